Source: an optimization exercise on an open RTL-to-GDS flow (aim: small area and a short achievable clock period). Production flows keep margins and buffers that such runs may drop.
Where RTL was checked, it was by simulation tests only, not by an equivalence proof against the original.
The runs stand in the order in which they began. Some may have run side by side, so a run need not build on the results above it, and the first need not be the original design.
The series may have gaps, and a smaller design here may also do less where the tests do not look.
No functional check of the RTL was part of runs 2 to 11, 13, 16 to 18, 21, 25, 26, 28 and 29.
No activity file was given, so power comes from the tool's default toggle rates.

===== config.mk =====
export PLATFORM = sky130hd
export DESIGN_NAME = CannyEdge
export DESIGN_NICKNAME = CannyEdge
export VERILOG_FILES = /design/flow/design.v
export SDC_FILE = /design/flow/constraint.sdc
export NUM_CORES = 4
export LEC_CHECK = 0
export CAP_MARGIN = 20
export CORE_MARGIN = 2
export CORE_UTILIZATION = 40
export SLEW_MARGIN = 20

===== constraint.sdc =====
create_clock -name core_clock -period 10.0 [get_ports {clk}]
set_input_delay 2.0000 -clock core_clock [delete_from_list [all_inputs] [get_ports {clk}]]
set_output_delay 2.0000 -clock core_clock [all_outputs]
set_load 0.01 [all_outputs]

===== design.v =====
`timescale 1ns/10ps
module CannyEdge(dAddrRegRow, dAddrRegCol, bWE, bCE, InData, OutData,
	OPMode, bOPEnable, dReadReg, dWriteReg,	clk, rst_b);
input 	[2:0]			dAddrRegRow, dAddrRegCol;
input				bWE, bCE;
input 	[8-1:0] 	InData;
output 	[8-1:0] 	OutData;
reg     [8-1:0] 	OutData;
input 	[2:0]			OPMode;
input 				bOPEnable;
input 	[3:0]			dReadReg, dWriteReg;
input				clk, rst_b;
reg [8-1:0] 	regX[0:24];	 
reg [8-1:0]	regY[0:24];	 
reg [8-1:0]	regZ[0:24];	 
function integer gf;
	input integer k;
	case (k)
		0, 4, 20, 24:		gf = 1;
		1, 3, 5, 9, 15, 19, 21, 23:	gf = 3;
		2, 10, 14, 22:		gf = 4;
		6, 8, 16, 18:		gf = 7;
		7, 11, 13, 17:		gf = 10;
		default:		gf = 16;
	endcase
endfunction
function integer Sobeldx;
	input integer k;
	case (k)
		0, 6:	Sobeldx = -1;
		3:	Sobeldx = -2;
		2, 8:	Sobeldx = 1;
		5:	Sobeldx = 2;
		default: Sobeldx = 0;
	endcase
endfunction
function integer Sobeldy;
	input integer k;
	case (k)
		0, 2:	Sobeldy = 1;
		1:	Sobeldy = 2;
		6, 8:	Sobeldy = -1;
		7:	Sobeldy = -2;
		default: Sobeldy = 0;
	endcase
endfunction
function [8-1:0] rdX;
	input integer k;
	rdX = (k >= 0 && k <= 24) ? regX[k] : 0;
endfunction
function [8-1:0] rdZ;
	input integer k;
	rdZ = (k >= 0 && k <= 24) ? regZ[k] : 0;
endfunction
reg signed 	[8-1:0]	Out_gf, Out_gradient, Out_direction, Out_bThres;
parameter 			dThresHigh = 10;
parameter			dThresLow = 3;
reg 	   [31:0]		tpSum;
reg		   [1:0]		IntSignal;
reg signed [31:0] 		Gx, Gy, fGx, fGy;
reg signed [1:0]		dx, dy;
reg [3:0] index1, index2;	 
integer  i, j, addr;
always @(*)
	addr = dAddrRegRow*5+dAddrRegCol;
always @(posedge clk or negedge rst_b)
begin
	if(!rst_b)
        begin
            IntSignal <= 2'b00;
            dx <= 0;
            dy <= 0;
            Out_gf <= 0;
            Out_gradient <= 0;
            Out_direction <= 0;
            Out_bThres <= 0;
            index1 <= 0;
            index2 <= 0;
	end
	else if(bCE==1'b0)
	begin
	end
	else
	begin
	if(bOPEnable==1'b0)
	begin
		if(OPMode == 0)
		begin
			if(IntSignal == 2'b00)
                            IntSignal <= 2'b01;
			else if(IntSignal == 2'b01)
                            Out_gf <= (tpSum >> 7);  
		end
		else if(OPMode == 1)
		begin
                    if(IntSignal == 2'b00)
                        IntSignal <= 2'b01;
                    else if(IntSignal == 2'b01)
                    begin
                        Out_gradient <= (((Gx < 0) ? -Gx : Gx) + ((Gy < 0) ? -Gy : Gy)) >> 3;
                        IntSignal <= 2'b10;
                    end
                    else if(IntSignal == 2'b10)
                        IntSignal <= 2'b11;
                    else if(IntSignal == 2'b11)
                    begin
                        if(fGx >=0)
                        begin
                            if(fGy <= (fGx >> 1))
                                Out_direction <= 0;
                            else if(fGy <= ((5 * fGx) >> 1))
                                Out_direction <= 45;
                            else
                                Out_direction <= 90;
                        end
                        else  
                        begin
                            if(fGy <= ((-fGx) >> 1))
                                Out_direction <= 0;
                            else if(fGy <= ((-5 * fGx) >> 1))
                                Out_direction <= 135;
                            else
                                Out_direction <= 90;
                        end
                    end
		end
		else if(OPMode == 2 || OPMode == 3)
		begin
                    if(IntSignal == 2'b00)
                    begin
                        if(regY[6] == 0)
                        begin
                            index1 <= 5;
                            index2 <= 7;
                        end
                        else if(regY[6] == 45)
                        begin
                            index1 <= 2;
                            index2 <= 10;
                        end
                        else if(regY[6] == 90)
                        begin
                            index1 <= 11;
                            index2 <= 1;
                        end
                        else
                        begin
                            index1 <= 12;
                            index2 <= 0;
                        end
                        if(OPMode == 3)
                        begin
                            dx <= index1;
                            dy <= index2;
                        end
                        IntSignal <= 2'b01;
                    end
                    else if(IntSignal == 2'b01 && OPMode == 3)
                    begin
                            if(regX[6] >= dThresHigh)		 
                                Out_bThres <= 1;
                            else if(regX[6] <= dThresLow)		 
                                Out_bThres <= 0;
                            else					 
                            begin
                                if(rdX(6-5*dy-dx) >= dThresHigh || rdX(6+5*dy+dx) >= dThresHigh)
                                    Out_bThres <= 1;
                                else if(rdZ(6-5*dy-dx) == 1 || rdZ(6+5*dy+dx) == 1)
                                    Out_bThres <= 1;
                                else
                                    Out_bThres <= 0;
                            end
                    end
		end
	end
	else
            IntSignal <= 2'b00;
	end
end
always @(posedge clk)
begin
	if(rst_b)
	begin
	if(bCE==1'b0 && bWE==1'b0)
	begin
		if(addr <= 24)
		begin
		if(dWriteReg == 0)
			regX[addr] <= InData;
		else if(dWriteReg == 1)
			regY[addr] <= InData;
		else
			regZ[addr] <= InData;
		end
	end
	else if(bCE==1'b0 && bWE==1'b1)
	begin
		if(dReadReg == 0)
			OutData <= Out_gf;
		else if(dReadReg == 1)
			OutData <= Out_gradient;
		else if(dReadReg == 2)
			OutData <= Out_direction;
		else if(dReadReg == 3)
			OutData <= rdX(addr);
		else if(dReadReg == 4)
			OutData <= Out_bThres;
	end
	else if(bOPEnable==1'b0)
	begin
		if(OPMode == 0 && IntSignal == 2'b00)
		begin
                    tpSum = 0;
                    for(i = 0; i <= 4; i = i + 1)
                        for(j = 0; j <= 4; j = j + 1)
                            tpSum = tpSum + (regX[i*5+j] * gf(i*5+j));
		end
		else if(OPMode == 1)
		begin
                    if(IntSignal == 2'b00)
                    begin
                        Gx = 0;
                        Gy = 0;
                        for(i = 0; i <= 2; i = i + 1)
                            for(j = 0; j <= 2; j = j + 1)
                            begin
                                Gx = Gx + (regX[i*5+j] * Sobeldx(i*3+j));
                                Gy = Gy + (regX[i*5+j] * Sobeldy(i*3+j));
                            end
                    end
                    else if(IntSignal == 2'b01)
                    begin
                        fGx = (Gx < 0) ? -Gx : Gx;
                        fGy = (Gy < 0) ? -Gy : Gy;
                    end
                    else if(IntSignal == 2'b10)
                    begin
                        if(Gy < 0)
                        begin
                            fGx = -Gx;
                            fGy = -Gy;
                        end
                        else
                        begin
                            fGx = Gx;
                            fGy = Gy;
                        end
                    end
		end
		else if(OPMode == 2 && IntSignal == 2'b01)
		begin
                    if((regX[6] >= regX[index1]) && (regX[6] >= regX[index2]))
                    begin
                        regX[index1] <= 0;
                        regX[index2] <= 0;
                    end
                    else
                        regX[6] <= 0;
		end
	end
	end
end
endmodule

===== run.sh =====
#!/bin/bash
# synth_recipe.tcl (not shown) runs the flow's synth.tcl, then flattens the netlist and writes it again
# the make line also repeats each setting of config.mk as NAME=value (left out here)
make -C /OpenROAD-flow-scripts/flow DESIGN_CONFIG=/design/flow/config.mk WORK_HOME=/design/flow/orfs CLKGATE_MAP_FILE= SYNTH_SCRIPT=/design/flow/synth_recipe.tcl finish

==> results of run 1 <==
-- power breakdown --
group          leakage, uW  internal (uW)  switching [uW]  total [uW]
Combinational       0.0246           1530            2650        4180
Sequential         0.00503           2590             101        2690
Clock              0.00102           1380            1000        2390
-- kinds of logic (layout without fill, tap and decap cells) --
group | after synthesis | after routing
muxes | 297 | 297
xor gates and xnor gates | 281 | 281
buffers and inverters | 1318 | 1481
AOI/OAI and AO/OA | 757 | 757
and+or+nand+nor | 920 | 920
other | 1 | 63
DFF | 547 | 547
adders and majority gates | 1408 | 1408
-- final timing paths --
path,slack [ns],end,cells after the start,start
max in group asynchronous,8.17,index1[0],2,rst_b
worst max register to register,0.37,Gy[30],35,regX[10][1]
min in group asynchronous,1.39,Out_gradient[1],2,rst_b
worst max-delay path,0.37,Gy[30],35,regX[10][1]
worst min register to register,0.48,Out_gf[3],1,tpSum[10]
worst min-delay path,0.48,Out_gf[3],1,tpSum[10]
-- per-layer routing --
layer,track usage,share of wire,vias to the layer above
met4,0.114,0.055,8
li1,-,-,18800
met1,0.305,0.41,20800
met2,0.400,0.47,1491
met5,0,0.00026,-
met3,0.0471,0.070,423
-- cell usage in the layout, fill, tap and decap left out, types with 145 or more instances in the layout --
cell | synthesis | layout
sky130_fd_sc_hd__nor2_1 | 290 | 286
sky130_fd_sc_hd__fa_1 | 762 | 758
sky130_fd_sc_hd__nand2_1 | 193 | 193
sky130_fd_sc_hd__edfxtp_1 | 384 | 384
sky130_fd_sc_hd__a21oi_1 | 199 | 195
sky130_fd_sc_hd__mux4_2 | 145 | 145
sky130_fd_sc_hd__ha_1 | 646 | 644
sky130_fd_sc_hd__inv_1 | 1219 | 1207
sky130_fd_sc_hd__xnor2_1 | 204 | 203
sky130_fd_sc_hd__o21ai_0 | 168 | 165
-- per-stage QoR --
| step | setup WS, ns | area [um^2] | hold WS [ns] | std cells |
|---|---|---|---|---|
| detailed placement | 0.178 | 63700 | 0.467 | 7645 |
| floorplan | 0.404 | 60300 | 0.450 | 5584 |
| finish | 0.374 | 65900 | 0.478 | 7770 |
| CTS | 0.116 | 65800 | 0.481 | 7760 |
| global placement | 0.286 | 63700 | 0.467 | 7645 |
| global route | -0.000195 | 65900 | 0.496 | 7765 |
-- flip-flops by register name (all words and copies together) (netlist names) --
signal and flops:
regX 256, dx 1, Gx 32, regZ 104, tpSum 8, Out_gf 8, index2 3, index1 4
Out_direction 6, Out_bThres 1, Gy 32, dy 2, IntSignal 2, fGx 32, fGy 32, regY 8
OutData 8, Out_gradient 8
-- worst max-delay path: cells and delay by family (launching register included) --
family | cells | cell delay [ns]
AOI/OAI and AO/OA | 14 | 3.25
xor gates and xnor gates | 1 | 0.08
adders and majority gates | 10 | 4.40
buffers and inverters | 9 | 0.86
DFF | 1 | 0.62
and+or+nand+nor | 1 | 0.09
-- repair_timing --
item | 4_1_cts | 5_1_grt
setup buffers | 0 | 1
setup endpoints to repair | 0 | 11
gates resized for setup | 0 | 16
-- area by class of cell --
| cell class | count | area [um^2] | area share |
|---|---|---|---|
| timing repair buffer | 146 | 1190 | 0.0180 |
| clock inverter | 39 | 485 | 0.00737 |
| antenna | 7 | 17.5 | 0.000266 |
| tap | 2016 | 2520 | 0.0383 |
| multi-input combinational | 3719 | 40500 | 0.614 |
| sequential | 547 | 15000 | 0.227 |
| clock buffer | 76 | 1640 | 0.0249 |
| inverter | 1220 | 4580 | 0.0695 |
==> out/qor.yml, run 1 <==
timing:
  finalHoldViolations: 0
  min_period_over_period: 0.963
  setup_viol: 0
  worst-slew-pin-transition_ns: 1.17
  grt_setup_unrepaired: "yes"
  setup_tns_ns: 0
  final_report_max_slew_violation_count: 0
  fmaxAchievable_mhz: 104
  timing.max_slew.rel_slack: 0.217
  final.min_clock_period_ns: 9.63
  skew_ns: 0.0889
critical_path:
  crit_arrival_ns: 10.03
  worst_ep_required_time_ns: 10.41
  cpPeakStageDelay_ns: 0.62
  end_kind: "register"
  critPathMaxFanout: 8
  crit_top_cell: "sky130_fd_sc_hd__inv_1"
  timing_worst_setup_path_type: "register to register"
  worst_path_max_delay_cell: "sky130_fd_sc_hd__dfxtp_1"
  start_kind: "register"
placement:
  place_hpwl_mm: 149
  buffer_ports.inserted: 37
  gp_congestion: 0.989
routing:
  wl_per_cell_um: 23.6
  antenna_violating_nets_post_route: 0
  route.detailed.vias_per_inst: 5.35
  drt_iter0_markers: 3385
  detail_route.wirelength_mm: 183
  route.vias.total: 41500
  first_pass_iters: 6
  drc_errors: 0
logic_synthesis:
  synth_fa_ha_area_frac: 0.389
  most_instantiated_library_cell_after_synthesis: "sky130_fd_sc_hd__inv_1"
  synthTopCellsByArea: "sky130_fd_sc_hd__fa_1 25%, sky130_fd_sc_hd__edfxtp_1 19%, sky130_fd_sc_hd__ha_1 13%"
  synth.ff_latch_count: 547
  netlist.area_leader.share: 0.254
  yosysSeqAreaShare: 0.249
  ys_async_sr_fraction: 0.0640
  synth-xor-area-share: 0.0411
  post_synthesis_simple_gate_area_fraction: 0.0766
  synthCells: 5529
  synth-edff-count: 384
  synth_compound_gate_area_share: 0.0820
  warnings_from_yosys: 1
  synth_top_family_by_area: "adder cells"
  ys.flop_type: "sky130_fd_sc_hd__edfxtp_1"
  synth_common_cells: "1219 x sky130_fd_sc_hd__inv_1, 762 x sky130_fd_sc_hd__fa_1, 646 x sky130_fd_sc_hd__ha_1"
  synth.mux.area_fraction: 0.0799
  synth_area_leader_cell: "sky130_fd_sc_hd__fa_1"
  ys_types: 101
  synth_area_mm2: 0.0601
  syn_avg_cell_area_um2: 10.9
layout:
  design.final.nets: 7133
  final_layout_size_suffix_gt1_frac: 0.0767
  area_growth_syn_to_fin_pct: 9.73
  finish.utilization: 0.441
  layout.filler_cells: 14000
clock_tree:
  numCtsBuffers: 61
  ctsHtreeMaxLevel: 2
  tritoncts: "yes"
  cts_max_path_buffers: 3
  cts.clk_slew.worst_paths_ns: 0.06
  clk_root_buffer_cell: "sky130_fd_sc_hd__clkbuf_16"
  clock_insertion_delay_worst_skew_ns: 0.74
  cts.sinks: 547
  cts.hold.buffers_added: 0
global_route:
  globalRouteOverflowTotal: 0
  grt_first_pass_wirelength_mm: 275
  grt_usage: 0.242
  antenna_found_initial: 13
  grt_pass1_vias: 43800
  grt_max_degree: 65
die:
  die_height_um: 392
  die_width_um: 392
  num_rows: 142
  die_area_mm2: 0.153
  ios: 38
  start_util: 0.402
  design.core.area_mm2: 0.149
power:
  totalPowerFinal_uw: 9260
  leak_uw: 0.0306
  peakVddDrop_uv: 281
  power-per-cell-area_mw_per_mm2: 140
run:
  max_cap_violations: 0
outcome:
  status: "finished clean"
hold_path:
  timing.hold.worst.class: "register to register"
==> run 2: changes to the inputs <==
==> design.v (replaced) <==
`timescale 1ns/10ps
module CannyEdge(dAddrRegRow, dAddrRegCol, bWE, bCE, InData, OutData,
	OPMode, bOPEnable, dReadReg, dWriteReg,	clk, rst_b);
input 	[2:0]	dAddrRegRow, dAddrRegCol;
input		bWE, bCE;
input 	[7:0] 	InData;
output 	[7:0] 	OutData;
reg     [7:0] 	OutData;
input 	[2:0]	OPMode;
input 		bOPEnable;
input 	[3:0]	dReadReg, dWriteReg;
input		clk, rst_b;
reg [7:0] regX [0:24];
reg [1:0] y6c;			 
reg z2, z6, z10, z18;		 
reg [1:0] st;			 
reg [1:0] pc;			 
reg [1:0] dc;			 
reg [7:0] Out_gf, Out_gradient;
reg [1:0] Out_dir;		 
reg       Out_bThres;
reg [14:0] gs, gc;		 
reg signed [10:0] Gx, Gy;
wire [5:0] addr = dAddrRegRow*5 + dAddrRegCol;
wire step   = bCE & ~bOPEnable;
wire m_gau  = OPMode == 3'd0;
wire m_sob  = OPMode == 3'd1;
wire m_nms  = OPMode == 3'd2;
wire m_hys  = OPMode == 3'd3;
wire [7:0] x0 = regX[0], x1 = regX[1], x2 = regX[2], x3 = regX[3], x4 = regX[4];
wire [7:0] x5 = regX[5], x6 = regX[6], x7 = regX[7], x8 = regX[8], x9 = regX[9];
wire [7:0] x10 = regX[10], x11 = regX[11], x12 = regX[12], x13 = regX[13], x14 = regX[14];
wire [7:0] x15 = regX[15], x16 = regX[16], x17 = regX[17], x18 = regX[18], x19 = regX[19];
wire [7:0] x20 = regX[20], x21 = regX[21], x22 = regX[22], x23 = regX[23], x24 = regX[24];
wire [14:0] gsum0, gsum1;
wire g_1 = x0[2] ^ x1[1] ^ x1[2];
wire g_2 = (x0[2] & x1[1]) | (x0[2] & x1[2]) | (x1[1] & x1[2]);
wire g_3 = x2[0] ^ x3[1] ^ x3[2];
wire g_4 = (x2[0] & x3[1]) | (x2[0] & x3[2]) | (x3[1] & x3[2]);
wire g_5 = x4[2] ^ x5[1];
wire g_6 = x4[2] & x5[1];
wire g_7 = x0[3] ^ x1[2] ^ x1[3];
wire g_8 = (x0[3] & x1[2]) | (x0[3] & x1[3]) | (x1[2] & x1[3]);
wire g_9 = x2[1] ^ x3[2] ^ x3[3];
wire g_10 = (x2[1] & x3[2]) | (x2[1] & x3[3]) | (x3[2] & x3[3]);
wire g_11 = x4[3] ^ x5[2] ^ x5[3];
wire g_12 = (x4[3] & x5[2]) | (x4[3] & x5[3]) | (x5[2] & x5[3]);
wire g_13 = x6[0] ^ ~x6[3] ^ x7[0];
wire g_14 = (x6[0] & ~x6[3]) | (x6[0] & x7[0]) | (~x6[3] & x7[0]);
wire g_15 = x7[2] ^ x8[0] ^ ~x8[3];
wire g_16 = (x7[2] & x8[0]) | (x7[2] & ~x8[3]) | (x8[0] & ~x8[3]);
wire g_17 = x9[2] ^ x9[3] ^ x10[1];
wire g_18 = (x9[2] & x9[3]) | (x9[2] & x10[1]) | (x9[3] & x10[1]);
wire g_19 = x11[0] ^ x11[2] ^ x13[0];
wire g_20 = (x11[0] & x11[2]) | (x11[0] & x13[0]) | (x11[2] & x13[0]);
wire g_21 = x13[2] ^ x14[1];
wire g_22 = x13[2] & x14[1];
wire g_23 = x0[4] ^ x1[3] ^ x1[4];
wire g_24 = (x0[4] & x1[3]) | (x0[4] & x1[4]) | (x1[3] & x1[4]);
wire g_25 = x2[2] ^ x3[3] ^ x3[4];
wire g_26 = (x2[2] & x3[3]) | (x2[2] & x3[4]) | (x3[3] & x3[4]);
wire g_27 = x4[4] ^ x5[3] ^ x5[4];
wire g_28 = (x4[4] & x5[3]) | (x4[4] & x5[4]) | (x5[3] & x5[4]);
wire g_29 = x6[1] ^ ~x6[4] ^ x7[1];
wire g_30 = (x6[1] & ~x6[4]) | (x6[1] & x7[1]) | (~x6[4] & x7[1]);
wire g_31 = x7[3] ^ x8[1] ^ ~x8[4];
wire g_32 = (x7[3] & x8[1]) | (x7[3] & ~x8[4]) | (x8[1] & ~x8[4]);
wire g_33 = x9[3] ^ x9[4] ^ x10[2];
wire g_34 = (x9[3] & x9[4]) | (x9[3] & x10[2]) | (x9[4] & x10[2]);
wire g_35 = x11[1] ^ x11[3] ^ x12[0];
wire g_36 = (x11[1] & x11[3]) | (x11[1] & x12[0]) | (x11[3] & x12[0]);
wire g_37 = x13[1] ^ x13[3] ^ x14[2];
wire g_38 = (x13[1] & x13[3]) | (x13[1] & x14[2]) | (x13[3] & x14[2]);
wire g_39 = x15[3] ^ x15[4] ^ x16[1];
wire g_40 = (x15[3] & x15[4]) | (x15[3] & x16[1]) | (x15[4] & x16[1]);
wire g_41 = ~x16[4] ^ x17[1] ^ x17[3];
wire g_42 = (~x16[4] & x17[1]) | (~x16[4] & x17[3]) | (x17[1] & x17[3]);
wire g_43 = x18[1] ^ ~x18[4];
wire g_44 = x18[1] & ~x18[4];
wire g_45 = x0[5] ^ x1[4] ^ x1[5];
wire g_46 = (x0[5] & x1[4]) | (x0[5] & x1[5]) | (x1[4] & x1[5]);
wire g_47 = x2[3] ^ x3[4] ^ x3[5];
wire g_48 = (x2[3] & x3[4]) | (x2[3] & x3[5]) | (x3[4] & x3[5]);
wire g_49 = x4[5] ^ x5[4] ^ x5[5];
wire g_50 = (x4[5] & x5[4]) | (x4[5] & x5[5]) | (x5[4] & x5[5]);
wire g_51 = x6[2] ^ ~x6[5] ^ x7[2];
wire g_52 = (x6[2] & ~x6[5]) | (x6[2] & x7[2]) | (~x6[5] & x7[2]);
wire g_53 = x7[4] ^ x8[2] ^ ~x8[5];
wire g_54 = (x7[4] & x8[2]) | (x7[4] & ~x8[5]) | (x8[2] & ~x8[5]);
wire g_55 = x9[4] ^ x9[5] ^ x10[3];
wire g_56 = (x9[4] & x9[5]) | (x9[4] & x10[3]) | (x9[5] & x10[3]);
wire g_57 = x11[2] ^ x11[4] ^ x12[1];
wire g_58 = (x11[2] & x11[4]) | (x11[2] & x12[1]) | (x11[4] & x12[1]);
wire g_59 = x13[2] ^ x13[4] ^ x14[3];
wire g_60 = (x13[2] & x13[4]) | (x13[2] & x14[3]) | (x13[4] & x14[3]);
wire g_61 = x15[4] ^ x15[5] ^ x16[2];
wire g_62 = (x15[4] & x15[5]) | (x15[4] & x16[2]) | (x15[5] & x16[2]);
wire g_63 = ~x16[5] ^ x17[2] ^ x17[4];
wire g_64 = (~x16[5] & x17[2]) | (~x16[5] & x17[4]) | (x17[2] & x17[4]);
wire g_65 = x18[2] ^ ~x18[5] ^ x19[4];
wire g_66 = (x18[2] & ~x18[5]) | (x18[2] & x19[4]) | (~x18[5] & x19[4]);
wire g_67 = x19[5] ^ x20[5] ^ x21[4];
wire g_68 = (x19[5] & x20[5]) | (x19[5] & x21[4]) | (x20[5] & x21[4]);
wire g_69 = x0[6] ^ x1[5] ^ x1[6];
wire g_70 = (x0[6] & x1[5]) | (x0[6] & x1[6]) | (x1[5] & x1[6]);
wire g_71 = x2[4] ^ x3[5] ^ x3[6];
wire g_72 = (x2[4] & x3[5]) | (x2[4] & x3[6]) | (x3[5] & x3[6]);
wire g_73 = x4[6] ^ x5[5] ^ x5[6];
wire g_74 = (x4[6] & x5[5]) | (x4[6] & x5[6]) | (x5[5] & x5[6]);
wire g_75 = x6[3] ^ ~x6[6] ^ x7[3];
wire g_76 = (x6[3] & ~x6[6]) | (x6[3] & x7[3]) | (~x6[6] & x7[3]);
wire g_77 = x7[5] ^ x8[3] ^ ~x8[6];
wire g_78 = (x7[5] & x8[3]) | (x7[5] & ~x8[6]) | (x8[3] & ~x8[6]);
wire g_79 = x9[5] ^ x9[6] ^ x10[4];
wire g_80 = (x9[5] & x9[6]) | (x9[5] & x10[4]) | (x9[6] & x10[4]);
wire g_81 = x11[3] ^ x11[5] ^ x12[2];
wire g_82 = (x11[3] & x11[5]) | (x11[3] & x12[2]) | (x11[5] & x12[2]);
wire g_83 = x13[3] ^ x13[5] ^ x14[4];
wire g_84 = (x13[3] & x13[5]) | (x13[3] & x14[4]) | (x13[5] & x14[4]);
wire g_85 = x15[5] ^ x15[6] ^ x16[3];
wire g_86 = (x15[5] & x15[6]) | (x15[5] & x16[3]) | (x15[6] & x16[3]);
wire g_87 = ~x16[6] ^ x17[3] ^ x17[5];
wire g_88 = (~x16[6] & x17[3]) | (~x16[6] & x17[5]) | (x17[3] & x17[5]);
wire g_89 = x18[3] ^ ~x18[6] ^ x19[5];
wire g_90 = (x18[3] & ~x18[6]) | (x18[3] & x19[5]) | (~x18[6] & x19[5]);
wire g_91 = x19[6] ^ x20[6] ^ x21[5];
wire g_92 = (x19[6] & x20[6]) | (x19[6] & x21[5]) | (x20[6] & x21[5]);
wire g_93 = x21[6] ^ x22[4];
wire g_94 = x21[6] & x22[4];
wire g_95 = x0[7] ^ x1[6] ^ x1[7];
wire g_96 = (x0[7] & x1[6]) | (x0[7] & x1[7]) | (x1[6] & x1[7]);
wire g_97 = x2[5] ^ x3[6] ^ x3[7];
wire g_98 = (x2[5] & x3[6]) | (x2[5] & x3[7]) | (x3[6] & x3[7]);
wire g_99 = x4[7] ^ x5[6] ^ x5[7];
wire g_100 = (x4[7] & x5[6]) | (x4[7] & x5[7]) | (x5[6] & x5[7]);
wire g_101 = x6[4] ^ ~x6[7] ^ x7[4];
wire g_102 = (x6[4] & ~x6[7]) | (x6[4] & x7[4]) | (~x6[7] & x7[4]);
wire g_103 = x7[6] ^ x8[4] ^ ~x8[7];
wire g_104 = (x7[6] & x8[4]) | (x7[6] & ~x8[7]) | (x8[4] & ~x8[7]);
wire g_105 = x9[6] ^ x9[7] ^ x10[5];
wire g_106 = (x9[6] & x9[7]) | (x9[6] & x10[5]) | (x9[7] & x10[5]);
wire g_107 = x11[4] ^ x11[6] ^ x12[3];
wire g_108 = (x11[4] & x11[6]) | (x11[4] & x12[3]) | (x11[6] & x12[3]);
wire g_109 = x13[4] ^ x13[6] ^ x14[5];
wire g_110 = (x13[4] & x13[6]) | (x13[4] & x14[5]) | (x13[6] & x14[5]);
wire g_111 = x15[6] ^ x15[7] ^ x16[4];
wire g_112 = (x15[6] & x15[7]) | (x15[6] & x16[4]) | (x15[7] & x16[4]);
wire g_113 = ~x16[7] ^ x17[4] ^ x17[6];
wire g_114 = (~x16[7] & x17[4]) | (~x16[7] & x17[6]) | (x17[4] & x17[6]);
wire g_115 = x18[4] ^ ~x18[7] ^ x19[6];
wire g_116 = (x18[4] & ~x18[7]) | (x18[4] & x19[6]) | (~x18[7] & x19[6]);
wire g_117 = x19[7] ^ x20[7] ^ x21[6];
wire g_118 = (x19[7] & x20[7]) | (x19[7] & x21[6]) | (x20[7] & x21[6]);
wire g_119 = x21[7] ^ x22[5] ^ x23[6];
wire g_120 = (x21[7] & x22[5]) | (x21[7] & x23[6]) | (x22[5] & x23[6]);
wire g_121 = x1[7] ^ x2[6] ^ x3[7];
wire g_122 = (x1[7] & x2[6]) | (x1[7] & x3[7]) | (x2[6] & x3[7]);
wire g_123 = x5[7] ^ x6[5] ^ x7[5];
wire g_124 = (x5[7] & x6[5]) | (x5[7] & x7[5]) | (x6[5] & x7[5]);
wire g_125 = x7[7] ^ x8[5] ^ x9[7];
wire g_126 = (x7[7] & x8[5]) | (x7[7] & x9[7]) | (x8[5] & x9[7]);
wire g_127 = x10[6] ^ x11[5] ^ x11[7];
wire g_128 = (x10[6] & x11[5]) | (x10[6] & x11[7]) | (x11[5] & x11[7]);
wire g_129 = x12[4] ^ x13[5] ^ x13[7];
wire g_130 = (x12[4] & x13[5]) | (x12[4] & x13[7]) | (x13[5] & x13[7]);
wire g_131 = x0[1] ^ x1[0] ^ x1[1];
wire g_132 = (x0[1] & x1[0]) | (x0[1] & x1[1]) | (x1[0] & x1[1]);
wire g_133 = x3[0] ^ x3[1] ^ x4[1];
wire g_134 = (x3[0] & x3[1]) | (x3[0] & x4[1]) | (x3[1] & x4[1]);
wire g_135 = x5[0] ^ x5[1] ^ ~x6[1];
wire g_136 = (x5[0] & x5[1]) | (x5[0] & ~x6[1]) | (x5[1] & ~x6[1]);
wire g_137 = x7[0] ^ ~x8[1] ^ x9[0];
wire g_138 = (x7[0] & ~x8[1]) | (x7[0] & x9[0]) | (~x8[1] & x9[0]);
wire g_139 = x9[1] ^ x11[0];
wire g_140 = x9[1] & x11[0];
wire g_141 = x5[2] ^ ~x6[2] ^ x7[1];
wire g_142 = (x5[2] & ~x6[2]) | (x5[2] & x7[1]) | (~x6[2] & x7[1]);
wire g_143 = ~x8[2] ^ x9[1] ^ x9[2];
wire g_144 = (~x8[2] & x9[1]) | (~x8[2] & x9[2]) | (x9[1] & x9[2]);
wire g_145 = x10[0] ^ x11[1] ^ x13[1];
wire g_146 = (x10[0] & x11[1]) | (x10[0] & x13[1]) | (x11[1] & x13[1]);
wire g_147 = x14[0] ^ x15[1] ^ x15[2];
wire g_148 = (x14[0] & x15[1]) | (x14[0] & x15[2]) | (x15[1] & x15[2]);
wire g_149 = ~x16[2] ^ x17[1] ^ ~x18[2];
wire g_150 = (~x16[2] & x17[1]) | (~x16[2] & ~x18[2]) | (x17[1] & ~x18[2]);
wire g_151 = x19[1] ^ x19[2] ^ x20[2];
wire g_152 = (x19[1] & x19[2]) | (x19[1] & x20[2]) | (x19[2] & x20[2]);
wire g_153 = x21[1] ^ x21[2] ^ x22[0];
wire g_154 = (x21[1] & x21[2]) | (x21[1] & x22[0]) | (x21[2] & x22[0]);
wire g_155 = x15[2] ^ x15[3] ^ x16[0];
wire g_156 = (x15[2] & x15[3]) | (x15[2] & x16[0]) | (x15[3] & x16[0]);
wire g_157 = ~x16[3] ^ x17[0] ^ x17[2];
wire g_158 = (~x16[3] & x17[0]) | (~x16[3] & x17[2]) | (x17[0] & x17[2]);
wire g_159 = x18[0] ^ ~x18[3] ^ x19[2];
wire g_160 = (x18[0] & ~x18[3]) | (x18[0] & x19[2]) | (~x18[3] & x19[2]);
wire g_161 = x19[3] ^ x20[3] ^ x21[2];
wire g_162 = (x19[3] & x20[3]) | (x19[3] & x21[2]) | (x20[3] & x21[2]);
wire g_163 = x21[3] ^ x22[1] ^ x23[2];
wire g_164 = (x21[3] & x22[1]) | (x21[3] & x23[2]) | (x22[1] & x23[2]);
wire g_165 = x23[3] ^ x24[3] ^ g_7;
wire g_166 = (x23[3] & x24[3]) | (x23[3] & g_7) | (x24[3] & g_7);
wire g_167 = g_9 ^ g_11 ^ g_13;
wire g_168 = (g_9 & g_11) | (g_9 & g_13) | (g_11 & g_13);
wire g_169 = g_15 ^ g_17 ^ g_19;
wire g_170 = (g_15 & g_17) | (g_15 & g_19) | (g_17 & g_19);
wire g_171 = x19[3] ^ x19[4] ^ x20[4];
wire g_172 = (x19[3] & x19[4]) | (x19[3] & x20[4]) | (x19[4] & x20[4]);
wire g_173 = x21[3] ^ x21[4] ^ x22[2];
wire g_174 = (x21[3] & x21[4]) | (x21[3] & x22[2]) | (x21[4] & x22[2]);
wire g_175 = x23[3] ^ x23[4] ^ x24[4];
wire g_176 = (x23[3] & x23[4]) | (x23[3] & x24[4]) | (x23[4] & x24[4]);
wire g_177 = g_23 ^ g_25 ^ g_27;
wire g_178 = (g_23 & g_25) | (g_23 & g_27) | (g_25 & g_27);
wire g_179 = g_29 ^ g_31 ^ g_33;
wire g_180 = (g_29 & g_31) | (g_29 & g_33) | (g_31 & g_33);
wire g_181 = g_35 ^ g_37 ^ g_39;
wire g_182 = (g_35 & g_37) | (g_35 & g_39) | (g_37 & g_39);
wire g_183 = g_41 ^ g_43 ^ g_8;
wire g_184 = (g_41 & g_43) | (g_41 & g_8) | (g_43 & g_8);
wire g_185 = g_10 ^ g_12 ^ g_14;
wire g_186 = (g_10 & g_12) | (g_10 & g_14) | (g_12 & g_14);
wire g_187 = g_16 ^ g_18;
wire g_188 = g_16 & g_18;
wire g_189 = x21[5] ^ x22[3] ^ x23[4];
wire g_190 = (x21[5] & x22[3]) | (x21[5] & x23[4]) | (x22[3] & x23[4]);
wire g_191 = x23[5] ^ x24[5] ^ g_45;
wire g_192 = (x23[5] & x24[5]) | (x23[5] & g_45) | (x24[5] & g_45);
wire g_193 = g_47 ^ g_49 ^ g_51;
wire g_194 = (g_47 & g_49) | (g_47 & g_51) | (g_49 & g_51);
wire g_195 = g_53 ^ g_55 ^ g_57;
wire g_196 = (g_53 & g_55) | (g_53 & g_57) | (g_55 & g_57);
wire g_197 = g_59 ^ g_61 ^ g_63;
wire g_198 = (g_59 & g_61) | (g_59 & g_63) | (g_61 & g_63);
wire g_199 = g_65 ^ g_67 ^ g_24;
wire g_200 = (g_65 & g_67) | (g_65 & g_24) | (g_67 & g_24);
wire g_201 = g_26 ^ g_28 ^ g_30;
wire g_202 = (g_26 & g_28) | (g_26 & g_30) | (g_28 & g_30);
wire g_203 = g_32 ^ g_34 ^ g_36;
wire g_204 = (g_32 & g_34) | (g_32 & g_36) | (g_34 & g_36);
wire g_205 = g_38 ^ g_40 ^ g_42;
wire g_206 = (g_38 & g_40) | (g_38 & g_42) | (g_40 & g_42);
wire g_207 = x23[5] ^ x23[6] ^ x24[6];
wire g_208 = (x23[5] & x23[6]) | (x23[5] & x24[6]) | (x23[6] & x24[6]);
wire g_209 = g_69 ^ g_71 ^ g_73;
wire g_210 = (g_69 & g_71) | (g_69 & g_73) | (g_71 & g_73);
wire g_211 = g_75 ^ g_77 ^ g_79;
wire g_212 = (g_75 & g_77) | (g_75 & g_79) | (g_77 & g_79);
wire g_213 = g_81 ^ g_83 ^ g_85;
wire g_214 = (g_81 & g_83) | (g_81 & g_85) | (g_83 & g_85);
wire g_215 = g_87 ^ g_89 ^ g_91;
wire g_216 = (g_87 & g_89) | (g_87 & g_91) | (g_89 & g_91);
wire g_217 = g_93 ^ g_46 ^ g_48;
wire g_218 = (g_93 & g_46) | (g_93 & g_48) | (g_46 & g_48);
wire g_219 = g_50 ^ g_52 ^ g_54;
wire g_220 = (g_50 & g_52) | (g_50 & g_54) | (g_52 & g_54);
wire g_221 = g_56 ^ g_58 ^ g_60;
wire g_222 = (g_56 & g_58) | (g_56 & g_60) | (g_58 & g_60);
wire g_223 = g_62 ^ g_64 ^ g_66;
wire g_224 = (g_62 & g_64) | (g_62 & g_66) | (g_64 & g_66);
wire g_225 = x23[7] ^ x24[7] ^ g_95;
wire g_226 = (x23[7] & x24[7]) | (x23[7] & g_95) | (x24[7] & g_95);
wire g_227 = g_97 ^ g_99 ^ g_101;
wire g_228 = (g_97 & g_99) | (g_97 & g_101) | (g_99 & g_101);
wire g_229 = g_103 ^ g_105 ^ g_107;
wire g_230 = (g_103 & g_105) | (g_103 & g_107) | (g_105 & g_107);
wire g_231 = g_109 ^ g_111 ^ g_113;
wire g_232 = (g_109 & g_111) | (g_109 & g_113) | (g_111 & g_113);
wire g_233 = g_115 ^ g_117 ^ g_119;
wire g_234 = (g_115 & g_117) | (g_115 & g_119) | (g_117 & g_119);
wire g_235 = g_70 ^ g_72 ^ g_74;
wire g_236 = (g_70 & g_72) | (g_70 & g_74) | (g_72 & g_74);
wire g_237 = g_76 ^ g_78 ^ g_80;
wire g_238 = (g_76 & g_78) | (g_76 & g_80) | (g_78 & g_80);
wire g_239 = g_82 ^ g_84 ^ g_86;
wire g_240 = (g_82 & g_84) | (g_82 & g_86) | (g_84 & g_86);
wire g_241 = g_88 ^ g_90 ^ g_92;
wire g_242 = (g_88 & g_90) | (g_88 & g_92) | (g_90 & g_92);
wire g_243 = x14[6] ^ x15[7] ^ x16[5];
wire g_244 = (x14[6] & x15[7]) | (x14[6] & x16[5]) | (x15[7] & x16[5]);
wire g_245 = x17[5] ^ x17[7] ^ x18[5];
wire g_246 = (x17[5] & x17[7]) | (x17[5] & x18[5]) | (x17[7] & x18[5]);
wire g_247 = x19[7] ^ x21[7] ^ x22[6];
wire g_248 = (x19[7] & x21[7]) | (x19[7] & x22[6]) | (x21[7] & x22[6]);
wire g_249 = x23[7] ^ g_121 ^ g_123;
wire g_250 = (x23[7] & g_121) | (x23[7] & g_123) | (g_121 & g_123);
wire g_251 = g_125 ^ g_127 ^ g_129;
wire g_252 = (g_125 & g_127) | (g_125 & g_129) | (g_127 & g_129);
wire g_253 = g_96 ^ g_98 ^ g_100;
wire g_254 = (g_96 & g_98) | (g_96 & g_100) | (g_98 & g_100);
wire g_255 = g_102 ^ g_104 ^ g_106;
wire g_256 = (g_102 & g_104) | (g_102 & g_106) | (g_104 & g_106);
wire g_257 = g_108 ^ g_110 ^ g_112;
wire g_258 = (g_108 & g_110) | (g_108 & g_112) | (g_110 & g_112);
wire g_259 = g_114 ^ g_116 ^ g_118;
wire g_260 = (g_114 & g_116) | (g_114 & g_118) | (g_116 & g_118);
wire g_261 = x2[7] ^ x6[6] ^ x7[6];
wire g_262 = (x2[7] & x6[6]) | (x2[7] & x7[6]) | (x6[6] & x7[6]);
wire g_263 = x8[6] ^ x10[7] ^ x11[6];
wire g_264 = (x8[6] & x10[7]) | (x8[6] & x11[6]) | (x10[7] & x11[6]);
wire g_265 = x12[5] ^ x13[6] ^ x14[7];
wire g_266 = (x12[5] & x13[6]) | (x12[5] & x14[7]) | (x13[6] & x14[7]);
wire g_267 = x16[6] ^ x17[6] ^ x18[6];
wire g_268 = (x16[6] & x17[6]) | (x16[6] & x18[6]) | (x17[6] & x18[6]);
wire g_269 = x0[0] ^ x1[0] ^ x3[0];
wire g_270 = (x0[0] & x1[0]) | (x0[0] & x3[0]) | (x1[0] & x3[0]);
wire g_271 = x4[0] ^ x5[0];
wire g_272 = x4[0] & x5[0];
wire g_273 = x13[0] ^ x15[0] ^ x15[1];
wire g_274 = (x13[0] & x15[0]) | (x13[0] & x15[1]) | (x15[0] & x15[1]);
wire g_275 = ~x16[1] ^ x17[0] ^ ~x18[1];
wire g_276 = (~x16[1] & x17[0]) | (~x16[1] & ~x18[1]) | (x17[0] & ~x18[1]);
wire g_277 = x19[0] ^ x19[1] ^ x20[1];
wire g_278 = (x19[0] & x19[1]) | (x19[0] & x20[1]) | (x19[1] & x20[1]);
wire g_279 = x21[0] ^ x21[1] ^ x23[0];
wire g_280 = (x21[0] & x21[1]) | (x21[0] & x23[0]) | (x21[1] & x23[0]);
wire g_281 = x23[1] ^ x23[2] ^ x24[2];
wire g_282 = (x23[1] & x23[2]) | (x23[1] & x24[2]) | (x23[2] & x24[2]);
wire g_283 = 1'b1 ^ g_1 ^ g_3;
wire g_284 = (1'b1 & g_1) | (1'b1 & g_3) | (g_1 & g_3);
wire g_285 = g_5 ^ g_141 ^ g_143;
wire g_286 = (g_5 & g_141) | (g_5 & g_143) | (g_141 & g_143);
wire g_287 = g_145 ^ g_147 ^ g_149;
wire g_288 = (g_145 & g_147) | (g_145 & g_149) | (g_147 & g_149);
wire g_289 = g_151 ^ g_153 ^ g_132;
wire g_290 = (g_151 & g_153) | (g_151 & g_132) | (g_153 & g_132);
wire g_291 = g_21 ^ g_2 ^ g_4;
wire g_292 = (g_21 & g_2) | (g_21 & g_4) | (g_2 & g_4);
wire g_293 = g_6 ^ g_155 ^ g_157;
wire g_294 = (g_6 & g_155) | (g_6 & g_157) | (g_155 & g_157);
wire g_295 = g_159 ^ g_161 ^ g_163;
wire g_296 = (g_159 & g_161) | (g_159 & g_163) | (g_161 & g_163);
wire g_297 = g_165 ^ g_167 ^ g_169;
wire g_298 = (g_165 & g_167) | (g_165 & g_169) | (g_167 & g_169);
wire g_299 = g_142 ^ g_144 ^ g_146;
wire g_300 = (g_142 & g_144) | (g_142 & g_146) | (g_144 & g_146);
wire g_301 = g_148 ^ g_150;
wire g_302 = g_148 & g_150;
wire g_303 = g_20 ^ g_22 ^ g_171;
wire g_304 = (g_20 & g_22) | (g_20 & g_171) | (g_22 & g_171);
wire g_305 = g_173 ^ g_175 ^ g_177;
wire g_306 = (g_173 & g_175) | (g_173 & g_177) | (g_175 & g_177);
wire g_307 = g_179 ^ g_181 ^ g_183;
wire g_308 = (g_179 & g_181) | (g_179 & g_183) | (g_181 & g_183);
wire g_309 = g_185 ^ g_187 ^ g_156;
wire g_310 = (g_185 & g_187) | (g_185 & g_156) | (g_187 & g_156);
wire g_311 = g_158 ^ g_160 ^ g_162;
wire g_312 = (g_158 & g_160) | (g_158 & g_162) | (g_160 & g_162);
wire g_313 = g_164 ^ g_166 ^ g_168;
wire g_314 = (g_164 & g_166) | (g_164 & g_168) | (g_166 & g_168);
wire g_315 = g_44 ^ g_189 ^ g_191;
wire g_316 = (g_44 & g_189) | (g_44 & g_191) | (g_189 & g_191);
wire g_317 = g_193 ^ g_195 ^ g_197;
wire g_318 = (g_193 & g_195) | (g_193 & g_197) | (g_195 & g_197);
wire g_319 = g_199 ^ g_201 ^ g_203;
wire g_320 = (g_199 & g_201) | (g_199 & g_203) | (g_201 & g_203);
wire g_321 = g_205 ^ g_172 ^ g_174;
wire g_322 = (g_205 & g_172) | (g_205 & g_174) | (g_172 & g_174);
wire g_323 = g_176 ^ g_178 ^ g_180;
wire g_324 = (g_176 & g_178) | (g_176 & g_180) | (g_178 & g_180);
wire g_325 = g_182 ^ g_184 ^ g_186;
wire g_326 = (g_182 & g_184) | (g_182 & g_186) | (g_184 & g_186);
wire g_327 = g_68 ^ g_207 ^ g_209;
wire g_328 = (g_68 & g_207) | (g_68 & g_209) | (g_207 & g_209);
wire g_329 = g_211 ^ g_213 ^ g_215;
wire g_330 = (g_211 & g_213) | (g_211 & g_215) | (g_213 & g_215);
wire g_331 = g_217 ^ g_219 ^ g_221;
wire g_332 = (g_217 & g_219) | (g_217 & g_221) | (g_219 & g_221);
wire g_333 = g_223 ^ g_190 ^ g_192;
wire g_334 = (g_223 & g_190) | (g_223 & g_192) | (g_190 & g_192);
wire g_335 = g_194 ^ g_196 ^ g_198;
wire g_336 = (g_194 & g_196) | (g_194 & g_198) | (g_196 & g_198);
wire g_337 = g_200 ^ g_202 ^ g_204;
wire g_338 = (g_200 & g_202) | (g_200 & g_204) | (g_202 & g_204);
wire g_339 = g_94 ^ g_225 ^ g_227;
wire g_340 = (g_94 & g_225) | (g_94 & g_227) | (g_225 & g_227);
wire g_341 = g_229 ^ g_231 ^ g_233;
wire g_342 = (g_229 & g_231) | (g_229 & g_233) | (g_231 & g_233);
wire g_343 = g_235 ^ g_237 ^ g_239;
wire g_344 = (g_235 & g_237) | (g_235 & g_239) | (g_237 & g_239);
wire g_345 = g_241 ^ g_208 ^ g_210;
wire g_346 = (g_241 & g_208) | (g_241 & g_210) | (g_208 & g_210);
wire g_347 = g_212 ^ g_214 ^ g_216;
wire g_348 = (g_212 & g_214) | (g_212 & g_216) | (g_214 & g_216);
wire g_349 = g_218 ^ g_220 ^ g_222;
wire g_350 = (g_218 & g_220) | (g_218 & g_222) | (g_220 & g_222);
wire g_351 = g_120 ^ g_243 ^ g_245;
wire g_352 = (g_120 & g_243) | (g_120 & g_245) | (g_243 & g_245);
wire g_353 = g_247 ^ g_249 ^ g_251;
wire g_354 = (g_247 & g_249) | (g_247 & g_251) | (g_249 & g_251);
wire g_355 = g_253 ^ g_255 ^ g_257;
wire g_356 = (g_253 & g_255) | (g_253 & g_257) | (g_255 & g_257);
wire g_357 = g_259 ^ g_226 ^ g_228;
wire g_358 = (g_259 & g_226) | (g_259 & g_228) | (g_226 & g_228);
wire g_359 = g_230 ^ g_232 ^ g_234;
wire g_360 = (g_230 & g_232) | (g_230 & g_234) | (g_232 & g_234);
wire g_361 = g_236 ^ g_238 ^ g_240;
wire g_362 = (g_236 & g_238) | (g_236 & g_240) | (g_238 & g_240);
wire g_363 = x22[7] ^ g_122 ^ g_124;
wire g_364 = (x22[7] & g_122) | (x22[7] & g_124) | (g_122 & g_124);
wire g_365 = g_126 ^ g_128 ^ g_130;
wire g_366 = (g_126 & g_128) | (g_126 & g_130) | (g_128 & g_130);
wire g_367 = g_261 ^ g_263 ^ g_265;
wire g_368 = (g_261 & g_263) | (g_261 & g_265) | (g_263 & g_265);
wire g_369 = g_267 ^ g_244 ^ g_246;
wire g_370 = (g_267 & g_244) | (g_267 & g_246) | (g_244 & g_246);
wire g_371 = g_248 ^ g_250 ^ g_252;
wire g_372 = (g_248 & g_250) | (g_248 & g_252) | (g_250 & g_252);
wire g_373 = g_254 ^ g_256 ^ g_258;
wire g_374 = (g_254 & g_256) | (g_254 & g_258) | (g_256 & g_258);
wire g_375 = x6[7] ^ x7[7] ^ x8[7];
wire g_376 = (x6[7] & x7[7]) | (x6[7] & x8[7]) | (x7[7] & x8[7]);
wire g_377 = x11[7] ^ x12[6] ^ x13[7];
wire g_378 = (x11[7] & x12[6]) | (x11[7] & x13[7]) | (x12[6] & x13[7]);
wire g_379 = x16[7] ^ x17[7] ^ x18[7];
wire g_380 = (x16[7] & x17[7]) | (x16[7] & x18[7]) | (x17[7] & x18[7]);
wire g_381 = 1'b1 ^ g_262;
wire g_382 = 1'b1 & g_262;
wire g_383 = ~x6[0] ^ ~x8[0] ^ x9[0];
wire g_384 = (~x6[0] & ~x8[0]) | (~x6[0] & x9[0]) | (~x8[0] & x9[0]);
wire g_385 = x15[0] ^ ~x16[0] ^ ~x18[0];
wire g_386 = (x15[0] & ~x16[0]) | (x15[0] & ~x18[0]) | (~x16[0] & ~x18[0]);
wire g_387 = x23[1] ^ x24[1] ^ g_131;
wire g_388 = (x23[1] & x24[1]) | (x23[1] & g_131) | (x24[1] & g_131);
wire g_389 = g_133 ^ g_135 ^ g_137;
wire g_390 = (g_133 & g_135) | (g_133 & g_137) | (g_135 & g_137);
wire g_391 = g_139 ^ g_273 ^ g_275;
wire g_392 = (g_139 & g_273) | (g_139 & g_275) | (g_273 & g_275);
wire g_393 = g_134 ^ g_136 ^ g_138;
wire g_394 = (g_134 & g_136) | (g_134 & g_138) | (g_136 & g_138);
wire g_395 = g_140 ^ g_281 ^ g_283;
wire g_396 = (g_140 & g_281) | (g_140 & g_283) | (g_281 & g_283);
wire g_397 = g_285 ^ g_287 ^ g_289;
wire g_398 = (g_285 & g_287) | (g_285 & g_289) | (g_287 & g_289);
wire g_399 = g_274 ^ g_276;
wire g_400 = g_274 & g_276;
wire g_401 = g_152 ^ g_154 ^ g_291;
wire g_402 = (g_152 & g_154) | (g_152 & g_291) | (g_154 & g_291);
wire g_403 = g_293 ^ g_295 ^ g_297;
wire g_404 = (g_293 & g_295) | (g_293 & g_297) | (g_295 & g_297);
wire g_405 = g_299 ^ g_301 ^ g_282;
wire g_406 = (g_299 & g_301) | (g_299 & g_282) | (g_301 & g_282);
wire g_407 = g_284 ^ g_286 ^ g_288;
wire g_408 = (g_284 & g_286) | (g_284 & g_288) | (g_286 & g_288);
wire g_409 = g_170 ^ g_303 ^ g_305;
wire g_410 = (g_170 & g_303) | (g_170 & g_305) | (g_303 & g_305);
wire g_411 = g_307 ^ g_309 ^ g_311;
wire g_412 = (g_307 & g_309) | (g_307 & g_311) | (g_309 & g_311);
wire g_413 = g_313 ^ g_292 ^ g_294;
wire g_414 = (g_313 & g_292) | (g_313 & g_294) | (g_292 & g_294);
wire g_415 = g_296 ^ g_298 ^ g_300;
wire g_416 = (g_296 & g_298) | (g_296 & g_300) | (g_298 & g_300);
wire g_417 = g_188 ^ g_315 ^ g_317;
wire g_418 = (g_188 & g_315) | (g_188 & g_317) | (g_315 & g_317);
wire g_419 = g_319 ^ g_321 ^ g_323;
wire g_420 = (g_319 & g_321) | (g_319 & g_323) | (g_321 & g_323);
wire g_421 = g_325 ^ g_304 ^ g_306;
wire g_422 = (g_325 & g_304) | (g_325 & g_306) | (g_304 & g_306);
wire g_423 = g_308 ^ g_310 ^ g_312;
wire g_424 = (g_308 & g_310) | (g_308 & g_312) | (g_310 & g_312);
wire g_425 = g_206 ^ g_327 ^ g_329;
wire g_426 = (g_206 & g_327) | (g_206 & g_329) | (g_327 & g_329);
wire g_427 = g_331 ^ g_333 ^ g_335;
wire g_428 = (g_331 & g_333) | (g_331 & g_335) | (g_333 & g_335);
wire g_429 = g_337 ^ g_316 ^ g_318;
wire g_430 = (g_337 & g_316) | (g_337 & g_318) | (g_316 & g_318);
wire g_431 = g_320 ^ g_322 ^ g_324;
wire g_432 = (g_320 & g_322) | (g_320 & g_324) | (g_322 & g_324);
wire g_433 = g_224 ^ g_339 ^ g_341;
wire g_434 = (g_224 & g_339) | (g_224 & g_341) | (g_339 & g_341);
wire g_435 = g_343 ^ g_345 ^ g_347;
wire g_436 = (g_343 & g_345) | (g_343 & g_347) | (g_345 & g_347);
wire g_437 = g_349 ^ g_328 ^ g_330;
wire g_438 = (g_349 & g_328) | (g_349 & g_330) | (g_328 & g_330);
wire g_439 = g_332 ^ g_334 ^ g_336;
wire g_440 = (g_332 & g_334) | (g_332 & g_336) | (g_334 & g_336);
wire g_441 = g_242 ^ g_351 ^ g_353;
wire g_442 = (g_242 & g_351) | (g_242 & g_353) | (g_351 & g_353);
wire g_443 = g_355 ^ g_357 ^ g_359;
wire g_444 = (g_355 & g_357) | (g_355 & g_359) | (g_357 & g_359);
wire g_445 = g_361 ^ g_340 ^ g_342;
wire g_446 = (g_361 & g_340) | (g_361 & g_342) | (g_340 & g_342);
wire g_447 = g_344 ^ g_346 ^ g_348;
wire g_448 = (g_344 & g_346) | (g_344 & g_348) | (g_346 & g_348);
wire g_449 = g_260 ^ g_363 ^ g_365;
wire g_450 = (g_260 & g_363) | (g_260 & g_365) | (g_363 & g_365);
wire g_451 = g_367 ^ g_369 ^ g_371;
wire g_452 = (g_367 & g_369) | (g_367 & g_371) | (g_369 & g_371);
wire g_453 = g_373 ^ g_352 ^ g_354;
wire g_454 = (g_373 & g_352) | (g_373 & g_354) | (g_352 & g_354);
wire g_455 = g_356 ^ g_358 ^ g_360;
wire g_456 = (g_356 & g_358) | (g_356 & g_360) | (g_358 & g_360);
wire g_457 = g_264 ^ g_266 ^ g_268;
wire g_458 = (g_264 & g_266) | (g_264 & g_268) | (g_266 & g_268);
wire g_459 = g_375 ^ g_377 ^ g_379;
wire g_460 = (g_375 & g_377) | (g_375 & g_379) | (g_377 & g_379);
wire g_461 = g_381 ^ g_364 ^ g_366;
wire g_462 = (g_381 & g_364) | (g_381 & g_366) | (g_364 & g_366);
wire g_463 = g_368 ^ g_370 ^ g_372;
wire g_464 = (g_368 & g_370) | (g_368 & g_372) | (g_370 & g_372);
wire g_465 = x12[7] ^ 1'b1;
wire g_466 = x12[7] & 1'b1;
wire g_467 = x19[0] ^ x20[0] ^ x21[0];
wire g_468 = (x19[0] & x20[0]) | (x19[0] & x21[0]) | (x20[0] & x21[0]);
wire g_469 = x23[0] ^ x24[0];
wire g_470 = x23[0] & x24[0];
wire g_471 = g_277 ^ g_279 ^ g_270;
wire g_472 = (g_277 & g_279) | (g_277 & g_270) | (g_279 & g_270);
wire g_473 = g_272 ^ g_387 ^ g_389;
wire g_474 = (g_272 & g_387) | (g_272 & g_389) | (g_387 & g_389);
wire g_475 = g_391 ^ g_384;
wire g_476 = g_391 & g_384;
wire g_477 = g_278 ^ g_280 ^ g_393;
wire g_478 = (g_278 & g_280) | (g_278 & g_393) | (g_280 & g_393);
wire g_479 = g_395 ^ g_397 ^ g_399;
wire g_480 = (g_395 & g_397) | (g_395 & g_399) | (g_397 & g_399);
wire g_481 = g_388 ^ g_390 ^ g_392;
wire g_482 = (g_388 & g_390) | (g_388 & g_392) | (g_390 & g_392);
wire g_483 = g_290 ^ g_401 ^ g_403;
wire g_484 = (g_290 & g_401) | (g_290 & g_403) | (g_401 & g_403);
wire g_485 = g_405 ^ g_407 ^ g_394;
wire g_486 = (g_405 & g_407) | (g_405 & g_394) | (g_407 & g_394);
wire g_487 = g_396 ^ g_398 ^ g_400;
wire g_488 = (g_396 & g_398) | (g_396 & g_400) | (g_398 & g_400);
wire g_489 = g_302 ^ g_409 ^ g_411;
wire g_490 = (g_302 & g_409) | (g_302 & g_411) | (g_409 & g_411);
wire g_491 = g_413 ^ g_415 ^ g_402;
wire g_492 = (g_413 & g_415) | (g_413 & g_402) | (g_415 & g_402);
wire g_493 = g_404 ^ g_406 ^ g_408;
wire g_494 = (g_404 & g_406) | (g_404 & g_408) | (g_406 & g_408);
wire g_495 = g_314 ^ g_417 ^ g_419;
wire g_496 = (g_314 & g_417) | (g_314 & g_419) | (g_417 & g_419);
wire g_497 = g_421 ^ g_423 ^ g_410;
wire g_498 = (g_421 & g_423) | (g_421 & g_410) | (g_423 & g_410);
wire g_499 = g_412 ^ g_414 ^ g_416;
wire g_500 = (g_412 & g_414) | (g_412 & g_416) | (g_414 & g_416);
wire g_501 = g_326 ^ g_425 ^ g_427;
wire g_502 = (g_326 & g_425) | (g_326 & g_427) | (g_425 & g_427);
wire g_503 = g_429 ^ g_431 ^ g_418;
wire g_504 = (g_429 & g_431) | (g_429 & g_418) | (g_431 & g_418);
wire g_505 = g_420 ^ g_422 ^ g_424;
wire g_506 = (g_420 & g_422) | (g_420 & g_424) | (g_422 & g_424);
wire g_507 = g_338 ^ g_433 ^ g_435;
wire g_508 = (g_338 & g_433) | (g_338 & g_435) | (g_433 & g_435);
wire g_509 = g_437 ^ g_439 ^ g_426;
wire g_510 = (g_437 & g_439) | (g_437 & g_426) | (g_439 & g_426);
wire g_511 = g_428 ^ g_430 ^ g_432;
wire g_512 = (g_428 & g_430) | (g_428 & g_432) | (g_430 & g_432);
wire g_513 = g_350 ^ g_441 ^ g_443;
wire g_514 = (g_350 & g_441) | (g_350 & g_443) | (g_441 & g_443);
wire g_515 = g_445 ^ g_447 ^ g_434;
wire g_516 = (g_445 & g_447) | (g_445 & g_434) | (g_447 & g_434);
wire g_517 = g_436 ^ g_438 ^ g_440;
wire g_518 = (g_436 & g_438) | (g_436 & g_440) | (g_438 & g_440);
wire g_519 = g_362 ^ g_449 ^ g_451;
wire g_520 = (g_362 & g_449) | (g_362 & g_451) | (g_449 & g_451);
wire g_521 = g_453 ^ g_455 ^ g_442;
wire g_522 = (g_453 & g_455) | (g_453 & g_442) | (g_455 & g_442);
wire g_523 = g_444 ^ g_446 ^ g_448;
wire g_524 = (g_444 & g_446) | (g_444 & g_448) | (g_446 & g_448);
wire g_525 = g_374 ^ g_457 ^ g_459;
wire g_526 = (g_374 & g_457) | (g_374 & g_459) | (g_457 & g_459);
wire g_527 = g_461 ^ g_463 ^ g_450;
wire g_528 = (g_461 & g_463) | (g_461 & g_450) | (g_463 & g_450);
wire g_529 = g_452 ^ g_454 ^ g_456;
wire g_530 = (g_452 & g_454) | (g_452 & g_456) | (g_454 & g_456);
wire g_531 = g_376 ^ g_378 ^ g_380;
wire g_532 = (g_376 & g_378) | (g_376 & g_380) | (g_378 & g_380);
wire g_533 = g_382 ^ g_465 ^ g_458;
wire g_534 = (g_382 & g_465) | (g_382 & g_458) | (g_465 & g_458);
wire g_535 = g_460 ^ g_462 ^ g_464;
wire g_536 = (g_460 & g_462) | (g_460 & g_464) | (g_462 & g_464);
wire g_537 = g_269 ^ g_271 ^ g_383;
wire g_538 = (g_269 & g_271) | (g_269 & g_383) | (g_271 & g_383);
wire g_539 = g_386 ^ g_471 ^ g_473;
wire g_540 = (g_386 & g_471) | (g_386 & g_473) | (g_471 & g_473);
wire g_541 = g_475 ^ g_468;
wire g_542 = g_475 & g_468;
wire g_543 = g_477 ^ g_479 ^ g_481;
wire g_544 = (g_477 & g_479) | (g_477 & g_481) | (g_479 & g_481);
wire g_545 = g_472 ^ g_474 ^ g_476;
wire g_546 = (g_472 & g_474) | (g_472 & g_476) | (g_474 & g_476);
wire g_547 = g_483 ^ g_485 ^ g_487;
wire g_548 = (g_483 & g_485) | (g_483 & g_487) | (g_485 & g_487);
wire g_549 = g_478 ^ g_480 ^ g_482;
wire g_550 = (g_478 & g_480) | (g_478 & g_482) | (g_480 & g_482);
wire g_551 = g_489 ^ g_491 ^ g_493;
wire g_552 = (g_489 & g_491) | (g_489 & g_493) | (g_491 & g_493);
wire g_553 = g_484 ^ g_486 ^ g_488;
wire g_554 = (g_484 & g_486) | (g_484 & g_488) | (g_486 & g_488);
wire g_555 = g_495 ^ g_497 ^ g_499;
wire g_556 = (g_495 & g_497) | (g_495 & g_499) | (g_497 & g_499);
wire g_557 = g_490 ^ g_492 ^ g_494;
wire g_558 = (g_490 & g_492) | (g_490 & g_494) | (g_492 & g_494);
wire g_559 = g_501 ^ g_503 ^ g_505;
wire g_560 = (g_501 & g_503) | (g_501 & g_505) | (g_503 & g_505);
wire g_561 = g_496 ^ g_498 ^ g_500;
wire g_562 = (g_496 & g_498) | (g_496 & g_500) | (g_498 & g_500);
wire g_563 = g_507 ^ g_509 ^ g_511;
wire g_564 = (g_507 & g_509) | (g_507 & g_511) | (g_509 & g_511);
wire g_565 = g_502 ^ g_504 ^ g_506;
wire g_566 = (g_502 & g_504) | (g_502 & g_506) | (g_504 & g_506);
wire g_567 = g_513 ^ g_515 ^ g_517;
wire g_568 = (g_513 & g_515) | (g_513 & g_517) | (g_515 & g_517);
wire g_569 = g_508 ^ g_510 ^ g_512;
wire g_570 = (g_508 & g_510) | (g_508 & g_512) | (g_510 & g_512);
wire g_571 = g_519 ^ g_521 ^ g_523;
wire g_572 = (g_519 & g_521) | (g_519 & g_523) | (g_521 & g_523);
wire g_573 = g_514 ^ g_516 ^ g_518;
wire g_574 = (g_514 & g_516) | (g_514 & g_518) | (g_516 & g_518);
wire g_575 = g_525 ^ g_527 ^ g_529;
wire g_576 = (g_525 & g_527) | (g_525 & g_529) | (g_527 & g_529);
wire g_577 = g_520 ^ g_522 ^ g_524;
wire g_578 = (g_520 & g_522) | (g_520 & g_524) | (g_522 & g_524);
wire g_579 = g_531 ^ g_533 ^ g_535;
wire g_580 = (g_531 & g_533) | (g_531 & g_535) | (g_533 & g_535);
wire g_581 = g_526 ^ g_528 ^ g_530;
wire g_582 = (g_526 & g_528) | (g_526 & g_530) | (g_528 & g_530);
wire g_583 = 1'b1 ^ g_466 ^ g_532;
wire g_584 = (1'b1 & g_466) | (1'b1 & g_532) | (g_466 & g_532);
wire g_585 = g_534 ^ g_536;
wire g_586 = g_534 & g_536;
wire g_587 = g_385 ^ g_467;
wire g_588 = g_385 & g_467;
wire g_589 = g_470 ^ g_539 ^ g_541;
wire g_590 = (g_470 & g_539) | (g_470 & g_541) | (g_539 & g_541);
wire g_591 = g_543 ^ g_545 ^ g_540;
wire g_592 = (g_543 & g_545) | (g_543 & g_540) | (g_545 & g_540);
wire g_593 = g_547 ^ g_549 ^ g_544;
wire g_594 = (g_547 & g_549) | (g_547 & g_544) | (g_549 & g_544);
wire g_595 = g_551 ^ g_553 ^ g_548;
wire g_596 = (g_551 & g_553) | (g_551 & g_548) | (g_553 & g_548);
wire g_597 = g_555 ^ g_557 ^ g_552;
wire g_598 = (g_555 & g_557) | (g_555 & g_552) | (g_557 & g_552);
wire g_599 = g_559 ^ g_561 ^ g_556;
wire g_600 = (g_559 & g_561) | (g_559 & g_556) | (g_561 & g_556);
wire g_601 = g_563 ^ g_565 ^ g_560;
wire g_602 = (g_563 & g_565) | (g_563 & g_560) | (g_565 & g_560);
wire g_603 = g_567 ^ g_569 ^ g_564;
wire g_604 = (g_567 & g_569) | (g_567 & g_564) | (g_569 & g_564);
wire g_605 = g_571 ^ g_573 ^ g_568;
wire g_606 = (g_571 & g_573) | (g_571 & g_568) | (g_573 & g_568);
wire g_607 = g_575 ^ g_577 ^ g_572;
wire g_608 = (g_575 & g_577) | (g_575 & g_572) | (g_577 & g_572);
wire g_609 = g_579 ^ g_581 ^ g_576;
wire g_610 = (g_579 & g_581) | (g_579 & g_576) | (g_581 & g_576);
wire g_611 = g_583 ^ g_585 ^ g_580;
wire g_612 = (g_583 & g_585) | (g_583 & g_580) | (g_585 & g_580);
wire g_613 = 1'b1 ^ g_584;
wire g_614 = 1'b1 & g_584;
wire g_615 = g_469 ^ g_537;
wire g_616 = g_469 & g_537;
wire g_617 = g_538 ^ g_589 ^ g_588;
wire g_618 = (g_538 & g_589) | (g_538 & g_588) | (g_589 & g_588);
wire g_619 = g_542 ^ g_591 ^ g_590;
wire g_620 = (g_542 & g_591) | (g_542 & g_590) | (g_591 & g_590);
wire g_621 = g_546 ^ g_593 ^ g_592;
wire g_622 = (g_546 & g_593) | (g_546 & g_592) | (g_593 & g_592);
wire g_623 = g_550 ^ g_595 ^ g_594;
wire g_624 = (g_550 & g_595) | (g_550 & g_594) | (g_595 & g_594);
wire g_625 = g_554 ^ g_597 ^ g_596;
wire g_626 = (g_554 & g_597) | (g_554 & g_596) | (g_597 & g_596);
wire g_627 = g_558 ^ g_599 ^ g_598;
wire g_628 = (g_558 & g_599) | (g_558 & g_598) | (g_599 & g_598);
wire g_629 = g_562 ^ g_601 ^ g_600;
wire g_630 = (g_562 & g_601) | (g_562 & g_600) | (g_601 & g_600);
wire g_631 = g_566 ^ g_603 ^ g_602;
wire g_632 = (g_566 & g_603) | (g_566 & g_602) | (g_603 & g_602);
wire g_633 = g_570 ^ g_605 ^ g_604;
wire g_634 = (g_570 & g_605) | (g_570 & g_604) | (g_605 & g_604);
wire g_635 = g_574 ^ g_607 ^ g_606;
wire g_636 = (g_574 & g_607) | (g_574 & g_606) | (g_607 & g_606);
wire g_637 = g_578 ^ g_609 ^ g_608;
wire g_638 = (g_578 & g_609) | (g_578 & g_608) | (g_609 & g_608);
wire g_639 = g_582 ^ g_611 ^ g_610;
wire g_640 = (g_582 & g_611) | (g_582 & g_610) | (g_611 & g_610);
wire g_641 = g_586 ^ g_613 ^ g_612;
wire g_642 = (g_586 & g_613) | (g_586 & g_612) | (g_613 & g_612);
wire g_643 = 1'b1 ^ g_614;
wire g_644 = 1'b1 & g_614;
assign gsum0 = {g_643, g_641, g_639, g_637, g_635, g_633, g_631, g_629, g_627, g_625, g_623, g_621, g_619, g_617, g_587};
assign gsum1 = {g_642, g_640, g_638, g_636, g_634, g_632, g_630, g_628, g_626, g_624, g_622, g_620, g_618, g_616, g_615};
wire signed [10:0] gx_n = $signed({3'b0, x2}) + $signed({3'b0, x12}) + $signed({2'b0, x7, 1'b0})
                        - $signed({3'b0, x0}) - $signed({3'b0, x10}) - $signed({2'b0, x5, 1'b0});
wire signed [10:0] gy_n = $signed({3'b0, x0}) + $signed({3'b0, x2}) + $signed({2'b0, x1, 1'b0})
                        - $signed({3'b0, x10}) - $signed({3'b0, x12}) - $signed({2'b0, x11, 1'b0});
wire sx = Gx[10], sy = Gy[10];
wire [10:0] ax = sx ? -Gx : Gx;
wire [10:0] ay = sy ? -Gy : Gy;
wire [11:0] asum = ax + ay;
wire d0  = {ay, 1'b0} <= {1'b0, ax};
wire d45 = {2'b0, ay, 1'b0} <= ({1'b0, ax, 2'b0} + {3'b0, ax});
wire [1:0] dir_n = d0 ? 2'd0 : d45 ? ((sx ^ sy) ? 2'd3 : 2'd1) : 2'd2;
reg [7:0] xa, xb;
always @(*)
	case (pc)
	2'd0: begin xa = x5;  xb = x7;  end
	2'd1: begin xa = x2;  xb = x10; end
	2'd2: begin xa = x11; xb = x1;  end
	default: begin xa = x12; xb = x0; end
	endcase
wire nms_ge = (x6 >= xa) && (x6 >= xb);
wire nms_do = step & m_nms & (st == 2'd1);
wire h6 = x6 >= 8'd10;
wire l6 = x6 <= 8'd3;
reg trace;
always @(*)
	case (dc)
	2'd0, 2'd2: trace = (x10 >= 8'd10) | (x2 >= 8'd10) | z10 | z2;
	2'd1:       trace = (x18 >= 8'd10) | z18;
	default:    trace = z6;
	endcase
wire bthres_n = h6 | (~l6 & trace);
always @(posedge clk or negedge rst_b)
	if (!rst_b) begin
		st <= 2'd0;
		pc <= 2'd3;
		dc <= 2'd3;
		Out_gf <= 8'd0;
		Out_gradient <= 8'd0;
		Out_dir <= 2'd0;
		Out_bThres <= 1'b0;
	end else if (bCE) begin
		if (bOPEnable)
			st <= 2'd0;
		else if (m_gau) begin
			if (st == 2'd0) st <= 2'd1;
			else if (st == 2'd1) Out_gf <= (gs + gc) >> 7;
		end else if (m_sob) begin
			st <= (st == 2'd3) ? 2'd3 : st + 2'd1;
			if (st == 2'd1) Out_gradient <= asum[10:3];
			if (st == 2'd3) Out_dir <= dir_n;
		end else if (m_nms | m_hys) begin
			if (st == 2'd0) begin
				pc <= y6c;
				if (m_hys) dc <= pc;
				st <= 2'd1;
			end else if (st == 2'd1 && m_hys)
				Out_bThres <= bthres_n;
		end
	end
wire wr = rst_b & ~bCE & ~bWE;
wire rd = rst_b & ~bCE & bWE;
wire [7:0] wdata = bCE ? 8'd0 : InData;	 
integer k;
always @(posedge clk) begin
	for (k = 0; k < 25; k = k + 1)
		if ((wr && dWriteReg == 4'd0 && addr == k) ||
		    (rst_b && nms_do && (nms_ge ? (
			(pc == 2'd0 && (k == 5 || k == 7)) ||
			(pc == 2'd1 && (k == 2 || k == 10)) ||
			(pc == 2'd2 && (k == 11 || k == 1)) ||
			(pc == 2'd3 && (k == 12 || k == 0))) : k == 6)))
			regX[k] <= wdata;
	if (wr && dWriteReg == 4'd1 && addr == 6'd6)
		y6c <= (InData == 8'd0) ? 2'd0 : (InData == 8'd45) ? 2'd1 : (InData == 8'd90) ? 2'd2 : 2'd3;
	if (wr && dWriteReg[3:1] != 3'd0) begin
		if (addr == 6'd2)  z2  <= InData == 8'd1;
		if (addr == 6'd6)  z6  <= InData == 8'd1;
		if (addr == 6'd10) z10 <= InData == 8'd1;
		if (addr == 6'd18) z18 <= InData == 8'd1;
	end
	if (rd)
		case (dReadReg)
		4'd0: OutData <= Out_gf;
		4'd1: OutData <= Out_gradient;
		4'd2: case (Out_dir)
		      2'd0: OutData <= 8'd0;
		      2'd1: OutData <= 8'd45;
		      2'd2: OutData <= 8'd90;
		      default: OutData <= 8'h87;
		      endcase
		4'd3: OutData <= (addr <= 6'd24) ? regX[addr[4:0]] : 8'd0;
		4'd4: OutData <= {7'd0, Out_bThres};
		default: ;
		endcase
	if (rst_b && step && m_gau && st == 2'd0) begin
		gs <= gsum0;
		gc <= gsum1;
	end
	if (rst_b && step && m_sob && st == 2'd0) begin
		Gx <= gx_n;
		Gy <= gy_n;
	end
end
endmodule
==> run 2 against run 1 <==
- largest cell class unchanged
- flip-flop and latch count decreased by 256
- final cell count decreased by 63%
- non-clock buffer count decreased by 86
- die area decreased by 59%
- critical path depth decreased by 23
- fmax increased by 52%
- routed wire length decreased by 51%
==> out/qor.yml, run 2 <==
clock_tree:
  cts.clk_slew.worst_paths_ns: 0.06
  ctsHtreeMaxLevel: 2
  cts.sinks: 291
  cts_max_path_buffers: 3
  post_cts_buffers: 0
  cts.hold.buffers_added: 0
  post_cts_resized: 0
  numCtsBuffers: 35
  tritoncts: "yes"
  clock_insertion_delay_worst_skew_ns: 0.58
  clk_root_buffer_cell: "sky130_fd_sc_hd__clkbuf_16"
layout:
  area_growth_syn_to_fin_pct: 10.9
  mostFrequentLayoutCells: "480 x sky130_fd_sc_hd__inv_1, 364 x sky130_fd_sc_hd__fa_1, 266 x sky130_fd_sc_hd__edfxtp_1"
  final_layout_size_suffix_gt1_frac: 0.0700
  largest_register_ff_count: 200
  non_filler_cells_in_the_finished_layout: 2883
  multi_input_comb_area_mm2: 0.0138
  layout_top_registers: "regX (200), gc (15), gs (15)"
  layout.filler_cells: 5449
  insertedDiodeCount: 0
  sequential_cell_area_mm2: 0.00862
  design.final.nets: 2575
  final_common_cell: "sky130_fd_sc_hd__inv_1"
  top_reg_by_flops: "regX"
critical_path:
  cpPeakStageDelay_ns: 1.07
  timing.critical_path.to: "OutData[4]"
  timing.critical_path.depth: 12
  end_kind: "register"
  timing_worst_setup_path_type: "primary input to register"
  number_of_cells_traversed_by_the_worst_register_to_register_path: 12
  critical_path.cell_chain: "clkdlybuf4s50_1, ha_1, ha_1, fa_1, nand2b_1, nor2_1, buf_4, a222oi_1, a31oi_1, a2111oi_0, a31oi_1, o32a_1"
  worst_path_max_delay_cell: "sky130_fd_sc_hd__fa_1"
  crit_arrival_ns: 6.63
  worst_ep_required_time_ns: 10.31
  r2r-end: "gs[5]"
  critical_path.startpoint: "dAddrRegRow[0]"
  critPathMaxFanout: 18
  cp_num_buf_inv: 2
  start_kind: "primary input"
  reg2reg_from: "regX[6][2]"
  critical-path-top-delay-family: "adder cells"
  r2r_setup_slack_ns: 4.32
power:
  power.switching_uw: 854
  intPower_uw: 2340
  totalPowerFinal_uw: 3190
  power.switching_fraction: 0.268
  share_of_power_burned_in_the_clock_network: 0.440
  power-per-cell-area_mw_per_mm2: 118
  p_comb_frac: 0.131
  sequentialPowerShare: 0.429
  leak_uw: 0.0113
  peakVddDrop_uv: 126
timing:
  worst-slew-pin-transition_ns: 1.15
  final.min_clock_period_ns: 6.32
  min_period_over_period: 0.632
  finalHoldViolations: 0
  final_report_max_slew_violation_count: 0
  setup_viol: 0
  fmaxAchievable_mhz: 158
  timing.max_slew.rel_slack: 0.230
  setup_tns_ns: 0
  skew_ns: 0.0305
  grt_setup_unrepaired: "no"
die:
  start_util: 0.403
  num_rows: 90
  die_height_um: 250
  die_area_mm2: 0.0627
  design.core.area_mm2: 0.0602
  die_width_um: 250
  ios: 38
logic_synthesis:
  ys_async_sr_fraction: 0.0859
  synthTopCellsByArea: "sky130_fd_sc_hd__edfxtp_1 33%, sky130_fd_sc_hd__fa_1 30%, sky130_fd_sc_hd__inv_1 7.4%"
  synth_area_mm2: 0.0243
  netlist.area_leader.share: 0.329
  ys_types: 87
  synth.ff_latch_count: 291
  yosysSeqAreaShare: 0.355
  synthCells: 2022
  synth_area_leader_cell: "sky130_fd_sc_hd__edfxtp_1"
  ys.flop_type: "sky130_fd_sc_hd__edfxtp_1"
  syn_avg_cell_area_um2: 12.0
  most_instantiated_library_cell_after_synthesis: "sky130_fd_sc_hd__inv_1"
  synth_common_cells: "480 x sky130_fd_sc_hd__inv_1, 364 x sky130_fd_sc_hd__fa_1, 266 x sky130_fd_sc_hd__edfxtp_1"
  warnings_from_yosys: 2
  synth-edff-count: 266
routing:
  first_pass_iters: 6
  route.vias.total: 16700
  route.detailed.vias_per_inst: 5.80
  wl_per_cell_um: 31.0
  detail_route.wirelength_mm: 89.2
  drc_errors: 0
  antenna_violating_nets_post_route: 0
  drt_iter0_markers: 1926
global_route:
  antenna_found_initial: 0
  globalRouteOverflowTotal: 0
  grt_first_pass_wirelength_mm: 128
  grt_max_degree: 41
  grt_pass1_vias: 17200
  grt_usage: 0.292
hold_path:
  timing.hold.worst.class: "register to register"
placement:
  place_hpwl_mm: 71.9
  buffer_ports.inserted: 37
  dpl.cell_count: 2819
  gp_congestion: 1.01
outcome:
  status: "finished clean"
run:
  max_cap_violations: 0
-- run 2: changes by cell type in the layout (fill, tap and decap cells not counted), sizes merged, moves of 135 or more --
cell   change
inv      -739
ha       -540
fa       -398
nor2     -225
xnor2    -155
a21oi    -137
mux2i    -135
-- run 2: how the worst min path moves through the flow --
stage	start	to	slack, ns	depth (start not counted)
final	Out_gf[1]	Out_gf[1]	0.49	2
after global routing	Out_bThres	Out_bThres	0.50	1
after CTS	Out_gf[1]	Out_gf[1]	0.48	2
after detailed placement	Out_gf[1]	Out_gf[1]	0.47	2
after global placement	Out_gf[1]	Out_gf[1]	0.47	2
after floorplan	Out_bThres	Out_bThres	0.44	1
-- run 2: final cells by class --
type,instances,area share
clock inverters,23,0.0121
well taps,782,0.0363
flip-flops and latches,291,0.320
clock buffers,40,0.0336
inverters,480,0.0668
multi-input cells,1207,0.512
repair buffers,60,0.0200
-- run 2: logic make-up after synthesis --
kind of cell / share of synthesized area
buffers and inverters: 0.0814
flip-flops: 0.355
AND/OR/NAND/NOR: 0.0642
AO/OA/AOI/OAI: 0.0973
multiplexers: 0.0204
XOR/XNOR: 0.0253
adder cells (fa/ha/maj): 0.357
-- run 2: layer usage --
layer | track usage | up-vias | wire [um]
li1 | - | 6868 | -
met1 | 0.403 | 8701 | 35700
met2 | 0.434 | 979 | 39500
met3 | 0.0766 | 173 | 9400
met4 | 0.130 | 0 | 4630
met5 | 0 | - | 0
-- run 2: tightest hold or removal path, stage by stage (launching register included) --
cell	delay, ns
sky130_fd_sc_hd__dfrtp_1	0.34
sky130_fd_sc_hd__nand2_1	0.05
sky130_fd_sc_hd__o21ai_0	0.06
-- run 2: power groups by stage --
stage	Combinational, uW	Clock [uW]	Sequential [uW]
after floorplan	256	0	1380
after global placement	408	0	1390
after detailed placement	412	0	1390
after CTS	413	1410	1370
after global routing	453	1460	1370
final	419	1400	1370
-- run 2: through the flow --
| step | worst slack, ns | hold slack [ns] | util | instance area (um^2) |
|---|---|---|---|---|
| 4_1_cts | 3.40 | 0.484 | 0.447 | 26900 |
| 3_5_place_dp | 2.79 | 0.472 | 0.427 | 25700 |
| 6_report | 3.68 | 0.487 | 0.447 | 27000 |
| 5_1_grt | 3.59 | 0.500 | 0.447 | 27000 |
| 3_3_place_gp | 3.09 | 0.466 | 0.426 | 25700 |
| 2_1_floorplan | 4.42 | 0.442 | - | 24300 |
## Run 3: large edit since run 2, in outline
design.v: 785 -> 649 lines; modules unchanged: 0
  CannyEdge: edited, 784 -> 648 lines, shown in part
==> module CannyEdge, changes in run 3, first 44 of 1210 lines <==
@@ -20,7 +20,17 @@
 reg       Out_bThres;
 reg [14:0] gs, gc;		 
 reg signed [10:0] Gx, Gy;
-wire [5:0] addr = dAddrRegRow*5 + dAddrRegCol;
+wire [7:0] rdec = 8'd1 << dAddrRegRow;
+wire [7:0] cdec = 8'd1 << dAddrRegCol;
+reg  [24:0] hit;
+integer hr, hc;
+always @(*) begin
+	hit = 25'd0;
+	for (hr = 0; hr < 8; hr = hr + 1)
+		for (hc = 0; hc < 8; hc = hc + 1)
+			if (hr*5 + hc <= 24)
+				hit[hr*5 + hc] = hit[hr*5 + hc] | (rdec[hr] & cdec[hc]);
+end
 wire step   = bCE & ~bOPEnable;
 wire m_gau  = OPMode == 3'd0;
 wire m_sob  = OPMode == 3'd1;
@@ -32,652 +42,500 @@
 wire [7:0] x15 = regX[15], x16 = regX[16], x17 = regX[17], x18 = regX[18], x19 = regX[19];
 wire [7:0] x20 = regX[20], x21 = regX[21], x22 = regX[22], x23 = regX[23], x24 = regX[24];
 wire [14:0] gsum0, gsum1;
-wire g_1 = x0[2] ^ x1[1] ^ x1[2];
-wire g_2 = (x0[2] & x1[1]) | (x0[2] & x1[2]) | (x1[1] & x1[2]);
-wire g_3 = x2[0] ^ x3[1] ^ x3[2];
-wire g_4 = (x2[0] & x3[1]) | (x2[0] & x3[2]) | (x3[1] & x3[2]);
-wire g_5 = x4[2] ^ x5[1];
-wire g_6 = x4[2] & x5[1];
-wire g_7 = x0[3] ^ x1[2] ^ x1[3];
-wire g_8 = (x0[3] & x1[2]) | (x0[3] & x1[3]) | (x1[2] & x1[3]);
-wire g_9 = x2[1] ^ x3[2] ^ x3[3];
-wire g_10 = (x2[1] & x3[2]) | (x2[1] & x3[3]) | (x3[2] & x3[3]);
-wire g_11 = x4[3] ^ x5[2] ^ x5[3];
-wire g_12 = (x4[3] & x5[2]) | (x4[3] & x5[3]) | (x5[2] & x5[3]);
-wire g_13 = x6[0] ^ ~x6[3] ^ x7[0];
-wire g_14 = (x6[0] & ~x6[3]) | (x6[0] & x7[0]) | (~x6[3] & x7[0]);
-wire g_15 = x7[2] ^ x8[0] ^ ~x8[3];
-wire g_16 = (x7[2] & x8[0]) | (x7[2] & ~x8[3]) | (x8[0] & ~x8[3]);
-wire g_17 = x9[2] ^ x9[3] ^ x10[1];
-wire g_18 = (x9[2] & x9[3]) | (x9[2] & x10[1]) | (x9[3] & x10[1]);
-wire g_19 = x11[0] ^ x11[2] ^ x13[0];
-wire g_20 = (x11[0] & x11[2]) | (x11[0] & x13[0]) | (x11[2] & x13[0]);
-wire g_21 = x13[2] ^ x14[1];
==> run 3 against run 2 <==
- global-route usage down 2.9 points
- non-clock buffer count up 7
- utilization up 0.40 points
- routed wire length down 15%
- sequential share of layout area up 2.0 points
- sequential power about the same
- final cell count down 4.4%
- synthesized cell count down 5.1%
- clock power up 6%
- flip-flop and latch count unchanged
- via count down 7.7%
- fmax up 20%
- critical endpoint is now gc[7]
- largest cell class unchanged
==> out/qor.yml, run 3 <==
outcome:
  status: "finished clean"
die:
  ios: 38
  num_rows: 87
  die_height_um: 242
  start_util: 0.403
  design.core.area_mm2: 0.0562
  die_width_um: 242
  die_area_mm2: 0.0585
critical_path:
  critPathMaxFanout: 4
  crit_arrival_ns: 5.57
  start_kind: "register"
  worst_ep_required_time_ns: 10.29
  timing_worst_setup_path_type: "register to register"
  r2r_setup_slack_ns: 4.72
  end_kind: "register"
timing:
  worst-slew-pin-transition_ns: 1.14
  holdWs_ns: 0.473
  final_report_max_slew_violation_count: 0
  setup_viol: 0
  setup_tns_ns: 0
  timing.max_slew.rel_slack: 0.237
  finalHoldViolations: 0
  final.min_clock_period_ns: 5.28
  grt_setup_unrepaired: "no"
  skew_ns: 0.0240
  fmaxAchievable_mhz: 189
  min_period_over_period: 0.528
layout:
  final_common_cell: "sky130_fd_sc_hd__inv_1"
  area_growth_syn_to_fin_pct: 12.0
  largest_register_ff_count: 200
  design.final.nets: 2406
  layout.filler_cells: 5181
  final_layout_size_suffix_gt1_frac: 0.0720
  non_filler_cells_in_the_finished_layout: 2757
  top_reg_by_flops: "regX"
  multi_input_comb_area_mm2: 0.0122
  finish.utilization: 0.451
  layout_top_registers: "regX (200), gc (15), gs (15)"
  mostFrequentLayoutCells: "439 x sky130_fd_sc_hd__inv_1, 289 x sky130_fd_sc_hd__fa_1, 266 x sky130_fd_sc_hd__edfxtp_1"
  sequential_cell_area_mm2: 0.00862
power:
  leak_uw: 0.0104
  power-per-cell-area_mw_per_mm2: 120
  peakVddDrop_uv: 88.3
logic_synthesis:
  synth_area_leader_cell: "sky130_fd_sc_hd__edfxtp_1"
  synth_common_cells: "439 x sky130_fd_sc_hd__inv_1, 289 x sky130_fd_sc_hd__fa_1, 266 x sky130_fd_sc_hd__edfxtp_1"
  syn_avg_cell_area_um2: 11.8
  ys_types: 79
  warnings_from_yosys: 2
  yosysSeqAreaShare: 0.381
  netlist.area_leader.share: 0.353
  synthCells: 1918
  most_instantiated_library_cell_after_synthesis: "sky130_fd_sc_hd__inv_1"
  synth.ff_latch_count: 291
  synthTopCellsByArea: "sky130_fd_sc_hd__edfxtp_1 35%, sky130_fd_sc_hd__fa_1 26%, sky130_fd_sc_hd__inv_1 7.3%"
  ys.flop_type: "sky130_fd_sc_hd__edfxtp_1"
  synth-edff-count: 266
  synth_area_mm2: 0.0226
  ys_async_sr_fraction: 0.0859
hold_path:
  timing.hold.worst.class: "register to register"
routing:
  route.vias.total: 15400
  detail_route.wirelength_mm: 75.6
  antenna_violating_nets_post_route: 0
  first_pass_iters: 6
  wl_per_cell_um: 27.4
  drc_errors: 0
  route.detailed.vias_per_inst: 5.60
  drt_iter0_markers: 1614
clock_tree:
  clock_insertion_delay_worst_skew_ns: 0.57
  cts.hold.buffers_added: 0
  ctsHtreeMaxLevel: 2
  numCtsBuffers: 36
  post_cts_resized: 0
  tritoncts: "yes"
  clk_root_buffer_cell: "sky130_fd_sc_hd__clkbuf_16"
  cts_max_path_buffers: 3
  cts.clk_slew.worst_paths_ns: 0.06
  cts.sinks: 291
  post_cts_buffers: 0
global_route:
  met1_usage: 0.349
  grt.met3_usage: 0.0418
  grt_usage: 0.263
  globalRoute.busiestLayer: "met2"
  grt_util_met2: 0.411
  globalRouteOverflowTotal: 0
  grt_pass1_vias: 16300
  antenna_found_initial: 0
  grt_first_pass_wirelength_mm: 111
  grt_max_degree: 46
placement:
  dpl.cell_count: 2691
  place_hpwl_mm: 61.1
  buffer_ports.inserted: 37
  gp_congestion: 1.04
run:
  max_cap_violations: 0
run 3: layout make-up:
class / instances / share of cell area
Clock inverter: 24 / 0.0146
Antenna cell: 1 / 0.0000987
Clock buffer: 41 / 0.0379
Timing Repair Buffer: 67 / 0.0233
Sequential cell: 291 / 0.340
Tap cell: 756 / 0.0373
Inverter: 439 / 0.0650
Multi-Input combinational cell: 1138 / 0.482
run 3: path summary, 6_finish.rpt:
kind	startpoint	end	depth (start not counted)
hold / removal	Out_gradient[1]	Out_gradient[1]	2
min in group asynchronous	rst_b	Out_gradient[4]	2
max in group asynchronous	rst_b	pc[1]	2
hold reg to reg	Out_gradient[1]	Out_gradient[1]	2
setup / recovery	regX[5][4]	gc[7]	13
setup reg to reg	regX[5][4]	gc[7]	13
run 3: logic make-up after synthesis:
family | share of synthesized area
adder cells (fa/ha/maj) | 0.319
AND/OR/NAND/NOR | 0.0822
XOR/XNOR | 0.0174
flip-flops | 0.381
multiplexers | 0.0206
buffers and inverters | 0.0825
AO/OA/AOI/OAI | 0.0979
run 3: routing by layer:
metal  routed length, um  part of all wire
met4                5100             0.067
met2               34100              0.45
met3                5430             0.072
met5                   0                 0
met1               31000              0.41
run 3: through the flow:
step           cell area (um^2)  worst slack [ns]  total power (uW)
2_1_floorplan             22600              4.22              1490
3_3_place_gp              24000              4.38              1570
3_5_place_dp              24000              4.37              1580
4_1_cts                   25300              4.69              3060
5_1_grt                   25400              4.59              3130
6_report                  25400              4.72              3040
run 3: critical path: stages (launching register included):
cell and delay (ns):
sky130_fd_sc_hd__edfxtp_1 0.55, sky130_fd_sc_hd__fa_1 0.62, sky130_fd_sc_hd__inv_1 0.08, sky130_fd_sc_hd__fa_1 0.41, sky130_fd_sc_hd__fa_1 0.52, sky130_fd_sc_hd__inv_1 0.05, sky130_fd_sc_hd__fa_1 0.49, sky130_fd_sc_hd__fa_1 0.50
sky130_fd_sc_hd__inv_1 0.05, sky130_fd_sc_hd__fa_1 0.38, sky130_fd_sc_hd__fa_1 0.39, sky130_fd_sc_hd__fa_1 0.49, sky130_fd_sc_hd__inv_1 0.05, sky130_fd_sc_hd__fa_1 0.42
run 3: power breakdown:
part	total, uW	internal, uW	leakage (uW)	switching (uW)
combinational	184	67.2	0.00726	117
sequential	1370	1350	0.00251	23.8
clock	1490	929	0.000655	562
==> run 4: changes to the inputs <==
--- a/config.mk
+++ b/config.mk
@@ -8,4 +8,5 @@
 export CAP_MARGIN = 20
 export CORE_MARGIN = 2
 export CORE_UTILIZATION = 40
+export SETUP_SLACK_MARGIN = 5
 export SLEW_MARGIN = 20
==> run 4 against run 3 <==
- largest power group is now sequential cells
- clock-buffer cell count down 1
- critical endpoint unchanged
- critical path type unchanged
- area after synthesis unchanged
- critical path depth unchanged
==> out/qor.yml, run 4 <==
timing:
  min_period_over_period: 0.504
  timing.max_slew.rel_slack: 0.281
  final.min_clock_period_ns: 5.04
  skew_ns: 0.0503
  worst-slew-pin-transition_ns: 1.07
  finalHoldViolations: 0
  setup_tns_ns: 0
  setup_viol: 0
  final_report_max_slew_violation_count: 0
  fmaxAchievable_mhz: 198
  grt_setup_unrepaired: "yes"
clock_tree:
  clock_insertion_delay_worst_skew_ns: 0.60
  cts_max_path_buffers: 3
  tritoncts: "yes"
  clk_root_buffer_cell: "sky130_fd_sc_hd__clkbuf_16"
  cts.sinks: 291
  numCtsBuffers: 36
  cts.hold.buffers_added: 0
  ctsHtreeMaxLevel: 2
  cts.clk_slew.worst_paths_ns: 0.06
logic_synthesis:
  ys.flop_type: "sky130_fd_sc_hd__edfxtp_1"
  synth_area_leader_cell: "sky130_fd_sc_hd__edfxtp_1"
  ys_types: 79
  warnings_from_yosys: 2
  synthTopCellsByArea: "sky130_fd_sc_hd__edfxtp_1 35%, sky130_fd_sc_hd__fa_1 26%, sky130_fd_sc_hd__inv_1 7.3%"
  synth-edff-count: 266
  synth.ff_latch_count: 291
  ys_async_sr_fraction: 0.0859
  synth_area_mm2: 0.0226
  yosysSeqAreaShare: 0.381
  netlist.area_leader.share: 0.353
  syn_avg_cell_area_um2: 11.8
  synthCells: 1918
  synth_common_cells: "439 x sky130_fd_sc_hd__inv_1, 289 x sky130_fd_sc_hd__fa_1, 266 x sky130_fd_sc_hd__edfxtp_1"
  most_instantiated_library_cell_after_synthesis: "sky130_fd_sc_hd__inv_1"
global_route:
  grt_first_pass_wirelength_mm: 113
  antenna_found_initial: 0
  grt_pass1_vias: 16200
  grt_max_degree: 46
  globalRouteOverflowTotal: 0
  grt_usage: 0.271
critical_path:
  r2r_setup_slack_ns: 4.96
  worst_ep_required_time_ns: 10.29
  timing_worst_setup_path_type: "register to register"
  critPathMaxFanout: 2
  crit_arrival_ns: 5.33
  end_kind: "register"
  start_kind: "register"
outcome:
  status: "finished clean"
routing:
  antenna_violating_nets_post_route: 0
  first_pass_iters: 6
  route.detailed.vias_per_inst: 5.62
  route.vias.total: 15800
  detail_route.wirelength_mm: 78.4
  drt_iter0_markers: 1884
  wl_per_cell_um: 27.9
  drc_errors: 0
layout:
  mostFrequentLayoutCells: "429 x sky130_fd_sc_hd__inv_1, 266 x sky130_fd_sc_hd__edfxtp_1, 245 x sky130_fd_sc_hd__fa_1"
  area_growth_syn_to_fin_pct: 13.9
  final_common_cell: "sky130_fd_sc_hd__inv_1"
  layout_top_registers: "regX (200), gc (15), gs (15)"
  insertedDiodeCount: 0
  design.final.nets: 2455
  largest_register_ff_count: 200
  final_layout_size_suffix_gt1_frac: 0.118
  top_reg_by_flops: "regX"
  non_filler_cells_in_the_finished_layout: 2804
die:
  design.core.area_mm2: 0.0562
  num_rows: 87
  ios: 38
  die_height_um: 242
  die_width_um: 242
  start_util: 0.403
  die_area_mm2: 0.0585
placement:
  place_hpwl_mm: 61.3
  buffer_ports.inserted: 37
  gp_congestion: 0.992
  dpl.cell_count: 2681
power:
  p_comb_frac: 0.067
  peakVddDrop_uv: 96.2
  sequentialPowerShare: 0.478
  share_of_power_burned_in_the_clock_network: 0.455
  intPower_uw: 2150
  power.switching_uw: 706
  leak_uw: 0.0105
  power-per-cell-area_mw_per_mm2: 111
  power.switching_fraction: 0.247
hold_path:
  timing.hold.worst.class: "register to register"
run:
  max_cap_violations: 0
run 4: kinds of logic after synthesis:
logic type,Yosys count,synth area share
AOI/OAI and AO/OA,316,0.0979
xor gates and xnor gates,45,0.0174
adders and majority gates,403,0.319
buffers and inverters,489,0.0825
DFF,291,0.381
muxes,26,0.0206
and+or+nand+nor,348,0.0822
run 4: layout make-up:
cell class              instances  area (um^2)
fillers                      5144        30400
repair buffers                116          978
well taps                     756          946
clock buffers                  40          926
flip-flops and latches        291         8620
clock inverters                24          248
inverters                     439         1650
multi-input cells            1138        12400
run 4: critical path, stage by stage (launching register included):
cell and delay [ns]:
sky130_fd_sc_hd__edfxtp_1 0.53, sky130_fd_sc_hd__fa_2 0.42, sky130_fd_sc_hd__fa_1 0.51, sky130_fd_sc_hd__inv_2 0.05, sky130_fd_sc_hd__fa_1 0.53, sky130_fd_sc_hd__inv_1 0.06
sky130_fd_sc_hd__fa_1 0.49, sky130_fd_sc_hd__fa_1 0.50, sky130_fd_sc_hd__inv_1 0.05, sky130_fd_sc_hd__fa_2 0.33, sky130_fd_sc_hd__fa_2 0.34, sky130_fd_sc_hd__fa_1 0.43
sky130_fd_sc_hd__inv_1 0.08, sky130_fd_sc_hd__fa_2 0.42
run 4: through the flow:
step	instance area [um^2]	setup slack [ns]	util	hold WS [ns]	total power [uW]
floorplan	22600	5.02	-	0.440	1490
global placement	23900	4.14	0.425	0.471	1570
detailed placement	23900	4.17	0.426	0.466	1580
CTS	25500	4.71	0.453	0.478	2870
global route	25800	4.85	0.459	0.504	2940
finish	25800	4.96	0.459	0.476	2860
run 4: routing by layer:
metal	vias up	wire length [um]	global-route usage
li1	6715	-	-
met1	7999	31000	0.355
met2	845	35400	0.426
met3	207	5890	0.0358
met4	0	6090	0.177
met5	-	0	0
run 4: timing repair:
item | CTS | global route
setup endpoints to repair | 61 | 113
pin swaps | 18 | 25
gates cloned | 0 | 0
buffers inserted | 40 | 19
resized for setup | 37 | 26
hold endpoints to repair | 0 | 0
run 4: power by group through the flow:
stage / clock network [uW] / logic [uW] / registers (uW)
global placement: 0 / 181 / 1390
finish: 1300 / 190 / 1370
CTS: 1320 / 185 / 1370
global route: 1360 / 207 / 1370
floorplan: 0 / 108 / 1380
detailed placement: 0 / 184 / 1390
run 4: worst paths after layout:
check	cells past startpoint	start	end
hold / removal	2	Out_gradient[1]	Out_gradient[1]
hold reg to reg	2	Out_gradient[1]	Out_gradient[1]
setup reg to reg	13	regX[1][4]	gc[7]
setup / recovery	13	regX[1][4]	gc[7]
max in group asynchronous	2	rst_b	dc[1]
min in group asynchronous	2	rst_b	Out_dir[0]
==> run 5: changes to the inputs <==
==> flow/run.sh (new file) <==
#!/bin/bash
cp standard.sh standard_sh.log
cp config.mk config_mk.log
export SETUP_SLACK_MARGIN=7
bash standard.sh > standard.log 2>&1
==> standard.sh (new file) <==
#!/bin/bash
# synth_recipe.tcl (not shown) runs the flow's synth.tcl, then flattens the netlist and writes it again
# the make line also repeats each setting of config.mk as NAME=value (left out here)
make -C /OpenROAD-flow-scripts/flow DESIGN_CONFIG=/design/flow/config.mk WORK_HOME=/design/flow/orfs CLKGATE_MAP_FILE= SYNTH_SCRIPT=/design/flow/synth_recipe.tcl "${@:-finish}"
--- a/config.mk
+++ b/config.mk
@@ -8,5 +8,4 @@
 export CAP_MARGIN = 20
 export CORE_MARGIN = 2
 export CORE_UTILIZATION = 40
-export SETUP_SLACK_MARGIN = 5
 export SLEW_MARGIN = 20
removed: run.sh
==> run 5 against run 4 <==
- final cell count is 7.1% higher
- largest power group unchanged
- still clean on timing, DRC and antenna
- synthesized cell count stayed put
- global-route usage is 1.8 points higher
- clock power is 5% higher
- area after synthesis stayed put
- sequential share of layout area is 4.6 points lower
- critical path depth is 2 higher
- sequential power hardly changed
- fmax is 0.91% higher
- non-clock buffer count is 198 higher
- clock-buffer cell count is 3 higher
==> out/qor.yml, run 5 <==
outcome:
  status: "finished clean"
routing:
  drc_errors: 0
  wl_per_cell_um: 28.0
  drt_iter0_markers: 1514
  antenna_violating_nets_post_route: 0
  detail_route.wirelength_mm: 84.1
  first_pass_iters: 8
  route.detailed.vias_per_inst: 5.52
  route.vias.total: 16600
critical_path:
  crit_arrival_ns: 5.28
  crit_top_cell: "sky130_fd_sc_hd__fa_2"
  end_kind: "register"
  worst_path_max_delay_cell: "sky130_fd_sc_hd__fa_2"
  timing_worst_setup_path_type: "register to register"
  critPathMaxFanout: 2
  cpPeakStageDelay_ns: 0.58
  worst_ep_required_time_ns: 10.29
  critical_path.cell_chain: "fa_1, inv_2, fa_2, fa_1, inv_1, fa_2, inv_2, fa_2, inv_2, fa_2, inv_2, fa_2, fa_1, inv_1, fa_2"
  r2r_setup_slack_ns: 5.00
  start_kind: "register"
logic_synthesis:
  synthCells: 1918
  ys.flop_type: "sky130_fd_sc_hd__edfxtp_1"
  netlist.area_leader.share: 0.353
  synth_area_leader_cell: "sky130_fd_sc_hd__edfxtp_1"
  synth-edff-count: 266
  ys_async_sr_fraction: 0.0859
  synth_area_mm2: 0.0226
  synthTopCellsByArea: "sky130_fd_sc_hd__edfxtp_1 35%, sky130_fd_sc_hd__fa_1 26%, sky130_fd_sc_hd__inv_1 7.3%"
  yosysSeqAreaShare: 0.381
  warnings_from_yosys: 2
  ys_types: 79
  syn_avg_cell_area_um2: 11.8
  most_instantiated_library_cell_after_synthesis: "sky130_fd_sc_hd__inv_1"
  synth_common_cells: "439 x sky130_fd_sc_hd__inv_1, 289 x sky130_fd_sc_hd__fa_1, 266 x sky130_fd_sc_hd__edfxtp_1"
  synth.ff_latch_count: 291
clock_tree:
  ctsHtreeMaxLevel: 2
  cts.hold.buffers_added: 0
  tritoncts: "yes"
  clock_insertion_delay_worst_skew_ns: 0.56
  cts_max_path_buffers: 3
  clk_root_buffer_cell: "sky130_fd_sc_hd__clkbuf_16"
  cts.sinks: 291
  numCtsBuffers: 36
  cts.clk_slew.worst_paths_ns: 0.07
power:
  leak_uw: 0.0122
  power.switching_uw: 723
  share_of_power_burned_in_the_clock_network: 0.457
  sequentialPowerShare: 0.458
  intPower_uw: 2260
  peakVddDrop_uv: 95.9
  power.switching_fraction: 0.242
  p_comb_frac: 0.085
  power-per-cell-area_mw_per_mm2: 99.7
layout:
  area_growth_syn_to_fin_pct: 32.3
  final_common_cell: "sky130_fd_sc_hd__inv_1"
  layout_top_registers: "regX (200), gc (15), gs (15)"
  mostFrequentLayoutCells: "380 x sky130_fd_sc_hd__inv_1, 266 x sky130_fd_sc_hd__edfxtp_1, 192 x sky130_fd_sc_hd__fa_1"
  insertedDiodeCount: 0
  design.final.nets: 2654
  largest_register_ff_count: 200
  final_layout_size_suffix_gt1_frac: 0.344
  top_reg_by_flops: "regX"
die:
  start_util: 0.403
  die_area_mm2: 0.0585
  design.core.area_mm2: 0.0562
  die_width_um: 242
  die_height_um: 242
  ios: 38
  num_rows: 87
placement:
  place_hpwl_mm: 61.3
  gp_congestion: 1.01
  buffer_ports.inserted: 37
global_route:
  antenna_found_initial: 1
  grt_pass1_vias: 17300
  grt_first_pass_wirelength_mm: 120
  globalRouteOverflowTotal: 0
  grt_max_degree: 31
  grt_usage: 0.289
timing:
  timing.max_slew.rel_slack: 0.360
  final.min_clock_period_ns: 5.00
  setup_viol: 0
  setup_tns_ns: 0
  skew_ns: 0.0193
  grt_setup_unrepaired: "yes"
  worst-slew-pin-transition_ns: 0.951
  holdWs_ns: 0.478
  fmaxAchievable_mhz: 200
  finalHoldViolations: 0
  final_report_max_slew_violation_count: 0
  min_period_over_period: 0.500
run:
  max_cap_violations: 0
hold_path:
  timing.hold.worst.class: "register to register"
## run 5: cell count changes in the layout (fill, tap and decap cells not counted), moves of 21 or more
cell and delta:
sky130_fd_sc_hd__buf_6 +56, sky130_fd_sc_hd__ha_4 +22, sky130_fd_sc_hd__inv_2 +46, sky130_fd_sc_hd__buf_12 +39, sky130_fd_sc_hd__nor2_4 +21, sky130_fd_sc_hd__inv_1 -49
sky130_fd_sc_hd__ha_1 -23, sky130_fd_sc_hd__fa_1 -53, sky130_fd_sc_hd__fa_2 +53, sky130_fd_sc_hd__nor2_1 -27, sky130_fd_sc_hd__clkdlybuf4s50_1 -26, sky130_fd_sc_hd__buf_4 +105
sky130_fd_sc_hd__o21ai_0 -21
## run 5: layout make-up
type / count / area [um^2]
sequential: 291 / 8630
multi-input combinational: 1139 / 14200
fill: 4784 / 26200
inverter: 439 / 1660
timing repair buffer: 314 / 3300
tap: 756 / 946
clock buffer: 43 / 948
clock inverter: 22 / 246
## run 5: worst paths after layout
| check | startpoint | endpoint | cells past startpoint |
|---|---|---|---|
| max | regX[1][4] | gc[8] | 15 |
| min | Out_gradient[1] | Out_gradient[1] | 2 |
| max reg2reg | regX[1][4] | gc[8] | 15 |
| min reg2reg | Out_gradient[1] | Out_gradient[1] | 2 |
| max in group asynchronous | rst_b | pc[0] | 3 |
| min in group asynchronous | rst_b | Out_gradient[2] | 3 |
## run 5: layer usage
layer | track usage | up-vias | part of all wire
li1 | - | 7117 | -
met1 | 0.374 | 8457 | 0.40
met2 | 0.449 | 784 | 0.46
met3 | 0.0576 | 211 | 0.073
met4 | 0.178 | 0 | 0.069
met5 | 0 | - | 0
## run 5: cell families after synthesis
family,after synthesis,share of synthesized area
buffers and inverters,489,0.0825
adder cells (fa/ha/maj),403,0.319
AND/OR/NAND/NOR,348,0.0822
AO/OA/AOI/OAI,316,0.0979
flip-flops,291,0.381
XOR/XNOR,45,0.0174
multiplexers,26,0.0206
## run 5: per-stage QoR
step | utilization | setup slack [ns] | instance area [um^2] | power (uW) | cells
floorplan | - | 5.22 | 23600 | 1510 | 1918
global placement | 0.439 | 4.70 | 24600 | 1580 | 2676
detailed placement | 0.439 | 4.75 | 24600 | 1590 | 2676
CTS | 0.518 | 5.00 | 29100 | 2990 | 2945
global route | 0.533 | 4.87 | 29900 | 3070 | 3004
finish | 0.533 | 5.00 | 29900 | 2990 | 3004
## run 5: critical path: cells and delay by family, from the launching register on
| kind | cells | cell delay [ns] |
|---|---|---|
| fa+ha+maj | 9 | 3.88 |
| flops | 1 | 0.50 |
| buf+inv | 6 | 0.32 |
## run 5: what timing repair did
action / in CTS / in global routing
resized for setup: 413 / 105
setup endpoints to repair: 400 / 338
hold endpoints to repair: 0 / 0
setup buffers: 198 / 57
pin swaps: 172 / 119
cloned: 6 / 2
## run 5: power by group through the flow
stage | sequential, uW | clock [uW] | combinational [uW]
detailed placement | 1390 | 0 | 194
finish | 1370 | 1360 | 254
global placement | 1390 | 0 | 192
CTS | 1370 | 1380 | 241
global route | 1370 | 1420 | 273
floorplan | 1380 | 0 | 124
==> run 6: too many edits to list; what changed since run 5 <==
design.v: 649 -> 625 lines; modules unchanged: 0
  CannyEdge: edited, 648 -> 624 lines, shown in part
==> module CannyEdge, changes in run 6, first 40 of 655 lines <==
@@ -18,7 +18,7 @@
 reg [7:0] Out_gf, Out_gradient;
 reg [1:0] Out_dir;		 
 reg       Out_bThres;
-reg [14:0] gs, gc;		 
+reg [14:0] gs0, gs1, gs2;	 
 reg signed [10:0] Gx, Gy;
 wire [7:0] rdec = 8'd1 << dAddrRegRow;
 wire [7:0] cdec = 8'd1 << dAddrRegCol;
@@ -41,7 +41,7 @@
 wire [7:0] x10 = regX[10], x11 = regX[11], x12 = regX[12], x13 = regX[13], x14 = regX[14];
 wire [7:0] x15 = regX[15], x16 = regX[16], x17 = regX[17], x18 = regX[18], x19 = regX[19];
 wire [7:0] x20 = regX[20], x21 = regX[21], x22 = regX[22], x23 = regX[23], x24 = regX[24];
-wire [14:0] gsum0, gsum1;
+wire [14:0] gsum0, gsum1, gsum2;
 wire g_1 = x1[0] ^ x3[0] ^ x5[0];
 wire g_2 = (x1[0] & x3[0]) | (x1[0] & x5[0]) | (x3[0] & x5[0]);
 wire g_3 = x9[0] ^ x15[0] ^ x19[0];
@@ -198,8 +198,8 @@
 wire g_154 = (x0[0] & x4[0]) | (x0[0] & x20[0]) | (x4[0] & x20[0]);
 wire g_155 = x24[0] ^ ~x18[0] ^ g_3;
 wire g_156 = (x24[0] & ~x18[0]) | (x24[0] & g_3) | (~x18[0] & g_3);
-wire g_157 = ~g_93 ^ g_153 ^ g_5;
-wire g_158 = (~g_93 & g_153) | (~g_93 & g_5) | (g_153 & g_5);
+wire g_157 = ~g_93 ^ g_153;
+wire g_158 = ~g_93 & g_153;
 wire g_159 = x0[1] ^ x4[1] ^ x20[1];
 wire g_160 = (x0[1] & x4[1]) | (x0[1] & x20[1]) | (x4[1] & x20[1]);
 wire g_161 = x24[1] ^ x17[0] ^ 1'b1;
@@ -208,12 +208,12 @@
 wire g_164 = (g_3 & ~g_95) | (g_3 & g_123) | (~g_95 & g_123);
 wire g_165 = g_154 ^ g_159 ^ g_161;
 wire g_166 = (g_154 & g_159) | (g_154 & g_161) | (g_159 & g_161);
-wire g_167 = ~g_97 ^ g_13 ^ g_5;
-wire g_168 = (~g_97 & g_13) | (~g_97 & g_5) | (g_13 & g_5);
-wire g_169 = g_156 ^ g_163 ^ g_165;
-wire g_170 = (g_156 & g_163) | (g_156 & g_165) | (g_163 & g_165);
-wire g_171 = g_15 ^ g_158 ^ g_167;
-wire g_172 = (g_15 & g_158) | (g_15 & g_167) | (g_158 & g_167);
+wire g_167 = ~g_97 ^ g_158 ^ g_13;
removed: flow/run.sh
removed: standard.sh
==> run.sh (new file) <==
#!/bin/bash
# synth_recipe.tcl (not shown) runs the flow's synth.tcl, then flattens the netlist and writes it again
# the make line also repeats each setting of config.mk as NAME=value (left out here)
make -C /OpenROAD-flow-scripts/flow DESIGN_CONFIG=/design/flow/config.mk WORK_HOME=/design/flow/orfs CLKGATE_MAP_FILE= SYNTH_SCRIPT=/design/flow/synth_recipe.tcl finish
--- a/config.mk
+++ b/config.mk
@@ -8,4 +8,5 @@
 export CAP_MARGIN = 20
 export CORE_MARGIN = 2
 export CORE_UTILIZATION = 40
+export SETUP_SLACK_MARGIN = 5
 export SLEW_MARGIN = 20
==> run 6 against run 5 <==
- global-route usage decreased by 1.2 points
- utilization fell by 7.8 points
- sequential share of layout area up 6.9 points
- sequential power increased by 4%
- first-iteration DRC count decreased by 3.8%
- combinational power is 29% lower
- critical path depth decreased by 10
- non-clock buffer count shrank 248
==> out/qor.yml, run 6 <==
critical_path:
  worst_ep_required_time_ns: 10.17
  critical_path.cell_chain: "clkdlybuf4s50_1, and3_1, and4b_1, nand4_1, o31ai_2"
  worst_path_max_delay_cell: "sky130_fd_sc_hd__clkdlybuf4s50_1"
  reg2reg_from: "regX[6][3]"
  r2r_setup_slack_ns: 5.32
  timing_worst_setup_path_type: "primary input to register"
  r2r-end: "gs2[11]"
  start_kind: "primary input"
  end_kind: "register"
  critical_path.startpoint: "bCE"
  crit_arrival_ns: 5.09
  number_of_cells_traversed_by_the_worst_register_to_register_path: 10
  cpPeakStageDelay_ns: 0.97
  critPathMaxFanout: 16
die:
  design.core.area_mm2: 0.0554
  start_util: 0.407
  die_area_mm2: 0.0583
  ios: 38
  die_height_um: 241
  num_rows: 86
  die_width_um: 241
layout:
  final_common_cell: "sky130_fd_sc_hd__inv_1"
  design.final.nets: 2297
  top_reg_by_flops: "regX"
  layout_top_registers: "regX (200), gs1 (15)"
  finish.utilization: 0.455
  area_growth_syn_to_fin_pct: 11.9
  mostFrequentLayoutCells: "379 x sky130_fd_sc_hd__inv_1, 290 x sky130_fd_sc_hd__fa_1, 279 x sky130_fd_sc_hd__edfxtp_1"
  insertedDiodeCount: 0
  layout.filler_cells: 5021
  largest_register_ff_count: 200
  final_layout_size_suffix_gt1_frac: 0.0793
power:
  power-per-cell-area_mw_per_mm2: 118
  leak_uw: 0.0100
  peakVddDrop_uv: 89.3
routing:
  drc_errors: 0
  detail_route.wirelength_mm: 77.4
  route.detailed.vias_per_inst: 5.58
  antenna_violating_nets_post_route: 0
  route.vias.total: 14700
  first_pass_iters: 7
  wl_per_cell_um: 29.3
  drt_iter0_markers: 1456
logic_synthesis:
  synthCells: 1795
  ys_types: 85
  synth-edff-count: 279
  netlist.area_leader.share: 0.372
  yosysSeqAreaShare: 0.400
  synth.ff_latch_count: 304
  ys_async_sr_fraction: 0.0822
  synthTopCellsByArea: "sky130_fd_sc_hd__edfxtp_1 37%, sky130_fd_sc_hd__fa_1 26%, sky130_fd_sc_hd__inv_1 6.3%"
  syn_avg_cell_area_um2: 12.6
  warnings_from_yosys: 2
  most_instantiated_library_cell_after_synthesis: "sky130_fd_sc_hd__inv_1"
  synth_area_mm2: 0.0225
  ys.flop_type: "sky130_fd_sc_hd__edfxtp_1"
  synth_common_cells: "379 x sky130_fd_sc_hd__inv_1, 290 x sky130_fd_sc_hd__fa_1, 279 x sky130_fd_sc_hd__edfxtp_1"
  synth_area_leader_cell: "sky130_fd_sc_hd__edfxtp_1"
timing:
  setup_tns_ns: 0
  worst-slew-pin-transition_ns: 1.14
  worst_slack_setup_final_ns: 5.08
  final.min_clock_period_ns: 4.92
  finalHoldViolations: 0
  setup_viol: 0
  timing.max_slew.rel_slack: 0.234
  grt_setup_unrepaired: "yes"
  min_period_over_period: 0.492
  fmaxAchievable_mhz: 203
  skew_ns: 0.0303
  final_report_max_slew_violation_count: 0
clock_tree:
  cts.sinks: 304
  cts_max_path_buffers: 3
  clock_insertion_delay_worst_skew_ns: 0.57
  cts.clk_slew.worst_paths_ns: 0.06
  ctsHtreeMaxLevel: 2
  clk_root_buffer_cell: "sky130_fd_sc_hd__clkbuf_16"
  tritoncts: "yes"
  numCtsBuffers: 37
run:
  max_cap_violations: 0
placement:
  gp_congestion: 0.981
  place_hpwl_mm: 62.8
  buffer_ports.inserted: 37
  pre_cts_slack_ns: 4.36
global_route:
  grt_first_pass_wirelength_mm: 111
  grt_pass1_vias: 15400
  grt_max_degree: 44
  grt_usage: 0.277
  antenna_found_initial: 0
  globalRouteOverflowTotal: 0
hold_path:
  min_path_cells: 1
  hold_end: "pc[0]"
  holdCritStartpoint: "y6c[0]"
  timing.hold.worst.class: "register to register"
outcome:
  status: "finished clean"
## run 6: timing repair
item	in CTS	in global routing
buffers inserted	0	0
setup endpoints to repair	36	8
hold buffers	0	0
gates resized for setup	1	1
## run 6: critical path, delay by kind of cell
| kind | cells | cell delay (ns) |
|---|---|---|
| buffers and inverters | 1 | 0.97 |
| AND/OR/NAND/NOR | 3 | 1.22 |
| AO/OA/AOI/OAI | 1 | 0.88 |
## run 6: layout make-up
type                       count  area [um^2]  share of cell area
multi-input combinational   1076        12100               0.478
sequential                   304         9010               0.357
inverter                     379         1420              0.0564
clock buffer                  51         1070              0.0425
tap                          748          936              0.0371
timing repair buffer          66          583              0.0231
clock inverter                15          140             0.00555
## run 6: report_power, final
| group | switching (uW) | internal (uW) | leakage [uW] | total [uW] |
|---|---|---|---|---|
| Combinational | 117 | 63.9 | 0.00684 | 181 |
| Sequential | 22.3 | 1400 | 0.00262 | 1430 |
| Clock | 556 | 805 | 0.000588 | 1360 |
## run 6: per-stage QoR
stage	instances	hold WS, ns	area [um^2]	total power (uW)
2_1_floorplan	1795	0.445	22600	1540
3_3_place_gp	2573	0.462	24000	1630
3_5_place_dp	2573	0.465	24000	1630
4_1_cts	2639	0.479	25200	2990
5_1_grt	2639	0.516	25200	3050
6_report	2639	0.479	25200	2970
## run 6: cells by family (layout without fill, tap and decap cells)
family,Yosys count,after routing,share of synthesized area
buf+inv,415,511,0.0704
flops,304,304,0.400
mux,22,22,0.0189
xor+xnor,53,53,0.0209
fa+ha+maj,408,408,0.323
compound gates,303,303,0.0959
simple gates,290,290,0.0715
## run 6: layer usage
| metal | global-route usage | vias to the layer above | share of wire |
|---|---|---|---|
| met1 | 0.390 | 7645 | 0.43 |
| met4 | 0.107 | 0 | 0.045 |
| met3 | 0.0605 | 144 | 0.079 |
| li1 | - | 6309 | - |
| met2 | 0.419 | 619 | 0.44 |
| met5 | 0 | - | 0 |
## run 6: how the worst max path moves through the flow
stage                              to  slack (ns)  depth (start not counted)
after floorplan                 Gx[0]        5.41                          3
after global placement    regX[20][6]        4.44                          5
after detailed placement  regX[20][6]        4.36                          5
after CTS                 regX[11][2]        5.05                          5
after global routing      regX[11][2]        4.98                          5
final                     regX[11][2]        5.08                          5
==> run 7: changes to the inputs <==
==> flow/run.sh (new file) <==
#!/bin/bash
# The standard layout (standard.sh), with:
#  - port buffers of a plain buffer cell (buf_2) instead of the default pick,
#  - the resizer's setup margin raised so repair_timing keeps shortening
#    the critical paths past the 10 ns constraint.
export BUFFER_PORTS_ARGS="-buffer_cell sky130_fd_sc_hd__buf_2"
export SETUP_SLACK_MARGIN=5.5
bash standard.sh > standard.log 2>&1
==> standard.sh (new file) <==
#!/bin/bash
# synth_recipe.tcl (not shown) runs the flow's synth.tcl, then flattens the netlist and writes it again
# the make line also repeats each setting of config.mk as NAME=value (left out here)
make -C /OpenROAD-flow-scripts/flow DESIGN_CONFIG=/design/flow/config.mk WORK_HOME=/design/flow/orfs CLKGATE_MAP_FILE= SYNTH_SCRIPT=/design/flow/synth_recipe.tcl "${@:-finish}"
--- a/config.mk
+++ b/config.mk
@@ -8,5 +8,4 @@
 export CAP_MARGIN = 20
 export CORE_MARGIN = 2
 export CORE_UTILIZATION = 40
-export SETUP_SLACK_MARGIN = 5
 export SLEW_MARGIN = 20
removed: run.sh
==> run 7 against run 6 <==
- still clean on timing, DRC and antenna
- fmax up 11%
- clock power down 7%
- flip-flop and latch count unchanged
- final cell count up 1.0%
- die area unchanged
- non-clock buffer count up 29
- clock skew down 0.0071 ns
- total power down 3.5%
- clock-buffer cell count down 8
- largest power group unchanged
- highest routed layer is now met5
==> out/qor.yml, run 7 <==
outcome:
  status: "finished clean"
logic_synthesis:
  ys_types: 85
  synthCells: 1795
  syn_avg_cell_area_um2: 12.6
  ys_async_sr_fraction: 0.0822
  yosysSeqAreaShare: 0.400
  synth.ff_latch_count: 304
  ys.flop_type: "sky130_fd_sc_hd__edfxtp_1"
  synthTopCellsByArea: "sky130_fd_sc_hd__edfxtp_1 37%, sky130_fd_sc_hd__fa_1 26%, sky130_fd_sc_hd__inv_1 6.3%"
  warnings_from_yosys: 2
  most_instantiated_library_cell_after_synthesis: "sky130_fd_sc_hd__inv_1"
  netlist.area_leader.share: 0.372
  synth_area_leader_cell: "sky130_fd_sc_hd__edfxtp_1"
  synth_common_cells: "379 x sky130_fd_sc_hd__inv_1, 290 x sky130_fd_sc_hd__fa_1, 279 x sky130_fd_sc_hd__edfxtp_1"
  synth-edff-count: 279
  synth_area_mm2: 0.0225
die:
  design.core.area_mm2: 0.0554
  die_height_um: 241
  die_width_um: 241
  die_area_mm2: 0.0583
  ios: 38
  num_rows: 86
  start_util: 0.407
placement:
  gp_congestion: 1.06
  place_hpwl_mm: 60.8
  buffer_ports.inserted: 37
power:
  sequentialPowerShare: 0.498
  p_comb_frac: 0.059
  power.switching_fraction: 0.238
  leak_uw: 0.0101
  intPower_uw: 2180
  peakVddDrop_uv: 84.3
  power.switching_uw: 682
  power-per-cell-area_mw_per_mm2: 114
  share_of_power_burned_in_the_clock_network: 0.443
timing:
  final.min_clock_period_ns: 4.44
  grt_setup_unrepaired: "yes"
  worst-slew-pin-transition_ns: 0.982
  final_report_max_slew_violation_count: 0
  timing.max_slew.rel_slack: 0.340
  setup_viol: 0
  min_period_over_period: 0.444
  finalHoldViolations: 0
  holdWs_ns: 0.480
  skew_ns: 0.0232
  setup_tns_ns: 0
  fmaxAchievable_mhz: 225
global_route:
  met1_usage: 0.365
  grt_pass1_vias: 15400
  grt_first_pass_wirelength_mm: 108
  antenna_found_initial: 5
  globalRouteOverflowTotal: 0
  grt.met3_usage: 0.0580
  grt_usage: 0.267
  globalRoute.busiestLayer: "met2"
  grt_util_met2: 0.409
  grt_max_degree: 44
clock_tree:
  cts.sinks: 304
  clock_insertion_delay_worst_skew_ns: 0.56
  tritoncts: "yes"
  ctsHtreeMaxLevel: 2
  numCtsBuffers: 35
  clk_root_buffer_cell: "sky130_fd_sc_hd__clkbuf_16"
  cts.hold.buffers_added: 0
  cts.clk_slew.worst_paths_ns: 0.07
  cts_max_path_buffers: 3
critical_path:
  worst_ep_required_time_ns: 10.30
  critPathMaxFanout: 4
  crit_arrival_ns: 4.74
  start_kind: "register"
  timing_worst_setup_path_type: "register to register"
  end_kind: "register"
layout:
  layout.filler_cells: 4988
  finish.utilization: 0.455
  sequential_cell_area_mm2: 0.00901
  multi_input_comb_area_mm2: 0.0121
  final_common_cell: "sky130_fd_sc_hd__inv_1"
  layout_top_registers: "regX (200), gs1 (15)"
  top_reg_by_flops: "regX"
  area_growth_syn_to_fin_pct: 11.9
  final_layout_size_suffix_gt1_frac: 0.119
  mostFrequentLayoutCells: "378 x sky130_fd_sc_hd__inv_1, 281 x sky130_fd_sc_hd__fa_1, 279 x sky130_fd_sc_hd__edfxtp_1"
  design.final.nets: 2324
  largest_register_ff_count: 200
hold_path:
  timing.hold.worst.class: "register to register"
routing:
  first_pass_iters: 6
  wl_per_cell_um: 28.1
  route.vias.total: 15000
  route.detailed.vias_per_inst: 5.62
  antenna_violating_nets_post_route: 0
  drt_iter0_markers: 1507
  drc_errors: 0
  detail_route.wirelength_mm: 75.0
run:
  max_cap_violations: 0
## run 7: cell counts after synthesis
Identical to the previous run, type by type.
## run 7: cell families after synthesis
| kind of cell | share of synthesized area |
|---|---|
| adder cells (fa/ha/maj) | 0.323 |
| AND/OR/NAND/NOR | 0.0715 |
| AO/OA/AOI/OAI | 0.0959 |
| XOR/XNOR | 0.0209 |
| multiplexers | 0.0189 |
| buffers and inverters | 0.0704 |
| flip-flops | 0.400 |
## run 7: metrics by stage
| step | instance area [um^2] | instances | power, uW | worst slack, ns |
|---|---|---|---|---|
| floorplan | 22600 | 1795 | 1540 | 5.62 |
| CTS | 24900 | 2640 | 2880 | 5.50 |
| detailed placement | 23700 | 2567 | 1620 | 5.02 |
| finish | 25200 | 2666 | 2860 | 5.56 |
| global route | 25200 | 2665 | 2940 | 5.47 |
| global placement | 23700 | 2567 | 1620 | 5.19 |
## run 7: layer usage
| metal | vias up | routed length, um |
|---|---|---|
| met5 | - | 13 |
| met4 | 2 | 4120 |
| met3 | 174 | 6040 |
| met2 | 715 | 33700 |
| met1 | 7727 | 31200 |
| li1 | 6354 | - |
## run 7: area by class of cell
type                            instances  share of cell area
Multi-Input combinational cell       1076               0.479
Sequential cell                       304               0.357
Inverter                              379              0.0564
Clock buffer                           43              0.0384
Tap cell                              748              0.0371
Timing Repair Buffer                   95              0.0256
Clock inverter                         20             0.00561
Antenna cell                            1           0.0000993
## run 7: worst max-delay path, cell delays in order (launching register included)
cell and delay (ns):
sky130_fd_sc_hd__edfxtp_1 0.61, sky130_fd_sc_hd__fa_1 0.58, sky130_fd_sc_hd__fa_1 0.49, sky130_fd_sc_hd__inv_1 0.09
sky130_fd_sc_hd__fa_1 0.41, sky130_fd_sc_hd__fa_1 0.50, sky130_fd_sc_hd__inv_1 0.05, sky130_fd_sc_hd__fa_1 0.38
sky130_fd_sc_hd__fa_1 0.42, sky130_fd_sc_hd__fa_1 0.37, sky130_fd_sc_hd__ha_1 0.27
## run 7: power groups by stage
| stage | Combinational [uW] | Clock, uW | Sequential (uW) |
|---|---|---|---|
| floorplan | 101 | 0 | 1440 |
| global placement | 162 | 0 | 1450 |
| detailed placement | 164 | 0 | 1450 |
| CTS | 165 | 1290 | 1430 |
| global route | 184 | 1330 | 1430 |
| finish | 168 | 1270 | 1430 |
## run 7: worst paths after layout
path / end / slack [ns] / depth (start not counted) / from
max in group asynchronous: Out_dir[1] / 8.03 / 1 / rst_b
hold reg to reg: pc[0] / 0.48 / 1 / y6c[0]
setup reg to reg: gs2[11] / 5.56 / 10 / regX[7][4]
hold / removal: pc[0] / 0.48 / 1 / y6c[0]
setup / recovery: gs2[11] / 5.56 / 10 / regX[7][4]
min in group asynchronous: Out_gf[6] / 1.49 / 1 / rst_b
## run 7: repair_timing
item / CTS / global route
pin swaps: 0 / 10
gates cloned: 0 / 0
buffers inserted: 10 / 24
endpoints found under the setup margin: 5 / 21
gates resized for setup: 2 / 11
==> run 8: changes to the inputs <==
==> flow/run.sh (replaced) <==
#!/bin/bash
# The standard layout (standard.sh), with:
#  - port buffers of a plain buffer cell (buf_2) instead of the default pick,
#  - the resizer's setup margin raised so repair_timing keeps shortening
#    the critical paths past the 10 ns constraint,
#  - a clock tree of smaller buffers and no dummy loads.
export BUFFER_PORTS_ARGS="-buffer_cell sky130_fd_sc_hd__buf_2"
export SETUP_SLACK_MARGIN=6
export CTS_ARGS="-sink_clustering_enable -repair_clock_nets -dont_use_dummy_load -buf_list sky130_fd_sc_hd__clkbuf_8 -sink_clustering_size 16 -sink_clustering_max_diameter 60"
bash standard.sh > standard.log 2>&1
==> run 8 against run 7 <==
- clock-buffer cell count decreased by 9
- combinational power increased by 6%
- synthesized cell count unchanged
- flip-flop and latch count unchanged
- total power decreased by 18%
- still clean
- largest cell class unchanged
- sequential share of layout area is 0.83 points lower
- die area is the same
==> out/qor.yml, run 8 <==
timing:
  final.min_clock_period_ns: 4.38
  grt_setup_unrepaired: "yes"
  min_period_over_period: 0.438
  timing.max_slew.rel_slack: 0.404
  final_report_max_slew_violation_count: 0
  finalHoldViolations: 0
  skew_ns: 0.0628
  setup_viol: 0
  setup_tns_ns: 0
  fmaxAchievable_mhz: 228
  holdWs_ns: 0.491
  worst-slew-pin-transition_ns: 0.890
global_route:
  antenna_found_initial: 2
  grt_usage: 0.271
  globalRouteOverflowTotal: 0
  grt_max_degree: 44
  grt_pass1_vias: 15800
  grt_first_pass_wirelength_mm: 110
die:
  die_width_um: 241
  die_area_mm2: 0.0583
  ios: 38
  design.core.area_mm2: 0.0554
  start_util: 0.407
  die_height_um: 241
  num_rows: 86
layout:
  non_filler_cells_in_the_finished_layout: 2724
  final_layout_size_suffix_gt1_frac: 0.228
  largest_register_ff_count: 200
  design.final.nets: 2410
  mostFrequentLayoutCells: "344 x sky130_fd_sc_hd__inv_1, 279 x sky130_fd_sc_hd__edfxtp_1, 222 x sky130_fd_sc_hd__fa_1"
  layout.filler_cells: 4926
  final_common_cell: "sky130_fd_sc_hd__inv_1"
  area_growth_syn_to_fin_pct: 14.6
  top_reg_by_flops: "regX"
  layout_top_registers: "regX (200), gs1 (15)"
routing:
  drt_iter0_markers: 1603
  wl_per_cell_um: 28.2
  route.detailed.vias_per_inst: 5.69
  drc_errors: 0
  route.vias.total: 15500
  first_pass_iters: 6
  detail_route.wirelength_mm: 76.9
  antenna_violating_nets_post_route: 0
power:
  sequentialPowerShare: 0.607
  peakVddDrop_uv: 60.6
  intPower_uw: 1770
  power.switching_fraction: 0.247
  share_of_power_burned_in_the_clock_network: 0.317
  power-per-cell-area_mw_per_mm2: 90.9
  p_comb_frac: 0.076
  leak_uw: 0.0103
  power.switching_uw: 579
clock_tree:
  ctsHtreeMaxLevel: 2
  clk_root_buffer_cell: "sky130_fd_sc_hd__clkbuf_8"
  cts.clk_slew.worst_paths_ns: 0.10
  tritoncts: "yes"
  clock_insertion_delay_worst_skew_ns: 0.63
  cts_max_path_buffers: 3
  numCtsBuffers: 34
  cts.sinks: 304
logic_synthesis:
  synth-edff-count: 279
  syn_avg_cell_area_um2: 12.6
  synth_common_cells: "379 x sky130_fd_sc_hd__inv_1, 290 x sky130_fd_sc_hd__fa_1, 279 x sky130_fd_sc_hd__edfxtp_1"
  most_instantiated_library_cell_after_synthesis: "sky130_fd_sc_hd__inv_1"
  ys.flop_type: "sky130_fd_sc_hd__edfxtp_1"
  warnings_from_yosys: 2
  yosysSeqAreaShare: 0.400
  synthCells: 1795
  synth_area_mm2: 0.0225
  netlist.area_leader.share: 0.372
  synth_area_leader_cell: "sky130_fd_sc_hd__edfxtp_1"
  synthTopCellsByArea: "sky130_fd_sc_hd__edfxtp_1 37%, sky130_fd_sc_hd__fa_1 26%, sky130_fd_sc_hd__inv_1 6.3%"
  synth.ff_latch_count: 304
  ys_async_sr_fraction: 0.0822
  ys_types: 85
outcome:
  status: "finished clean"
run:
  max_cap_violations: 0
critical_path:
  r2r_setup_slack_ns: 5.62
  critPathMaxFanout: 2
  start_kind: "register"
  crit_arrival_ns: 4.71
  worst_ep_required_time_ns: 10.34
  end_kind: "register"
  timing_worst_setup_path_type: "register to register"
placement:
  buffer_ports.inserted: 37
  place_hpwl_mm: 60.2
  gp_congestion: 1.03
  dpl.cell_count: 2567
hold_path:
  timing.hold.worst.class: "register to register"
-- run 8: changes by cell type in the layout (fill, tap and decap cells not counted), sizes merged --
cell,before,now
clkinvlp,2,0
bufinv,1,0
clkbuf,43,34
buf,95,182
inv,382,379
clkinv,14,0
-- run 8: worst max-delay path: stages, from the launching register on --
cell and delay, ns:
sky130_fd_sc_hd__edfxtp_1 0.54, sky130_fd_sc_hd__fa_2 0.41, sky130_fd_sc_hd__inv_2 0.06, sky130_fd_sc_hd__fa_1 0.42
sky130_fd_sc_hd__inv_2 0.07, sky130_fd_sc_hd__fa_1 0.43, sky130_fd_sc_hd__fa_1 0.49, sky130_fd_sc_hd__buf_4 0.16
sky130_fd_sc_hd__fa_2 0.52, sky130_fd_sc_hd__inv_2 0.04, sky130_fd_sc_hd__fa_2 0.52, sky130_fd_sc_hd__inv_2 0.04
sky130_fd_sc_hd__fa_2 0.40
-- run 8: what timing repair did --
action / CTS / global route
gates cloned: 0 / 0
buffers inserted: 75 / 46
setup endpoints to repair: 145 / 120
gates resized for setup: 79 / 107
hold buffers: 0 / 0
pin swaps: 37 / 50
-- run 8: final timing paths --
| check | cells after the start | from | to |
|---|---|---|---|
| min reg2reg | 1 | y6c[1] | pc[1] |
| min | 1 | y6c[1] | pc[1] |
| max | 12 | regX[1][6] | gs2[8] |
| max reg2reg | 12 | regX[1][6] | gs2[8] |
| max in group asynchronous | 1 | rst_b | st[0] |
| min in group asynchronous | 1 | rst_b | Out_gf[3] |
-- run 8: per-layer routing --
layer	routed length, um	GRT usage
met5	9	0
met4	5010	0.148
met3	6840	0.0573
met2	34100	0.412
met1	31000	0.364
-- run 8: final cells by class --
class / instances / area [um^2] / area share
inverters: 379 / 1420 / 0.0551
multi-input cells: 1076 / 12700 / 0.490
repair buffers: 182 / 1330 / 0.0515
well taps: 748 / 936 / 0.0362
flip-flops and latches: 304 / 9020 / 0.349
diodes: 1 / 2.50 / 0.0000969
clock buffers: 34 / 468 / 0.0181
-- run 8: power by group through the flow --
stage	Combinational, uW	Sequential, uW	Clock, uW
floorplan	102	1440	0
finish	178	1430	744
global route	194	1430	802
detailed placement	166	1450	0
CTS	169	1430	759
global placement	162	1450	0
-- run 8: per-stage QoR --
| stage | area, um^2 | setup slack, ns | power [uW] | util |
|---|---|---|---|---|
| 2_1_floorplan | 22600 | 5.69 | 1540 | - |
| 3_3_place_gp | 23800 | 5.11 | 1620 | 0.430 |
| 3_5_place_dp | 23800 | 5.07 | 1620 | 0.430 |
| 4_1_cts | 25100 | 5.64 | 2350 | 0.453 |
| 5_1_grt | 25800 | 5.53 | 2420 | 0.466 |
| 6_report | 25800 | 5.62 | 2350 | 0.466 |
-- run 8: cells by family after synthesis --
group | Yosys count | share of synthesized area
AO/OA/AOI/OAI | 303 | 0.0959
multiplexers | 22 | 0.0189
adder cells (fa/ha/maj) | 408 | 0.323
AND/OR/NAND/NOR | 290 | 0.0715
XOR/XNOR | 53 | 0.0209
buffers and inverters | 415 | 0.0704
flip-flops | 304 | 0.400
==> run 9: changes to the inputs <==
==> design.v (replaced) <==
`timescale 1ns/10ps
module CannyEdge(dAddrRegRow, dAddrRegCol, bWE, bCE, InData, OutData,
	OPMode, bOPEnable, dReadReg, dWriteReg,	clk, rst_b);
input 	[2:0]	dAddrRegRow, dAddrRegCol;
input		bWE, bCE;
input 	[7:0] 	InData;
output 	[7:0] 	OutData;
reg     [7:0] 	OutData;
input 	[2:0]	OPMode;
input 		bOPEnable;
input 	[3:0]	dReadReg, dWriteReg;
input		clk, rst_b;
reg [7:0] regX [0:24];
reg [1:0] y6c;			 
reg z2, z6, z10, z18;		 
reg [1:0] st;			 
reg [1:0] pc;			 
reg [1:0] dc;			 
reg [7:0] Out_gf, Out_gradient;
reg [1:0] Out_dir;		 
reg       Out_bThres;
reg [14:0] gs0, gs1, gs2, gs3;	 
reg signed [10:0] Gx, Gy;
wire [7:0] rdec = 8'd1 << dAddrRegRow;
wire [7:0] cdec = 8'd1 << dAddrRegCol;
reg  [24:0] hit;
integer hr, hc;
always @(*) begin
	hit = 25'd0;
	for (hr = 0; hr < 8; hr = hr + 1)
		for (hc = 0; hc < 8; hc = hc + 1)
			if (hr*5 + hc <= 24)
				hit[hr*5 + hc] = hit[hr*5 + hc] | (rdec[hr] & cdec[hc]);
end
wire step   = bCE & ~bOPEnable;
wire m_gau  = OPMode == 3'd0;
wire m_sob  = OPMode == 3'd1;
wire m_nms  = OPMode == 3'd2;
wire m_hys  = OPMode == 3'd3;
wire [7:0] x0 = regX[0], x1 = regX[1], x2 = regX[2], x3 = regX[3], x4 = regX[4];
wire [7:0] x5 = regX[5], x6 = regX[6], x7 = regX[7], x8 = regX[8], x9 = regX[9];
wire [7:0] x10 = regX[10], x11 = regX[11], x12 = regX[12], x13 = regX[13], x14 = regX[14];
wire [7:0] x15 = regX[15], x16 = regX[16], x17 = regX[17], x18 = regX[18], x19 = regX[19];
wire [7:0] x20 = regX[20], x21 = regX[21], x22 = regX[22], x23 = regX[23], x24 = regX[24];
wire [14:0] gsum0, gsum1, gsum2, gsum3;
wire g_1 = x1[0] ^ x3[0] ^ x5[0];
wire g_2 = (x1[0] & x3[0]) | (x1[0] & x5[0]) | (x3[0] & x5[0]);
wire g_3 = x9[0] ^ x15[0] ^ x19[0];
wire g_4 = (x9[0] & x15[0]) | (x9[0] & x19[0]) | (x15[0] & x19[0]);
wire g_5 = x21[0] ^ x23[0] ^ g_1;
wire g_6 = (x21[0] & x23[0]) | (x21[0] & g_1) | (x23[0] & g_1);
wire g_7 = x1[1] ^ x3[1] ^ x5[1];
wire g_8 = (x1[1] & x3[1]) | (x1[1] & x5[1]) | (x3[1] & x5[1]);
wire g_9 = x9[1] ^ x15[1] ^ x19[1];
wire g_10 = (x9[1] & x15[1]) | (x9[1] & x19[1]) | (x15[1] & x19[1]);
wire g_11 = x21[1] ^ x23[1] ^ g_2;
wire g_12 = (x21[1] & x23[1]) | (x21[1] & g_2) | (x23[1] & g_2);
wire g_13 = g_4 ^ g_7 ^ g_9;
wire g_14 = (g_4 & g_7) | (g_4 & g_9) | (g_7 & g_9);
wire g_15 = g_6 ^ g_11;
wire g_16 = g_6 & g_11;
wire g_17 = x1[2] ^ x3[2] ^ x5[2];
wire g_18 = (x1[2] & x3[2]) | (x1[2] & x5[2]) | (x3[2] & x5[2]);
wire g_19 = x9[2] ^ x15[2] ^ x19[2];
wire g_20 = (x9[2] & x15[2]) | (x9[2] & x19[2]) | (x15[2] & x19[2]);
wire g_21 = x21[2] ^ x23[2] ^ g_8;
wire g_22 = (x21[2] & x23[2]) | (x21[2] & g_8) | (x23[2] & g_8);
wire g_23 = g_10 ^ g_17 ^ g_19;
wire g_24 = (g_10 & g_17) | (g_10 & g_19) | (g_17 & g_19);
wire g_25 = g_12 ^ g_14 ^ g_21;
wire g_26 = (g_12 & g_14) | (g_12 & g_21) | (g_14 & g_21);
wire g_27 = g_23 ^ g_16;
wire g_28 = g_23 & g_16;
wire g_29 = x1[3] ^ x3[3] ^ x5[3];
wire g_30 = (x1[3] & x3[3]) | (x1[3] & x5[3]) | (x3[3] & x5[3]);
wire g_31 = x9[3] ^ x15[3] ^ x19[3];
wire g_32 = (x9[3] & x15[3]) | (x9[3] & x19[3]) | (x15[3] & x19[3]);
wire g_33 = x21[3] ^ x23[3] ^ g_18;
wire g_34 = (x21[3] & x23[3]) | (x21[3] & g_18) | (x23[3] & g_18);
wire g_35 = g_20 ^ g_29 ^ g_31;
wire g_36 = (g_20 & g_29) | (g_20 & g_31) | (g_29 & g_31);
wire g_37 = g_22 ^ g_24 ^ g_33;
wire g_38 = (g_22 & g_24) | (g_22 & g_33) | (g_24 & g_33);
wire g_39 = g_35 ^ g_26 ^ g_37;
wire g_40 = (g_35 & g_26) | (g_35 & g_37) | (g_26 & g_37);
wire g_41 = x1[4] ^ x3[4] ^ x5[4];
wire g_42 = (x1[4] & x3[4]) | (x1[4] & x5[4]) | (x3[4] & x5[4]);
wire g_43 = x9[4] ^ x15[4] ^ x19[4];
wire g_44 = (x9[4] & x15[4]) | (x9[4] & x19[4]) | (x15[4] & x19[4]);
wire g_45 = x21[4] ^ x23[4] ^ g_30;
wire g_46 = (x21[4] & x23[4]) | (x21[4] & g_30) | (x23[4] & g_30);
wire g_47 = g_32 ^ g_41 ^ g_43;
wire g_48 = (g_32 & g_41) | (g_32 & g_43) | (g_41 & g_43);
wire g_49 = g_34 ^ g_36 ^ g_45;
wire g_50 = (g_34 & g_36) | (g_34 & g_45) | (g_36 & g_45);
wire g_51 = g_47 ^ g_38 ^ g_49;
wire g_52 = (g_47 & g_38) | (g_47 & g_49) | (g_38 & g_49);
wire g_53 = x1[5] ^ x3[5] ^ x5[5];
wire g_54 = (x1[5] & x3[5]) | (x1[5] & x5[5]) | (x3[5] & x5[5]);
wire g_55 = x9[5] ^ x15[5] ^ x19[5];
wire g_56 = (x9[5] & x15[5]) | (x9[5] & x19[5]) | (x15[5] & x19[5]);
wire g_57 = x21[5] ^ x23[5] ^ g_42;
wire g_58 = (x21[5] & x23[5]) | (x21[5] & g_42) | (x23[5] & g_42);
wire g_59 = g_44 ^ g_53 ^ g_55;
wire g_60 = (g_44 & g_53) | (g_44 & g_55) | (g_53 & g_55);
wire g_61 = g_46 ^ g_48 ^ g_57;
wire g_62 = (g_46 & g_48) | (g_46 & g_57) | (g_48 & g_57);
wire g_63 = g_59 ^ g_50 ^ g_61;
wire g_64 = (g_59 & g_50) | (g_59 & g_61) | (g_50 & g_61);
wire g_65 = x1[6] ^ x3[6] ^ x5[6];
wire g_66 = (x1[6] & x3[6]) | (x1[6] & x5[6]) | (x3[6] & x5[6]);
wire g_67 = x9[6] ^ x15[6] ^ x19[6];
wire g_68 = (x9[6] & x15[6]) | (x9[6] & x19[6]) | (x15[6] & x19[6]);
wire g_69 = x21[6] ^ x23[6] ^ g_54;
wire g_70 = (x21[6] & x23[6]) | (x21[6] & g_54) | (x23[6] & g_54);
wire g_71 = g_56 ^ g_65 ^ g_67;
wire g_72 = (g_56 & g_65) | (g_56 & g_67) | (g_65 & g_67);
wire g_73 = g_58 ^ g_60 ^ g_69;
wire g_74 = (g_58 & g_60) | (g_58 & g_69) | (g_60 & g_69);
wire g_75 = g_71 ^ g_62 ^ g_73;
wire g_76 = (g_71 & g_62) | (g_71 & g_73) | (g_62 & g_73);
wire g_77 = x1[7] ^ x3[7] ^ x5[7];
wire g_78 = (x1[7] & x3[7]) | (x1[7] & x5[7]) | (x3[7] & x5[7]);
wire g_79 = x9[7] ^ x15[7] ^ x19[7];
wire g_80 = (x9[7] & x15[7]) | (x9[7] & x19[7]) | (x15[7] & x19[7]);
wire g_81 = x21[7] ^ x23[7] ^ g_66;
wire g_82 = (x21[7] & x23[7]) | (x21[7] & g_66) | (x23[7] & g_66);
wire g_83 = g_68 ^ g_77 ^ g_79;
wire g_84 = (g_68 & g_77) | (g_68 & g_79) | (g_77 & g_79);
wire g_85 = g_70 ^ g_72 ^ g_81;
wire g_86 = (g_70 & g_72) | (g_70 & g_81) | (g_72 & g_81);
wire g_87 = g_83 ^ g_74 ^ g_85;
wire g_88 = (g_83 & g_74) | (g_83 & g_85) | (g_74 & g_85);
wire g_89 = g_78 ^ g_80 ^ g_82;
wire g_90 = (g_78 & g_80) | (g_78 & g_82) | (g_80 & g_82);
wire g_91 = g_84 ^ g_86 ^ g_89;
wire g_92 = (g_84 & g_86) | (g_84 & g_89) | (g_86 & g_89);
wire g_93 = x6[0] ^ x8[0] ^ x16[0];
wire g_94 = (x6[0] & x8[0]) | (x6[0] & x16[0]) | (x8[0] & x16[0]);
wire g_95 = x6[1] ^ x8[1] ^ x16[1];
wire g_96 = (x6[1] & x8[1]) | (x6[1] & x16[1]) | (x8[1] & x16[1]);
wire g_97 = x18[1] ^ g_94;
wire g_98 = x18[1] & g_94;
wire g_99 = x6[2] ^ x8[2] ^ x16[2];
wire g_100 = (x6[2] & x8[2]) | (x6[2] & x16[2]) | (x8[2] & x16[2]);
wire g_101 = x18[2] ^ g_96 ^ g_99;
wire g_102 = (x18[2] & g_96) | (x18[2] & g_99) | (g_96 & g_99);
wire g_103 = x6[3] ^ x8[3] ^ x16[3];
wire g_104 = (x6[3] & x8[3]) | (x6[3] & x16[3]) | (x8[3] & x16[3]);
wire g_105 = x18[3] ^ g_100 ^ g_103;
wire g_106 = (x18[3] & g_100) | (x18[3] & g_103) | (g_100 & g_103);
wire g_107 = x6[4] ^ x8[4] ^ x16[4];
wire g_108 = (x6[4] & x8[4]) | (x6[4] & x16[4]) | (x8[4] & x16[4]);
wire g_109 = x18[4] ^ g_104 ^ g_107;
wire g_110 = (x18[4] & g_104) | (x18[4] & g_107) | (g_104 & g_107);
wire g_111 = x6[5] ^ x8[5] ^ x16[5];
wire g_112 = (x6[5] & x8[5]) | (x6[5] & x16[5]) | (x8[5] & x16[5]);
wire g_113 = x18[5] ^ g_108 ^ g_111;
wire g_114 = (x18[5] & g_108) | (x18[5] & g_111) | (g_108 & g_111);
wire g_115 = x6[6] ^ x8[6] ^ x16[6];
wire g_116 = (x6[6] & x8[6]) | (x6[6] & x16[6]) | (x8[6] & x16[6]);
wire g_117 = x18[6] ^ g_112 ^ g_115;
wire g_118 = (x18[6] & g_112) | (x18[6] & g_115) | (g_112 & g_115);
wire g_119 = x6[7] ^ x8[7] ^ x16[7];
wire g_120 = (x6[7] & x8[7]) | (x6[7] & x16[7]) | (x8[7] & x16[7]);
wire g_121 = x18[7] ^ g_116 ^ g_119;
wire g_122 = (x18[7] & g_116) | (x18[7] & g_119) | (g_116 & g_119);
wire g_123 = x7[0] ^ x11[0] ^ x13[0];
wire g_124 = (x7[0] & x11[0]) | (x7[0] & x13[0]) | (x11[0] & x13[0]);
wire g_125 = x7[1] ^ x11[1] ^ x13[1];
wire g_126 = (x7[1] & x11[1]) | (x7[1] & x13[1]) | (x11[1] & x13[1]);
wire g_127 = x17[1] ^ g_124;
wire g_128 = x17[1] & g_124;
wire g_129 = x7[2] ^ x11[2] ^ x13[2];
wire g_130 = (x7[2] & x11[2]) | (x7[2] & x13[2]) | (x11[2] & x13[2]);
wire g_131 = x17[2] ^ g_126 ^ g_129;
wire g_132 = (x17[2] & g_126) | (x17[2] & g_129) | (g_126 & g_129);
wire g_133 = x7[3] ^ x11[3] ^ x13[3];
wire g_134 = (x7[3] & x11[3]) | (x7[3] & x13[3]) | (x11[3] & x13[3]);
wire g_135 = x17[3] ^ g_130 ^ g_133;
wire g_136 = (x17[3] & g_130) | (x17[3] & g_133) | (g_130 & g_133);
wire g_137 = x7[4] ^ x11[4] ^ x13[4];
wire g_138 = (x7[4] & x11[4]) | (x7[4] & x13[4]) | (x11[4] & x13[4]);
wire g_139 = x17[4] ^ g_134 ^ g_137;
wire g_140 = (x17[4] & g_134) | (x17[4] & g_137) | (g_134 & g_137);
wire g_141 = x7[5] ^ x11[5] ^ x13[5];
wire g_142 = (x7[5] & x11[5]) | (x7[5] & x13[5]) | (x11[5] & x13[5]);
wire g_143 = x17[5] ^ g_138 ^ g_141;
wire g_144 = (x17[5] & g_138) | (x17[5] & g_141) | (g_138 & g_141);
wire g_145 = x7[6] ^ x11[6] ^ x13[6];
wire g_146 = (x7[6] & x11[6]) | (x7[6] & x13[6]) | (x11[6] & x13[6]);
wire g_147 = x17[6] ^ g_142 ^ g_145;
wire g_148 = (x17[6] & g_142) | (x17[6] & g_145) | (g_142 & g_145);
wire g_149 = x7[7] ^ x11[7] ^ x13[7];
wire g_150 = (x7[7] & x11[7]) | (x7[7] & x13[7]) | (x11[7] & x13[7]);
wire g_151 = x17[7] ^ g_146 ^ g_149;
wire g_152 = (x17[7] & g_146) | (x17[7] & g_149) | (g_146 & g_149);
wire g_153 = x0[0] ^ x4[0] ^ x20[0];
wire g_154 = (x0[0] & x4[0]) | (x0[0] & x20[0]) | (x4[0] & x20[0]);
wire g_155 = x24[0] ^ ~x18[0] ^ g_3;
wire g_156 = (x24[0] & ~x18[0]) | (x24[0] & g_3) | (~x18[0] & g_3);
wire g_157 = x0[1] ^ x4[1] ^ x20[1];
wire g_158 = (x0[1] & x4[1]) | (x0[1] & x20[1]) | (x4[1] & x20[1]);
wire g_159 = x24[1] ^ x17[0] ^ 1'b1;
wire g_160 = (x24[1] & x17[0]) | (x24[1] & 1'b1) | (x17[0] & 1'b1);
wire g_161 = g_3 ^ ~g_95 ^ g_123;
wire g_162 = (g_3 & ~g_95) | (g_3 & g_123) | (~g_95 & g_123);
wire g_163 = g_154 ^ g_157 ^ g_159;
wire g_164 = (g_154 & g_157) | (g_154 & g_159) | (g_157 & g_159);
wire g_165 = ~g_97 ^ g_13 ^ g_5;
wire g_166 = (~g_97 & g_13) | (~g_97 & g_5) | (g_13 & g_5);
wire g_167 = g_156 ^ g_161;
wire g_168 = g_156 & g_161;
wire g_169 = x0[2] ^ x4[2] ^ x20[2];
wire g_170 = (x0[2] & x4[2]) | (x0[2] & x20[2]) | (x4[2] & x20[2]);
wire g_171 = x24[2] ^ x2[0] ^ x10[0];
wire g_172 = (x24[2] & x2[0]) | (x24[2] & x10[0]) | (x2[0] & x10[0]);
wire g_173 = x14[0] ^ x22[0] ^ g_125;
wire g_174 = (x14[0] & x22[0]) | (x14[0] & g_125) | (x22[0] & g_125);
wire g_175 = g_158 ^ g_160 ^ g_169;
wire g_176 = (g_158 & g_160) | (g_158 & g_169) | (g_160 & g_169);
wire g_177 = g_171 ^ ~g_98 ^ g_127;
wire g_178 = (g_171 & ~g_98) | (g_171 & g_127) | (~g_98 & g_127);
wire g_179 = g_13 ^ ~g_101 ^ g_162;
wire g_180 = (g_13 & ~g_101) | (g_13 & g_162) | (~g_101 & g_162);
wire g_181 = g_164 ^ g_173 ^ g_175;
wire g_182 = (g_164 & g_173) | (g_164 & g_175) | (g_173 & g_175);
wire g_183 = g_15 ^ g_168 ^ g_177;
wire g_184 = (g_15 & g_168) | (g_15 & g_177) | (g_168 & g_177);
wire g_185 = g_25 ^ g_166 ^ g_179;
wire g_186 = (g_25 & g_166) | (g_25 & g_179) | (g_166 & g_179);
wire g_187 = x0[3] ^ x4[3] ^ x20[3];
wire g_188 = (x0[3] & x4[3]) | (x0[3] & x20[3]) | (x4[3] & x20[3]);
wire g_189 = x24[3] ^ x2[1] ^ x10[1];
wire g_190 = (x24[3] & x2[1]) | (x24[3] & x10[1]) | (x2[1] & x10[1]);
wire g_191 = x14[1] ^ x22[1] ^ x18[0];
wire g_192 = (x14[1] & x22[1]) | (x14[1] & x18[0]) | (x22[1] & x18[0]);
wire g_193 = x17[0] ^ g_93 ^ g_123;
wire g_194 = (x17[0] & g_93) | (x17[0] & g_123) | (g_93 & g_123);
wire g_195 = g_170 ^ g_172 ^ g_187;
wire g_196 = (g_170 & g_172) | (g_170 & g_187) | (g_172 & g_187);
wire g_197 = g_189 ^ g_191 ^ g_128;
wire g_198 = (g_189 & g_191) | (g_189 & g_128) | (g_191 & g_128);
wire g_199 = ~g_102 ^ ~g_105 ^ g_131;
wire g_200 = (~g_102 & ~g_105) | (~g_102 & g_131) | (~g_105 & g_131);
wire g_201 = g_174 ^ g_176 ^ g_193;
wire g_202 = (g_174 & g_176) | (g_174 & g_193) | (g_176 & g_193);
wire g_203 = g_195 ^ g_178 ^ g_197;
wire g_204 = (g_195 & g_178) | (g_195 & g_197) | (g_178 & g_197);
wire g_205 = g_25 ^ g_180 ^ g_182;
wire g_206 = (g_25 & g_180) | (g_25 & g_182) | (g_180 & g_182);
wire g_207 = g_199 ^ g_201 ^ g_28;
wire g_208 = (g_199 & g_201) | (g_199 & g_28) | (g_201 & g_28);
wire g_209 = g_27 ^ g_184 ^ g_203;
wire g_210 = (g_27 & g_184) | (g_27 & g_203) | (g_184 & g_203);
wire g_211 = g_39 ^ g_186;
wire g_212 = g_39 & g_186;
wire g_213 = x0[4] ^ x4[4] ^ x20[4];
wire g_214 = (x0[4] & x4[4]) | (x0[4] & x20[4]) | (x4[4] & x20[4]);
wire g_215 = x24[4] ^ x2[2] ^ x10[2];
wire g_216 = (x24[4] & x2[2]) | (x24[4] & x10[2]) | (x2[2] & x10[2]);
wire g_217 = x14[2] ^ x22[2] ^ x12[0];
wire g_218 = (x14[2] & x22[2]) | (x14[2] & x12[0]) | (x22[2] & x12[0]);
wire g_219 = g_95 ^ g_125 ^ g_188;
wire g_220 = (g_95 & g_125) | (g_95 & g_188) | (g_125 & g_188);
wire g_221 = g_190 ^ g_192 ^ g_213;
wire g_222 = (g_190 & g_192) | (g_190 & g_213) | (g_192 & g_213);
wire g_223 = g_215 ^ g_217 ^ g_97;
wire g_224 = (g_215 & g_217) | (g_215 & g_97) | (g_217 & g_97);
wire g_225 = g_127 ^ ~g_106 ^ ~g_109;
wire g_226 = (g_127 & ~g_106) | (g_127 & ~g_109) | (~g_106 & ~g_109);
wire g_227 = g_132 ^ g_135 ^ g_194;
wire g_228 = (g_132 & g_135) | (g_132 & g_194) | (g_135 & g_194);
wire g_229 = g_196 ^ g_219 ^ g_221;
wire g_230 = (g_196 & g_219) | (g_196 & g_221) | (g_219 & g_221);
wire g_231 = g_198 ^ g_223 ^ g_200;
wire g_232 = (g_198 & g_223) | (g_198 & g_200) | (g_223 & g_200);
wire g_233 = g_202 ^ g_225 ^ g_227;
wire g_234 = (g_202 & g_225) | (g_202 & g_227) | (g_225 & g_227);
wire g_235 = g_229 ^ g_28 ^ g_204;
wire g_236 = (g_229 & g_28) | (g_229 & g_204) | (g_28 & g_204);
wire g_237 = g_40 ^ g_51 ^ g_39;
wire g_238 = (g_40 & g_51) | (g_40 & g_39) | (g_51 & g_39);
wire g_239 = g_206 ^ g_231 ^ g_233;
wire g_240 = (g_206 & g_231) | (g_206 & g_233) | (g_231 & g_233);
wire g_241 = g_208 ^ g_210 ^ g_212;
wire g_242 = (g_208 & g_210) | (g_208 & g_212) | (g_210 & g_212);
wire g_243 = x0[5] ^ x4[5] ^ x20[5];
wire g_244 = (x0[5] & x4[5]) | (x0[5] & x20[5]) | (x4[5] & x20[5]);
wire g_245 = x24[5] ^ x2[3] ^ x10[3];
wire g_246 = (x24[5] & x2[3]) | (x24[5] & x10[3]) | (x2[3] & x10[3]);
wire g_247 = x14[3] ^ x22[3] ^ x12[1];
wire g_248 = (x14[3] & x22[3]) | (x14[3] & x12[1]) | (x22[3] & x12[1]);
wire g_249 = g_214 ^ g_216 ^ g_218;
wire g_250 = (g_214 & g_216) | (g_214 & g_218) | (g_216 & g_218);
wire g_251 = g_243 ^ g_245 ^ g_247;
wire g_252 = (g_243 & g_245) | (g_243 & g_247) | (g_245 & g_247);
wire g_253 = g_98 ^ g_128 ^ g_101;
wire g_254 = (g_98 & g_128) | (g_98 & g_101) | (g_128 & g_101);
wire g_255 = ~g_110 ^ ~g_113 ^ g_136;
wire g_256 = (~g_110 & ~g_113) | (~g_110 & g_136) | (~g_113 & g_136);
wire g_257 = g_139 ^ g_131 ^ g_220;
wire g_258 = (g_139 & g_131) | (g_139 & g_220) | (g_131 & g_220);
wire g_259 = g_222 ^ g_249 ^ g_251;
wire g_260 = (g_222 & g_249) | (g_222 & g_251) | (g_249 & g_251);
wire g_261 = g_224 ^ g_226 ^ g_228;
wire g_262 = (g_224 & g_226) | (g_224 & g_228) | (g_226 & g_228);
wire g_263 = g_230 ^ g_253 ^ g_255;
wire g_264 = (g_230 & g_253) | (g_230 & g_255) | (g_253 & g_255);
wire g_265 = g_257 ^ g_259 ^ g_52;
wire g_266 = (g_257 & g_259) | (g_257 & g_52) | (g_259 & g_52);
wire g_267 = g_63 ^ g_40 ^ g_51;
wire g_268 = (g_63 & g_40) | (g_63 & g_51) | (g_40 & g_51);
wire g_269 = g_232 ^ g_234 ^ g_261;
wire g_270 = (g_232 & g_234) | (g_232 & g_261) | (g_234 & g_261);
wire g_271 = g_263 ^ g_236 ^ g_238;
wire g_272 = (g_263 & g_236) | (g_263 & g_238) | (g_236 & g_238);
wire g_273 = g_240 ^ g_265 ^ g_267;
wire g_274 = (g_240 & g_265) | (g_240 & g_267) | (g_265 & g_267);
wire g_275 = x0[6] ^ x4[6] ^ x20[6];
wire g_276 = (x0[6] & x4[6]) | (x0[6] & x20[6]) | (x4[6] & x20[6]);
wire g_277 = x24[6] ^ x2[4] ^ x10[4];
wire g_278 = (x24[6] & x2[4]) | (x24[6] & x10[4]) | (x2[4] & x10[4]);
wire g_279 = x14[4] ^ x22[4] ^ x12[2];
wire g_280 = (x14[4] & x22[4]) | (x14[4] & x12[2]) | (x22[4] & x12[2]);
wire g_281 = g_244 ^ g_246 ^ g_248;
wire g_282 = (g_244 & g_246) | (g_244 & g_248) | (g_246 & g_248);
wire g_283 = g_275 ^ g_277 ^ g_279;
wire g_284 = (g_275 & g_277) | (g_275 & g_279) | (g_277 & g_279);
wire g_285 = g_102 ^ g_105 ^ ~g_114;
wire g_286 = (g_102 & g_105) | (g_102 & ~g_114) | (g_105 & ~g_114);
wire g_287 = ~g_117 ^ g_140 ^ g_143;
wire g_288 = (~g_117 & g_140) | (~g_117 & g_143) | (g_140 & g_143);
wire g_289 = g_132 ^ g_135 ^ g_250;
wire g_290 = (g_132 & g_135) | (g_132 & g_250) | (g_135 & g_250);
wire g_291 = g_252 ^ g_281 ^ g_283;
wire g_292 = (g_252 & g_281) | (g_252 & g_283) | (g_281 & g_283);
wire g_293 = g_254 ^ g_256 ^ g_258;
wire g_294 = (g_254 & g_256) | (g_254 & g_258) | (g_256 & g_258);
wire g_295 = g_260 ^ g_285 ^ g_287;
wire g_296 = (g_260 & g_285) | (g_260 & g_287) | (g_285 & g_287);
wire g_297 = g_289 ^ g_291 ^ g_64;
wire g_298 = (g_289 & g_291) | (g_289 & g_64) | (g_291 & g_64);
wire g_299 = g_75 ^ g_52 ^ g_63;
wire g_300 = (g_75 & g_52) | (g_75 & g_63) | (g_52 & g_63);
wire g_301 = g_262 ^ g_264 ^ g_293;
wire g_302 = (g_262 & g_264) | (g_262 & g_293) | (g_264 & g_293);
wire g_303 = g_295 ^ g_266 ^ g_268;
wire g_304 = (g_295 & g_266) | (g_295 & g_268) | (g_266 & g_268);
wire g_305 = g_270 ^ g_297 ^ g_299;
wire g_306 = (g_270 & g_297) | (g_270 & g_299) | (g_297 & g_299);
wire g_307 = g_301 ^ g_272;
wire g_308 = g_301 & g_272;
wire g_309 = x0[7] ^ x4[7] ^ x20[7];
wire g_310 = (x0[7] & x4[7]) | (x0[7] & x20[7]) | (x4[7] & x20[7]);
wire g_311 = x24[7] ^ x2[5] ^ x10[5];
wire g_312 = (x24[7] & x2[5]) | (x24[7] & x10[5]) | (x2[5] & x10[5]);
wire g_313 = x14[5] ^ x22[5] ^ x12[3];
wire g_314 = (x14[5] & x22[5]) | (x14[5] & x12[3]) | (x22[5] & x12[3]);
wire g_315 = g_276 ^ g_278 ^ g_280;
wire g_316 = (g_276 & g_278) | (g_276 & g_280) | (g_278 & g_280);
wire g_317 = g_309 ^ g_311 ^ g_313;
wire g_318 = (g_309 & g_311) | (g_309 & g_313) | (g_311 & g_313);
wire g_319 = g_106 ^ g_109 ^ ~g_118;
wire g_320 = (g_106 & g_109) | (g_106 & ~g_118) | (g_109 & ~g_118);
wire g_321 = ~g_121 ^ g_144 ^ g_147;
wire g_322 = (~g_121 & g_144) | (~g_121 & g_147) | (g_144 & g_147);
wire g_323 = g_136 ^ g_139 ^ g_282;
wire g_324 = (g_136 & g_139) | (g_136 & g_282) | (g_139 & g_282);
wire g_325 = g_284 ^ g_315 ^ g_317;
wire g_326 = (g_284 & g_315) | (g_284 & g_317) | (g_315 & g_317);
wire g_327 = g_286 ^ g_288 ^ g_290;
wire g_328 = (g_286 & g_288) | (g_286 & g_290) | (g_288 & g_290);
wire g_329 = g_292 ^ g_319 ^ g_321;
wire g_330 = (g_292 & g_319) | (g_292 & g_321) | (g_319 & g_321);
wire g_331 = g_323 ^ g_325 ^ g_76;
wire g_332 = (g_323 & g_325) | (g_323 & g_76) | (g_325 & g_76);
wire g_333 = g_87 ^ g_64 ^ g_75;
wire g_334 = (g_87 & g_64) | (g_87 & g_75) | (g_64 & g_75);
wire g_335 = g_294 ^ g_296 ^ g_327;
wire g_336 = (g_294 & g_296) | (g_294 & g_327) | (g_296 & g_327);
wire g_337 = g_329 ^ g_298 ^ g_300;
wire g_338 = (g_329 & g_298) | (g_329 & g_300) | (g_298 & g_300);
wire g_339 = g_302 ^ g_331 ^ g_333;
wire g_340 = (g_302 & g_331) | (g_302 & g_333) | (g_331 & g_333);
wire g_341 = g_335 ^ g_304 ^ g_306;
wire g_342 = (g_335 & g_304) | (g_335 & g_306) | (g_304 & g_306);
wire g_343 = x2[6] ^ x10[6] ^ x14[6];
wire g_344 = (x2[6] & x10[6]) | (x2[6] & x14[6]) | (x10[6] & x14[6]);
wire g_345 = x22[6] ^ x12[4] ^ ~g_120;
wire g_346 = (x22[6] & x12[4]) | (x22[6] & ~g_120) | (x12[4] & ~g_120);
wire g_347 = g_310 ^ g_312 ^ g_314;
wire g_348 = (g_310 & g_312) | (g_310 & g_314) | (g_312 & g_314);
wire g_349 = g_343 ^ g_110 ^ g_113;
wire g_350 = (g_343 & g_110) | (g_343 & g_113) | (g_110 & g_113);
wire g_351 = ~g_122 ^ g_148 ^ g_151;
wire g_352 = (~g_122 & g_148) | (~g_122 & g_151) | (g_148 & g_151);
wire g_353 = g_140 ^ g_143 ^ g_316;
wire g_354 = (g_140 & g_143) | (g_140 & g_316) | (g_143 & g_316);
wire g_355 = g_318 ^ g_345 ^ g_347;
wire g_356 = (g_318 & g_345) | (g_318 & g_347) | (g_345 & g_347);
wire g_357 = g_320 ^ g_322 ^ g_324;
wire g_358 = (g_320 & g_322) | (g_320 & g_324) | (g_322 & g_324);
wire g_359 = g_326 ^ g_349 ^ g_351;
wire g_360 = (g_326 & g_349) | (g_326 & g_351) | (g_349 & g_351);
wire g_361 = g_353 ^ g_355 ^ g_88;
wire g_362 = (g_353 & g_355) | (g_353 & g_88) | (g_355 & g_88);
wire g_363 = g_91 ^ g_76 ^ g_87;
wire g_364 = (g_91 & g_76) | (g_91 & g_87) | (g_76 & g_87);
wire g_365 = g_328 ^ g_330 ^ g_357;
wire g_366 = (g_328 & g_330) | (g_328 & g_357) | (g_330 & g_357);
wire g_367 = g_359 ^ g_332 ^ g_334;
wire g_368 = (g_359 & g_332) | (g_359 & g_334) | (g_332 & g_334);
wire g_369 = g_336 ^ g_361 ^ g_363;
wire g_370 = (g_336 & g_361) | (g_336 & g_363) | (g_361 & g_363);
wire g_371 = g_365 ^ g_338 ^ g_340;
wire g_372 = (g_365 & g_338) | (g_365 & g_340) | (g_338 & g_340);
wire g_373 = x2[7] ^ x10[7] ^ x14[7];
wire g_374 = (x2[7] & x10[7]) | (x2[7] & x14[7]) | (x10[7] & x14[7]);
wire g_375 = x22[7] ^ ~1'b0 ^ ~1'b0;
wire g_376 = (x22[7] & ~1'b0) | (x22[7] & ~1'b0) | (~1'b0 & ~1'b0);
wire g_377 = x12[5] ^ g_150 ^ g_344;
wire g_378 = (x12[5] & g_150) | (x12[5] & g_344) | (g_150 & g_344);
wire g_379 = g_373 ^ g_375 ^ g_114;
wire g_380 = (g_373 & g_375) | (g_373 & g_114) | (g_375 & g_114);
wire g_381 = g_117 ^ g_152 ^ g_144;
wire g_382 = (g_117 & g_152) | (g_117 & g_144) | (g_152 & g_144);
wire g_383 = g_147 ^ g_346 ^ g_348;
wire g_384 = (g_147 & g_346) | (g_147 & g_348) | (g_346 & g_348);
wire g_385 = g_377 ^ g_90 ^ g_350;
wire g_386 = (g_377 & g_90) | (g_377 & g_350) | (g_90 & g_350);
wire g_387 = g_352 ^ g_354 ^ g_356;
wire g_388 = (g_352 & g_354) | (g_352 & g_356) | (g_354 & g_356);
wire g_389 = g_379 ^ g_381 ^ g_383;
wire g_390 = (g_379 & g_381) | (g_379 & g_383) | (g_381 & g_383);
wire g_391 = g_92 ^ g_88 ^ g_91;
wire g_392 = (g_92 & g_88) | (g_92 & g_91) | (g_88 & g_91);
wire g_393 = g_358 ^ g_360 ^ g_385;
wire g_394 = (g_358 & g_360) | (g_358 & g_385) | (g_360 & g_385);
wire g_395 = g_387 ^ g_389 ^ g_362;
wire g_396 = (g_387 & g_389) | (g_387 & g_362) | (g_389 & g_362);
wire g_397 = g_364 ^ g_366 ^ g_391;
wire g_398 = (g_364 & g_366) | (g_364 & g_391) | (g_366 & g_391);
wire g_399 = g_393 ^ g_368 ^ g_370;
wire g_400 = (g_393 & g_368) | (g_393 & g_370) | (g_368 & g_370);
wire g_401 = ~1'b0 ^ ~1'b0 ^ x12[6];
wire g_402 = (~1'b0 & ~1'b0) | (~1'b0 & x12[6]) | (~1'b0 & x12[6]);
wire g_403 = g_374 ^ g_376 ^ g_401;
wire g_404 = (g_374 & g_376) | (g_374 & g_401) | (g_376 & g_401);
wire g_405 = g_118 ^ g_121 ^ g_148;
wire g_406 = (g_118 & g_121) | (g_118 & g_148) | (g_121 & g_148);
wire g_407 = g_151 ^ g_378 ^ g_403;
wire g_408 = (g_151 & g_378) | (g_151 & g_403) | (g_378 & g_403);
wire g_409 = g_90 ^ g_380 ^ g_382;
wire g_410 = (g_90 & g_380) | (g_90 & g_382) | (g_380 & g_382);
wire g_411 = g_384 ^ g_405 ^ g_407;
wire g_412 = (g_384 & g_405) | (g_384 & g_407) | (g_405 & g_407);
wire g_413 = g_92 ^ g_386 ^ g_388;
wire g_414 = (g_92 & g_386) | (g_92 & g_388) | (g_386 & g_388);
wire g_415 = g_390 ^ g_409 ^ g_411;
wire g_416 = (g_390 & g_409) | (g_390 & g_411) | (g_409 & g_411);
wire g_417 = g_392 ^ g_394 ^ g_413;
wire g_418 = (g_392 & g_394) | (g_392 & g_413) | (g_394 & g_413);
wire g_419 = g_415 ^ g_396;
wire g_420 = g_415 & g_396;
wire g_421 = ~1'b0 ^ ~1'b0 ^ x12[7];
wire g_422 = (~1'b0 & ~1'b0) | (~1'b0 & x12[7]) | (~1'b0 & x12[7]);
wire g_423 = g_120 ^ g_150 ^ g_402;
wire g_424 = (g_120 & g_150) | (g_120 & g_402) | (g_150 & g_402);
wire g_425 = g_421 ^ g_122 ^ g_152;
wire g_426 = (g_421 & g_122) | (g_421 & g_152) | (g_122 & g_152);
wire g_427 = g_404 ^ g_423 ^ g_406;
wire g_428 = (g_404 & g_423) | (g_404 & g_406) | (g_423 & g_406);
wire g_429 = g_408 ^ g_425 ^ g_410;
wire g_430 = (g_408 & g_425) | (g_408 & g_410) | (g_425 & g_410);
wire g_431 = g_412 ^ g_427 ^ g_414;
wire g_432 = (g_412 & g_427) | (g_412 & g_414) | (g_427 & g_414);
wire g_433 = g_416 ^ g_429;
wire g_434 = g_416 & g_429;
wire g_435 = g_422 ^ g_424 ^ g_426;
wire g_436 = (g_422 & g_424) | (g_422 & g_426) | (g_424 & g_426);
wire g_437 = g_428 ^ g_435;
wire g_438 = g_428 & g_435;
assign gsum0 = {1'b1, 1'b1, g_430, g_418, g_398, g_395, g_367, g_337, g_274, g_269, g_235, g_205, g_181, g_163, ~g_93};
assign gsum1 = {1'b0, g_436, g_434, g_431, g_417, g_397, g_369, g_339, g_303, g_242, g_237, g_207, g_27, g_15, g_153};
assign gsum2 = {1'b0, g_438, g_432, g_420, g_400, g_372, g_342, g_308, g_305, g_271, g_239, g_209, g_183, g_165, g_5};
assign gsum3 = {1'b0, 1'b0, g_437, g_433, g_419, g_399, g_371, g_341, g_307, g_273, g_241, g_211, g_185, g_167, g_155};
wire signed [10:0] gx_n = $signed({3'b0, x2}) + $signed({3'b0, x12}) + $signed({2'b0, x7, 1'b0})
                        - $signed({3'b0, x0}) - $signed({3'b0, x10}) - $signed({2'b0, x5, 1'b0});
wire signed [10:0] gy_n = $signed({3'b0, x0}) + $signed({3'b0, x2}) + $signed({2'b0, x1, 1'b0})
                        - $signed({3'b0, x10}) - $signed({3'b0, x12}) - $signed({2'b0, x11, 1'b0});
wire sx = Gx[10], sy = Gy[10];
wire [10:0] ax = sx ? -Gx : Gx;
wire [10:0] ay = sy ? -Gy : Gy;
wire [11:0] asum = ax + ay;
wire d0  = {ay, 1'b0} <= {1'b0, ax};
wire d45 = {2'b0, ay, 1'b0} <= ({1'b0, ax, 2'b0} + {3'b0, ax});
wire [1:0] dir_n = d0 ? 2'd0 : d45 ? ((sx ^ sy) ? 2'd3 : 2'd1) : 2'd2;
reg [7:0] xa, xb;
always @(*)
	case (pc)
	2'd0: begin xa = x5;  xb = x7;  end
	2'd1: begin xa = x2;  xb = x10; end
	2'd2: begin xa = x11; xb = x1;  end
	default: begin xa = x12; xb = x0; end
	endcase
wire nms_ge = (x6 >= xa) && (x6 >= xb);
wire nms_do = step & m_nms & (st == 2'd1);
wire h6 = x6 >= 8'd10;
wire l6 = x6 <= 8'd3;
reg trace;
always @(*)
	case (dc)
	2'd0, 2'd2: trace = (x10 >= 8'd10) | (x2 >= 8'd10) | z10 | z2;
	2'd1:       trace = (x18 >= 8'd10) | z18;
	default:    trace = z6;
	endcase
wire bthres_n = h6 | (~l6 & trace);
always @(posedge clk or negedge rst_b)
	if (!rst_b) begin
		st <= 2'd0;
		pc <= 2'd3;
		dc <= 2'd3;
		Out_gf <= 8'd0;
		Out_gradient <= 8'd0;
		Out_dir <= 2'd0;
		Out_bThres <= 1'b0;
	end else if (bCE) begin
		if (bOPEnable)
			st <= 2'd0;
		else if (m_gau) begin
			if (st == 2'd0) st <= 2'd1;
			else if (st == 2'd1) Out_gf <= (gs0 + gs1 + gs2 + gs3) >> 7;
		end else if (m_sob) begin
			st <= (st == 2'd3) ? 2'd3 : st + 2'd1;
			if (st == 2'd1) Out_gradient <= asum[10:3];
			if (st == 2'd3) Out_dir <= dir_n;
		end else if (m_nms | m_hys) begin
			if (st == 2'd0) begin
				pc <= y6c;
				if (m_hys) dc <= pc;
				st <= 2'd1;
			end else if (st == 2'd1 && m_hys)
				Out_bThres <= bthres_n;
		end
	end
wire wr = rst_b & ~bCE & ~bWE;
wire rd = rst_b & ~bCE & bWE;
wire [7:0] wdata = bCE ? 8'd0 : InData;	 
integer k;
reg [7:0] xr;	 
always @(*) begin
	xr = 8'd0;
	for (k = 0; k < 25; k = k + 1)
		xr = xr | ({8{hit[k]}} & regX[k]);
end
always @(posedge clk) begin
	for (k = 0; k < 25; k = k + 1)
		if ((wr && dWriteReg == 4'd0 && hit[k]) ||
		    (rst_b && nms_do && (nms_ge ? (
			(pc == 2'd0 && (k == 5 || k == 7)) ||
			(pc == 2'd1 && (k == 2 || k == 10)) ||
			(pc == 2'd2 && (k == 11 || k == 1)) ||
			(pc == 2'd3 && (k == 12 || k == 0))) : k == 6)))
			regX[k] <= wdata;
	if (wr && dWriteReg == 4'd1 && hit[6])
		y6c <= (InData == 8'd0) ? 2'd0 : (InData == 8'd45) ? 2'd1 : (InData == 8'd90) ? 2'd2 : 2'd3;
	if (wr && dWriteReg[3:1] != 3'd0) begin
		if (hit[2])  z2  <= InData == 8'd1;
		if (hit[6])  z6  <= InData == 8'd1;
		if (hit[10]) z10 <= InData == 8'd1;
		if (hit[18]) z18 <= InData == 8'd1;
	end
	if (rd)
		case (dReadReg)
		4'd0: OutData <= Out_gf;
		4'd1: OutData <= Out_gradient;
		4'd2: case (Out_dir)
		      2'd0: OutData <= 8'd0;
		      2'd1: OutData <= 8'd45;
		      2'd2: OutData <= 8'd90;
		      default: OutData <= 8'h87;
		      endcase
		4'd3: OutData <= xr;
		4'd4: OutData <= {7'd0, Out_bThres};
		default: ;
		endcase
	if (rst_b && step && m_gau && st == 2'd0) begin
		gs0 <= gsum0;
		gs1 <= gsum1;
		gs2 <= gsum2;
		gs3 <= gsum3;
	end
	if (rst_b && step && m_sob && st == 2'd0) begin
		Gx <= gx_n;
		Gy <= gy_n;
	end
end
endmodule
==> run 9 against run 8 <==
- still clean
- hold slack worse by 0.0013 ns
- clock skew is 0.0056 ns higher
- synthesized cell count is 0.89% higher
- area after synthesis is 2.0% higher
- design area is 0.32% higher
- total power is 2.7% higher
- clock power is 2% higher
- register-to-register slack better by 0.15 ns
- sequential power is 3% higher
- sequential share of layout area is 1.1 points higher
- critical path type unchanged
- critical endpoint is now gs3[7]
- highest routed layer is now met4
==> out/qor.yml, run 9 <==
global_route:
  grt_max_degree: 55
  grt_first_pass_wirelength_mm: 109
  grt_usage: 0.260
  antenna_found_initial: 1
  grt_pass1_vias: 15800
  globalRouteOverflowTotal: 0
critical_path:
  worst_ep_required_time_ns: 10.37
  end_kind: "register"
  crit_arrival_ns: 4.60
  r2r-end: "gs3[7]"
  start_kind: "register"
  timing_worst_setup_path_type: "register to register"
  critPathMaxFanout: 2
  number_of_cells_traversed_by_the_worst_register_to_register_path: 11
  critical_path.startpoint: "regX[1][4]"
  r2r_setup_slack_ns: 5.77
  reg2reg_from: "regX[1][4]"
die:
  design.core.area_mm2: 0.0566
  die_area_mm2: 0.0594
  start_util: 0.406
  die_height_um: 244
  num_rows: 87
  ios: 38
  die_width_um: 244
logic_synthesis:
  ys_types: 81
  synth.ff_latch_count: 315
  most_instantiated_library_cell_after_synthesis: "sky130_fd_sc_hd__inv_1"
  synthTopCellsByArea: "sky130_fd_sc_hd__edfxtp_1 38%, sky130_fd_sc_hd__fa_1 25%, sky130_fd_sc_hd__inv_1 6.4%"
  synth_area_mm2: 0.0230
  yosysSeqAreaShare: 0.406
  ys.flop_type: "sky130_fd_sc_hd__edfxtp_1"
  synthCells: 1811
  netlist.area_leader.share: 0.379
  synth_common_cells: "394 x sky130_fd_sc_hd__inv_1, 290 x sky130_fd_sc_hd__edfxtp_1, 290 x sky130_fd_sc_hd__fa_1"
  synth_area_leader_cell: "sky130_fd_sc_hd__edfxtp_1"
  warnings_from_yosys: 2
  ys_async_sr_fraction: 0.0794
  syn_avg_cell_area_um2: 12.7
  synth-edff-count: 290
power:
  sequentialPowerShare: 0.611
  share_of_power_burned_in_the_clock_network: 0.314
  leak_uw: 0.0104
  p_comb_frac: 0.075
  peakVddDrop_uv: 67.9
  power.switching_uw: 587
  totalPowerFinal_uw: 2410
  power-per-cell-area_mw_per_mm2: 93.1
  intPower_uw: 1830
  power.switching_fraction: 0.243
timing:
  fmaxAchievable_mhz: 237
  setup_viol: 0
  worst-slew-pin-transition_ns: 1.11
  grt_setup_unrepaired: "yes"
  final.min_clock_period_ns: 4.23
  setup_tns_ns: 0
  final_report_max_slew_violation_count: 0
  finalHoldViolations: 0
  timing.max_slew.rel_slack: 0.251
  skew_ns: 0.0684
  min_period_over_period: 0.423
  worst_slack_setup_final_ns: 5.77
clock_tree:
  cts_max_path_buffers: 3
  tritoncts: "yes"
  cts.sinks: 315
  clk_root_buffer_cell: "sky130_fd_sc_hd__clkbuf_8"
  clock_insertion_delay_worst_skew_ns: 0.62
  numCtsBuffers: 35
  ctsHtreeMaxLevel: 2
  cts.clk_slew.worst_paths_ns: 0.10
layout:
  final_layout_size_suffix_gt1_frac: 0.176
  largest_register_ff_count: 200
  final_common_cell: "sky130_fd_sc_hd__inv_1"
  top_reg_by_flops: "regX"
  mostFrequentLayoutCells: "379 x sky130_fd_sc_hd__inv_1, 290 x sky130_fd_sc_hd__edfxtp_1, 256 x sky130_fd_sc_hd__fa_1"
  layout_top_registers: "regX (200), gs1 (14), gs2 (14)"
  area_growth_syn_to_fin_pct: 12.8
  design.final.nets: 2379
routing:
  wl_per_cell_um: 28.2
  detail_route.wirelength_mm: 76.1
  route.detailed.vias_per_inst: 5.62
  route.vias.total: 15200
  first_pass_iters: 7
  drt_iter0_markers: 1589
  drc_errors: 0
  antenna_violating_nets_post_route: 0
placement:
  place_hpwl_mm: 59.9
  buffer_ports.inserted: 37
  gp_congestion: 0.994
  pre_cts_slack_ns: 4.63
hold_path:
  min_path_cells: 2
  holdCritStartpoint: "Out_gradient[3]"
  hold_end: "Out_gradient[3]"
  timing.hold.worst.class: "register to register"
run:
  max_cap_violations: 0
outcome:
  status: "finished clean"
[run 9: cell types whose count changed in the layout (fill, tap and decap cells not counted), moves of 16 or more]
cell,before,now
sky130_fd_sc_hd__fa_2,68,34
sky130_fd_sc_hd__mux2i_1,2,18
sky130_fd_sc_hd__buf_4,137,82
sky130_fd_sc_hd__inv_1,344,379
sky130_fd_sc_hd__fa_1,222,256
sky130_fd_sc_hd__inv_2,35,14
sky130_fd_sc_hd__a22oi_1,49,25
[run 9: power groups by stage]
stage | clock network, uW | registers [uW] | logic (uW)
floorplan | 0 | 1490 | 104
finish | 757 | 1470 | 181
global placement | 0 | 1500 | 166
global route | 814 | 1470 | 199
CTS | 773 | 1470 | 175
detailed placement | 0 | 1500 | 169
[run 9: cell type report]
| type | instances | area [um^2] |
|---|---|---|
| fill | 5093 | 30700 |
| multi-input combinational | 1070 | 12600 |
| sequential | 315 | 9340 |
| tap | 756 | 946 |
| inverter | 395 | 1490 |
| clock buffer | 35 | 482 |
| timing repair buffer | 129 | 1000 |
| antenna | 2 | 5.00 |
[run 9: kinds of logic (layout without fill, tap and decap cells)]
group	after synthesis	after routing	synth area share
xor+xnor	56	56	0.0213
other cells	0	2	0
fa+ha+maj	406	406	0.316
buf+inv	427	559	0.0722
simple gates	282	283	0.0712
flops	315	315	0.406
compound gates	287	287	0.0878
mux	38	38	0.0255
[run 9: worst max-delay path, cell delays in order, from the launching register on]
cell and delay [ns]:
sky130_fd_sc_hd__edfxtp_1 0.52, sky130_fd_sc_hd__fa_2 0.59, sky130_fd_sc_hd__inv_2 0.06, sky130_fd_sc_hd__fa_2 0.36, sky130_fd_sc_hd__fa_1 0.50, sky130_fd_sc_hd__inv_1 0.05, sky130_fd_sc_hd__fa_1 0.50, sky130_fd_sc_hd__inv_2 0.05
sky130_fd_sc_hd__fa_1 0.49, sky130_fd_sc_hd__inv_1 0.05, sky130_fd_sc_hd__fa_2 0.33, sky130_fd_sc_hd__fa_1 0.44
[run 9: worst max path at each step]
stage | to | slack [ns] | depth (start not counted)
after detailed placement | regX[16][0] | 4.63 | 5
after global placement | regX[16][2] | 4.73 | 5
final | gs3[7] | 5.77 | 11
after CTS | gs3[7] | 5.73 | 11
after floorplan | gs0[0] | 5.36 | 4
after global routing | gs3[7] | 5.70 | 11
[run 9: timing repair]
item                       CTS  global route
resized for setup           71            69
cloned                       1             0
setup endpoints to repair  224            97
hold buffers                 0             0
pin swaps                   14            24
buffers inserted            33            43
[run 9: per-stage QoR]
step                      std cells   util  hold slack [ns]  instance area [um^2]
after detailed placement       2588  0.427            0.475                 24200
after floorplan                1811      -            0.445                 23000
after CTS                      2657  0.446            0.493                 25300
after global placement         2588  0.427            0.478                 24200
after global routing           2701  0.458            0.536                 25900
final                          2702  0.458            0.490                 25900
[run 9: layer usage]
layer | wire (um) | GRT usage | part of all wire | vias to the layer above
met3 | 5810 | 0.0433 | 0.076 | 197
met1 | 30600 | 0.344 | 0.40 | 7800
met4 | 4670 | 0.137 | 0.061 | 0
met5 | 0 | 0 | 0 | -
met2 | 35000 | 0.411 | 0.46 | 722
li1 | - | - | - | 6457
==> run 10: too many edits to list; what changed since run 9 <==
design.v: 599 -> 634 lines; modules unchanged: 0
  CannyEdge: edited, 598 -> 633 lines, shown in part
==> module CannyEdge as of run 10, first 49 of 633 lines <==
module CannyEdge(dAddrRegRow, dAddrRegCol, bWE, bCE, InData, OutData,
	OPMode, bOPEnable, dReadReg, dWriteReg,	clk, rst_b);
input 	[2:0]	dAddrRegRow, dAddrRegCol;
input		bWE, bCE;
input 	[7:0] 	InData;
output 	[7:0] 	OutData;
reg     [7:0] 	OutData;
input 	[2:0]	OPMode;
input 		bOPEnable;
input 	[3:0]	dReadReg, dWriteReg;
input		clk, rst_b;
reg [7:0] regX [0:24];
reg [1:0] y6c;			 
reg z2, z6, z10, z18;		 
reg [1:0] st;			 
reg [1:0] pc;			 
reg [1:0] dc;			 
reg [7:0] Out_gf, Out_gradient;
reg [1:0] Out_dir;		 
reg       Out_bThres;
reg [10:0] gs0, gs1, gs2;	 
reg signed [10:0] Gx, Gy;
wire [7:0] rdec = 8'd1 << dAddrRegRow;
wire [7:0] cdec = 8'd1 << dAddrRegCol;
reg  [24:0] hit;
integer hr, hc;
always @(*) begin
	hit = 25'd0;
	for (hr = 0; hr < 8; hr = hr + 1)
		for (hc = 0; hc < 8; hc = hc + 1)
			if (hr*5 + hc <= 24)
				hit[hr*5 + hc] = hit[hr*5 + hc] | (rdec[hr] & cdec[hc]);
end
wire step   = bCE & ~bOPEnable;
wire m_gau  = OPMode == 3'd0;
wire m_sob  = OPMode == 3'd1;
wire m_nms  = OPMode == 3'd2;
wire m_hys  = OPMode == 3'd3;
wire [7:0] x0 = regX[0], x1 = regX[1], x2 = regX[2], x3 = regX[3], x4 = regX[4];
wire [7:0] x5 = regX[5], x6 = regX[6], x7 = regX[7], x8 = regX[8], x9 = regX[9];
wire [7:0] x10 = regX[10], x11 = regX[11], x12 = regX[12], x13 = regX[13], x14 = regX[14];
wire [7:0] x15 = regX[15], x16 = regX[16], x17 = regX[17], x18 = regX[18], x19 = regX[19];
wire [7:0] x20 = regX[20], x21 = regX[21], x22 = regX[22], x23 = regX[23], x24 = regX[24];
wire [10:0] gsum0, gsum1, gsum2;
wire g_1 = x1[0] ^ x3[0] ^ x5[0];
wire g_2 = (x1[0] & x3[0]) | (x1[0] & x5[0]) | (x3[0] & x5[0]);
wire g_3 = x9[0] ^ x15[0] ^ x19[0];
wire g_4 = (x9[0] & x15[0]) | (x9[0] & x19[0]) | (x15[0] & x19[0]);
wire g_5 = x21[0] ^ x23[0] ^ g_1;
new, not shown: flow/fapol.py
==> flow/run.sh (replaced) <==
#!/bin/bash
# Layout flow: the standard flow (standard.sh), unchanged synthesis, plus
#  1. fapol.py on the synthesized netlist: full adders are self-dual, so
#     each fa cell may be fed complemented inputs and give complemented
#     outputs; fapol picks the polarities that need the fewest inverters
#     and rewrites the netlist (registers and ports untouched).
#  2. port buffers of a plain buffer cell (buf_2) instead of the default pick,
#  3. the resizer's setup margin raised so repair_timing keeps shortening
#     the critical paths past the 10 ns constraint,
#  4. a clock tree of smaller buffers and no dummy loads.
# Each tool's output goes to a log file in this folder.
set -u
R=orfs/results/${FLOW_PLATFORM:-sky130hd}/CannyEdge/base
export BUFFER_PORTS_ARGS="-buffer_cell sky130_fd_sc_hd__buf_2"
export SETUP_SLACK_MARGIN=${MARGIN:-5.6}
export CTS_ARGS="-sink_clustering_enable -repair_clock_nets -dont_use_dummy_load -buf_list sky130_fd_sc_hd__clkbuf_8 -sink_clustering_size 16 -sink_clustering_max_diameter 60"
bash standard.sh synth > synth.log 2>&1 || exit 1
if python3 flow/fapol.py $R/1_2_yosys.v $R/1_2_yosys_fapol.v > fapol.log 2>&1; then
  cp $R/1_2_yosys.v $R/1_2_yosys_std.v
  cp $R/1_2_yosys_fapol.v $R/1_2_yosys.v
  rm -f $R/1_synth.odb $R/1_synth.sdc
fi
bash standard.sh > standard.log 2>&1
==> run 10 against run 9 <==
- first-iteration DRC count up 8.7%
- total power decreased by 8.5%
- non-clock buffer count is 18 higher
- global-route usage fell by 0.60 points
- via count fell by 9.1%
- area after synthesis decreased by 7.9%
- synthesized cell count decreased by 15%
- routed wire length fell by 11%
- combinational power decreased by 8%
- largest cell class unchanged
- highest routed layer unchanged
==> out/qor.yml, run 10 <==
power:
  p_comb_frac: 0.075
  intPower_uw: 1670
  peakVddDrop_uv: 94.2
  share_of_power_burned_in_the_clock_network: 0.306
  power-per-cell-area_mw_per_mm2: 93.3
  power.switching_fraction: 0.244
  power.switching_uw: 538
  leak_uw: 0.00833
  sequentialPowerShare: 0.619
critical_path:
  cpPeakStageDelay_ns: 0.61
  number_of_cells_traversed_by_the_worst_register_to_register_path: 9
  crit_arrival_ns: 4.85
  worst_path_max_delay_cell: "sky130_fd_sc_hd__fa_2"
  critPathMaxFanout: 2
  crit_top_cell: "sky130_fd_sc_hd__fa_2"
  r2r-end: "gs2[2]"
  timing_worst_setup_path_type: "register to register"
  critical_path.cell_chain: "fa_1, fa_2, inv_2, fa_2, fa_2, fa_2, fa_2, ha_4, fa_1"
  worst_ep_required_time_ns: 10.36
  end_kind: "register"
  reg2reg_from: "regX[6][4]"
  r2r_setup_slack_ns: 5.51
  start_kind: "register"
timing:
  setup_tns_ns: 0
  holdWs_ns: 0.481
  worst-slew-pin-transition_ns: 1.17
  final.min_clock_period_ns: 4.49
  setup_viol: 0
  grt_setup_unrepaired: "yes"
  timing.max_slew.rel_slack: 0.220
  skew_ns: 0.0572
  min_period_over_period: 0.449
  worst_slack_setup_final_ns: 5.51
  fmaxAchievable_mhz: 223
  final_report_max_slew_violation_count: 0
  finalHoldViolations: 0
routing:
  wl_per_cell_um: 28.6
  route.vias.total: 13800
  first_pass_iters: 7
  detail_route.wirelength_mm: 67.9
  drt_iter0_markers: 1728
  antenna_violating_nets_post_route: 0
  route.detailed.vias_per_inst: 5.82
  drc_errors: 0
global_route:
  antenna_found_initial: 2
  grt_first_pass_wirelength_mm: 98.1
  grt_usage: 0.254
  globalRouteOverflowTotal: 0
  grt_max_degree: 32
  grt_pass1_vias: 14400
logic_synthesis:
  synthCells: 1540
  warnings_from_yosys: 2
  syn_avg_cell_area_um2: 13.7
  synth_area_mm2: 0.0212
clock_tree:
  clk_root_buffer_cell: "sky130_fd_sc_hd__clkbuf_8"
  tritoncts: "yes"
  cts.sinks: 292
  cts_max_path_buffers: 3
  numCtsBuffers: 30
  cts.hold.buffers_added: 0
  clock_insertion_delay_worst_skew_ns: 0.66
  ctsHtreeMaxLevel: 1
  cts.clk_slew.worst_paths_ns: 0.11
layout:
  top_reg_by_flops: "regX"
  mostFrequentLayoutCells: "267 x sky130_fd_sc_hd__edfxtp_1, 239 x sky130_fd_sc_hd__fa_1, 121 x sky130_fd_sc_hd__inv_1"
  final_layout_size_suffix_gt1_frac: 0.178
  design.final.nets: 2114
  largest_register_ff_count: 200
  area_growth_syn_to_fin_pct: 11.7
  final_common_cell: "sky130_fd_sc_hd__edfxtp_1"
placement:
  buffer_ports.inserted: 37
  gp_congestion: 0.999
  pre_cts_slack_ns: 5.22
  place_hpwl_mm: 54.1
die:
  die_height_um: 234
  design.core.area_mm2: 0.0524
  die_area_mm2: 0.0548
  num_rows: 84
  ios: 38
  die_width_um: 234
  start_util: 0.404
outcome:
  status: "finished clean"
hold_path:
  min_path_cells: 1
  holdCritStartpoint: "y6c[0]"
  hold_end: "pc[0]"
  timing.hold.worst.class: "register to register"
run:
  max_cap_violations: 0
-- run 10: repair_timing --
item | CTS | global route
setup endpoints to repair | 17 | 17
gates resized for setup | 45 | 31
endpoints found under the hold margin | 0 | 0
setup buffers | 46 | 27
pin swaps | 21 | 21
-- run 10: worst max path at each step --
stage / start / endpoint / slack, ns / cells past startpoint
final: regX[6][4] / gs2[2] / 5.51 / 9
after global routing: regX[6][4] / gs2[2] / 5.46 / 9
after CTS: regX[1][4] / gs2[2] / 5.51 / 8
after detailed placement: dAddrRegRow[0] / regX[12][7] / 5.22 / 6
after global placement: rst_b / regX[9][6] / 4.73 / 5
after floorplan: regX[6][4] / gs2[3] / 5.61 / 9
-- run 10: final cells by class --
cell class,instances,area [um^2]
Antenna cell,1,2.50
Clock buffer,30,413
Fill cell,4682,28800
Inverter,124,465
Multi-Input combinational cell,1087,12200
Sequential cell,292,8650
Tap cell,688,861
Timing Repair Buffer,147,1010
-- run 10: power by group through the flow --
stage          Sequential (uW)  Combinational, uW  Clock (uW)
2_1_floorplan             1380               97.3           0
3_3_place_gp              1390                157           0
3_5_place_dp              1390                159           0
4_1_cts                   1370                162         691
5_1_grt                   1370                183         732
6_report                  1370                166         674
-- run 10: critical path, delay by kind of cell, from the launching register on --
family / cells / cell delay [ns]
buf+inv: 1 / 0.07
flops: 1 / 0.47
fa+ha+maj: 8 / 3.63
-- run 10: per-layer routing --
metal  vias to the layer above  track usage  part of all wire
met1                      7096        0.332              0.40
met3                       181       0.0512             0.075
li1                       5874            -                 -
met5                         -            0                 0
met4                         0        0.132             0.060
met2                       638        0.400              0.46
-- run 10: per-stage QoR --
step,area [um^2],util,cells,total power (uW)
2_1_floorplan,21200,-,1540,1480
3_3_place_gp,22300,0.425,2255,1550
3_5_place_dp,22400,0.428,2264,1550
4_1_cts,23300,0.444,2340,2220
5_1_grt,23600,0.451,2369,2280
6_report,23600,0.451,2369,2210
==> run 11: changes to the inputs <==
--- a/design.v
+++ b/design.v
@@ -19,7 +19,7 @@
 reg [7:0] Out_gf, Out_gradient;
 reg [1:0] Out_dir;		 
 reg       Out_bThres;
-reg [10:0] gs0, gs1, gs2;	 
+reg [11:0] gs0, gs1, gs2, gs3;	 
 reg signed [10:0] Gx, Gy;
 wire [7:0] rdec = 8'd1 << dAddrRegRow;
 wire [7:0] cdec = 8'd1 << dAddrRegCol;
@@ -42,7 +42,7 @@
 wire [7:0] x10 = regX[10], x11 = regX[11], x12 = regX[12], x13 = regX[13], x14 = regX[14];
 wire [7:0] x15 = regX[15], x16 = regX[16], x17 = regX[17], x18 = regX[18], x19 = regX[19];
 wire [7:0] x20 = regX[20], x21 = regX[21], x22 = regX[22], x23 = regX[23], x24 = regX[24];
-wire [10:0] gsum0, gsum1, gsum2;
+wire [11:0] gsum0, gsum1, gsum2, gsum3;
 wire g_1 = x1[0] ^ x3[0] ^ x5[0];
 wire g_2 = (x1[0] & x3[0]) | (x1[0] & x5[0]) | (x3[0] & x5[0]);
 wire g_3 = x9[0] ^ x15[0] ^ x19[0];
@@ -237,6 +237,7 @@
 wire g_192 = (g_185 & g_27) | (g_185 & g_172) | (g_27 & g_172);
 wire g_193 = g_187 ^ g_189;
 wire g_194 = g_187 & g_189;
+wire [3:0] glow = {1'b0, g_191, g_169, g_155} + {1'b0, g_193, g_171, g_157};
 wire g_195 = x0[3] ^ x4[3] ^ x20[3];
 wire g_196 = (x0[3] & x4[3]) | (x0[3] & x20[3]) | (x4[3] & x20[3]);
 wire g_197 = x24[3] ^ x2[1] ^ x10[1];
@@ -265,262 +266,240 @@
 wire g_220 = (g_188 & g_190) | (g_188 & g_213) | (g_190 & g_213);
 wire g_221 = g_215 ^ g_194 ^ g_192;
 wire g_222 = (g_215 & g_194) | (g_215 & g_192) | (g_194 & g_192);
-wire g_223 = g_217 ^ g_219;
-wire g_224 = g_217 & g_219;
-wire [4:0] glow = {1'b0, g_221, g_191, g_169, g_155} + {1'b0, g_223, g_193, g_171, g_157};
-wire g_225 = x0[4] ^ x4[4] ^ x20[4];
-wire g_226 = (x0[4] & x4[4]) | (x0[4] & x20[4]) | (x4[4] & x20[4]);
-wire g_227 = x24[4] ^ x2[2] ^ x10[2];
-wire g_228 = (x24[4] & x2[2]) | (x24[4] & x10[2]) | (x2[2] & x10[2]);
-wire g_229 = x14[2] ^ x22[2] ^ x12[0];
-wire g_230 = (x14[2] & x22[2]) | (x14[2] & x12[0]) | (x22[2] & x12[0]);
-wire g_231 = g_95 ^ g_125 ^ g_196;
-wire g_232 = (g_95 & g_125) | (g_95 & g_196) | (g_125 & g_196);
-wire g_233 = g_198 ^ g_200 ^ g_225;
-wire g_234 = (g_198 & g_200) | (g_198 & g_225) | (g_200 & g_225);
-wire g_235 = g_227 ^ g_229 ^ g_97;
-wire g_236 = (g_227 & g_229) | (g_227 & g_97) | (g_229 & g_97);
-wire g_237 = g_127 ^ ~g_106 ^ ~g_109;
-wire g_238 = (g_127 & ~g_106) | (g_127 & ~g_109) | (~g_106 & ~g_109);
-wire g_239 = g_132 ^ g_135 ^ g_202;
-wire g_240 = (g_132 & g_135) | (g_132 & g_202) | (g_135 & g_202);
-wire g_241 = g_204 ^ g_231 ^ g_233;
-wire g_242 = (g_204 & g_231) | (g_204 & g_233) | (g_231 & g_233);
-wire g_243 = g_206 ^ g_235 ^ g_208;
-wire g_244 = (g_206 & g_235) | (g_206 & g_208) | (g_235 & g_208);
-wire g_245 = g_210 ^ g_237 ^ g_239;
-wire g_246 = (g_210 & g_237) | (g_210 & g_239) | (g_237 & g_239);
-wire g_247 = g_241 ^ g_28 ^ g_212;
-wire g_248 = (g_241 & g_28) | (g_241 & g_212) | (g_28 & g_212);
-wire g_249 = g_40 ^ g_51 ^ g_39;
-wire g_250 = (g_40 & g_51) | (g_40 & g_39) | (g_51 & g_39);
-wire g_251 = g_214 ^ g_243 ^ g_245;
-wire g_252 = (g_214 & g_243) | (g_214 & g_245) | (g_243 & g_245);
-wire g_253 = g_216 ^ g_247 ^ g_218;
-wire g_254 = (g_216 & g_247) | (g_216 & g_218) | (g_247 & g_218);
-wire g_255 = g_220 ^ g_249 ^ g_251;
-wire g_256 = (g_220 & g_249) | (g_220 & g_251) | (g_249 & g_251);
-wire g_257 = g_224 ^ g_222 ^ g_253;
-wire g_258 = (g_224 & g_222) | (g_224 & g_253) | (g_222 & g_253);
-wire g_259 = x0[5] ^ x4[5] ^ x20[5];
-wire g_260 = (x0[5] & x4[5]) | (x0[5] & x20[5]) | (x4[5] & x20[5]);
-wire g_261 = x24[5] ^ x2[3] ^ x10[3];
-wire g_262 = (x24[5] & x2[3]) | (x24[5] & x10[3]) | (x2[3] & x10[3]);
-wire g_263 = x14[3] ^ x22[3] ^ x12[1];
-wire g_264 = (x14[3] & x22[3]) | (x14[3] & x12[1]) | (x22[3] & x12[1]);
-wire g_265 = g_226 ^ g_228 ^ g_230;
-wire g_266 = (g_226 & g_228) | (g_226 & g_230) | (g_228 & g_230);
-wire g_267 = g_259 ^ g_261 ^ g_263;
-wire g_268 = (g_259 & g_261) | (g_259 & g_263) | (g_261 & g_263);
-wire g_269 = g_98 ^ g_128 ^ g_101;
-wire g_270 = (g_98 & g_128) | (g_98 & g_101) | (g_128 & g_101);
-wire g_271 = ~g_110 ^ ~g_113 ^ g_136;
-wire g_272 = (~g_110 & ~g_113) | (~g_110 & g_136) | (~g_113 & g_136);
-wire g_273 = g_139 ^ g_131 ^ g_232;
-wire g_274 = (g_139 & g_131) | (g_139 & g_232) | (g_131 & g_232);
-wire g_275 = g_234 ^ g_265 ^ g_267;
-wire g_276 = (g_234 & g_265) | (g_234 & g_267) | (g_265 & g_267);
-wire g_277 = g_236 ^ g_238 ^ g_240;
-wire g_278 = (g_236 & g_238) | (g_236 & g_240) | (g_238 & g_240);
-wire g_279 = g_242 ^ g_269 ^ g_271;
-wire g_280 = (g_242 & g_269) | (g_242 & g_271) | (g_269 & g_271);
-wire g_281 = g_273 ^ g_275 ^ g_52;
-wire g_282 = (g_273 & g_275) | (g_273 & g_52) | (g_275 & g_52);
-wire g_283 = g_63 ^ g_40 ^ g_51;
-wire g_284 = (g_63 & g_40) | (g_63 & g_51) | (g_40 & g_51);
-wire g_285 = g_244 ^ g_246 ^ g_277;
-wire g_286 = (g_244 & g_246) | (g_244 & g_277) | (g_246 & g_277);
-wire g_287 = g_279 ^ g_248 ^ g_250;
-wire g_288 = (g_279 & g_248) | (g_279 & g_250) | (g_248 & g_250);
-wire g_289 = g_252 ^ g_281 ^ g_283;
-wire g_290 = (g_252 & g_281) | (g_252 & g_283) | (g_281 & g_283);
-wire g_291 = g_285 ^ g_254 ^ g_256;
-wire g_292 = (g_285 & g_254) | (g_285 & g_256) | (g_254 & g_256);
-wire g_293 = g_287 ^ g_289;
-wire g_294 = g_287 & g_289;
-wire g_295 = x0[6] ^ x4[6] ^ x20[6];
-wire g_296 = (x0[6] & x4[6]) | (x0[6] & x20[6]) | (x4[6] & x20[6]);
-wire g_297 = x24[6] ^ x2[4] ^ x10[4];
-wire g_298 = (x24[6] & x2[4]) | (x24[6] & x10[4]) | (x2[4] & x10[4]);
-wire g_299 = x14[4] ^ x22[4] ^ x12[2];
-wire g_300 = (x14[4] & x22[4]) | (x14[4] & x12[2]) | (x22[4] & x12[2]);
-wire g_301 = g_260 ^ g_262 ^ g_264;
-wire g_302 = (g_260 & g_262) | (g_260 & g_264) | (g_262 & g_264);
-wire g_303 = g_295 ^ g_297 ^ g_299;
-wire g_304 = (g_295 & g_297) | (g_295 & g_299) | (g_297 & g_299);
-wire g_305 = g_102 ^ g_105 ^ ~g_114;
-wire g_306 = (g_102 & g_105) | (g_102 & ~g_114) | (g_105 & ~g_114);
-wire g_307 = ~g_117 ^ g_140 ^ g_143;
-wire g_308 = (~g_117 & g_140) | (~g_117 & g_143) | (g_140 & g_143);
-wire g_309 = g_132 ^ g_135 ^ g_266;
-wire g_310 = (g_132 & g_135) | (g_132 & g_266) | (g_135 & g_266);
-wire g_311 = g_268 ^ g_301 ^ g_303;
-wire g_312 = (g_268 & g_301) | (g_268 & g_303) | (g_301 & g_303);
-wire g_313 = g_270 ^ g_272 ^ g_274;
-wire g_314 = (g_270 & g_272) | (g_270 & g_274) | (g_272 & g_274);
-wire g_315 = g_276 ^ g_305 ^ g_307;
-wire g_316 = (g_276 & g_305) | (g_276 & g_307) | (g_305 & g_307);
-wire g_317 = g_309 ^ g_311 ^ g_64;
-wire g_318 = (g_309 & g_311) | (g_309 & g_64) | (g_311 & g_64);
-wire g_319 = g_75 ^ g_52 ^ g_63;
-wire g_320 = (g_75 & g_52) | (g_75 & g_63) | (g_52 & g_63);
-wire g_321 = g_278 ^ g_280 ^ g_313;
-wire g_322 = (g_278 & g_280) | (g_278 & g_313) | (g_280 & g_313);
-wire g_323 = g_315 ^ g_282 ^ g_284;
-wire g_324 = (g_315 & g_282) | (g_315 & g_284) | (g_282 & g_284);
-wire g_325 = g_286 ^ g_317 ^ g_319;
-wire g_326 = (g_286 & g_317) | (g_286 & g_319) | (g_317 & g_319);
-wire g_327 = g_321 ^ g_288 ^ g_290;
-wire g_328 = (g_321 & g_288) | (g_321 & g_290) | (g_288 & g_290);
-wire g_329 = g_323 ^ g_325 ^ g_294;
-wire g_330 = (g_323 & g_325) | (g_323 & g_294) | (g_325 & g_294);
-wire g_331 = x0[7] ^ x4[7] ^ x20[7];
-wire g_332 = (x0[7] & x4[7]) | (x0[7] & x20[7]) | (x4[7] & x20[7]);
-wire g_333 = x24[7] ^ x2[5] ^ x10[5];
-wire g_334 = (x24[7] & x2[5]) | (x24[7] & x10[5]) | (x2[5] & x10[5]);
-wire g_335 = x14[5] ^ x22[5] ^ x12[3];
-wire g_336 = (x14[5] & x22[5]) | (x14[5] & x12[3]) | (x22[5] & x12[3]);
-wire g_337 = g_296 ^ g_298 ^ g_300;
-wire g_338 = (g_296 & g_298) | (g_296 & g_300) | (g_298 & g_300);
-wire g_339 = g_331 ^ g_333 ^ g_335;
-wire g_340 = (g_331 & g_333) | (g_331 & g_335) | (g_333 & g_335);
-wire g_341 = g_106 ^ g_109 ^ ~g_118;
-wire g_342 = (g_106 & g_109) | (g_106 & ~g_118) | (g_109 & ~g_118);
-wire g_343 = ~g_121 ^ g_144 ^ g_147;
-wire g_344 = (~g_121 & g_144) | (~g_121 & g_147) | (g_144 & g_147);
-wire g_345 = g_136 ^ g_139 ^ g_302;
-wire g_346 = (g_136 & g_139) | (g_136 & g_302) | (g_139 & g_302);
-wire g_347 = g_304 ^ g_337 ^ g_339;
-wire g_348 = (g_304 & g_337) | (g_304 & g_339) | (g_337 & g_339);
-wire g_349 = g_306 ^ g_308 ^ g_310;
-wire g_350 = (g_306 & g_308) | (g_306 & g_310) | (g_308 & g_310);
-wire g_351 = g_312 ^ g_341 ^ g_343;
-wire g_352 = (g_312 & g_341) | (g_312 & g_343) | (g_341 & g_343);
-wire g_353 = g_345 ^ g_347 ^ g_76;
-wire g_354 = (g_345 & g_347) | (g_345 & g_76) | (g_347 & g_76);
-wire g_355 = g_87 ^ g_64 ^ g_75;
-wire g_356 = (g_87 & g_64) | (g_87 & g_75) | (g_64 & g_75);
-wire g_357 = g_314 ^ g_316 ^ g_349;
-wire g_358 = (g_314 & g_316) | (g_314 & g_349) | (g_316 & g_349);
-wire g_359 = g_351 ^ g_318 ^ g_320;
-wire g_360 = (g_351 & g_318) | (g_351 & g_320) | (g_318 & g_320);
-wire g_361 = g_322 ^ g_353 ^ g_355;
-wire g_362 = (g_322 & g_353) | (g_322 & g_355) | (g_353 & g_355);
-wire g_363 = g_357 ^ g_324 ^ g_326;
-wire g_364 = (g_357 & g_324) | (g_357 & g_326) | (g_324 & g_326);
-wire g_365 = g_359 ^ g_361 ^ g_328;
-wire g_366 = (g_359 & g_361) | (g_359 & g_328) | (g_361 & g_328);
-wire g_367 = x2[6] ^ x10[6] ^ x14[6];
-wire g_368 = (x2[6] & x10[6]) | (x2[6] & x14[6]) | (x10[6] & x14[6]);
-wire g_369 = x22[6] ^ x12[4] ^ ~g_120;
-wire g_370 = (x22[6] & x12[4]) | (x22[6] & ~g_120) | (x12[4] & ~g_120);
-wire g_371 = g_332 ^ g_334 ^ g_336;
-wire g_372 = (g_332 & g_334) | (g_332 & g_336) | (g_334 & g_336);
-wire g_373 = g_367 ^ g_110 ^ g_113;
-wire g_374 = (g_367 & g_110) | (g_367 & g_113) | (g_110 & g_113);
-wire g_375 = ~g_122 ^ g_148 ^ g_151;
-wire g_376 = (~g_122 & g_148) | (~g_122 & g_151) | (g_148 & g_151);
-wire g_377 = g_140 ^ g_143 ^ g_338;
-wire g_378 = (g_140 & g_143) | (g_140 & g_338) | (g_143 & g_338);
-wire g_379 = g_340 ^ g_369 ^ g_371;
-wire g_380 = (g_340 & g_369) | (g_340 & g_371) | (g_369 & g_371);
-wire g_381 = g_342 ^ g_344 ^ g_346;
-wire g_382 = (g_342 & g_344) | (g_342 & g_346) | (g_344 & g_346);
-wire g_383 = g_348 ^ g_373 ^ g_375;
-wire g_384 = (g_348 & g_373) | (g_348 & g_375) | (g_373 & g_375);
-wire g_385 = g_377 ^ g_379 ^ g_88;
-wire g_386 = (g_377 & g_379) | (g_377 & g_88) | (g_379 & g_88);
-wire g_387 = g_91 ^ g_76 ^ g_87;
-wire g_388 = (g_91 & g_76) | (g_91 & g_87) | (g_76 & g_87);
-wire g_389 = g_350 ^ g_352 ^ g_381;
-wire g_390 = (g_350 & g_352) | (g_350 & g_381) | (g_352 & g_381);
-wire g_391 = g_383 ^ g_354 ^ g_356;
-wire g_392 = (g_383 & g_354) | (g_383 & g_356) | (g_354 & g_356);
-wire g_393 = g_358 ^ g_385 ^ g_387;
-wire g_394 = (g_358 & g_385) | (g_358 & g_387) | (g_385 & g_387);
-wire g_395 = g_389 ^ g_360 ^ g_362;
-wire g_396 = (g_389 & g_360) | (g_389 & g_362) | (g_360 & g_362);
-wire g_397 = g_391 ^ g_393 ^ g_364;
-wire g_398 = (g_391 & g_393) | (g_391 & g_364) | (g_393 & g_364);
-wire g_399 = x2[7] ^ x10[7] ^ x14[7];
-wire g_400 = (x2[7] & x10[7]) | (x2[7] & x14[7]) | (x10[7] & x14[7]);
-wire g_401 = x22[7] ^ ~1'b0 ^ ~1'b0;
-wire g_402 = (x22[7] & ~1'b0) | (x22[7] & ~1'b0) | (~1'b0 & ~1'b0);
-wire g_403 = x12[5] ^ g_150 ^ g_368;
-wire g_404 = (x12[5] & g_150) | (x12[5] & g_368) | (g_150 & g_368);
-wire g_405 = g_399 ^ g_401 ^ g_114;
-wire g_406 = (g_399 & g_401) | (g_399 & g_114) | (g_401 & g_114);
-wire g_407 = g_117 ^ g_152 ^ g_144;
-wire g_408 = (g_117 & g_152) | (g_117 & g_144) | (g_152 & g_144);
-wire g_409 = g_147 ^ g_370 ^ g_372;
-wire g_410 = (g_147 & g_370) | (g_147 & g_372) | (g_370 & g_372);
-wire g_411 = g_403 ^ g_90 ^ g_374;
-wire g_412 = (g_403 & g_90) | (g_403 & g_374) | (g_90 & g_374);
-wire g_413 = g_376 ^ g_378 ^ g_380;
-wire g_414 = (g_376 & g_378) | (g_376 & g_380) | (g_378 & g_380);
-wire g_415 = g_405 ^ g_407 ^ g_409;
-wire g_416 = (g_405 & g_407) | (g_405 & g_409) | (g_407 & g_409);
-wire g_417 = g_92 ^ g_88 ^ g_91;
-wire g_418 = (g_92 & g_88) | (g_92 & g_91) | (g_88 & g_91);
-wire g_419 = g_382 ^ g_384 ^ g_411;
-wire g_420 = (g_382 & g_384) | (g_382 & g_411) | (g_384 & g_411);
-wire g_421 = g_413 ^ g_415 ^ g_386;
-wire g_422 = (g_413 & g_415) | (g_413 & g_386) | (g_415 & g_386);
-wire g_423 = g_388 ^ g_390 ^ g_417;
-wire g_424 = (g_388 & g_390) | (g_388 & g_417) | (g_390 & g_417);
-wire g_425 = g_419 ^ g_392 ^ g_394;
-wire g_426 = (g_419 & g_392) | (g_419 & g_394) | (g_392 & g_394);
-wire g_427 = g_421 ^ g_423 ^ g_396;
-wire g_428 = (g_421 & g_423) | (g_421 & g_396) | (g_423 & g_396);
-wire g_429 = ~1'b0 ^ ~1'b0 ^ x12[6];
-wire g_430 = (~1'b0 & ~1'b0) | (~1'b0 & x12[6]) | (~1'b0 & x12[6]);
-wire g_431 = g_400 ^ g_402 ^ g_429;
-wire g_432 = (g_400 & g_402) | (g_400 & g_429) | (g_402 & g_429);
-wire g_433 = g_118 ^ g_121 ^ g_148;
-wire g_434 = (g_118 & g_121) | (g_118 & g_148) | (g_121 & g_148);
-wire g_435 = g_151 ^ g_404 ^ g_431;
-wire g_436 = (g_151 & g_404) | (g_151 & g_431) | (g_404 & g_431);
-wire g_437 = g_90 ^ g_406 ^ g_408;
-wire g_438 = (g_90 & g_406) | (g_90 & g_408) | (g_406 & g_408);
-wire g_439 = g_410 ^ g_433 ^ g_435;
-wire g_440 = (g_410 & g_433) | (g_410 & g_435) | (g_433 & g_435);
-wire g_441 = g_92 ^ g_412 ^ g_414;
-wire g_442 = (g_92 & g_412) | (g_92 & g_414) | (g_412 & g_414);
-wire g_443 = g_416 ^ g_437 ^ g_439;
-wire g_444 = (g_416 & g_437) | (g_416 & g_439) | (g_437 & g_439);
-wire g_445 = g_418 ^ g_420 ^ g_441;
-wire g_446 = (g_418 & g_420) | (g_418 & g_441) | (g_420 & g_441);
-wire g_447 = g_443 ^ g_422 ^ g_424;
-wire g_448 = (g_443 & g_422) | (g_443 & g_424) | (g_422 & g_424);
-wire g_449 = g_445 ^ g_426;
-wire g_450 = g_445 & g_426;
-wire g_451 = ~1'b0 ^ ~1'b0 ^ x12[7];
-wire g_452 = (~1'b0 & ~1'b0) | (~1'b0 & x12[7]) | (~1'b0 & x12[7]);
-wire g_453 = g_120 ^ g_150 ^ g_430;
-wire g_454 = (g_120 & g_150) | (g_120 & g_430) | (g_150 & g_430);
-wire g_455 = g_451 ^ g_122 ^ g_152;
-wire g_456 = (g_451 & g_122) | (g_451 & g_152) | (g_122 & g_152);
-wire g_457 = g_432 ^ g_453 ^ g_434;
-wire g_458 = (g_432 & g_453) | (g_432 & g_434) | (g_453 & g_434);
-wire g_459 = g_436 ^ g_455 ^ g_438;
-wire g_460 = (g_436 & g_455) | (g_436 & g_438) | (g_455 & g_438);
-wire g_461 = g_440 ^ g_457 ^ g_442;
-wire g_462 = (g_440 & g_457) | (g_440 & g_442) | (g_457 & g_442);
-wire g_463 = g_444 ^ g_459 ^ g_446;
-wire g_464 = (g_444 & g_459) | (g_444 & g_446) | (g_459 & g_446);
-wire g_465 = g_461 ^ g_448;
-wire g_466 = g_461 & g_448;
-wire g_467 = g_452 ^ g_454 ^ g_456;
-wire g_468 = (g_452 & g_454) | (g_452 & g_456) | (g_454 & g_456);
-wire g_469 = g_458 ^ g_467 ^ g_460;
-wire g_470 = (g_458 & g_467) | (g_458 & g_460) | (g_467 & g_460);
-wire g_471 = g_462 ^ g_469;
-wire g_472 = g_462 & g_469;
-wire g_473 = 1'b1 ^ g_468;
-wire g_474 = 1'b1 & g_468;
-assign gsum0 = {1'b1, g_470, g_464, g_463, g_447, g_425, g_395, g_363, g_292, g_258, g_255};
-assign gsum1 = {g_474, g_472, g_466, g_450, g_428, g_398, g_366, g_330, g_327, g_291, glow[4]};
-assign gsum2 = {1'b0, g_473, g_471, g_465, g_449, g_427, g_397, g_365, g_329, g_293, g_257};
+wire g_223 = x0[4] ^ x4[4] ^ x20[4];
+wire g_224 = (x0[4] & x4[4]) | (x0[4] & x20[4]) | (x4[4] & x20[4]);
+wire g_225 = x24[4] ^ x2[2] ^ x10[2];
+wire g_226 = (x24[4] & x2[2]) | (x24[4] & x10[2]) | (x2[2] & x10[2]);
+wire g_227 = x14[2] ^ x22[2] ^ x12[0];
+wire g_228 = (x14[2] & x22[2]) | (x14[2] & x12[0]) | (x22[2] & x12[0]);
+wire g_229 = g_95 ^ g_125 ^ g_196;
+wire g_230 = (g_95 & g_125) | (g_95 & g_196) | (g_125 & g_196);
+wire g_231 = g_198 ^ g_200 ^ g_223;
+wire g_232 = (g_198 & g_200) | (g_198 & g_223) | (g_200 & g_223);
+wire g_233 = g_225 ^ g_227 ^ g_97;
+wire g_234 = (g_225 & g_227) | (g_225 & g_97) | (g_227 & g_97);
+wire g_235 = g_127 ^ ~g_106 ^ ~g_109;
+wire g_236 = (g_127 & ~g_106) | (g_127 & ~g_109) | (~g_106 & ~g_109);
+wire g_237 = g_132 ^ g_135 ^ g_202;
+wire g_238 = (g_132 & g_135) | (g_132 & g_202) | (g_135 & g_202);
+wire g_239 = g_204 ^ g_229 ^ g_231;
+wire g_240 = (g_204 & g_229) | (g_204 & g_231) | (g_229 & g_231);
+wire g_241 = g_206 ^ g_233 ^ g_208;
+wire g_242 = (g_206 & g_233) | (g_206 & g_208) | (g_233 & g_208);
+wire g_243 = g_210 ^ g_235 ^ g_237;
+wire g_244 = (g_210 & g_235) | (g_210 & g_237) | (g_235 & g_237);
+wire g_245 = g_239 ^ g_28 ^ g_212;
+wire g_246 = (g_239 & g_28) | (g_239 & g_212) | (g_28 & g_212);
+wire g_247 = g_40 ^ g_51 ^ g_39;
+wire g_248 = (g_40 & g_51) | (g_40 & g_39) | (g_51 & g_39);
+wire g_249 = g_214 ^ g_241 ^ g_243;
+wire g_250 = (g_214 & g_241) | (g_214 & g_243) | (g_241 & g_243);
+wire g_251 = g_216 ^ g_245 ^ g_218;
+wire g_252 = (g_216 & g_245) | (g_216 & g_218) | (g_245 & g_218);
+wire g_253 = g_220 ^ g_247;
+wire g_254 = g_220 & g_247;
+wire g_255 = x0[5] ^ x4[5] ^ x20[5];
+wire g_256 = (x0[5] & x4[5]) | (x0[5] & x20[5]) | (x4[5] & x20[5]);
+wire g_257 = x24[5] ^ x2[3] ^ x10[3];
+wire g_258 = (x24[5] & x2[3]) | (x24[5] & x10[3]) | (x2[3] & x10[3]);
+wire g_259 = x14[3] ^ x22[3] ^ x12[1];
+wire g_260 = (x14[3] & x22[3]) | (x14[3] & x12[1]) | (x22[3] & x12[1]);
+wire g_261 = g_224 ^ g_226 ^ g_228;
+wire g_262 = (g_224 & g_226) | (g_224 & g_228) | (g_226 & g_228);
+wire g_263 = g_255 ^ g_257 ^ g_259;
+wire g_264 = (g_255 & g_257) | (g_255 & g_259) | (g_257 & g_259);
+wire g_265 = g_98 ^ g_128 ^ g_101;
+wire g_266 = (g_98 & g_128) | (g_98 & g_101) | (g_128 & g_101);
+wire g_267 = ~g_110 ^ ~g_113 ^ g_136;
+wire g_268 = (~g_110 & ~g_113) | (~g_110 & g_136) | (~g_113 & g_136);
+wire g_269 = g_139 ^ g_131 ^ g_230;
+wire g_270 = (g_139 & g_131) | (g_139 & g_230) | (g_131 & g_230);
+wire g_271 = g_232 ^ g_261 ^ g_263;
+wire g_272 = (g_232 & g_261) | (g_232 & g_263) | (g_261 & g_263);
+wire g_273 = g_234 ^ g_236 ^ g_238;
+wire g_274 = (g_234 & g_236) | (g_234 & g_238) | (g_236 & g_238);
+wire g_275 = g_240 ^ g_265 ^ g_267;
+wire g_276 = (g_240 & g_265) | (g_240 & g_267) | (g_265 & g_267);
+wire g_277 = g_269 ^ g_271 ^ g_52;
+wire g_278 = (g_269 & g_271) | (g_269 & g_52) | (g_271 & g_52);
+wire g_279 = g_63 ^ g_40 ^ g_51;
+wire g_280 = (g_63 & g_40) | (g_63 & g_51) | (g_40 & g_51);
+wire g_281 = g_242 ^ g_244 ^ g_273;
+wire g_282 = (g_242 & g_244) | (g_242 & g_273) | (g_244 & g_273);
+wire g_283 = g_275 ^ g_246 ^ g_248;
+wire g_284 = (g_275 & g_246) | (g_275 & g_248) | (g_246 & g_248);
+wire g_285 = g_250 ^ g_277 ^ g_279;
+wire g_286 = (g_250 & g_277) | (g_250 & g_279) | (g_277 & g_279);
+wire g_287 = g_281 ^ g_254;
+wire g_288 = g_281 & g_254;
+wire g_289 = x0[6] ^ x4[6] ^ x20[6];
+wire g_290 = (x0[6] & x4[6]) | (x0[6] & x20[6]) | (x4[6] & x20[6]);
+wire g_291 = x24[6] ^ x2[4] ^ x10[4];
+wire g_292 = (x24[6] & x2[4]) | (x24[6] & x10[4]) | (x2[4] & x10[4]);
+wire g_293 = x14[4] ^ x22[4] ^ x12[2];
+wire g_294 = (x14[4] & x22[4]) | (x14[4] & x12[2]) | (x22[4] & x12[2]);
+wire g_295 = g_256 ^ g_258 ^ g_260;
+wire g_296 = (g_256 & g_258) | (g_256 & g_260) | (g_258 & g_260);
+wire g_297 = g_289 ^ g_291 ^ g_293;
+wire g_298 = (g_289 & g_291) | (g_289 & g_293) | (g_291 & g_293);
+wire g_299 = g_102 ^ g_105 ^ ~g_114;
+wire g_300 = (g_102 & g_105) | (g_102 & ~g_114) | (g_105 & ~g_114);
+wire g_301 = ~g_117 ^ g_140 ^ g_143;
+wire g_302 = (~g_117 & g_140) | (~g_117 & g_143) | (g_140 & g_143);
+wire g_303 = g_132 ^ g_135 ^ g_262;
+wire g_304 = (g_132 & g_135) | (g_132 & g_262) | (g_135 & g_262);
+wire g_305 = g_264 ^ g_295 ^ g_297;
+wire g_306 = (g_264 & g_295) | (g_264 & g_297) | (g_295 & g_297);
+wire g_307 = g_266 ^ g_268 ^ g_270;
+wire g_308 = (g_266 & g_268) | (g_266 & g_270) | (g_268 & g_270);
+wire g_309 = g_272 ^ g_299 ^ g_301;
+wire g_310 = (g_272 & g_299) | (g_272 & g_301) | (g_299 & g_301);
+wire g_311 = g_303 ^ g_305 ^ g_64;
+wire g_312 = (g_303 & g_305) | (g_303 & g_64) | (g_305 & g_64);
+wire g_313 = g_75 ^ g_52 ^ g_63;
+wire g_314 = (g_75 & g_52) | (g_75 & g_63) | (g_52 & g_63);
+wire g_315 = g_274 ^ g_276 ^ g_307;
+wire g_316 = (g_274 & g_276) | (g_274 & g_307) | (g_276 & g_307);
+wire g_317 = g_309 ^ g_278 ^ g_280;
+wire g_318 = (g_309 & g_278) | (g_309 & g_280) | (g_278 & g_280);
+wire g_319 = g_282 ^ g_311 ^ g_313;
+wire g_320 = (g_282 & g_311) | (g_282 & g_313) | (g_311 & g_313);
+wire g_321 = g_315 ^ g_284 ^ g_286;
+wire g_322 = (g_315 & g_284) | (g_315 & g_286) | (g_284 & g_286);
+wire g_323 = x0[7] ^ x4[7] ^ x20[7];
+wire g_324 = (x0[7] & x4[7]) | (x0[7] & x20[7]) | (x4[7] & x20[7]);
+wire g_325 = x24[7] ^ x2[5] ^ x10[5];
+wire g_326 = (x24[7] & x2[5]) | (x24[7] & x10[5]) | (x2[5] & x10[5]);
+wire g_327 = x14[5] ^ x22[5] ^ x12[3];
+wire g_328 = (x14[5] & x22[5]) | (x14[5] & x12[3]) | (x22[5] & x12[3]);
+wire g_329 = g_290 ^ g_292 ^ g_294;
+wire g_330 = (g_290 & g_292) | (g_290 & g_294) | (g_292 & g_294);
+wire g_331 = g_323 ^ g_325 ^ g_327;
+wire g_332 = (g_323 & g_325) | (g_323 & g_327) | (g_325 & g_327);
+wire g_333 = g_106 ^ g_109 ^ ~g_118;
+wire g_334 = (g_106 & g_109) | (g_106 & ~g_118) | (g_109 & ~g_118);
+wire g_335 = ~g_121 ^ g_144 ^ g_147;
+wire g_336 = (~g_121 & g_144) | (~g_121 & g_147) | (g_144 & g_147);
+wire g_337 = g_136 ^ g_139 ^ g_296;
+wire g_338 = (g_136 & g_139) | (g_136 & g_296) | (g_139 & g_296);
+wire g_339 = g_298 ^ g_329 ^ g_331;
+wire g_340 = (g_298 & g_329) | (g_298 & g_331) | (g_329 & g_331);
+wire g_341 = g_300 ^ g_302 ^ g_304;
+wire g_342 = (g_300 & g_302) | (g_300 & g_304) | (g_302 & g_304);
+wire g_343 = g_306 ^ g_333 ^ g_335;
+wire g_344 = (g_306 & g_333) | (g_306 & g_335) | (g_333 & g_335);
+wire g_345 = g_337 ^ g_339 ^ g_76;
+wire g_346 = (g_337 & g_339) | (g_337 & g_76) | (g_339 & g_76);
+wire g_347 = g_87 ^ g_64 ^ g_75;
+wire g_348 = (g_87 & g_64) | (g_87 & g_75) | (g_64 & g_75);
+wire g_349 = g_308 ^ g_310 ^ g_341;
+wire g_350 = (g_308 & g_310) | (g_308 & g_341) | (g_310 & g_341);
+wire g_351 = g_343 ^ g_312 ^ g_314;
+wire g_352 = (g_343 & g_312) | (g_343 & g_314) | (g_312 & g_314);
+wire g_353 = g_316 ^ g_345 ^ g_347;
+wire g_354 = (g_316 & g_345) | (g_316 & g_347) | (g_345 & g_347);
+wire g_355 = g_349 ^ g_318 ^ g_320;
+wire g_356 = (g_349 & g_318) | (g_349 & g_320) | (g_318 & g_320);
+wire g_357 = x2[6] ^ x10[6] ^ x14[6];
+wire g_358 = (x2[6] & x10[6]) | (x2[6] & x14[6]) | (x10[6] & x14[6]);
+wire g_359 = x22[6] ^ x12[4] ^ ~g_120;
+wire g_360 = (x22[6] & x12[4]) | (x22[6] & ~g_120) | (x12[4] & ~g_120);
+wire g_361 = g_324 ^ g_326 ^ g_328;
+wire g_362 = (g_324 & g_326) | (g_324 & g_328) | (g_326 & g_328);
+wire g_363 = g_357 ^ g_110 ^ g_113;
+wire g_364 = (g_357 & g_110) | (g_357 & g_113) | (g_110 & g_113);
+wire g_365 = ~g_122 ^ g_148 ^ g_151;
+wire g_366 = (~g_122 & g_148) | (~g_122 & g_151) | (g_148 & g_151);
+wire g_367 = g_140 ^ g_143 ^ g_330;
+wire g_368 = (g_140 & g_143) | (g_140 & g_330) | (g_143 & g_330);
+wire g_369 = g_332 ^ g_359 ^ g_361;
+wire g_370 = (g_332 & g_359) | (g_332 & g_361) | (g_359 & g_361);
+wire g_371 = g_334 ^ g_336 ^ g_338;
+wire g_372 = (g_334 & g_336) | (g_334 & g_338) | (g_336 & g_338);
+wire g_373 = g_340 ^ g_363 ^ g_365;
+wire g_374 = (g_340 & g_363) | (g_340 & g_365) | (g_363 & g_365);
+wire g_375 = g_367 ^ g_369 ^ g_88;
+wire g_376 = (g_367 & g_369) | (g_367 & g_88) | (g_369 & g_88);
+wire g_377 = g_91 ^ g_76 ^ g_87;
+wire g_378 = (g_91 & g_76) | (g_91 & g_87) | (g_76 & g_87);
+wire g_379 = g_342 ^ g_344 ^ g_371;
+wire g_380 = (g_342 & g_344) | (g_342 & g_371) | (g_344 & g_371);
+wire g_381 = g_373 ^ g_346 ^ g_348;
+wire g_382 = (g_373 & g_346) | (g_373 & g_348) | (g_346 & g_348);
+wire g_383 = g_350 ^ g_375 ^ g_377;
+wire g_384 = (g_350 & g_375) | (g_350 & g_377) | (g_375 & g_377);
+wire g_385 = g_379 ^ g_352 ^ g_354;
+wire g_386 = (g_379 & g_352) | (g_379 & g_354) | (g_352 & g_354);
+wire g_387 = x2[7] ^ x10[7] ^ x14[7];
+wire g_388 = (x2[7] & x10[7]) | (x2[7] & x14[7]) | (x10[7] & x14[7]);
+wire g_389 = x22[7] ^ ~1'b0 ^ ~1'b0;
+wire g_390 = (x22[7] & ~1'b0) | (x22[7] & ~1'b0) | (~1'b0 & ~1'b0);
+wire g_391 = x12[5] ^ g_150 ^ g_358;
+wire g_392 = (x12[5] & g_150) | (x12[5] & g_358) | (g_150 & g_358);
+wire g_393 = g_387 ^ g_389 ^ g_114;
+wire g_394 = (g_387 & g_389) | (g_387 & g_114) | (g_389 & g_114);
+wire g_395 = g_117 ^ g_152 ^ g_144;
+wire g_396 = (g_117 & g_152) | (g_117 & g_144) | (g_152 & g_144);
+wire g_397 = g_147 ^ g_360 ^ g_362;
+wire g_398 = (g_147 & g_360) | (g_147 & g_362) | (g_360 & g_362);
+wire g_399 = g_391 ^ g_90 ^ g_364;
+wire g_400 = (g_391 & g_90) | (g_391 & g_364) | (g_90 & g_364);
+wire g_401 = g_366 ^ g_368 ^ g_370;
+wire g_402 = (g_366 & g_368) | (g_366 & g_370) | (g_368 & g_370);
+wire g_403 = g_393 ^ g_395 ^ g_397;
+wire g_404 = (g_393 & g_395) | (g_393 & g_397) | (g_395 & g_397);
+wire g_405 = g_92 ^ g_88 ^ g_91;
+wire g_406 = (g_92 & g_88) | (g_92 & g_91) | (g_88 & g_91);
+wire g_407 = g_372 ^ g_374 ^ g_399;
+wire g_408 = (g_372 & g_374) | (g_372 & g_399) | (g_374 & g_399);
+wire g_409 = g_401 ^ g_403 ^ g_376;
+wire g_410 = (g_401 & g_403) | (g_401 & g_376) | (g_403 & g_376);
+wire g_411 = g_378 ^ g_380 ^ g_405;
+wire g_412 = (g_378 & g_380) | (g_378 & g_405) | (g_380 & g_405);
+wire g_413 = g_407 ^ g_382 ^ g_384;
+wire g_414 = (g_407 & g_382) | (g_407 & g_384) | (g_382 & g_384);
+wire g_415 = ~1'b0 ^ ~1'b0 ^ x12[6];
+wire g_416 = (~1'b0 & ~1'b0) | (~1'b0 & x12[6]) | (~1'b0 & x12[6]);
+wire g_417 = g_388 ^ g_390 ^ g_415;
+wire g_418 = (g_388 & g_390) | (g_388 & g_415) | (g_390 & g_415);
+wire g_419 = g_118 ^ g_121 ^ g_148;
+wire g_420 = (g_118 & g_121) | (g_118 & g_148) | (g_121 & g_148);
+wire g_421 = g_151 ^ g_392 ^ g_417;
+wire g_422 = (g_151 & g_392) | (g_151 & g_417) | (g_392 & g_417);
+wire g_423 = g_90 ^ g_394 ^ g_396;
+wire g_424 = (g_90 & g_394) | (g_90 & g_396) | (g_394 & g_396);
+wire g_425 = g_398 ^ g_419 ^ g_421;
+wire g_426 = (g_398 & g_419) | (g_398 & g_421) | (g_419 & g_421);
+wire g_427 = g_92 ^ g_400 ^ g_402;
+wire g_428 = (g_92 & g_400) | (g_92 & g_402) | (g_400 & g_402);
+wire g_429 = g_404 ^ g_423 ^ g_425;
+wire g_430 = (g_404 & g_423) | (g_404 & g_425) | (g_423 & g_425);
+wire g_431 = g_406 ^ g_408 ^ g_427;
+wire g_432 = (g_406 & g_408) | (g_406 & g_427) | (g_408 & g_427);
+wire g_433 = g_429 ^ g_410;
+wire g_434 = g_429 & g_410;
+wire g_435 = ~1'b0 ^ ~1'b0 ^ x12[7];
+wire g_436 = (~1'b0 & ~1'b0) | (~1'b0 & x12[7]) | (~1'b0 & x12[7]);
+wire g_437 = g_120 ^ g_150 ^ g_416;
+wire g_438 = (g_120 & g_150) | (g_120 & g_416) | (g_150 & g_416);
+wire g_439 = g_435 ^ g_122 ^ g_152;
+wire g_440 = (g_435 & g_122) | (g_435 & g_152) | (g_122 & g_152);
+wire g_441 = g_418 ^ g_437 ^ g_420;
+wire g_442 = (g_418 & g_437) | (g_418 & g_420) | (g_437 & g_420);
+wire g_443 = g_422 ^ g_439 ^ g_424;
+wire g_444 = (g_422 & g_439) | (g_422 & g_424) | (g_439 & g_424);
+wire g_445 = g_426 ^ g_441 ^ g_428;
+wire g_446 = (g_426 & g_441) | (g_426 & g_428) | (g_441 & g_428);
+wire g_447 = g_430 ^ g_443;
+wire g_448 = g_430 & g_443;
+wire g_449 = g_436 ^ g_438 ^ g_440;
+wire g_450 = (g_436 & g_438) | (g_436 & g_440) | (g_438 & g_440);
+wire g_451 = g_442 ^ g_449;
+wire g_452 = g_442 & g_449;
+assign gsum0 = {1'b1, 1'b1, g_444, g_432, g_412, g_409, g_381, g_351, g_317, g_252, g_249, g_217};
+assign gsum1 = {1'b0, g_450, g_448, g_445, g_431, g_411, g_383, g_353, g_319, g_283, g_222, g_219};
+assign gsum2 = {1'b0, g_452, g_446, g_434, g_414, g_386, g_356, g_322, g_288, g_285, g_251, glow[3]};
+assign gsum3 = {1'b0, 1'b0, g_451, g_447, g_433, g_413, g_385, g_355, g_321, g_287, g_253, g_221};
 wire signed [10:0] gx_n = $signed({3'b0, x2}) + $signed({3'b0, x12}) + $signed({2'b0, x7, 1'b0})
                         - $signed({3'b0, x0}) - $signed({3'b0, x10}) - $signed({2'b0, x5, 1'b0});
 wire signed [10:0] gy_n = $signed({3'b0, x0}) + $signed({3'b0, x2}) + $signed({2'b0, x1, 1'b0})
@@ -566,7 +545,7 @@
 			st <= 2'd0;
 		else if (m_gau) begin
 			if (st == 2'd0) st <= 2'd1;
-			else if (st == 2'd1) Out_gf <= (gs0 + gs1 + gs2) >> 3;
+			else if (st == 2'd1) Out_gf <= (gs0 + gs1 + gs2 + gs3) >> 4;
 		end else if (m_sob) begin
 			st <= (st == 2'd3) ? 2'd3 : st + 2'd1;
 			if (st == 2'd1) Out_gradient <= asum[10:3];
@@ -625,6 +604,7 @@
 		gs0 <= gsum0;
 		gs1 <= gsum1;
 		gs2 <= gsum2;
+		gs3 <= gsum3;
 	end
 	if (rst_b && step && m_sob && st == 2'd0) begin
 		Gx <= gx_n;
==> run 11 against run 10 <==
- global-route usage is 2.8 points higher
- non-clock buffer count is 76 lower
- clock power rose by 11%
- critical endpoint is now regX[5][7]
- die area increased by 3.0%
- register-to-register slack improved by 0.17 ns
- total power up 6.6%
- final cell count is 1.4% lower
==> out/qor.yml, run 11 <==
routing:
  route.detailed.vias_per_inst: 6.16
  drt_iter0_markers: 1919
  route.vias.total: 14400
  drc_errors: 0
  wl_per_cell_um: 33.2
  antenna_violating_nets_post_route: 0
  first_pass_iters: 6
  detail_route.wirelength_mm: 77.5
layout:
  layout.filler_cells: 4879
  final_layout_size_suffix_gt1_frac: 0.102
  largest_register_ff_count: 200
  mostFrequentLayoutCells: "286 x sky130_fd_sc_hd__fa_1, 278 x sky130_fd_sc_hd__edfxtp_1, 133 x sky130_fd_sc_hd__inv_1"
  top_reg_by_flops: "regX"
  area_growth_syn_to_fin_pct: 7.65
  multi_input_comb_area_mm2: 0.0122
  sequential_cell_area_mm2: 0.00898
  design.final.nets: 2075
  final_common_cell: "sky130_fd_sc_hd__fa_1"
clock_tree:
  clk_root_buffer_cell: "sky130_fd_sc_hd__clkbuf_8"
  ctsHtreeMaxLevel: 2
  cts.sinks: 303
  cts_max_path_buffers: 3
  clock_insertion_delay_worst_skew_ns: 0.65
  numCtsBuffers: 34
  tritoncts: "yes"
  cts.clk_slew.worst_paths_ns: 0.10
timing:
  min_period_over_period: 0.432
  setup_tns_ns: 0
  timing.max_slew.rel_slack: 0.338
  finalHoldViolations: 0
  skew_ns: 0.0764
  grt_setup_unrepaired: "yes"
  setup_viol: 0
  final_report_max_slew_violation_count: 0
  worst-slew-pin-transition_ns: 0.993
  final.min_clock_period_ns: 4.32
  fmaxAchievable_mhz: 231
critical_path:
  worst_ep_required_time_ns: 10.19
  crit_arrival_ns: 4.51
  end_kind: "register"
  reg2reg_from: "regX[7][2]"
  timing_worst_setup_path_type: "primary input to register"
  number_of_cells_traversed_by_the_worst_register_to_register_path: 7
  critPathMaxFanout: 30
  r2r-end: "gs3[3]"
  r2r_setup_slack_ns: 5.68
  start_kind: "primary input"
placement:
  place_hpwl_mm: 61.9
  buffer_ports.inserted: 37
  gp_congestion: 0.995
power:
  totalPowerFinal_uw: 2350
  leak_uw: 0.00822
  power-per-cell-area_mw_per_mm2: 100
  peakVddDrop_uv: 63.2
global_route:
  antenna_found_initial: 4
  grt_max_degree: 43
  grt_first_pass_wirelength_mm: 110
  grt_usage: 0.282
  grt_pass1_vias: 14600
  globalRouteOverflowTotal: 0
logic_synthesis:
  syn_avg_cell_area_um2: 13.8
  warnings_from_yosys: 2
  synthCells: 1579
  synth_area_mm2: 0.0218
die:
  die_area_mm2: 0.0564
  die_width_um: 238
  num_rows: 85
  start_util: 0.405
  ios: 38
  design.core.area_mm2: 0.0539
  die_height_um: 238
outcome:
  status: "finished clean"
run:
  max_cap_violations: 0
hold_path:
  holdCritStartpoint: "y6c[1]"
  hold_end: "pc[1]"
  min_path_cells: 1
  timing.hold.worst.class: "register to register"
run 11: changes by cell type in the layout (fill, tap and decap cells not counted), sizes merged, moves of 7 or more:
cell    previous run  this run
a21boi             1         8
a22oi             40        33
and2              10        30
buf              147        71
edfxtp           267       278
inv              124       133
nand2             75        63
nor2              57        47
nor3              27        19
nor3b              2         9
run 11: cell type report:
type,instances,area share
Multi-Input combinational cell,1097,0.520
Timing Repair Buffer,71,0.0188
Antenna cell,1,0.000107
Inverter,135,0.0217
Tap cell,696,0.0371
Sequential cell,303,0.382
Clock buffer,34,0.0199
run 11: power by group:
group	switching (uW)	internal, uW	total [uW]
clock network	446	304	749
logic	121	61.7	182
registers	22.1	1400	1420
total	589	1760	2350
run 11: timing repair:
action / CTS / global route
buffers inserted: 6 / 10
resized for setup: 5 / 11
hold buffers: 0 / 0
endpoints found under the setup margin: 39 / 83
run 11: worst max-delay path, stage by stage:
cell	delay, ns
sky130_fd_sc_hd__buf_2	0.07
sky130_fd_sc_hd__buf_4	0.45
sky130_fd_sc_hd__nor3b_1	0.38
sky130_fd_sc_hd__nand3b_1	0.46
sky130_fd_sc_hd__clkinvlp_4	0.56
sky130_fd_sc_hd__nand2_1	0.11
sky130_fd_sc_hd__o21ai_1	0.44
run 11: metal layers:
layer  GRT usage  routed length, um  vias to the layer above
met2       0.417              33600                      812
met1       0.400              32500                     7539
met3      0.0723               7770                      170
met4       0.106               3530                        2
li1            -                  -                     5867
met5           0                 13                        -
run 11: stage by stage:
| step | hold WS [ns] | instances | instance area [um^2] | setup slack [ns] | utilization |
|---|---|---|---|---|---|
| finish | 0.488 | 2337 | 23500 | 5.68 | 0.436 |
| global route | 0.502 | 2337 | 23500 | 5.58 | 0.436 |
| CTS | 0.490 | 2326 | 23400 | 5.60 | 0.433 |
| detailed placement | 0.467 | 2286 | 22800 | 4.82 | 0.424 |
| global placement | 0.469 | 2286 | 22800 | 5.03 | 0.424 |
| floorplan | 0.445 | 1579 | 21800 | 5.97 | - |
run 11: worst max-delay path by stage:
stage / startpoint / to / slack [ns]
floorplan: regX[6][2] / gs3[3] / 5.97
global placement: rst_b / regX[5][4] / 5.03
detailed placement: bCE / regX[1][6] / 4.82
CTS: regX[16][2] / gs3[5] / 5.60
global route: rst_b / regX[5][7] / 5.58
finish: rst_b / regX[5][7] / 5.68
==> run 12: changes to the inputs <==
--- a/design.v
+++ b/design.v
@@ -500,10 +500,10 @@
 assign gsum1 = {1'b0, g_450, g_448, g_445, g_431, g_411, g_383, g_353, g_319, g_283, g_222, g_219};
 assign gsum2 = {1'b0, g_452, g_446, g_434, g_414, g_386, g_356, g_322, g_288, g_285, g_251, glow[3]};
 assign gsum3 = {1'b0, 1'b0, g_451, g_447, g_433, g_413, g_385, g_355, g_321, g_287, g_253, g_221};
-wire signed [10:0] gx_n = $signed({3'b0, x2}) + $signed({3'b0, x12}) + $signed({2'b0, x7, 1'b0})
-                        - $signed({3'b0, x0}) - $signed({3'b0, x10}) - $signed({2'b0, x5, 1'b0});
-wire signed [10:0] gy_n = $signed({3'b0, x0}) + $signed({3'b0, x2}) + $signed({2'b0, x1, 1'b0})
-                        - $signed({3'b0, x10}) - $signed({3'b0, x12}) - $signed({2'b0, x11, 1'b0});
+wire signed [10:0] gx_n = {3'b0, x2} + {3'b0, x12} + {2'b0, x7, 1'b0}
+                        - {3'b0, x0} - {3'b0, x10} - {2'b0, x5, 1'b0};
+wire signed [10:0] gy_n = {3'b0, x0} + {3'b0, x2} + {2'b0, x1, 1'b0}
+                        - {3'b0, x10} - {3'b0, x12} - {2'b0, x11, 1'b0};
 wire sx = Gx[10], sy = Gy[10];
 wire [10:0] ax = sx ? -Gx : Gx;
 wire [10:0] ay = sy ? -Gy : Gy;
==> run 12 against run 11 <==
- still clean
- routed wire length did not move
- fmax did not move
- hold slack did not move
- clock power barely moved
- design area did not move
- utilization did not move
- combinational power barely moved
- area after synthesis did not move
- synthesized cell count did not move
- critical endpoint unchanged
==> out/qor.yml, run 12 <==
outcome:
  status: "finished clean"
timing:
  worst_slack_setup_final_ns: 5.68
  finalHoldViolations: 0
  final_report_max_slew_violation_count: 0
  worst-slew-pin-transition_ns: 0.993
  timing.max_slew.rel_slack: 0.338
  grt_setup_unrepaired: "yes"
  fmaxAchievable_mhz: 231
  setup_viol: 0
  min_period_over_period: 0.432
  skew_ns: 0.0764
  setup_tns_ns: 0
  final.min_clock_period_ns: 4.32
power:
  p_comb_frac: 0.078
  share_of_power_burned_in_the_clock_network: 0.319
  leak_uw: 0.00822
  sequentialPowerShare: 0.604
  power.switching_fraction: 0.250
  peakVddDrop_uv: 63.2
  intPower_uw: 1760
  power.switching_uw: 589
  power-per-cell-area_mw_per_mm2: 100
critical_path:
  critical_path.startpoint: "rst_b"
  number_of_cells_traversed_by_the_worst_register_to_register_path: 7
  reg2reg_from: "regX[7][2]"
  cp_num_buf_inv: 3
  r2r-end: "gs3[3]"
  cpPeakStageDelay_ns: 0.56
  critPathMaxFanout: 30
  start_kind: "primary input"
  worst_ep_required_time_ns: 10.19
  end_kind: "register"
  r2r_setup_slack_ns: 5.68
  timing.critical_path.to: "regX[5][7]"
  crit_arrival_ns: 4.51
  worst_path_max_delay_cell: "sky130_fd_sc_hd__clkinvlp_4"
  critical-path-top-delay-family: "buffers and inverters"
  critical_path.cell_chain: "buf_2, buf_4, nor3b_1, nand3b_1, clkinvlp_4, nand2_1, o21ai_1"
  timing.critical_path.depth: 7
  timing_worst_setup_path_type: "primary input to register"
routing:
  wl_per_cell_um: 33.2
  drc_errors: 0
  route.detailed.vias_per_inst: 6.16
  route.vias.total: 14400
  antenna_violating_nets_post_route: 0
  drt_iter0_markers: 1919
  first_pass_iters: 6
  detail_route.wirelength_mm: 77.5
logic_synthesis:
  synthCells: 1579
  syn_avg_cell_area_um2: 13.8
  synth_area_mm2: 0.0218
  warnings_from_yosys: 2
clock_tree:
  cts.hold.buffers_added: 0
  clock_insertion_delay_worst_skew_ns: 0.65
  ctsHtreeMaxLevel: 2
  cts.clk_slew.worst_paths_ns: 0.10
  clk_root_buffer_cell: "sky130_fd_sc_hd__clkbuf_8"
  cts_max_path_buffers: 3
  tritoncts: "yes"
  cts.sinks: 303
  numCtsBuffers: 34
layout:
  largest_register_ff_count: 200
  final_layout_size_suffix_gt1_frac: 0.102
  area_growth_syn_to_fin_pct: 7.65
  mostFrequentLayoutCells: "286 x sky130_fd_sc_hd__fa_1, 278 x sky130_fd_sc_hd__edfxtp_1, 133 x sky130_fd_sc_hd__inv_1"
  design.final.nets: 2075
  final_common_cell: "sky130_fd_sc_hd__fa_1"
  top_reg_by_flops: "regX"
global_route:
  grt_first_pass_wirelength_mm: 110
  antenna_found_initial: 4
  grt_usage: 0.282
  globalRouteOverflowTotal: 0
  grt_max_degree: 43
  grt_pass1_vias: 14600
die:
  start_util: 0.405
  design.core.area_mm2: 0.0539
  die_width_um: 238
  num_rows: 85
  ios: 38
  die_height_um: 238
  die_area_mm2: 0.0564
hold_path:
  timing.hold.worst.class: "register to register"
  holdCritStartpoint: "y6c[1]"
placement:
  pre_cts_slack_ns: 4.82
  gp_congestion: 0.995
  place_hpwl_mm: 61.9
  buffer_ports.inserted: 37
run:
  max_cap_violations: 0
## run 12: cell type report
| type | count | area, um^2 |
|---|---|---|
| Multi-Input combinational cell | 1097 | 12200 |
| Antenna cell | 1 | 2.50 |
| Tap cell | 696 | 871 |
| Inverter | 135 | 510 |
| Timing Repair Buffer | 71 | 440 |
| Fill cell | 4879 | 30400 |
| Clock buffer | 34 | 468 |
| Sequential cell | 303 | 8980 |
## run 12: how the worst min path moves through the flow
stage                     end  slack [ns]  cells after the start
floorplan           Out_gf[2]        0.44                      2
global placement        pc[0]        0.47                      1
detailed placement      pc[1]        0.47                      1
CTS                     pc[1]        0.49                      1
global route            pc[1]        0.50                      1
finish                  pc[1]        0.49                      1
## run 12: worst register-to-register path, delay by kind of cell, from the launching register on
kind	cells	cell delay, ns
fa+ha+maj	7	3.54
flops	1	0.57
## run 12: stage by stage
step                      power (uW)   util  hold WS (ns)  area [um^2]  cells
after global placement          1620  0.424         0.469        22800   2286
after detailed placement        1630  0.424         0.467        22800   2286
final                           2350  0.436         0.488        23500   2337
after global routing            2420  0.436         0.502        23500   2337
after CTS                       2360  0.433         0.490        23400   2326
after floorplan                 1540      -         0.445        21800   1579
## run 12: power by group through the flow
stage	clock network (uW)	logic [uW]	registers (uW)
after CTS	759	177	1420
after detailed placement	0	176	1450
final	749	182	1420
after global routing	801	197	1420
after global placement	0	175	1450
after floorplan	0	105	1430
## run 12: what timing repair did
item | CTS | global route
setup endpoints to repair | 39 | 83
gates resized for setup | 5 | 11
setup buffers | 6 | 10
pin swaps | 0 | 0
## run 12: per-layer routing
metal / part of all wire / global-route usage / vias up
met1: 0.42 / 0.400 / 7539
li1: - / - / 5867
met5: 0.00017 / 0 / -
met4: 0.046 / 0.106 / 2
met2: 0.43 / 0.417 / 812
met3: 0.10 / 0.0723 / 170
--- run 13: outline of the changes from run 12 ---
design.v: 614 -> 879 lines; modules unchanged: 0
  CannyEdge: edited, 613 -> 878 lines, shown in part
==> module CannyEdge as of run 13, first 49 of 878 lines <==
module CannyEdge(dAddrRegRow, dAddrRegCol, bWE, bCE, InData, OutData,
	OPMode, bOPEnable, dReadReg, dWriteReg,	clk, rst_b);
input 	[2:0]	dAddrRegRow, dAddrRegCol;
input		bWE, bCE;
input 	[7:0] 	InData;
output 	[7:0] 	OutData;
reg     [7:0] 	OutData;
input 	[2:0]	OPMode;
input 		bOPEnable;
input 	[3:0]	dReadReg, dWriteReg;
input		clk, rst_b;
reg [7:0] regX [0:24];
reg [1:0] y6c;			 
reg z2, z6, z10, z18;		 
reg [1:0] st;			 
reg [1:0] pc;			 
reg [1:0] dc;			 
reg [7:0] Out_gf, Out_gradient;
reg [1:0] Out_dir;		 
reg       Out_bThres;
reg [10:0] gs0, gs1, gs2;	 
reg signed [10:0] Gx, Gy;
wire [7:0] rdec = 8'd1 << dAddrRegRow;
wire [7:0] cdec = 8'd1 << dAddrRegCol;
reg  [24:0] hit;
integer hr, hc;
always @(*) begin
	hit = 25'd0;
	for (hr = 0; hr < 8; hr = hr + 1)
		for (hc = 0; hc < 8; hc = hc + 1)
			if (hr*5 + hc <= 24)
				hit[hr*5 + hc] = hit[hr*5 + hc] | (rdec[hr] & cdec[hc]);
end
wire step   = bCE & ~bOPEnable;
wire m_gau  = OPMode == 3'd0;
wire m_sob  = OPMode == 3'd1;
wire m_nms  = OPMode == 3'd2;
wire m_hys  = OPMode == 3'd3;
wire [7:0] x0 = regX[0], x1 = regX[1], x2 = regX[2], x3 = regX[3], x4 = regX[4];
wire [7:0] x5 = regX[5], x6 = regX[6], x7 = regX[7], x8 = regX[8], x9 = regX[9];
wire [7:0] x10 = regX[10], x11 = regX[11], x12 = regX[12], x13 = regX[13], x14 = regX[14];
wire [7:0] x15 = regX[15], x16 = regX[16], x17 = regX[17], x18 = regX[18], x19 = regX[19];
wire [7:0] x20 = regX[20], x21 = regX[21], x22 = regX[22], x23 = regX[23], x24 = regX[24];
wire [10:0] gsum0, gsum1, gsum2;
wire g_1 = x1[0] ^ x3[0] ^ x5[0];
wire g_2 = (x1[0] & x3[0]) | (x1[0] & x5[0]) | (x3[0] & x5[0]);
wire g_3 = x9[0] ^ x15[0] ^ x19[0];
wire g_4 = (x9[0] & x15[0]) | (x9[0] & x19[0]) | (x15[0] & x19[0]);
wire g_5 = x21[0] ^ x23[0] ^ g_1;
==> run 13 against run 12 <==
- hold slack improved by 0.0021 ns
- clock-buffer cell count fell by 6
- utilization rose by 1.5 points
- global-route usage fell by 0.14 points
==> out/qor.yml, run 13 <==
power:
  sequentialPowerShare: 0.619
  p_comb_frac: 0.086
  power.switching_fraction: 0.246
  power.switching_uw: 542
  power-per-cell-area_mw_per_mm2: 92.6
  totalPowerFinal_uw: 2200
  intPower_uw: 1660
  share_of_power_burned_in_the_clock_network: 0.294
  leak_uw: 0.00836
  peakVddDrop_uv: 83.1
timing:
  final_report_max_slew_violation_count: 0
  final.min_clock_period_ns: 4.53
  setup_viol: 0
  skew_ns: 0.0795
  timing.max_slew.rel_slack: 0.238
  holdWs_ns: 0.491
  min_period_over_period: 0.453
  fmaxAchievable_mhz: 221
  setup_tns_ns: 0
  grt_setup_unrepaired: "yes"
  worst-slew-pin-transition_ns: 1.14
  finalHoldViolations: 0
clock_tree:
  ctsHtreeMaxLevel: 1
  cts_max_path_buffers: 3
  tritoncts: "yes"
  numCtsBuffers: 28
  cts.clk_slew.worst_paths_ns: 0.09
  clk_root_buffer_cell: "sky130_fd_sc_hd__clkbuf_8"
  clock_insertion_delay_worst_skew_ns: 0.67
  cts.hold.buffers_added: 0
  cts.sinks: 292
logic_synthesis:
  synthCells: 1509
  warnings_from_yosys: 2
  syn_avg_cell_area_um2: 14.2
  synth_area_mm2: 0.0214
hold_path:
  timing.hold.worst.class: "register to register"
die:
  die_width_um: 235
  ios: 38
  design.core.area_mm2: 0.0528
  die_area_mm2: 0.0554
  die_height_um: 235
  start_util: 0.406
  num_rows: 84
placement:
  gp_congestion: 1.07
  buffer_ports.inserted: 37
  place_hpwl_mm: 60.8
  placed_cell_area_mm2: 0.0224
critical_path:
  worst_ep_required_time_ns: 10.34
  critPathMaxFanout: 2
  end_kind: "register"
  timing_worst_setup_path_type: "register to register"
  start_kind: "register"
  crit_arrival_ns: 4.86
layout:
  design.final.nets: 2090
  final_layout_size_suffix_gt1_frac: 0.195
  top_reg_by_flops: "regX"
  finish.utilization: 0.450
  final_common_cell: "sky130_fd_sc_hd__edfxtp_1"
  largest_register_ff_count: 200
  layout.filler_cells: 4742
  area_growth_syn_to_fin_pct: 10.9
  postLayoutCellArea_mm2: 0.0237
  mostFrequentLayoutCells: "267 x sky130_fd_sc_hd__edfxtp_1, 218 x sky130_fd_sc_hd__fa_1, 129 x sky130_fd_sc_hd__inv_1"
routing:
  route.detailed.vias_per_inst: 6.07
  drc_errors: 0
  first_pass_iters: 6
  drt_iter0_markers: 1822
  wl_per_cell_um: 33.2
  route.vias.total: 14100
  antenna_violating_nets_post_route: 0
  detail_route.wirelength_mm: 77.1
outcome:
  status: "finished clean"
global_route:
  grt_max_degree: 40
  antenna_found_initial: 5
  grt_pass1_vias: 14600
  grt_usage: 0.280
  globalRouteOverflowTotal: 0
  grt_first_pass_wirelength_mm: 109
run:
  max_cap_violations: 0
## run 13: per-layer routing
metal  track usage  share of wire
met1         0.377           0.40
met2         0.431           0.44
met3        0.0501          0.090
met4         0.159          0.068
met5             0        0.00017
## run 13: timing repair
item | CTS | global route
hold endpoints to repair | 0 | 0
buffers inserted | 58 | 16
pin swaps | 44 | 54
setup endpoints to repair | 65 | 53
resized for setup | 59 | 47
## run 13: layout make-up
type	count	area, um^2	share of cell area
Clock buffer	28	385	0.0162
Antenna cell	2	5.00	0.000211
Timing Repair Buffer	130	928	0.0391
Tap cell	688	861	0.0363
Multi-Input combinational cell	1049	12400	0.523
Inverter	130	488	0.0206
Sequential cell	292	8650	0.364
## run 13: critical path: stages, from the launching register on
cell	delay [ns]
sky130_fd_sc_hd__edfxtp_1	0.54
sky130_fd_sc_hd__fa_2	0.44
sky130_fd_sc_hd__fa_2	0.60
sky130_fd_sc_hd__fa_2	0.45
sky130_fd_sc_hd__fa_2	0.62
sky130_fd_sc_hd__fa_1	0.45
sky130_fd_sc_hd__fa_2	0.35
sky130_fd_sc_hd__fa_2	0.35
sky130_fd_sc_hd__fa_2	0.41
## run 13: worst paths after layout
check                           start  depth (start not counted)  slack [ns]              end
setup / recovery           regX[3][3]                          8        5.47           gs2[3]
hold / removal              Out_gf[0]                          2        0.49        Out_gf[0]
setup reg to reg           regX[3][3]                          8        5.47           gs2[3]
hold reg to reg             Out_gf[0]                          2        0.49        Out_gf[0]
max in group asynchronous       rst_b                          1        8.15        Out_gf[2]
min in group asynchronous       rst_b                          1        1.39  Out_gradient[4]
## run 13: power groups by stage
| stage | clock, uW | combinational, uW | sequential [uW] |
|---|---|---|---|
| final | 648 | 189 | 1360 |
| after CTS | 658 | 184 | 1360 |
| after global placement | 0 | 180 | 1390 |
| after floorplan | 0 | 110 | 1380 |
| after detailed placement | 0 | 182 | 1390 |
| after global routing | 699 | 205 | 1360 |
## run 13: metrics by stage
step                instances  setup slack [ns]
floorplan                1509              5.61
global route             2318              5.43
finish                   2319              5.47
global placement         2214              4.86
detailed placement       2215              4.83
CTS                      2301              5.47
==> run 14: changes to the inputs <==
==> design.v: back to that of run 12 <==
--- a/flow/run.sh
+++ b/flow/run.sh
@@ -12,7 +12,7 @@
 set -u
 R=orfs/results/${FLOW_PLATFORM:-sky130hd}/CannyEdge/base
 export BUFFER_PORTS_ARGS="-buffer_cell sky130_fd_sc_hd__buf_2"
-export SETUP_SLACK_MARGIN=${MARGIN:-5.6}
+export SETUP_SLACK_MARGIN=${MARGIN:-6.0}
 export CTS_ARGS="-sink_clustering_enable -repair_clock_nets -dont_use_dummy_load -buf_list sky130_fd_sc_hd__clkbuf_8 -sink_clustering_size 16 -sink_clustering_max_diameter 60"
 bash standard.sh synth > synth.log 2>&1 || exit 1
 if python3 flow/fapol.py $R/1_2_yosys.v $R/1_2_yosys_fapol.v > fapol.log 2>&1; then
==> run 14 against run 13 <==
- total power up 7.4%
- final cell count rose by 3.8%
- critical endpoint is now gs3[3]
- sequential share of layout area up 0.28 points
- design area rose by 3.1%
==> out/qor.yml, run 14 <==
routing:
  wl_met1_mm: 29.4
  drt_iter0_markers: 2037
  route.vias.total: 14700
  route.detailed.vias_per_inst: 6.09
  drc_errors: 0
  first_pass_iters: 8
  top_layer_in_use: "met5"
  wl_per_cell_um: 31.6
  dr_wl_met2_mm: 33.4
  antenna_violating_nets_post_route: 0
  detail_route.wirelength_mm: 76.0
  met3_wirelength_mm: 8.39
die:
  ios: 38
  die_area_mm2: 0.0564
  die_width_um: 238
  die_height_um: 238
  num_rows: 85
  design.core.area_mm2: 0.0539
  start_util: 0.405
clock_tree:
  clock_insertion_delay_worst_skew_ns: 0.64
  tritoncts: "yes"
  cts.sinks: 303
  cts.clk_slew.worst_paths_ns: 0.10
  numCtsBuffers: 35
  ctsHtreeMaxLevel: 2
  cts_max_path_buffers: 3
  clk_root_buffer_cell: "sky130_fd_sc_hd__clkbuf_8"
logic_synthesis:
  syn_avg_cell_area_um2: 13.8
  synth_area_mm2: 0.0218
  synthCells: 1579
  warnings_from_yosys: 2
power:
  power-per-cell-area_mw_per_mm2: 96.5
  leak_uw: 0.00861
  totalPowerFinal_uw: 2360
  peakVddDrop_uv: 70.4
global_route:
  grt_max_degree: 43
  grt_first_pass_wirelength_mm: 108
  grt_pass1_vias: 14900
  globalRouteOverflowTotal: 0
  grt_usage: 0.274
  antenna_found_initial: 4
critical_path:
  end_kind: "register"
  start_kind: "register"
  crit_arrival_ns: 4.48
  worst_ep_required_time_ns: 10.34
  critPathMaxFanout: 2
  timing_worst_setup_path_type: "register to register"
placement:
  buffer_ports.inserted: 37
  gp_congestion: 1.05
  place_hpwl_mm: 58.5
layout:
  final_layout_size_suffix_gt1_frac: 0.191
  finish.utilization: 0.454
  final_common_cell: "sky130_fd_sc_hd__edfxtp_1"
  top_reg_by_flops: "regX"
  design.final.nets: 2144
  area_growth_syn_to_fin_pct: 12.2
  mostFrequentLayoutCells: "278 x sky130_fd_sc_hd__edfxtp_1, 237 x sky130_fd_sc_hd__fa_1, 128 x sky130_fd_sc_hd__inv_1"
  largest_register_ff_count: 200
timing:
  setup_tns_ns: 0
  final_report_max_slew_violation_count: 0
  fmaxAchievable_mhz: 242
  min_period_over_period: 0.414
  grt_setup_unrepaired: "yes"
  worst-slew-pin-transition_ns: 1.26
  setup_viol: 0
  finalHoldViolations: 0
  skew_ns: 0.0692
  holdWs_ns: 0.499
  final.min_clock_period_ns: 4.14
  timing.max_slew.rel_slack: 0.157
hold_path:
  timing.hold.worst.class: "register to register"
run:
  max_cap_violations: 0
outcome:
  status: "finished clean"
## run 14: final timing paths
kind,startpoint,to,slack [ns],cells after the start
worst min register to register,Out_gradient[5],Out_gradient[5],0.50,2
worst min-delay path,Out_gradient[5],Out_gradient[5],0.50,2
min in group asynchronous,rst_b,Out_gf[3],1.40,1
worst max-delay path,regX[1][3],gs3[3],5.86,7
worst max register to register,regX[1][3],gs3[3],5.86,7
max in group asynchronous,rst_b,Out_gradient[1],8.18,1
## run 14: per-stage QoR
step                      instance area [um^2]  instances  setup slack, ns
after floorplan                          21800       1579             6.00
after global placement                   22800       2278             4.86
after detailed placement                 22800       2278             4.71
after CTS                                23900       2371             5.88
after global routing                     24500       2406             5.79
final                                    24500       2407             5.86
## run 14: repair_timing
| item | CTS | global route |
|---|---|---|
| pin swaps | 39 | 49 |
| buffers inserted | 57 | 34 |
| cloned | 1 | 0 |
| hold buffers | 0 | 0 |
| endpoints found under the setup margin | 225 | 139 |
| gates resized for setup | 71 | 65 |
## run 14: per-layer routing
metal	up-vias	global-route usage
met5	-	0
met4	2	0.139
met3	216	0.0736
met2	899	0.413
met1	7533	0.366
li1	6020	-
## run 14: cell type report
cell class                      count  area (um^2)
Sequential cell                   303         8990
Fill cell                        4787        29400
Timing Repair inverter              1         7.51
Inverter                          135          513
Clock buffer                       35          482
Multi-Input combinational cell   1097        12600
Tap cell                          696          871
Antenna cell                        2         5.00
Timing Repair Buffer              138          973
## run 14: power by group
group | total (uW) | switching (uW) | internal (uW)
Clock | 763 | 451 | 312
Combinational | 180 | 117 | 63.4
Sequential | 1420 | 20.6 | 1400
Total | 2360 | 588 | 1770
## run 14: critical path, cell delays in order, from the launching register on
cell and delay (ns):
sky130_fd_sc_hd__edfxtp_1 0.50, sky130_fd_sc_hd__fa_2 0.54, sky130_fd_sc_hd__fa_1 0.43, sky130_fd_sc_hd__fa_1 0.52
sky130_fd_sc_hd__fa_2 0.62, sky130_fd_sc_hd__fa_2 0.48, sky130_fd_sc_hd__fa_2 0.40, sky130_fd_sc_hd__fa_2 0.41
==> run 15: changes to the inputs <==
--- a/flow/run.sh
+++ b/flow/run.sh
@@ -12,7 +12,7 @@
 set -u
 R=orfs/results/${FLOW_PLATFORM:-sky130hd}/CannyEdge/base
 export BUFFER_PORTS_ARGS="-buffer_cell sky130_fd_sc_hd__buf_2"
-export SETUP_SLACK_MARGIN=${MARGIN:-6.0}
+export SETUP_SLACK_MARGIN=${MARGIN:-6.4}
 export CTS_ARGS="-sink_clustering_enable -repair_clock_nets -dont_use_dummy_load -buf_list sky130_fd_sc_hd__clkbuf_8 -sink_clustering_size 16 -sink_clustering_max_diameter 60"
 bash standard.sh synth > synth.log 2>&1 || exit 1
 if python3 flow/fapol.py $R/1_2_yosys.v $R/1_2_yosys_fapol.v > fapol.log 2>&1; then
==> run 15 against run 14 <==
- synthesized cell count did not move
- flip-flop and latch count unchanged
- combinational power increased by 9%
- final cell count increased by 3.2%
- non-clock buffer count is 80 higher
- routed wire length is 4.5% higher
- total power down 2.2%
- global-route usage is 0.71 points higher
- via count rose by 2.2%
- critical path type unchanged
- largest cell class unchanged
- highest routed layer is now met4
==> out/qor.yml, run 15 <==
logic_synthesis:
  synth_area_mm2: 0.0218
  syn_avg_cell_area_um2: 13.8
  synthCells: 1579
  warnings_from_yosys: 2
routing:
  route.vias.total: 15000
  antenna_violating_nets_post_route: 0
  met3_wirelength_mm: 7.23
  wl_met1_mm: 31.2
  first_pass_iters: 6
  drc_errors: 0
  top_layer_in_use: "met4"
  detail_route.wirelength_mm: 79.4
  wl_per_cell_um: 32.0
  drt_iter0_markers: 1699
  route.detailed.vias_per_inst: 6.03
  dr_wl_met2_mm: 35.7
critical_path:
  r2r-end: "gs3[3]"
  number_of_cells_traversed_by_the_worst_register_to_register_path: 7
  start_kind: "register"
  crit_arrival_ns: 4.51
  end_kind: "register"
  critPathMaxFanout: 2
  reg2reg_from: "regX[5][4]"
  r2r_setup_slack_ns: 5.86
  timing_worst_setup_path_type: "register to register"
  worst_ep_required_time_ns: 10.37
layout:
  sequential_cell_area_mm2: 0.00899
  non_filler_cells_in_the_finished_layout: 2484
  finish.utilization: 0.478
  multi_input_comb_area_mm2: 0.0132
  largest_register_ff_count: 200
  top_reg_by_flops: "regX"
  design.final.nets: 2221
  postLayoutCellArea_mm2: 0.0258
  final_common_cell: "sky130_fd_sc_hd__edfxtp_1"
  final_layout_size_suffix_gt1_frac: 0.300
  area_growth_syn_to_fin_pct: 18.1
  layout.filler_cells: 4683
  mostFrequentLayoutCells: "278 x sky130_fd_sc_hd__edfxtp_1, 184 x sky130_fd_sc_hd__fa_1, 159 x sky130_fd_sc_hd__buf_4"
hold_path:
  timing.hold.worst.class: "register to register"
  holdCritStartpoint: "Out_gradient[4]"
  hold_end: "Out_gradient[4]"
  min_path_cells: 2
clock_tree:
  numCtsBuffers: 31
  cts.sinks: 303
  clk_root_buffer_cell: "sky130_fd_sc_hd__clkbuf_8"
  cts.clk_slew.worst_paths_ns: 0.10
  cts_max_path_buffers: 3
  tritoncts: "yes"
  ctsHtreeMaxLevel: 1
  clock_insertion_delay_worst_skew_ns: 0.66
die:
  num_rows: 85
  die_area_mm2: 0.0564
  design.core.area_mm2: 0.0539
  ios: 38
  start_util: 0.405
  die_width_um: 238
  die_height_um: 238
placement:
  buffer_ports.inserted: 37
  placed_cell_area_mm2: 0.0230
  place_hpwl_mm: 59.6
  dpl.cell_count: 2280
  gp_congestion: 1.02
timing:
  final_report_max_slew_violation_count: 0
  setup_tns_ns: 0
  worst-slew-pin-transition_ns: 0.933
  finalHoldViolations: 0
  min_period_over_period: 0.414
  skew_ns: 0.0704
  fmaxAchievable_mhz: 242
  grt_setup_unrepaired: "yes"
  timing.max_slew.rel_slack: 0.371
  final.min_clock_period_ns: 4.14
  setup_viol: 0
global_route:
  grt_max_degree: 35
  antenna_found_initial: 2
  grt_usage: 0.281
  grt_first_pass_wirelength_mm: 111
  grt_pass1_vias: 15400
  globalRouteOverflowTotal: 0
power:
  power-per-cell-area_mw_per_mm2: 89.7
  totalPowerFinal_uw: 2310
  leak_uw: 0.00905
  peakVddDrop_uv: 104
run:
  max_cap_violations: 0
outcome:
  status: "finished clean"
-- run 15: cell types whose count changed in the layout (fill, tap and decap cells not counted), sizes merged --
cell / previous run / this run
and3b: 1 / 2
clkinvlp: 2 / 3
buf: 137 / 215
clkbuf: 36 / 34
clkinv: 1 / 0
-- run 15: how the worst max path moves through the flow --
stage / from / to / slack [ns] / depth (start not counted)
after global routing: regX[6][4] / gs3[3] / 5.81 / 8
after floorplan: regX[1][4] / gs3[3] / 6.09 / 7
after global placement: rst_b / regX[17][4] / 4.29 / 6
after CTS: regX[5][3] / gs3[3] / 5.91 / 7
final: regX[5][4] / gs3[3] / 5.86 / 7
after detailed placement: rst_b / regX[17][7] / 4.23 / 6
-- run 15: repair_timing --
| item | in CTS | in global routing |
|---|---|---|
| setup buffers | 128 | 41 |
| endpoints found under the hold margin | 0 | 0 |
| gates resized for setup | 146 | 99 |
| pin swaps | 93 | 83 |
| hold buffers | 0 | 0 |
| cloned | 2 | 0 |
| setup endpoints to repair | 306 | 238 |
-- run 15: layer usage --
layer,up-vias,GRT usage
met2,841,0.441
met3,228,0.0663
met1,7732,0.364
li1,6185,-
met4,0,0.149
met5,-,0
-- run 15: critical path, cell delays in order, from the launching register on --
cell and delay [ns]:
sky130_fd_sc_hd__edfxtp_1 0.54, sky130_fd_sc_hd__fa_2 0.40, sky130_fd_sc_hd__fa_2 0.59, sky130_fd_sc_hd__fa_1 0.45
sky130_fd_sc_hd__fa_2 0.59, sky130_fd_sc_hd__fa_1 0.46, sky130_fd_sc_hd__fa_2 0.41, sky130_fd_sc_hd__fa_2 0.40
-- run 15: area by class of cell --
cell class                 count  area share
multi-input combinational   1098       0.514
clock buffer                  31      0.0166
sequential                   303       0.349
timing repair buffer         218      0.0667
timing repair inverter         1    0.000291
tap                          696      0.0338
antenna                        2    0.000194
inverter                     135      0.0200
-- run 15: per-stage QoR --
step / setup slack (ns) / hold slack [ns]
after floorplan: 6.09 / 0.445
after global placement: 4.29 / 0.472
after detailed placement: 4.23 / 0.480
after CTS: 5.91 / 0.498
after global routing: 5.81 / 0.530
final: 5.86 / 0.497
-- run 15: power by group --
group	internal [uW]	switching (uW)	leakage (uW)	total [uW]
Clock	273	421	0.000223	694
Sequential	1400	21.2	0.00261	1420
Combinational	72.3	125	0.00622	197
Total	1740	567	0.00905	2310
==> run 16: too many edits to list; what changed since run 15 <==
design.v: 614 -> 594 lines; modules unchanged: 0
  CannyEdge: edited, 613 -> 593 lines, shown in part
==> module CannyEdge as of run 16, first 49 of 593 lines <==
module CannyEdge(dAddrRegRow, dAddrRegCol, bWE, bCE, InData, OutData,
	OPMode, bOPEnable, dReadReg, dWriteReg,	clk, rst_b);
input 	[2:0]	dAddrRegRow, dAddrRegCol;
input		bWE, bCE;
input 	[7:0] 	InData;
output 	[7:0] 	OutData;
reg     [7:0] 	OutData;
input 	[2:0]	OPMode;
input 		bOPEnable;
input 	[3:0]	dReadReg, dWriteReg;
input		clk, rst_b;
reg [7:0] regX [0:24];
reg [1:0] y6c;			 
reg z2, z6, z10, z18;		 
reg [1:0] st;			 
reg [1:0] pc;			 
reg [1:0] dc;			 
reg [7:0] Out_gf, Out_gradient;
reg [1:0] Out_dir;		 
reg       Out_bThres;
reg [12:0] gs0, gs1, gs2, gs3, gs4;	 
reg signed [10:0] Gx, Gy;
wire [7:0] rdec = 8'd1 << dAddrRegRow;
wire [7:0] cdec = 8'd1 << dAddrRegCol;
reg  [24:0] hit;
integer hr, hc;
always @(*) begin
	hit = 25'd0;
	for (hr = 0; hr < 8; hr = hr + 1)
		for (hc = 0; hc < 8; hc = hc + 1)
			if (hr*5 + hc <= 24)
				hit[hr*5 + hc] = hit[hr*5 + hc] | (rdec[hr] & cdec[hc]);
end
wire step   = bCE & ~bOPEnable;
wire m_gau  = OPMode == 3'd0;
wire m_sob  = OPMode == 3'd1;
wire m_nms  = OPMode == 3'd2;
wire m_hys  = OPMode == 3'd3;
wire [7:0] x0 = regX[0], x1 = regX[1], x2 = regX[2], x3 = regX[3], x4 = regX[4];
wire [7:0] x5 = regX[5], x6 = regX[6], x7 = regX[7], x8 = regX[8], x9 = regX[9];
wire [7:0] x10 = regX[10], x11 = regX[11], x12 = regX[12], x13 = regX[13], x14 = regX[14];
wire [7:0] x15 = regX[15], x16 = regX[16], x17 = regX[17], x18 = regX[18], x19 = regX[19];
wire [7:0] x20 = regX[20], x21 = regX[21], x22 = regX[22], x23 = regX[23], x24 = regX[24];
wire [12:0] gsum0, gsum1, gsum2, gsum3, gsum4;
wire g_1 = x1[0] ^ x3[0] ^ x5[0];
wire g_2 = (x1[0] & x3[0]) | (x1[0] & x5[0]) | (x3[0] & x5[0]);
wire g_3 = x9[0] ^ x15[0] ^ x19[0];
wire g_4 = (x9[0] & x15[0]) | (x9[0] & x19[0]) | (x15[0] & x19[0]);
wire g_5 = x21[0] ^ x23[0] ^ g_1;
--- a/flow/run.sh
+++ b/flow/run.sh
@@ -12,7 +12,7 @@
 set -u
 R=orfs/results/${FLOW_PLATFORM:-sky130hd}/CannyEdge/base
 export BUFFER_PORTS_ARGS="-buffer_cell sky130_fd_sc_hd__buf_2"
-export SETUP_SLACK_MARGIN=${MARGIN:-6.4}
+export SETUP_SLACK_MARGIN=${MARGIN:-6.0}
 export CTS_ARGS="-sink_clustering_enable -repair_clock_nets -dont_use_dummy_load -buf_list sky130_fd_sc_hd__clkbuf_8 -sink_clustering_size 16 -sink_clustering_max_diameter 60"
 bash standard.sh synth > synth.log 2>&1 || exit 1
 if python3 flow/fapol.py $R/1_2_yosys.v $R/1_2_yosys_fapol.v > fapol.log 2>&1; then
==> run 16 against run 15 <==
- first-iteration DRC count fell by 2.4%
- flip-flop and latch count grew 14
- register-to-register slack improved by 0.07 ns
- largest cell class unchanged
- still clean
- total power rose by 4.7%
- synthesized cell count down 0.44%
- area after synthesis is 1.8% higher
- fmax increased by 1.6%
- largest power group unchanged
- clock skew is 0.039 ns higher
- non-clock buffer count decreased by 99
- final cell count decreased by 1.7%
- clock-buffer cell count rose by 3
- routed wire length is 5.3% lower
==> out/qor.yml, run 16 <==
critical_path:
  worst_ep_required_time_ns: 10.45
  worst_path_max_delay_cell: "sky130_fd_sc_hd__edfxtp_1"
  cpPeakStageDelay_ns: 0.40
  reg2reg_from: "Gx[1]"
  critical_path.cell_chain: "inv_2, ha_4, nor3b_4, nand2_1, o31a_1, xor2_4, ha_4, or4_4, o211ai_1, nand2b_1, a21oi_2, xnor2_1, ha_1, o21ai_1, a21oi_1, o31ai_2, a31oi_1, buf_4, o22ai_4, nand2_1"
  r2r_setup_slack_ns: 5.93
  start_kind: "register"
  critPathMaxFanout: 6
  r2r-end: "Out_dir[1]"
  end_kind: "register"
  crit_arrival_ns: 4.52
  number_of_cells_traversed_by_the_worst_register_to_register_path: 20
  timing_worst_setup_path_type: "register to register"
global_route:
  grt_max_degree: 57
  antenna_found_initial: 6
  grt_pass1_vias: 14700
  grt_usage: 0.268
  grt_first_pass_wirelength_mm: 107
  globalRouteOverflowTotal: 0
hold_path:
  timing.hold.worst.class: "register to register"
  hold_end: "Out_gradient[0]"
  holdCritStartpoint: "Out_gradient[0]"
  min_path_cells: 2
die:
  num_rows: 86
  design.core.area_mm2: 0.0550
  die_area_mm2: 0.0574
  ios: 38
  die_width_um: 240
  die_height_um: 240
  start_util: 0.404
logic_synthesis:
  synthCells: 1572
  warnings_from_yosys: 2
  synth_area_mm2: 0.0222
  syn_avg_cell_area_um2: 14.1
outcome:
  status: "finished clean"
timing:
  holdWs_ns: 0.486
  setup_viol: 0
  worst-slew-pin-transition_ns: 1.12
  final.min_clock_period_ns: 4.07
  grt_setup_unrepaired: "yes"
  setup_tns_ns: 0
  finalHoldViolations: 0
  timing.max_slew.rel_slack: 0.247
  skew_ns: 0.109
  min_period_over_period: 0.407
  fmaxAchievable_mhz: 246
  final_report_max_slew_violation_count: 0
clock_tree:
  tritoncts: "yes"
  clock_insertion_delay_worst_skew_ns: 0.65
  numCtsBuffers: 34
  clk_root_buffer_cell: "sky130_fd_sc_hd__clkbuf_8"
  cts.sinks: 317
  cts.hold.buffers_added: 0
  cts_max_path_buffers: 3
  cts.clk_slew.worst_paths_ns: 0.07
  ctsHtreeMaxLevel: 2
power:
  power-per-cell-area_mw_per_mm2: 97.9
  leak_uw: 0.00863
  peakVddDrop_uv: 74.0
routing:
  route.vias.total: 14300
  detail_route.wirelength_mm: 75.2
  route.detailed.vias_per_inst: 5.85
  drc_errors: 0
  wl_per_cell_um: 30.8
  first_pass_iters: 5
  drt_iter0_markers: 1658
  antenna_violating_nets_post_route: 0
layout:
  mostFrequentLayoutCells: "292 x sky130_fd_sc_hd__edfxtp_1, 285 x sky130_fd_sc_hd__fa_1, 125 x sky130_fd_sc_hd__inv_1"
  final_layout_size_suffix_gt1_frac: 0.166
  largest_register_ff_count: 200
  top_reg_by_flops: "regX"
  layout.filler_cells: 4907
  design.final.nets: 2130
  layout_top_registers: "regX (200), gs1 (12)"
  final_common_cell: "sky130_fd_sc_hd__edfxtp_1"
  area_growth_syn_to_fin_pct: 11.4
placement:
  place_hpwl_mm: 59.5
  gp_congestion: 0.994
  buffer_ports.inserted: 37
run:
  max_cap_violations: 0
## run 16: through the flow
| step | utilization | setup WS [ns] | total power [uW] | cell area, um^2 | instances |
|---|---|---|---|---|---|
| 5_1_grt | 0.450 | 5.79 | 2490 | 24700 | 2442 |
| 3_3_place_gp | 0.424 | 4.79 | 1680 | 23300 | 2346 |
| 6_report | 0.450 | 5.93 | 2420 | 24700 | 2442 |
| 2_1_floorplan | - | 5.48 | 1610 | 22200 | 1572 |
| 4_1_cts | 0.441 | 5.99 | 2430 | 24300 | 2411 |
| 3_5_place_dp | 0.424 | 4.69 | 1680 | 23300 | 2346 |
## run 16: where the power goes
group	internal, uW	switching, uW	leakage (uW)
registers	1460	14.6	0.00274
logic	64.2	122	0.00565
clock network	304	454	0.000244
total	1830	591	0.00863
## run 16: final cells by class
type	count	area, um^2	share of cell area
multi-input combinational	1095	12600	0.510
sequential	317	9410	0.380
tap	748	936	0.0378
timing repair buffer	119	828	0.0335
inverter	128	480	0.0194
clock buffer	34	468	0.0189
antenna	1	2.50	0.000101
## run 16: how the worst max path moves through the flow
stage | startpoint | to | cells after the start
floorplan | bOPEnable | gs0[0] | 3
global placement | rst_b | regX[9][0] | 6
detailed placement | rst_b | regX[9][5] | 6
CTS | rst_b | regX[10][4] | 6
global route | Gx[7] | Out_dir[1] | 16
finish | Gx[1] | Out_dir[1] | 20
## run 16: what timing repair did
| item | 4_1_cts | 5_1_grt |
|---|---|---|
| buffers inserted | 31 | 30 |
| pin swaps | 3 | 22 |
| gates resized for setup | 45 | 48 |
| setup endpoints to repair | 198 | 149 |
## run 16: worst max-delay path: cells and delay by family, from the launching register on
family	cells	cell delay, ns
flops	1	0.40
buf+inv	2	0.28
xor+xnor	2	0.33
compound gates	8	1.49
fa+ha+maj	3	0.59
simple gates	5	0.89
## run 16: layer usage
| metal | track usage | wire length [um] |
|---|---|---|
| met5 | 0 | 15 |
| met1 | 0.364 | 31000 |
| met3 | 0.0475 | 5520 |
| met4 | 0.128 | 3910 |
| met2 | 0.420 | 34800 |
==> run 17: changes to the inputs <==
--- a/flow/run.sh
+++ b/flow/run.sh
@@ -12,7 +12,7 @@
 set -u
 R=orfs/results/${FLOW_PLATFORM:-sky130hd}/CannyEdge/base
 export BUFFER_PORTS_ARGS="-buffer_cell sky130_fd_sc_hd__buf_2"
-export SETUP_SLACK_MARGIN=${MARGIN:-6.0}
+export SETUP_SLACK_MARGIN=${MARGIN:-6.2}
 export CTS_ARGS="-sink_clustering_enable -repair_clock_nets -dont_use_dummy_load -buf_list sky130_fd_sc_hd__clkbuf_8 -sink_clustering_size 16 -sink_clustering_max_diameter 60"
 bash standard.sh synth > synth.log 2>&1 || exit 1
 if python3 flow/fapol.py $R/1_2_yosys.v $R/1_2_yosys_fapol.v > fapol.log 2>&1; then
==> run 17 against run 16 <==
- still clean on timing, DRC and antenna
- fmax grew 4.4%
- synthesized cell count unchanged
- design area is 3.2% higher
- critical path depth stayed put
- via count grew 1.9%
- clock-buffer cell count is the same
- utilization up 1.4 points
- critical endpoint unchanged
==> out/qor.yml, run 17 <==
power:
  power.switching_uw: 603
  power-per-cell-area_mw_per_mm2: 95.5
  totalPowerFinal_uw: 2440
  p_comb_frac: 0.081
  leak_uw: 0.00895
  sequentialPowerShare: 0.606
  peakVddDrop_uv: 74.2
  intPower_uw: 1830
  power.switching_fraction: 0.247
  share_of_power_burned_in_the_clock_network: 0.313
routing:
  wl_per_cell_um: 31.7
  first_pass_iters: 8
  antenna_violating_nets_post_route: 0
  route.detailed.vias_per_inst: 5.86
  detail_route.wirelength_mm: 78.7
  route.vias.total: 14600
  drt_iter0_markers: 1601
  drc_errors: 0
timing:
  finalHoldViolations: 0
  worst_slack_setup_final_ns: 6.10
  worst-slew-pin-transition_ns: 0.965
  final_report_max_slew_violation_count: 0
  final.min_clock_period_ns: 3.90
  setup_tns_ns: 0
  fmaxAchievable_mhz: 256
  grt_setup_unrepaired: "yes"
  timing.max_slew.rel_slack: 0.352
  min_period_over_period: 0.390
  skew_ns: 0.103
  holdWs_ns: 0.481
  setup_viol: 0
global_route:
  met1_usage: 0.366
  globalRoute.busiestLayer: "met2"
  globalRouteOverflowTotal: 0
  grt_pass1_vias: 15000
  grt_first_pass_wirelength_mm: 111
  grt_max_degree: 57
  grt_util_met2: 0.427
  grt.met3_usage: 0.0557
  antenna_found_initial: 3
  grt_usage: 0.280
die:
  design.core.area_mm2: 0.0550
  die_height_um: 240
  die_area_mm2: 0.0574
  die_width_um: 240
  ios: 38
  num_rows: 86
  start_util: 0.404
logic_synthesis:
  synthCells: 1572
  syn_avg_cell_area_um2: 14.1
  synth_area_mm2: 0.0222
  warnings_from_yosys: 2
critical_path:
  cpPeakStageDelay_ns: 0.41
  cp_num_buf_inv: 1
  worst_path_max_delay_cell: "sky130_fd_sc_hd__edfxtp_1"
  critical_path.cell_chain: "inv_2, ha_4, nor3b_4, nand2_1, o31a_1, xor2_4, ha_4, or4_1, o211ai_1, nand2b_1, a21oi_2, xnor2_1, ha_1, nand2_2, nor2_1, a41oi_2, o31ai_4, a31oi_4, o22ai_1, nand2_1"
  end_kind: "register"
  start_kind: "register"
  crit_arrival_ns: 4.42
  worst_ep_required_time_ns: 10.52
  critPathMaxFanout: 5
  critical-path-top-delay-family: "compound AO/OA/AOI/OAI gates"
  timing_worst_setup_path_type: "register to register"
placement:
  buffer_ports.inserted: 37
  place_hpwl_mm: 59.6
  gp_congestion: 1.01
  pre_cts_slack_ns: 4.64
layout:
  finish.utilization: 0.464
  layout_top_registers: "regX (200), gs1 (12)"
  largest_register_ff_count: 200
  final_layout_size_suffix_gt1_frac: 0.223
  final_common_cell: "sky130_fd_sc_hd__edfxtp_1"
  top_reg_by_flops: "regX"
  area_growth_syn_to_fin_pct: 14.9
  mostFrequentLayoutCells: "292 x sky130_fd_sc_hd__edfxtp_1, 248 x sky130_fd_sc_hd__fa_1, 124 x sky130_fd_sc_hd__inv_1"
  design.final.nets: 2171
clock_tree:
  clk_root_buffer_cell: "sky130_fd_sc_hd__clkbuf_8"
  cts.sinks: 317
  numCtsBuffers: 34
  clock_insertion_delay_worst_skew_ns: 0.65
  tritoncts: "yes"
  cts_max_path_buffers: 3
  ctsHtreeMaxLevel: 2
  cts.hold.buffers_added: 0
  cts.clk_slew.worst_paths_ns: 0.09
hold_path:
  timing.hold.worst.class: "register to register"
outcome:
  status: "finished clean"
run:
  max_cap_violations: 0
==> run 17: changes by cell type in the layout (fill, tap and decap cells not counted), sizes merged <==
cell / before / now
buf: 119 / 159
clkbuf: 34 / 35
==> run 17: per-layer routing <==
metal  up-vias  routed length [um]
met5         -                  18
met4         2                6090
met3       213                6810
met2       811               35200
met1      7485               30600
li1       6047                   -
==> run 17: final cells by class <==
type	count	area, um^2
sequential	317	9410
multi-input combinational	1095	13000
inverter	128	480
antenna	1	2.50
fill	4828	29500
tap	748	936
clock buffer	34	468
timing repair buffer	160	1260
==> run 17: worst reg2reg max path, cell delays in order, from the launching register on <==
cell                       delay [ns]
sky130_fd_sc_hd__edfxtp_1        0.41
sky130_fd_sc_hd__inv_2           0.10
sky130_fd_sc_hd__ha_4            0.13
sky130_fd_sc_hd__nor3b_4         0.22
sky130_fd_sc_hd__nand2_1         0.11
sky130_fd_sc_hd__o31a_1          0.31
sky130_fd_sc_hd__xor2_4          0.18
sky130_fd_sc_hd__ha_4            0.18
sky130_fd_sc_hd__or4_1           0.40
sky130_fd_sc_hd__o211ai_1        0.28
sky130_fd_sc_hd__nand2b_1        0.12
sky130_fd_sc_hd__a21oi_2         0.16
sky130_fd_sc_hd__xnor2_1         0.13
sky130_fd_sc_hd__ha_1            0.26
sky130_fd_sc_hd__nand2_2         0.09
sky130_fd_sc_hd__nor2_1          0.05
sky130_fd_sc_hd__a41oi_2         0.18
sky130_fd_sc_hd__o31ai_4         0.12
sky130_fd_sc_hd__a31oi_4         0.21
sky130_fd_sc_hd__o22ai_1         0.10
sky130_fd_sc_hd__nand2_1         0.07
==> run 17: power groups by stage <==
stage                     Sequential [uW]  Combinational, uW  Clock, uW
after floorplan                      1500                108          0
after global placement               1510                178          0
after detailed placement             1510                180          0
after CTS                            1480                189        772
after global routing                 1480                214        820
final                                1480                198        764
==> run 17: worst paths after layout <==
kind	end	startpoint	cells after the start	slack, ns
min in group asynchronous	Out_gf[1]	rst_b	1	1.33
max	Out_dir[1]	Gx[1]	20	6.10
max reg2reg	Out_dir[1]	Gx[1]	20	6.10
min	Out_gradient[3]	Out_gradient[3]	2	0.48
max in group asynchronous	pc[0]	rst_b	1	8.30
min reg2reg	Out_gradient[3]	Out_gradient[3]	2	0.48
==> run 17: repair_timing <==
| item | 4_1_cts | 5_1_grt |
|---|---|---|
| hold endpoints to repair | 0 | 0 |
| cloned | 0 | 0 |
| pin swaps | 46 | 40 |
| endpoints found under the setup margin | 234 | 151 |
| buffers inserted | 78 | 26 |
| gates resized for setup | 107 | 70 |
==> run 17: metrics by stage <==
step                cell area, um^2  instances
floorplan                     22300       1572
global placement              23300       2344
detailed placement            23400       2344
CTS                           24900       2456
global route                  25500       2483
finish                        25500       2483
==> run 18: changes to the inputs <==
--- a/config.mk
+++ b/config.mk
@@ -7,5 +7,5 @@
 export LEC_CHECK = 0
 export CAP_MARGIN = 20
 export CORE_MARGIN = 2
-export CORE_UTILIZATION = 40
+export CORE_UTILIZATION = 60
 export SLEW_MARGIN = 20
==> run 18 against run 17 <==
- combinational power shrank 2%
- area after synthesis is the same
- setup slack lost 0.20 ns
==> out/qor.yml, run 18 <==
routing:
  drc_errors: 0
  detail_route.wirelength_mm: 76.7
  antenna_violating_nets_post_route: 0
  drt_iter0_markers: 2095
  wl_per_cell_um: 34.3
  route.detailed.vias_per_inst: 6.76
  route.vias.total: 15100
  first_pass_iters: 6
global_route:
  grt_pass1_vias: 15500
  globalRouteOverflowTotal: 0
  grt_max_degree: 57
  antenna_found_initial: 3
  grt_first_pass_wirelength_mm: 108
  grt_usage: 0.406
timing:
  final_report_max_slew_violation_count: 0
  final.min_clock_period_ns: 4.10
  skew_ns: 0.108
  fmaxAchievable_mhz: 244
  setup_viol: 0
  setup_tns_ns: 0
  grt_setup_unrepaired: "yes"
  finalHoldViolations: 0
  timing.max_slew.rel_slack: 0.308
  worst-slew-pin-transition_ns: 1.03
  min_period_over_period: 0.410
logic_synthesis:
  warnings_from_yosys: 2
  synth_area_mm2: 0.0222
  syn_avg_cell_area_um2: 14.1
  synthCells: 1572
clock_tree:
  cts.sinks: 317
  clk_root_buffer_cell: "sky130_fd_sc_hd__clkbuf_8"
  numCtsBuffers: 29
  ctsHtreeMaxLevel: 1
  tritoncts: "yes"
  cts.clk_slew.worst_paths_ns: 0.09
  cts_max_path_buffers: 3
  clock_insertion_delay_worst_skew_ns: 0.68
layout:
  final_layout_size_suffix_gt1_frac: 0.243
  largest_register_ff_count: 200
  non_filler_cells_in_the_finished_layout: 2235
  design.final.nets: 2204
  insertedDiodeCount: 0
  multi_input_comb_area_mm2: 0.0129
  area_growth_syn_to_fin_pct: 13.8
  sequential_cell_area_mm2: 0.00941
  top_reg_by_flops: "regX"
  mostFrequentLayoutCells: "292 x sky130_fd_sc_hd__edfxtp_1, 237 x sky130_fd_sc_hd__fa_1, 151 x sky130_fd_sc_hd__buf_4"
  layout_top_registers: "regX (200), gs1 (12)"
  final_common_cell: "sky130_fd_sc_hd__edfxtp_1"
  layout.filler_cells: 2436
critical_path:
  crit_arrival_ns: 4.61
  start_kind: "register"
  worst_path_max_delay_cell: "sky130_fd_sc_hd__edfxtp_1"
  cp_num_buf_inv: 1
  end_kind: "register"
  cpPeakStageDelay_ns: 0.41
  critical_path.cell_chain: "inv_2, ha_4, nor3b_4, nand2_1, o31a_1, xor2_2, ha_4, or4_4, o211ai_1, nand2b_1, a21oi_2, xnor2_1, ha_1, nand2_2, nor2_1, a41oi_2, o31ai_2, a31oi_2, o22ai_2, nand2_1"
  timing_worst_setup_path_type: "register to register"
  worst_ep_required_time_ns: 10.51
  critPathMaxFanout: 5
  critical-path-top-delay-family: "compound AO/OA/AOI/OAI gates"
die:
  start_util: 0.608
  ios: 38
  die_area_mm2: 0.0386
  die_width_um: 196
  design.core.area_mm2: 0.0365
  num_rows: 70
  die_height_um: 196
power:
  intPower_uw: 1790
  power.switching_uw: 565
  power.switching_fraction: 0.240
  peakVddDrop_uv: 110
  share_of_power_burned_in_the_clock_network: 0.290
  p_comb_frac: 0.083
  sequentialPowerShare: 0.628
  leak_uw: 0.00904
  power-per-cell-area_mw_per_mm2: 93.1
placement:
  gp_congestion: 1.02
  buffer_ports.inserted: 37
  dpl.cell_count: 2070
  place_hpwl_mm: 58.2
hold_path:
  timing.hold.worst.class: "register to register"
outcome:
  status: "finished clean"
run:
  max_cap_violations: 0
run 18: per-layer routing:
metal  vias to the layer above  GRT usage  wire (um)
li1                       6128          -          -
met1                      7602      0.533      27500
met2                      1099      0.611      33900
met3                       288      0.114       9500
met4                         2      0.239       5860
met5                         -          0         11
run 18: worst paths after layout:
| check | to | slack, ns | cells past startpoint | start |
|---|---|---|---|---|
| worst max-delay path | Out_dir[1] | 5.90 | 20 | Gx[1] |
| worst min-delay path | Out_gradient[3] | 0.49 | 2 | Out_gradient[3] |
| worst max register to register | Out_dir[1] | 5.90 | 20 | Gx[1] |
| worst min register to register | Out_gradient[3] | 0.49 | 2 | Out_gradient[3] |
| max in group asynchronous | Out_dir[1] | 8.38 | 1 | rst_b |
| min in group asynchronous | Out_gf[7] | 1.29 | 1 | rst_b |
run 18: timing repair:
action / in CTS / in global routing
hold buffers: 0 / 0
pin swaps: 40 / 48
endpoints found under the setup margin: 239 / 104
resized for setup: 117 / 64
buffers inserted: 90 / 46
run 18: layout make-up:
cell class                      count  area share
Multi-Input combinational cell   1095       0.511
Sequential cell                   317       0.372
Timing Repair Buffer              198      0.0588
Tap cell                          468      0.0232
Inverter                          128      0.0190
Clock buffer                       29      0.0158
run 18: through the flow:
| stage | total power (uW) | hold WS [ns] | utilization | instance area, um^2 | worst slack, ns |
|---|---|---|---|---|---|
| final | 2350 | 0.489 | 0.692 | 25300 | 5.90 |
| after global routing | 2410 | 0.524 | 0.692 | 25300 | 5.78 |
| after CTS | 2340 | 0.490 | 0.674 | 24600 | 6.12 |
| after detailed placement | 1680 | 0.476 | 0.631 | 23000 | 5.02 |
| after global placement | 1680 | 0.467 | 0.631 | 23000 | 5.14 |
| after floorplan | 1610 | 0.444 | - | 22300 | 5.48 |
run 18: worst register-to-register path, stage by stage (launching register included):
cell and delay, ns:
sky130_fd_sc_hd__edfxtp_1 0.41, sky130_fd_sc_hd__inv_2 0.10, sky130_fd_sc_hd__ha_4 0.13, sky130_fd_sc_hd__nor3b_4 0.24
sky130_fd_sc_hd__nand2_1 0.13, sky130_fd_sc_hd__o31a_1 0.34, sky130_fd_sc_hd__xor2_2 0.18, sky130_fd_sc_hd__ha_4 0.19
sky130_fd_sc_hd__or4_4 0.40, sky130_fd_sc_hd__o211ai_1 0.27, sky130_fd_sc_hd__nand2b_1 0.12, sky130_fd_sc_hd__a21oi_2 0.17
sky130_fd_sc_hd__xnor2_1 0.14, sky130_fd_sc_hd__ha_1 0.28, sky130_fd_sc_hd__nand2_2 0.09, sky130_fd_sc_hd__nor2_1 0.06
sky130_fd_sc_hd__a41oi_2 0.15, sky130_fd_sc_hd__o31ai_2 0.11, sky130_fd_sc_hd__a31oi_2 0.27, sky130_fd_sc_hd__o22ai_2 0.13
sky130_fd_sc_hd__nand2_1 0.08
run 18: power groups by stage:
stage	Combinational (uW)	Clock [uW]	Sequential, uW
floorplan	108	0	1500
global placement	175	0	1510
detailed placement	178	0	1510
CTS	185	680	1480
global route	209	727	1480
finish	194	681	1480
==> run 19: changes to the inputs <==
--- a/design.v
+++ b/design.v
@@ -484,11 +484,256 @@
 wire signed [10:0] gy_n = {3'b0, x0} + {3'b0, x2} + {2'b0, x1, 1'b0}
                         - {3'b0, x10} - {3'b0, x12} - {2'b0, x11, 1'b0};
 wire sx = Gx[10], sy = Gy[10];
-wire [10:0] ax = sx ? -Gx : Gx;
-wire [10:0] ay = sy ? -Gy : Gy;
-wire [11:0] asum = ax + ay;
-wire d0  = {ay, 1'b0} <= {1'b0, ax};
-wire d45 = {2'b0, ay, 1'b0} <= ({1'b0, ax, 2'b0} + {3'b0, ax});
+wire [10:0] A = Gx ^ {11{sx}};
+wire [10:0] B = Gy ^ {11{sy}};
+wire sg_1 = A[0] ^ B[0] ^ sx;
+wire sg_2 = (A[0] & B[0]) | (A[0] & sx) | (B[0] & sx);
+wire sg_3 = A[1] ^ B[1];
+wire sg_4 = A[1] & B[1];
+wire sg_5 = A[2] ^ B[2];
+wire sg_6 = A[2] & B[2];
+wire sg_7 = A[3] ^ B[3];
+wire sg_8 = A[3] & B[3];
+wire sg_9 = A[4] ^ B[4];
+wire sg_10 = A[4] & B[4];
+wire sg_11 = A[5] ^ B[5];
+wire sg_12 = A[5] & B[5];
+wire sg_13 = A[6] ^ B[6];
+wire sg_14 = A[6] & B[6];
+wire sg_15 = A[7] ^ B[7];
+wire sg_16 = A[7] & B[7];
+wire sg_17 = A[8] ^ B[8];
+wire sg_18 = A[8] & B[8];
+wire sg_19 = A[9] ^ B[9];
+wire sg_20 = A[9] & B[9];
+wire sg_21 = A[10] ^ B[10];
+wire sg_22 = A[10] & B[10];
+wire [11:0] sg_r0 = {sg_22, sg_20, sg_18, sg_16, sg_14, sg_12, sg_10, sg_8, sg_6, sg_4, sg_2, sy};
+wire [11:0] sg_r1 = {1'b0, sg_21, sg_19, sg_17, sg_15, sg_13, sg_11, sg_9, sg_7, sg_5, sg_3, sg_1};
+wire s0_1 = A[1] ^ ~B[0];
+wire s0_2 = A[1] & ~B[0];
+wire s0_3 = A[2] ^ ~B[1];
+wire s0_4 = A[2] & ~B[1];
+wire s0_5 = A[3] ^ ~B[2];
+wire s0_6 = A[3] & ~B[2];
+wire s0_7 = A[4] ^ ~B[3];
+wire s0_8 = A[4] & ~B[3];
+wire s0_9 = A[5] ^ ~B[4];
+wire s0_10 = A[5] & ~B[4];
+wire s0_11 = A[6] ^ ~B[5];
+wire s0_12 = A[6] & ~B[5];
+wire s0_13 = A[7] ^ ~B[6];
+wire s0_14 = A[7] & ~B[6];
+wire s0_15 = A[8] ^ ~B[7];
+wire s0_16 = A[8] & ~B[7];
+wire s0_17 = A[9] ^ ~B[8];
+wire s0_18 = A[9] & ~B[8];
+wire s0_19 = A[10] ^ ~B[9];
+wire s0_20 = A[10] & ~B[9];
+wire [13:0] s0_r0 = {1'b1, 1'b1, ~B[10], s0_18, s0_16, s0_14, s0_12, s0_10, s0_8, s0_6, s0_4, s0_2, ~sy, A[0]};
+wire [13:0] s0_r1 = {1'b0, 1'b0, s0_20, s0_19, s0_17, s0_15, s0_13, s0_11, s0_9, s0_7, s0_5, s0_3, s0_1, sx};
+wire s5_1 = A[1] ^ ~B[0];
+wire s5_2 = A[1] & ~B[0];
+wire s5_3 = A[0] ^ A[2] ^ sx;
+wire s5_4 = (A[0] & A[2]) | (A[0] & sx) | (A[2] & sx);
+wire s5_5 = ~B[1] ^ s5_2;
+wire s5_6 = ~B[1] & s5_2;
+wire s5_7 = A[1] ^ A[3] ^ ~B[2];
+wire s5_8 = (A[1] & A[3]) | (A[1] & ~B[2]) | (A[3] & ~B[2]);
+wire s5_9 = s5_4 ^ s5_7;
+wire s5_10 = s5_4 & s5_7;
+wire s5_11 = A[2] ^ A[4] ^ ~B[3];
+wire s5_12 = (A[2] & A[4]) | (A[2] & ~B[3]) | (A[4] & ~B[3]);
+wire s5_13 = s5_8 ^ s5_11;
+wire s5_14 = s5_8 & s5_11;
+wire s5_15 = A[3] ^ A[5] ^ ~B[4];
+wire s5_16 = (A[3] & A[5]) | (A[3] & ~B[4]) | (A[5] & ~B[4]);
+wire s5_17 = s5_12 ^ s5_15;
+wire s5_18 = s5_12 & s5_15;
+wire s5_19 = A[4] ^ A[6] ^ ~B[5];
+wire s5_20 = (A[4] & A[6]) | (A[4] & ~B[5]) | (A[6] & ~B[5]);
+wire s5_21 = s5_16 ^ s5_19;
+wire s5_22 = s5_16 & s5_19;
+wire s5_23 = A[5] ^ A[7] ^ ~B[6];
+wire s5_24 = (A[5] & A[7]) | (A[5] & ~B[6]) | (A[7] & ~B[6]);
+wire s5_25 = s5_20 ^ s5_23;
+wire s5_26 = s5_20 & s5_23;
+wire s5_27 = A[6] ^ A[8] ^ ~B[7];
+wire s5_28 = (A[6] & A[8]) | (A[6] & ~B[7]) | (A[8] & ~B[7]);
+wire s5_29 = s5_24 ^ s5_27;
+wire s5_30 = s5_24 & s5_27;
+wire s5_31 = A[7] ^ A[9] ^ ~B[8];
+wire s5_32 = (A[7] & A[9]) | (A[7] & ~B[8]) | (A[9] & ~B[8]);
+wire s5_33 = s5_28 ^ s5_31;
+wire s5_34 = s5_28 & s5_31;
+wire s5_35 = A[8] ^ A[10] ^ ~B[9];
+wire s5_36 = (A[8] & A[10]) | (A[8] & ~B[9]) | (A[10] & ~B[9]);
+wire s5_37 = s5_32 ^ s5_35;
+wire s5_38 = s5_32 & s5_35;
+wire s5_39 = A[9] ^ ~B[10] ^ s5_36;
+wire s5_40 = (A[9] & ~B[10]) | (A[9] & s5_36) | (~B[10] & s5_36);
+wire s5_41 = A[10] ^ 1'b1;
+wire s5_42 = A[10] & 1'b1;
+wire [14:0] s5_r0 = {1'b1, 1'b1, s5_40, s5_38, s5_34, s5_30, s5_26, s5_22, s5_18, s5_14, s5_10, s5_6, s5_3, ~sy, A[0]};
+wire [14:0] s5_r1 = {1'b0, s5_42, s5_41, s5_39, s5_37, s5_33, s5_29, s5_25, s5_21, s5_17, s5_13, s5_9, s5_5, s5_1, sx};
+wire [11:0] sga_g0 = sg_r0 & sg_r1;
+wire [11:0] sga_p0 = sg_r0 ^ sg_r1;
+wire sga_G1_1 = sga_g0[1] | (sga_p0[1] & sga_g0[0]);
+wire sga_P1_1 = sga_p0[1] & sga_p0[0];
+wire sga_G1_3 = sga_g0[3] | (sga_p0[3] & sga_g0[2]);
+wire sga_P1_3 = sga_p0[3] & sga_p0[2];
+wire sga_G1_5 = sga_g0[5] | (sga_p0[5] & sga_g0[4]);
+wire sga_P1_5 = sga_p0[5] & sga_p0[4];
+wire sga_G1_7 = sga_g0[7] | (sga_p0[7] & sga_g0[6]);
+wire sga_P1_7 = sga_p0[7] & sga_p0[6];
+wire sga_G1_9 = sga_g0[9] | (sga_p0[9] & sga_g0[8]);
+wire sga_P1_9 = sga_p0[9] & sga_p0[8];
+wire sga_G1_11 = sga_g0[11] | (sga_p0[11] & sga_g0[10]);
+wire sga_P1_11 = sga_p0[11] & sga_p0[10];
+wire sga_G2_2 = sga_g0[2] | (sga_p0[2] & sga_G1_1);
+wire sga_P2_2 = sga_p0[2] & sga_P1_1;
+wire sga_G2_3 = sga_G1_3 | (sga_P1_3 & sga_G1_1);
+wire sga_P2_3 = sga_P1_3 & sga_P1_1;
+wire sga_G2_6 = sga_g0[6] | (sga_p0[6] & sga_G1_5);
+wire sga_P2_6 = sga_p0[6] & sga_P1_5;
+wire sga_G2_7 = sga_G1_7 | (sga_P1_7 & sga_G1_5);
+wire sga_P2_7 = sga_P1_7 & sga_P1_5;
+wire sga_G2_10 = sga_g0[10] | (sga_p0[10] & sga_G1_9);
+wire sga_P2_10 = sga_p0[10] & sga_P1_9;
+wire sga_G2_11 = sga_G1_11 | (sga_P1_11 & sga_G1_9);
+wire sga_P2_11 = sga_P1_11 & sga_P1_9;
+wire sga_G3_4 = sga_g0[4] | (sga_p0[4] & sga_G2_3);
+wire sga_P3_4 = sga_p0[4] & sga_P2_3;
+wire sga_G3_5 = sga_G1_5 | (sga_P1_5 & sga_G2_3);
+wire sga_P3_5 = sga_P1_5 & sga_P2_3;
+wire sga_G3_6 = sga_G2_6 | (sga_P2_6 & sga_G2_3);
+wire sga_P3_6 = sga_P2_6 & sga_P2_3;
+wire sga_G3_7 = sga_G2_7 | (sga_P2_7 & sga_G2_3);
+wire sga_P3_7 = sga_P2_7 & sga_P2_3;
+wire sga_G4_8 = sga_g0[8] | (sga_p0[8] & sga_G3_7);
+wire sga_P4_8 = sga_p0[8] & sga_P3_7;
+wire sga_G4_9 = sga_G1_9 | (sga_P1_9 & sga_G3_7);
+wire sga_P4_9 = sga_P1_9 & sga_P3_7;
+wire sga_G4_10 = sga_G2_10 | (sga_P2_10 & sga_G3_7);
+wire sga_P4_10 = sga_P2_10 & sga_P3_7;
+wire sga_G4_11 = sga_G2_11 | (sga_P2_11 & sga_G3_7);
+wire sga_P4_11 = sga_P2_11 & sga_P3_7;
+wire [11:0] sga_s = {(sga_p0[11] ^ sga_G4_10), (sga_p0[10] ^ sga_G4_9), (sga_p0[9] ^ sga_G4_8), (sga_p0[8] ^ sga_G3_7), (sga_p0[7] ^ sga_G3_6), (sga_p0[6] ^ sga_G3_5), (sga_p0[5] ^ sga_G3_4), (sga_p0[4] ^ sga_G2_3), (sga_p0[3] ^ sga_G2_2), (sga_p0[2] ^ sga_G1_1), (sga_p0[1] ^ sga_g0[0]), sga_p0[0]};
+wire [13:0] s0a_g0 = s0_r0 & s0_r1;
+wire [13:0] s0a_p0 = s0_r0 ^ s0_r1;
+wire s0a_G1_1 = s0a_g0[1] | (s0a_p0[1] & s0a_g0[0]);
+wire s0a_P1_1 = s0a_p0[1] & s0a_p0[0];
+wire s0a_G1_3 = s0a_g0[3] | (s0a_p0[3] & s0a_g0[2]);
+wire s0a_P1_3 = s0a_p0[3] & s0a_p0[2];
+wire s0a_G1_5 = s0a_g0[5] | (s0a_p0[5] & s0a_g0[4]);
+wire s0a_P1_5 = s0a_p0[5] & s0a_p0[4];
+wire s0a_G1_7 = s0a_g0[7] | (s0a_p0[7] & s0a_g0[6]);
+wire s0a_P1_7 = s0a_p0[7] & s0a_p0[6];
+wire s0a_G1_9 = s0a_g0[9] | (s0a_p0[9] & s0a_g0[8]);
+wire s0a_P1_9 = s0a_p0[9] & s0a_p0[8];
+wire s0a_G1_11 = s0a_g0[11] | (s0a_p0[11] & s0a_g0[10]);
+wire s0a_P1_11 = s0a_p0[11] & s0a_p0[10];
+wire s0a_G1_13 = s0a_g0[13] | (s0a_p0[13] & s0a_g0[12]);
+wire s0a_P1_13 = s0a_p0[13] & s0a_p0[12];
+wire s0a_G2_2 = s0a_g0[2] | (s0a_p0[2] & s0a_G1_1);
+wire s0a_P2_2 = s0a_p0[2] & s0a_P1_1;
+wire s0a_G2_3 = s0a_G1_3 | (s0a_P1_3 & s0a_G1_1);
+wire s0a_P2_3 = s0a_P1_3 & s0a_P1_1;
+wire s0a_G2_6 = s0a_g0[6] | (s0a_p0[6] & s0a_G1_5);
+wire s0a_P2_6 = s0a_p0[6] & s0a_P1_5;
+wire s0a_G2_7 = s0a_G1_7 | (s0a_P1_7 & s0a_G1_5);
+wire s0a_P2_7 = s0a_P1_7 & s0a_P1_5;
+wire s0a_G2_10 = s0a_g0[10] | (s0a_p0[10] & s0a_G1_9);
+wire s0a_P2_10 = s0a_p0[10] & s0a_P1_9;
+wire s0a_G2_11 = s0a_G1_11 | (s0a_P1_11 & s0a_G1_9);
+wire s0a_P2_11 = s0a_P1_11 & s0a_P1_9;
+wire s0a_G3_4 = s0a_g0[4] | (s0a_p0[4] & s0a_G2_3);
+wire s0a_P3_4 = s0a_p0[4] & s0a_P2_3;
+wire s0a_G3_5 = s0a_G1_5 | (s0a_P1_5 & s0a_G2_3);
+wire s0a_P3_5 = s0a_P1_5 & s0a_P2_3;
+wire s0a_G3_6 = s0a_G2_6 | (s0a_P2_6 & s0a_G2_3);
+wire s0a_P3_6 = s0a_P2_6 & s0a_P2_3;
+wire s0a_G3_7 = s0a_G2_7 | (s0a_P2_7 & s0a_G2_3);
+wire s0a_P3_7 = s0a_P2_7 & s0a_P2_3;
+wire s0a_G3_12 = s0a_g0[12] | (s0a_p0[12] & s0a_G2_11);
+wire s0a_P3_12 = s0a_p0[12] & s0a_P2_11;
+wire s0a_G3_13 = s0a_G1_13 | (s0a_P1_13 & s0a_G2_11);
+wire s0a_P3_13 = s0a_P1_13 & s0a_P2_11;
+wire s0a_G4_8 = s0a_g0[8] | (s0a_p0[8] & s0a_G3_7);
+wire s0a_P4_8 = s0a_p0[8] & s0a_P3_7;
+wire s0a_G4_9 = s0a_G1_9 | (s0a_P1_9 & s0a_G3_7);
+wire s0a_P4_9 = s0a_P1_9 & s0a_P3_7;
+wire s0a_G4_10 = s0a_G2_10 | (s0a_P2_10 & s0a_G3_7);
+wire s0a_P4_10 = s0a_P2_10 & s0a_P3_7;
+wire s0a_G4_11 = s0a_G2_11 | (s0a_P2_11 & s0a_G3_7);
+wire s0a_P4_11 = s0a_P2_11 & s0a_P3_7;
+wire s0a_G4_12 = s0a_G3_12 | (s0a_P3_12 & s0a_G3_7);
+wire s0a_P4_12 = s0a_P3_12 & s0a_P3_7;
+wire s0a_G4_13 = s0a_G3_13 | (s0a_P3_13 & s0a_G3_7);
+wire s0a_P4_13 = s0a_P3_13 & s0a_P3_7;
+wire s0a_msb = s0a_p0[13] ^ s0a_G4_12;
+wire [14:0] s5a_g0 = s5_r0 & s5_r1;
+wire [14:0] s5a_p0 = s5_r0 ^ s5_r1;
+wire s5a_G1_1 = s5a_g0[1] | (s5a_p0[1] & s5a_g0[0]);
+wire s5a_P1_1 = s5a_p0[1] & s5a_p0[0];
+wire s5a_G1_3 = s5a_g0[3] | (s5a_p0[3] & s5a_g0[2]);
+wire s5a_P1_3 = s5a_p0[3] & s5a_p0[2];
+wire s5a_G1_5 = s5a_g0[5] | (s5a_p0[5] & s5a_g0[4]);
+wire s5a_P1_5 = s5a_p0[5] & s5a_p0[4];
+wire s5a_G1_7 = s5a_g0[7] | (s5a_p0[7] & s5a_g0[6]);
+wire s5a_P1_7 = s5a_p0[7] & s5a_p0[6];
+wire s5a_G1_9 = s5a_g0[9] | (s5a_p0[9] & s5a_g0[8]);
+wire s5a_P1_9 = s5a_p0[9] & s5a_p0[8];
+wire s5a_G1_11 = s5a_g0[11] | (s5a_p0[11] & s5a_g0[10]);
+wire s5a_P1_11 = s5a_p0[11] & s5a_p0[10];
+wire s5a_G1_13 = s5a_g0[13] | (s5a_p0[13] & s5a_g0[12]);
+wire s5a_P1_13 = s5a_p0[13] & s5a_p0[12];
+wire s5a_G2_2 = s5a_g0[2] | (s5a_p0[2] & s5a_G1_1);
+wire s5a_P2_2 = s5a_p0[2] & s5a_P1_1;
+wire s5a_G2_3 = s5a_G1_3 | (s5a_P1_3 & s5a_G1_1);
+wire s5a_P2_3 = s5a_P1_3 & s5a_P1_1;
+wire s5a_G2_6 = s5a_g0[6] | (s5a_p0[6] & s5a_G1_5);
+wire s5a_P2_6 = s5a_p0[6] & s5a_P1_5;
+wire s5a_G2_7 = s5a_G1_7 | (s5a_P1_7 & s5a_G1_5);
+wire s5a_P2_7 = s5a_P1_7 & s5a_P1_5;
+wire s5a_G2_10 = s5a_g0[10] | (s5a_p0[10] & s5a_G1_9);
+wire s5a_P2_10 = s5a_p0[10] & s5a_P1_9;
+wire s5a_G2_11 = s5a_G1_11 | (s5a_P1_11 & s5a_G1_9);
+wire s5a_P2_11 = s5a_P1_11 & s5a_P1_9;
+wire s5a_G2_14 = s5a_g0[14] | (s5a_p0[14] & s5a_G1_13);
+wire s5a_P2_14 = s5a_p0[14] & s5a_P1_13;
+wire s5a_G3_4 = s5a_g0[4] | (s5a_p0[4] & s5a_G2_3);
+wire s5a_P3_4 = s5a_p0[4] & s5a_P2_3;
+wire s5a_G3_5 = s5a_G1_5 | (s5a_P1_5 & s5a_G2_3);
+wire s5a_P3_5 = s5a_P1_5 & s5a_P2_3;
+wire s5a_G3_6 = s5a_G2_6 | (s5a_P2_6 & s5a_G2_3);
+wire s5a_P3_6 = s5a_P2_6 & s5a_P2_3;
+wire s5a_G3_7 = s5a_G2_7 | (s5a_P2_7 & s5a_G2_3);
+wire s5a_P3_7 = s5a_P2_7 & s5a_P2_3;
+wire s5a_G3_12 = s5a_g0[12] | (s5a_p0[12] & s5a_G2_11);
+wire s5a_P3_12 = s5a_p0[12] & s5a_P2_11;
+wire s5a_G3_13 = s5a_G1_13 | (s5a_P1_13 & s5a_G2_11);
+wire s5a_P3_13 = s5a_P1_13 & s5a_P2_11;
+wire s5a_G3_14 = s5a_G2_14 | (s5a_P2_14 & s5a_G2_11);
+wire s5a_P3_14 = s5a_P2_14 & s5a_P2_11;
+wire s5a_G4_8 = s5a_g0[8] | (s5a_p0[8] & s5a_G3_7);
+wire s5a_P4_8 = s5a_p0[8] & s5a_P3_7;
+wire s5a_G4_9 = s5a_G1_9 | (s5a_P1_9 & s5a_G3_7);
+wire s5a_P4_9 = s5a_P1_9 & s5a_P3_7;
+wire s5a_G4_10 = s5a_G2_10 | (s5a_P2_10 & s5a_G3_7);
+wire s5a_P4_10 = s5a_P2_10 & s5a_P3_7;
+wire s5a_G4_11 = s5a_G2_11 | (s5a_P2_11 & s5a_G3_7);
+wire s5a_P4_11 = s5a_P2_11 & s5a_P3_7;
+wire s5a_G4_12 = s5a_G3_12 | (s5a_P3_12 & s5a_G3_7);
+wire s5a_P4_12 = s5a_P3_12 & s5a_P3_7;
+wire s5a_G4_13 = s5a_G3_13 | (s5a_P3_13 & s5a_G3_7);
+wire s5a_P4_13 = s5a_P3_13 & s5a_P3_7;
+wire s5a_G4_14 = s5a_G3_14 | (s5a_P3_14 & s5a_G3_7);
+wire s5a_P4_14 = s5a_P3_14 & s5a_P3_7;
+wire s5a_msb = s5a_p0[14] ^ s5a_G4_13;
+wire [11:0] asum = sga_s;		 
+wire d0  = ~s0a_msb;			 
+wire d45 = ~s5a_msb;			 
 wire [1:0] dir_n = d0 ? 2'd0 : d45 ? ((sx ^ sy) ? 2'd3 : 2'd1) : 2'd2;
 reg [7:0] xa, xb;
 always @(*)
--- a/config.mk
+++ b/config.mk
@@ -7,5 +7,5 @@
 export LEC_CHECK = 0
 export CAP_MARGIN = 20
 export CORE_MARGIN = 2
-export CORE_UTILIZATION = 60
+export CORE_UTILIZATION = 40
 export SLEW_MARGIN = 20
==> run 19 against run 18 <==
- still clean
- flip-flop and latch count did not move
- sequential power barely moved
- synthesized cell count fell by 4.8%
- fmax rose by 7.5%
- critical path type unchanged
==> out/qor.yml, run 19 <==
outcome:
  status: "finished clean"
clock_tree:
  clk_root_buffer_cell: "sky130_fd_sc_hd__clkbuf_8"
  clock_insertion_delay_worst_skew_ns: 0.68
  ctsHtreeMaxLevel: 1
  tritoncts: "yes"
  numCtsBuffers: 31
  cts.clk_slew.worst_paths_ns: 0.10
  cts.sinks: 317
  cts_max_path_buffers: 3
die:
  die_area_mm2: 0.0566
  die_height_um: 238
  design.core.area_mm2: 0.0539
  die_width_um: 238
  ios: 38
  start_util: 0.406
  num_rows: 85
timing:
  setup_tns_ns: 0
  min_period_over_period: 0.381
  holdWs_ns: 0.492
  setup_viol: 0
  fmaxAchievable_mhz: 262
  final_report_max_slew_violation_count: 0
  final.min_clock_period_ns: 3.81
  grt_setup_unrepaired: "yes"
  worst-slew-pin-transition_ns: 0.922
  worst_slack_setup_final_ns: 6.19
  finalHoldViolations: 0
  timing.max_slew.rel_slack: 0.383
  skew_ns: 0.0632
layout:
  largest_register_ff_count: 200
  mostFrequentLayoutCells: "292 x sky130_fd_sc_hd__edfxtp_1, 251 x sky130_fd_sc_hd__fa_1, 129 x sky130_fd_sc_hd__ha_1"
  multi_input_comb_area_mm2: 0.0125
  sequential_cell_area_mm2: 0.00941
  final_common_cell: "sky130_fd_sc_hd__edfxtp_1"
  design.final.nets: 2126
  top_reg_by_flops: "regX"
  area_growth_syn_to_fin_pct: 14.3
  layout_top_registers: "regX (200), gs1 (12)"
  postLayoutCellArea_mm2: 0.0250
  final_layout_size_suffix_gt1_frac: 0.218
  layout.filler_cells: 4730
power:
  peakVddDrop_uv: 75.5
  totalPowerFinal_uw: 2380
  power-per-cell-area_mw_per_mm2: 95.3
  leak_uw: 0.00890
placement:
  buffer_ports.inserted: 37
  gp_congestion: 1.11
  pre_cts_slack_ns: 5.27
  placed_cell_area_mm2: 0.0231
  place_hpwl_mm: 61.1
run:
  max_cap_violations: 0
routing:
  route.detailed.vias_per_inst: 5.98
  drc_errors: 0
  antenna_violating_nets_post_route: 0
  route.vias.total: 14100
  wl_per_cell_um: 33.3
  drt_iter0_markers: 1732
  detail_route.wirelength_mm: 78.6
  first_pass_iters: 6
logic_synthesis:
  warnings_from_yosys: 2
  synth_area_mm2: 0.0219
  syn_avg_cell_area_um2: 14.6
  synthCells: 1496
hold_path:
  timing.hold.worst.class: "register to register"
critical_path:
  critPathMaxFanout: 2
  timing_worst_setup_path_type: "register to register"
  start_kind: "register"
  crit_top_cell: "sky130_fd_sc_hd__fa_1"
  worst_ep_required_time_ns: 10.38
  crit_arrival_ns: 4.19
  critical_path.cell_chain: "fa_2, fa_1, fa_1, fa_2, fa_1, fa_1"
  end_kind: "register"
  critical-path-top-delay-family: "adder cells"
  worst_path_max_delay_cell: "sky130_fd_sc_hd__fa_2"
  cp_num_buf_inv: 0
  cpPeakStageDelay_ns: 0.61
global_route:
  grt.met3_usage: 0.0545
  grt_max_degree: 57
  globalRoute.busiestLayer: "met2"
  antenna_found_initial: 5
  grt_usage: 0.280
  grt_util_met2: 0.428
  globalRouteOverflowTotal: 0
  grt_pass1_vias: 14800
  grt_first_pass_wirelength_mm: 110
  met1_usage: 0.375
-- run 19: metrics by stage --
| stage | util | instances |
|---|---|---|
| after floorplan | - | 1496 |
| after global placement | 0.429 | 2213 |
| after detailed placement | 0.429 | 2213 |
| after CTS | 0.454 | 2327 |
| after global routing | 0.464 | 2359 |
| final | 0.464 | 2360 |
-- run 19: timing repair --
action,CTS,global route
pin swaps,44,46
hold buffers,0,0
hold endpoints to repair,0,0
endpoints found under the setup margin,205,204
gates resized for setup,62,68
buffers inserted,83,31
-- run 19: worst paths after layout --
| kind | from | endpoint | slack, ns | depth (start not counted) |
|---|---|---|---|---|
| setup / recovery | regX[1][6] | gs4[5] | 6.19 | 6 |
| hold / removal | Out_gradient[5] | Out_gradient[5] | 0.49 | 2 |
| setup reg to reg | regX[1][6] | gs4[5] | 6.19 | 6 |
| hold reg to reg | Out_gradient[5] | Out_gradient[5] | 0.49 | 2 |
| max in group asynchronous | rst_b | dc[1] | 8.39 | 2 |
| min in group asynchronous | rst_b | Out_gf[6] | 1.32 | 2 |
-- run 19: metal layers --
metal	routed length, um	share of wire
met3	7310	0.093
met2	35000	0.45
met1	30700	0.39
met5	23	0.00029
met4	5610	0.071
-- run 19: final cells by class --
cell class	count	area share
repair buffers	167	0.0524
well taps	696	0.0348
clock buffers	31	0.0171
multi-input cells	1017	0.500
flip-flops and latches	317	0.376
inverters	130	0.0195
diodes	2	0.000200
-- run 19: worst register-to-register path, cell delays in order, from the launching register on --
cell and delay, ns:
sky130_fd_sc_hd__edfxtp_1 0.54, sky130_fd_sc_hd__fa_2 0.44, sky130_fd_sc_hd__fa_1 0.47, sky130_fd_sc_hd__fa_1 0.51, sky130_fd_sc_hd__fa_2 0.61, sky130_fd_sc_hd__fa_1 0.46, sky130_fd_sc_hd__fa_1 0.46
-- run 19: report_power, final --
| part | switching (uW) | internal [uW] | total, uW |
|---|---|---|---|
| Combinational | 122 | 63.9 | 186 |
| Sequential | 14.5 | 1460 | 1480 |
| Clock | 448 | 274 | 722 |
==> run 20: changes to the inputs <==
--- a/flow/run.sh
+++ b/flow/run.sh
@@ -12,7 +12,7 @@
 set -u
 R=orfs/results/${FLOW_PLATFORM:-sky130hd}/CannyEdge/base
 export BUFFER_PORTS_ARGS="-buffer_cell sky130_fd_sc_hd__buf_2"
-export SETUP_SLACK_MARGIN=${MARGIN:-6.2}
+export SETUP_SLACK_MARGIN=${MARGIN:-6.4}
 export CTS_ARGS="-sink_clustering_enable -repair_clock_nets -dont_use_dummy_load -buf_list sky130_fd_sc_hd__clkbuf_8 -sink_clustering_size 16 -sink_clustering_max_diameter 60"
 bash standard.sh synth > synth.log 2>&1 || exit 1
 if python3 flow/fapol.py $R/1_2_yosys.v $R/1_2_yosys_fapol.v > fapol.log 2>&1; then
==> run 20 against run 19 <==
- fmax shrank 2.7%
- utilization grew 0.87 points
- setup slack lost 0.11 ns
- area after synthesis did not move
- critical path depth stayed put
- global-route usage down 0.14 points
- total power hardly changed
- hold slack better by 0.0056 ns
- clock-buffer cell count unchanged
- via count shrank 0.23%
==> out/qor.yml, run 20 <==
routing:
  route.vias.total: 14100
  antenna_violating_nets_post_route: 0
  drt_iter0_markers: 1694
  wl_per_cell_um: 32.7
  drc_errors: 0
  first_pass_iters: 6
  route.detailed.vias_per_inst: 5.91
  detail_route.wirelength_mm: 77.7
timing:
  final_report_max_slew_violation_count: 0
  min_period_over_period: 0.392
  worst-slew-pin-transition_ns: 0.972
  final.min_clock_period_ns: 3.92
  skew_ns: 0.0800
  setup_viol: 0
  grt_setup_unrepaired: "yes"
  setup_tns_ns: 0
  timing.max_slew.rel_slack: 0.350
  fmaxAchievable_mhz: 255
  finalHoldViolations: 0
clock_tree:
  clock_insertion_delay_worst_skew_ns: 0.68
  tritoncts: "yes"
  ctsHtreeMaxLevel: 1
  cts.clk_slew.worst_paths_ns: 0.10
  clk_root_buffer_cell: "sky130_fd_sc_hd__clkbuf_8"
  cts_max_path_buffers: 3
  cts.sinks: 317
  numCtsBuffers: 31
layout:
  final_common_cell: "sky130_fd_sc_hd__edfxtp_1"
  final_layout_size_suffix_gt1_frac: 0.253
  layout_top_registers: "regX (200), gs1 (12)"
  design.final.nets: 2145
  mostFrequentLayoutCells: "292 x sky130_fd_sc_hd__edfxtp_1, 220 x sky130_fd_sc_hd__fa_1, 127 x sky130_fd_sc_hd__ha_1"
  area_growth_syn_to_fin_pct: 16.5
  largest_register_ff_count: 200
  non_filler_cells_in_the_finished_layout: 2380
  top_reg_by_flops: "regX"
die:
  start_util: 0.406
  design.core.area_mm2: 0.0539
  die_width_um: 238
  ios: 38
  die_area_mm2: 0.0566
  die_height_um: 238
  num_rows: 85
global_route:
  grt.met3_usage: 0.0383
  grt_usage: 0.279
  globalRouteOverflowTotal: 0
  met1_usage: 0.381
  grt_first_pass_wirelength_mm: 109
  grt_max_degree: 57
  grt_util_met2: 0.437
  grt_pass1_vias: 14600
  globalRoute.busiestLayer: "met2"
  antenna_found_initial: 3
hold_path:
  min_path_cells: 2
  timing.hold.worst.class: "register to register"
power:
  peakVddDrop_uv: 98.3
  leak_uw: 0.00906
  power-per-cell-area_mw_per_mm2: 93.6
critical_path:
  r2r-end: "gs4[4]"
  crit_arrival_ns: 4.28
  start_kind: "register"
  reg2reg_from: "regX[15][5]"
  r2r_setup_slack_ns: 6.08
  critical_path.startpoint: "regX[15][5]"
  worst_ep_required_time_ns: 10.36
  timing_worst_setup_path_type: "register to register"
  timing.critical_path.to: "gs4[4]"
  end_kind: "register"
  critPathMaxFanout: 2
  number_of_cells_traversed_by_the_worst_register_to_register_path: 6
logic_synthesis:
  synth_area_mm2: 0.0219
  synthCells: 1496
  syn_avg_cell_area_um2: 14.6
  warnings_from_yosys: 2
placement:
  place_hpwl_mm: 60.1
  dpl.cell_count: 2217
  gp_congestion: 1.03
  buffer_ports.inserted: 37
run:
  max_cap_violations: 0
outcome:
  status: "finished clean"
run 20: cell type report:
| cell class | count | area, um^2 |
|---|---|---|
| clock buffers | 31 | 427 |
| flip-flops and latches | 317 | 9410 |
| repair buffers | 186 | 1550 |
| fillers | 4649 | 28500 |
| multi-input cells | 1017 | 12700 |
| inverters | 130 | 488 |
| diodes | 3 | 7.51 |
| well taps | 696 | 871 |
run 20: routing by layer:
| metal | up-vias | share of wire |
|---|---|---|
| li1 | 5832 | - |
| met5 | - | 0 |
| met4 | 0 | 0.066 |
| met1 | 7384 | 0.41 |
| met3 | 167 | 0.072 |
| met2 | 689 | 0.45 |
run 20: where the power goes:
part           leakage (uW)  total (uW)  switching (uW)  internal (uW)
clock              0.000223         712             438            273
sequential          0.00274        1480            14.3           1460
combinational       0.00609         196             125           71.4
total               0.00906        2380             577           1810
run 20: how the worst min path moves through the flow:
| stage | start | end | slack, ns |
|---|---|---|---|
| 2_1_floorplan | Out_gf[6] | Out_gf[6] | 0.45 |
| 5_1_grt | Out_gradient[4] | Out_gradient[4] | 0.53 |
| 6_report | Out_gradient[3] | Out_gradient[3] | 0.50 |
| 4_1_cts | Out_gradient[3] | Out_gradient[3] | 0.50 |
| 3_3_place_gp | Out_gradient[4] | Out_gradient[4] | 0.47 |
| 3_5_place_dp | Out_gradient[3] | Out_gradient[3] | 0.48 |
run 20: critical path, stage by stage (launching register included):
cell and delay [ns]:
sky130_fd_sc_hd__edfxtp_1 0.53, sky130_fd_sc_hd__fa_1 0.54, sky130_fd_sc_hd__fa_2 0.41, sky130_fd_sc_hd__fa_1 0.60
sky130_fd_sc_hd__fa_2 0.51, sky130_fd_sc_hd__fa_2 0.56, sky130_fd_sc_hd__fa_2 0.44
run 20: timing repair:
item | in CTS | in global routing
pin swaps | 91 | 54
buffers inserted | 101 | 28
hold endpoints to repair | 0 | 0
gates resized for setup | 132 | 37
setup endpoints to repair | 254 | 195
hold buffers | 0 | 0
run 20: stage by stage:
step | util | setup WS, ns | area [um^2] | hold slack (ns) | power, uW
after floorplan | - | 5.29 | 22300 | 0.450 | 1610
after global placement | 0.433 | 5.04 | 23300 | 0.470 | 1680
after detailed placement | 0.433 | 4.92 | 23300 | 0.476 | 1680
after CTS | 0.465 | 6.13 | 25100 | 0.500 | 2390
after global routing | 0.472 | 6.04 | 25500 | 0.527 | 2460
final | 0.472 | 6.08 | 25500 | 0.497 | 2380
## Run 21: large edit since run 20, in outline
design.v: 839 -> 859 lines; modules unchanged: 0
  CannyEdge: edited, 838 -> 858 lines, shown in part
==> module CannyEdge as of run 21, first 49 of 858 lines <==
module CannyEdge(dAddrRegRow, dAddrRegCol, bWE, bCE, InData, OutData,
	OPMode, bOPEnable, dReadReg, dWriteReg,	clk, rst_b);
input 	[2:0]	dAddrRegRow, dAddrRegCol;
input		bWE, bCE;
input 	[7:0] 	InData;
output 	[7:0] 	OutData;
reg     [7:0] 	OutData;
input 	[2:0]	OPMode;
input 		bOPEnable;
input 	[3:0]	dReadReg, dWriteReg;
input		clk, rst_b;
reg [7:0] regX [0:24];
reg [1:0] y6c;			 
reg z2, z6, z10, z18;		 
reg [1:0] st;			 
reg [1:0] pc;			 
reg [1:0] dc;			 
reg [7:0] Out_gf, Out_gradient;
reg [1:0] Out_dir;		 
reg       Out_bThres;
reg [11:0] gs0, gs1, gs2, gs3;	 
reg signed [10:0] Gx, Gy;
wire [7:0] rdec = 8'd1 << dAddrRegRow;
wire [7:0] cdec = 8'd1 << dAddrRegCol;
reg  [24:0] hit;
integer hr, hc;
always @(*) begin
	hit = 25'd0;
	for (hr = 0; hr < 8; hr = hr + 1)
		for (hc = 0; hc < 8; hc = hc + 1)
			if (hr*5 + hc <= 24)
				hit[hr*5 + hc] = hit[hr*5 + hc] | (rdec[hr] & cdec[hc]);
end
wire step   = bCE & ~bOPEnable;
wire m_gau  = OPMode == 3'd0;
wire m_sob  = OPMode == 3'd1;
wire m_nms  = OPMode == 3'd2;
wire m_hys  = OPMode == 3'd3;
wire [7:0] x0 = regX[0], x1 = regX[1], x2 = regX[2], x3 = regX[3], x4 = regX[4];
wire [7:0] x5 = regX[5], x6 = regX[6], x7 = regX[7], x8 = regX[8], x9 = regX[9];
wire [7:0] x10 = regX[10], x11 = regX[11], x12 = regX[12], x13 = regX[13], x14 = regX[14];
wire [7:0] x15 = regX[15], x16 = regX[16], x17 = regX[17], x18 = regX[18], x19 = regX[19];
wire [7:0] x20 = regX[20], x21 = regX[21], x22 = regX[22], x23 = regX[23], x24 = regX[24];
wire [11:0] gsum0, gsum1, gsum2, gsum3;
wire g_1 = x1[0] ^ x3[0] ^ x5[0];
wire g_2 = (x1[0] & x3[0]) | (x1[0] & x5[0]) | (x3[0] & x5[0]);
wire g_3 = x9[0] ^ x15[0] ^ x19[0];
wire g_4 = (x9[0] & x15[0]) | (x9[0] & x19[0]) | (x15[0] & x19[0]);
wire g_5 = x21[0] ^ x23[0] ^ g_1;
--- a/flow/run.sh
+++ b/flow/run.sh
@@ -12,7 +12,7 @@
 set -u
 R=orfs/results/${FLOW_PLATFORM:-sky130hd}/CannyEdge/base
 export BUFFER_PORTS_ARGS="-buffer_cell sky130_fd_sc_hd__buf_2"
-export SETUP_SLACK_MARGIN=${MARGIN:-6.4}
+export SETUP_SLACK_MARGIN=${MARGIN:-6.2}
 export CTS_ARGS="-sink_clustering_enable -repair_clock_nets -dont_use_dummy_load -buf_list sky130_fd_sc_hd__clkbuf_8 -sink_clustering_size 16 -sink_clustering_max_diameter 60"
 bash standard.sh synth > synth.log 2>&1 || exit 1
 if python3 flow/fapol.py $R/1_2_yosys.v $R/1_2_yosys_fapol.v > fapol.log 2>&1; then
==> run 21 against run 20 <==
- clock skew down 0.0087 ns
- combinational power is 8% lower
- setup slack got worse by 0.23 ns
- via count fell by 0.95%
- critical path depth up 1
- final cell count shrank 0.50%
- utilization grew 0.22 points
- non-clock buffer count up 7
- first-iteration DRC count up 4.3%
- critical endpoint is now gs3[3]
==> out/qor.yml, run 21 <==
routing:
  detail_route.wirelength_mm: 72.8
  drc_errors: 0
  route.detailed.vias_per_inst: 5.89
  route.vias.total: 13900
  antenna_violating_nets_post_route: 0
  wl_per_cell_um: 30.8
  drt_iter0_markers: 1767
  first_pass_iters: 7
clock_tree:
  cts_max_path_buffers: 3
  cts.sinks: 303
  clock_insertion_delay_worst_skew_ns: 0.63
  tritoncts: "yes"
  clk_root_buffer_cell: "sky130_fd_sc_hd__clkbuf_8"
  cts.hold.buffers_added: 0
  ctsHtreeMaxLevel: 2
  numCtsBuffers: 35
  cts.clk_slew.worst_paths_ns: 0.10
die:
  die_width_um: 235
  num_rows: 84
  die_height_um: 235
  die_area_mm2: 0.0555
  start_util: 0.406
  design.core.area_mm2: 0.0528
  ios: 38
critical_path:
  start_kind: "register"
  timing_worst_setup_path_type: "register to register"
  critical_path.cell_chain: "fa_2, fa_2, fa_1, fa_2, fa_1, fa_2, fa_2"
  number_of_cells_traversed_by_the_worst_register_to_register_path: 7
  r2r_setup_slack_ns: 5.86
  reg2reg_from: "regX[1][4]"
  crit_top_cell: "sky130_fd_sc_hd__fa_2"
  worst_ep_required_time_ns: 10.31
  r2r-end: "gs3[3]"
  cpPeakStageDelay_ns: 0.60
  critPathMaxFanout: 2
  worst_path_max_delay_cell: "sky130_fd_sc_hd__fa_2"
  cp_num_buf_inv: 0
  timing.critical_path.to: "gs3[3]"
  crit_arrival_ns: 4.45
  critical-path-top-delay-family: "adder cells"
  timing.critical_path.depth: 7
  critical_path.startpoint: "regX[1][4]"
  end_kind: "register"
layout:
  postLayoutCellArea_mm2: 0.0250
  mostFrequentLayoutCells: "278 x sky130_fd_sc_hd__edfxtp_1, 218 x sky130_fd_sc_hd__fa_1, 135 x sky130_fd_sc_hd__inv_1, 135 x sky130_fd_sc_hd__buf_4, 125 x sky130_fd_sc_hd__ha_1"
  final_layout_size_suffix_gt1_frac: 0.260
  finish.utilization: 0.475
  design.final.nets: 2141
  area_growth_syn_to_fin_pct: 16.8
  top_reg_by_flops: "regX"
  layout.filler_cells: 4616
  largest_register_ff_count: 200
  non_filler_cells_in_the_finished_layout: 2368
  final_common_cell: "sky130_fd_sc_hd__edfxtp_1"
run:
  max_cap_violations: 0
placement:
  place_hpwl_mm: 55.7
  gp_congestion: 0.973
  placed_cell_area_mm2: 0.0227
  dpl.cell_count: 2193
  buffer_ports.inserted: 37
power:
  peakVddDrop_uv: 66.3
  power-per-cell-area_mw_per_mm2: 93.8
  leak_uw: 0.00888
timing:
  min_period_over_period: 0.414
  finalHoldViolations: 0
  setup_viol: 0
  timing.max_slew.rel_slack: 0.464
  fmaxAchievable_mhz: 241
  skew_ns: 0.0714
  final.min_clock_period_ns: 4.14
  setup_tns_ns: 0
  final_report_max_slew_violation_count: 0
  worst-slew-pin-transition_ns: 0.799
  grt_setup_unrepaired: "yes"
global_route:
  grt_usage: 0.265
  antenna_found_initial: 2
  grt_first_pass_wirelength_mm: 104
  grt_max_degree: 43
  globalRouteOverflowTotal: 0
  grt_pass1_vias: 14500
hold_path:
  timing.hold.worst.class: "register to register"
  holdCritStartpoint: "Out_gf[4]"
logic_synthesis:
  synthCells: 1487
  warnings_from_yosys: 2
  synth_area_mm2: 0.0214
  syn_avg_cell_area_um2: 14.4
outcome:
  status: "finished clean"
==> run 21: cell count changes in the layout (fill, tap and decap cells not counted), sizes merged, moves of 5 or more <==
cell,before,now
a2111oi,7,2
a221oi,9,29
a222oi,21,15
a22o,6,11
a22oi,46,37
buf,183,190
edfxtp,292,278
inv,130,140
nand3,19,10
nand4,9,15
nor2,39,44
o21ai,56,49
o32ai,2,8
==> run 21: how the worst min path moves through the flow <==
| stage | endpoint | slack [ns] | cells after the start |
|---|---|---|---|
| floorplan | Out_gradient[3] | 0.44 | 2 |
| global placement | Out_gf[3] | 0.46 | 2 |
| detailed placement | pc[0] | 0.47 | 1 |
| CTS | Out_gf[4] | 0.49 | 2 |
| global route | Out_gf[1] | 0.50 | 2 |
| finish | Out_gf[4] | 0.48 | 2 |
==> run 21: where the power goes <==
group,switching [uW],internal (uW),total [uW]
clock network,445,312,757
registers,14.0,1400,1410
logic,118,62.8,181
==> run 21: worst register-to-register path, stage by stage, from the launching register on <==
cell	delay, ns
sky130_fd_sc_hd__edfxtp_1	0.50
sky130_fd_sc_hd__fa_2	0.56
sky130_fd_sc_hd__fa_2	0.38
sky130_fd_sc_hd__fa_1	0.52
sky130_fd_sc_hd__fa_2	0.60
sky130_fd_sc_hd__fa_1	0.47
sky130_fd_sc_hd__fa_2	0.40
sky130_fd_sc_hd__fa_2	0.41
==> run 21: through the flow <==
step                hold slack (ns)  setup slack, ns  total power [uW]
global route                  0.500             5.82              2430
detailed placement            0.466             5.11              1610
floorplan                     0.441             5.72              1540
global placement              0.461             5.15              1610
CTS                           0.492             5.86              2360
finish                        0.485             5.86              2350
==> run 21: routing by layer <==
| layer | vias up | wire, um | track usage |
|---|---|---|---|
| met4 | 0 | 5080 | 0.158 |
| met5 | - | 0 | 0 |
| met1 | 7181 | 28900 | 0.355 |
| li1 | 5778 | - | - |
| met3 | 209 | 5910 | 0.0441 |
| met2 | 771 | 33000 | 0.409 |
==> run 21: timing repair <==
action                                  in CTS  in global routing
endpoints found under the setup margin     200                221
pin swaps                                   65                 72
gates cloned                                 0                  0
gates resized for setup                    108                 52
buffers inserted                            90                 49
==> run 21: cell type report <==
cell class	instances	area, um^2	area share
sequential	303	8990	0.359
antenna	1	2.50	0.000100
tap	688	861	0.0344
timing repair buffer	193	1540	0.0614
multi-input combinational	1008	12600	0.505
clock buffer	35	482	0.0192
inverter	140	526	0.0210
==> run 22: changes to the inputs <==
==> design.v: back to that of run 19 <==
--- a/config.mk
+++ b/config.mk
@@ -9,3 +9,4 @@
 export CORE_MARGIN = 2
 export CORE_UTILIZATION = 40
 export SLEW_MARGIN = 20
+export TNS_END_PERCENT = 10
==> run 22 against run 21 <==
- clock power down 8.9%
- hold slack better by 0.011 ns
- synthesized cell count up 0.61%
- via count down 1.1%
- sequential power up 5%
- fmax up 3.9%
- largest power group unchanged
==> out/qor.yml, run 22 <==
critical_path:
  worst_ep_required_time_ns: 10.35
  number_of_cells_traversed_by_the_worst_register_to_register_path: 6
  crit_arrival_ns: 4.34
  start_kind: "register"
  timing_worst_setup_path_type: "register to register"
  critPathMaxFanout: 2
  end_kind: "register"
  worst_path_max_delay_cell: "sky130_fd_sc_hd__fa_1"
  cpPeakStageDelay_ns: 0.62
  crit_top_cell: "sky130_fd_sc_hd__fa_1"
  critical_path.cell_chain: "fa_1, fa_1, fa_1, fa_1, fa_1, fa_1"
placement:
  gp_congestion: 1.02
  place_hpwl_mm: 58.3
  dpl.cell_count: 2216
  buffer_ports.inserted: 37
die:
  design.core.area_mm2: 0.0539
  start_util: 0.406
  ios: 38
  die_width_um: 238
  die_area_mm2: 0.0566
  num_rows: 85
  die_height_um: 238
power:
  peakVddDrop_uv: 89.0
  leak_uw: 0.00864
  power-per-cell-area_mw_per_mm2: 96.6
timing:
  min_period_over_period: 0.399
  final_report_max_slew_violation_count: 0
  timing.max_slew.rel_slack: 0.419
  fmaxAchievable_mhz: 251
  skew_ns: 0.0779
  final.min_clock_period_ns: 3.99
  finalHoldViolations: 0
  grt_setup_unrepaired: "yes"
  setup_tns_ns: 0
  worst-slew-pin-transition_ns: 0.867
  setup_viol: 0
routing:
  drt_iter0_markers: 1527
  antenna_violating_nets_post_route: 0
  first_pass_iters: 8
  detail_route.wirelength_mm: 74.3
  route.detailed.vias_per_inst: 5.96
  drc_errors: 0
  wl_per_cell_um: 32.1
  route.vias.total: 13800
run:
  max_cap_violations: 0
global_route:
  antenna_found_initial: 1
  grt_first_pass_wirelength_mm: 106
  grt_usage: 0.267
  grt_pass1_vias: 14600
  globalRouteOverflowTotal: 0
  grt_max_degree: 57
layout:
  design.final.nets: 2079
  layout.filler_cells: 4682
  mostFrequentLayoutCells: "292 x sky130_fd_sc_hd__edfxtp_1, 287 x sky130_fd_sc_hd__fa_1, 130 x sky130_fd_sc_hd__ha_1"
  final_common_cell: "sky130_fd_sc_hd__edfxtp_1"
  top_reg_by_flops: "regX"
  non_filler_cells_in_the_finished_layout: 2312
  final_layout_size_suffix_gt1_frac: 0.165
  largest_register_ff_count: 200
  area_growth_syn_to_fin_pct: 11.3
  layout_top_registers: "regX (200), gs1 (12)"
clock_tree:
  clock_insertion_delay_worst_skew_ns: 0.67
  cts.sinks: 317
  cts.hold.buffers_added: 0
  cts.clk_slew.worst_paths_ns: 0.10
  numCtsBuffers: 29
  tritoncts: "yes"
  clk_root_buffer_cell: "sky130_fd_sc_hd__clkbuf_8"
  cts_max_path_buffers: 3
  ctsHtreeMaxLevel: 1
logic_synthesis:
  syn_avg_cell_area_um2: 14.6
  synthCells: 1496
  synth_area_mm2: 0.0219
  warnings_from_yosys: 2
outcome:
  status: "finished clean"
hold_path:
  timing.hold.worst.class: "register to register"
  min_path_cells: 2
run 22: worst max-delay path: cells and delay by family, from the launching register on:
kind / cells / cell delay, ns
fa+ha+maj: 6 / 3.10
flops: 1 / 0.57
run 22: worst paths after layout:
| path | startpoint | to | slack, ns |
|---|---|---|---|
| hold / removal | Out_gf[0] | Out_gf[0] | 0.50 |
| max in group asynchronous | rst_b | pc[0] | 8.36 |
| setup / recovery | regX[1][6] | gs4[6] | 6.01 |
| hold reg to reg | Out_gf[0] | Out_gf[0] | 0.50 |
| setup reg to reg | regX[1][6] | gs4[6] | 6.01 |
| min in group asynchronous | rst_b | Out_gradient[0] | 1.30 |
run 22: through the flow:
step	cell area, um^2	total power (uW)	hold slack (ns)	utilization	setup slack (ns)
after global placement	23000	1680	0.473	0.426	4.94
after floorplan	21900	1600	0.450	-	5.29
after detailed placement	23000	1680	0.481	0.426	4.79
final	24300	2350	0.495	0.451	6.01
after CTS	24000	2350	0.502	0.444	6.05
after global routing	24300	2420	0.531	0.451	5.97
run 22: power by group:
part / switching, uW / internal [uW] / total [uW]
Clock: 433 / 257 / 690
Sequential: 18.6 / 1460 / 1480
Combinational: 119 / 62.3 / 181
run 22: routing by layer:
layer | share of wire | track usage | up-vias
met2 | 0.45 | 0.408 | 751
li1 | - | - | 5691
met3 | 0.087 | 0.0563 | 201
met4 | 0.072 | 0.161 | 0
met5 | 0 | 0 | -
met1 | 0.39 | 0.352 | 7141
run 22: what timing repair did:
action | CTS | global route
endpoints found under the setup margin | 237 | 240
pin swaps | 12 | 29
buffers inserted | 45 | 21
gates cloned | 0 | 0
hold endpoints to repair | 0 | 0
resized for setup | 45 | 50
run 22: layout make-up:
cell class / count / area (um^2) / area share
inverter: 130 / 488 / 0.0200
multi-input combinational: 1017 / 12300 / 0.505
timing repair buffer: 122 / 885 / 0.0363
tap: 696 / 871 / 0.0358
clock buffer: 29 / 399 / 0.0164
sequential: 317 / 9410 / 0.386
antenna: 1 / 2.50 / 0.000103
==> run 23: changes to the inputs <==
--- a/config.mk
+++ b/config.mk
@@ -9,4 +9,4 @@
 export CORE_MARGIN = 2
 export CORE_UTILIZATION = 40
 export SLEW_MARGIN = 20
-export TNS_END_PERCENT = 10
+export TNS_END_PERCENT = 30
==> run 23 against run 22 <==
- combinational power is essentially flat
- global-route usage shrank 1.2 points
- fmax up 3.2%
- clock power is 4.6% lower
- final cell count is 0.48% higher
- flip-flop and latch count unchanged
- total power decreased by 1.4%
- clock skew decreased by 0.015 ns
- sequential share of layout area down 0.35 points
- design area rose by 0.93%
- hold slack barely moved
- utilization increased by 0.42 points
==> out/qor.yml, run 23 <==
power:
  peakVddDrop_uv: 77.7
  leak_uw: 0.00868
  power-per-cell-area_mw_per_mm2: 94.3
  totalPowerFinal_uw: 2320
global_route:
  grt_usage: 0.255
  grt_max_degree: 57
  grt_pass1_vias: 14200
  globalRouteOverflowTotal: 0
  grt_first_pass_wirelength_mm: 101
  antenna_found_initial: 4
routing:
  detail_route.wirelength_mm: 71.3
  first_pass_iters: 7
  wl_per_cell_um: 30.7
  route.detailed.vias_per_inst: 5.90
  route.vias.total: 13700
  antenna_violating_nets_post_route: 0
  drc_errors: 0
  drt_iter0_markers: 1927
timing:
  setup_tns_ns: 0
  final_report_max_slew_violation_count: 0
  final.min_clock_period_ns: 3.87
  worst-slew-pin-transition_ns: 0.953
  timing.max_slew.rel_slack: 0.362
  skew_ns: 0.0631
  fmaxAchievable_mhz: 259
  grt_setup_unrepaired: "yes"
  setup_viol: 0
  finalHoldViolations: 0
  min_period_over_period: 0.387
logic_synthesis:
  syn_avg_cell_area_um2: 14.6
  synth_area_mm2: 0.0219
  warnings_from_yosys: 2
  synthCells: 1496
layout:
  layout.filler_cells: 4708
  finish.utilization: 0.456
  final_common_cell: "sky130_fd_sc_hd__edfxtp_1"
  area_growth_syn_to_fin_pct: 12.3
  postLayoutCellArea_mm2: 0.0246
  top_reg_by_flops: "regX"
  mostFrequentLayoutCells: "292 x sky130_fd_sc_hd__edfxtp_1, 250 x sky130_fd_sc_hd__fa_1, 129 x sky130_fd_sc_hd__ha_1"
  sequential_cell_area_mm2: 0.00941
  final_layout_size_suffix_gt1_frac: 0.192
  largest_register_ff_count: 200
  multi_input_comb_area_mm2: 0.0124
  layout_top_registers: "regX (200), gs1 (12)"
  design.final.nets: 2090
critical_path:
  worst_ep_required_time_ns: 10.36
  timing.critical_path.depth: 13
  worst_path_max_delay_cell: "sky130_fd_sc_hd__edfxtp_1"
  cpPeakStageDelay_ns: 0.53
  critPathMaxFanout: 4
  critical-path-top-delay-family: "adder cells"
  critical_path.startpoint: "regX[10][2]"
  reg2reg_from: "regX[10][2]"
  cp_num_buf_inv: 3
  crit_top_cell: "sky130_fd_sc_hd__fa_1"
  timing_worst_setup_path_type: "register to register"
  crit_arrival_ns: 4.22
  start_kind: "register"
  critical_path.cell_chain: "buf_6, fa_1, inv_1, fa_1, fa_1, buf_4, fa_2, a21oi_2, o21bai_2, a21o_1, a21oi_2, o21ai_1, xor2_1"
  end_kind: "register"
  number_of_cells_traversed_by_the_worst_register_to_register_path: 13
clock_tree:
  cts_max_path_buffers: 3
  cts.hold.buffers_added: 0
  cts.clk_slew.worst_paths_ns: 0.09
  clk_root_buffer_cell: "sky130_fd_sc_hd__clkbuf_8"
  cts.sinks: 317
  clock_insertion_delay_worst_skew_ns: 0.63
  numCtsBuffers: 28
  tritoncts: "yes"
  ctsHtreeMaxLevel: 1
die:
  ios: 38
  die_height_um: 238
  design.core.area_mm2: 0.0539
  die_area_mm2: 0.0566
  die_width_um: 238
  num_rows: 85
  start_util: 0.406
placement:
  gp_congestion: 1.05
  place_hpwl_mm: 56.5
  buffer_ports.inserted: 37
  placed_cell_area_mm2: 0.0230
hold_path:
  timing.hold.worst.class: "register to register"
  holdCritStartpoint: "Out_gf[0]"
  min_path_cells: 2
outcome:
  status: "finished clean"
run:
  max_cap_violations: 0
==> run 23: where the power goes <==
| part | internal [uW] | total, uW | switching (uW) |
|---|---|---|---|
| logic | 62.3 | 178 | 116 |
| registers | 1460 | 1480 | 19.8 |
| clock network | 248 | 658 | 410 |
| total | 1770 | 2320 | 545 |
==> run 23: tightest hold or removal path: cells and delay by family (launching register included) <==
family	cells	cell delay (ns)
AOI/OAI and AO/OA	1	0.06
DFF	1	0.36
and+or+nand+nor	1	0.05
==> run 23: final cells by class <==
| type | instances | share of cell area |
|---|---|---|
| Sequential cell | 317 | 0.383 |
| Inverter | 130 | 0.0199 |
| Timing Repair Buffer | 134 | 0.0420 |
| Antenna cell | 1 | 0.000102 |
| Multi-Input combinational cell | 1017 | 0.504 |
| Clock buffer | 28 | 0.0157 |
| Tap cell | 696 | 0.0354 |
==> run 23: through the flow <==
step | hold WS, ns | std cells | setup WS (ns)
finish | 0.495 | 2323 | 6.13
global placement | 0.480 | 2215 | 4.68
detailed placement | 0.480 | 2215 | 4.74
floorplan | 0.450 | 1496 | 5.29
CTS | 0.498 | 2263 | 5.98
global route | 0.529 | 2323 | 6.00
==> run 23: path summary, 6_finish.rpt <==
path / to / slack [ns]
worst min register to register: Out_gf[0] / 0.50
max in group asynchronous: pc[1] / 8.35
min in group asynchronous: Out_gf[3] / 1.32
worst max register to register: Gx[9] / 6.13
worst min-delay path: Out_gf[0] / 0.50
worst max-delay path: Gx[9] / 6.13
==> run 23: layer usage <==
| metal | part of all wire | GRT usage | routed length, um | vias up |
|---|---|---|---|---|
| li1 | - | - | - | 5708 |
| met1 | 0.40 | 0.352 | 28400 | 7035 |
| met2 | 0.45 | 0.390 | 31800 | 787 |
| met3 | 0.088 | 0.0397 | 6250 | 182 |
| met4 | 0.068 | 0.137 | 4870 | 0 |
| met5 | 0 | 0 | 0 | - |
==> run 23: repair_timing <==
item                       CTS  global route
buffers inserted            20            59
setup endpoints to repair  233           218
gates resized for setup     35           100
pin swaps                    1            67
==> run 24: changes to the inputs <==
--- a/flow/run.sh
+++ b/flow/run.sh
@@ -5,8 +5,9 @@
 #     outputs; fapol picks the polarities that need the fewest inverters
 #     and rewrites the netlist (registers and ports untouched).
 #  2. port buffers of a plain buffer cell (buf_2) instead of the default pick,
-#  3. the resizer's setup margin raised so repair_timing keeps shortening
-#     the critical paths past the 10 ns constraint,
+#  3. the resizer's setup margin raised (at CTS and global routing) so
+#     repair_timing keeps shortening the critical paths past the 10 ns
+#     constraint,
 #  4. a clock tree of smaller buffers and no dummy loads.
 # Each tool's output goes to a log file in this folder.
 set -u
@@ -20,4 +21,6 @@
   cp $R/1_2_yosys_fapol.v $R/1_2_yosys.v
   rm -f $R/1_synth.odb $R/1_synth.sdc
 fi
+# floorplan and placement without the raised margin; CTS and routing with it
+SETUP_SLACK_MARGIN=0 bash standard.sh place > place.log 2>&1 || exit 1
 bash standard.sh > standard.log 2>&1
--- a/config.mk
+++ b/config.mk
@@ -9,4 +9,3 @@
 export CORE_MARGIN = 2
 export CORE_UTILIZATION = 40
 export SLEW_MARGIN = 20
-export TNS_END_PERCENT = 30
==> run 24 against run 23 <==
- global-route usage rose by 0.91 points
- clock power rose by 5.9%
- sequential power barely moved
- clock skew fell by 0.011 ns
- flip-flop and latch count did not move
- clock-buffer cell count rose by 2
- total power rose by 1.8%
- utilization rose by 0.41 points
- final cell count rose by 0.90%
- hold slack improved by 0.0065 ns
- routed wire length rose by 3.7%
- critical path depth fell by 1
==> out/qor.yml, run 24 <==
placement:
  gp_congestion: 0.988
  place_hpwl_mm: 57.9
  buffer_ports.inserted: 37
die:
  die_width_um: 238
  die_height_um: 238
  die_area_mm2: 0.0566
  start_util: 0.406
  ios: 38
  num_rows: 85
  design.core.area_mm2: 0.0539
run:
  max_cap_violations: 0
timing:
  setup_tns_ns: 0
  grt_setup_unrepaired: "yes"
  fmaxAchievable_mhz: 252
  setup_viol: 0
  worst-slew-pin-transition_ns: 0.892
  finalHoldViolations: 0
  skew_ns: 0.0522
  min_period_over_period: 0.397
  final.min_clock_period_ns: 3.97
  timing.max_slew.rel_slack: 0.402
  final_report_max_slew_violation_count: 0
routing:
  route.vias.total: 13900
  wl_per_cell_um: 31.6
  detail_route.wirelength_mm: 74.0
  antenna_violating_nets_post_route: 0
  first_pass_iters: 6
  route.detailed.vias_per_inst: 5.92
  drt_iter0_markers: 1689
  drc_errors: 0
logic_synthesis:
  synthCells: 1496
  warnings_from_yosys: 2
  synth_area_mm2: 0.0219
  syn_avg_cell_area_um2: 14.6
global_route:
  grt_first_pass_wirelength_mm: 105
  grt_max_degree: 57
  antenna_found_initial: 2
  globalRouteOverflowTotal: 0
  grt_usage: 0.264
  grt_pass1_vias: 14500
critical_path:
  worst_ep_required_time_ns: 10.40
  crit_arrival_ns: 4.37
  end_kind: "register"
  critPathMaxFanout: 6
  start_kind: "register"
  timing_worst_setup_path_type: "register to register"
power:
  p_comb_frac: 0.079
  power.switching_uw: 568
  peakVddDrop_uv: 73.3
  power-per-cell-area_mw_per_mm2: 95.1
  sequentialPowerShare: 0.626
  power.switching_fraction: 0.241
  totalPowerFinal_uw: 2360
  share_of_power_burned_in_the_clock_network: 0.295
  leak_uw: 0.00878
  intPower_uw: 1790
layout:
  largest_register_ff_count: 200
  sequential_cell_area_mm2: 0.00941
  design.final.nets: 2110
  final_layout_size_suffix_gt1_frac: 0.213
  area_growth_syn_to_fin_pct: 13.3
  mostFrequentLayoutCells: "292 x sky130_fd_sc_hd__edfxtp_1, 243 x sky130_fd_sc_hd__fa_1, 129 x sky130_fd_sc_hd__ha_1"
  layout.filler_cells: 4714
  final_common_cell: "sky130_fd_sc_hd__edfxtp_1"
  layout_top_registers: "regX (200), gs1 (12)"
  multi_input_comb_area_mm2: 0.0125
  top_reg_by_flops: "regX"
clock_tree:
  clock_insertion_delay_worst_skew_ns: 0.67
  tritoncts: "yes"
  cts.sinks: 317
  ctsHtreeMaxLevel: 1
  numCtsBuffers: 30
  cts.clk_slew.worst_paths_ns: 0.10
  cts_max_path_buffers: 3
  clk_root_buffer_cell: "sky130_fd_sc_hd__clkbuf_8"
hold_path:
  timing.hold.worst.class: "register to register"
outcome:
  status: "finished clean"
run 24: layout make-up:
type | instances | share of cell area
Timing Repair Buffer | 151 | 0.0455
Multi-Input combinational cell | 1018 | 0.503
Clock buffer | 30 | 0.0167
Tap cell | 696 | 0.0351
Sequential cell | 317 | 0.379
Antenna cell | 2 | 0.000202
Inverter | 130 | 0.0197
run 24: layer usage:
layer / part of all wire / track usage
met1: 0.39 / 0.349
met2: 0.44 / 0.403
met3: 0.086 / 0.0485
met4: 0.077 / 0.169
met5: 0 / 0
run 24: stage by stage:
stage / worst slack, ns / utilization / instance area [um^2] / hold WS, ns / instances
floorplan: 1.58 / - / 21900 / 0.450 / 1496
detailed placement: 4.74 / 0.425 / 22900 / 0.489 / 2213
finish: 6.03 / 0.460 / 24800 / 0.502 / 2344
CTS: 6.08 / 0.452 / 24400 / 0.511 / 2319
global placement: 4.82 / 0.425 / 22900 / 0.484 / 2213
global route: 5.92 / 0.460 / 24800 / 0.539 / 2343
run 24: power groups by stage:
stage / Sequential [uW] / Combinational (uW) / Clock, uW
final: 1480 / 185 / 697
after global routing: 1480 / 202 / 752
after CTS: 1480 / 177 / 705
after detailed placement: 1510 / 169 / 0
after global placement: 1510 / 166 / 0
after floorplan: 1500 / 101 / 0
run 24: final timing paths:
path                       depth (start not counted)              end  slack (ns)        start
max reg2reg                                       12            Gx[9]        6.03  regX[10][1]
min in group asynchronous                          1  Out_gradient[2]        1.25        rst_b
min reg2reg                                        2        Out_gf[1]        0.50    Out_gf[1]
max in group asynchronous                          1            pc[0]        8.40        rst_b
min                                                2        Out_gf[1]        0.50    Out_gf[1]
max                                               12            Gx[9]        6.03  regX[10][1]
run 24: critical path, stage by stage, from the launching register on:
cell and delay, ns:
sky130_fd_sc_hd__edfxtp_1 0.70, sky130_fd_sc_hd__ha_1 0.37, sky130_fd_sc_hd__fa_1 0.50, sky130_fd_sc_hd__fa_1 0.51
sky130_fd_sc_hd__inv_2 0.05, sky130_fd_sc_hd__ha_4 0.16, sky130_fd_sc_hd__fa_2 0.38, sky130_fd_sc_hd__a21oi_2 0.16
sky130_fd_sc_hd__o21bai_2 0.10, sky130_fd_sc_hd__a21o_1 0.19, sky130_fd_sc_hd__a21oi_2 0.15, sky130_fd_sc_hd__o21ai_1 0.08
sky130_fd_sc_hd__xor2_1 0.35
run 24: timing repair:
item / 4_1_cts / 5_1_grt
hold buffers: 0 / 0
pin swaps: 61 / 43
gates cloned: 0 / 1
setup buffers: 76 / 22
resized for setup: 111 / 61
endpoints found under the setup margin: 240 / 243
--- run 25: outline of the changes from run 24 ---
design.v: 839 -> 769 lines; modules unchanged: 0
  CannyEdge: edited, 838 -> 768 lines, shown in part
==> module CannyEdge, changes in run 25, first 30 of 508 lines <==
@@ -164,6 +164,7 @@
 wire g_120 = (x6[7] & x8[7]) | (x6[7] & x16[7]) | (x8[7] & x16[7]);
 wire g_121 = x18[7] ^ g_116 ^ g_119;
 wire g_122 = (x18[7] & g_116) | (x18[7] & g_119) | (g_116 & g_119);
+wire [11:0] grp7 = {1'b0, 1'b0, 1'b0, g_120, g_118, g_114, g_110, g_106, g_102, g_98, g_95, x18[0]} + {1'b0, 1'b0, 1'b0, g_122, g_121, g_117, g_113, g_109, g_105, g_101, g_97, g_93};
 wire g_123 = x7[0] ^ x11[0] ^ x13[0];
 wire g_124 = (x7[0] & x11[0]) | (x7[0] & x13[0]) | (x11[0] & x13[0]);
 wire g_125 = x7[1] ^ x11[1] ^ x13[1];
@@ -194,290 +195,219 @@
 wire g_150 = (x7[7] & x11[7]) | (x7[7] & x13[7]) | (x11[7] & x13[7]);
 wire g_151 = x17[7] ^ g_146 ^ g_149;
 wire g_152 = (x17[7] & g_146) | (x17[7] & g_149) | (g_146 & g_149);
+wire [11:0] grp10 = {1'b0, 1'b0, 1'b0, g_150, g_148, g_144, g_140, g_136, g_132, g_128, g_125, x17[0]} + {1'b0, 1'b0, 1'b0, g_152, g_151, g_147, g_143, g_139, g_135, g_131, g_127, g_123};
 wire g_153 = x0[0] ^ x4[0] ^ x20[0];
 wire g_154 = (x0[0] & x4[0]) | (x0[0] & x20[0]) | (x4[0] & x20[0]);
-wire g_155 = x24[0] ^ ~x18[0] ^ g_3;
-wire g_156 = (x24[0] & ~x18[0]) | (x24[0] & g_3) | (~x18[0] & g_3);
-wire g_157 = ~g_93 ^ g_153 ^ g_5;
-wire g_158 = (~g_93 & g_153) | (~g_93 & g_5) | (g_153 & g_5);
+wire g_155 = x24[0] ^ 1'b1 ^ g_3;
+wire g_156 = (x24[0] & 1'b1) | (x24[0] & g_3) | (1'b1 & g_3);
+wire g_157 = g_153 ^ g_5 ^ g_155;
+wire g_158 = (g_153 & g_5) | (g_153 & g_155) | (g_5 & g_155);
 wire g_159 = x0[1] ^ x4[1] ^ x20[1];
 wire g_160 = (x0[1] & x4[1]) | (x0[1] & x20[1]) | (x4[1] & x20[1]);
-wire g_161 = x24[1] ^ x17[0] ^ 1'b1;
-wire g_162 = (x24[1] & x17[0]) | (x24[1] & 1'b1) | (x17[0] & 1'b1);
-wire g_163 = g_3 ^ ~g_95 ^ g_123;
-wire g_164 = (g_3 & ~g_95) | (g_3 & g_123) | (~g_95 & g_123);
-wire g_165 = g_154 ^ g_159 ^ g_161;
--- a/flow/run.sh
+++ b/flow/run.sh
@@ -5,9 +5,8 @@
 #     outputs; fapol picks the polarities that need the fewest inverters
 #     and rewrites the netlist (registers and ports untouched).
 #  2. port buffers of a plain buffer cell (buf_2) instead of the default pick,
-#  3. the resizer's setup margin raised (at CTS and global routing) so
-#     repair_timing keeps shortening the critical paths past the 10 ns
-#     constraint,
+#  3. the resizer's setup margin raised so repair_timing keeps shortening
+#     the critical paths past the 10 ns constraint,
 #  4. a clock tree of smaller buffers and no dummy loads.
 # Each tool's output goes to a log file in this folder.
 set -u
@@ -21,6 +20,4 @@
   cp $R/1_2_yosys_fapol.v $R/1_2_yosys.v
   rm -f $R/1_synth.odb $R/1_synth.sdc
 fi
-# floorplan and placement without the raised margin; CTS and routing with it
-SETUP_SLACK_MARGIN=0 bash standard.sh place > place.log 2>&1 || exit 1
 bash standard.sh > standard.log 2>&1
==> run 25 against run 24 <==
- setup slack got worse by 0.086 ns
- final cell count rose by 3.7%
- register-to-register slack got worse by 0.09 ns
- die area rose by 0.32%
- area after synthesis rose by 0.33%
- via count rose by 6.9%
- non-clock buffer count rose by 14
- clock-buffer cell count rose by 1
- sequential power barely moved
- combinational power rose by 59%
- global-route usage rose by 2.0 points
- clock power rose by 1%
- largest power group unchanged
- highest routed layer is now met5
==> out/qor.yml, run 25 <==
power:
  intPower_uw: 1850
  leak_uw: 0.00917
  sequentialPowerShare: 0.601
  p_comb_frac: 0.118
  share_of_power_burned_in_the_clock_network: 0.282
  power-per-cell-area_mw_per_mm2: 99.3
  power.switching_uw: 647
  power.switching_fraction: 0.259
  peakVddDrop_uv: 91.5
critical_path:
  crit_top_cell: "sky130_fd_sc_hd__fa_1"
  crit_arrival_ns: 4.40
  r2r_setup_slack_ns: 5.95
  timing_worst_setup_path_type: "register to register"
  critPathMaxFanout: 3
  worst_path_max_delay_cell: "sky130_fd_sc_hd__fa_1"
  worst_ep_required_time_ns: 10.35
  reg2reg_from: "regX[6][2]"
  start_kind: "register"
  number_of_cells_traversed_by_the_worst_register_to_register_path: 12
  r2r-end: "gs4[4]"
  cpPeakStageDelay_ns: 0.58
  end_kind: "register"
  critical_path.cell_chain: "fa_1, fa_1, ha_4, a21oi_2, nor2_1, nor2_2, o21bai_1, a21oi_2, xor2_2, buf_6, fa_1, fa_2"
routing:
  detail_route.wirelength_mm: 80.4
  route.vias.total: 14800
  drc_errors: 0
  wl_per_cell_um: 33.1
  route.detailed.vias_per_inst: 6.11
  drt_iter0_markers: 1739
  antenna_violating_nets_post_route: 0
  first_pass_iters: 8
timing:
  setup_tns_ns: 0
  final_report_max_slew_violation_count: 0
  skew_ns: 0.0614
  setup_viol: 0
  worst-slew-pin-transition_ns: 1.05
  worst_slack_setup_final_ns: 5.95
  grt_setup_unrepaired: "yes"
  final.min_clock_period_ns: 4.05
  fmaxAchievable_mhz: 247
  min_period_over_period: 0.405
  finalHoldViolations: 0
  timing.max_slew.rel_slack: 0.302
die:
  die_width_um: 238
  design.core.area_mm2: 0.0540
  die_height_um: 238
  die_area_mm2: 0.0567
  start_util: 0.406
  num_rows: 85
  ios: 38
logic_synthesis:
  syn_avg_cell_area_um2: 13.9
  synthCells: 1578
  synth_area_mm2: 0.0219
  warnings_from_yosys: 2
clock_tree:
  numCtsBuffers: 31
  cts.hold.buffers_added: 0
  cts_max_path_buffers: 3
  ctsHtreeMaxLevel: 1
  clock_insertion_delay_worst_skew_ns: 0.66
  tritoncts: "yes"
  cts.sinks: 317
  cts.clk_slew.worst_paths_ns: 0.09
  clk_root_buffer_cell: "sky130_fd_sc_hd__clkbuf_8"
global_route:
  grt_max_degree: 57
  grt_pass1_vias: 15100
  grt_usage: 0.284
  globalRouteOverflowTotal: 0
  antenna_found_initial: 4
  grt_first_pass_wirelength_mm: 112
placement:
  buffer_ports.inserted: 37
  gp_congestion: 1.03
  pre_cts_slack_ns: 4.56
  place_hpwl_mm: 61.5
layout:
  mostFrequentLayoutCells: "292 x sky130_fd_sc_hd__edfxtp_1, 228 x sky130_fd_sc_hd__fa_1, 137 x sky130_fd_sc_hd__ha_1"
  layout_top_registers: "regX (200), gs3 (12)"
  area_growth_syn_to_fin_pct: 14.8
  final_layout_size_suffix_gt1_frac: 0.224
  design.final.nets: 2182
  top_reg_by_flops: "regX"
  final_common_cell: "sky130_fd_sc_hd__edfxtp_1"
  largest_register_ff_count: 200
hold_path:
  hold_end: "Out_gradient[3]"
  min_path_cells: 1
  timing.hold.worst.class: "register to register"
  holdCritStartpoint: "Out_gradient[3]"
run:
  max_cap_violations: 0
outcome:
  status: "finished clean"
## run 25: per-stage QoR
step / util / hold WS, ns / instance area, um^2 / power (uW) / std cells
final: 0.466 / 0.485 / 25200 / 2500 / 2430
after global routing: 0.466 / 0.533 / 25200 / 2570 / 2430
after floorplan: - / 0.429 / 22000 / 1680 / 1578
after detailed placement: 0.427 / 0.474 / 23000 / 1780 / 2295
after CTS: 0.454 / 0.495 / 24500 / 2490 / 2395
after global placement: 0.427 / 0.465 / 23000 / 1780 / 2295
## run 25: how the worst max path moves through the flow
stage / from / to / slack [ns] / depth (start not counted)
after floorplan: OPMode[2] / regX[0][0] / 5.91 / 5
after CTS: regX[6][2] / gs4[4] / 5.99 / 12
final: regX[6][2] / gs4[4] / 5.95 / 12
after detailed placement: bCE / regX[7][3] / 4.56 / 6
after global routing: regX[6][2] / gs4[4] / 5.84 / 12
after global placement: rst_b / regX[6][5] / 4.72 / 5
## run 25: power groups by stage
stage	registers, uW	clock network (uW)	logic (uW)
after floorplan	1510	0	166
after global placement	1530	0	248
after detailed placement	1530	0	250
after CTS	1510	714	264
after global routing	1510	753	314
final	1500	704	294
## run 25: cell type report
cell class                      instances  area [um^2]
Multi-Input combinational cell       1089        12700
Clock buffer                           31          427
Tap cell                              696          871
Fill cell                            4746        28800
Inverter                              131          492
Antenna cell                            1         2.50
Sequential cell                       317         9410
Timing Repair Buffer                  165         1270
## run 25: layer usage
metal  vias to the layer above  share of wire  track usage
met5                         -        0.00050            0
met4                         6          0.074        0.168
met3                       254           0.11       0.0761
met2                       946           0.42        0.419
met1                      7617           0.39        0.378
li1                       6018              -            -
## run 25: worst max-delay path: cells and delay by family, from the launching register on
family,cells,cell delay [ns]
AOI/OAI and AO/OA,3,0.45
adders and majority gates,5,2.26
buffers and inverters,1,0.14
xor gates and xnor gates,1,0.16
DFF,1,0.56
and+or+nand+nor,2,0.18
## run 25: timing repair
item | 4_1_cts | 5_1_grt
hold endpoints to repair | 0 | 0
endpoints found under the setup margin | 253 | 195
pin swaps | 55 | 55
setup buffers | 69 | 34
resized for setup | 120 | 78
==> run 26: changes to the inputs <==
--- a/flow/run.sh
+++ b/flow/run.sh
@@ -12,7 +12,7 @@
 set -u
 R=orfs/results/${FLOW_PLATFORM:-sky130hd}/CannyEdge/base
 export BUFFER_PORTS_ARGS="-buffer_cell sky130_fd_sc_hd__buf_2"
-export SETUP_SLACK_MARGIN=${MARGIN:-6.2}
+export SETUP_SLACK_MARGIN=${MARGIN:-6.0}
 export CTS_ARGS="-sink_clustering_enable -repair_clock_nets -dont_use_dummy_load -buf_list sky130_fd_sc_hd__clkbuf_8 -sink_clustering_size 16 -sink_clustering_max_diameter 60"
 bash standard.sh synth > synth.log 2>&1 || exit 1
 if python3 flow/fapol.py $R/1_2_yosys.v $R/1_2_yosys_fapol.v > fapol.log 2>&1; then
==> run 26 against run 25 <==
- synthesized cell count stayed put
- hold slack got worse by 0.0017 ns
- total power increased by 1.4%
- critical path depth did not move
- register-to-register slack barely moved
- clock power rose by 7.7%
- area after synthesis did not move
- flip-flop and latch count unchanged
- routed wire length shrank 9.1%
- largest power group unchanged
- die area is the same
- combinational power shrank 9.2%
==> out/qor.yml, run 26 <==
outcome:
  status: "finished clean"
critical_path:
  crit_arrival_ns: 4.35
  end_kind: "register"
  timing_worst_setup_path_type: "register to register"
  critPathMaxFanout: 3
  start_kind: "register"
  worst_ep_required_time_ns: 10.30
timing:
  setup_tns_ns: 0
  setup_viol: 0
  worst_slack_setup_final_ns: 5.96
  final_report_max_slew_violation_count: 0
  timing.max_slew.rel_slack: 0.321
  worst-slew-pin-transition_ns: 1.02
  finalHoldViolations: 0
  final.min_clock_period_ns: 4.04
  min_period_over_period: 0.404
  skew_ns: 0.0716
  grt_setup_unrepaired: "yes"
  fmaxAchievable_mhz: 247
logic_synthesis:
  synthCells: 1578
  warnings_from_yosys: 2
  syn_avg_cell_area_um2: 13.9
  synth_area_mm2: 0.0219
layout:
  area_growth_syn_to_fin_pct: 12.4
  top_reg_by_flops: "regX"
  non_filler_cells_in_the_finished_layout: 2406
  design.final.nets: 2156
  layout_top_registers: "regX (200), gs3 (12)"
  finish.utilization: 0.456
  mostFrequentLayoutCells: "292 x sky130_fd_sc_hd__edfxtp_1, 253 x sky130_fd_sc_hd__fa_1, 141 x sky130_fd_sc_hd__ha_1"
  final_layout_size_suffix_gt1_frac: 0.179
  layout.filler_cells: 4777
  final_common_cell: "sky130_fd_sc_hd__edfxtp_1"
  largest_register_ff_count: 200
routing:
  dr_wl_met2_mm: 33.5
  top_layer_in_use: "met5"
  wl_per_cell_um: 30.4
  met3_wirelength_mm: 6.43
  detail_route.wirelength_mm: 73.1
  antenna_violating_nets_post_route: 0
  wl_met1_mm: 28.4
  drc_errors: 0
  route.vias.total: 14400
  route.detailed.vias_per_inst: 5.98
  drt_iter0_markers: 1573
  first_pass_iters: 8
placement:
  buffer_ports.inserted: 37
  gp_congestion: 1.03
  dpl.cell_count: 2288
  place_hpwl_mm: 55.8
  pre_cts_slack_ns: 4.57
die:
  die_area_mm2: 0.0567
  die_width_um: 238
  ios: 38
  num_rows: 85
  start_util: 0.406
  design.core.area_mm2: 0.0540
  die_height_um: 238
power:
  totalPowerFinal_uw: 2530
  peakVddDrop_uv: 67.5
  power-per-cell-area_mw_per_mm2: 103
  leak_uw: 0.00897
global_route:
  grt_usage: 0.260
  grt_max_degree: 57
  grt_first_pass_wirelength_mm: 103
  grt_pass1_vias: 14800
  antenna_found_initial: 4
  globalRouteOverflowTotal: 0
hold_path:
  timing.hold.worst.class: "register to register"
clock_tree:
  clock_insertion_delay_worst_skew_ns: 0.63
  cts.sinks: 317
  numCtsBuffers: 34
  clk_root_buffer_cell: "sky130_fd_sc_hd__clkbuf_8"
  cts.hold.buffers_added: 0
  cts_max_path_buffers: 3
  tritoncts: "yes"
  cts.clk_slew.worst_paths_ns: 0.09
  ctsHtreeMaxLevel: 2
run:
  max_cap_violations: 0
==> run 26: metal layers <==
metal,vias to the layer above,track usage
met1,7457,0.332
met2,752,0.409
met4,4,0.141
li1,5976,-
met3,202,0.0640
met5,-,0
==> run 26: what timing repair did <==
item	in CTS	in global routing
pin swaps	21	41
gates cloned	0	0
gates resized for setup	60	70
setup buffers	53	28
setup endpoints to repair	235	105
==> run 26: power by group <==
| group | switching (uW) | internal, uW |
|---|---|---|
| Sequential | 39.1 | 1470 |
| Combinational | 164 | 103 |
| Clock | 454 | 304 |
| Total | 657 | 1880 |
==> run 26: path summary, 6_finish.rpt <==
| path | depth (start not counted) | startpoint | to | slack (ns) |
|---|---|---|---|---|
| worst max-delay path | 12 | regX[6][2] | gs4[4] | 5.96 |
| worst min register to register | 2 | Out_gradient[5] | Out_gradient[5] | 0.48 |
| worst min-delay path | 2 | Out_gradient[5] | Out_gradient[5] | 0.48 |
| max in group asynchronous | 1 | rst_b | dc[0] | 8.34 |
| worst max register to register | 12 | regX[6][2] | gs4[4] | 5.96 |
| min in group asynchronous | 1 | rst_b | Out_gradient[2] | 1.33 |
==> run 26: area by class of cell <==
type | instances | area [um^2] | share of cell area
sequential | 317 | 9410 | 0.381
clock buffer | 34 | 468 | 0.0190
tap | 696 | 871 | 0.0353
timing repair buffer | 136 | 961 | 0.0390
multi-input combinational | 1089 | 12500 | 0.505
inverter | 131 | 495 | 0.0201
antenna | 3 | 7.51 | 0.000304
==> run 26: through the flow <==
stage	hold slack, ns	cell area [um^2]
after floorplan	0.429	21900
after global placement	0.459	23000
after detailed placement	0.470	23000
after CTS	0.491	24100
after global routing	0.516	24700
final	0.484	24700
==> run 26: critical path, stage by stage, from the launching register on <==
cell and delay [ns]:
sky130_fd_sc_hd__edfxtp_1 0.56, sky130_fd_sc_hd__fa_1 0.50, sky130_fd_sc_hd__fa_1 0.55, sky130_fd_sc_hd__ha_4 0.23, sky130_fd_sc_hd__a21oi_2 0.14, sky130_fd_sc_hd__nor2_2 0.06, sky130_fd_sc_hd__nor2_4 0.12, sky130_fd_sc_hd__o21bai_2 0.10
sky130_fd_sc_hd__a21oi_2 0.17, sky130_fd_sc_hd__buf_4 0.15, sky130_fd_sc_hd__xor2_4 0.24, sky130_fd_sc_hd__fa_1 0.48, sky130_fd_sc_hd__fa_2 0.42
==> run 27: changes to the inputs <==
==> design.v: back to that of run 19 <==
--- a/flow/run.sh
+++ b/flow/run.sh
@@ -12,7 +12,7 @@
 set -u
 R=orfs/results/${FLOW_PLATFORM:-sky130hd}/CannyEdge/base
 export BUFFER_PORTS_ARGS="-buffer_cell sky130_fd_sc_hd__buf_2"
-export SETUP_SLACK_MARGIN=${MARGIN:-6.0}
+export SETUP_SLACK_MARGIN=${MARGIN:-6.2}
 export CTS_ARGS="-sink_clustering_enable -repair_clock_nets -dont_use_dummy_load -buf_list sky130_fd_sc_hd__clkbuf_8 -sink_clustering_size 16 -sink_clustering_max_diameter 60"
 bash standard.sh synth > synth.log 2>&1 || exit 1
 if python3 flow/fapol.py $R/1_2_yosys.v $R/1_2_yosys_fapol.v > fapol.log 2>&1; then
--- a/config.mk
+++ b/config.mk
@@ -5,7 +5,7 @@
 export SDC_FILE = /design/flow/constraint.sdc
 export NUM_CORES = 4
 export LEC_CHECK = 0
-export CAP_MARGIN = 20
+export CAP_MARGIN = 5
 export CORE_MARGIN = 2
 export CORE_UTILIZATION = 40
-export SLEW_MARGIN = 20
+export SLEW_MARGIN = 5
==> run 27 against run 26 <==
- still clean on timing, DRC and antenna
- hold slack improved by 0.0080 ns
- non-clock buffer count rose by 31
- clock-buffer cell count fell by 3
- register-to-register slack improved by 0.21 ns
- sequential share of layout area fell by 0.51 points
- via count fell by 1.8%
- critical path type unchanged
- critical endpoint is now gs4[5]
==> out/qor.yml, run 27 <==
timing:
  timing.max_slew.rel_slack: 0.282
  grt_setup_unrepaired: "yes"
  holdWs_ns: 0.492
  final_report_max_slew_violation_count: 0
  setup_viol: 0
  final.min_clock_period_ns: 3.83
  fmaxAchievable_mhz: 261
  worst-slew-pin-transition_ns: 1.08
  skew_ns: 0.0716
  setup_tns_ns: 0
  min_period_over_period: 0.383
  finalHoldViolations: 0
hold_path:
  holdCritStartpoint: "Out_gradient[5]"
  min_path_cells: 2
  hold_end: "Out_gradient[5]"
  timing.hold.worst.class: "register to register"
layout:
  postLayoutCellArea_mm2: 0.0250
  layout.filler_cells: 4730
  non_filler_cells_in_the_finished_layout: 2360
  layout_top_registers: "regX (200), gs1 (12)"
  top_reg_by_flops: "regX"
  mostFrequentLayoutCells: "292 x sky130_fd_sc_hd__edfxtp_1, 251 x sky130_fd_sc_hd__fa_1, 129 x sky130_fd_sc_hd__ha_1"
  largest_register_ff_count: 200
  design.final.nets: 2126
  finish.utilization: 0.464
  multi_input_comb_area_mm2: 0.0125
  area_growth_syn_to_fin_pct: 14.3
  sequential_cell_area_mm2: 0.00941
  final_layout_size_suffix_gt1_frac: 0.218
  final_common_cell: "sky130_fd_sc_hd__edfxtp_1"
routing:
  route.vias.total: 14100
  drc_errors: 0
  drt_iter0_markers: 1689
  detail_route.wirelength_mm: 78.6
  antenna_violating_nets_post_route: 0
  route.detailed.vias_per_inst: 5.99
  first_pass_iters: 8
  wl_per_cell_um: 33.3
power:
  power-per-cell-area_mw_per_mm2: 95.4
  leak_uw: 0.00890
  peakVddDrop_uv: 75.4
critical_path:
  r2r_setup_slack_ns: 6.17
  crit_arrival_ns: 4.20
  critPathMaxFanout: 2
  end_kind: "register"
  start_kind: "register"
  r2r-end: "gs4[5]"
  worst_ep_required_time_ns: 10.37
  timing_worst_setup_path_type: "register to register"
  reg2reg_from: "regX[1][6]"
  number_of_cells_traversed_by_the_worst_register_to_register_path: 6
die:
  die_height_um: 238
  die_width_um: 238
  start_util: 0.406
  die_area_mm2: 0.0566
  num_rows: 85
  ios: 38
  design.core.area_mm2: 0.0539
placement:
  buffer_ports.inserted: 37
  placed_cell_area_mm2: 0.0231
  place_hpwl_mm: 61.1
  gp_congestion: 1.11
  dpl.cell_count: 2213
global_route:
  globalRouteOverflowTotal: 0
  grt_pass1_vias: 14800
  antenna_found_initial: 5
  grt_usage: 0.280
  grt_first_pass_wirelength_mm: 110
  grt_max_degree: 57
clock_tree:
  numCtsBuffers: 31
  cts_max_path_buffers: 3
  clk_root_buffer_cell: "sky130_fd_sc_hd__clkbuf_8"
  ctsHtreeMaxLevel: 1
  tritoncts: "yes"
  cts.clk_slew.worst_paths_ns: 0.10
  clock_insertion_delay_worst_skew_ns: 0.69
  cts.sinks: 317
  cts.hold.buffers_added: 0
run:
  max_cap_violations: 0
logic_synthesis:
  synthCells: 1496
  synth_area_mm2: 0.0219
  syn_avg_cell_area_um2: 14.6
  warnings_from_yosys: 2
outcome:
  status: "finished clean"
==> run 27: power breakdown <==
| group | internal, uW | total (uW) | switching [uW] |
|---|---|---|---|
| clock | 274 | 722 | 448 |
| combinational | 63.9 | 186 | 122 |
| sequential | 1460 | 1480 | 14.6 |
| total | 1800 | 2380 | 585 |
==> run 27: worst max-delay path by stage <==
| stage | from | end | slack [ns] | depth (start not counted) |
|---|---|---|---|---|
| 3_5_place_dp | dAddrRegCol[1] | regX[6][7] | 5.27 | 5 |
| 3_3_place_gp | dAddrRegCol[1] | regX[18][6] | 5.31 | 5 |
| 6_report | regX[1][6] | gs4[5] | 6.17 | 6 |
| 5_1_grt | gs2[2] | Out_gf[7] | 6.05 | 11 |
| 2_1_floorplan | bOPEnable | gs0[0] | 5.29 | 4 |
| 4_1_cts | rst_b | regX[18][2] | 6.11 | 6 |
==> run 27: final cells by class <==
class                   instances  area share
diodes                          2    0.000200
repair buffers                167      0.0524
inverters                     130      0.0195
flip-flops and latches        317       0.376
multi-input cells            1017       0.500
clock buffers                  31      0.0171
well taps                     696      0.0348
==> run 27: per-stage QoR <==
| stage | total power, uW | setup WS [ns] |
|---|---|---|
| after detailed placement | 1680 | 5.27 |
| after global routing | 2450 | 6.05 |
| after floorplan | 1600 | 5.29 |
| final | 2380 | 6.17 |
| after CTS | 2380 | 6.11 |
| after global placement | 1670 | 5.31 |
==> run 27: critical path, cell delays in order (launching register included) <==
cell,delay [ns]
sky130_fd_sc_hd__edfxtp_1,0.55
sky130_fd_sc_hd__fa_2,0.44
sky130_fd_sc_hd__fa_1,0.47
sky130_fd_sc_hd__fa_1,0.52
sky130_fd_sc_hd__fa_2,0.61
sky130_fd_sc_hd__fa_1,0.46
sky130_fd_sc_hd__fa_1,0.46
==> run 27: layer usage <==
layer  vias up  share of wire  routed length (um)  global-route usage
li1       5770              -                   -                   -
met1      7339           0.39               30700               0.375
met2       813           0.44               34900               0.428
met3       212          0.092                7210              0.0545
met4         4          0.073                5740               0.166
met5         -        0.00029                  23                   0
==> run 27: what timing repair did <==
| action | CTS | global route |
|---|---|---|
| endpoints found under the hold margin | 0 | 0 |
| gates cloned | 0 | 0 |
| buffers inserted | 83 | 31 |
| setup endpoints to repair | 205 | 204 |
| resized for setup | 62 | 68 |
| pin swaps | 44 | 46 |
==> run 28: changes to the inputs <==
--- a/design.v
+++ b/design.v
@@ -479,13 +479,133 @@
 assign gsum2 = {1'b0, 1'b0, g_428, g_425, g_396, g_372, g_344, g_312, g_278, g_248, g_243, g_213, g_189};
 assign gsum3 = {1'b0, 1'b0, g_426, g_416, g_398, g_395, g_369, g_341, g_309, g_277, g_245, g_215, glow[2]};
 assign gsum4 = {1'b0, 1'b0, g_429, g_427, g_415, g_397, g_371, g_343, g_311, g_279, g_247, g_217, g_191};
-wire signed [10:0] gx_n = {3'b0, x2} + {3'b0, x12} + {2'b0, x7, 1'b0}
-                        - {3'b0, x0} - {3'b0, x10} - {2'b0, x5, 1'b0};
-wire signed [10:0] gy_n = {3'b0, x0} + {3'b0, x2} + {2'b0, x1, 1'b0}
-                        - {3'b0, x10} - {3'b0, x12} - {2'b0, x11, 1'b0};
 wire sx = Gx[10], sy = Gy[10];
 wire [10:0] A = Gx ^ {11{sx}};
 wire [10:0] B = Gy ^ {11{sy}};
+wire gx_1 = x2[0] ^ x12[0] ^ ~x0[0];
+wire gx_2 = (x2[0] & x12[0]) | (x2[0] & ~x0[0]) | (x12[0] & ~x0[0]);
+wire gx_3 = x2[1] ^ x12[1] ^ x7[0];
+wire gx_4 = (x2[1] & x12[1]) | (x2[1] & x7[0]) | (x12[1] & x7[0]);
+wire gx_5 = ~x0[1] ^ ~x10[1] ^ ~x5[0];
+wire gx_6 = (~x0[1] & ~x10[1]) | (~x0[1] & ~x5[0]) | (~x10[1] & ~x5[0]);
+wire gx_7 = gx_2 ^ gx_3;
+wire gx_8 = gx_2 & gx_3;
+wire gx_9 = x2[2] ^ x12[2] ^ x7[1];
+wire gx_10 = (x2[2] & x12[2]) | (x2[2] & x7[1]) | (x12[2] & x7[1]);
+wire gx_11 = ~x0[2] ^ ~x10[2] ^ ~x5[1];
+wire gx_12 = (~x0[2] & ~x10[2]) | (~x0[2] & ~x5[1]) | (~x10[2] & ~x5[1]);
+wire gx_13 = 1'b1 ^ gx_4 ^ gx_6;
+wire gx_14 = (1'b1 & gx_4) | (1'b1 & gx_6) | (gx_4 & gx_6);
+wire gx_15 = gx_9 ^ gx_11 ^ gx_8;
+wire gx_16 = (gx_9 & gx_11) | (gx_9 & gx_8) | (gx_11 & gx_8);
+wire gx_17 = x2[3] ^ x12[3] ^ x7[2];
+wire gx_18 = (x2[3] & x12[3]) | (x2[3] & x7[2]) | (x12[3] & x7[2]);
+wire gx_19 = ~x0[3] ^ ~x10[3] ^ ~x5[2];
+wire gx_20 = (~x0[3] & ~x10[3]) | (~x0[3] & ~x5[2]) | (~x10[3] & ~x5[2]);
+wire gx_21 = gx_10 ^ gx_12 ^ gx_17;
+wire gx_22 = (gx_10 & gx_12) | (gx_10 & gx_17) | (gx_12 & gx_17);
+wire gx_23 = gx_19 ^ gx_14 ^ gx_21;
+wire gx_24 = (gx_19 & gx_14) | (gx_19 & gx_21) | (gx_14 & gx_21);
+wire gx_25 = x2[4] ^ x12[4] ^ x7[3];
+wire gx_26 = (x2[4] & x12[4]) | (x2[4] & x7[3]) | (x12[4] & x7[3]);
+wire gx_27 = ~x0[4] ^ ~x10[4] ^ ~x5[3];
+wire gx_28 = (~x0[4] & ~x10[4]) | (~x0[4] & ~x5[3]) | (~x10[4] & ~x5[3]);
+wire gx_29 = gx_18 ^ gx_20 ^ gx_25;
+wire gx_30 = (gx_18 & gx_20) | (gx_18 & gx_25) | (gx_20 & gx_25);
+wire gx_31 = gx_27 ^ gx_22 ^ gx_29;
+wire gx_32 = (gx_27 & gx_22) | (gx_27 & gx_29) | (gx_22 & gx_29);
+wire gx_33 = x2[5] ^ x12[5] ^ x7[4];
+wire gx_34 = (x2[5] & x12[5]) | (x2[5] & x7[4]) | (x12[5] & x7[4]);
+wire gx_35 = ~x0[5] ^ ~x10[5] ^ ~x5[4];
+wire gx_36 = (~x0[5] & ~x10[5]) | (~x0[5] & ~x5[4]) | (~x10[5] & ~x5[4]);
+wire gx_37 = gx_26 ^ gx_28 ^ gx_33;
+wire gx_38 = (gx_26 & gx_28) | (gx_26 & gx_33) | (gx_28 & gx_33);
+wire gx_39 = gx_35 ^ gx_30 ^ gx_37;
+wire gx_40 = (gx_35 & gx_30) | (gx_35 & gx_37) | (gx_30 & gx_37);
+wire gx_41 = x2[6] ^ x12[6] ^ x7[5];
+wire gx_42 = (x2[6] & x12[6]) | (x2[6] & x7[5]) | (x12[6] & x7[5]);
+wire gx_43 = ~x0[6] ^ ~x10[6] ^ ~x5[5];
+wire gx_44 = (~x0[6] & ~x10[6]) | (~x0[6] & ~x5[5]) | (~x10[6] & ~x5[5]);
+wire gx_45 = gx_34 ^ gx_36 ^ gx_41;
+wire gx_46 = (gx_34 & gx_36) | (gx_34 & gx_41) | (gx_36 & gx_41);
+wire gx_47 = gx_43 ^ gx_38 ^ gx_45;
+wire gx_48 = (gx_43 & gx_38) | (gx_43 & gx_45) | (gx_38 & gx_45);
+wire gx_49 = x2[7] ^ x12[7] ^ x7[6];
+wire gx_50 = (x2[7] & x12[7]) | (x2[7] & x7[6]) | (x12[7] & x7[6]);
+wire gx_51 = ~x0[7] ^ ~x10[7] ^ ~x5[6];
+wire gx_52 = (~x0[7] & ~x10[7]) | (~x0[7] & ~x5[6]) | (~x10[7] & ~x5[6]);
+wire gx_53 = gx_42 ^ gx_44 ^ gx_49;
+wire gx_54 = (gx_42 & gx_44) | (gx_42 & gx_49) | (gx_44 & gx_49);
+wire gx_55 = gx_51 ^ gx_46 ^ gx_53;
+wire gx_56 = (gx_51 & gx_46) | (gx_51 & gx_53) | (gx_46 & gx_53);
+wire gx_57 = x7[7] ^ ~x5[7] ^ gx_50;
+wire gx_58 = (x7[7] & ~x5[7]) | (x7[7] & gx_50) | (~x5[7] & gx_50);
+wire gx_59 = gx_52 ^ gx_54 ^ gx_57;
+wire gx_60 = (gx_52 & gx_54) | (gx_52 & gx_57) | (gx_54 & gx_57);
+wire [10:0] gx_r0 = {1'b1, gx_58, gx_56, gx_48, gx_40, gx_32, gx_24, gx_16, gx_13, gx_5, ~x10[0]};
+wire [10:0] gx_r1 = {1'b0, gx_60, gx_59, gx_55, gx_47, gx_39, gx_31, gx_23, gx_15, gx_7, gx_1};
+wire gy_1 = x0[0] ^ x2[0] ^ ~x10[0];
+wire gy_2 = (x0[0] & x2[0]) | (x0[0] & ~x10[0]) | (x2[0] & ~x10[0]);
+wire gy_3 = x0[1] ^ x2[1] ^ x1[0];
+wire gy_4 = (x0[1] & x2[1]) | (x0[1] & x1[0]) | (x2[1] & x1[0]);
+wire gy_5 = ~x10[1] ^ ~x12[1] ^ ~x11[0];
+wire gy_6 = (~x10[1] & ~x12[1]) | (~x10[1] & ~x11[0]) | (~x12[1] & ~x11[0]);
+wire gy_7 = gy_2 ^ gy_3;
+wire gy_8 = gy_2 & gy_3;
+wire gy_9 = x0[2] ^ x2[2] ^ x1[1];
+wire gy_10 = (x0[2] & x2[2]) | (x0[2] & x1[1]) | (x2[2] & x1[1]);
+wire gy_11 = ~x10[2] ^ ~x12[2] ^ ~x11[1];
+wire gy_12 = (~x10[2] & ~x12[2]) | (~x10[2] & ~x11[1]) | (~x12[2] & ~x11[1]);
+wire gy_13 = 1'b1 ^ gy_4 ^ gy_6;
+wire gy_14 = (1'b1 & gy_4) | (1'b1 & gy_6) | (gy_4 & gy_6);
+wire gy_15 = gy_9 ^ gy_11 ^ gy_8;
+wire gy_16 = (gy_9 & gy_11) | (gy_9 & gy_8) | (gy_11 & gy_8);
+wire gy_17 = x0[3] ^ x2[3] ^ x1[2];
+wire gy_18 = (x0[3] & x2[3]) | (x0[3] & x1[2]) | (x2[3] & x1[2]);
+wire gy_19 = ~x10[3] ^ ~x12[3] ^ ~x11[2];
+wire gy_20 = (~x10[3] & ~x12[3]) | (~x10[3] & ~x11[2]) | (~x12[3] & ~x11[2]);
+wire gy_21 = gy_10 ^ gy_12 ^ gy_17;
+wire gy_22 = (gy_10 & gy_12) | (gy_10 & gy_17) | (gy_12 & gy_17);
+wire gy_23 = gy_19 ^ gy_14 ^ gy_21;
+wire gy_24 = (gy_19 & gy_14) | (gy_19 & gy_21) | (gy_14 & gy_21);
+wire gy_25 = x0[4] ^ x2[4] ^ x1[3];
+wire gy_26 = (x0[4] & x2[4]) | (x0[4] & x1[3]) | (x2[4] & x1[3]);
+wire gy_27 = ~x10[4] ^ ~x12[4] ^ ~x11[3];
+wire gy_28 = (~x10[4] & ~x12[4]) | (~x10[4] & ~x11[3]) | (~x12[4] & ~x11[3]);
+wire gy_29 = gy_18 ^ gy_20 ^ gy_25;
+wire gy_30 = (gy_18 & gy_20) | (gy_18 & gy_25) | (gy_20 & gy_25);
+wire gy_31 = gy_27 ^ gy_22 ^ gy_29;
+wire gy_32 = (gy_27 & gy_22) | (gy_27 & gy_29) | (gy_22 & gy_29);
+wire gy_33 = x0[5] ^ x2[5] ^ x1[4];
+wire gy_34 = (x0[5] & x2[5]) | (x0[5] & x1[4]) | (x2[5] & x1[4]);
+wire gy_35 = ~x10[5] ^ ~x12[5] ^ ~x11[4];
+wire gy_36 = (~x10[5] & ~x12[5]) | (~x10[5] & ~x11[4]) | (~x12[5] & ~x11[4]);
+wire gy_37 = gy_26 ^ gy_28 ^ gy_33;
+wire gy_38 = (gy_26 & gy_28) | (gy_26 & gy_33) | (gy_28 & gy_33);
+wire gy_39 = gy_35 ^ gy_30 ^ gy_37;
+wire gy_40 = (gy_35 & gy_30) | (gy_35 & gy_37) | (gy_30 & gy_37);
+wire gy_41 = x0[6] ^ x2[6] ^ x1[5];
+wire gy_42 = (x0[6] & x2[6]) | (x0[6] & x1[5]) | (x2[6] & x1[5]);
+wire gy_43 = ~x10[6] ^ ~x12[6] ^ ~x11[5];
+wire gy_44 = (~x10[6] & ~x12[6]) | (~x10[6] & ~x11[5]) | (~x12[6] & ~x11[5]);
+wire gy_45 = gy_34 ^ gy_36 ^ gy_41;
+wire gy_46 = (gy_34 & gy_36) | (gy_34 & gy_41) | (gy_36 & gy_41);
+wire gy_47 = gy_43 ^ gy_38 ^ gy_45;
+wire gy_48 = (gy_43 & gy_38) | (gy_43 & gy_45) | (gy_38 & gy_45);
+wire gy_49 = x0[7] ^ x2[7] ^ x1[6];
+wire gy_50 = (x0[7] & x2[7]) | (x0[7] & x1[6]) | (x2[7] & x1[6]);
+wire gy_51 = ~x10[7] ^ ~x12[7] ^ ~x11[6];
+wire gy_52 = (~x10[7] & ~x12[7]) | (~x10[7] & ~x11[6]) | (~x12[7] & ~x11[6]);
+wire gy_53 = gy_42 ^ gy_44 ^ gy_49;
+wire gy_54 = (gy_42 & gy_44) | (gy_42 & gy_49) | (gy_44 & gy_49);
+wire gy_55 = gy_51 ^ gy_46 ^ gy_53;
+wire gy_56 = (gy_51 & gy_46) | (gy_51 & gy_53) | (gy_46 & gy_53);
+wire gy_57 = x1[7] ^ ~x11[7] ^ gy_50;
+wire gy_58 = (x1[7] & ~x11[7]) | (x1[7] & gy_50) | (~x11[7] & gy_50);
+wire gy_59 = gy_52 ^ gy_54 ^ gy_57;
+wire gy_60 = (gy_52 & gy_54) | (gy_52 & gy_57) | (gy_54 & gy_57);
+wire [10:0] gy_r0 = {1'b1, gy_58, gy_56, gy_48, gy_40, gy_32, gy_24, gy_16, gy_13, gy_5, ~x12[0]};
+wire [10:0] gy_r1 = {1'b0, gy_60, gy_59, gy_55, gy_47, gy_39, gy_31, gy_23, gy_15, gy_7, gy_1};
 wire sg_1 = A[0] ^ B[0] ^ sx;
 wire sg_2 = (A[0] & B[0]) | (A[0] & sx) | (B[0] & sx);
 wire sg_3 = A[1] ^ B[1];
@@ -832,8 +952,8 @@
 		gs4 <= gsum4;
 	end
 	if (rst_b && step && m_sob && st == 2'd0) begin
-		Gx <= gx_n;
-		Gy <= gy_n;
+		Gx <= gx_r0 + gx_r1;
+		Gy <= gy_r0 + gy_r1;
 	end
 end
 endmodule
--- a/config.mk
+++ b/config.mk
@@ -5,7 +5,7 @@
 export SDC_FILE = /design/flow/constraint.sdc
 export NUM_CORES = 4
 export LEC_CHECK = 0
-export CAP_MARGIN = 5
+export CAP_MARGIN = 20
 export CORE_MARGIN = 2
 export CORE_UTILIZATION = 40
-export SLEW_MARGIN = 5
+export SLEW_MARGIN = 20
==> run 28 against run 27 <==
- still clean
- register-to-register slack lost 0.04 ns
- final cell count grew 2.3%
- first-iteration DRC count grew 9.1%
- fmax shrank 0.92%
- routed wire length shrank 0.37%
- non-clock buffer count grew 2
- hold slack lost 0.0097 ns
- clock-buffer cell count shrank 3
- clock power shrank 3.5%
- synthesized cell count grew 4.2%
- total power shrank 0.54%
- clock skew shrank 0.010 ns
- largest cell class unchanged
==> out/qor.yml, run 28 <==
critical_path:
  worst_ep_required_time_ns: 10.39
  cpPeakStageDelay_ns: 0.65
  number_of_cells_traversed_by_the_worst_register_to_register_path: 8
  critical_path.cell_chain: "fa_2, fa_2, buf_4, inv_1, fa_2, fa_2, fa_2, fa_2"
  timing_worst_setup_path_type: "register to register"
  critPathMaxFanout: 2
  start_kind: "register"
  worst_path_max_delay_cell: "sky130_fd_sc_hd__fa_2"
  timing.critical_path.depth: 8
  cp_num_buf_inv: 2
  crit_top_cell: "sky130_fd_sc_hd__fa_2"
  end_kind: "register"
  critical-path-top-delay-family: "adder cells"
  crit_arrival_ns: 4.26
layout:
  finish.utilization: 0.454
  design.final.nets: 2168
  sequential_cell_area_mm2: 0.00940
  top_reg_by_flops: "regX"
  final_layout_size_suffix_gt1_frac: 0.192
  mostFrequentLayoutCells: "292 x sky130_fd_sc_hd__edfxtp_1, 243 x sky130_fd_sc_hd__fa_1, 126 x sky130_fd_sc_hd__ha_1, 126 x sky130_fd_sc_hd__inv_1, 121 x sky130_fd_sc_hd__buf_4"
  area_growth_syn_to_fin_pct: 12.8
  largest_register_ff_count: 200
  layout.filler_cells: 4900
  multi_input_comb_area_mm2: 0.0125
  final_common_cell: "sky130_fd_sc_hd__edfxtp_1"
  layout_top_registers: "regX (200), gs1 (12)"
timing:
  finalHoldViolations: 0
  worst_slack_setup_final_ns: 6.14
  skew_ns: 0.0612
  worst-slew-pin-transition_ns: 1.15
  final_report_max_slew_violation_count: 0
  fmaxAchievable_mhz: 259
  timing.max_slew.rel_slack: 0.227
  min_period_over_period: 0.386
  setup_viol: 0
  holdWs_ns: 0.482
  grt_setup_unrepaired: "yes"
  final.min_clock_period_ns: 3.86
  setup_tns_ns: 0
routing:
  route.vias.total: 14600
  route.detailed.vias_per_inst: 6.04
  drc_errors: 0
  drt_iter0_markers: 1843
  first_pass_iters: 5
  detail_route.wirelength_mm: 78.3
  antenna_violating_nets_post_route: 0
  wl_per_cell_um: 32.4
global_route:
  globalRouteOverflowTotal: 0
  grt_usage: 0.277
  antenna_found_initial: 4
  grt_max_degree: 57
  grt_first_pass_wirelength_mm: 110
  grt_pass1_vias: 14900
clock_tree:
  cts_max_path_buffers: 3
  cts.sinks: 317
  clock_insertion_delay_worst_skew_ns: 0.67
  tritoncts: "yes"
  cts.clk_slew.worst_paths_ns: 0.11
  numCtsBuffers: 28
  ctsHtreeMaxLevel: 1
  clk_root_buffer_cell: "sky130_fd_sc_hd__clkbuf_8"
power:
  leak_uw: 0.00894
  power-per-cell-area_mw_per_mm2: 95.1
  peakVddDrop_uv: 101
hold_path:
  min_path_cells: 2
  timing.hold.worst.class: "register to register"
placement:
  gp_congestion: 0.973
  pre_cts_slack_ns: 5.28
  buffer_ports.inserted: 37
  place_hpwl_mm: 59.9
die:
  die_width_um: 239
  start_util: 0.403
  ios: 38
  design.core.area_mm2: 0.0549
  die_height_um: 239
  die_area_mm2: 0.0572
  num_rows: 86
run:
  max_cap_violations: 0
outcome:
  status: "finished clean"
logic_synthesis:
  synthCells: 1559
  synth_area_mm2: 0.0221
  syn_avg_cell_area_um2: 14.2
  warnings_from_yosys: 2
## run 28: cell count changes in the layout (fill, tap and decap cells not counted), sizes merged, moves of 7 or more
cell	previous run	this run
nor2	39	48
and2	11	24
nand2	55	62
nor2b	18	25
o31ai	1	9
a211oi	3	11
o21bai	11	2
## run 28: metrics by stage
stage,instances,power (uW),cell area [um^2]
2_1_floorplan,1559,1610,22300
3_3_place_gp,2272,1690,23300
3_5_place_dp,2272,1690,23300
4_1_cts,2379,2360,24400
5_1_grt,2415,2420,24900
6_report,2415,2370,24900
## run 28: path summary, 6_finish.rpt
check,from,end,slack (ns)
worst min register to register,Out_gradient[0],Out_gradient[0],0.48
min in group asynchronous,rst_b,Out_gf[3],1.38
max in group asynchronous,rst_b,pc[0],8.21
worst max-delay path,regX[6][4],gs4[4],6.14
worst max register to register,regX[6][4],gs4[4],6.14
worst min-delay path,Out_gradient[0],Out_gradient[0],0.48
## run 28: area by class of cell
| cell class | instances | share of cell area |
|---|---|---|
| Timing Repair Buffer | 169 | 0.0507 |
| Clock buffer | 28 | 0.0155 |
| Antenna cell | 1 | 0.000100 |
| Multi-Input combinational cell | 1068 | 0.502 |
| Sequential cell | 317 | 0.377 |
| Inverter | 128 | 0.0193 |
| Tap cell | 704 | 0.0353 |
## run 28: per-layer routing
metal,wire length [um],vias to the layer above,GRT usage
met5,27,-,0
met4,4970,4,0.153
met3,7350,197,0.0535
met2,35000,897,0.423
met1,30900,7523,0.375
li1,-,5960,-
## run 28: where the power goes
part,leakage [uW],internal (uW),switching [uW]
sequential,0.00274,1460,22.8
combinational,0.00600,66.2,123
clock,0.000201,249,448
total,0.00894,1780,594
## run 28: timing repair
action	in CTS	in global routing
pin swaps	34	39
endpoints found under the setup margin	210	219
hold buffers	0	0
cloned	0	0
setup buffers	79	35
resized for setup	57	43
## run 28: worst reg2reg max path, cell delays in order (launching register included)
cell and delay [ns]:
sky130_fd_sc_hd__edfxtp_1 0.54, sky130_fd_sc_hd__fa_2 0.66, sky130_fd_sc_hd__fa_2 0.48, sky130_fd_sc_hd__buf_4 0.17, sky130_fd_sc_hd__inv_1 0.08, sky130_fd_sc_hd__fa_2 0.45, sky130_fd_sc_hd__fa_2 0.38, sky130_fd_sc_hd__fa_2 0.37
sky130_fd_sc_hd__fa_2 0.47
==> run 29: changes to the inputs <==
--- a/design.v
+++ b/design.v
@@ -479,133 +479,13 @@
 assign gsum2 = {1'b0, 1'b0, g_428, g_425, g_396, g_372, g_344, g_312, g_278, g_248, g_243, g_213, g_189};
 assign gsum3 = {1'b0, 1'b0, g_426, g_416, g_398, g_395, g_369, g_341, g_309, g_277, g_245, g_215, glow[2]};
 assign gsum4 = {1'b0, 1'b0, g_429, g_427, g_415, g_397, g_371, g_343, g_311, g_279, g_247, g_217, g_191};
+wire [10:0] sp = {3'b0, x2} - {3'b0, x10};
+wire [10:0] sq = {3'b0, x12} - {3'b0, x0};
+wire [10:0] gx_n = sp + sq + {2'b0, x7, 1'b0} - {2'b0, x5, 1'b0};
+wire [10:0] gy_n = sp - sq + {2'b0, x1, 1'b0} - {2'b0, x11, 1'b0};
 wire sx = Gx[10], sy = Gy[10];
 wire [10:0] A = Gx ^ {11{sx}};
 wire [10:0] B = Gy ^ {11{sy}};
-wire gx_1 = x2[0] ^ x12[0] ^ ~x0[0];
-wire gx_2 = (x2[0] & x12[0]) | (x2[0] & ~x0[0]) | (x12[0] & ~x0[0]);
-wire gx_3 = x2[1] ^ x12[1] ^ x7[0];
-wire gx_4 = (x2[1] & x12[1]) | (x2[1] & x7[0]) | (x12[1] & x7[0]);
-wire gx_5 = ~x0[1] ^ ~x10[1] ^ ~x5[0];
-wire gx_6 = (~x0[1] & ~x10[1]) | (~x0[1] & ~x5[0]) | (~x10[1] & ~x5[0]);
-wire gx_7 = gx_2 ^ gx_3;
-wire gx_8 = gx_2 & gx_3;
-wire gx_9 = x2[2] ^ x12[2] ^ x7[1];
-wire gx_10 = (x2[2] & x12[2]) | (x2[2] & x7[1]) | (x12[2] & x7[1]);
-wire gx_11 = ~x0[2] ^ ~x10[2] ^ ~x5[1];
-wire gx_12 = (~x0[2] & ~x10[2]) | (~x0[2] & ~x5[1]) | (~x10[2] & ~x5[1]);
-wire gx_13 = 1'b1 ^ gx_4 ^ gx_6;
-wire gx_14 = (1'b1 & gx_4) | (1'b1 & gx_6) | (gx_4 & gx_6);
-wire gx_15 = gx_9 ^ gx_11 ^ gx_8;
-wire gx_16 = (gx_9 & gx_11) | (gx_9 & gx_8) | (gx_11 & gx_8);
-wire gx_17 = x2[3] ^ x12[3] ^ x7[2];
-wire gx_18 = (x2[3] & x12[3]) | (x2[3] & x7[2]) | (x12[3] & x7[2]);
-wire gx_19 = ~x0[3] ^ ~x10[3] ^ ~x5[2];
-wire gx_20 = (~x0[3] & ~x10[3]) | (~x0[3] & ~x5[2]) | (~x10[3] & ~x5[2]);
-wire gx_21 = gx_10 ^ gx_12 ^ gx_17;
-wire gx_22 = (gx_10 & gx_12) | (gx_10 & gx_17) | (gx_12 & gx_17);
-wire gx_23 = gx_19 ^ gx_14 ^ gx_21;
-wire gx_24 = (gx_19 & gx_14) | (gx_19 & gx_21) | (gx_14 & gx_21);
-wire gx_25 = x2[4] ^ x12[4] ^ x7[3];
-wire gx_26 = (x2[4] & x12[4]) | (x2[4] & x7[3]) | (x12[4] & x7[3]);
-wire gx_27 = ~x0[4] ^ ~x10[4] ^ ~x5[3];
-wire gx_28 = (~x0[4] & ~x10[4]) | (~x0[4] & ~x5[3]) | (~x10[4] & ~x5[3]);
-wire gx_29 = gx_18 ^ gx_20 ^ gx_25;
-wire gx_30 = (gx_18 & gx_20) | (gx_18 & gx_25) | (gx_20 & gx_25);
-wire gx_31 = gx_27 ^ gx_22 ^ gx_29;
-wire gx_32 = (gx_27 & gx_22) | (gx_27 & gx_29) | (gx_22 & gx_29);
-wire gx_33 = x2[5] ^ x12[5] ^ x7[4];
-wire gx_34 = (x2[5] & x12[5]) | (x2[5] & x7[4]) | (x12[5] & x7[4]);
-wire gx_35 = ~x0[5] ^ ~x10[5] ^ ~x5[4];
-wire gx_36 = (~x0[5] & ~x10[5]) | (~x0[5] & ~x5[4]) | (~x10[5] & ~x5[4]);
-wire gx_37 = gx_26 ^ gx_28 ^ gx_33;
-wire gx_38 = (gx_26 & gx_28) | (gx_26 & gx_33) | (gx_28 & gx_33);
-wire gx_39 = gx_35 ^ gx_30 ^ gx_37;
-wire gx_40 = (gx_35 & gx_30) | (gx_35 & gx_37) | (gx_30 & gx_37);
-wire gx_41 = x2[6] ^ x12[6] ^ x7[5];
-wire gx_42 = (x2[6] & x12[6]) | (x2[6] & x7[5]) | (x12[6] & x7[5]);
-wire gx_43 = ~x0[6] ^ ~x10[6] ^ ~x5[5];
-wire gx_44 = (~x0[6] & ~x10[6]) | (~x0[6] & ~x5[5]) | (~x10[6] & ~x5[5]);
-wire gx_45 = gx_34 ^ gx_36 ^ gx_41;
-wire gx_46 = (gx_34 & gx_36) | (gx_34 & gx_41) | (gx_36 & gx_41);
-wire gx_47 = gx_43 ^ gx_38 ^ gx_45;
-wire gx_48 = (gx_43 & gx_38) | (gx_43 & gx_45) | (gx_38 & gx_45);
-wire gx_49 = x2[7] ^ x12[7] ^ x7[6];
-wire gx_50 = (x2[7] & x12[7]) | (x2[7] & x7[6]) | (x12[7] & x7[6]);
-wire gx_51 = ~x0[7] ^ ~x10[7] ^ ~x5[6];
-wire gx_52 = (~x0[7] & ~x10[7]) | (~x0[7] & ~x5[6]) | (~x10[7] & ~x5[6]);
-wire gx_53 = gx_42 ^ gx_44 ^ gx_49;
-wire gx_54 = (gx_42 & gx_44) | (gx_42 & gx_49) | (gx_44 & gx_49);
-wire gx_55 = gx_51 ^ gx_46 ^ gx_53;
-wire gx_56 = (gx_51 & gx_46) | (gx_51 & gx_53) | (gx_46 & gx_53);
-wire gx_57 = x7[7] ^ ~x5[7] ^ gx_50;
-wire gx_58 = (x7[7] & ~x5[7]) | (x7[7] & gx_50) | (~x5[7] & gx_50);
-wire gx_59 = gx_52 ^ gx_54 ^ gx_57;
-wire gx_60 = (gx_52 & gx_54) | (gx_52 & gx_57) | (gx_54 & gx_57);
-wire [10:0] gx_r0 = {1'b1, gx_58, gx_56, gx_48, gx_40, gx_32, gx_24, gx_16, gx_13, gx_5, ~x10[0]};
-wire [10:0] gx_r1 = {1'b0, gx_60, gx_59, gx_55, gx_47, gx_39, gx_31, gx_23, gx_15, gx_7, gx_1};
-wire gy_1 = x0[0] ^ x2[0] ^ ~x10[0];
-wire gy_2 = (x0[0] & x2[0]) | (x0[0] & ~x10[0]) | (x2[0] & ~x10[0]);
-wire gy_3 = x0[1] ^ x2[1] ^ x1[0];
-wire gy_4 = (x0[1] & x2[1]) | (x0[1] & x1[0]) | (x2[1] & x1[0]);
-wire gy_5 = ~x10[1] ^ ~x12[1] ^ ~x11[0];
-wire gy_6 = (~x10[1] & ~x12[1]) | (~x10[1] & ~x11[0]) | (~x12[1] & ~x11[0]);
-wire gy_7 = gy_2 ^ gy_3;
-wire gy_8 = gy_2 & gy_3;
-wire gy_9 = x0[2] ^ x2[2] ^ x1[1];
-wire gy_10 = (x0[2] & x2[2]) | (x0[2] & x1[1]) | (x2[2] & x1[1]);
-wire gy_11 = ~x10[2] ^ ~x12[2] ^ ~x11[1];
-wire gy_12 = (~x10[2] & ~x12[2]) | (~x10[2] & ~x11[1]) | (~x12[2] & ~x11[1]);
-wire gy_13 = 1'b1 ^ gy_4 ^ gy_6;
-wire gy_14 = (1'b1 & gy_4) | (1'b1 & gy_6) | (gy_4 & gy_6);
-wire gy_15 = gy_9 ^ gy_11 ^ gy_8;
-wire gy_16 = (gy_9 & gy_11) | (gy_9 & gy_8) | (gy_11 & gy_8);
-wire gy_17 = x0[3] ^ x2[3] ^ x1[2];
-wire gy_18 = (x0[3] & x2[3]) | (x0[3] & x1[2]) | (x2[3] & x1[2]);
-wire gy_19 = ~x10[3] ^ ~x12[3] ^ ~x11[2];
-wire gy_20 = (~x10[3] & ~x12[3]) | (~x10[3] & ~x11[2]) | (~x12[3] & ~x11[2]);
-wire gy_21 = gy_10 ^ gy_12 ^ gy_17;
-wire gy_22 = (gy_10 & gy_12) | (gy_10 & gy_17) | (gy_12 & gy_17);
-wire gy_23 = gy_19 ^ gy_14 ^ gy_21;
-wire gy_24 = (gy_19 & gy_14) | (gy_19 & gy_21) | (gy_14 & gy_21);
-wire gy_25 = x0[4] ^ x2[4] ^ x1[3];
-wire gy_26 = (x0[4] & x2[4]) | (x0[4] & x1[3]) | (x2[4] & x1[3]);
-wire gy_27 = ~x10[4] ^ ~x12[4] ^ ~x11[3];
-wire gy_28 = (~x10[4] & ~x12[4]) | (~x10[4] & ~x11[3]) | (~x12[4] & ~x11[3]);
-wire gy_29 = gy_18 ^ gy_20 ^ gy_25;
-wire gy_30 = (gy_18 & gy_20) | (gy_18 & gy_25) | (gy_20 & gy_25);
-wire gy_31 = gy_27 ^ gy_22 ^ gy_29;
-wire gy_32 = (gy_27 & gy_22) | (gy_27 & gy_29) | (gy_22 & gy_29);
-wire gy_33 = x0[5] ^ x2[5] ^ x1[4];
-wire gy_34 = (x0[5] & x2[5]) | (x0[5] & x1[4]) | (x2[5] & x1[4]);
-wire gy_35 = ~x10[5] ^ ~x12[5] ^ ~x11[4];
-wire gy_36 = (~x10[5] & ~x12[5]) | (~x10[5] & ~x11[4]) | (~x12[5] & ~x11[4]);
-wire gy_37 = gy_26 ^ gy_28 ^ gy_33;
-wire gy_38 = (gy_26 & gy_28) | (gy_26 & gy_33) | (gy_28 & gy_33);
-wire gy_39 = gy_35 ^ gy_30 ^ gy_37;
-wire gy_40 = (gy_35 & gy_30) | (gy_35 & gy_37) | (gy_30 & gy_37);
-wire gy_41 = x0[6] ^ x2[6] ^ x1[5];
-wire gy_42 = (x0[6] & x2[6]) | (x0[6] & x1[5]) | (x2[6] & x1[5]);
-wire gy_43 = ~x10[6] ^ ~x12[6] ^ ~x11[5];
-wire gy_44 = (~x10[6] & ~x12[6]) | (~x10[6] & ~x11[5]) | (~x12[6] & ~x11[5]);
-wire gy_45 = gy_34 ^ gy_36 ^ gy_41;
-wire gy_46 = (gy_34 & gy_36) | (gy_34 & gy_41) | (gy_36 & gy_41);
-wire gy_47 = gy_43 ^ gy_38 ^ gy_45;
-wire gy_48 = (gy_43 & gy_38) | (gy_43 & gy_45) | (gy_38 & gy_45);
-wire gy_49 = x0[7] ^ x2[7] ^ x1[6];
-wire gy_50 = (x0[7] & x2[7]) | (x0[7] & x1[6]) | (x2[7] & x1[6]);
-wire gy_51 = ~x10[7] ^ ~x12[7] ^ ~x11[6];
-wire gy_52 = (~x10[7] & ~x12[7]) | (~x10[7] & ~x11[6]) | (~x12[7] & ~x11[6]);
-wire gy_53 = gy_42 ^ gy_44 ^ gy_49;
-wire gy_54 = (gy_42 & gy_44) | (gy_42 & gy_49) | (gy_44 & gy_49);
-wire gy_55 = gy_51 ^ gy_46 ^ gy_53;
-wire gy_56 = (gy_51 & gy_46) | (gy_51 & gy_53) | (gy_46 & gy_53);
-wire gy_57 = x1[7] ^ ~x11[7] ^ gy_50;
-wire gy_58 = (x1[7] & ~x11[7]) | (x1[7] & gy_50) | (~x11[7] & gy_50);
-wire gy_59 = gy_52 ^ gy_54 ^ gy_57;
-wire gy_60 = (gy_52 & gy_54) | (gy_52 & gy_57) | (gy_54 & gy_57);
-wire [10:0] gy_r0 = {1'b1, gy_58, gy_56, gy_48, gy_40, gy_32, gy_24, gy_16, gy_13, gy_5, ~x12[0]};
-wire [10:0] gy_r1 = {1'b0, gy_60, gy_59, gy_55, gy_47, gy_39, gy_31, gy_23, gy_15, gy_7, gy_1};
 wire sg_1 = A[0] ^ B[0] ^ sx;
 wire sg_2 = (A[0] & B[0]) | (A[0] & sx) | (B[0] & sx);
 wire sg_3 = A[1] ^ B[1];
@@ -952,8 +832,8 @@
 		gs4 <= gsum4;
 	end
 	if (rst_b && step && m_sob && st == 2'd0) begin
-		Gx <= gx_r0 + gx_r1;
-		Gy <= gy_r0 + gy_r1;
+		Gx <= gx_n;
+		Gy <= gy_n;
 	end
 end
 endmodule
==> run 29 against run 28 <==
- still clean on timing, DRC and antenna
- via count decreased by 1.2%
- hold slack improved by 0.017 ns
- area after synthesis decreased by 0.26%
- synthesized cell count unchanged
- design area increased by 1.1%
- critical endpoint is now Gy[9]
==> out/qor.yml, run 29 <==
layout:
  layout_top_registers: "regX (200), gs1 (12)"
  largest_register_ff_count: 200
  sequential_cell_area_mm2: 0.00938
  area_growth_syn_to_fin_pct: 14.3
  top_reg_by_flops: "regX"
  mostFrequentLayoutCells: "291 x sky130_fd_sc_hd__edfxtp_1, 218 x sky130_fd_sc_hd__fa_1, 138 x sky130_fd_sc_hd__ha_1"
  final_common_cell: "sky130_fd_sc_hd__edfxtp_1"
  multi_input_comb_area_mm2: 0.0128
  layout.filler_cells: 4849
  design.final.nets: 2164
  final_layout_size_suffix_gt1_frac: 0.227
global_route:
  antenna_found_initial: 2
  globalRouteOverflowTotal: 0
  grt_max_degree: 57
  grt_usage: 0.273
  grt_pass1_vias: 14900
  grt_first_pass_wirelength_mm: 108
power:
  p_comb_frac: 0.076
  power.switching_uw: 545
  leak_uw: 0.00919
  share_of_power_burned_in_the_clock_network: 0.286
  intPower_uw: 1770
  peakVddDrop_uv: 95.2
  power-per-cell-area_mw_per_mm2: 91.9
  power.switching_fraction: 0.236
  sequentialPowerShare: 0.638
critical_path:
  reg2reg_from: "regX[12][0]"
  worst_ep_required_time_ns: 10.40
  cp_num_buf_inv: 2
  start_kind: "register"
  cpPeakStageDelay_ns: 0.58
  end_kind: "register"
  critPathMaxFanout: 5
  worst_path_max_delay_cell: "sky130_fd_sc_hd__fa_2"
  critical-path-top-delay-family: "adder cells"
  critical_path.cell_chain: "inv_1, ha_1, inv_2, fa_2, a21o_1, a21oi_2, nor2b_1, o21a_1, or3_4, nand2_4, fa_1, fa_2, ha_4, o2111ai_2, nand3_2, o41a_1, xor2_1"
  critical_path.startpoint: "regX[12][0]"
  crit_arrival_ns: 4.71
  timing_worst_setup_path_type: "register to register"
  crit_top_cell: "sky130_fd_sc_hd__fa_2"
clock_tree:
  tritoncts: "yes"
  clock_insertion_delay_worst_skew_ns: 0.64
  ctsHtreeMaxLevel: 1
  numCtsBuffers: 28
  cts.hold.buffers_added: 0
  clk_root_buffer_cell: "sky130_fd_sc_hd__clkbuf_8"
  cts.sinks: 316
  cts_max_path_buffers: 3
  cts.clk_slew.worst_paths_ns: 0.10
routing:
  wl_per_cell_um: 31.9
  first_pass_iters: 9
  antenna_violating_nets_post_route: 0
  route.detailed.vias_per_inst: 5.97
  route.vias.total: 14400
  drt_iter0_markers: 1664
  detail_route.wirelength_mm: 77.0
  drc_errors: 0
die:
  die_height_um: 239
  die_area_mm2: 0.0570
  num_rows: 86
  ios: 38
  design.core.area_mm2: 0.0548
  start_util: 0.403
  die_width_um: 239
placement:
  buffer_ports.inserted: 37
  pre_cts_slack_ns: 4.66
  gp_congestion: 1.07
  place_hpwl_mm: 59.4
logic_synthesis:
  synthCells: 1559
  syn_avg_cell_area_um2: 14.2
  synth_area_mm2: 0.0221
  warnings_from_yosys: 2
hold_path:
  holdCritStartpoint: "Out_gradient[5]"
  timing.hold.worst.class: "register to register"
timing:
  timing.max_slew.rel_slack: 0.227
  setup_tns_ns: 0
  fmaxAchievable_mhz: 232
  skew_ns: 0.0451
  finalHoldViolations: 0
  final_report_max_slew_violation_count: 0
  worst-slew-pin-transition_ns: 1.15
  setup_viol: 0
  min_period_over_period: 0.431
  grt_setup_unrepaired: "yes"
  worst_slack_setup_final_ns: 5.69
  final.min_clock_period_ns: 4.31
run:
  max_cap_violations: 0
outcome:
  status: "finished clean"
-- run 29: worst paths after layout --
kind / end / slack, ns / cells after the start
max in group asynchronous: pc[1] / 8.36 / 1
min in group asynchronous: Out_gf[3] / 1.28 / 1
max: Gy[9] / 5.69 / 17
min: Out_gradient[5] / 0.50 / 2
min reg2reg: Out_gradient[5] / 0.50 / 2
max reg2reg: Gy[9] / 5.69 / 17
-- run 29: routing by layer --
layer | track usage | wire length [um]
met1 | 0.365 | 30100
met3 | 0.0566 | 7710
met4 | 0.148 | 5290
met2 | 0.419 | 33800
met5 | 0 | 18
-- run 29: stage by stage --
step	power (uW)	util	hold WS [ns]	cells	instance area (um^2)
after floorplan	1600	-	0.449	1559	22400
after global placement	1670	0.426	0.476	2275	23400
after detailed placement	1670	0.427	0.484	2275	23400
after CTS	2320	0.450	0.506	2385	24600
after global routing	2390	0.460	0.532	2415	25200
final	2320	0.460	0.499	2415	25200
-- run 29: area by class of cell --
cell class / instances / share of cell area
timing repair buffer: 161 / 0.0488
antenna: 1 / 0.0000993
clock buffer: 28 / 0.0153
multi-input combinational: 1063 / 0.508
tap: 704 / 0.0349
sequential: 316 / 0.372
inverter: 142 / 0.0211
-- run 29: what timing repair did --
| item | 4_1_cts | 5_1_grt |
|---|---|---|
| endpoints found under the setup margin | 241 | 214 |
| resized for setup | 71 | 63 |
| setup buffers | 82 | 29 |
| pin swaps | 36 | 42 |
-- run 29: worst reg2reg max path, stage by stage (launching register included) --
cell	delay [ns]
sky130_fd_sc_hd__edfxtp_1	0.47
sky130_fd_sc_hd__inv_1	0.09
sky130_fd_sc_hd__ha_1	0.16
sky130_fd_sc_hd__inv_2	0.05
sky130_fd_sc_hd__fa_2	0.36
sky130_fd_sc_hd__a21o_1	0.22
sky130_fd_sc_hd__a21oi_2	0.16
sky130_fd_sc_hd__nor2b_1	0.07
sky130_fd_sc_hd__o21a_1	0.19
sky130_fd_sc_hd__or3_4	0.34
sky130_fd_sc_hd__nand2_4	0.08
sky130_fd_sc_hd__fa_1	0.42
sky130_fd_sc_hd__fa_2	0.58
sky130_fd_sc_hd__ha_4	0.23
sky130_fd_sc_hd__o2111ai_2	0.07
sky130_fd_sc_hd__nand3_2	0.10
sky130_fd_sc_hd__o41a_1	0.34
sky130_fd_sc_hd__xor2_1	0.15
-- run 29: power by group through the flow --
| stage | sequential, uW | clock, uW | combinational (uW) |
|---|---|---|---|
| 6_report | 1480 | 663 | 176 |
| 5_1_grt | 1480 | 719 | 192 |
| 4_1_cts | 1480 | 674 | 167 |
| 3_5_place_dp | 1510 | 0 | 162 |
| 3_3_place_gp | 1510 | 0 | 160 |
| 2_1_floorplan | 1500 | 0 | 103 |
==> run 30: changes to the inputs <==
--- a/design.v
+++ b/design.v
@@ -479,10 +479,10 @@
 assign gsum2 = {1'b0, 1'b0, g_428, g_425, g_396, g_372, g_344, g_312, g_278, g_248, g_243, g_213, g_189};
 assign gsum3 = {1'b0, 1'b0, g_426, g_416, g_398, g_395, g_369, g_341, g_309, g_277, g_245, g_215, glow[2]};
 assign gsum4 = {1'b0, 1'b0, g_429, g_427, g_415, g_397, g_371, g_343, g_311, g_279, g_247, g_217, g_191};
-wire [10:0] sp = {3'b0, x2} - {3'b0, x10};
-wire [10:0] sq = {3'b0, x12} - {3'b0, x0};
-wire [10:0] gx_n = sp + sq + {2'b0, x7, 1'b0} - {2'b0, x5, 1'b0};
-wire [10:0] gy_n = sp - sq + {2'b0, x1, 1'b0} - {2'b0, x11, 1'b0};
+wire signed [10:0] gx_n = {3'b0, x2} + {3'b0, x12} + {2'b0, x7, 1'b0}
+                        - {3'b0, x0} - {3'b0, x10} - {2'b0, x5, 1'b0};
+wire signed [10:0] gy_n = {3'b0, x0} + {3'b0, x2} + {2'b0, x1, 1'b0}
+                        - {3'b0, x10} - {3'b0, x12} - {2'b0, x11, 1'b0};
 wire sx = Gx[10], sy = Gy[10];
 wire [10:0] A = Gx ^ {11{sx}};
 wire [10:0] B = Gy ^ {11{sy}};
--- a/config.mk
+++ b/config.mk
@@ -5,6 +5,7 @@
 export SDC_FILE = /design/flow/constraint.sdc
 export NUM_CORES = 4
 export LEC_CHECK = 0
+export ABC_AREA = 1
 export CAP_MARGIN = 20
 export CORE_MARGIN = 2
 export CORE_UTILIZATION = 40
==> run 30 against run 29 <==
- critical path depth down 11
- hold slack better by 0.0025 ns
- clock power up 3.3%
- register-to-register slack better by 0.48 ns
- via count up 5.1%
- sequential share of layout area up 0.79 points
- largest cell class unchanged
- largest power group unchanged
==> out/qor.yml, run 30 <==
hold_path:
  min_path_cells: 2
  hold_end: "dc[0]"
  timing.hold.worst.class: "register to register"
  holdCritStartpoint: "dc[0]"
critical_path:
  worst_ep_required_time_ns: 10.38
  number_of_cells_traversed_by_the_worst_register_to_register_path: 6
  r2r-end: "gs4[4]"
  timing_worst_setup_path_type: "register to register"
  r2r_setup_slack_ns: 6.17
  crit_arrival_ns: 4.21
  end_kind: "register"
  reg2reg_from: "regX[1][5]"
  start_kind: "register"
  critPathMaxFanout: 2
logic_synthesis:
  warnings_from_yosys: 2
  synthCells: 1888
  synth_area_mm2: 0.0223
  syn_avg_cell_area_um2: 11.8
layout:
  top_reg_by_flops: "regX"
  largest_register_ff_count: 200
  final_common_cell: "sky130_fd_sc_hd__nand2_1"
  non_filler_cells_in_the_finished_layout: 2772
  final_layout_size_suffix_gt1_frac: 0.142
  design.final.nets: 2487
  mostFrequentLayoutCells: "408 x sky130_fd_sc_hd__nand2_1, 292 x sky130_fd_sc_hd__edfxtp_1, 265 x sky130_fd_sc_hd__fa_1"
  layout_top_registers: "regX (200), gs1 (12)"
  layout.filler_cells: 5137
  postLayoutCellArea_mm2: 0.0248
  area_growth_syn_to_fin_pct: 11.1
die:
  die_width_um: 240
  num_rows: 86
  ios: 38
  start_util: 0.404
  die_height_um: 240
  design.core.area_mm2: 0.0551
  die_area_mm2: 0.0576
routing:
  route.vias.total: 15100
  antenna_violating_nets_post_route: 0
  route.detailed.vias_per_inst: 5.46
  drt_iter0_markers: 1661
  drc_errors: 0
  wl_per_cell_um: 27.9
  detail_route.wirelength_mm: 77.3
  first_pass_iters: 7
global_route:
  grt_pass1_vias: 15500
  globalRouteOverflowTotal: 0
  grt_usage: 0.274
  grt_max_degree: 57
  grt_first_pass_wirelength_mm: 109
  antenna_found_initial: 3
power:
  leak_uw: 0.00965
  power-per-cell-area_mw_per_mm2: 104
  totalPowerFinal_uw: 2570
  peakVddDrop_uv: 88.0
timing:
  min_period_over_period: 0.383
  holdWs_ns: 0.502
  worst-slew-pin-transition_ns: 0.927
  final.min_clock_period_ns: 3.83
  finalHoldViolations: 0
  grt_setup_unrepaired: "yes"
  setup_viol: 0
  fmaxAchievable_mhz: 261
  skew_ns: 0.0780
  final_report_max_slew_violation_count: 0
  timing.max_slew.rel_slack: 0.382
  setup_tns_ns: 0
clock_tree:
  cts_max_path_buffers: 3
  clk_root_buffer_cell: "sky130_fd_sc_hd__clkbuf_8"
  cts.hold.buffers_added: 0
  ctsHtreeMaxLevel: 1
  cts.clk_slew.worst_paths_ns: 0.10
  cts.sinks: 317
  clock_insertion_delay_worst_skew_ns: 0.65
  tritoncts: "yes"
  numCtsBuffers: 30
outcome:
  status: "finished clean"
placement:
  placed_cell_area_mm2: 0.0235
  place_hpwl_mm: 61.6
  buffer_ports.inserted: 37
  dpl.cell_count: 2672
  gp_congestion: 1.02
run:
  max_cap_violations: 0
-- run 30: metrics by stage --
stage | util | setup WS [ns]
6_report | 0.449 | 6.17
5_1_grt | 0.449 | 6.07
4_1_cts | 0.444 | 6.17
3_5_place_dp | 0.426 | 4.30
3_3_place_gp | 0.426 | 4.55
2_1_floorplan | - | 6.28
-- run 30: worst max path at each step --
stage,from,end,slack (ns),cells after the start
floorplan,bCE,regX[16][0],6.28,8
global placement,rst_b,regX[24][0],4.55,7
detailed placement,rst_b,regX[6][2],4.30,7
CTS,regX[6][3],gs4[4],6.17,7
global route,regX[10][3],Gy[8],6.07,14
finish,regX[1][5],gs4[4],6.17,6
-- run 30: critical path: stages, from the launching register on --
cell and delay [ns]:
sky130_fd_sc_hd__edfxtp_1 0.56, sky130_fd_sc_hd__fa_2 0.43, sky130_fd_sc_hd__fa_1 0.50, sky130_fd_sc_hd__fa_1 0.53, sky130_fd_sc_hd__fa_2 0.61, sky130_fd_sc_hd__fa_1 0.45
sky130_fd_sc_hd__fa_1 0.52
-- run 30: final cells by class --
cell class	count	area, um^2	area share
tap	748	936	0.0378
clock buffer	30	413	0.0167
antenna	1	2.50	0.000101
sequential	317	9400	0.380
inverter	231	871	0.0352
timing repair buffer	118	832	0.0336
multi-input combinational	1327	12300	0.497
-- run 30: layer usage --
metal  routed length (um)  GRT usage  vias to the layer above
met5                   15          0                        -
met4                 3440      0.108                        2
met3                 6790     0.0512                      145
met2                36100      0.442                      792
met1                31000      0.369                     7662
li1                     -          -                     6541
-- run 30: timing repair --
item,4_1_cts,5_1_grt
endpoints found under the setup margin,217,205
resized for setup,56,48
setup buffers,53,15
pin swaps,18,28
endpoints found under the hold margin,0,0
-- run 30: report_power, final --
| group | internal (uW) | total [uW] | switching [uW] |
|---|---|---|---|
| sequential | 1480 | 1520 | 41.2 |
| clock | 265 | 685 | 420 |
| combinational | 117 | 366 | 249 |
| total | 1860 | 2570 | 709 |
==> run 31: changes to the inputs <==
--- a/flow/run.sh
+++ b/flow/run.sh
@@ -12,7 +12,7 @@
 set -u
 R=orfs/results/${FLOW_PLATFORM:-sky130hd}/CannyEdge/base
 export BUFFER_PORTS_ARGS="-buffer_cell sky130_fd_sc_hd__buf_2"
-export SETUP_SLACK_MARGIN=${MARGIN:-6.2}
+export SETUP_SLACK_MARGIN=${MARGIN:-6.4}
 export CTS_ARGS="-sink_clustering_enable -repair_clock_nets -dont_use_dummy_load -buf_list sky130_fd_sc_hd__clkbuf_8 -sink_clustering_size 16 -sink_clustering_max_diameter 60"
 bash standard.sh synth > synth.log 2>&1 || exit 1
 if python3 flow/fapol.py $R/1_2_yosys.v $R/1_2_yosys_fapol.v > fapol.log 2>&1; then
==> run 31 against run 30 <==
- still clean on timing, DRC and antenna
- via count up 2.2%
- global-route usage grew 0.43 points
- clock skew down 0.022 ns
- clock-buffer cell count is 1 higher
==> out/qor.yml, run 31 <==
outcome:
  status: "finished clean"
die:
  die_height_um: 240
  die_width_um: 240
  design.core.area_mm2: 0.0551
  start_util: 0.404
  ios: 38
  die_area_mm2: 0.0576
  num_rows: 86
critical_path:
  cpPeakStageDelay_ns: 0.59
  worst_ep_required_time_ns: 10.39
  end_kind: "register"
  critPathMaxFanout: 3
  start_kind: "register"
  crit_top_cell: "sky130_fd_sc_hd__fa_2"
  timing_worst_setup_path_type: "register to register"
  critical_path.cell_chain: "fa_2, fa_2, fa_1, fa_2, fa_2, fa_2"
  crit_arrival_ns: 4.20
  worst_path_max_delay_cell: "sky130_fd_sc_hd__fa_2"
timing:
  setup_viol: 0
  fmaxAchievable_mhz: 262
  setup_tns_ns: 0
  grt_setup_unrepaired: "yes"
  final_report_max_slew_violation_count: 0
  skew_ns: 0.0564
  final.min_clock_period_ns: 3.81
  worst-slew-pin-transition_ns: 1.13
  timing.max_slew.rel_slack: 0.245
  min_period_over_period: 0.381
  worst_slack_setup_final_ns: 6.19
  finalHoldViolations: 0
run:
  max_cap_violations: 0
clock_tree:
  cts.sinks: 317
  tritoncts: "yes"
  clk_root_buffer_cell: "sky130_fd_sc_hd__clkbuf_8"
  cts.hold.buffers_added: 0
  ctsHtreeMaxLevel: 1
  numCtsBuffers: 31
  clock_insertion_delay_worst_skew_ns: 0.64
  cts.clk_slew.worst_paths_ns: 0.10
  cts_max_path_buffers: 3
layout:
  sequential_cell_area_mm2: 0.00940
  largest_register_ff_count: 200
  layout.filler_cells: 5022
  layout_top_registers: "regX (200), gs1 (12)"
  final_layout_size_suffix_gt1_frac: 0.206
  multi_input_comb_area_mm2: 0.0128
  finish.utilization: 0.468
  area_growth_syn_to_fin_pct: 15.9
  mostFrequentLayoutCells: "405 x sky130_fd_sc_hd__nand2_1, 292 x sky130_fd_sc_hd__edfxtp_1, 219 x sky130_fd_sc_hd__fa_1"
  design.final.nets: 2555
  top_reg_by_flops: "regX"
  final_common_cell: "sky130_fd_sc_hd__nand2_1"
placement:
  place_hpwl_mm: 62.4
  buffer_ports.inserted: 37
  pre_cts_slack_ns: 4.57
  gp_congestion: 1.02
logic_synthesis:
  synth_area_mm2: 0.0223
  warnings_from_yosys: 2
  syn_avg_cell_area_um2: 11.8
  synthCells: 1888
power:
  peakVddDrop_uv: 83.8
  leak_uw: 0.0100
  power-per-cell-area_mw_per_mm2: 101
routing:
  drc_errors: 0
  detail_route.wirelength_mm: 79.0
  wl_per_cell_um: 27.8
  drt_iter0_markers: 1702
  antenna_violating_nets_post_route: 0
  route.vias.total: 15500
  first_pass_iters: 5
  route.detailed.vias_per_inst: 5.45
global_route:
  grt_usage: 0.279
  grt_first_pass_wirelength_mm: 111
  globalRouteOverflowTotal: 0
  grt_max_degree: 57
  grt_pass1_vias: 15600
  antenna_found_initial: 3
hold_path:
  timing.hold.worst.class: "register to register"
## run 31: area by class of cell
class,count,share of cell area
Antenna cell,2,0.000194
Sequential cell,317,0.364
Multi-Input combinational cell,1327,0.496
Clock buffer,31,0.0165
Timing Repair Buffer,185,0.0527
Tap cell,748,0.0363
Inverter,231,0.0336
## run 31: worst paths after layout
kind                            slack, ns         endpoint            start  cells past startpoint
min in group asynchronous            1.22        Out_gf[7]            rst_b                      1
worst min-delay path                 0.50  Out_gradient[7]  Out_gradient[7]                      2
worst max register to register       6.19           gs4[4]       regX[5][4]                      6
worst max-delay path                 6.19           gs4[4]       regX[5][4]                      6
max in group asynchronous            8.47            pc[1]            rst_b                      1
worst min register to register       0.50  Out_gradient[7]  Out_gradient[7]                      2
## run 31: power by group
group          internal (uW)  switching (uW)  leakage, uW
logic                    133             257      0.00702
clock network            274             430     0.000223
registers               1480            34.7      0.00278
total                   1880             722       0.0100
## run 31: stage by stage
stage	power (uW)	instance area (um^2)	std cells	hold WS [ns]
2_1_floorplan	1750	22300	1888	0.449
3_3_place_gp	1880	23500	2672	0.479
3_5_place_dp	1890	23500	2673	0.487
4_1_cts	2580	25100	2802	0.503
5_1_grt	2700	25800	2840	0.526
6_report	2610	25800	2841	0.499
## run 31: per-layer routing
| metal | vias up | GRT usage | part of all wire |
|---|---|---|---|
| li1 | 6678 | - | - |
| met1 | 7869 | 0.389 | 0.41 |
| met2 | 751 | 0.444 | 0.46 |
| met3 | 177 | 0.0349 | 0.075 |
| met4 | 0 | 0.112 | 0.050 |
| met5 | - | 0 | 0 |
## run 31: critical path: cells and delay by family (launching register included)
family	cells	cell delay, ns
flip-flops	1	0.57
adder cells (fa/ha/maj)	6	2.98
## run 31: timing repair
item,CTS,global route
pin swaps,65,47
endpoints found under the setup margin,232,185
buffers inserted,98,37
resized for setup,118,80
==> run 32: changes to the inputs <==
--- a/flow/run.sh
+++ b/flow/run.sh
@@ -12,7 +12,7 @@
 set -u
 R=orfs/results/${FLOW_PLATFORM:-sky130hd}/CannyEdge/base
 export BUFFER_PORTS_ARGS="-buffer_cell sky130_fd_sc_hd__buf_2"
-export SETUP_SLACK_MARGIN=${MARGIN:-6.4}
+export SETUP_SLACK_MARGIN=${MARGIN:-6.0}
 export CTS_ARGS="-sink_clustering_enable -repair_clock_nets -dont_use_dummy_load -buf_list sky130_fd_sc_hd__clkbuf_8 -sink_clustering_size 16 -sink_clustering_max_diameter 60"
 bash standard.sh synth > synth.log 2>&1 || exit 1
 if python3 flow/fapol.py $R/1_2_yosys.v $R/1_2_yosys_fapol.v > fapol.log 2>&1; then
==> run 32 against run 31 <==
- still clean on timing, DRC and antenna
- total power decreased by 1.4%
- routed wire length decreased by 4.1%
- design area fell by 6.2%
- largest cell class unchanged
- largest power group unchanged
==> out/qor.yml, run 32 <==
global_route:
  grt_pass1_vias: 15500
  grt_usage: 0.269
  grt_max_degree: 57
  antenna_found_initial: 2
  globalRouteOverflowTotal: 0
  grt_first_pass_wirelength_mm: 108
timing:
  skew_ns: 0.117
  worst-slew-pin-transition_ns: 0.974
  setup_tns_ns: 0
  timing.max_slew.rel_slack: 0.347
  final.min_clock_period_ns: 3.96
  worst_slack_setup_final_ns: 6.04
  fmaxAchievable_mhz: 253
  setup_viol: 0
  final_report_max_slew_violation_count: 0
  finalHoldViolations: 0
  min_period_over_period: 0.396
  grt_setup_unrepaired: "yes"
clock_tree:
  tritoncts: "yes"
  clk_root_buffer_cell: "sky130_fd_sc_hd__clkbuf_8"
  cts.hold.buffers_added: 0
  clock_insertion_delay_worst_skew_ns: 0.68
  cts.clk_slew.worst_paths_ns: 0.10
  cts.sinks: 317
  ctsHtreeMaxLevel: 1
  cts_max_path_buffers: 3
  numCtsBuffers: 30
routing:
  first_pass_iters: 5
  wl_per_cell_um: 27.8
  antenna_violating_nets_post_route: 0
  route.vias.total: 15000
  drc_errors: 0
  route.detailed.vias_per_inst: 5.52
  detail_route.wirelength_mm: 75.8
  drt_iter0_markers: 1677
logic_synthesis:
  synth_area_mm2: 0.0223
  warnings_from_yosys: 2
  synthCells: 1888
  syn_avg_cell_area_um2: 11.8
layout:
  postLayoutCellArea_mm2: 0.0242
  area_growth_syn_to_fin_pct: 8.65
  final_layout_size_suffix_gt1_frac: 0.0981
  final_common_cell: "sky130_fd_sc_hd__nand2_1"
  layout_top_registers: "regX (200), gs1 (12)"
  largest_register_ff_count: 200
  layout.filler_cells: 5231
  top_reg_by_flops: "regX"
  design.final.nets: 2442
  non_filler_cells_in_the_finished_layout: 2727
  mostFrequentLayoutCells: "412 x sky130_fd_sc_hd__nand2_1, 295 x sky130_fd_sc_hd__fa_1, 292 x sky130_fd_sc_hd__edfxtp_1"
placement:
  place_hpwl_mm: 61.7
  placed_cell_area_mm2: 0.0234
  dpl.cell_count: 2671
  gp_congestion: 1.03
  buffer_ports.inserted: 37
  pre_cts_slack_ns: 4.35
die:
  num_rows: 86
  die_area_mm2: 0.0576
  ios: 38
  design.core.area_mm2: 0.0551
  start_util: 0.404
  die_width_um: 240
  die_height_um: 240
run:
  max_cap_violations: 0
critical_path:
  crit_arrival_ns: 4.36
  end_kind: "register"
  worst_ep_required_time_ns: 10.40
  critPathMaxFanout: 5
  timing_worst_setup_path_type: "register to register"
  start_kind: "register"
power:
  peakVddDrop_uv: 91.4
  power-per-cell-area_mw_per_mm2: 106
  leak_uw: 0.00944
  totalPowerFinal_uw: 2570
hold_path:
  timing.hold.worst.class: "register to register"
outcome:
  status: "finished clean"
## run 32: worst max-delay path, stage by stage (launching register included)
cell and delay, ns:
sky130_fd_sc_hd__edfxtp_1 0.73, sky130_fd_sc_hd__fa_1 0.60, sky130_fd_sc_hd__fa_1 0.47, sky130_fd_sc_hd__fa_1 0.52, sky130_fd_sc_hd__fa_1 0.46, sky130_fd_sc_hd__fa_1 0.45, sky130_fd_sc_hd__fa_1 0.53
## run 32: path summary, 6_finish.rpt
check                                 from              end  slack (ns)  cells after the start
max in group asynchronous            rst_b            dc[1]        8.30                      1
min                        Out_gradient[4]  Out_gradient[4]        0.50                      2
max reg2reg                    regX[11][0]           gs4[4]        6.04                      6
min reg2reg                Out_gradient[4]  Out_gradient[4]        0.50                      2
max                            regX[11][0]           gs4[4]        6.04                      6
min in group asynchronous            rst_b        Out_gf[1]        1.24                      1
## run 32: what timing repair did
| action | in CTS | in global routing |
|---|---|---|
| setup endpoints to repair | 205 | 109 |
| resized for setup | 28 | 13 |
| pin swaps | 0 | 1 |
| setup buffers | 15 | 10 |
## run 32: stage by stage
stage          utilization  hold WS, ns
6_report             0.439        0.496
3_5_place_dp         0.425        0.471
3_3_place_gp         0.425        0.475
4_1_cts              0.437        0.497
2_1_floorplan            -        0.449
5_1_grt              0.439        0.518
## run 32: final cells by class
class | instances | area, um^2 | area share
diodes | 1 | 2.50 | 0.000103
clock buffers | 30 | 413 | 0.0171
inverters | 231 | 871 | 0.0360
multi-input cells | 1327 | 12100 | 0.501
flip-flops and latches | 317 | 9400 | 0.388
well taps | 748 | 936 | 0.0387
repair buffers | 73 | 458 | 0.0189
## run 32: layer usage
metal | wire length (um) | global-route usage | up-vias
met5 | 0 | 0 | -
met4 | 3580 | 0.116 | 0
met3 | 6990 | 0.0567 | 146
met2 | 34500 | 0.418 | 770
met1 | 30700 | 0.365 | 7673
li1 | - | - | 6458
## run 32: power by group
| group | switching (uW) | internal, uW |
|---|---|---|
| Combinational | 242 | 117 |
| Sequential | 42.8 | 1480 |
| Clock | 426 | 265 |
| Total | 711 | 1860 |

what the ideal ports hide:
Ports are ideal in the flow. The routed layouts listed here were re-timed in OpenROAD. Step 1, drivers: a clkbuf_16 drives clk and a buf_2 each remaining input, both assumed. Step 2, shift: input delay + t, output delay - t, t = (earliest + latest rising clock arrival at the registers) / 2. This alone moves slack from input paths to output paths. a / b / c = ideal / step 1 / step 2; a / b = the first two.
run	shift t [ns]	slack for setup (ns)	worst setup path after step 2	worst slew at a driven data input, ns
run 1	0.777	0.374 / 0.374 / 0.374	register to register	0.22
run 2	0.619	3.683 / 3.712 / 3.093	input to register	0.05
run 3	0.616	4.720 / 4.720 / 4.230	input to register	0.06
run 4	0.626	4.956 / 4.956 / 4.558	input to register	0.05
run 5	0.609	5.002 / 5.002 / 5.002	register to register	0.08
run 6	0.601	5.080 / 5.104 / 4.503	input to register	0.04
run 7	0.605	5.562 / 5.562 / 5.144	input to register	0.03
run 8	0.651	5.623 / 5.623 / 5.438	input to register	0.04
run 9	0.650	5.772 / 5.772 / 5.461	input to register	0.04
run 10	0.688	5.507 / 5.507 / 5.138	input to register	0.04
run 11	0.645	5.678 / 5.679 / 5.065	input to register	0.03
run 12	0.645	5.678 / 5.679 / 5.065	input to register	0.03
run 13	0.679	5.474 / 5.474 / 5.067	input to register	0.04
run 14	0.652	5.863 / 5.863 / 5.272	input to register	0.06
run 15	0.677	5.863 / 5.863 / 5.686	input to register	0.10
run 16	0.644	5.929 / 5.929 / 5.405	input to register	0.04
run 17	0.661	6.101 / 6.101 / 5.545	input to register	0.05
run 18	0.680	5.903 / 5.903 / 5.583	input to register	0.03
run 19	0.704	6.190 / 6.190 / 5.562	input to register	0.09
run 20	0.694	6.085 / 6.085 / 5.696	input to register	0.10
run 21	0.643	5.855 / 5.855 / 5.568	input to register	0.05
run 22	0.683	6.012 / 6.012 / 5.499	input to register	0.08
run 23	0.649	6.134 / 6.134 / 5.513	input to register	0.06
run 24	0.698	6.033 / 6.033 / 5.544	input to register	0.10
run 25	0.686	5.947 / 5.947 / 5.504	input to register	0.09
run 26	0.650	5.957 / 5.957 / 5.357	input to register	0.07
run 27	0.704	6.171 / 6.171 / 5.552	input to register	0.08
run 28	0.688	6.135 / 6.135 / 5.575	input to register	0.06
run 29	0.665	5.689 / 5.689 / 5.592	input to register	0.12
run 30	0.664	6.174 / 6.174 / 5.667	input to register	0.06
run 31	0.671	6.187 / 6.187 / 5.718	input to register	0.08
run 32	0.683	6.040 / 6.040 / 5.495	input to register	0.07
After both steps setup and hold are still met in every run listed. The setup slack of run 19, which loses most, moves by 0.000 ns with the drivers and by -0.628 ns with both steps.
